What follows belongs to an exercise in optimizing a design on an open flow for small area and a short achievable clock period; a production flow would make more cautious choices.
RTL that was checked went through simulation tests only; none was proved equivalent to the original.
Order is by start time. A run may have started before the one above it ended, and the first run may already hold edits.
Some runs may be left out. An edit can pass the tests and still lose a function that they never use.
Function not checked in runs 2 to 5, 7, 11 to 17, 25 to 30, 34 to 37, 44, 45, 50 and 51: the RTL went through the layout flow alone.

===== flow/config.mk =====
export PLATFORM = sky130hd
export DESIGN_NAME = mac
export DESIGN_NICKNAME = mac
export VERILOG_FILES = /design/flow/design.v
export SDC_FILE = /design/flow/constraint.sdc
export NUM_CORES = 4
export LEC_CHECK = 0
export CAP_MARGIN = 20
export CORE_MARGIN = 2
export CORE_UTILIZATION = 40
export SLEW_MARGIN = 20

===== flow/design.v =====
module fullreg #(  parameter N = 16 )(
    input [N-1:0] d,
    output reg [N-1:0] q,
    input clk,
    input en,
    input clr,  
    input rst   
    );
always @(posedge clk,posedge rst) begin
    if(rst)
        q=0;
    else    
    if(en==1)begin
        if(clr)
            q=0;
        else
            q=d;
    end
end
endmodule
`timescale 1ns / 1ps
module adder
   #(parameter integer N=16)
   (
    input  [N-1:0] x1,
    input  [N-1:0] x2,
    output  [N-1:0] y
    );
    assign y=$unsigned(x1)+$unsigned(x2);
endmodule
`timescale 1ns / 1ps
module mult
   #(parameter integer N=9)
   (
    input  [N-1:0] x1,
    input  [N-1:0] x2,
    output  [2*N-1:0] y
    );
    assign y=$signed(x1)*$signed(x2);
endmodule
`timescale 1ns / 1ps
module mac(
    input [15:0] x1,
    input [15:0] x2,
    input clk,
    input rst,
    input en,
    output [39:0] y
    );
     wire [39:0]adder_out,reg_out,adder_x2;
     wire [31:0] mult_out;
      mult #(.N(16)) mult0
    (
    .x1(x1),
    .x2(x2),    
    .y(mult_out)
    );
    assign adder_x2={{8{mult_out[31]}},mult_out};
     adder #(.N(40)) adder0
    (
    .x1(reg_out),
    .x2(adder_x2),
    .y(adder_out)    
    );
     fullreg #(.N(40)) reg0
    (
    .d(adder_out),
    .q(reg_out),
    .clk(clk),
    .en(en),
    .rst(rst),
    .clr(1'b0)
    );
    assign y=reg_out;
endmodule

===== flow/constraint.sdc =====
create_clock -name core_clock -period 12.0 [get_ports {clk}]
set_input_delay 2.4000 -clock core_clock [delete_from_list [all_inputs] [get_ports {clk}]]
set_output_delay 2.4000 -clock core_clock [all_outputs]
set_load 0.01 [all_outputs]

===== flow/run.sh =====
#!/bin/bash
# synth_recipe.tcl (not shown) runs the flow's synth.tcl, then flattens the netlist and writes it again
# the make line also repeats each setting of config.mk as NAME=value (left out here)
make -C /OpenROAD-flow-scripts/flow DESIGN_CONFIG=/design/flow/config.mk WORK_HOME=/design/flow/orfs CLKGATE_MAP_FILE= SYNTH_SCRIPT=/design/flow/synth_recipe.tcl finish

==> impl_metrics.tcl, run 1 <==
set metrics [dict create \
    tightest_slew_ns 1.04 \
    syn_area_mm2 0.0132 \
    drc 0 \
    path_class "input port to flip-flop" \
    die_y_um 185 \
    wl_per_cell_um 15.6 \
    die_width_um 185 \
    async_reset_ff_frac 1.00 \
    core_mm2 0.0325 \
    rsz0062_at_grt "false" \
    rr_endpoint "reg0.q[36]$_DFFE_PP0P_" \
    skew_ns 0.00820 \
    grt_usage 0.183 \
    holdPathStages 1 \
    antenna_found_initial 0 \
    grt_max_degree 48 \
    max_freq_mhz 89.6 \
    slowest_delay_ns 0.94 \
    area_growth_pct 10.3 \
    setup_viol 0 \
    fillers 3191 \
    start_util 0.406 \
    layout_common_cells "296 x inv_1, 263 x fa_1, 137 x nand2_1" \
    rows 66 \
    clkTransAtPathRegs_ns 0.06 \
    fin_crit_sh 0.930 \
    status "complete, no violations" \
    dr_total_vias 9499 \
    yosys_warnings 1 \
    cts.repair.resized 0 \
    drive_gt1_frac 0.0472 \
    cpMostUsedCell "fa_1" \
    reg2reg_slack_ns 8.37 \
    largest_reg_flops 40 \
    gp_congestion 0.875 \
    cts_setup_buffers 0 \
    synth_ff_type "dfrtp_1" \
    grt_pass1_vias 10000 \
    r2r.worst_path.cells 13 \
    min_to "reg0.q[39]$_DFFE_PP0P_" \
    clkLatencyLatePin_ns 0.29 \
    slew_violations 0 \
    wl_um 29600 \
    die_area_mm2 0.0344 \
    cp_max_fo 16 \
    cts.path.max_buffers 2 \
    numClockSinks 40 \
    dr.first_iter.drc_count 375 \
    cts_hold_buf 0 \
    final_common_cell "inv_1" \
    ant_nets 0 \
    layout.nets 1884 \
    netlist-cell-type-count 59 \
    hold_viol 0 \
    rr_startpoint "reg0.q[0]$_DFFE_PP0P_" \
    hold_start "reg0.q[39]$_DFFE_PP0P_" \
    gr-total-overflow 0 \
    cts_buffers 5 \
    drtPass1Iterations 5 \
    hold_path.class "flip-flop to flip-flop" \
    crit_family "adder cells" \
    synth-edff-count 0 \
    antenna_cells 0 \
    fin_crit_ns 11.16 \
    viasPerCell 4.99 \
    cts_tree "yes" \
    cts_root_buffer "clkbuf_16" \
    critPathLaunchType "input port" \
    worstPathArrival_ns 11.33 \
    postLayoutCoreUtil 0.448 \
    path_buf_inv 6 \
    ys_seq_area_frac 0.0760 \
    relSlewSlack 0.304 \
    netlist_instances 1410 \
    hpwl_um 25200 \
    port_buffers 74 \
    worst_path_max_delay_cell "clkdlybuf4s50_1" \
    htree_levels 2 \
    io_pins 75 \
    cp_data_required_time_ns 12.17 \
    avgSynthCellArea_um2 9.34 \
    grt_pass1_wl_um 49800 \
    fin_setup_tns_ns 0 \
    endpoint_kind "flip-flop" \
    maxCapViolCount 0 \
    synth_seq_cells 40 \
]
[per-stage QoR]
step                      cells  cell area [um2]  hold slack (ns)  setup WS [ns]
after floorplan            1410            13200            0.504           1.90
after global placement     1896            14400            0.469          0.724
after detailed placement   1896            14400            0.467          0.541
after CTS                  1903            14500            0.481          0.842
after global routing       1903            14500            0.486          0.305
final                      1903            14500            0.481          0.845
[worst max path at each step]
stage	depth (start not counted)	endpoint	slack, ns	start
final	35	reg0.q[36]$_DFFE_PP0P_	0.84	x1[7]
after floorplan	35	reg0.q[36]$_DFFE_PP0P_	1.90	x2[7]
after global placement	35	reg0.q[38]$_DFFE_PP0P_	0.72	x1[7]
after detailed placement	35	reg0.q[38]$_DFFE_PP0P_	0.54	x1[7]
after CTS	35	reg0.q[36]$_DFFE_PP0P_	0.84	x1[7]
after global routing	36	reg0.q[37]$_DFFE_PP0P_	0.31	x1[7]
[area by class of cell]
cell class | instances | area [um2] | share of cell area
clock buffers | 6 | 129 | 0.00887
clock inverters | 1 | 5.00 | 0.000344
inverters | 296 | 1110 | 0.0765
multi-input cells | 1031 | 10900 | 0.750
flip-flops and latches | 40 | 1000 | 0.0689
well taps | 442 | 553 | 0.0381
repair buffers | 87 | 833 | 0.0573
[cell usage after synthesis, types with 3 or more instances]
cell type,count,share of area
a211oi_1,5,0.0028
a21o_1,33,0.019
a21oi_1,58,0.022
a31oi_1,11,0.0052
and2_1,126,0.060
and3_1,8,0.0038
and4_1,3,0.0020
buf_1,3,0.00085
clkbuf_1,39,0.011
dfrtp_1,40,0.076
fa_1,263,0.40
ha_1,125,0.12
inv_1,296,0.084
mux2_2,35,0.030
nand2_1,137,0.039
nand2b_1,15,0.0071
nand3_1,11,0.0042
nand4_1,7,0.0033
nor2_1,31,0.0088
nor2b_1,8,0.0038
nor3_1,4,0.0015
o21a_1,8,0.0046
o21ai_0,21,0.0080
o21ai_1,3,0.0011
o21bai_1,10,0.0057
xnor2_1,54,0.036
xor2_1,17,0.011
[worst register-to-register path, cell delays in order, from the launching register on]
cell and delay, ns:
dfrtp_1 0.42, ha_1 0.25, fa_1 0.41, a21o_1 0.22
a21oi_2 0.18, o21bai_1 0.15, a211oi_2 0.35, o31ai_2 0.20
a31oi_4 0.27, o21ai_2 0.11, a2111o_1 0.41, a31oi_1 0.22
xnor2_1 0.08, mux2_2 0.26
[metal layers]
layer	up-vias	track usage	wire [um]
met4	0	0.0460	775
met1	4837	0.233	12500
li1	4471	-	-
met5	-	0	0
met2	149	0.332	15600
met3	42	0.0182	794
[kinds of logic after synthesis]
| group | count (synthesis) | synth area share |
|---|---|---|
| adders and majority gates | 388 | 0.518 |
| buffers and inverters | 339 | 0.0967 |
| DFF | 40 | 0.0760 |
| muxes | 36 | 0.0307 |
| AOI/OAI and AO/OA | 182 | 0.0949 |
| xor gates and xnor gates | 71 | 0.0472 |
| and+or+nand+nor | 354 | 0.136 |
Power of run 1 is not shown: default switching activity piles up to over one toggle a cycle in this logic, so the estimate is an artifact.
==> run 2: too many edits to list; what changed since run 1 <==
flow/design.v: 75 -> 849 lines; modules unchanged: 3
  mac: edited, 34 -> 809 lines, shown in part
  code outside the modules changed too, not shown
==> module mac, changes in run 2, first 142 of 829 lines <==
@@ -7,28 +7,803 @@
     output [39:0] y
     );
-     wire [39:0]adder_out,reg_out,adder_x2;
-     wire [31:0] mult_out;
-      mult #(.N(16)) mult0
-    (
-    .x1(x1),
-    .x2(x2),    
-    .y(mult_out)
-    );
-    assign adder_x2={{8{mult_out[31]}},mult_out};
-     adder #(.N(40)) adder0
-    (
-    .x1(reg_out),
-    .x2(adder_x2),
-    .y(adder_out)    
-    );
-     fullreg #(.N(40)) reg0
-    (
-    .d(adder_out),
-    .q(reg_out),
-    .clk(clk),
-    .en(en),
-    .rst(rst),
-    .clr(1'b0)
-    );
-    assign y=reg_out;
+reg [39:0] A;
+reg K10;
+reg K20;
+reg K30;
+wire s1;
+wire c2;
+wire s3;
+wire c4;
+wire s5;
+wire c6;
+wire s7;
+wire c8;
+wire s9;
+wire c10;
+wire s11;
+wire c12;
+wire s13;
+wire c14;
+wire s15;
+wire c16;
+wire s17;
+wire c18;
+wire s19;
+wire c20;
+wire s21;
+wire c22;
+wire s23;
+wire c24;
+wire s25;
+wire c26;
+wire s27;
+wire c28;
+wire s29;
+wire c30;
+wire s31;
+wire c32;
+wire s33;
+wire c34;
+wire s35;
+wire c36;
+wire s37;
+wire c38;
+wire s39;
+wire c40;
+wire s41;
+wire c42;
+wire s43;
+wire c44;
+wire s45;
+wire c46;
+wire s47;
+wire c48;
+wire s49;
+wire c50;
+wire s51;
+wire c52;
+wire s53;
+wire c54;
+wire s55;
+wire c56;
+wire s57;
+wire c58;
+wire s59;
+wire c60;
+wire s61;
+wire c62;
+wire s63;
+wire c64;
+wire s65;
+wire c66;
+wire s67;
+wire c68;
+wire s69;
+wire c70;
+wire s71;
+wire c72;
+wire s73;
+wire c74;
+wire s75;
+wire c76;
+wire s77;
+wire c78;
+wire s79;
+wire c80;
+wire s81;
+wire c82;
+wire s83;
+wire c84;
+wire s85;
+wire c86;
+wire s87;
+wire c88;
+wire s89;
+wire c90;
+wire s91;
+wire c92;
+wire s93;
+wire c94;
+wire s95;
+wire c96;
+wire s97;
+wire c98;
+wire s99;
+wire c100;
+wire s101;
+wire c102;
+wire s103;
+wire c104;
+wire s105;
+wire c106;
+wire s107;
+wire c108;
+wire s109;
+wire c110;
==> impl_metrics.tcl, run 2 <==
set metrics [dict create \
    wl_per_cell_um 18.2 \
    fin_setup_tns_ns 0 \
    r2r.worst_path.cells 14 \
    hpwl_um 25400 \
    path_class "input port to flip-flop" \
    maxCapViolCount 0 \
    fin_crit_ns 8.58 \
    status "complete, no violations" \
    dr.first_iter.drc_count 1269 \
    die_area_mm2 0.0296 \
    synth_top_area_frac 0.209 \
    numClockSinks 43 \
    die_y_um 172 \
    worstSetupEndpoint "K30$_DFF_PP0_" \
    yosys.area.top_type "fa_1" \
    core_mm2 0.0278 \
    avgSynthCellArea_um2 7.28 \
    tightest_slew_ns 0.984 \
    fin_crit_sh 0.715 \
    viasPerCell 5.56 \
    port_buffers 74 \
    synth.area.top_cells "fa_1 21%, o21ai_0 11%, dfrtp_1 9.5%" \
    rsz0062_at_grt "false" \
    cts_root_buffer "clkbuf_16" \
    synth_ff_type "dfrtp_1" \
    drc 0 \
    ys_seq_area_frac 0.0952 \
    wl_um 34300 \
    synth_fa_ha_area_frac 0.302 \
    synth_compound_area_frac 0.248 \
    ant_nets 0 \
    syn_area_mm2 0.0113 \
    largest_reg_flops 40 \
    synth_seq_cells 43 \
    grt_pass1_wl_um 54300 \
    gr-total-overflow 0 \
    cts_tree "yes" \
    drtPass1Iterations 6 \
    relSlewSlack 0.342 \
    hold_path.class "flip-flop to flip-flop" \
    io_pins 75 \
    clkLatencyLatePin_ns 0.31 \
    setup_viol 0 \
    critPathLaunchType "input port" \
    grt_max_degree 78 \
    cts_buffers 5 \
    cp_max_fo 24 \
    skew_ns 0.00738 \
    die_width_um 172 \
    endpoint_kind "flip-flop" \
    grt_pass1_vias 9622 \
    start_util 0.407 \
    worstPathArrival_ns 8.75 \
    cts_hold_buf 0 \
    antenna_cells 0 \
    reg2reg_slack_ns 7.41 \
    cts.path.max_buffers 2 \
    grt_usage 0.237 \
    synthSimpleGateAreaFrac 0.176 \
    drive_gt1_frac 0.0344 \
    hold_viol 0 \
    netlist-cell-type-count 60 \
    rr_endpoint "K30$_DFF_PP0_" \
    async_reset_ff_frac 1.00 \
    synth-xor-area-share 0.0659 \
    layout_common_cells "239 x o21ai_0, 181 x nand2_1, 175 x inv_1" \
    synth_top_family_by_area "adder cells" \
    synthMuxAreaShare 0 \
    synthTopCellsByCount "239 x o21ai_0, 181 x nand2_1, 176 x inv_1" \
    htree_levels 2 \
    antenna_found_initial 2 \
    synth.most_common_cell "o21ai_0" \
    rows 61 \
    slew_violations 0 \
    cp-startpoint "x2[5]" \
    cts.repair.resized 0 \
    layout.nets 1746 \
    dr_total_vias 10500 \
    gp_congestion 0.856 \
    cp_data_required_time_ns 12.17 \
    cts_setup_buffers 0 \
    synth-edff-count 0 \
    max_freq_mhz 117 \
    fillers 2891 \
    clkTransAtPathRegs_ns 0.08 \
    area_growth_pct 8.01 \
    netlist_instances 1552 \
    yosys_warnings 1 \
    rr_startpoint "A[18]$_DFF_PP0_" \
    final_common_cell "o21ai_0" \
]
-- run 2: cells by family (layout without fill, tap and decap cells) --
| family | after synthesis | after routing |
|---|---|---|
| adder cells (fa/ha/maj) | 203 | 203 |
| buffers and inverters | 318 | 279 |
| AND/OR/NAND/NOR | 451 | 451 |
| flip-flops | 43 | 43 |
| XOR/XNOR | 85 | 85 |
| AO/OA/AOI/OAI | 452 | 452 |
-- run 2: cell type report --
class                   instances  area, um2  area share
repair buffers                 95        896      0.0734
well taps                     378        473      0.0388
clock inverters                 2       12.5     0.00103
clock buffers                   6        129      0.0106
inverters                     176        662      0.0542
multi-input cells            1191       8950       0.734
flip-flops and latches         43       1080      0.0882
-- run 2: stage by stage --
stage               instances  area (um2)  setup slack [ns]   util  hold slack, ns
floorplan                1552       11300              4.74      -           0.590
global placement         1883       12100              3.25  0.434           0.611
detailed placement       1883       12100              3.16  0.434           0.619
CTS                      1891       12200              3.49  0.439           0.636
global route             1891       12200              2.99  0.439           0.663
finish                   1891       12200              3.42  0.439           0.628
-- run 2: critical path: stages --
cell and delay, ns:
clkdlybuf4s50_1 0.96, inv_1 0.24, nor2_1 0.71, a22oi_1 0.19, nand2_1 0.12, nand2_1 0.08, fa_1 0.59, inv_1 0.06
fa_1 0.35, inv_1 0.08, fa_1 0.43, fa_1 0.50, inv_1 0.04, ha_1 0.26, ha_1 0.22, fa_1 0.41
a21o_1 0.21, a211oi_1 0.23, nor2_1 0.09, o41ai_1 0.40, o21ai_0 0.16
-- run 2: layer usage --
metal | routed length (um) | vias up | share of wire | track usage
met5 | 13 | - | 0.00038 | 0
met4 | 346 | 2 | 0.010 | 0.0406
met3 | 3150 | 29 | 0.092 | 0.0412
met2 | 14700 | 416 | 0.43 | 0.352
met1 | 16100 | 5024 | 0.47 | 0.362
li1 | - | 5042 | - | -
-- run 2: worst min-delay path by stage --
stage	end	from	depth (start not counted)	slack [ns]
3_5_place_dp	A[0]$_DFF_PP0_	A[0]$_DFF_PP0_	2	0.62
5_1_grt	A[0]$_DFF_PP0_	A[0]$_DFF_PP0_	2	0.66
3_3_place_gp	A[0]$_DFF_PP0_	A[0]$_DFF_PP0_	2	0.61
6_report	A[0]$_DFF_PP0_	A[0]$_DFF_PP0_	2	0.63
2_1_floorplan	A[0]$_DFF_PP0_	A[0]$_DFF_PP0_	2	0.59
4_1_cts	A[0]$_DFF_PP0_	A[0]$_DFF_PP0_	2	0.64
Power of run 2 is not shown: the default activity estimate is doubtful for this run.
==> run 3: too many edits to list; what changed since run 2 <==
flow/design.v: 849 -> 920 lines; modules unchanged: 3
  mac: edited, 809 -> 880 lines, shown in part
==> module mac, changes in run 3, first 84 of 737 lines <==
@@ -7,8 +7,5 @@
     output [39:0] y
     );
-reg [39:0] A;
-reg K10;
-reg K20;
-reg K30;
+reg [39:0] S, C;
 wire s1;
 wire c2;
@@ -319,4 +316,48 @@
 wire s307;
 wire c308;
+wire s309;
+wire c310;
+wire s311;
+wire c312;
+wire s313;
+wire c314;
+wire s315;
+wire c316;
+wire s317;
+wire c318;
+wire s319;
+wire c320;
+wire s321;
+wire c322;
+wire s323;
+wire c324;
+wire s325;
+wire c326;
+wire s327;
+wire c328;
+wire s329;
+wire c330;
+wire s331;
+wire c332;
+wire s333;
+wire c334;
+wire s335;
+wire c336;
+wire s337;
+wire c338;
+wire s339;
+wire c340;
+wire s341;
+wire c342;
+wire s343;
+wire c344;
+wire s345;
+wire c346;
+wire s347;
+wire c348;
+wire s349;
+wire c350;
+wire s351;
+wire c352;
 wire one0 = en & (x2[0] ^ 1'b0);
 wire two0 = en & ((x2[1] & ~x2[0] & ~1'b0) | (~x2[1] & x2[0] & 1'b0));
@@ -479,66 +520,66 @@
 wire pp7_15 = ((one7 & x1[15]) | (two7 & x1[14])) ^ neg7;
 wire pp7_16 = ~(((one7 & x1[15]) | (two7 & x1[15])) ^ neg7);
-assign s1 = A[0] ^ neg0;
-assign c2 = A[0] & neg0;
-assign s3 = A[1] ^ c2;
-assign c4 = A[1] & c2;
-assign s5 = A[2] ^ neg1 ^ pp0_2;
-assign c6 = (A[2] & neg1) | (A[2] & pp0_2) | (neg1 & pp0_2);
-assign s7 = pp1_0 ^ c4;
-assign c8 = pp1_0 & c4;
-assign s9 = A[3] ^ pp0_3 ^ pp1_1;
-assign c10 = (A[3] & pp0_3) | (A[3] & pp1_1) | (pp0_3 & pp1_1);
-assign s11 = c8 ^ c6;
-assign c12 = c8 & c6;
-assign s13 = A[4] ^ neg2 ^ pp0_4;
-assign c14 = (A[4] & neg2) | (A[4] & pp0_4) | (neg2 & pp0_4);
-assign s15 = pp1_2 ^ pp2_0 ^ c10;
-assign c16 = (pp1_2 & pp2_0) | (pp1_2 & c10) | (pp2_0 & c10);
-assign s17 = s13 ^ c12;
-assign c18 = s13 & c12;
-assign s19 = A[5] ^ pp0_5 ^ pp1_3;
-assign c20 = (A[5] & pp0_5) | (A[5] & pp1_3) | (pp0_5 & pp1_3);
-assign s21 = pp2_1 ^ c14 ^ s19;
-assign c22 = (pp2_1 & c14) | (pp2_1 & s19) | (c14 & s19);
==> impl_metrics.tcl, run 3 <==
set metrics [dict create \
    yosys.area.top_type "fa_1" \
    grt_pass1_wl_um 60400 \
    inverters_excl_clock 213 \
    grt_use_met3 0.0481 \
    cts_hold_buf 0 \
    seq_cells 80 \
    yosys_warnings 1 \
    fillers 3155 \
    tightest_slew_ns 1.12 \
    syn_area_mm2 0.0126 \
    synth-edff-count 0 \
    cts.repair.resized 0 \
    cts_buffers 9 \
    synth.area.top_cells "fa_1 23%, dfrtp_1 16%, o21ai_0 9.9%" \
    cp_data_required_time_ns 12.23 \
    drive_gt1_frac 0.0363 \
    synth_top_family_by_area "adder cells" \
    path_class "input port to flip-flop" \
    maxCapViolCount 0 \
    critPathLaunchType "input port" \
    layout_common_cells "249 x o21ai_0, 210 x inv_1, 194 x nand2_1" \
    hpwl_um 28300 \
    drtPass1Iterations 6 \
    drc 0 \
    synth_fa_ha_area_frac 0.298 \
    endpoint_kind "flip-flop" \
    worstPathArrival_ns 7.32 \
    synthMuxAreaShare 0 \
    num_tap_cells 402 \
    multi_input_cells 1223 \
    synthTopCellsByCount "249 x o21ai_0, 211 x inv_1, 194 x nand2_1" \
    die_y_um 182 \
    cts_tree "yes" \
    sh_seq_area 0.144 \
    grt_max_degree 80 \
    grt_pass1_vias 10900 \
    synth_ff_type "dfrtp_1" \
    synth_compound_area_frac 0.249 \
    cp_max_fo 23 \
    synth.most_common_cell "o21ai_0" \
    synth_top_area_frac 0.227 \
    final_common_cell "o21ai_0" \
    setup_viol 0 \
    antenna_cells 2 \
    clkbuf_count 10 \
    multi_input_area_mm2 0.00933 \
    ys_seq_area_frac 0.158 \
    cts_setup_buffers 0 \
    wl_um 37200 \
    area_growth_pct 9.83 \
    status "complete, no violations" \
    fin_setup_tns_ns 0 \
    viasPerCell 5.51 \
    cts_root_buffer "clkbuf_16" \
    clkLatencyLatePin_ns 0.35 \
    seqCellArea_mm2 0.00200 \
    clkTransAtPathRegs_ns 0.07 \
    rsz0062_at_grt "false" \
    relSlewSlack 0.254 \
    clkCellAreaFrac 0.0249 \
    gr-usage-met1 0.347 \
    cts.path.max_buffers 2 \
    die_width_um 182 \
    nNonClkBuffers 94 \
    rows 65 \
    max_freq_mhz 141 \
    start_util 0.403 \
    dr.first_iter.drc_count 993 \
    ant_nets 0 \
    buf_share 0.0640 \
    die_area_mm2 0.0330 \
    dr_total_vias 11200 \
    htree_levels 3 \
    fin_crit_ns 7.09 \
    wl_per_cell_um 18.3 \
    layout.nets 1870 \
    gr-total-overflow 0 \
    port_buffers 74 \
    io_pins 75 \
    gp_congestion 0.931 \
    netlist-cell-type-count 57 \
    multi_input_area_share 0.672 \
    grt_usage 0.231 \
    netlist_instances 1648 \
    synth_seq_cells 80 \
    finalHoldWorstSlack_ns 0.571 \
    synth-xor-area-share 0.0458 \
    skew_ns 0.0117 \
    largest_class "multi-input gates" \
    synthSimpleGateAreaFrac 0.146 \
    hold_viol 0 \
    avgSynthCellArea_um2 7.67 \
    core_mm2 0.0313 \
    hold_path.class "flip-flop to flip-flop" \
    slew_violations 0 \
    async_reset_ff_frac 1.00 \
    grt-busiest-layer "met1" \
    numClockSinks 80 \
    antenna_found_initial 1 \
    fin_crit_sh 0.591 \
    use_met2 0.337 \
]
[run 3: cell count changes after synthesis, moves of 13 or more]
cell      before  now
fa_1         118  143
clkbuf_1      99  125
buf_2         27    4
a21oi_1       25   38
dfrtp_1       43   80
xnor2_1       63   40
nor2b_1       28   14
inv_1        176  211
nand2_1      181  194
[run 3: cell families after synthesis]
group                    after synthesis
adder cells (fa/ha/maj)              215
buffers and inverters                345
AO/OA/AOI/OAI                        507
flip-flops                            80
XOR/XNOR                              66
AND/OR/NAND/NOR                      435
[run 3: final timing paths]
| check | cells past startpoint | slack, ns | startpoint | end |
|---|---|---|---|---|
| max | 12 | 4.91 | x2[9] | C[18]$_DFF_PP0_ |
| min | 1 | 0.57 | S[3]$_DFF_PP0_ | S[3]$_DFF_PP0_ |
| max reg2reg | 13 | 8.25 | C[17]$_DFF_PP0_ | C[20]$_DFF_PP0_ |
| min reg2reg | 1 | 0.57 | S[3]$_DFF_PP0_ | S[3]$_DFF_PP0_ |
| max in group asynchronous | 3 | 8.58 | rst | C[29]$_DFF_PP0_ |
| min in group asynchronous | 2 | 2.31 | rst | S[1]$_DFF_PP0_ |
[run 3: through the flow]
| stage | utilization | area (um2) | instances | setup slack (ns) |
|---|---|---|---|---|
| 2_1_floorplan | - | 12600 | 1648 | 5.95 |
| 3_3_place_gp | 0.432 | 13500 | 2012 | 4.71 |
| 3_5_place_dp | 0.432 | 13500 | 2012 | 4.61 |
| 4_1_cts | 0.443 | 13900 | 2028 | 4.98 |
| 5_1_grt | 0.443 | 13900 | 2028 | 4.62 |
| 6_report | 0.443 | 13900 | 2030 | 4.91 |
[run 3: layer usage]
| metal | vias up | share of wire |
|---|---|---|
| met5 | - | 0 |
| met4 | 0 | 0.018 |
| met3 | 43 | 0.087 |
| met2 | 418 | 0.42 |
| met1 | 5385 | 0.47 |
| li1 | 5346 | - |
[run 3: critical path: stages]
cell and delay [ns]:
clkdlybuf4s50_1 0.92, inv_1 0.27, nor2_1 0.87, a22oi_1 0.21
nand2_1 0.12, nand2_1 0.07, fa_1 0.44, fa_1 0.52
fa_1 0.46, fa_1 0.54, inv_1 0.05, fa_1 0.43
Power of run 3 is not shown: the default activity estimate is doubtful for this run.
==> run 4: changes to the inputs <==
--- a/flow/config.mk
+++ b/flow/config.mk
@@ -6,4 +6,5 @@
 export NUM_CORES = 4
 export LEC_CHECK = 0
+export ABC_AREA = 1
 export CAP_MARGIN = 20
 export CORE_MARGIN = 2
==> impl_metrics.tcl, run 4 <==
set metrics [dict create \
    status "complete, no violations" \
    cts.repair.resized 0 \
    antenna_cells 0 \
    cts_hold_buf 0 \
    synth_fa_ha_area_frac 0.316 \
    synth.area.top_cells "fa_1 24%, dfrtp_1 17%, xor2_1 11%" \
    wl_um 32400 \
    drc 0 \
    cts_root_buffer "clkbuf_16" \
    htree_levels 3 \
    ys_seq_area_frac 0.169 \
    port_buffers 74 \
    die_area_mm2 0.0311 \
    cts_buffers 9 \
    crit_family "adder cells" \
    grt_usage 0.219 \
    yosys.area.top_type "fa_1" \
    synth_compound_area_frac 0.128 \
    grt_pass1_vias 9681 \
    synth-xor-area-share 0.117 \
    synthTopCellsByCount "342 x inv_1, 271 x nand2_1, 152 x xor2_1" \
    slowest_delay_ns 0.72 \
    drtPass1Iterations 5 \
    drive_gt1_frac 0.0704 \
    synth-edff-count 0 \
    cp_cell_sequence "clkdlybuf4s50_1, nand2_1, nor2_1, a31oi_2, o22ai_1, xor2_1, fa_1, fa_1, fa_1, fa_1, inv_1, fa_1" \
    viasPerCell 5.02 \
    layout.nets 1750 \
    dr.first_iter.drc_count 951 \
    cp_data_required_time_ns 12.22 \
    antenna_found_initial 0 \
    clkTransAtPathRegs_ns 0.07 \
    relSlewSlack 0.360 \
    tightest_slew_ns 0.960 \
    place_inst 1880 \
    cts_tree "yes" \
    hold_path.class "flip-flop to flip-flop" \
    final_common_cell "inv_1" \
    numClockSinks 80 \
    gp_congestion 0.884 \
    synth_top_family_by_area "adder cells" \
    skew_ns 0.0158 \
    cp_max_fo 16 \
    rows 63 \
    cts.path.max_buffers 2 \
    io_pins 75 \
    fin_cells 1896 \
    max_freq_mhz 138 \
    cts_setup_buffers 0 \
    slew_violations 0 \
    postLayoutCoreUtil 0.450 \
    clkLatencyLatePin_ns 0.34 \
    synth_top_area_frac 0.241 \
    avgSynthCellArea_um2 8.17 \
    netlist-cell-type-count 34 \
    rsz0062_at_grt "false" \
    endpoint_kind "flip-flop" \
    hold_viol 0 \
    critPathLaunchType "input port" \
    fillers 2943 \
    core_mm2 0.0294 \
    async_reset_ff_frac 1.00 \
    path_buf_inv 2 \
    die_y_um 176 \
    grt_max_degree 81 \
    dr_total_vias 9525 \
    layout_common_cells "341 x inv_1, 271 x nand2_1, 152 x xor2_1" \
    path_class "input port to flip-flop" \
    wl_per_cell_um 17.1 \
    cpMostUsedCell "fa_1" \
    netlist_instances 1453 \
    grt_pass1_wl_um 52800 \
    gr-total-overflow 0 \
    hpwl_um 26100 \
    yosys_warnings 1 \
    finalHoldWorstSlack_ns 0.578 \
    syn_area_mm2 0.0119 \
    synth_ff_type "dfrtp_1" \
    fin_crit_sh 0.604 \
    ant_nets 0 \
    fin_crit_ns 7.25 \
    synth.most_common_cell "inv_1" \
    start_util 0.404 \
    worstPathArrival_ns 7.47 \
    synthMuxAreaShare 0 \
    area_growth_pct 11.5 \
    fin_setup_tns_ns 0 \
    synthSimpleGateAreaFrac 0.143 \
    worst_path_max_delay_cell "clkdlybuf4s50_1" \
    setup_viol 0 \
    synth_seq_cells 80 \
    maxCapViolCount 0 \
    die_width_um 176 \
]
[run 4: cell types whose count changed after synthesis, moves of 16 or more]
| cell | delta |
|---|---|
| o21ai_0 | -231 |
| inv_1 | +131 |
| xor2_1 | +126 |
| clkbuf_1 | -117 |
| a22oi_1 | -105 |
| nand2_1 | +77 |
| nor2_1 | -74 |
| o22ai_1 | +70 |
| o22ai_2 | +50 |
| a21boi_0 | -45 |
| xnor2_1 | -34 |
| nand3_1 | +21 |
| and2_1 | -16 |
[run 4: logic make-up (layout without fill, tap and decap cells)]
| kind of cell | count (synthesis) | in the layout |
|---|---|---|
| AND/OR/NAND/NOR | 419 | 419 |
| buffers and inverters | 391 | 444 |
| adder cells (fa/ha/maj) | 214 | 214 |
| AO/OA/AOI/OAI | 191 | 191 |
| XOR/XNOR | 158 | 158 |
| flip-flops | 80 | 80 |
[run 4: metal layers]
metal	GRT usage	part of all wire	vias to the layer above
met1	0.323	0.47	4568
met4	0.0541	0.019	0
li1	-	-	4522
met2	0.333	0.44	384
met3	0.0383	0.078	51
met5	0	0	-
[run 4: stage by stage]
step / setup WS [ns] / cell area (um2)
floorplan: 6.07 / 11900
global placement: 4.48 / 12900
detailed placement: 4.45 / 12900
CTS: 4.79 / 13200
global route: 4.46 / 13200
finish: 4.75 / 13200
[run 4: cell type report]
type	instances	area, um2	area share
Inverter	350	1320	0.0994
Multi-Input combinational cell	982	8350	0.631
Tap cell	390	488	0.0369
Timing Repair Buffer	78	774	0.0585
Clock inverter	7	80.1	0.00605
Sequential cell	80	2000	0.151
Clock buffer	9	225	0.0170
[run 4: final timing paths]
kind / from / endpoint / slack (ns) / cells past startpoint
min: S[3]$_DFF_PP0_ / S[3]$_DFF_PP0_ / 0.58 / 1
min in group asynchronous: rst / C[1]$_DFF_PP0_ / 2.54 / 3
max in group asynchronous: rst / C[37]$_DFF_PP0_ / 8.91 / 3
max: en / C[18]$_DFF_PP0_ / 4.75 / 12
max reg2reg: C[17]$_DFF_PP0_ / C[20]$_DFF_PP0_ / 8.29 / 13
min reg2reg: S[3]$_DFF_PP0_ / S[3]$_DFF_PP0_ / 0.58 / 1
[run 4: worst register-to-register path: cells and delay by family (launching register included)]
kind / cells / cell delay, ns
adder cells (fa/ha/maj): 7 / 2.77
flip-flops: 1 / 0.40
buffers and inverters: 6 / 0.40
Power of run 4 is not shown: the default activity estimate is doubtful for this run.
==> run 5: changes to the inputs <==
--- a/flow/config.mk
+++ b/flow/config.mk
@@ -10,3 +10,4 @@
 export CORE_MARGIN = 2
 export CORE_UTILIZATION = 40
+export SETUP_SLACK_MARGIN = 5
 export SLEW_MARGIN = 20
==> impl_metrics.tcl, run 5 <==
set metrics [dict create \
    hold_viol 0 \
    synth_top_area_frac 0.241 \
    cts_setup_buffers 0 \
    grt_pass1_vias 9697 \
    hold_start "S[3]$_DFF_PP0_" \
    path_class "input port to flip-flop" \
    die_width_um 176 \
    io_pins 75 \
    layout_setup_ws_ns 5.36 \
    wl_um 32500 \
    fillers 2937 \
    synthTopCellsByCount "342 x inv_1, 271 x nand2_1, 152 x xor2_1" \
    syn_area_mm2 0.0119 \
    fin_crit_sh 0.553 \
    netlist-cell-type-count 34 \
    ant_nets 0 \
    endpoint_kind "flip-flop" \
    yosys_warnings 1 \
    avgSynthCellArea_um2 8.17 \
    hpwl_um 26100 \
    antenna_cells 0 \
    cts_buffers 9 \
    drc 0 \
    port_buffers 74 \
    drive_gt1_frac 0.0744 \
    slowest_delay_ns 0.62 \
    critPathLaunchType "input port" \
    cts.path.max_buffers 2 \
    pre_cts_slack_ns 4.45 \
    status "complete, no violations" \
    antenna_found_initial 0 \
    dr.first_iter.drc_count 785 \
    design_area_mm2 0.0133 \
    ys_seq_area_frac 0.169 \
    synth-edff-count 0 \
    cp_max_fo 17 \
    start_util 0.404 \
    yosys.area.top_type "fa_1" \
    gr-total-overflow 0 \
    gp_congestion 0.884 \
    rows 63 \
    cts_root_buffer "clkbuf_16" \
    layout_common_cells "341 x inv_1, 266 x nand2_1, 152 x xor2_1" \
    crit_family "adder cells" \
    cp_data_required_time_ns 12.22 \
    grt_max_degree 81 \
    async_reset_ff_frac 1.00 \
    die_y_um 176 \
    rr_startpoint "C[17]$_DFF_PP0_" \
    layout.nets 1750 \
    tightest_slew_ns 0.841 \
    hold_path.class "flip-flop to flip-flop" \
    dr_total_vias 9492 \
    grt_pass1_wl_um 52800 \
    fin_setup_tns_ns 0 \
    core_mm2 0.0294 \
    worst_path_max_delay_cell "dlymetal6s2s_1" \
    netlist_instances 1453 \
    cts_hold_buf 0 \
    synth_seq_cells 80 \
    synth.most_common_cell "inv_1" \
    grt_usage 0.219 \
    fin_crit_ns 6.64 \
    maxCapViolCount 0 \
    cts_tree "yes" \
    clkLatencyLatePin_ns 0.34 \
    setup_viol 0 \
    die_area_mm2 0.0311 \
    drtPass1Iterations 6 \
    relSlewSlack 0.439 \
    htree_levels 3 \
    path_buf_inv 3 \
    clkTransAtPathRegs_ns 0.07 \
    viasPerCell 5.01 \
    worstPathArrival_ns 6.86 \
    area_growth_pct 11.9 \
    numClockSinks 80 \
    cp-startpoint "en" \
    synth.area.top_cells "fa_1 24%, dfrtp_1 17%, xor2_1 11%" \
    placed_area_mm2 0.0129 \
    wl_per_cell_um 17.1 \
    synth_ff_type "dfrtp_1" \
    max_freq_mhz 151 \
    cpMostUsedCell "fa_1" \
    rsz0062_at_grt "false" \
    cp_cell_sequence "dlymetal6s2s_1, inv_2, a21oi_1, nand2_1, o22ai_1, xor2_1, fa_1, fa_1, fa_1, fa_1, inv_1, fa_1" \
    skew_ns 0.0167 \
    final_common_cell "inv_1" \
    slew_violations 0 \
]
[run 5: logic make-up (layout without fill, tap and decap cells)]
group / count (synthesis) / after routing / share of synthesized area
simple gates: 419 / 419 / 0.143
buf+inv: 391 / 444 / 0.128
fa+ha+maj: 214 / 214 / 0.316
compound gates: 191 / 191 / 0.128
xor+xnor: 158 / 158 / 0.117
flops: 80 / 80 / 0.169
[run 5: worst register-to-register path, cell delays in order, from the launching register on]
cell,delay (ns)
dfrtp_1,0.40
inv_1,0.07
ha_1,0.14
inv_1,0.05
fa_1,0.48
inv_1,0.07
fa_1,0.48
inv_1,0.05
fa_1,0.40
inv_1,0.08
fa_1,0.44
fa_1,0.42
inv_1,0.09
fa_1,0.42
[run 5: metal layers]
layer	track usage	share of wire	wire length (um)
met1	0.321	0.47	15400
met2	0.333	0.44	14200
met3	0.0413	0.072	2340
met4	0.0541	0.018	573
met5	0	0	0
[run 5: area by class of cell]
| cell class | count | area [um2] | area share |
|---|---|---|---|
| clock inverter | 7 | 80.1 | 0.00603 |
| inverter | 350 | 1320 | 0.0990 |
| clock buffer | 9 | 225 | 0.0170 |
| timing repair buffer | 78 | 777 | 0.0585 |
| multi-input combinational | 982 | 8390 | 0.632 |
| sequential | 80 | 2000 | 0.151 |
| tap | 390 | 488 | 0.0367 |
[run 5: worst paths after layout]
| check | end | slack, ns | cells after the start |
|---|---|---|---|
| worst max-delay path | C[18]$_DFF_PP0_ | 5.36 | 12 |
| worst min-delay path | S[3]$_DFF_PP0_ | 0.58 | 1 |
| worst max register to register | C[20]$_DFF_PP0_ | 8.29 | 13 |
| worst min register to register | S[3]$_DFF_PP0_ | 0.58 | 1 |
| max in group asynchronous | C[37]$_DFF_PP0_ | 8.89 | 3 |
| min in group asynchronous | C[1]$_DFF_PP0_ | 2.54 | 3 |
[run 5: stage by stage]
stage	util	hold slack [ns]	cells
after floorplan	-	0.538	1453
after global placement	0.440	0.558	1880
after detailed placement	0.440	0.566	1880
after CTS	0.451	0.581	1896
after global routing	0.452	0.609	1896
final	0.452	0.578	1896
[run 5: repair_timing]
item	4_1_cts	5_1_grt
resized for setup	9	3
hold endpoints to repair	0	0
endpoints found under the setup margin	8	10
Power of run 5 is not shown: the default activity estimate is doubtful for this run.
==> run 6: too many edits to list; what changed since run 5 <==
flow/design.v: 920 -> 922 lines; modules unchanged: 3
  fa_cell: new, 4 lines
  ha_cell: new, 4 lines
  mac: edited, 880 -> 874 lines, shown in part
==> module fa_cell as of run 6 <==
module fa_cell(input a, input b, input c, output s, output co);
  assign s = a ^ b ^ c;
  assign co = (a & b) | (a & c) | (b & c);
endmodule
==> module ha_cell as of run 6 <==
module ha_cell(input a, input b, output s, output co);
  assign s = a ^ b;
  assign co = a & b;
endmodule
==> module mac as of run 6, first 169 of 874 lines <==
module mac(
    input [15:0] x1,
    input [15:0] x2,
    input clk,
    input rst,
    input en,
    output [39:0] y
    );
reg [39:0] S;
reg [39:0] C;
wire s1;
wire c2;
wire s3;
wire c4;
wire s5;
wire c6;
wire s7;
wire c8;
wire s9;
wire c10;
wire s11;
wire c12;
wire s13;
wire c14;
wire s15;
wire c16;
wire s17;
wire c18;
wire s19;
wire c20;
wire s21;
wire c22;
wire s23;
wire c24;
wire s25;
wire c26;
wire s27;
wire c28;
wire s29;
wire c30;
wire s31;
wire c32;
wire s33;
wire c34;
wire s35;
wire c36;
wire s37;
wire c38;
wire s39;
wire c40;
wire s41;
wire c42;
wire s43;
wire c44;
wire s45;
wire c46;
wire s47;
wire c48;
wire s49;
wire c50;
wire s51;
wire c52;
wire s53;
wire c54;
wire s55;
wire c56;
wire s57;
wire c58;
wire s59;
wire c60;
wire s61;
wire c62;
wire s63;
wire c64;
wire s65;
wire c66;
wire s67;
wire c68;
wire s69;
wire c70;
wire s71;
wire c72;
wire s73;
wire c74;
wire s75;
wire c76;
wire s77;
wire c78;
wire s79;
wire c80;
wire s81;
wire c82;
wire s83;
wire c84;
wire s85;
wire c86;
wire s87;
wire c88;
wire s89;
wire c90;
wire s91;
wire c92;
wire s93;
wire c94;
wire s95;
wire c96;
wire s97;
wire c98;
wire s99;
wire c100;
wire s101;
wire c102;
wire s103;
wire c104;
wire s105;
wire c106;
wire s107;
wire c108;
wire s109;
wire c110;
wire s111;
wire c112;
wire s113;
wire c114;
wire s115;
wire c116;
wire s117;
wire c118;
wire s119;
wire c120;
wire s121;
wire c122;
wire s123;
wire c124;
wire s125;
wire c126;
wire s127;
wire c128;
wire s129;
wire c130;
wire s131;
wire c132;
wire s133;
wire c134;
wire s135;
wire c136;
wire s137;
wire c138;
wire s139;
wire c140;
wire s141;
wire c142;
wire s143;
wire c144;
wire s145;
wire c146;
wire s147;
wire c148;
wire s149;
wire c150;
wire s151;
wire c152;
wire s153;
wire c154;
wire s155;
wire c156;
wire s157;
wire c158;
wire s159;
--- a/flow/config.mk
+++ b/flow/config.mk
@@ -12,2 +12,3 @@
 export SETUP_SLACK_MARGIN = 5
 export SLEW_MARGIN = 20
+export SYNTH_HIERARCHICAL = 1
==> impl_metrics.tcl, run 6 <==
set metrics [dict create \
    skew_ns 0.00718 \
    netlist-cell-type-count 29 \
    multi_input_area_mm2 0.00704 \
    fillers 2316 \
    gp_congestion 0.856 \
    cts_root_buffer "clkbuf_16" \
    port_buffers 74 \
    grt_pass1_wl_um 35800 \
    dr_total_vias 6689 \
    hold_start "C[0]$_DFF_PP0_" \
    cpMostUsedCell "fa_1" \
    place_inst 1295 \
    async_reset_ff_frac 1.00 \
    wl_per_cell_um 16.6 \
    avgSynthCellArea_um2 10.4 \
    grt_usage 0.178 \
    synth.most_common_cell "fa_1" \
    pre_cts_slack_ns 5.08 \
    status "complete, no violations" \
    hpwl_um 17600 \
    die_y_um 160 \
    netlist_instances 937 \
    dr.first_iter.drc_count 446 \
    fin_crit_sh 0.550 \
    hold_viol 0 \
    synthTopCellsByCount "166 x fa_1, 148 x xor2_1, 133 x inv_1" \
    hold_path.class "flip-flop to flip-flop" \
    final_common_cell "fa_1" \
    rr_endpoint "C[20]$_DFF_PP0_" \
    cts_hold_buf 0 \
    grt_pass1_vias 6741 \
    critPathLaunchType "input port" \
    endpoint_kind "flip-flop" \
    rows 57 \
    setup_viol 0 \
    syn_area_mm2 0.00976 \
    clkLatencyLatePin_ns 0.35 \
    relSlewSlack 0.524 \
    start_util 0.405 \
    cts.path.max_buffers 2 \
    maxCapViolCount 0 \
    r2r.worst_path.cells 9 \
    max_freq_mhz 152 \
    cts_setup_buffers 0 \
    largest_reg_flops 40 \
    ys_seq_area_frac 0.192 \
    yosys.area.top_type "fa_1" \
    drtPass1Iterations 6 \
    synth.area.top_cells "fa_1 34%, dfrtp_1 19%, xor2_1 13%" \
    synth_ff_type "dfrtp_1" \
    core_mm2 0.0241 \
    grt_max_degree 76 \
    cp_max_fo 15 \
    antenna_cells 0 \
    fin_crit_ns 6.60 \
    worst_path_max_delay_cell "clkdlybuf4s50_1" \
    layout.nets 1241 \
    fin_cells 1311 \
    die_width_um 160 \
    die_area_mm2 0.0257 \
    rsz0062_at_grt "false" \
    yosys_warnings 7 \
    numClockSinks 75 \
    cp_data_required_time_ns 12.22 \
    area_growth_pct 12.2 \
    fin_setup_tns_ns 0 \
    synth_top_area_frac 0.341 \
    seqCellArea_mm2 0.00188 \
    cts.repair.resized 0 \
    clkTransAtPathRegs_ns 0.06 \
    synth_seq_cells 75 \
    holdPathStages 1 \
    ant_nets 0 \
    htree_levels 3 \
    antenna_found_initial 0 \
    cp_cell_sequence "clkdlybuf4s50_1, inv_2, nor2_1, nand2_1, o21ai_2, inv_1, o22ai_1, xor2_1, fa_1, fa_1, fa_1, fa_1, fa_1" \
    synth-edff-count 0 \
    layout_setup_ws_ns 5.40 \
    slew_violations 0 \
    rr_startpoint "C[17]$_DFF_PP0_" \
    tightest_slew_ns 0.713 \
    finalHoldWorstSlack_ns 0.569 \
    wl_um 21800 \
    worstPathArrival_ns 6.82 \
    path_class "input port to flip-flop" \
    cts_buffers 9 \
    cts_tree "yes" \
    layout_common_cells "166 x fa_1, 148 x xor2_1, 132 x inv_1" \
    io_pins 75 \
    drive_gt1_frac 0.0608 \
    viasPerCell 5.10 \
    drc 0 \
    reg2reg_slack_ns 8.51 \
    min_to "S[1]$_DFF_PP0_" \
    slowest_delay_ns 0.62 \
    gr-total-overflow 0 \
]
[run 6: changes by cell type after synthesis, moves of 29 or more]
| cell | before | now |
|---|---|---|
| a21oi_1 | 39 | 10 |
| inv_1 | 342 | 133 |
| nand2_1 | 271 | 94 |
| nor2_1 | 79 | 26 |
| o22ai_1 | 70 | 109 |
| o22ai_2 | 50 | 10 |
[run 6: metal layers]
metal,GRT usage,part of all wire,vias to the layer above
li1,-,-,3084
met1,0.259,0.47,3395
met2,0.277,0.47,183
met3,0.0257,0.047,27
met4,0.0500,0.017,0
met5,0,0,-
[run 6: worst max path at each step]
| stage | from | to | slack [ns] | cells after the start |
|---|---|---|---|---|
| 3_3_place_gp | en | S[16]$_DFF_PP0_ | 5.14 | 13 |
| 4_1_cts | en | S[16]$_DFF_PP0_ | 5.43 | 13 |
| 2_1_floorplan | en | S[16]$_DFF_PP0_ | 6.20 | 10 |
| 3_5_place_dp | en | S[16]$_DFF_PP0_ | 5.08 | 13 |
| 5_1_grt | en | S[16]$_DFF_PP0_ | 5.19 | 13 |
| 6_report | en | S[16]$_DFF_PP0_ | 5.40 | 13 |
[run 6: cell families after synthesis]
family          after synthesis  share of synthesized area
flops                        75                      0.192
xor+xnor                    154                      0.138
simple gates                141                     0.0654
buf+inv                     192                     0.0857
fa+ha+maj                   224                      0.415
compound gates              151                      0.103
[run 6: final cells by class]
| class | instances | area share |
|---|---|---|
| sequential | 75 | 0.171 |
| inverter | 151 | 0.0518 |
| timing repair buffer | 75 | 0.0687 |
| tap | 324 | 0.0370 |
| clock inverter | 5 | 0.00560 |
| clock buffer | 11 | 0.0222 |
| multi-input combinational | 670 | 0.643 |
[run 6: per-module statistics from Yosys (local to each module, per instance)]
module	cell area [um2]	cells
mac	6660	778
fa_cell	20.0	1
ha_cell	12.5	1
[run 6: through the flow]
stage,cell area [um2],utilization
2_1_floorplan,9760,-
3_3_place_gp,10600,0.441
3_5_place_dp,10600,0.441
4_1_cts,10900,0.454
5_1_grt,10900,0.454
6_report,10900,0.454
[run 6: worst max-delay path: cells and delay by family]
| kind | cells | cell delay (ns) |
|---|---|---|
| XOR/XNOR | 1 | 0.20 |
| adder cells (fa/ha/maj) | 5 | 2.36 |
| AND/OR/NAND/NOR | 2 | 0.17 |
| AO/OA/AOI/OAI | 2 | 0.22 |
| buffers and inverters | 3 | 1.46 |
Power of run 6 is not shown: the default activity estimate is doubtful for this run.
==> run 7: changes to the inputs <==
--- a/flow/design.v
+++ b/flow/design.v
@@ -56,5 +56,5 @@
     );
 reg [39:0] S;
-reg [39:0] C;
+reg [39:4] C;
 wire s1;
 wire c2;
@@ -569,10 +569,10 @@
 wire pp7_15 = ((one7 & x1[15]) | (two7 & x1[14])) ^ neg7;
 wire pp7_16 = ~(((one7 & x1[15]) | (two7 & x1[15])) ^ neg7);
-fa_cell fs1 (.a(S[0]), .b(C[0]), .c(neg0), .s(s1), .co(c2));
-fa_cell fs3 (.a(S[1]), .b(C[1]), .c(pp0_1), .s(s3), .co(c4));
-fa_cell fs5 (.a(S[2]), .b(C[2]), .c(neg1), .s(s5), .co(c6));
-fa_cell fs7 (.a(pp0_2), .b(pp1_0), .c(s5), .s(s7), .co(c8));
-fa_cell fs9 (.a(S[3]), .b(C[3]), .c(pp0_3), .s(s9), .co(c10));
-fa_cell fs11 (.a(pp1_1), .b(c6), .c(c8), .s(s11), .co(c12));
+fa_cell fs1 (.a(S[0]), .b(neg0), .c(pp0_0), .s(s1), .co(c2));
+fa_cell fs3 (.a(S[1]), .b(pp0_1), .c(c2), .s(s3), .co(c4));
+fa_cell fs5 (.a(S[2]), .b(neg1), .c(pp0_2), .s(s5), .co(c6));
+fa_cell fs7 (.a(pp1_0), .b(s5), .c(c4), .s(s7), .co(c8));
+fa_cell fs9 (.a(S[3]), .b(pp0_3), .c(pp1_1), .s(s9), .co(c10));
+fa_cell fs11 (.a(c6), .b(s9), .c(c8), .s(s11), .co(c12));
 fa_cell fs13 (.a(S[4]), .b(C[4]), .c(neg2), .s(s13), .co(c14));
 fa_cell fs15 (.a(pp0_4), .b(pp1_2), .c(pp2_0), .s(s15), .co(c16));
@@ -762,16 +762,17 @@
 assign c350 = S[39] | C[39];
 fa_cell fs351 (.a(c346), .b(s349), .c(c348), .s(s351), .co(c352));
-wire [39:0] Sn = {s351, c344, s343, c336, s335, c328, s327, c320, c316, c312, c306, c300, c292, c284, c274, c264, c252, c240, c226, c212, c196, c180, c162, s161, c128, c112, c98, c84, c72, c60, c50, c40, c32, s29, c18, c12, s9, c4, c2, pp0_0};
-wire [39:0] Cn = {1'b0, s347, 1'b0, s339, 1'b0, s331, 1'b0, s323, s319, s315, s311, s305, s299, s291, s283, s273, s263, s251, s239, s225, s211, s195, s179, 1'b0, s143, s127, s111, s97, s83, s71, s59, s49, s39, s31, s23, s17, s11, s7, s3, s1};
+wire [39:0] Sn = {s351, c344, s343, c336, s335, c328, s327, c320, c316, c312, c306, c300, c292, c284, c274, c264, c252, c240, c226, c212, c196, c180, c162, s161, c128, c112, c98, c84, c72, c60, c50, c40, c32, s29, c18, c12, s11, s7, s3, s1};
+wire [39:4] Cn = {1'b0, s347, 1'b0, s339, 1'b0, s331, 1'b0, s323, s319, s315, s311, s305, s299, s291, s283, s273, s263, s251, s239, s225, s211, s195, s179, 1'b0, s143, s127, s111, s97, s83, s71, s59, s49, s39, s31, s23, s17};
 always @(posedge clk or posedge rst)
   if (rst) begin
     S <= 40'd0;
-    C <= 40'd0;
+    C <= 36'd0;
   end else begin
     S <= Sn;
     C <= Cn;
   end
-wire [39:0] ya = S[39:0], yb = C[39:0];
-wire [39:0] p0 = ya ^ yb, g0 = ya & yb;
+assign y[3:0] = S[3:0];
+wire [35:0] ya = S[39:4], yb = C[39:4];
+wire [35:0] p0 = ya ^ yb, g0 = ya & yb;
 wire bg0_1 = g0[1] | (p0[1] & g0[0]);
 wire bp0_1 = p0[1] & p0[0];
@@ -810,8 +811,4 @@
 wire bg0_35 = g0[35] | (p0[35] & g0[34]);
 wire bp0_35 = p0[35] & p0[34];
-wire bg0_37 = g0[37] | (p0[37] & g0[36]);
-wire bp0_37 = p0[37] & p0[36];
-wire bg0_39 = g0[39] | (p0[39] & g0[38]);
-wire bp0_39 = p0[39] & p0[38];
 wire bg1_3 = bg0_3 | (bp0_3 & bg0_1);
 wire bp1_3 = bp0_3 & bp0_1;
@@ -832,6 +829,4 @@
 wire bg1_35 = bg0_35 | (bp0_35 & bg0_33);
 wire bp1_35 = bp0_35 & bp0_33;
-wire bg1_39 = bg0_39 | (bp0_39 & bg0_37);
-wire bp1_39 = bp0_39 & bp0_37;
 wire bg2_7 = bg1_7 | (bp1_7 & bg1_3);
 wire bp2_7 = bp1_7 & bp1_3;
@@ -842,6 +837,4 @@
 wire bg2_31 = bg1_31 | (bp1_31 & bg1_27);
 wire bp2_31 = bp1_31 & bp1_27;
-wire bg2_39 = bg1_39 | (bp1_39 & bg1_35);
-wire bp2_39 = bp1_39 & bp1_35;
 wire bg3_15 = bg2_15 | (bp2_15 & bg2_7);
 wire bp3_15 = bp2_15 & bp2_7;
@@ -852,6 +845,4 @@
 wire bg8_23 = bg2_23 | (bp2_23 & bg3_15);
 wire bp8_23 = bp2_23 & bp3_15;
-wire bg8_39 = bg2_39 | (bp2_39 & bg4_31);
-wire bp8_39 = bp2_39 & bp4_31;
 wire bg9_11 = bg1_11 | (bp1_11 & bg2_7);
 wire bp9_11 = bp1_11 & bp2_7;
@@ -878,6 +869,4 @@
 wire bg10_33 = bg0_33 | (bp0_33 & bg4_31);
 wire bp10_33 = bp0_33 & bp4_31;
-wire bg10_37 = bg0_37 | (bp0_37 & bg9_35);
-wire bp10_37 = bp0_37 & bp9_35;
 wire bg11_2 = g0[2] | (p0[2] & bg0_1);
 wire bp11_2 = p0[2] & bp0_1;
@@ -914,9 +903,5 @@
 wire bg11_34 = g0[34] | (p0[34] & bg10_33);
 wire bp11_34 = p0[34] & bp10_33;
-wire bg11_36 = g0[36] | (p0[36] & bg9_35);
-wire bp11_36 = p0[36] & bp9_35;
-wire bg11_38 = g0[38] | (p0[38] & bg10_37);
-wire bp11_38 = p0[38] & bp10_37;
-wire [39:0] cy = {bg11_38, bg10_37, bg11_36, bg9_35, bg11_34, bg10_33, bg11_32, bg4_31, bg11_30, bg10_29, bg11_28, bg9_27, bg11_26, bg10_25, bg11_24, bg8_23, bg11_22, bg10_21, bg11_20, bg9_19, bg11_18, bg10_17, bg11_16, bg3_15, bg11_14, bg10_13, bg11_12, bg9_11, bg11_10, bg10_9, bg11_8, bg2_7, bg11_6, bg10_5, bg11_4, bg1_3, bg11_2, bg0_1, g0[0], 1'b0};
-assign y[39:0] = p0 ^ cy;
+wire [35:0] cy = {bg11_34, bg10_33, bg11_32, bg4_31, bg11_30, bg10_29, bg11_28, bg9_27, bg11_26, bg10_25, bg11_24, bg8_23, bg11_22, bg10_21, bg11_20, bg9_19, bg11_18, bg10_17, bg11_16, bg3_15, bg11_14, bg10_13, bg11_12, bg9_11, bg11_10, bg10_9, bg11_8, bg2_7, bg11_6, bg10_5, bg11_4, bg1_3, bg11_2, bg0_1, g0[0], 1'b0};
+assign y[39:4] = p0 ^ cy;
 endmodule
==> impl_metrics.tcl, run 7 <==
set metrics [dict create \
    die_y_um 158 \
    antenna_cells 0 \
    maxCapViolCount 0 \
    io_pins 75 \
    max_freq_mhz 151 \
    netlist-cell-type-count 30 \
    cp_cell_sequence "clkdlybuf4s50_1, inv_2, nor2_1, nand2_1, o21ai_2, inv_1, o22ai_1, xor2_1, fa_1, fa_1, fa_1, fa_1, fa_1" \
    antenna_found_initial 0 \
    start_util 0.405 \
    gp_congestion 0.912 \
    synthTopCellsByCount "164 x fa_1, 147 x xor2_1, 120 x inv_1" \
    drive_gt1_frac 0.0661 \
    cts_hold_buf 0 \
    netlist_instances 892 \
    rr_endpoint "C[16]$_DFF_PP0_" \
    cts_setup_buffers 0 \
    yosys_warnings 7 \
    worstSetupEndpoint "C[14]$_DFF_PP0_" \
    avgSynthCellArea_um2 10.6 \
    path_class "input port to flip-flop" \
    fin_crit_ns 6.64 \
    slew_violations 0 \
    cp_max_fo 15 \
    tightest_slew_ns 0.934 \
    rsz0062_at_grt "false" \
    layout_common_cells "164 x fa_1, 147 x xor2_1, 119 x inv_1" \
    relSlewSlack 0.377 \
    grt_usage 0.189 \
    holdPathStages 1 \
    wl_per_cell_um 17.4 \
    crit_cells 13 \
    synth_fa_ha_area_frac 0.419 \
    synthMuxAreaShare 0 \
    async_reset_ff_frac 1.00 \
    skew_ns 0.00948 \
    htree_levels 3 \
    rows 56 \
    core_mm2 0.0233 \
    synth_seq_cells 71 \
    drc 0 \
    grt_pass1_wl_um 35900 \
    endpoint_kind "flip-flop" \
    die_width_um 158 \
    synth.most_common_cell "fa_1" \
    hold_viol 0 \
    synth.area.top_cells "fa_1 35%, dfrtp_1 19%, xor2_1 14%" \
    die_area_mm2 0.0249 \
    grt_max_degree 72 \
    slowest_delay_ns 0.64 \
    multi_input_area_mm2 0.00686 \
    numClockSinks 71 \
    ant_nets 0 \
    final_common_cell "fa_1" \
    setup_viol 0 \
    cts_tree "yes" \
    clkLatencyLatePin_ns 0.35 \
    status "complete, no violations" \
    dr.first_iter.drc_count 473 \
    cp_data_required_time_ns 12.21 \
    synth_top_area_frac 0.347 \
    synth_top_family_by_area "adder cells" \
    synth_ff_type "dfrtp_1" \
    crit_family "adder cells" \
    worstPathArrival_ns 6.86 \
    cts.repair.resized 0 \
    fillers 2181 \
    cts_root_buffer "clkbuf_16" \
    fin_crit_sh 0.554 \
    hpwl_um 16900 \
    drtPass1Iterations 5 \
    worst_path_max_delay_cell "clkdlybuf4s50_1" \
    gr-total-overflow 0 \
    viasPerCell 5.08 \
    critPathLaunchType "input port" \
    synth-edff-count 0 \
    reg2reg_slack_ns 8.48 \
    clkTransAtPathRegs_ns 0.06 \
    grt_pass1_vias 6482 \
    cp-startpoint "en" \
    layout.nets 1186 \
    synthSimpleGateAreaFrac 0.0581 \
    synth-xor-area-share 0.141 \
    largest_reg_flops 40 \
    fin_setup_tns_ns 0 \
    syn_area_mm2 0.00946 \
    hold_path.class "flip-flop to flip-flop" \
    wl_um 21900 \
    cts_buffers 9 \
    cts.path.max_buffers 2 \
    seqCellArea_mm2 0.00178 \
    cpMostUsedCell "fa_1" \
    port_buffers 74 \
    ys_seq_area_frac 0.188 \
    synth_compound_area_frac 0.108 \
    rr_startpoint "S[17]$_DFF_PP0_" \
    yosys.area.top_type "fa_1" \
    path_buf_inv 3 \
    r2r.worst_path.cells 9 \
    area_growth_pct 12.5 \
    dr_total_vias 6390 \
]
[run 7: cell types whose count changed in the layout (fill, tap and decap cells not counted), sizes merged, moves of 4 or more]
cell / previous run / this run
nor2: 26 / 22
nand4: 0 / 4
ha: 58 / 54
dfrtp: 75 / 71
nand2: 94 / 69
inv: 151 / 138
[run 7: cell type report]
type | count | area share
multi-input combinational | 638 | 0.645
sequential | 71 | 0.167
timing repair buffer | 75 | 0.0703
inverter | 138 | 0.0487
tap | 319 | 0.0375
clock buffer | 10 | 0.0225
clock inverter | 6 | 0.00870
[run 7: per-module statistics from Yosys, one instance, submodules excluded]
| module | flops+latches | area [um2] | cells inside | times used |
|---|---|---|---|---|
| fa_cell | 0 | 20.0 | 1 | 147 |
| ha_cell | 0 | 12.5 | 1 | 12 |
| mac | 71 | 6360 | 733 | 1 |
[run 7: how the worst min path moves through the flow]
stage,endpoint,slack (ns),start
3_5_place_dp,S[1]$_DFF_PP0_,0.58,S[1]$_DFF_PP0_
3_3_place_gp,S[1]$_DFF_PP0_,0.59,S[1]$_DFF_PP0_
6_report,S[0]$_DFF_PP0_,0.60,S[0]$_DFF_PP0_
2_1_floorplan,S[0]$_DFF_PP0_,0.55,S[0]$_DFF_PP0_
5_1_grt,S[0]$_DFF_PP0_,0.64,S[0]$_DFF_PP0_
4_1_cts,S[0]$_DFF_PP0_,0.61,S[0]$_DFF_PP0_
[run 7: cells by family after synthesis]
group	after synthesis
DFF	71
xor gates and xnor gates	152
and+or+nand+nor	115
AOI/OAI and AO/OA	153
buffers and inverters	183
adders and majority gates	218
[run 7: per-layer routing]
metal | share of wire | track usage
met1 | 0.47 | 0.286
met2 | 0.44 | 0.273
met3 | 0.072 | 0.0446
met4 | 0.015 | 0.0424
met5 | 0 | 0
[run 7: per-stage QoR]
step | utilization | cells | hold WS [ns] | cell area (um2) | worst slack [ns]
2_1_floorplan | - | 892 | 0.545 | 9460 | 6.20
6_report | 0.456 | 1257 | 0.597 | 10600 | 5.36
5_1_grt | 0.456 | 1257 | 0.638 | 10600 | 5.12
3_3_place_gp | 0.442 | 1241 | 0.589 | 10300 | 5.09
3_5_place_dp | 0.442 | 1241 | 0.585 | 10300 | 5.06
4_1_cts | 0.456 | 1257 | 0.612 | 10600 | 5.41
Power of run 7 is not shown: the default activity estimate is doubtful for this run.
==> run 8: changes to the inputs <==
==> flow/design.v: back to that of run 6 <==
==> flow/flow/run.sh (new file) <==
#!/bin/bash
MARGIN=${MARGIN:-7}
bash standard.sh SETUP_SLACK_MARGIN=$MARGIN finish > standard.log 2>&1
==> flow/standard.sh (new file) <==
#!/bin/bash
# synth_recipe.tcl (not shown) runs the flow's synth.tcl, then flattens the netlist and writes it again
# the make line also repeats each setting of config.mk as NAME=value (left out here)
make -C /OpenROAD-flow-scripts/flow DESIGN_CONFIG=/design/flow/config.mk WORK_HOME=/design/flow/orfs CLKGATE_MAP_FILE= SYNTH_SCRIPT=/design/flow/synth_recipe.tcl "${@:-finish}"
removed: flow/run.sh
==> impl_metrics.tcl, run 8 <==
set metrics [dict create \
    ant_nets 0 \
    ys_seq_area_frac 0.192 \
    grt_max_degree 76 \
    cts_setup_buffers 127 \
    synth_top_area_frac 0.341 \
    yosys_warnings 7 \
    seqCellArea_mm2 0.00188 \
    drive_gt1_frac 0.465 \
    numClockSinks 75 \
    rr_startpoint "C[17]$_DFF_PP0_" \
    port_buffers 74 \
    synth_seq_cells 75 \
    setup_viol 0 \
    die_y_um 160 \
    netlist_instances 937 \
    layout_common_cells "124 x xor2_1, 116 x buf_4, 97 x inv_1" \
    wl_um 29400 \
    avgSynthCellArea_um2 10.4 \
    synth.most_common_cell "fa_1" \
    synth.area.top_cells "fa_1 34%, dfrtp_1 19%, xor2_1 13%" \
    rsz0062_at_grt "true" \
    multi_input_cells 670 \
    fin_crit_sh 0.453 \
    antenna_found_initial 0 \
    cts_root_buffer "clkbuf_16" \
    synth_ff_type "dfrtp_1" \
    reg2reg_slack_ns 8.53 \
    endpoint_kind "flip-flop" \
    area_growth_pct 41.0 \
    clkTransAtPathRegs_ns 0.06 \
    final_common_cell "xor2_1" \
    slowest_delay_ns 0.54 \
    critPathLaunchType "input port" \
    skew_ns 0.0127 \
    cts.path.max_buffers 2 \
    cp_max_fo 7 \
    largest_reg_flops 40 \
    htree_levels 3 \
    synth-edff-count 0 \
    syn_area_mm2 0.00976 \
    tightest_slew_ns 0.734 \
    buf_share 0.150 \
    wl_per_cell_um 20.0 \
    fin_crit_ns 5.44 \
    yosys.area.top_type "fa_1" \
    maxCapViolCount 0 \
    clkCellAreaFrac 0.0205 \
    worst_path_max_delay_cell "fa_2" \
    cpMostUsedCell "fa_2" \
    sh_seq_area 0.137 \
    nNonClkBuffers 230 \
    seq_cells 75 \
    num_tap_cells 324 \
    multi_input_area_mm2 0.00840 \
    cts_tree "yes" \
    hpwl_um 18400 \
    cp-startpoint "x2[7]" \
    inverters_excl_clock 152 \
    gp_congestion 0.882 \
    core_mm2 0.0241 \
    clkLatencyLatePin_ns 0.36 \
    slew_violations 0 \
    r2r.worst_path.cells 9 \
    path_class "input port to flip-flop" \
    fillers 1967 \
    viasPerCell 5.30 \
    dr.first_iter.drc_count 683 \
    gr-total-overflow 0 \
    cp_cell_sequence "buf_4, nand2_1, inv_2, nor3_4, inv_4, o22ai_2, xor2_1, fa_2, fa_2, fa_1, fa_2, fa_2" \
    multi_input_area_share 0.611 \
    hold_path.class "flip-flop to flip-flop" \
    holdPathStages 1 \
    start_util 0.405 \
    drc 0 \
    fin_setup_tns_ns 0 \
    io_pins 75 \
    synthTopCellsByCount "166 x fa_1, 148 x xor2_1, 133 x inv_1" \
    rows 57 \
    grt_pass1_wl_um 44900 \
    status "complete, no violations" \
    cts.repair.resized 445 \
    netlist-cell-type-count 29 \
    drtPass1Iterations 7 \
    largest_class "multi-input gates" \
    grt_pass1_vias 8027 \
    relSlewSlack 0.511 \
    cts_hold_buf 0 \
    worstSetupEndpoint "S[16]$_DFF_PP0_" \
    layout.nets 1397 \
    max_freq_mhz 184 \
    async_reset_ff_frac 1.00 \
    grt_usage 0.227 \
    clkbuf_count 9 \
    die_area_mm2 0.0257 \
    hold_viol 0 \
    cp_data_required_time_ns 12.29 \
    worstPathArrival_ns 5.73 \
    rr_endpoint "C[20]$_DFF_PP0_" \
    antenna_cells 0 \
    cts_buffers 9 \
    dr_total_vias 7769 \
    die_width_um 160 \
]
-- run 8: changes by cell type after synthesis, moves of 2 or more --
cell     before  now
a21o_1        3    1
buf_4        18   14
dfrtp_1      71   75
fa_1        164  166
ha_1         54   58
inv_1       120  133
nand2_1      69   94
nand4_1       4    0
nor2_1       22   26
nor3_1        1    3
-- run 8: how the worst min path moves through the flow --
stage | end | startpoint | slack, ns
finish | C[36]$_DFF_PP0_ | S[35]$_DFF_PP0_ | 0.62
global route | C[36]$_DFF_PP0_ | S[35]$_DFF_PP0_ | 0.65
CTS | S[3]$_DFF_PP0_ | C[3]$_DFF_PP0_ | 0.57
detailed placement | S[3]$_DFF_PP0_ | C[3]$_DFF_PP0_ | 0.57
global placement | S[3]$_DFF_PP0_ | C[3]$_DFF_PP0_ | 0.55
floorplan | C[34]$_DFF_PP0_ | S[33]$_DFF_PP0_ | 0.54
-- run 8: cell families after synthesis --
logic type,after synthesis,share of synthesized area
buf+inv,192,0.0857
fa+ha+maj,224,0.415
simple gates,141,0.0654
compound gates,151,0.103
flops,75,0.192
xor+xnor,154,0.138
-- run 8: routing by layer --
layer	vias up	wire length, um	GRT usage
met5	-	0	0
met4	0	903	0.0610
met3	87	2880	0.0548
met2	401	13700	0.343
met1	3904	11900	0.330
li1	3377	-	-
-- run 8: per-module statistics from Yosys (local to each module, per instance) --
module / copies in the design / cell area [um2] / flip-flops and latches / cells inside
ha_cell: 12 / 12.5 / 0 / 1
fa_cell: 147 / 20.0 / 0 / 1
mac: 1 / 6660 / 75 / 778
-- run 8: through the flow --
| stage | hold WS, ns | cell area (um2) | utilization | std cells | worst slack, ns |
|---|---|---|---|---|---|
| after floorplan | 0.540 | 10000 | - | 937 | 6.41 |
| after global placement | 0.552 | 10900 | 0.451 | 1295 | 4.98 |
| after detailed placement | 0.570 | 10900 | 0.451 | 1295 | 4.86 |
| after CTS | 0.572 | 12900 | 0.533 | 1438 | 6.65 |
| after global routing | 0.653 | 13800 | 0.571 | 1465 | 6.48 |
| final | 0.618 | 13800 | 0.571 | 1465 | 6.56 |
-- run 8: worst max-delay path: cells and delay by family --
kind	cells	cell delay, ns
adders and majority gates	5	2.33
buffers and inverters	3	0.28
xor gates and xnor gates	1	0.27
and+or+nand+nor	2	0.23
AOI/OAI and AO/OA	1	0.19
Power of run 8 is not shown: the default activity estimate is doubtful for this run.
==> run 9: changes to the inputs <==
==> flow/flow/run.sh (replaced) <==
#!/bin/bash
MARGIN=${MARGIN:-8}
bash standard.sh SETUP_SLACK_MARGIN=$MARGIN finish > standard.log 2>&1
==> impl_metrics.tcl, run 9 <==
set metrics [dict create \
    syn_area_mm2 0.00976 \
    inverters_excl_clock 152 \
    relSlewSlack 0.512 \
    num_tap_cells 324 \
    synth.area.top_cells "fa_1 34%, dfrtp_1 19%, xor2_1 13%" \
    port_buffers 74 \
    cts_buffers 9 \
    drtPass1Iterations 5 \
    seqCellArea_mm2 0.00188 \
    core_mm2 0.0241 \
    cp_max_fo 6 \
    maxCapViolCount 0 \
    synthTopCellsByCount "166 x fa_1, 148 x xor2_1, 133 x inv_1" \
    grt-busiest-layer "met2" \
    skew_ns 0.00861 \
    netlist_instances 937 \
    synth_top_area_frac 0.341 \
    ys_seq_area_frac 0.192 \
    seq_cells 75 \
    endpoint_kind "flip-flop" \
    tightest_slew_ns 0.732 \
    avgSynthCellArea_um2 10.4 \
    max_freq_mhz 180 \
    die_y_um 160 \
    clkbuf_count 10 \
    rr_startpoint "C[17]$_DFF_PP0_" \
    dr_total_vias 7709 \
    synth_ff_type "dfrtp_1" \
    fin_crit_ns 5.55 \
    drive_gt1_frac 0.530 \
    nNonClkBuffers 233 \
    buf_share 0.149 \
    cts_tree "yes" \
    largest_class "multi-input gates" \
    viasPerCell 5.24 \
    cts_hold_buf 0 \
    dr.first_iter.drc_count 549 \
    sh_seq_area 0.131 \
    clkTransAtPathRegs_ns 0.06 \
    use_met2 0.343 \
    numClockSinks 75 \
    antenna_found_initial 0 \
    hold_viol 0 \
    rsz0062_at_grt "true" \
    yosys.area.top_type "fa_1" \
    cp-startpoint "x2[11]" \
    clkCellAreaFrac 0.0222 \
    async_reset_ff_frac 1.00 \
    rows 57 \
    holdPathStages 1 \
    r2r.worst_path.cells 9 \
    worstPathArrival_ns 5.83 \
    htree_levels 3 \
    start_util 0.405 \
    gp_congestion 0.862 \
    multi_input_cells 670 \
    multi_input_area_share 0.618 \
    layout.nets 1400 \
    antenna_cells 0 \
    setup_viol 0 \
    drc 0 \
    die_width_um 160 \
    cp_data_required_time_ns 12.29 \
    gr-total-overflow 0 \
    final_common_cell "xor2_1" \
    grt_max_degree 76 \
    cts_root_buffer "clkbuf_16" \
    grt_pass1_vias 8149 \
    largest_reg_flops 40 \
    io_pins 75 \
    critPathLaunchType "input port" \
    hold_start "S[1]$_DFF_PP0_" \
    fillers 1919 \
    synth-edff-count 0 \
    area_growth_pct 46.6 \
    grt_pass1_wl_um 44200 \
    die_area_mm2 0.0257 \
    cts.path.max_buffers 2 \
    fin_crit_sh 0.462 \
    clkLatencyLatePin_ns 0.36 \
    ant_nets 0 \
    gr-usage-met1 0.309 \
    hpwl_um 18000 \
    grt_usage 0.221 \
    fin_setup_tns_ns 0 \
    grt_use_met3 0.0447 \
    synth_seq_cells 75 \
    hold_path.class "flip-flop to flip-flop" \
    layout_common_cells "104 x xor2_1, 103 x fa_2, 98 x buf_4" \
    wl_per_cell_um 19.3 \
    netlist-cell-type-count 29 \
    slew_violations 0 \
    multi_input_area_mm2 0.00883 \
    yosys_warnings 7 \
    path_class "input port to flip-flop" \
    wl_um 28300 \
    status "complete, no violations" \
    synth.most_common_cell "fa_1" \
]
==> run 9: per-stage QoR <==
step	instances	util	hold slack, ns	instance area [um2]	setup slack [ns]
after floorplan	937	-	0.540	10500	6.41
after global placement	1296	0.466	0.562	11200	5.38
after detailed placement	1296	0.466	0.560	11200	5.32
after CTS	1432	0.554	0.586	13400	6.57
after global routing	1470	0.593	0.660	14300	6.36
final	1470	0.593	0.618	14300	6.45
==> run 9: kinds of logic (layout without fill, tap and decap cells) <==
family / Yosys count / in the layout / share of synthesized area
buffers and inverters: 192 / 401 / 0.0857
AOI/OAI and AO/OA: 151 / 151 / 0.103
DFF: 75 / 75 / 0.192
and+or+nand+nor: 141 / 141 / 0.0654
adders and majority gates: 224 / 224 / 0.415
xor gates and xnor gates: 154 / 154 / 0.138
==> run 9: final timing paths <==
check,end,slack (ns)
hold reg to reg,C[1]$_DFF_PP0_,0.62
setup reg to reg,C[20]$_DFF_PP0_,8.50
hold / removal,C[1]$_DFF_PP0_,0.62
min in group asynchronous,S[39]$_DFF_PP0_,2.58
max in group asynchronous,C[12]$_DFF_PP0_,8.85
setup / recovery,C[20]$_DFF_PP0_,6.45
==> run 9: repair_timing <==
item                       4_1_cts  5_1_grt
setup endpoints to repair       99       94
gates cloned                     1        0
pin swaps                      105       87
hold endpoints to repair         0        0
gates resized for setup        479      153
buffers inserted               119       38
==> run 9: layer usage <==
| metal | wire, um | vias to the layer above | share of wire |
|---|---|---|---|
| met3 | 2100 | 82 | 0.074 |
| met2 | 13400 | 355 | 0.47 |
| met4 | 897 | 0 | 0.032 |
| met1 | 11900 | 3909 | 0.42 |
| li1 | - | 3363 | - |
| met5 | 0 | - | 0 |
==> run 9: critical path, stage by stage <==
cell and delay (ns):
buf_4 0.14, nand2_2 0.06, inv_2 0.04, nor3_4 0.25, clkinv_4 0.18, buf_6 0.18
o22ai_4 0.18, xor2_2 0.21, fa_2 0.49, fa_2 0.39, fa_2 0.40, fa_2 0.37
fa_2 0.52
==> run 9: per-module statistics from Yosys (local to each module, per instance) <==
module   area (um2)  copies in the design  cells inside  flops+latches
ha_cell        12.5                    12             1              0
mac            6660                     1           778             75
fa_cell        20.0                   147             1              0
Power of run 9 is not shown: the default activity estimate is doubtful for this run.
==> run 10: changes to the inputs <==
==> flow/flow/run.sh (replaced) <==
#!/bin/bash
MARGIN=${MARGIN:-6}
bash standard.sh SETUP_SLACK_MARGIN=$MARGIN finish > standard.log 2>&1
==> impl_metrics.tcl, run 10 <==
set metrics [dict create \
    die_width_um 160 \
    grt-busiest-layer "met2" \
    setup_viol 0 \
    ys_seq_area_frac 0.192 \
    slowest_delay_ns 0.51 \
    synth_ff_type "dfrtp_1" \
    synthTopCellsByCount "166 x fa_1, 148 x xor2_1, 133 x inv_1" \
    dr.first_iter.drc_count 492 \
    netlist_instances 937 \
    status "complete, no violations" \
    multi_input_area_mm2 0.00728 \
    layout.nets 1276 \
    gr-total-overflow 0 \
    avgSynthCellArea_um2 10.4 \
    synth_seq_cells 75 \
    gr-usage-met1 0.263 \
    layout_common_cells "156 x fa_1, 144 x xor2_1, 122 x inv_1" \
    max_freq_mhz 169 \
    endpoint_kind "flip-flop" \
    clkLatencyLatePin_ns 0.35 \
    multi_input_area_share 0.632 \
    grt_pass1_vias 6925 \
    ant_nets 0 \
    seq_cells 75 \
    synth.most_common_cell "fa_1" \
    tightest_slew_ns 0.724 \
    num_tap_cells 324 \
    area_growth_pct 18.0 \
    antenna_cells 0 \
    largest_reg_flops 40 \
    cts_root_buffer "clkbuf_16" \
    async_reset_ff_frac 1.00 \
    worst_path_max_delay_cell "fa_1" \
    maxCapViolCount 0 \
    synth_top_area_frac 0.341 \
    grt_max_degree 76 \
    multi_input_cells 670 \
    fillers 2266 \
    clkCellAreaFrac 0.0264 \
    placed_area_mm2 0.0106 \
    grt_pass1_wl_um 36500 \
    cts.path.max_buffers 2 \
    path_buf_inv 2 \
    drive_gt1_frac 0.145 \
    start_util 0.405 \
    yosys_warnings 7 \
    hpwl_um 17600 \
    hold_path.class "flip-flop to flip-flop" \
    antenna_found_initial 0 \
    cts_buffers 9 \
    drtPass1Iterations 5 \
    inverters_excl_clock 153 \
    clkbuf_count 11 \
    cp_data_required_time_ns 12.22 \
    gp_congestion 0.856 \
    largest_class "multi-input gates" \
    port_buffers 74 \
    critPathLaunchType "input port" \
    rows 57 \
    grt_use_met3 0.0275 \
    die_area_mm2 0.0257 \
    rsz0062_at_grt "true" \
    fin_crit_ns 5.93 \
    wl_per_cell_um 16.8 \
    final_common_cell "fa_1" \
    die_y_um 160 \
    netlist-cell-type-count 29 \
    path_class "input port to flip-flop" \
    use_met2 0.284 \
    cp_cell_sequence "clkdlybuf4s50_1, nand2_1, o21ai_2, clkinvlp_4, o22ai_1, xor2_1, fa_1, fa_1, fa_1, fa_1, fa_1" \
    syn_area_mm2 0.00976 \
    relSlewSlack 0.517 \
    skew_ns 0.00694 \
    sh_seq_area 0.163 \
    htree_levels 3 \
    synth.area.top_cells "fa_1 34%, dfrtp_1 19%, xor2_1 13%" \
    io_pins 75 \
    slew_violations 0 \
    fin_setup_tns_ns 0 \
    seqCellArea_mm2 0.00188 \
    cts_tree "yes" \
    grt_usage 0.181 \
    nNonClkBuffers 108 \
    core_mm2 0.0241 \
    crit_family "adder cells" \
    numClockSinks 75 \
    wl_um 22600 \
    fin_crit_sh 0.494 \
    dr_total_vias 6834 \
    synth-edff-count 0 \
    yosys.area.top_type "fa_1" \
    hold_viol 0 \
    design_area_mm2 0.0115 \
    cp_max_fo 7 \
    clkTransAtPathRegs_ns 0.06 \
    cpMostUsedCell "fa_1" \
    worstPathArrival_ns 6.15 \
    cts_hold_buf 0 \
    drc 0 \
    buf_share 0.0893 \
    viasPerCell 5.08 \
]
-- run 10: cell count changes in the layout (fill, tap and decap cells not counted), moves of 16 or more --
cell,previous run,this run
xor2_1,104,144
o22ai_2,40,23
xor2_2,43,4
clkdlybuf4s50_1,1,59
buf_4,98,31
inv_1,93,122
nand2_1,59,87
ha_1,42,58
o22ai_1,52,95
fa_2,103,10
buf_2,30,2
o22ai_4,27,1
buf_6,72,1
fa_1,63,156
-- run 10: per-module statistics from Yosys (local to each module, per instance) --
| module | cells | flops+latches | times used |
|---|---|---|---|
| fa_cell | 1 | 0 | 147 |
| ha_cell | 1 | 0 | 12 |
| mac | 778 | 75 | 1 |
-- run 10: worst paths after layout --
path                                    to       startpoint  slack (ns)  depth (start not counted)
setup / recovery           C[18]$_DFF_PP0_           x2[15]        6.07                         11
hold / removal              S[1]$_DFF_PP0_   C[0]$_DFF_PP0_        0.57                          1
setup reg to reg           C[20]$_DFF_PP0_  C[17]$_DFF_PP0_        8.51                          9
hold reg to reg             S[1]$_DFF_PP0_   C[0]$_DFF_PP0_        0.57                          1
max in group asynchronous   C[2]$_DFF_PP0_              rst        8.96                          3
min in group asynchronous  S[39]$_DFF_PP0_              rst        2.54                          3
-- run 10: what timing repair did --
item / CTS / global route
setup endpoints to repair: 32 / 20
gates cloned: 2 / 0
setup buffers: 18 / 15
resized for setup: 33 / 58
pin swaps: 8 / 8
-- run 10: stage by stage --
step                hold slack, ns  setup WS, ns  instances  utilization
floorplan                    0.540          6.20        937            -
global placement             0.562          5.14       1295        0.441
detailed placement           0.564          5.08       1295        0.441
CTS                          0.577          5.99       1331        0.464
global route                 0.618          5.93       1346        0.478
finish                       0.570          6.07       1346        0.478
-- run 10: metal layers --
layer  wire, um  vias to the layer above
li1           -                     3147
met4        335                        0
met3       1430                       21
met1      10000                     3433
met2      10800                      233
met5          0                        -
-- run 10: kinds of logic (layout without fill, tap and decap cells) --
kind of cell / count (synthesis) / after routing / synth area share
AOI/OAI and AO/OA: 151 / 151 / 0.103
xor gates and xnor gates: 154 / 154 / 0.138
adders and majority gates: 224 / 224 / 0.415
buffers and inverters: 192 / 277 / 0.0857
DFF: 75 / 75 / 0.192
and+or+nand+nor: 141 / 141 / 0.0654
Power of run 10 is not shown: the default activity estimate is doubtful for this run.
--- run 11: outline of the changes from run 10 ---
flow/design.v: 922 -> 850 lines; modules unchanged: 5
  mac: edited, 874 -> 802 lines, shown in part
==> module mac as of run 11, first 169 of 802 lines <==
module mac(
    input [15:0] x1,
    input [15:0] x2,
    input clk,
    input rst,
    input en,
    output [39:0] y
    );
reg [39:0] S;
reg [39:0] C;
wire s1;
wire c2;
wire s3;
wire c4;
wire s5;
wire c6;
wire s7;
wire c8;
wire s9;
wire c10;
wire s11;
wire c12;
wire s13;
wire c14;
wire s15;
wire c16;
wire s17;
wire c18;
wire s19;
wire c20;
wire s21;
wire c22;
wire s23;
wire c24;
wire s25;
wire c26;
wire s27;
wire c28;
wire s29;
wire c30;
wire s31;
wire c32;
wire s33;
wire c34;
wire s35;
wire c36;
wire s37;
wire c38;
wire s39;
wire c40;
wire s41;
wire c42;
wire s43;
wire c44;
wire s45;
wire c46;
wire s47;
wire c48;
wire s49;
wire c50;
wire s51;
wire c52;
wire s53;
wire c54;
wire s55;
wire c56;
wire s57;
wire c58;
wire s59;
wire c60;
wire s61;
wire c62;
wire s63;
wire c64;
wire s65;
wire c66;
wire s67;
wire c68;
wire s69;
wire c70;
wire s71;
wire c72;
wire s73;
wire c74;
wire s75;
wire c76;
wire s77;
wire c78;
wire s79;
wire c80;
wire s81;
wire c82;
wire s83;
wire c84;
wire s85;
wire c86;
wire s87;
wire c88;
wire s89;
wire c90;
wire s91;
wire c92;
wire s93;
wire c94;
wire s95;
wire c96;
wire s97;
wire c98;
wire s99;
wire c100;
wire s101;
wire c102;
wire s103;
wire c104;
wire s105;
wire c106;
wire s107;
wire c108;
wire s109;
wire c110;
wire s111;
wire c112;
wire s113;
wire c114;
wire s115;
wire c116;
wire s117;
wire c118;
wire s119;
wire c120;
wire s121;
wire c122;
wire s123;
wire c124;
wire s125;
wire c126;
wire s127;
wire c128;
wire s129;
wire c130;
wire s131;
wire c132;
wire s133;
wire c134;
wire s135;
wire c136;
wire s137;
wire c138;
wire s139;
wire c140;
wire s141;
wire c142;
wire s143;
wire c144;
wire s145;
wire c146;
wire s147;
wire c148;
wire s149;
wire c150;
wire s151;
wire c152;
wire s153;
wire c154;
wire s155;
wire c156;
wire s157;
wire c158;
wire s159;
==> impl_metrics.tcl, run 11 <==
set metrics [dict create \
    path_class "flip-flop to primary output" \
    relSlewSlack 0.500 \
    wl_per_cell_um 17.7 \
    critPathLaunchType "flip-flop" \
    synth_fa_ha_area_frac 0.370 \
    cts_buffers 9 \
    die_width_um 157 \
    rsz0062_at_grt "false" \
    synth_top_family_by_area "adder cells" \
    synth_compound_area_frac 0.109 \
    start_util 0.403 \
    maxCapViolCount 0 \
    skew_ns 0.0113 \
    yosys_warnings 7 \
    cts_tree "yes" \
    cp_data_required_time_ns 9.60 \
    die_y_um 157 \
    wl_um 22600 \
    fin_crit_sh 0.481 \
    avgSynthCellArea_um2 10.2 \
    drive_gt1_frac 0.0832 \
    max_freq_mhz 173 \
    final_common_cell "xor2_1" \
    yosys.area.top_type "fa_1" \
    port_buffers 74 \
    dr_total_vias 6508 \
    setup_viol 0 \
    hpwl_um 17400 \
    htree_levels 3 \
    io_pins 75 \
    gp_congestion 0.910 \
    grt_pass1_vias 6678 \
    antenna_cells 0 \
    viasPerCell 5.08 \
    layout.nets 1187 \
    hold_path.class "flip-flop to flip-flop" \
    synth_top_area_frac 0.290 \
    numClockSinks 80 \
    gr-total-overflow 0 \
    antenna_found_initial 0 \
    syn_area_mm2 0.00938 \
    status "complete, no violations" \
    cts_hold_buf 0 \
    fillers 2213 \
    cp_max_fo 3 \
    slew_violations 0 \
    ant_nets 0 \
    synthSimpleGateAreaFrac 0.0674 \
    netlist_instances 919 \
    endpoint_kind "primary output" \
    grt_max_degree 45 \
    cts_root_buffer "clkbuf_16" \
    area_growth_pct 13.2 \
    dr.first_iter.drc_count 540 \
    hold_viol 0 \
    rows 56 \
    tightest_slew_ns 0.749 \
    synth-xor-area-share 0.145 \
    clkTransAtPathRegs_ns 0.07 \
    drc 0 \
    core_mm2 0.0233 \
    fin_setup_tns_ns 0 \
    cts.path.max_buffers 2 \
    die_area_mm2 0.0247 \
    layout_common_cells "142 x xor2_1, 133 x fa_1, 116 x inv_1" \
    netlist-cell-type-count 32 \
    synth.area.top_cells "fa_1 29%, dfrtp_1 21%, xor2_1 13%" \
    grt_pass1_wl_um 36500 \
    synth.most_common_cell "xor2_1" \
    worstPathArrival_ns 3.38 \
    synth_ff_type "dfrtp_1" \
    async_reset_ff_frac 1.00 \
    grt_usage 0.194 \
    synthTopCellsByCount "142 x xor2_1, 136 x fa_1, 119 x inv_1" \
    drtPass1Iterations 5 \
    clkLatencyLatePin_ns 0.35 \
    ys_seq_area_frac 0.213 \
    synth-edff-count 0 \
    fin_crit_ns 5.78 \
    synth_seq_cells 80 \
    synthMuxAreaShare 0 \
]
run 11: worst paths after layout:
check	to	slack [ns]	cells past startpoint	from
min in group asynchronous	C[39]$_DFF_PP0_	2.43	2	rst
hold / removal	C[39]$_DFF_PP0_	0.60	2	C[39]$_DFF_PP0_
setup reg to reg	C[16]$_DFF_PP0_	7.26	16	C[0]$_DFF_PP0_
setup / recovery	y[15]	6.22	11	C[7]$_DFF_PP0_
hold reg to reg	C[39]$_DFF_PP0_	0.60	2	C[39]$_DFF_PP0_
max in group asynchronous	C[8]$_DFF_PP0_	8.53	3	rst
run 11: per-layer routing:
layer  GRT usage  part of all wire  vias to the layer above
li1            -                 -                     3021
met1       0.281              0.46                     3243
met2       0.298              0.46                      214
met3      0.0430             0.069                       30
met4      0.0450             0.017                        0
met5           0                 0                        -
run 11: kinds of logic after synthesis:
logic type      count (synthesis)
flops                          80
compound gates                154
buf+inv                       193
xor+xnor                      155
simple gates                  141
fa+ha+maj                     196
run 11: timing repair:
item | in CTS | in global routing
buffers inserted | 3 | 2
setup endpoints to repair | 27 | 34
pin swaps | 4 | 3
resized for setup | 10 | 18
run 11: cell type report:
type	instances	area [um2]	share of cell area
clock buffers	10	239	0.0225
clock inverters	6	90.1	0.00849
inverters	139	526	0.0495
multi-input cells	646	6560	0.618
flip-flops and latches	80	2000	0.189
well taps	319	399	0.0376
repair buffers	80	803	0.0757
run 11: critical path: stages (launching register included):
cell and delay (ns):
dfrtp_1 0.36, ha_1 0.33, nand2_1 0.09, nor2_1 0.11
nand3_1 0.09, nand2_2 0.15, inv_1 0.10, o21bai_1 0.24
a31oi_1 0.15, fa_1 0.43, xnor2_2 0.35, clkdlybuf4s50_1 0.62
run 11: modules after synthesis, one instance, submodules excluded:
module   cells inside  flops+latches  times used  cell area, um2
mac               784             80           1            6820
fa_cell             1              0         116            20.0
ha_cell             1              0          19            12.5
run 11: stage by stage:
| stage | util | area [um2] | std cells | setup slack [ns] | hold slack, ns |
|---|---|---|---|---|---|
| after global routing | 0.456 | 10600 | 1280 | 6.02 | 0.631 |
| after detailed placement | 0.437 | 10200 | 1259 | 5.53 | 0.597 |
| after global placement | 0.437 | 10200 | 1259 | 5.61 | 0.594 |
| after CTS | 0.453 | 10500 | 1278 | 5.99 | 0.610 |
| after floorplan | - | 9380 | 919 | 6.67 | 0.561 |
| final | 0.456 | 10600 | 1280 | 6.22 | 0.603 |
Power of run 11 is not shown: the default activity estimate is doubtful for this run.
==> run 12: changes to the inputs <==
--- a/flow/design.v
+++ b/flow/design.v
@@ -353,12 +353,4 @@
 wire s295;
 wire c296;
-wire s297;
-wire c298;
-wire s299;
-wire c300;
-wire s301;
-wire c302;
-wire s303;
-wire c304;
 wire one0 = en & (x2[0] ^ 1'b0);
 wire two0 = en & ((x2[1] & ~x2[0] & ~1'b0) | (~x2[1] & x2[0] & 1'b0));
@@ -521,175 +513,172 @@
 wire pp7_15 = ((one7 & x1[15]) | (two7 & x1[14])) ^ neg7;
 wire pp7_16 = ~(((one7 & x1[15]) | (two7 & x1[15])) ^ neg7);
-ha_cell hs1 (.a(y[14]), .b(neg7), .s(s1), .co(c2));
-ha_cell hs3 (.a(y[15]), .b(pp0_15), .s(s3), .co(c4));
-assign s5 = ~(y[16] ^ pp0_16);
-assign c6 = y[16] | pp0_16;
-assign s7 = ~y[17];
-assign c8 = y[17];
-ha_cell hs9 (.a(y[8]), .b(neg4), .s(s9), .co(c10));
-ha_cell hs11 (.a(y[9]), .b(pp0_9), .s(s11), .co(c12));
-fa_cell fs13 (.a(y[10]), .b(neg5), .c(pp0_10), .s(s13), .co(c14));
-ha_cell hs15 (.a(pp1_8), .b(pp2_6), .s(s15), .co(c16));
-fa_cell fs17 (.a(y[11]), .b(pp0_11), .c(pp1_9), .s(s17), .co(c18));
-ha_cell hs19 (.a(pp2_7), .b(pp3_5), .s(s19), .co(c20));
-fa_cell fs21 (.a(y[12]), .b(neg6), .c(pp0_12), .s(s21), .co(c22));
-fa_cell fs23 (.a(pp1_10), .b(pp2_8), .c(pp3_6), .s(s23), .co(c24));
-ha_cell hs25 (.a(pp4_4), .b(pp5_2), .s(s25), .co(c26));
-fa_cell fs27 (.a(y[13]), .b(pp0_13), .c(pp1_11), .s(s27), .co(c28));
-fa_cell fs29 (.a(pp2_9), .b(pp3_7), .c(pp4_5), .s(s29), .co(c30));
-ha_cell hs31 (.a(pp5_3), .b(pp6_1), .s(s31), .co(c32));
-fa_cell fs33 (.a(s1), .b(pp0_14), .c(pp1_12), .s(s33), .co(c34));
-fa_cell fs35 (.a(pp2_10), .b(pp3_8), .c(pp4_6), .s(s35), .co(c36));
-fa_cell fs37 (.a(pp5_4), .b(pp6_2), .c(pp7_0), .s(s37), .co(c38));
-fa_cell fs39 (.a(c2), .b(pp1_13), .c(pp2_11), .s(s39), .co(c40));
-fa_cell fs41 (.a(pp3_9), .b(pp4_7), .c(pp5_5), .s(s41), .co(c42));
-fa_cell fs43 (.a(pp6_3), .b(pp7_1), .c(s3), .s(s43), .co(c44));
-fa_cell fs45 (.a(pp1_14), .b(pp2_12), .c(pp3_10), .s(s45), .co(c46));
-fa_cell fs47 (.a(pp4_8), .b(pp5_6), .c(pp6_4), .s(s47), .co(c48));
-fa_cell fs49 (.a(pp7_2), .b(c4), .c(s5), .s(s49), .co(c50));
-fa_cell fs51 (.a(s7), .b(pp1_15), .c(pp2_13), .s(s51), .co(c52));
-fa_cell fs53 (.a(pp3_11), .b(pp4_9), .c(pp5_7), .s(s53), .co(c54));
-fa_cell fs55 (.a(pp6_5), .b(pp7_3), .c(c6), .s(s55), .co(c56));
-fa_cell fs57 (.a(y[18]), .b(c8), .c(pp1_16), .s(s57), .co(c58));
-fa_cell fs59 (.a(pp2_14), .b(pp3_12), .c(pp4_10), .s(s59), .co(c60));
-fa_cell fs61 (.a(pp5_8), .b(pp6_6), .c(pp7_4), .s(s61), .co(c62));
-assign s63 = ~(y[19] ^ pp2_15);
-assign c64 = y[19] | pp2_15;
-fa_cell fs65 (.a(pp3_13), .b(pp4_11), .c(pp5_9), .s(s65), .co(c66));
-ha_cell hs67 (.a(pp6_7), .b(pp7_5), .s(s67), .co(c68));
-fa_cell fs69 (.a(y[20]), .b(pp2_16), .c(pp3_14), .s(s69), .co(c70));
-fa_cell fs71 (.a(pp4_12), .b(pp5_10), .c(pp6_8), .s(s71), .co(c72));
-assign s73 = ~(y[21] ^ pp3_15);
-assign c74 = y[21] | pp3_15;
-ha_cell hs75 (.a(pp4_13), .b(pp5_11), .s(s75), .co(c76));
-fa_cell fs77 (.a(y[22]), .b(pp3_16), .c(pp4_14), .s(s77), .co(c78));
-assign s79 = ~y[23];
-assign c80 = y[23];
-ha_cell hs81 (.a(y[4]), .b(neg2), .s(s81), .co(c82));
-ha_cell hs83 (.a(y[5]), .b(pp0_5), .s(s83), .co(c84));
-fa_cell fs85 (.a(y[6]), .b(neg3), .c(pp0_6), .s(s85), .co(c86));
-ha_cell hs87 (.a(pp1_4), .b(pp2_2), .s(s87), .co(c88));
-fa_cell fs89 (.a(y[7]), .b(pp0_7), .c(pp1_5), .s(s89), .co(c90));
-ha_cell hs91 (.a(pp2_3), .b(pp3_1), .s(s91), .co(c92));
-fa_cell fs93 (.a(s9), .b(pp0_8), .c(pp1_6), .s(s93), .co(c94));
-fa_cell fs95 (.a(pp2_4), .b(pp3_2), .c(pp4_0), .s(s95), .co(c96));
-fa_cell fs97 (.a(c10), .b(pp1_7), .c(pp2_5), .s(s97), .co(c98));
-fa_cell fs99 (.a(pp3_3), .b(pp4_1), .c(s11), .s(s99), .co(c100));
-fa_cell fs101 (.a(pp3_4), .b(pp4_2), .c(pp5_0), .s(s101), .co(c102));
-fa_cell fs103 (.a(c12), .b(s15), .c(s13), .s(s103), .co(c104));
-fa_cell fs105 (.a(pp4_3), .b(pp5_1), .c(c16), .s(s105), .co(c106));
-fa_cell fs107 (.a(s19), .b(c14), .c(s17), .s(s107), .co(c108));
-fa_cell fs109 (.a(pp6_0), .b(c20), .c(s25), .s(s109), .co(c110));
-fa_cell fs111 (.a(c18), .b(s21), .c(s23), .s(s111), .co(c112));
-fa_cell fs113 (.a(c26), .b(s31), .c(c22), .s(s113), .co(c114));
-fa_cell fs115 (.a(c24), .b(s27), .c(s29), .s(s115), .co(c116));
-fa_cell fs117 (.a(c32), .b(c28), .c(c30), .s(s117), .co(c118));
-fa_cell fs119 (.a(s33), .b(s35), .c(s37), .s(s119), .co(c120));
-fa_cell fs121 (.a(c34), .b(c36), .c(c38), .s(s121), .co(c122));
-fa_cell fs123 (.a(s39), .b(s41), .c(s43), .s(s123), .co(c124));
-fa_cell fs125 (.a(c40), .b(c42), .c(s45), .s(s125), .co(c126));
-fa_cell fs127 (.a(s47), .b(c44), .c(s49), .s(s127), .co(c128));
-fa_cell fs129 (.a(c46), .b(c48), .c(s51), .s(s129), .co(c130));
-fa_cell fs131 (.a(s53), .b(c50), .c(s55), .s(s131), .co(c132));
-fa_cell fs133 (.a(c52), .b(c54), .c(s57), .s(s133), .co(c134));
-fa_cell fs135 (.a(s59), .b(s61), .c(c56), .s(s135), .co(c136));
-fa_cell fs137 (.a(s67), .b(c58), .c(c60), .s(s137), .co(c138));
-fa_cell fs139 (.a(c62), .b(s63), .c(s65), .s(s139), .co(c140));
-fa_cell fs141 (.a(pp7_6), .b(c68), .c(c64), .s(s141), .co(c142));
-fa_cell fs143 (.a(c66), .b(s69), .c(s71), .s(s143), .co(c144));
-fa_cell fs145 (.a(pp6_9), .b(pp7_7), .c(s75), .s(s145), .co(c146));
-fa_cell fs147 (.a(c70), .b(c72), .c(s73), .s(s147), .co(c148));
-fa_cell fs149 (.a(pp5_12), .b(pp6_10), .c(pp7_8), .s(s149), .co(c150));
-fa_cell fs151 (.a(c76), .b(c74), .c(s77), .s(s151), .co(c152));
-fa_cell fs153 (.a(s79), .b(pp4_15), .c(pp5_13), .s(s153), .co(c154));
-fa_cell fs155 (.a(pp6_11), .b(pp7_9), .c(c78), .s(s155), .co(c156));
-fa_cell fs157 (.a(y[24]), .b(c80), .c(pp4_16), .s(s157), .co(c158));
-fa_cell fs159 (.a(pp5_14), .b(pp6_12), .c(pp7_10), .s(s159), .co(c160));
-assign s161 = ~(y[25] ^ pp5_15);
-assign c162 = y[25] | pp5_15;
-ha_cell hs163 (.a(pp6_13), .b(pp7_11), .s(s163), .co(c164));
-fa_cell fs165 (.a(y[26]), .b(pp5_16), .c(pp6_14), .s(s165), .co(c166));
-assign s167 = ~y[27];
-assign c168 = y[27];
-ha_cell hs169 (.a(y[2]), .b(neg1), .s(s169), .co(c170));
-ha_cell hs171 (.a(y[3]), .b(pp0_3), .s(s171), .co(c172));
-fa_cell fs173 (.a(s81), .b(pp0_4), .c(pp1_2), .s(s173), .co(c174));
-fa_cell fs175 (.a(c82), .b(pp1_3), .c(pp2_1), .s(s175), .co(c176));
-fa_cell fs177 (.a(pp3_0), .b(c84), .c(s87), .s(s177), .co(c178));
-fa_cell fs179 (.a(c88), .b(s91), .c(c86), .s(s179), .co(c180));
-fa_cell fs181 (.a(c92), .b(c90), .c(s93), .s(s181), .co(c182));
-fa_cell fs183 (.a(c94), .b(c96), .c(s97), .s(s183), .co(c184));
-fa_cell fs185 (.a(c98), .b(s101), .c(c100), .s(s185), .co(c186));
-fa_cell fs187 (.a(c102), .b(s105), .c(c104), .s(s187), .co(c188));
-fa_cell fs189 (.a(c106), .b(s109), .c(c108), .s(s189), .co(c190));
-fa_cell fs191 (.a(c110), .b(c112), .c(s113), .s(s191), .co(c192));
-fa_cell fs193 (.a(c114), .b(c116), .c(s117), .s(s193), .co(c194));
-fa_cell fs195 (.a(c118), .b(c120), .c(s121), .s(s195), .co(c196));
-fa_cell fs197 (.a(c122), .b(s125), .c(c124), .s(s197), .co(c198));
-fa_cell fs199 (.a(c126), .b(s129), .c(c128), .s(s199), .co(c200));
-fa_cell fs201 (.a(c130), .b(s133), .c(c132), .s(s201), .co(c202));
-fa_cell fs203 (.a(c134), .b(s137), .c(s139), .s(s203), .co(c204));
-fa_cell fs205 (.a(c138), .b(c140), .c(s141), .s(s205), .co(c206));
-fa_cell fs207 (.a(s145), .b(c142), .c(c144), .s(s207), .co(c208));
-fa_cell fs209 (.a(s149), .b(c146), .c(c148), .s(s209), .co(c210));
-fa_cell fs211 (.a(c150), .b(s153), .c(c152), .s(s211), .co(c212));
-fa_cell fs213 (.a(c154), .b(s157), .c(s159), .s(s213), .co(c214));
-fa_cell fs215 (.a(s163), .b(c158), .c(c160), .s(s215), .co(c216));
-fa_cell fs217 (.a(pp7_12), .b(c164), .c(c162), .s(s217), .co(c218));
-fa_cell fs219 (.a(s167), .b(pp6_15), .c(pp7_13), .s(s219), .co(c220));
-fa_cell fs221 (.a(y[28]), .b(c168), .c(pp6_16), .s(s221), .co(c222));
-assign s223 = ~y[29];
-assign c224 = y[29];
-ha_cell hs225 (.a(y[0]), .b(neg0), .s(s225), .co(c226));
-ha_cell hs227 (.a(y[1]), .b(pp0_1), .s(s227), .co(c228));
-fa_cell fs229 (.a(s169), .b(pp0_2), .c(pp1_0), .s(s229), .co(c230));
-fa_cell fs231 (.a(c170), .b(pp1_1), .c(s171), .s(s231), .co(c232));
-fa_cell fs233 (.a(pp2_0), .b(c172), .c(s173), .s(s233), .co(c234));
-fa_cell fs235 (.a(s83), .b(c174), .c(s175), .s(s235), .co(c236));
-fa_cell fs237 (.a(c176), .b(s85), .c(s177), .s(s237), .co(c238));
-fa_cell fs239 (.a(s89), .b(c178), .c(s179), .s(s239), .co(c240));
-fa_cell fs241 (.a(s95), .b(c180), .c(s181), .s(s241), .co(c242));
-fa_cell fs243 (.a(s99), .b(c182), .c(s183), .s(s243), .co(c244));
-fa_cell fs245 (.a(c184), .b(s103), .c(s185), .s(s245), .co(c246));
-fa_cell fs247 (.a(s107), .b(c186), .c(s187), .s(s247), .co(c248));
-fa_cell fs249 (.a(s111), .b(c188), .c(s189), .s(s249), .co(c250));
-fa_cell fs251 (.a(s115), .b(c190), .c(s191), .s(s251), .co(c252));
-fa_cell fs253 (.a(s119), .b(c192), .c(s193), .s(s253), .co(c254));
-fa_cell fs255 (.a(s123), .b(c194), .c(s195), .s(s255), .co(c256));
-fa_cell fs257 (.a(c196), .b(s127), .c(s197), .s(s257), .co(c258));
-fa_cell fs259 (.a(s131), .b(c198), .c(s199), .s(s259), .co(c260));
-fa_cell fs261 (.a(s135), .b(c200), .c(s201), .s(s261), .co(c262));
-fa_cell fs263 (.a(c136), .b(s203), .c(c202), .s(s263), .co(c264));
-fa_cell fs265 (.a(s143), .b(c204), .c(s205), .s(s265), .co(c266));
-fa_cell fs267 (.a(s147), .b(c206), .c(s207), .s(s267), .co(c268));
-fa_cell fs269 (.a(s151), .b(c208), .c(s209), .s(s269), .co(c270));
-fa_cell fs271 (.a(s155), .b(c210), .c(s211), .s(s271), .co(c272));
-fa_cell fs273 (.a(c156), .b(s213), .c(c212), .s(s273), .co(c274));
-fa_cell fs275 (.a(s161), .b(c214), .c(s215), .s(s275), .co(c276));
-fa_cell fs277 (.a(s165), .b(c216), .c(s217), .s(s277), .co(c278));
-fa_cell fs279 (.a(c166), .b(s219), .c(c218), .s(s279), .co(c280));
-fa_cell fs281 (.a(pp7_14), .b(c220), .c(s221), .s(s281), .co(c282));
-fa_cell fs283 (.a(s223), .b(pp7_15), .c(c222), .s(s283), .co(c284));
-fa_cell fs285 (.a(y[30]), .b(c224), .c(pp7_16), .s(s285), .co(c286));
-assign s287 = ~y[31];
-assign c288 = y[31];
-assign s289 = ~y[32];
-assign c290 = y[32];
-assign s291 = ~y[33];
-assign c292 = y[33];
-assign s293 = ~y[34];
-assign c294 = y[34];
-assign s295 = ~y[35];
-assign c296 = y[35];
-assign s297 = ~y[36];
-assign c298 = y[36];
-assign s299 = ~y[37];
-assign c300 = y[37];
-assign s301 = ~y[38];
-assign c302 = y[38];
-assign s303 = ~y[39];
-assign c304 = y[39];
-wire [39:0] Sn = {c302, c300, c298, c296, c294, c292, c290, c288, c286, c284, c282, c280, c278, c276, c274, c272, c270, c268, c266, c264, c262, c260, c258, c256, c254, c252, c250, c248, c246, c244, c242, c240, c238, c236, c234, c232, c230, c228, c226, pp0_0};
-wire [39:0] Cn = {s303, s301, s299, s297, s295, s293, s291, s289, s287, s285, s283, s281, s279, s277, s275, s273, s271, s269, s267, s265, s263, s261, s259, s257, s255, s253, s251, s249, s247, s245, s243, s241, s239, s237, s235, s233, s231, s229, s227, s225};
+wire s0n = ~pp0_16;
+wire [4:0] yi = y[18:14];
+wire [5:0] yinc = {1'b0, yi} + {5'b0, neg7};
+ha_cell hs1 (.a(y[8]), .b(neg4), .s(s1), .co(c2));
+ha_cell hs3 (.a(y[9]), .b(pp0_9), .s(s3), .co(c4));
+fa_cell fs5 (.a(y[10]), .b(neg5), .c(pp0_10), .s(s5), .co(c6));
+ha_cell hs7 (.a(pp1_8), .b(pp2_6), .s(s7), .co(c8));
+fa_cell fs9 (.a(y[11]), .b(pp0_11), .c(pp1_9), .s(s9), .co(c10));
+ha_cell hs11 (.a(pp2_7), .b(pp3_5), .s(s11), .co(c12));
+fa_cell fs13 (.a(y[12]), .b(neg6), .c(pp0_12), .s(s13), .co(c14));
+fa_cell fs15 (.a(pp1_10), .b(pp2_8), .c(pp3_6), .s(s15), .co(c16));
+ha_cell hs17 (.a(pp4_4), .b(pp5_2), .s(s17), .co(c18));
+fa_cell fs19 (.a(y[13]), .b(pp0_13), .c(pp1_11), .s(s19), .co(c20));
+fa_cell fs21 (.a(pp2_9), .b(pp3_7), .c(pp4_5), .s(s21), .co(c22));
+ha_cell hs23 (.a(pp5_3), .b(pp6_1), .s(s23), .co(c24));
+fa_cell fs25 (.a(yinc[0]), .b(pp0_14), .c(pp1_12), .s(s25), .co(c26));
+fa_cell fs27 (.a(pp2_10), .b(pp3_8), .c(pp4_6), .s(s27), .co(c28));
+fa_cell fs29 (.a(pp5_4), .b(pp6_2), .c(pp7_0), .s(s29), .co(c30));
+fa_cell fs31 (.a(yinc[1]), .b(pp0_15), .c(pp1_13), .s(s31), .co(c32));
+fa_cell fs33 (.a(pp2_11), .b(pp3_9), .c(pp4_7), .s(s33), .co(c34));
+fa_cell fs35 (.a(pp5_5), .b(pp6_3), .c(pp7_1), .s(s35), .co(c36));
+fa_cell fs37 (.a(yinc[2]), .b(pp1_14), .c(pp2_12), .s(s37), .co(c38));
+fa_cell fs39 (.a(pp3_10), .b(pp4_8), .c(pp5_6), .s(s39), .co(c40));
+fa_cell fs41 (.a(pp6_4), .b(pp7_2), .c(s0n), .s(s41), .co(c42));
+fa_cell fs43 (.a(yinc[3]), .b(pp1_15), .c(pp2_13), .s(s43), .co(c44));
+fa_cell fs45 (.a(pp3_11), .b(pp4_9), .c(pp5_7), .s(s45), .co(c46));
+fa_cell fs47 (.a(pp6_5), .b(pp7_3), .c(s0n), .s(s47), .co(c48));
+fa_cell fs49 (.a(yinc[4]), .b(pp1_16), .c(pp2_14), .s(s49), .co(c50));
+fa_cell fs51 (.a(pp3_12), .b(pp4_10), .c(pp5_8), .s(s51), .co(c52));
+fa_cell fs53 (.a(pp6_6), .b(pp7_4), .c(pp0_16), .s(s53), .co(c54));
+assign s55 = ~(y[19] ^ yinc[5]);
+assign c56 = y[19] | yinc[5];
+fa_cell fs57 (.a(pp2_15), .b(pp3_13), .c(pp4_11), .s(s57), .co(c58));
+fa_cell fs59 (.a(pp5_9), .b(pp6_7), .c(pp7_5), .s(s59), .co(c60));
+fa_cell fs61 (.a(y[20]), .b(pp2_16), .c(pp3_14), .s(s61), .co(c62));
+fa_cell fs63 (.a(pp4_12), .b(pp5_10), .c(pp6_8), .s(s63), .co(c64));
+assign s65 = ~(y[21] ^ pp3_15);
+assign c66 = y[21] | pp3_15;
+ha_cell hs67 (.a(pp4_13), .b(pp5_11), .s(s67), .co(c68));
+fa_cell fs69 (.a(y[22]), .b(pp3_16), .c(pp4_14), .s(s69), .co(c70));
+assign s71 = ~y[23];
+assign c72 = y[23];
+ha_cell hs73 (.a(y[4]), .b(neg2), .s(s73), .co(c74));
+ha_cell hs75 (.a(y[5]), .b(pp0_5), .s(s75), .co(c76));
+fa_cell fs77 (.a(y[6]), .b(neg3), .c(pp0_6), .s(s77), .co(c78));
+ha_cell hs79 (.a(pp1_4), .b(pp2_2), .s(s79), .co(c80));
+fa_cell fs81 (.a(y[7]), .b(pp0_7), .c(pp1_5), .s(s81), .co(c82));
+ha_cell hs83 (.a(pp2_3), .b(pp3_1), .s(s83), .co(c84));
+fa_cell fs85 (.a(s1), .b(pp0_8), .c(pp1_6), .s(s85), .co(c86));
+fa_cell fs87 (.a(pp2_4), .b(pp3_2), .c(pp4_0), .s(s87), .co(c88));
+fa_cell fs89 (.a(c2), .b(pp1_7), .c(pp2_5), .s(s89), .co(c90));
+fa_cell fs91 (.a(pp3_3), .b(pp4_1), .c(s3), .s(s91), .co(c92));
+fa_cell fs93 (.a(pp3_4), .b(pp4_2), .c(pp5_0), .s(s93), .co(c94));
+fa_cell fs95 (.a(c4), .b(s7), .c(s5), .s(s95), .co(c96));
+fa_cell fs97 (.a(pp4_3), .b(pp5_1), .c(c8), .s(s97), .co(c98));
+fa_cell fs99 (.a(s11), .b(c6), .c(s9), .s(s99), .co(c100));
+fa_cell fs101 (.a(pp6_0), .b(c12), .c(s17), .s(s101), .co(c102));
+fa_cell fs103 (.a(c10), .b(s13), .c(s15), .s(s103), .co(c104));
+fa_cell fs105 (.a(c18), .b(s23), .c(c14), .s(s105), .co(c106));
+fa_cell fs107 (.a(c16), .b(s19), .c(s21), .s(s107), .co(c108));
+fa_cell fs109 (.a(c24), .b(c20), .c(c22), .s(s109), .co(c110));
+fa_cell fs111 (.a(s25), .b(s27), .c(s29), .s(s111), .co(c112));
+fa_cell fs113 (.a(c26), .b(c28), .c(c30), .s(s113), .co(c114));
+fa_cell fs115 (.a(s31), .b(s33), .c(s35), .s(s115), .co(c116));
+fa_cell fs117 (.a(c32), .b(c34), .c(c36), .s(s117), .co(c118));
+fa_cell fs119 (.a(s37), .b(s39), .c(s41), .s(s119), .co(c120));
+fa_cell fs121 (.a(c38), .b(c40), .c(c42), .s(s121), .co(c122));
+fa_cell fs123 (.a(s43), .b(s45), .c(s47), .s(s123), .co(c124));
+fa_cell fs125 (.a(c44), .b(c46), .c(c48), .s(s125), .co(c126));
+fa_cell fs127 (.a(s49), .b(s51), .c(s53), .s(s127), .co(c128));
+fa_cell fs129 (.a(s55), .b(c50), .c(c52), .s(s129), .co(c130));
+fa_cell fs131 (.a(c54), .b(s57), .c(s59), .s(s131), .co(c132));
+fa_cell fs133 (.a(pp7_6), .b(c56), .c(c58), .s(s133), .co(c134));
+fa_cell fs135 (.a(c60), .b(s61), .c(s63), .s(s135), .co(c136));
+fa_cell fs137 (.a(pp6_9), .b(pp7_7), .c(s67), .s(s137), .co(c138));
+fa_cell fs139 (.a(c62), .b(c64), .c(s65), .s(s139), .co(c140));
+fa_cell fs141 (.a(pp5_12), .b(pp6_10), .c(pp7_8), .s(s141), .co(c142));
+fa_cell fs143 (.a(c68), .b(c66), .c(s69), .s(s143), .co(c144));
+fa_cell fs145 (.a(s71), .b(pp4_15), .c(pp5_13), .s(s145), .co(c146));
+fa_cell fs147 (.a(pp6_11), .b(pp7_9), .c(c70), .s(s147), .co(c148));
+fa_cell fs149 (.a(y[24]), .b(c72), .c(pp4_16), .s(s149), .co(c150));
+fa_cell fs151 (.a(pp5_14), .b(pp6_12), .c(pp7_10), .s(s151), .co(c152));
+assign s153 = ~(y[25] ^ pp5_15);
+assign c154 = y[25] | pp5_15;
+ha_cell hs155 (.a(pp6_13), .b(pp7_11), .s(s155), .co(c156));
+fa_cell fs157 (.a(y[26]), .b(pp5_16), .c(pp6_14), .s(s157), .co(c158));
+assign s159 = ~y[27];
+assign c160 = y[27];
+ha_cell hs161 (.a(y[2]), .b(neg1), .s(s161), .co(c162));
+ha_cell hs163 (.a(y[3]), .b(pp0_3), .s(s163), .co(c164));
+fa_cell fs165 (.a(s73), .b(pp0_4), .c(pp1_2), .s(s165), .co(c166));
+fa_cell fs167 (.a(c74), .b(pp1_3), .c(pp2_1), .s(s167), .co(c168));
+fa_cell fs169 (.a(pp3_0), .b(c76), .c(s79), .s(s169), .co(c170));
+fa_cell fs171 (.a(c80), .b(s83), .c(c78), .s(s171), .co(c172));
+fa_cell fs173 (.a(c84), .b(c82), .c(s85), .s(s173), .co(c174));
+fa_cell fs175 (.a(c86), .b(c88), .c(s89), .s(s175), .co(c176));
+fa_cell fs177 (.a(c90), .b(s93), .c(c92), .s(s177), .co(c178));
+fa_cell fs179 (.a(c94), .b(s97), .c(c96), .s(s179), .co(c180));
+fa_cell fs181 (.a(c98), .b(s101), .c(c100), .s(s181), .co(c182));
+fa_cell fs183 (.a(c102), .b(c104), .c(s105), .s(s183), .co(c184));
+fa_cell fs185 (.a(c106), .b(c108), .c(s109), .s(s185), .co(c186));
+fa_cell fs187 (.a(c110), .b(c112), .c(s113), .s(s187), .co(c188));
+fa_cell fs189 (.a(c114), .b(c116), .c(s117), .s(s189), .co(c190));
+fa_cell fs191 (.a(c118), .b(c120), .c(s121), .s(s191), .co(c192));
+fa_cell fs193 (.a(c122), .b(c124), .c(s125), .s(s193), .co(c194));
+fa_cell fs195 (.a(c126), .b(c128), .c(s129), .s(s195), .co(c196));
+fa_cell fs197 (.a(c130), .b(c132), .c(s133), .s(s197), .co(c198));
+fa_cell fs199 (.a(s137), .b(c134), .c(c136), .s(s199), .co(c200));
+fa_cell fs201 (.a(s141), .b(c138), .c(c140), .s(s201), .co(c202));
+fa_cell fs203 (.a(c142), .b(s145), .c(c144), .s(s203), .co(c204));
+fa_cell fs205 (.a(c146), .b(s149), .c(s151), .s(s205), .co(c206));
+fa_cell fs207 (.a(s155), .b(c150), .c(c152), .s(s207), .co(c208));
+fa_cell fs209 (.a(pp7_12), .b(c156), .c(c154), .s(s209), .co(c210));
+fa_cell fs211 (.a(s159), .b(pp6_15), .c(pp7_13), .s(s211), .co(c212));
+fa_cell fs213 (.a(y[28]), .b(c160), .c(pp6_16), .s(s213), .co(c214));
+assign s215 = ~y[29];
+assign c216 = y[29];
+ha_cell hs217 (.a(y[0]), .b(neg0), .s(s217), .co(c218));
+ha_cell hs219 (.a(y[1]), .b(pp0_1), .s(s219), .co(c220));
+fa_cell fs221 (.a(s161), .b(pp0_2), .c(pp1_0), .s(s221), .co(c222));
+fa_cell fs223 (.a(c162), .b(pp1_1), .c(s163), .s(s223), .co(c224));
+fa_cell fs225 (.a(pp2_0), .b(c164), .c(s165), .s(s225), .co(c226));
+fa_cell fs227 (.a(s75), .b(c166), .c(s167), .s(s227), .co(c228));
+fa_cell fs229 (.a(c168), .b(s77), .c(s169), .s(s229), .co(c230));
+fa_cell fs231 (.a(s81), .b(c170), .c(s171), .s(s231), .co(c232));
+fa_cell fs233 (.a(s87), .b(c172), .c(s173), .s(s233), .co(c234));
+fa_cell fs235 (.a(s91), .b(c174), .c(s175), .s(s235), .co(c236));
+fa_cell fs237 (.a(c176), .b(s95), .c(s177), .s(s237), .co(c238));
+fa_cell fs239 (.a(s99), .b(c178), .c(s179), .s(s239), .co(c240));
+fa_cell fs241 (.a(s103), .b(c180), .c(s181), .s(s241), .co(c242));
+fa_cell fs243 (.a(s107), .b(c182), .c(s183), .s(s243), .co(c244));
+fa_cell fs245 (.a(s111), .b(c184), .c(s185), .s(s245), .co(c246));
+fa_cell fs247 (.a(s115), .b(c186), .c(s187), .s(s247), .co(c248));
+fa_cell fs249 (.a(s119), .b(c188), .c(s189), .s(s249), .co(c250));
+fa_cell fs251 (.a(s123), .b(c190), .c(s191), .s(s251), .co(c252));
+fa_cell fs253 (.a(s127), .b(c192), .c(s193), .s(s253), .co(c254));
+fa_cell fs255 (.a(s131), .b(c194), .c(s195), .s(s255), .co(c256));
+fa_cell fs257 (.a(s135), .b(c196), .c(s197), .s(s257), .co(c258));
+fa_cell fs259 (.a(s139), .b(c198), .c(s199), .s(s259), .co(c260));
+fa_cell fs261 (.a(s143), .b(c200), .c(s201), .s(s261), .co(c262));
+fa_cell fs263 (.a(s147), .b(c202), .c(s203), .s(s263), .co(c264));
+fa_cell fs265 (.a(c148), .b(s205), .c(c204), .s(s265), .co(c266));
+fa_cell fs267 (.a(s153), .b(c206), .c(s207), .s(s267), .co(c268));
+fa_cell fs269 (.a(s157), .b(c208), .c(s209), .s(s269), .co(c270));
+fa_cell fs271 (.a(c158), .b(s211), .c(c210), .s(s271), .co(c272));
+fa_cell fs273 (.a(pp7_14), .b(c212), .c(s213), .s(s273), .co(c274));
+fa_cell fs275 (.a(s215), .b(pp7_15), .c(c214), .s(s275), .co(c276));
+fa_cell fs277 (.a(y[30]), .b(c216), .c(pp7_16), .s(s277), .co(c278));
+assign s279 = ~y[31];
+assign c280 = y[31];
+assign s281 = ~y[32];
+assign c282 = y[32];
+assign s283 = ~y[33];
+assign c284 = y[33];
+assign s285 = ~y[34];
+assign c286 = y[34];
+assign s287 = ~y[35];
+assign c288 = y[35];
+assign s289 = ~y[36];
+assign c290 = y[36];
+assign s291 = ~y[37];
+assign c292 = y[37];
+assign s293 = ~y[38];
+assign c294 = y[38];
+assign s295 = ~y[39];
+assign c296 = y[39];
+wire [39:0] Sn = {c294, c292, c290, c288, c286, c284, c282, c280, c278, c276, c274, c272, c270, c268, c266, c264, c262, c260, c258, c256, c254, c252, c250, c248, c246, c244, c242, c240, c238, c236, c234, c232, c230, c228, c226, c224, c222, c220, c218, pp0_0};
+wire [39:0] Cn = {s295, s293, s291, s289, s287, s285, s283, s281, s279, s277, s275, s273, s271, s269, s267, s265, s263, s261, s259, s257, s255, s253, s251, s249, s247, s245, s243, s241, s239, s237, s235, s233, s231, s229, s227, s225, s223, s221, s219, s217};
 always @(posedge clk or posedge rst)
   if (rst) begin
==> impl_metrics.tcl, run 12 <==
set metrics [dict create \
    pre_cts_slack_ns 5.51 \
    layout_common_cells "144 x xor2_1, 134 x fa_1, 105 x inv_1" \
    relSlewSlack 0.396 \
    final_common_cell "xor2_1" \
    wl_per_cell_um 18.0 \
    area_growth_pct 12.3 \
    antenna_found_initial 0 \
    status "complete, no violations" \
    placed_area_mm2 0.0105 \
    seqCellArea_mm2 0.00200 \
    cp_max_fo 10 \
    gr-usage-met1 0.262 \
    grt_pass1_wl_um 37500 \
    cpMostUsedCell "fa_1" \
    fin_crit_ns 5.96 \
    async_reset_ff_frac 1.00 \
    synth_ff_type "dfrtp_1" \
    design_area_mm2 0.0110 \
    cp_data_required_time_ns 12.23 \
    port_buffers 74 \
    place_inst 1263 \
    avgSynthCellArea_um2 10.6 \
    max_freq_mhz 168 \
    synth-edff-count 0 \
    die_y_um 160 \
    cts_hold_buf 0 \
    drive_gt1_frac 0.149 \
    postLayoutCoreUtil 0.454 \
    cts_buffers 9 \
    yosys.area.top_type "fa_1" \
    dr.first_iter.drc_count 437 \
    fin_cells 1281 \
    yosys_warnings 7 \
    grt_max_degree 81 \
    fillers 2323 \
    clkTransAtPathRegs_ns 0.07 \
    grt_usage 0.187 \
    start_util 0.405 \
    viasPerCell 5.08 \
    slew_violations 0 \
    rows 57 \
    hold_path.class "flip-flop to flip-flop" \
    layout_setup_ws_ns 6.04 \
    die_area_mm2 0.0256 \
    cts.path.max_buffers 2 \
    rsz0062_at_grt "true" \
    hpwl_um 17700 \
    finalHoldWorstSlack_ns 0.604 \
    drc 0 \
    numClockSinks 80 \
    hold_viol 0 \
    layout.nets 1182 \
    drtPass1Iterations 5 \
    synth_seq_cells 80 \
    gp_congestion 0.860 \
    critPathLaunchType "input port" \
    antenna_cells 0 \
    path_class "input port to flip-flop" \
    tightest_slew_ns 0.905 \
    setup_viol 0 \
    core_mm2 0.0241 \
    htree_levels 3 \
    wl_um 23100 \
    gr-total-overflow 0 \
    grt-busiest-layer "met2" \
    maxCapViolCount 0 \
    synth.most_common_cell "xor2_1" \
    ant_nets 0 \
    skew_ns 0.0120 \
    grt_use_met3 0.0364 \
    cts_root_buffer "clkbuf_16" \
    fin_setup_tns_ns 0 \
    io_pins 75 \
    slowest_delay_ns 0.67 \
    ys_seq_area_frac 0.205 \
    synthTopCellsByCount "145 x xor2_1, 137 x fa_1, 106 x inv_1" \
    synth.area.top_cells "fa_1 28%, dfrtp_1 21%, xor2_1 13%" \
    clkLatencyLatePin_ns 0.36 \
    netlist-cell-type-count 32 \
    syn_area_mm2 0.00975 \
    netlist_instances 917 \
    fin_crit_sh 0.496 \
    worst_path_max_delay_cell "clkdlybuf4s50_1" \
    endpoint_kind "flip-flop" \
    cp_cell_sequence "clkdlybuf4s50_1, clkinv_1, nor3_1, o21bai_1, fa_1, fa_1, fa_1, fa_1" \
    grt_pass1_vias 6811 \
    multi_input_area_mm2 0.00697 \
    cts_tree "yes" \
    use_met2 0.302 \
    die_width_um 160 \
    dr_total_vias 6507 \
    worstPathArrival_ns 6.19 \
    synth_top_area_frac 0.281 \
]
-- run 12: cell types whose count changed in the layout (fill, tap and decap cells not counted), moves of 3 or more --
cell	change
nand2_2	+3
o22ai_1	-59
nand2_1	-4
inv_1	-11
buf_4	-4
o22ai_2	+58
-- run 12: cell families (layout without fill, tap and decap cells) --
group / after synthesis / in the layout / share of synthesized area
xor gates and xnor gates: 157 / 157 / 0.141
and+or+nand+nor: 145 / 145 / 0.0674
adders and majority gates: 195 / 195 / 0.356
DFF: 80 / 80 / 0.205
AOI/OAI and AO/OA: 155 / 155 / 0.143
buffers and inverters: 185 / 225 / 0.0876
-- run 12: cell type report --
| class | count | share of cell area |
|---|---|---|
| inverter | 132 | 0.0458 |
| clock inverter | 6 | 0.00628 |
| multi-input combinational | 652 | 0.636 |
| timing repair buffer | 77 | 0.0712 |
| tap | 324 | 0.0370 |
| clock buffer | 10 | 0.0209 |
| sequential | 80 | 0.183 |
-- run 12: final timing paths --
check / startpoint / to / slack [ns] / cells after the start
worst max-delay path: x1[15] / C[16]$_DFF_PP0_ / 6.04 / 8
worst min-delay path: S[39]$_DFF_PP0_ / C[39]$_DFF_PP0_ / 0.60 / 2
worst max register to register: C[0]$_DFF_PP0_ / C[19]$_DFF_PP0_ / 6.78 / 17
worst min register to register: S[39]$_DFF_PP0_ / C[39]$_DFF_PP0_ / 0.60 / 2
max in group asynchronous: rst / S[0]$_DFF_PP0_ / 8.90 / 3
min in group asynchronous: rst / C[36]$_DFF_PP0_ / 2.55 / 3
-- run 12: timing repair --
action                                  4_1_cts  5_1_grt
buffers inserted                              2        0
pin swaps                                     3        2
endpoints found under the hold margin         0        0
endpoints found under the setup margin       28        8
resized for setup                            15       14
-- run 12: metal layers --
metal,wire [um],up-vias
met3,1290,39
met2,10900,202
met5,0,-
met1,10400,3251
li1,-,3015
met4,440,0
-- run 12: Yosys stat by module, one instance, submodules excluded --
module	times used	cell area, um2	cells inside	flip-flops and latches
ha_cell	16	12.5	1	0
fa_cell	117	20.0	1	0
mac	1	7210	784	80
-- run 12: worst max-delay path: cells and delay by family --
kind	cells	cell delay [ns]
adders and majority gates	4	1.90
buffers and inverters	2	1.13
AOI/OAI and AO/OA	1	0.29
and+or+nand+nor	1	0.46
Power of run 12 is not shown: the default activity estimate is doubtful for this run.
==> run 13: changes to the inputs <==
==> flow/flow/run.sh (replaced) <==
#!/bin/bash
MARGIN=${MARGIN:-6}
bash standard.sh SETUP_SLACK_MARGIN=$MARGIN "BUFFER_PORTS_ARGS=-buffer_cell sky130_fd_sc_hd__buf_2" finish > standard.log 2>&1
==> impl_metrics.tcl, run 13 <==
set metrics [dict create \
    endpoint_kind "primary output" \
    cts_buffers 9 \
    die_area_mm2 0.0256 \
    pre_cts_slack_ns 6.07 \
    status "complete, no violations" \
    synth_top_area_frac 0.281 \
    critPathLaunchType "flip-flop" \
    placed_area_mm2 0.0102 \
    yosys.area.top_type "fa_1" \
    slew_violations 0 \
    dr.first_iter.drc_count 369 \
    dr_total_vias 6465 \
    ant_nets 0 \
    avgSynthCellArea_um2 10.6 \
    postLayoutCoreUtil 0.437 \
    max_freq_mhz 174 \
    rsz0062_at_grt "false" \
    start_util 0.405 \
    setup_viol 0 \
    grt_pass1_wl_um 37600 \
    skew_ns 0.0125 \
    gp_congestion 0.878 \
    fin_setup_tns_ns 0 \
    cts_tree "yes" \
    cp_max_fo 5 \
    hold_path.class "flip-flop to flip-flop" \
    multi_input_area_mm2 0.00693 \
    synth_seq_cells 80 \
    seqCellArea_mm2 0.00200 \
    hold_viol 0 \
    wl_per_cell_um 17.9 \
    htree_levels 3 \
    viasPerCell 5.05 \
    path_class "flip-flop to primary output" \
    hpwl_um 17900 \
    die_width_um 160 \
    synth.area.top_cells "fa_1 28%, dfrtp_1 21%, xor2_1 13%" \
    synth.most_common_cell "xor2_1" \
    netlist-cell-type-count 32 \
    clkLatencyLatePin_ns 0.35 \
    drive_gt1_frac 0.218 \
    die_y_um 160 \
    area_growth_pct 8.05 \
    gr-total-overflow 0 \
    antenna_found_initial 0 \
    fin_crit_sh 0.479 \
    grt_max_degree 81 \
    grt_pass1_vias 6855 \
    numClockSinks 80 \
    final_common_cell "xor2_1" \
    drc 0 \
    place_inst 1263 \
    synth-edff-count 0 \
    syn_area_mm2 0.00975 \
    drtPass1Iterations 5 \
    fin_cells 1280 \
    synthTopCellsByCount "145 x xor2_1, 137 x fa_1, 106 x inv_1" \
    grt_usage 0.187 \
    wl_um 22900 \
    clkTransAtPathRegs_ns 0.06 \
    netlist_instances 917 \
    tightest_slew_ns 0.879 \
    yosys_warnings 7 \
    cts_root_buffer "clkbuf_16" \
    async_reset_ff_frac 1.00 \
    port_buffers 74 \
    finalHoldWorstSlack_ns 0.609 \
    maxCapViolCount 0 \
    antenna_cells 0 \
    cp_data_required_time_ns 9.60 \
    io_pins 75 \
    design_area_mm2 0.0105 \
    rows 57 \
    layout_common_cells "145 x xor2_1, 137 x fa_1, 105 x inv_1" \
    layout_setup_ws_ns 6.25 \
    relSlewSlack 0.413 \
    worstPathArrival_ns 3.35 \
    layout.nets 1181 \
    cts.path.max_buffers 2 \
    fillers 2385 \
    fin_crit_ns 5.75 \
    ys_seq_area_frac 0.205 \
    core_mm2 0.0241 \
    synth_ff_type "dfrtp_1" \
]
run 13: cell counts after synthesis:
No cell type changed its count.
run 13: worst max-delay path, stage by stage (launching register included):
cell and delay (ns):
dfrtp_1 0.37, ha_1 0.20, fa_1 0.40, nand3_1 0.13, nand3_2 0.12, nand2_2 0.12, nand2_1 0.11, nand2_1 0.10
nand2_2 0.12, nand2_1 0.09, nand2_1 0.13, a31o_2 0.24, fa_1 0.40, xnor2_2 0.21, inv_1 0.11, buf_2 0.15
run 13: cell type report:
type / instances / share of cell area
multi-input cells: 652 / 0.658
flip-flops and latches: 80 / 0.190
inverters: 132 / 0.0471
well taps: 324 / 0.0385
repair buffers: 76 / 0.0369
clock buffers: 11 / 0.0240
clock inverters: 5 / 0.00594
run 13: metal layers:
layer / GRT usage / vias up / routed length, um
li1: - / 3013 / -
met1: 0.266 / 3232 / 10600
met2: 0.302 / 200 / 10900
met3: 0.0369 / 20 / 1190
met4: 0.0348 / 0 / 238
met5: 0 / - / 0
run 13: cell families (layout without fill, tap and decap cells):
| group | count (synthesis) | in the layout | synth area share |
|---|---|---|---|
| buf+inv | 185 | 224 | 0.0876 |
| xor+xnor | 157 | 157 | 0.141 |
| fa+ha+maj | 195 | 195 | 0.356 |
| flops | 80 | 80 | 0.205 |
| compound gates | 155 | 155 | 0.143 |
| simple gates | 145 | 145 | 0.0674 |
run 13: worst paths after layout:
path | from | end | slack, ns | cells past startpoint
min in group asynchronous | rst | C[37]$_DFF_PP0_ | 2.21 | 3
worst max-delay path | C[0]$_DFF_PP0_ | y[27] | 6.25 | 15
max in group asynchronous | rst | C[0]$_DFF_PP0_ | 9.22 | 3
worst min-delay path | S[39]$_DFF_PP0_ | C[39]$_DFF_PP0_ | 0.61 | 2
worst max register to register | C[0]$_DFF_PP0_ | C[19]$_DFF_PP0_ | 6.69 | 17
worst min register to register | S[39]$_DFF_PP0_ | C[39]$_DFF_PP0_ | 0.61 | 2
run 13: repair_timing:
action                     in CTS  in global routing
buffers inserted                0                  1
hold buffers                    0                  0
hold endpoints to repair        0                  0
setup endpoints to repair       2                  4
resized for setup               2                  4
pin swaps                       1                  2
run 13: Yosys stat by module, one instance, submodules excluded:
module   flops+latches  cell area, um2
ha_cell              0            12.5
mac                 80            7210
fa_cell              0            20.0
Power of run 13 is not shown: the default activity estimate is doubtful for this run.
==> run 14: changes to the inputs <==
==> flow/design.v: back to that of run 11 <==
==> impl_metrics.tcl, run 14 <==
set metrics [dict create \
    postLayoutCoreUtil 0.437 \
    status "complete, no violations" \
    cp_data_required_time_ns 9.60 \
    clkTransAtPathRegs_ns 0.06 \
    dr_total_vias 6510 \
    grt_pass1_vias 6760 \
    use_met2 0.306 \
    numClockSinks 80 \
    drc 0 \
    wl_um 22900 \
    hpwl_um 17500 \
    synth.most_common_cell "xor2_1" \
    cts_root_buffer "clkbuf_16" \
    die_area_mm2 0.0247 \
    critPathLaunchType "flip-flop" \
    slew_violations 0 \
    syn_area_mm2 0.00938 \
    synthTopCellsByCount "142 x xor2_1, 136 x fa_1, 119 x inv_1" \
    ant_nets 0 \
    fillers 2286 \
    skew_ns 0.00834 \
    layout.nets 1183 \
    rr_endpoint "C[16]$_DFF_PP0_" \
    drtPass1Iterations 5 \
    fin_crit_ns 5.68 \
    grt_max_degree 47 \
    grt-busiest-layer "met2" \
    avgSynthCellArea_um2 10.2 \
    netlist-cell-type-count 32 \
    endpoint_kind "primary output" \
    yosys_warnings 7 \
    drive_gt1_frac 0.142 \
    die_y_um 157 \
    htree_levels 3 \
    gp_congestion 0.922 \
    final_common_cell "xor2_1" \
    holdPathStages 2 \
    cts_buffers 9 \
    yosys.area.top_type "fa_1" \
    async_reset_ff_frac 1.00 \
    synth_top_area_frac 0.290 \
    cts_tree "yes" \
    gr-total-overflow 0 \
    grt_use_met3 0.0463 \
    port_buffers 74 \
    antenna_found_initial 0 \
    grt_pass1_wl_um 37200 \
    relSlewSlack 0.467 \
    fin_setup_tns_ns 0 \
    r2r.worst_path.cells 15 \
    min_to "C[39]$_DFF_PP0_" \
    grt_usage 0.198 \
    multi_input_area_mm2 0.00650 \
    gr-usage-met1 0.279 \
    clkLatencyLatePin_ns 0.35 \
    area_growth_pct 8.47 \
    rr_startpoint "C[7]$_DFF_PP0_" \
    core_mm2 0.0233 \
    dr.first_iter.drc_count 459 \
    hold_start "S[39]$_DFF_PP0_" \
    synth_seq_cells 80 \
    cts.path.max_buffers 2 \
    rsz0062_at_grt "false" \
    io_pins 75 \
    tightest_slew_ns 0.800 \
    setup_viol 0 \
    max_freq_mhz 176 \
    path_class "flip-flop to primary output" \
    start_util 0.403 \
    synth-edff-count 0 \
    reg2reg_slack_ns 7.07 \
    worstPathArrival_ns 3.28 \
    cp_max_fo 5 \
    ys_seq_area_frac 0.213 \
    rows 56 \
    seqCellArea_mm2 0.00200 \
    synth.area.top_cells "fa_1 29%, dfrtp_1 21%, xor2_1 13%" \
    cts_hold_buf 0 \
    hold_viol 0 \
    synth_ff_type "dfrtp_1" \
    wl_per_cell_um 18.0 \
    hold_path.class "flip-flop to flip-flop" \
    maxCapViolCount 0 \
    die_width_um 157 \
    netlist_instances 919 \
    viasPerCell 5.11 \
    fin_crit_sh 0.473 \
    antenna_cells 0 \
    layout_common_cells "142 x xor2_1, 136 x fa_1, 118 x inv_1" \
]
==> run 14: cell count changes after synthesis, sizes merged, moves of 2 or more <==
cell and change:
inv +9, nand3 -3, xor2 -3, a21oi -2, buf +2, clkinv -2, ha +2
==> run 14: cells by family after synthesis <==
logic type / Yosys count / share of synthesized area
xor gates and xnor gates: 155 / 0.145
adders and majority gates: 196 / 0.370
buffers and inverters: 193 / 0.0953
AOI/OAI and AO/OA: 154 / 0.109
DFF: 80 / 0.213
and+or+nand+nor: 141 / 0.0674
==> run 14: routing by layer <==
layer  wire length [um]  vias to the layer above
li1                   -                     3010
met1              10200                     3223
met2              10500                      245
met3               1720                       32
met4                453                        0
met5                  0                        -
==> run 14: metrics by stage <==
stage | worst slack, ns | instance area, um2 | cells | hold slack, ns
floorplan | 6.67 | 9380 | 919 | 0.561
global placement | 6.13 | 9780 | 1259 | 0.594
detailed placement | 6.06 | 9780 | 1259 | 0.596
CTS | 6.10 | 10100 | 1274 | 0.608
global route | 6.02 | 10200 | 1275 | 0.652
finish | 6.32 | 10200 | 1275 | 0.595
==> run 14: worst max-delay path by stage <==
stage,from,end,cells past startpoint
floorplan,x2[9],C[17]$_DFF_PP0_,11
global placement,en,C[19]$_DFF_PP0_,12
detailed placement,en,C[16]$_DFF_PP0_,12
CTS,C[0]$_DFF_PP0_,y[23],16
global route,C[0]$_DFF_PP0_,y[31],18
finish,C[0]$_DFF_PP0_,y[29],16
==> run 14: cell type report <==
class	count	area share
multi-input combinational	646	0.639
clock inverter	5	0.0127
inverter	139	0.0514
tap	319	0.0392
timing repair buffer	76	0.0379
sequential	80	0.197
clock buffer	10	0.0225
==> run 14: repair_timing <==
item | 4_1_cts | 5_1_grt
resized for setup | 1 | 3
pin swaps | 0 | 2
buffers inserted | 0 | 1
setup endpoints to repair | 2 | 4
==> run 14: per-module statistics from Yosys, one instance, submodules excluded <==
module | cell area (um2) | flops+latches
ha_cell | 12.5 | 0
fa_cell | 20.0 | 0
mac | 6820 | 80
==> run 14: critical path: stages (launching register included) <==
cell     delay [ns]
dfrtp_1        0.36
ha_1           0.21
fa_1           0.38
nand2_1        0.07
nand2_1        0.08
nand3_1        0.09
nand2_1        0.15
nand2_1        0.15
nand2_4        0.12
nand2_1        0.08
nand2_1        0.10
nand2_1        0.08
nand2_1        0.09
fa_1           0.39
xnor2_1        0.31
inv_1          0.12
buf_2          0.16
Power of run 14 is not shown: the default activity estimate is doubtful for this run.
==> run 15: changes to the inputs <==
==> flow/flow/run.sh (replaced) <==
#!/bin/bash
MARGIN=${MARGIN:-6.5}
bash standard.sh SETUP_SLACK_MARGIN=$MARGIN "BUFFER_PORTS_ARGS=-buffer_cell sky130_fd_sc_hd__buf_2" finish > standard.log 2>&1
==> impl_metrics.tcl, run 15 <==
set metrics [dict create \
    status "complete, no violations" \
    postLayoutCoreUtil 0.447 \
    grt_pass1_wl_um 37300 \
    port_buffers 74 \
    dr_total_vias 6584 \
    maxCapViolCount 0 \
    fin_crit_sh 0.450 \
    ys_seq_area_frac 0.213 \
    clkTransAtPathRegs_ns 0.06 \
    synth.most_common_cell "xor2_1" \
    synth.area.top_cells "fa_1 29%, dfrtp_1 21%, xor2_1 13%" \
    synthTopCellsByCount "142 x xor2_1, 136 x fa_1, 119 x inv_1" \
    yosys_warnings 7 \
    dr.first_iter.drc_count 422 \
    reg2reg_slack_ns 7.36 \
    fin_setup_tns_ns 0 \
    cp-startpoint "en" \
    hold_start "S[39]$_DFF_PP0_" \
    htree_levels 3 \
    yosys.area.top_type "fa_1" \
    netlist_instances 919 \
    netlist-cell-type-count 32 \
    die_area_mm2 0.0247 \
    critPathLaunchType "input port" \
    hpwl_um 17500 \
    max_freq_mhz 185 \
    cts_hold_buf 0 \
    ant_nets 0 \
    cts_tree "yes" \
    wl_um 23200 \
    gp_congestion 0.922 \
    start_util 0.403 \
    gr-total-overflow 0 \
    hold_path.class "flip-flop to flip-flop" \
    worstPathArrival_ns 5.61 \
    hold_viol 0 \
    cts_root_buffer "clkbuf_16" \
    endpoint_kind "flip-flop" \
    setup_viol 0 \
    clkLatencyLatePin_ns 0.35 \
    rsz0062_at_grt "true" \
    core_mm2 0.0233 \
    numClockSinks 80 \
    drc 0 \
    cts_buffers 9 \
    area_growth_pct 10.9 \
    tightest_slew_ns 0.799 \
    layout.nets 1190 \
    path_class "input port to flip-flop" \
    rr_startpoint "C[0]$_DFF_PP0_" \
    rows 56 \
    grt_usage 0.199 \
    antenna_found_initial 0 \
    syn_area_mm2 0.00938 \
    drive_gt1_frac 0.186 \
    cts.path.max_buffers 2 \
    layout_setup_ws_ns 6.60 \
    async_reset_ff_frac 1.00 \
    grt_max_degree 47 \
    synth_top_area_frac 0.290 \
    wl_per_cell_um 18.1 \
    grt_pass1_vias 6771 \
    avgSynthCellArea_um2 10.2 \
    drtPass1Iterations 5 \
    pre_cts_slack_ns 6.06 \
    final_common_cell "xor2_1" \
    synth-edff-count 0 \
    layout_common_cells "142 x xor2_1, 131 x fa_1, 113 x inv_1" \
    cp_max_fo 15 \
    slew_violations 0 \
    synth_seq_cells 80 \
    synth_ff_type "dfrtp_1" \
    die_y_um 157 \
    viasPerCell 5.14 \
    fillers 2256 \
    skew_ns 0.00866 \
    io_pins 75 \
    fin_crit_ns 5.40 \
    cp_data_required_time_ns 12.22 \
    antenna_cells 0 \
    die_width_um 157 \
    finalHoldWorstSlack_ns 0.610 \
    relSlewSlack 0.467 \
]
==> run 15: path summary, 6_finish.rpt <==
path                                         to  cells after the start
worst max-delay path            C[19]$_DFF_PP0_                     12
max in group asynchronous       S[13]$_DFF_PP0_                      3
worst max register to register  C[16]$_DFF_PP0_                     16
min in group asynchronous       C[39]$_DFF_PP0_                      2
worst min register to register  C[39]$_DFF_PP0_                      2
worst min-delay path            C[39]$_DFF_PP0_                      2
==> run 15: layer usage <==
layer | vias up | part of all wire | track usage
met5 | - | 0 | 0
met2 | 241 | 0.46 | 0.307
met4 | 0 | 0.019 | 0.0571
met1 | 3293 | 0.45 | 0.280
li1 | 3020 | - | -
met3 | 30 | 0.073 | 0.0463
==> run 15: area by class of cell <==
type | count | area [um2] | share of cell area
tap | 319 | 399 | 0.0384
inverter | 139 | 536 | 0.0515
multi-input combinational | 646 | 6670 | 0.641
clock buffer | 10 | 229 | 0.0220
timing repair buffer | 83 | 440 | 0.0423
clock inverter | 5 | 129 | 0.0124
sequential | 80 | 2000 | 0.192
==> run 15: kinds of logic (layout without fill, tap and decap cells) <==
kind of cell	Yosys count	count (layout)	share of synthesized area
AOI/OAI and AO/OA	154	154	0.109
xor gates and xnor gates	155	155	0.145
adders and majority gates	196	196	0.370
buffers and inverters	193	237	0.0953
DFF	80	80	0.213
and+or+nand+nor	141	141	0.0674
==> run 15: critical path, cell delays in order <==
cell and delay [ns]:
clkbuf_4 0.18, inv_4 0.24, nor2_1 0.07, nand2_1 0.08, o21ai_2 0.08, inv_2 0.28, o22ai_1 0.15, xor2_1 0.21
fa_1 0.57, fa_1 0.42, fa_1 0.52, fa_1 0.41
==> run 15: timing repair <==
item,in CTS,in global routing
setup endpoints to repair,26,30
setup buffers,5,3
resized for setup,14,42
pin swaps,6,9
==> run 15: modules after synthesis (local to each module, per instance) <==
module   copies in the design  cell area [um2]
ha_cell                    19             12.5
fa_cell                   116             20.0
mac                         1             6820
==> run 15: metrics by stage <==
step,instance area [um2],cells
floorplan,9380,919
global placement,9780,1259
detailed placement,9780,1259
CTS,10200,1279
global route,10400,1282
finish,10400,1282
Power of run 15 is not shown: the default activity estimate is doubtful for this run.
==> run 16: changes to the inputs <==
==> flow/flow/run.sh (replaced) <==
#!/bin/bash
MARGIN=${MARGIN:-6}
bash standard.sh SETUP_SLACK_MARGIN=$MARGIN "BUFFER_PORTS_ARGS=-buffer_cell sky130_fd_sc_hd__buf_1" finish > standard.log 2>&1
==> impl_metrics.tcl, run 16 <==
set metrics [dict create \
    cts_buffers 9 \
    gr-total-overflow 0 \
    layout.nets 1187 \
    slowest_delay_ns 0.41 \
    area_growth_pct 7.08 \
    wl_per_cell_um 18.0 \
    synth-edff-count 0 \
    cpMostUsedCell "nand2_1" \
    core_mm2 0.0233 \
    fillers 2356 \
    syn_area_mm2 0.00938 \
    status "complete, no violations" \
    cts.path.max_buffers 2 \
    synth.most_common_cell "xor2_1" \
    endpoint_kind "primary output" \
    synth.area.top_cells "fa_1 29%, dfrtp_1 21%, xor2_1 13%" \
    synth_seq_cells 80 \
    setup_viol 0 \
    cts_tree "yes" \
    antenna_cells 0 \
    rsz0062_at_grt "false" \
    cp_cell_sequence "ha_1, fa_1, nand2_1, nand2_1, nand3_1, nand2_1, nand2_1, nand2_2, nand2_1, nand2_1, a31o_2, fa_1, xnor2_2, inv_1, buf_1" \
    skew_ns 0.0147 \
    netlist-cell-type-count 32 \
    placed_area_mm2 0.00969 \
    io_pins 75 \
    hpwl_um 17600 \
    start_util 0.403 \
    ys_seq_area_frac 0.213 \
    clkTransAtPathRegs_ns 0.07 \
    maxCapViolCount 0 \
    hold_path.class "flip-flop to flip-flop" \
    hold_viol 0 \
    slew_violations 0 \
    grt_usage 0.196 \
    yosys.area.top_type "fa_1" \
    dr_total_vias 6601 \
    tightest_slew_ns 0.741 \
    rows 56 \
    design_area_mm2 0.0100 \
    fin_crit_ns 5.73 \
    synth_top_area_frac 0.290 \
    netlist_instances 919 \
    drtPass1Iterations 5 \
    gp_congestion 0.908 \
    die_width_um 157 \
    ant_nets 0 \
    dr.first_iter.drc_count 507 \
    clkLatencyLatePin_ns 0.36 \
    path_buf_inv 2 \
    layout_common_cells "142 x xor2_1, 136 x fa_1, 118 x inv_1" \
    wl_um 23100 \
    crit_family "adder cells" \
    fin_crit_sh 0.477 \
    synthTopCellsByCount "142 x xor2_1, 136 x fa_1, 119 x inv_1" \
    numClockSinks 80 \
    final_common_cell "xor2_1" \
    async_reset_ff_frac 1.00 \
    avgSynthCellArea_um2 10.2 \
    worst_path_max_delay_cell "fa_1" \
    pre_cts_slack_ns 5.79 \
    cp_data_required_time_ns 9.60 \
    htree_levels 3 \
    viasPerCell 5.16 \
    port_buffers 74 \
    max_freq_mhz 175 \
    drc 0 \
    synth_ff_type "dfrtp_1" \
    critPathLaunchType "flip-flop" \
    grt_max_degree 45 \
    worstPathArrival_ns 3.33 \
    fin_setup_tns_ns 0 \
    cts_root_buffer "clkbuf_16" \
    path_class "flip-flop to primary output" \
    die_y_um 157 \
    antenna_found_initial 0 \
    drive_gt1_frac 0.0728 \
    die_area_mm2 0.0247 \
    relSlewSlack 0.505 \
    grt_pass1_vias 6837 \
    layout_setup_ws_ns 6.27 \
    finalHoldWorstSlack_ns 0.602 \
    cp_max_fo 5 \
    grt_pass1_wl_um 37000 \
    yosys_warnings 7 \
]
## run 16: cell counts after synthesis
Identical to the previous run, type by type.
## run 16: timing repair
action | 4_1_cts | 5_1_grt
hold endpoints to repair | 0 | 0
gates resized for setup | 2 | 3
hold buffers | 0 | 0
pin swaps | 0 | 2
endpoints found under the setup margin | 2 | 6
setup buffers | 0 | 5
## run 16: path summary, 6_finish.rpt
check                                 from  depth (start not counted)  slack [ns]               to
setup / recovery            C[0]$_DFF_PP0_                         15        6.27            y[27]
max in group asynchronous              rst                          3        8.87  C[15]$_DFF_PP0_
setup reg to reg            C[7]$_DFF_PP0_                         15        7.18  C[16]$_DFF_PP0_
hold / removal             S[39]$_DFF_PP0_                          2        0.60  C[39]$_DFF_PP0_
min in group asynchronous              rst                          2        2.09  S[39]$_DFF_PP0_
hold reg to reg            S[39]$_DFF_PP0_                          2        0.60  C[39]$_DFF_PP0_
## run 16: cells by family after synthesis
kind of cell               Yosys count  share of synthesized area
AOI/OAI and AO/OA                  154                      0.109
and+or+nand+nor                    141                     0.0674
DFF                                 80                      0.213
buffers and inverters              193                     0.0953
xor gates and xnor gates           155                      0.145
adders and majority gates          196                      0.370
## run 16: Yosys stat by module, one instance, submodules excluded
module | copies in the design | area [um2] | flops+latches | cells inside
fa_cell | 116 | 20.0 | 0 | 1
ha_cell | 19 | 12.5 | 0 | 1
mac | 1 | 6820 | 80 | 784
## run 16: through the flow
stage | utilization | instances
3_5_place_dp | 0.417 | 1259
5_1_grt | 0.432 | 1280
2_1_floorplan | - | 919
3_3_place_gp | 0.417 | 1259
4_1_cts | 0.429 | 1275
6_report | 0.432 | 1280
## run 16: routing by layer
metal | global-route usage | vias to the layer above | part of all wire
li1 | - | 3022 | -
met3 | 0.0432 | 34 | 0.079
met5 | 0 | - | 0
met2 | 0.306 | 272 | 0.46
met1 | 0.276 | 3273 | 0.44
met4 | 0.0515 | 0 | 0.021
## run 16: final cells by class
class / instances / area [um2] / share of cell area
multi-input combinational: 646 / 6510 / 0.648
sequential: 80 / 2000 / 0.199
inverter: 139 / 523 / 0.0521
tap: 319 / 399 / 0.0397
timing repair buffer: 80 / 324 / 0.0323
clock buffer: 9 / 225 / 0.0224
clock inverter: 7 / 61.3 / 0.00611
Power of run 16 is left out: the tool's default activity adds up to more than one toggle a clock period on the data nets, which glitch-free logic cannot reach.
==> run 17: changes to the inputs <==
==> flow/flow/run.sh (replaced) <==
#!/bin/bash
# The standard layout (standard.sh: ORFS synthesis to final layout) with a
# few extra ORFS settings; the clock, constraints and synthesis script are
# unchanged. Settings come from flow/params.sh:
#   MARGIN      setup slack that repair_timing aims for (ns)
#   PORTBUF     cell used to buffer every input and output port
#   EXTRA       further ORFS make variables
set -u
. flow/params.sh
bash standard.sh SETUP_SLACK_MARGIN=$MARGIN "BUFFER_PORTS_ARGS=-buffer_cell $PORTBUF" $EXTRA finish > standard.log 2>&1
==> flow/flow/params.sh (new file) <==
MARGIN=7
PORTBUF=sky130_fd_sc_hd__buf_2
EXTRA=""
==> impl_metrics.tcl, run 17 <==
set metrics [dict create \
    setup_viol 0 \
    io_pins 75 \
    tightest_slew_ns 0.671 \
    slew_violations 0 \
    dr_total_vias 7452 \
    gp_congestion 0.931 \
    viasPerCell 5.19 \
    die_y_um 157 \
    hold_viol 0 \
    area_growth_pct 42.8 \
    core_mm2 0.0233 \
    ant_nets 0 \
    relSlewSlack 0.552 \
    layout.nets 1342 \
    sh_seq_area 0.150 \
    holdPathStages 2 \
    drc 0 \
    synth_seq_cells 80 \
    synth_ff_type "dfrtp_1" \
    max_freq_mhz 187 \
    skew_ns 0.0176 \
    multi_input_area_share 0.593 \
    synth.area.top_cells "fa_1 29%, dfrtp_1 21%, xor2_1 13%" \
    inverters_excl_clock 146 \
    r2r.worst_path.cells 32 \
    synth.most_common_cell "xor2_1" \
    endpoint_kind "primary output" \
    layout_common_cells "116 x xor2_1, 100 x buf_4, 79 x dfrtp_1" \
    status "complete, no violations" \
    grt_pass1_wl_um 41400 \
    hold_start "S[31]$_DFF_PP0_" \
    antenna_found_initial 0 \
    synth_top_area_frac 0.290 \
    fillers 1900 \
    yosys.area.top_type "fa_1" \
    worstPathArrival_ns 2.94 \
    cp_max_fo 4 \
    maxCapViolCount 0 \
    wl_um 27600 \
    path_class "flip-flop to primary output" \
    clkCellAreaFrac 0.0246 \
    hpwl_um 17500 \
    cts_hold_buf 0 \
    rr_startpoint "S[0]$_DFF_PP0_" \
    synthTopCellsByCount "142 x xor2_1, 136 x fa_1, 119 x inv_1" \
    ys_seq_area_frac 0.213 \
    numClockSinks 80 \
    htree_levels 3 \
    clkbuf_count 9 \
    die_width_um 157 \
    avgSynthCellArea_um2 10.2 \
    grt_pass1_vias 7592 \
    grt_max_degree 74 \
    cts.path.max_buffers 2 \
    multi_input_cells 646 \
    async_reset_ff_frac 1.00 \
    hold_path.class "flip-flop to flip-flop" \
    synth-edff-count 0 \
    drive_gt1_frac 0.516 \
    fin_crit_ns 5.34 \
    cts_buffers 9 \
    seqCellArea_mm2 0.00200 \
    drtPass1Iterations 6 \
    yosys_warnings 7 \
    num_tap_cells 319 \
    gr-total-overflow 0 \
    start_util 0.403 \
    dr.first_iter.drc_count 601 \
    syn_area_mm2 0.00938 \
    min_to "C[31]$_DFF_PP0_" \
    fin_crit_sh 0.445 \
    antenna_cells 0 \
    seq_cells 80 \
    grt_usage 0.221 \
    cp_data_required_time_ns 9.60 \
    nNonClkBuffers 228 \
    clkTransAtPathRegs_ns 0.07 \
    reg2reg_slack_ns 6.74 \
    rows 56 \
    fin_setup_tns_ns 0 \
    die_area_mm2 0.0247 \
    buf_share 0.149 \
    largest_class "multi-input gates" \
    final_common_cell "xor2_1" \
    cts_tree "yes" \
    netlist-cell-type-count 32 \
    rsz0062_at_grt "true" \
    multi_input_area_mm2 0.00795 \
    netlist_instances 919 \
    rr_endpoint "C[28]$_DFF_PP0_" \
    clkLatencyLatePin_ns 0.36 \
    port_buffers 74 \
    wl_per_cell_um 19.3 \
    cts_root_buffer "clkbuf_16" \
    critPathLaunchType "flip-flop" \
]
run 17: cell counts after synthesis:
Identical to the previous run, type by type.
run 17: worst max-delay path by stage:
stage,cells after the start,slack [ns],to,from
floorplan,11,6.80,C[19]$_DFF_PP0_,en
global placement,11,6.00,C[17]$_DFF_PP0_,en
detailed placement,9,5.93,C[16]$_DFF_PP0_,en
CTS,18,6.64,y[31],C[0]$_DFF_PP0_
global route,17,6.55,y[29],S[0]$_DFF_PP0_
finish,17,6.66,y[29],S[0]$_DFF_PP0_
run 17: modules after synthesis, one instance, submodules excluded:
module | cells inside | cell area, um2 | flip-flops and latches | copies in the design
mac | 784 | 6820 | 80 | 1
fa_cell | 1 | 20.0 | 0 | 116
ha_cell | 1 | 12.5 | 0 | 19
run 17: cells by family (layout without fill, tap and decap cells):
family / after synthesis / after routing / synth area share
fa+ha+maj: 196 / 196 / 0.370
xor+xnor: 155 / 155 / 0.145
compound gates: 154 / 154 / 0.109
flops: 80 / 80 / 0.213
simple gates: 141 / 141 / 0.0674
buf+inv: 193 / 390 / 0.0953
run 17: per-layer routing:
layer,global-route usage,vias up,share of wire
met3,0.0441,81,0.077
met4,0.0710,0,0.034
met5,0,-,0
met2,0.343,312,0.47
li1,-,3323,-
met1,0.311,3736,0.41
run 17: timing repair:
action | 4_1_cts | 5_1_grt
setup buffers | 100 | 52
gates cloned | 7 | 0
pin swaps | 84 | 91
gates resized for setup | 205 | 175
setup endpoints to repair | 62 | 68
run 17: critical path: stages (launching register included):
cell and delay [ns]:
dfrtp_1 0.37, ha_2 0.19, fa_2 0.34, nand2_2 0.08
nand2_2 0.06, nand3_2 0.08, nand2_4 0.07, nand2_4 0.09
nand2_8 0.09, nand2_4 0.08, nand2_4 0.06, nand2_2 0.06
nand2_2 0.07, buf_6 0.12, fa_2 0.35, xnor2_2 0.23
inv_2 0.09, buf_6 0.13
run 17: per-stage QoR:
step,hold WS (ns),setup slack (ns),instance area [um2],instances,utilization
floorplan,0.561,6.80,9720,919,-
global placement,0.600,6.00,10100,1259,0.433
detailed placement,0.590,5.93,10100,1259,0.433
CTS,0.637,6.64,12200,1382,0.522
global route,0.675,6.55,13400,1435,0.576
finish,0.645,6.66,13400,1435,0.576
Power of run 17 is not shown: the default activity estimate is doubtful for this run.
==> run 18: changes to the inputs <==
--- a/flow/design.v
+++ b/flow/design.v
@@ -56,5 +56,5 @@
     );
 reg [39:0] S;
-reg [39:0] C;
+reg [31:0] C;
 wire s1;
 wire c2;
@@ -690,15 +690,16 @@
 assign s303 = ~y[39];
 assign c304 = y[39];
-wire [39:0] Sn = {c302, c300, c298, c296, c294, c292, c290, c288, c286, c284, c282, c280, c278, c276, c274, c272, c270, c268, c266, c264, c262, c260, c258, c256, c254, c252, c250, c248, c246, c244, c242, c240, c238, c236, c234, c232, c230, c228, c226, pp0_0};
-wire [39:0] Cn = {s303, s301, s299, s297, s295, s293, s291, s289, s287, s285, s283, s281, s279, s277, s275, s273, s271, s269, s267, s265, s263, s261, s259, s257, s255, s253, s251, s249, s247, s245, s243, s241, s239, s237, s235, s233, s231, s229, s227, s225};
+wire [7:0] hs = {c302, c300, c298, c296, c294, c292, c290, c288} + {s303, s301, s299, s297, s295, s293, s291, s289};
+wire [39:0] Sn = {hs[7], hs[6], hs[5], hs[4], hs[3], hs[2], hs[1], hs[0], c286, c284, c282, c280, c278, c276, c274, c272, c270, c268, c266, c264, c262, c260, c258, c256, c254, c252, c250, c248, c246, c244, c242, c240, c238, c236, c234, c232, c230, c228, c226, pp0_0};
+wire [31:0] Cn = {s287, s285, s283, s281, s279, s277, s275, s273, s271, s269, s267, s265, s263, s261, s259, s257, s255, s253, s251, s249, s247, s245, s243, s241, s239, s237, s235, s233, s231, s229, s227, s225};
 always @(posedge clk or posedge rst)
   if (rst) begin
     S <= 40'd0;
-    C <= 40'd0;
+    C <= 32'd0;
   end else begin
     S <= Sn;
     C <= Cn;
   end
-wire [39:0] ya = S[39:0], yb = C[39:0];
+wire [39:0] ya = S[39:0], yb = {8'd0, C};
 wire [39:0] p0 = ya ^ yb, g0 = ya & yb;
 wire bg0_1 = g0[1] | (p0[1] & g0[0]);
==> flow/flow/params.sh (replaced) <==
MARGIN=6.5
PORTBUF=sky130_fd_sc_hd__buf_2
EXTRA="ABC_LOAD_IN_FF=2"
==> impl_metrics.tcl, run 18 <==
set metrics [dict create \
    antenna_cells 0 \
    skew_ns 0.00893 \
    cts_tree "yes" \
    status "complete, no violations" \
    cts_buffers 9 \
    yosys.area.top_type "fa_1" \
    layout_common_cells "145 x xor2_1, 130 x fa_1, 108 x o22ai_1" \
    start_util 0.407 \
    worstPathArrival_ns 3.06 \
    numClockSinks 72 \
    synth_seq_cells 72 \
    netlist-cell-type-count 33 \
    dr.first_iter.drc_count 567 \
    die_width_um 156 \
    final_common_cell "xor2_1" \
    fin_setup_tns_ns 0 \
    core_mm2 0.0226 \
    synth_ff_type "dfrtp_1" \
    critPathLaunchType "flip-flop" \
    hpwl_um 17700 \
    hold_viol 0 \
    fin_crit_sh 0.455 \
    gp_congestion 0.890 \
    die_area_mm2 0.0243 \
    cp_max_fo 4 \
    wl_per_cell_um 18.6 \
    antenna_found_initial 0 \
    slowest_delay_ns 0.38 \
    tightest_slew_ns 0.939 \
    max_freq_mhz 183 \
    async_reset_ff_frac 1.00 \
    largest_reg_flops 40 \
    viasPerCell 5.34 \
    synth-edff-count 0 \
    clkLatencyLatePin_ns 0.35 \
    gr-total-overflow 0 \
    setup_viol 0 \
    fin_crit_ns 5.46 \
    synthTopCellsByCount "145 x xor2_1, 133 x fa_1, 110 x inv_1" \
    grt_usage 0.202 \
    cp_cell_sequence "ha_2, fa_2, nand2_1, nand2_2, nand3_2, nand2_2, nand2_2, nand2_4, nand2_4, nand2_4, nand2_1, nand2_2, nand2_1, nand2_1, fa_2, xnor2_4, inv_2, buf_2" \
    cts.path.max_buffers 2 \
    rsz0062_at_grt "true" \
    path_class "flip-flop to primary output" \
    syn_area_mm2 0.00921 \
    relSlewSlack 0.374 \
    cts_hold_buf 0 \
    fillers 2196 \
    placed_area_mm2 0.00959 \
    rows 55 \
    grt_pass1_wl_um 37900 \
    port_buffers 74 \
    clkTransAtPathRegs_ns 0.06 \
    drive_gt1_frac 0.178 \
    cts_root_buffer "clkbuf_16" \
    wl_um 23000 \
    synth.most_common_cell "xor2_1" \
    yosys_warnings 7 \
    drtPass1Iterations 6 \
    maxCapViolCount 0 \
    die_y_um 156 \
    area_growth_pct 9.45 \
    ant_nets 0 \
    avgSynthCellArea_um2 10.2 \
    drc 0 \
    ys_seq_area_frac 0.196 \
    design_area_mm2 0.0101 \
    grt_max_degree 73 \
    netlist_instances 906 \
    htree_levels 3 \
    worst_path_max_delay_cell "fa_2" \
    cp_data_required_time_ns 9.60 \
    hold_path.class "flip-flop to flip-flop" \
    layout.nets 1177 \
    synth_top_area_frac 0.289 \
    synth.area.top_cells "fa_1 29%, dfrtp_1 20%, xor2_1 14%" \
    slew_violations 0 \
    dr_total_vias 6582 \
    io_pins 75 \
    endpoint_kind "primary output" \
    grt_pass1_vias 7058 \
]
==> run 18: logic make-up (layout without fill, tap and decap cells) <==
logic type      after synthesis  after routing  share of synthesized area
fa+ha+maj                   198            198                      0.377
simple gates                126            126                     0.0642
buf+inv                     184            226                     0.0922
xor+xnor                    161            161                      0.153
compound gates              165            165                      0.118
flops                        72             72                      0.196
==> run 18: final timing paths <==
check / startpoint / cells past startpoint / slack, ns / to
worst max-delay path: C[0]$_DFF_PP0_ / 18 / 6.54 / y[31]
min in group asynchronous: rst / 3 / 2.34 / C[7]$_DFF_PP0_
worst min-delay path: S[0]$_DFF_PP0_ / 2 / 0.64 / C[0]$_DFF_PP0_
max in group asynchronous: rst / 3 / 9.06 / S[22]$_DFF_PP0_
worst max register to register: C[0]$_DFF_PP0_ / 17 / 7.39 / C[16]$_DFF_PP0_
worst min register to register: S[0]$_DFF_PP0_ / 2 / 0.64 / C[0]$_DFF_PP0_
==> run 18: worst max-delay path: cells and delay by family (launching register included) <==
kind                     cells  cell delay, ns
XOR/XNOR                     1            0.30
adder cells (fa/ha/maj)      3            0.93
buffers and inverters        2            0.20
flip-flops                   1            0.37
AND/OR/NAND/NOR             12            0.90
==> run 18: per-module statistics from Yosys, one instance, submodules excluded <==
module / area [um2] / flip-flops and latches / cells / times used
fa_cell: 20.0 / 0 / 1 / 116
mac: 6650 / 72 / 771 / 1
ha_cell: 12.5 / 0 / 1 / 19
==> run 18: routing by layer <==
layer,wire (um),global-route usage,share of wire
met4,436,0.0524,0.019
met2,11100,0.335,0.48
met3,1470,0.0336,0.064
met5,0,0,0
met1,10000,0.277,0.44
==> run 18: cell type report <==
cell class              instances  area (um2)  share of cell area
clock buffers                   9         225              0.0223
clock inverters                 6        85.1             0.00844
inverters                     130         500              0.0496
multi-input cells             650        6690               0.663
flip-flops and latches         72        1800               0.179
well taps                     285         357              0.0354
repair buffers                 81         425              0.0422
==> run 18: through the flow <==
step | instances | setup WS, ns | util | hold WS [ns]
CTS | 1232 | 6.42 | 0.442 | 0.641
global route | 1233 | 6.45 | 0.445 | 0.662
floorplan | 906 | 6.67 | - | 0.608
detailed placement | 1212 | 5.99 | 0.423 | 0.625
finish | 1233 | 6.54 | 0.445 | 0.639
global placement | 1212 | 6.03 | 0.423 | 0.619
==> run 18: what timing repair did <==
item,CTS,global route
setup endpoints to repair,27,27
hold endpoints to repair,0,0
pin swaps,6,4
gates resized for setup,18,26
setup buffers,5,1
Power of run 18 is not shown: the default activity estimate is doubtful for this run.
==> run 19: changes to the inputs <==
--- a/flow/config.mk
+++ b/flow/config.mk
@@ -9,5 +9,6 @@
 export CAP_MARGIN = 20
 export CORE_MARGIN = 2
-export CORE_UTILIZATION = 40
+export CORE_UTILIZATION = 60
+export CTS_BUF_LIST = sky130_fd_sc_hd__clkbuf_4 sky130_fd_sc_hd__clkbuf_8
 export SETUP_SLACK_MARGIN = 5
 export SLEW_MARGIN = 20
==> impl_metrics.tcl, run 19 <==
set metrics [dict create \
    status "complete, no violations" \
    cp_max_fo 17 \
    drive_gt1_frac 0.187 \
    port_buffers 74 \
    layout.nets 1184 \
    final_common_cell "xor2_1" \
    max_freq_mhz 185 \
    grt_pass1_vias 7009 \
    maxCapViolCount 0 \
    path_buf_inv 2 \
    wl_um 22300 \
    synth_seq_cells 72 \
    hpwl_um 17400 \
    slew_violations 0 \
    netlist-cell-type-count 33 \
    avgSynthCellArea_um2 10.2 \
    fin_crit_sh 0.451 \
    drtPass1Iterations 4 \
    yosys_warnings 7 \
    synth_top_area_frac 0.289 \
    grt_pass1_wl_um 36600 \
    ys_seq_area_frac 0.196 \
    die_area_mm2 0.0164 \
    cp_cell_sequence "clkbuf_4, nand2_1, inv_2, xor2_1, fa_1, fa_1, fa_1, fa_1" \
    core_mm2 0.0151 \
    yosys.area.top_type "fa_1" \
    area_growth_pct 7.09 \
    wl_per_cell_um 19.5 \
    viasPerCell 5.85 \
    synth_ff_type "dfrtp_1" \
    slowest_delay_ns 0.57 \
    grt_usage 0.292 \
    path_class "input port to flip-flop" \
    async_reset_ff_frac 1.00 \
    syn_area_mm2 0.00921 \
    grt_max_degree 73 \
    skew_ns 0.0148 \
    fin_setup_tns_ns 0 \
    cts.path.max_buffers 2 \
    hold_viol 0 \
    io_pins 75 \
    rsz0062_at_grt "true" \
    cts_tree "yes" \
    endpoint_kind "flip-flop" \
    fin_crit_ns 5.41 \
    worstPathArrival_ns 5.66 \
    drc 0 \
    worst_path_max_delay_cell "fa_1" \
    setup_viol 0 \
    die_width_um 128 \
    antenna_cells 0 \
    hold_path.class "flip-flop to flip-flop" \
    cpMostUsedCell "fa_1" \
    synthTopCellsByCount "145 x xor2_1, 133 x fa_1, 110 x inv_1" \
    cp_data_required_time_ns 12.24 \
    crit_family "adder cells" \
    start_util 0.611 \
    fillers 1287 \
    clkLatencyLatePin_ns 0.38 \
    cts_root_buffer "clkbuf_8" \
    layout_common_cells "145 x xor2_1, 129 x fa_1, 108 x o22ai_1" \
    dr.first_iter.drc_count 533 \
    dr_total_vias 6686 \
    die_y_um 128 \
    gr-total-overflow 0 \
    ant_nets 0 \
    gp_congestion 0.956 \
    synth.most_common_cell "xor2_1" \
    synth.area.top_cells "fa_1 29%, dfrtp_1 20%, xor2_1 14%" \
    antenna_found_initial 0 \
    rows 45 \
    critPathLaunchType "input port" \
    htree_levels 3 \
    cts_buffers 9 \
    numClockSinks 72 \
    largest_reg_flops 40 \
    synth-edff-count 0 \
    tightest_slew_ns 0.925 \
    netlist_instances 906 \
    relSlewSlack 0.383 \
    clkTransAtPathRegs_ns 0.08 \
]
## run 19: per-stage QoR
stage	hold WS, ns	std cells	util	setup WS [ns]	instance area, um2
finish	0.660	1143	0.654	6.59	9870
global placement	0.605	1115	0.627	6.09	9470
floorplan	0.608	906	-	6.67	9210
CTS	0.672	1132	0.642	6.46	9690
global route	0.702	1143	0.654	6.47	9870
detailed placement	0.649	1115	0.627	5.99	9470
## run 19: cell families after synthesis
logic type / Yosys count / synth area share
compound gates: 165 / 0.118
xor+xnor: 161 / 0.153
fa+ha+maj: 198 / 0.377
buf+inv: 184 / 0.0922
flops: 72 / 0.196
simple gates: 126 / 0.0642
## run 19: timing repair
item / 4_1_cts / 5_1_grt
pin swaps: 5 / 11
gates cloned: 0 / 0
setup endpoints to repair: 18 / 17
buffers inserted: 2 / 11
hold buffers: 0 / 0
resized for setup: 15 / 34
## run 19: path summary, 6_finish.rpt
kind | slack [ns] | start | depth (start not counted) | end
worst max-delay path | 6.59 | en | 8 | C[18]$_DFF_PP0_
worst min register to register | 0.66 | S[31]$_DFF_PP0_ | 2 | C[31]$_DFF_PP0_
min in group asynchronous | 2.31 | rst | 3 | C[16]$_DFF_PP0_
max in group asynchronous | 9.10 | rst | 3 | C[5]$_DFF_PP0_
worst min-delay path | 0.66 | S[31]$_DFF_PP0_ | 2 | C[31]$_DFF_PP0_
worst max register to register | 7.41 | S[0]$_DFF_PP0_ | 17 | C[15]$_DFF_PP0_
## run 19: cell type report
| type | count | area, um2 | share of cell area |
|---|---|---|---|
| Inverter | 130 | 503 | 0.0510 |
| Multi-Input combinational cell | 650 | 6690 | 0.678 |
| Sequential cell | 72 | 1800 | 0.183 |
| Clock buffer | 9 | 124 | 0.0126 |
| Timing Repair Buffer | 88 | 478 | 0.0484 |
| Tap cell | 188 | 235 | 0.0238 |
| Clock inverter | 6 | 37.5 | 0.00380 |
## run 19: Yosys stat by module, one instance, submodules excluded
module,flip-flops and latches,cell area [um2],cells inside
ha_cell,0,12.5,1
mac,72,6650,771
fa_cell,0,20.0,1
## run 19: layer usage
layer  vias to the layer above  wire, um  track usage
met5                         -         0            0
met1                      3363      9980        0.423
li1                       3043         -            -
met2                       251     10600        0.460
met4                         0       377       0.0802
met3                        29      1380       0.0522
Power of run 19 is left out: the tool's default activity adds up to more than one toggle a clock period on the data nets, which glitch-free logic cannot reach.
==> run 20: changes to the inputs <==
==> flow/flow/params.sh (replaced) <==
MARGIN=6.7
PORTBUF=sky130_fd_sc_hd__buf_2
EXTRA="ABC_LOAD_IN_FF=2"
==> impl_metrics.tcl, run 20 <==
set metrics [dict create \
    status "complete, no violations" \
    synth.area.top_cells "fa_1 29%, dfrtp_1 20%, xor2_1 14%" \
    ant_nets 0 \
    cp_data_required_time_ns 12.25 \
    die_width_um 128 \
    cp-startpoint "x2[5]" \
    slew_violations 0 \
    layout_common_cells "134 x xor2_1, 120 x fa_1, 100 x inv_1" \
    netlist-cell-type-count 33 \
    hpwl_um 17300 \
    layout.nets 1224 \
    clkTransAtPathRegs_ns 0.08 \
    drive_gt1_frac 0.283 \
    drtPass1Iterations 5 \
    synth.most_common_cell "xor2_1" \
    fin_crit_sh 0.443 \
    dr_total_vias 6923 \
    critPathLaunchType "input port" \
    largest_reg_flops 40 \
    io_pins 75 \
    relSlewSlack 0.373 \
    drc 0 \
    final_common_cell "xor2_1" \
    fin_crit_ns 5.32 \
    cpMostUsedCell "fa_2" \
    cts_hold_buf 0 \
    cp_cell_sequence "buf_2, nand2_1, inv_1, nor3_4, clkinv_4, buf_2, o22ai_1, xor2_1, fa_2, fa_2, fa_2, fa_1" \
    max_freq_mhz 188 \
    slowest_delay_ns 0.54 \
    gp_congestion 0.940 \
    path_class "input port to flip-flop" \
    ys_seq_area_frac 0.196 \
    synth_ff_type "dfrtp_1" \
    syn_area_mm2 0.00921 \
    wl_per_cell_um 19.6 \
    rows 45 \
    cts.path.max_buffers 2 \
    hold_viol 0 \
    gr-total-overflow 0 \
    grt_usage 0.292 \
    endpoint_kind "flip-flop" \
    rsz0062_at_grt "true" \
    htree_levels 3 \
    area_growth_pct 15.5 \
    clkLatencyLatePin_ns 0.38 \
    hold_path.class "flip-flop to flip-flop" \
    antenna_cells 0 \
    antenna_found_initial 0 \
    holdPathStages 2 \
    r2r.worst_path.cells 15 \
    yosys.area.top_type "fa_1" \
    tightest_slew_ns 0.940 \
    port_buffers 74 \
    dr.first_iter.drc_count 512 \
    setup_viol 0 \
    synth_seq_cells 72 \
    maxCapViolCount 0 \
    synth_top_area_frac 0.289 \
    synth-edff-count 0 \
    viasPerCell 5.85 \
    worstPathArrival_ns 5.57 \
    fin_setup_tns_ns 0 \
    cts_root_buffer "clkbuf_8" \
    start_util 0.611 \
    synthTopCellsByCount "145 x xor2_1, 133 x fa_1, 110 x inv_1" \
    die_area_mm2 0.0164 \
    grt_max_degree 73 \
    numClockSinks 72 \
    yosys_warnings 7 \
    netlist_instances 906 \
    cp_max_fo 6 \
    rr_endpoint "C[16]$_DFF_PP0_" \
    reg2reg_slack_ns 7.50 \
    async_reset_ff_frac 1.00 \
    hold_start "S[0]$_DFF_PP0_" \
    die_y_um 128 \
    min_to "C[0]$_DFF_PP0_" \
    grt_pass1_vias 7066 \
    core_mm2 0.0151 \
    skew_ns 0.0172 \
    cts_buffers 9 \
    grt_pass1_wl_um 36500 \
    worst_path_max_delay_cell "fa_2" \
    rr_startpoint "C[7]$_DFF_PP0_" \
    cts_tree "yes" \
    avgSynthCellArea_um2 10.2 \
    wl_um 23200 \
]
-- run 20: changes by cell type in the layout (fill, tap and decap cells not counted), sizes merged --
cell      previous run  this run
clkbuf              10        13
clkinvlp             0         3
buf                 87       126
clkinv               7         6
inv                129       124
bufinv               0         1
-- run 20: metrics by stage --
stage	instance area (um2)	hold slack, ns	util	cells	setup WS (ns)
6_report	10600	0.646	0.705	1183	6.68
4_1_cts	9900	0.638	0.656	1140	6.59
2_1_floorplan	9220	0.608	-	906	6.70
3_5_place_dp	9470	0.616	0.628	1115	5.97
3_3_place_gp	9470	0.602	0.628	1115	6.13
5_1_grt	10600	0.685	0.705	1183	6.55
-- run 20: what timing repair did --
item,4_1_cts,5_1_grt
resized for setup,44,88
setup buffers,10,41
gates cloned,0,2
endpoints found under the setup margin,50,32
pin swaps,16,37
-- run 20: per-layer routing --
metal,wire length (um),GRT usage,up-vias
met5,0,0,-
met1,9800,0.410,3482
met3,1830,0.0551,25
met2,11300,0.477,312
li1,-,-,3104
met4,302,0.0666,0
-- run 20: critical path: cells and delay by family --
kind,cells,cell delay (ns)
buf+inv,4,0.51
fa+ha+maj,4,1.80
xor+xnor,1,0.29
simple gates,2,0.34
compound gates,1,0.22
-- run 20: area by class of cell --
| type | instances | area, um2 |
|---|---|---|
| clock buffers | 13 | 173 |
| clock inverters | 2 | 37.5 |
| fillers | 1173 | 4450 |
| inverters | 130 | 527 |
| multi-input cells | 650 | 7050 |
| flip-flops and latches | 72 | 1800 |
| well taps | 188 | 235 |
| repair buffers | 126 | 800 |
| repair inverters | 2 | 12.5 |
-- run 20: how the worst max path moves through the flow --
stage                      endpoint  slack [ns]  depth (start not counted)
global route                  y[31]        6.55                         17
CTS                           y[23]        6.59                         16
global placement    C[19]$_DFF_PP0_        6.13                         12
detailed placement  C[16]$_DFF_PP0_        5.97                         12
finish              C[13]$_DFF_PP0_        6.68                         12
floorplan           C[18]$_DFF_PP0_        6.70                         11
-- run 20: logic make-up after synthesis --
logic type,count (synthesis),synth area share
AOI/OAI and AO/OA,165,0.118
buffers and inverters,184,0.0922
xor gates and xnor gates,161,0.153
and+or+nand+nor,126,0.0642
DFF,72,0.196
adders and majority gates,198,0.377
-- run 20: per-module statistics from Yosys (local to each module, per instance) --
module   cells inside  area (um2)
ha_cell             1        12.5
fa_cell             1        20.0
mac               771        6650
Power of run 20 is not shown: the default activity estimate is doubtful for this run.
==> run 21: changes to the inputs <==
==> flow/flow/params.sh (replaced) <==
MARGIN=6.5
PORTBUF=sky130_fd_sc_hd__buf_2
EXTRA="ABC_LOAD_IN_FF=2"
--- a/flow/config.mk
+++ b/flow/config.mk
@@ -9,5 +9,5 @@
 export CAP_MARGIN = 20
 export CORE_MARGIN = 2
-export CORE_UTILIZATION = 60
+export CORE_UTILIZATION = 75
 export CTS_BUF_LIST = sky130_fd_sc_hd__clkbuf_4 sky130_fd_sc_hd__clkbuf_8
 export SETUP_SLACK_MARGIN = 5
==> impl_metrics.tcl, run 21 <==
set metrics [dict create \
    cp_data_required_time_ns 9.60 \
    max_freq_mhz 183 \
    fin_crit_sh 0.454 \
    nNonClkBuffers 90 \
    clkLatencyLatePin_ns 0.39 \
    core_mm2 0.0120 \
    sh_seq_area 0.183 \
    synth-edff-count 0 \
    synth_seq_cells 72 \
    synth_compound_area_frac 0.118 \
    num_tap_cells 147 \
    clkbuf_count 10 \
    relSlewSlack 0.386 \
    rr_startpoint "C[7]$_DFF_PP0_" \
    hpwl_um 16800 \
    hold_start "S[0]$_DFF_PP0_" \
    gp_congestion 0.961 \
    start_util 0.767 \
    die_y_um 115 \
    synth.area.top_cells "fa_1 29%, dfrtp_1 20%, xor2_1 14%" \
    slew_violations 0 \
    synthTopCellsByCount "145 x xor2_1, 133 x fa_1, 110 x inv_1" \
    syn_area_mm2 0.00921 \
    setup_viol 0 \
    synth_fa_ha_area_frac 0.377 \
    layout.nets 1186 \
    maxCapViolCount 0 \
    seqCellArea_mm2 0.00180 \
    wl_um 22600 \
    drive_gt1_frac 0.187 \
    wl_per_cell_um 20.4 \
    numClockSinks 72 \
    grt_pass1_vias 7146 \
    clkTransAtPathRegs_ns 0.08 \
    drc 0 \
    die_area_mm2 0.0132 \
    viasPerCell 6.29 \
    ys_seq_area_frac 0.196 \
    synth.most_common_cell "xor2_1" \
    rows 40 \
    async_reset_ff_frac 1.00 \
    multi_input_area_mm2 0.00667 \
    grt_pass1_wl_um 36000 \
    gr-total-overflow 0 \
    hold_path.class "flip-flop to flip-flop" \
    cts_tree "yes" \
    critPathLaunchType "flip-flop" \
    cts_buffers 9 \
    cts.path.max_buffers 2 \
    synthSimpleGateAreaFrac 0.0642 \
    hold_viol 0 \
    io_pins 75 \
    cp-startpoint "C[0]$_DFF_PP0_" \
    cts_hold_buf 0 \
    clkCellAreaFrac 0.0223 \
    multi_input_cells 650 \
    cts_root_buffer "clkbuf_8" \
    dr_total_vias 6955 \
    yosys.area.top_type "fa_1" \
    avgSynthCellArea_um2 10.2 \
    layout_common_cells "145 x xor2_1, 129 x fa_1, 107 x o22ai_1" \
    cp_max_fo 4 \
    antenna_cells 0 \
    htree_levels 3 \
    rsz0062_at_grt "true" \
    fin_setup_tns_ns 0 \
    synth-xor-area-share 0.153 \
    area_growth_pct 7.10 \
    synthMuxAreaShare 0 \
    placed_area_mm2 0.00941 \
    synth_top_family_by_area "adder cells" \
    fillers 719 \
    inverters_excl_clock 130 \
    dr.first_iter.drc_count 781 \
    largest_reg_flops 40 \
    netlist-cell-type-count 33 \
    seq_cells 72 \
    grt_usage 0.358 \
    multi_input_area_share 0.676 \
    path_class "flip-flop to primary output" \
    ant_nets 0 \
    skew_ns 0.0160 \
    netlist_instances 906 \
    final_common_cell "xor2_1" \
    grt_max_degree 73 \
    reg2reg_slack_ns 7.30 \
    largest_class "multi-input gates" \
    endpoint_kind "primary output" \
    fin_crit_ns 5.45 \
    drtPass1Iterations 8 \
    status "complete, no violations" \
    worstPathArrival_ns 3.05 \
    synth_ff_type "dfrtp_1" \
    design_area_mm2 0.00987 \
    tightest_slew_ns 0.921 \
    buf_share 0.0500 \
    synth_top_area_frac 0.289 \
    antenna_found_initial 0 \
    port_buffers 74 \
    yosys_warnings 7 \
    die_width_um 115 \
]
==> run 21: cell counts after synthesis <==
Identical to the previous run, type by type.
==> run 21: critical path: stages, from the launching register on <==
cell,delay [ns]
dfrtp_1,0.37
ha_2,0.18
fa_2,0.34
nand2_2,0.06
nand2_1,0.06
nand3_1,0.10
nand2_2,0.12
nand2_2,0.11
nand2_4,0.09
inv_2,0.08
nor2_1,0.05
nor2_2,0.17
o21ai_2,0.09
fa_2,0.37
xnor2_2,0.24
inv_2,0.07
buf_2,0.14
==> run 21: cells by family (layout without fill, tap and decap cells) <==
group	after synthesis	count (layout)
adder cells (fa/ha/maj)	198	198
AO/OA/AOI/OAI	165	165
flip-flops	72	72
AND/OR/NAND/NOR	126	126
buffers and inverters	184	236
XOR/XNOR	161	161
==> run 21: metal layers <==
layer  up-vias  wire length, um  track usage
met5         -                0            0
met4         0              706        0.110
met3        86             2150       0.0944
met2       434            10700        0.571
met1      3399             9020        0.488
li1       3036                -            -
==> run 21: final timing paths <==
check / end / cells past startpoint
min in group asynchronous: C[15]$_DFF_PP0_ / 3
worst min register to register: C[0]$_DFF_PP0_ / 2
worst min-delay path: C[0]$_DFF_PP0_ / 2
max in group asynchronous: C[24]$_DFF_PP0_ / 3
worst max register to register: C[16]$_DFF_PP0_ / 16
worst max-delay path: y[23] / 16
==> run 21: per-stage QoR <==
step / utilization / worst slack, ns / hold slack (ns) / instances
floorplan: - / 6.67 / 0.608 / 906
CTS: 0.809 / 6.46 / 0.635 / 1095
global route: 0.822 / 6.40 / 0.666 / 1105
global placement: 0.784 / 6.13 / 0.599 / 1074
finish: 0.822 / 6.55 / 0.636 / 1105
detailed placement: 0.784 / 6.03 / 0.621 / 1074
==> run 21: modules after synthesis, one instance, submodules excluded <==
| module | times used | flops+latches | cell area, um2 |
|---|---|---|---|
| ha_cell | 19 | 0 | 12.5 |
| fa_cell | 116 | 0 | 20.0 |
| mac | 1 | 72 | 6650 |
==> run 21: timing repair <==
| item | in CTS | in global routing |
|---|---|---|
| setup endpoints to repair | 17 | 22 |
| buffers inserted | 5 | 10 |
| pin swaps | 5 | 11 |
| endpoints found under the hold margin | 0 | 0 |
| resized for setup | 12 | 30 |
| gates cloned | 0 | 0 |
Power of run 21 is not shown: default switching activity piles up to over one toggle a cycle in this logic, so the estimate is an artifact.
==> run 22: changes to the inputs <==
==> flow/flow/params.sh (replaced) <==
MARGIN=6.5
PORTBUF=sky130_fd_sc_hd__buf_2
EXTRA="ABC_LOAD_IN_FF=1"
--- a/flow/config.mk
+++ b/flow/config.mk
@@ -9,5 +9,5 @@
 export CAP_MARGIN = 20
 export CORE_MARGIN = 2
-export CORE_UTILIZATION = 75
+export CORE_UTILIZATION = 60
 export CTS_BUF_LIST = sky130_fd_sc_hd__clkbuf_4 sky130_fd_sc_hd__clkbuf_8
 export SETUP_SLACK_MARGIN = 5
==> impl_metrics.tcl, run 22 <==
set metrics [dict create \
    multi_input_area_mm2 0.00677 \
    tightest_slew_ns 0.931 \
    viasPerCell 5.77 \
    die_area_mm2 0.0165 \
    synthTopCellsByCount "145 x xor2_1, 133 x fa_1, 111 x inv_1" \
    port_buffers 74 \
    avgSynthCellArea_um2 10.2 \
    grt_pass1_wl_um 36100 \
    cpMostUsedCell "nand2_2" \
    seqCellArea_mm2 0.00180 \
    rsz0062_at_grt "true" \
    fin_crit_sh 0.447 \
    yosys.area.top_type "fa_1" \
    antenna_cells 0 \
    setup_viol 0 \
    dr.first_iter.drc_count 509 \
    syn_area_mm2 0.00928 \
    grt_usage 0.285 \
    fillers 1255 \
    layout_common_cells "144 x xor2_1, 129 x fa_1, 103 x inv_1" \
    die_width_um 128 \
    drtPass1Iterations 5 \
    largest_reg_flops 40 \
    critPathLaunchType "flip-flop" \
    maxCapViolCount 0 \
    slowest_delay_ns 0.38 \
    cp_cell_sequence "ha_2, fa_2, nand2_2, nand2_2, nand3_2, nand2_4, nand2_4, nand2_8, nand2_4, nand2_4, nand2_1, nand2_2, nand2_2, nand2_2, fa_2, xnor2_2, inv_1, buf_2" \
    path_class "flip-flop to primary output" \
    cts_setup_buffers 7 \
    die_y_um 128 \
    placed_area_mm2 0.00952 \
    ys_seq_area_frac 0.194 \
    endpoint_kind "primary output" \
    max_freq_mhz 186 \
    synth.most_common_cell "xor2_1" \
    worst_path_max_delay_cell "fa_2" \
    antenna_found_initial 0 \
    hold_viol 0 \
    cts_hold_buf 0 \
    wl_per_cell_um 18.9 \
    drive_gt1_frac 0.200 \
    htree_levels 3 \
    worstPathArrival_ns 2.97 \
    cts.path.max_buffers 2 \
    dr_total_vias 6606 \
    start_util 0.613 \
    cts_tree "yes" \
    ant_nets 0 \
    clkTransAtPathRegs_ns 0.08 \
    final_common_cell "xor2_1" \
    gr-total-overflow 0 \
    yosys_warnings 7 \
    synth-edff-count 0 \
    crit_family "simple AND/OR/NAND/NOR gates" \
    hold_path.class "flip-flop to flip-flop" \
    relSlewSlack 0.379 \
    cts_buffers 9 \
    netlist-cell-type-count 33 \
    cp_max_fo 4 \
    hpwl_um 16900 \
    cp_data_required_time_ns 9.60 \
    synth.area.top_cells "fa_1 29%, dfrtp_1 19%, xor2_1 14%" \
    grt_pass1_vias 7108 \
    clkLatencyLatePin_ns 0.38 \
    async_reset_ff_frac 1.00 \
    rows 45 \
    io_pins 75 \
    synth_top_area_frac 0.287 \
    gp_congestion 0.939 \
    core_mm2 0.0151 \
    fin_crit_ns 5.37 \
    numClockSinks 72 \
    synth_ff_type "dfrtp_1" \
    drc 0 \
    layout.nets 1185 \
    slew_violations 0 \
    netlist_instances 906 \
    status "complete, no violations" \
    synth_seq_cells 72 \
    cts.repair.resized 19 \
    grt_max_degree 73 \
    skew_ns 0.0164 \
    fin_setup_tns_ns 0 \
    path_buf_inv 2 \
    design_area_mm2 0.0101 \
    cts_root_buffer "clkbuf_8" \
    wl_um 21600 \
    area_growth_pct 8.61 \
]
-- run 22: cell types whose count changed after synthesis, sizes merged --
cell,before,now
clkbuf,13,6
buf,41,48
-- run 22: Yosys stat by module, one instance, submodules excluded --
module / cell area (um2) / copies in the design / flops+latches
mac: 6720 / 1 / 72
fa_cell: 20.0 / 116 / 0
ha_cell: 12.5 / 19 / 0
-- run 22: metal layers --
layer	part of all wire	vias up	global-route usage
met2	0.47	252	0.456
li1	-	3022	-
met1	0.45	3300	0.408
met3	0.066	32	0.0520
met5	0	-	0
met4	0.018	0	0.0730
-- run 22: worst paths after layout --
| path | from | endpoint | slack (ns) | depth (start not counted) |
|---|---|---|---|---|
| max | C[0]$_DFF_PP0_ | y[31] | 6.63 | 18 |
| min | S[0]$_DFF_PP0_ | C[0]$_DFF_PP0_ | 0.65 | 2 |
| max reg2reg | C[7]$_DFF_PP0_ | C[15]$_DFF_PP0_ | 7.41 | 15 |
| min reg2reg | S[0]$_DFF_PP0_ | C[0]$_DFF_PP0_ | 0.65 | 2 |
| max in group asynchronous | rst | S[29]$_DFF_PP0_ | 9.09 | 3 |
| min in group asynchronous | rst | S[36]$_DFF_PP0_ | 2.31 | 3 |
-- run 22: area by class of cell --
| type | count | area share |
|---|---|---|
| Multi-Input combinational cell | 650 | 0.672 |
| Clock buffer | 9 | 0.0123 |
| Tap cell | 188 | 0.0233 |
| Timing Repair Buffer | 89 | 0.0506 |
| Sequential cell | 72 | 0.179 |
| Clock inverter | 6 | 0.0132 |
| Inverter | 130 | 0.0504 |
-- run 22: worst reg2reg max path: cells and delay by family, from the launching register on --
family | cells | cell delay, ns
simple gates | 4 | 0.46
flops | 1 | 0.37
compound gates | 2 | 0.35
buf+inv | 2 | 0.16
fa+ha+maj | 7 | 3.11
-- run 22: stage by stage --
stage	hold WS [ns]	std cells	util	setup WS, ns
after floorplan	0.608	906	-	6.67
after global routing	0.675	1144	0.666	6.48
after global placement	0.603	1115	0.629	6.00
after detailed placement	0.626	1115	0.629	5.89
final	0.650	1144	0.666	6.63
after CTS	0.650	1137	0.655	6.52
-- run 22: kinds of logic after synthesis --
family,Yosys count,synth area share
fa+ha+maj,198,0.374
flops,72,0.194
compound gates,165,0.123
simple gates,126,0.0638
xor+xnor,161,0.152
buf+inv,184,0.0931
Power of run 22 is left out for the same reason.
==> run 23: changes to the inputs <==
==> flow/flow/params.sh (replaced) <==
MARGIN=6.5
PORTBUF=sky130_fd_sc_hd__buf_2
EXTRA="ABC_LOAD_IN_FF=2 RECOVER_POWER=30"
==> impl_metrics.tcl, run 23 <==
set metrics [dict create \
    syn_area_mm2 0.00921 \
    dr_wl_met2_um 10500 \
    layout.nets 1184 \
    die_area_mm2 0.0164 \
    dr_total_vias 6650 \
    synth_top_area_frac 0.289 \
    netlist-cell-type-count 33 \
    wl_met1_um 9800 \
    status "complete, but fails checks" \
    hold_viol 0 \
    fillers 1287 \
    numClockSinks 72 \
    drtPass1Iterations 5 \
    wl_um 22200 \
    drc 0 \
    gr-total-overflow 0 \
    die_width_um 128 \
    wl_per_cell_um 19.4 \
    fin_crit_sh 0.478 \
    setup_viol 0 \
    max_freq_mhz 174 \
    die_y_um 128 \
    rows 45 \
    path_class "input port to async pin" \
    relSlewSlack -1.61 \
    grt_usage 0.292 \
    ys_seq_area_frac 0.196 \
    drive_gt1_frac 0.184 \
    critPathLaunchType "input port" \
    start_util 0.611 \
    cp_data_required_time_ns 11.57 \
    ant_nets 0 \
    cts_root_buffer "clkbuf_8" \
    design_area_mm2 0.00986 \
    clkLatencyLatePin_ns 0.38 \
    synth.area.top_cells "fa_1 29%, dfrtp_1 20%, xor2_1 14%" \
    avgSynthCellArea_um2 10.2 \
    cts.path.max_buffers 2 \
    synth.most_common_cell "xor2_1" \
    core_mm2 0.0151 \
    yosys_warnings 7 \
    synth_ff_type "dfrtp_1" \
    routed-wl-met3_um 1520 \
    largest_reg_flops 40 \
    fin_setup_tns_ns 0 \
    clkTransAtPathRegs_ns 0.09 \
    fin_crit_ns 5.73 \
    hold_path.class "flip-flop to flip-flop" \
    placed_area_mm2 0.00947 \
    tightest_slew_ns 3.91 \
    grt_pass1_wl_um 36600 \
    viasPerCell 5.82 \
    seqCellArea_mm2 0.00180 \
    layout_common_cells "145 x xor2_1, 130 x fa_1, 108 x o22ai_1" \
    maxCapViolCount 1 \
    worstPathArrival_ns 5.31 \
    rsz0062_at_grt "true" \
    slew_violations 73 \
    holdPathStages 2 \
    multi_input_area_mm2 0.00669 \
    synth-edff-count 0 \
    async_reset_ff_frac 1.00 \
    port_buffers 74 \
    hpwl_um 17400 \
    cp_max_fo 72 \
    htree_levels 3 \
    endpoint_kind "async pin" \
    cts_hold_buf 0 \
    r2r.worst_path.cells 17 \
    final_common_cell "xor2_1" \
    cts_buffers 9 \
    cts_tree "yes" \
    io_pins 75 \
    skew_ns 0.0151 \
    antenna_found_initial 0 \
    antenna_cells 0 \
    highest_layer "met4" \
    area_growth_pct 7.02 \
    yosys.area.top_type "fa_1" \
    synthTopCellsByCount "145 x xor2_1, 133 x fa_1, 110 x inv_1" \
    grt_max_degree 73 \
    grt_pass1_vias 7009 \
    so.violations "capacitance limit, slew limit" \
    netlist_instances 906 \
    gp_congestion 0.956 \
    synth_seq_cells 72 \
    dr.first_iter.drc_count 534 \
]
[run 23: path summary, 6_finish.rpt]
check                                 from               to  slack [ns]
max in group core_clock                 en  C[18]$_DFF_PP0_        6.58
setup reg to reg            S[0]$_DFF_PP0_  C[15]$_DFF_PP0_        7.41
hold reg to reg            S[31]$_DFF_PP0_  C[31]$_DFF_PP0_        0.66
hold / removal             S[31]$_DFF_PP0_  C[31]$_DFF_PP0_        0.66
min in group asynchronous              rst  C[16]$_DFF_PP0_        3.55
setup / recovery                       rst   C[5]$_DFF_PP0_        6.27
[run 23: logic make-up (layout without fill, tap and decap cells)]
kind of cell    count (synthesis)  count (layout)  synth area share
compound gates                165             165             0.118
xor+xnor                      161             161             0.153
fa+ha+maj                     198             198             0.377
buf+inv                       184             233            0.0922
flops                          72              72             0.196
simple gates                  126             126            0.0642
[run 23: timing repair]
item                       in CTS  in global routing
pin swaps                       5                 11
setup buffers                   2                 11
resized for setup              15                 34
setup endpoints to repair      18                 17
[run 23: through the flow]
step                setup WS (ns)  std cells  hold slack (ns)  utilization
finish                       6.27       1143            0.659        0.653
detailed placement           5.99       1115            0.649        0.627
global placement             6.09       1115            0.605        0.627
CTS                          6.46       1132            0.672        0.642
floorplan                    6.67        906            0.608            -
global route                 5.33       1143            0.702        0.653
[run 23: cell type report]
| class | count | area share |
|---|---|---|
| clock buffer | 9 | 0.0126 |
| clock inverter | 6 | 0.00381 |
| tap | 188 | 0.0239 |
| inverter | 130 | 0.0510 |
| multi-input combinational | 650 | 0.678 |
| sequential | 72 | 0.183 |
| timing repair buffer | 88 | 0.0481 |
[run 23: modules after synthesis (local to each module, per instance)]
module,cells,area [um2],flops+latches,times used
mac,771,6650,72,1
fa_cell,1,20.0,0,116
ha_cell,1,12.5,0,19
[run 23: worst max-delay path: stages]
cell	delay [ns]
buf_2	0.09
inv_1	0.04
clkbuf_1	2.74
[run 23: metal layers]
layer | global-route usage | vias to the layer above
met2 | 0.460 | 261
met3 | 0.0522 | 29
met4 | 0.0802 | 0
met5 | 0 | -
met1 | 0.423 | 3327
li1 | - | 3033
Power of run 23 is left out for the same reason.
==> run 24: changes to the inputs <==
==> flow/flow/params.sh (replaced) <==
MARGIN=6.5
PORTBUF=sky130_fd_sc_hd__buf_2
EXTRA="ABC_LOAD_IN_FF=2"
--- a/flow/config.mk
+++ b/flow/config.mk
@@ -11,4 +11,5 @@
 export CORE_UTILIZATION = 60
 export CTS_BUF_LIST = sky130_fd_sc_hd__clkbuf_4 sky130_fd_sc_hd__clkbuf_8
+export PLACE_DENSITY = 0.8
 export SETUP_SLACK_MARGIN = 5
 export SLEW_MARGIN = 20
==> impl_metrics.tcl, run 24 <==
set metrics [dict create \
    cp_max_fo 4 \
    skew_ns 0.00957 \
    hpwl_um 16400 \
    drc 0 \
    clkLatencyLatePin_ns 0.38 \
    grt_usage 0.283 \
    wl_per_cell_um 18.9 \
    die_area_mm2 0.0164 \
    relSlewSlack 0.397 \
    htree_levels 3 \
    final_common_cell "xor2_1" \
    fin_setup_tns_ns 0 \
    wl_um 21500 \
    grt_pass1_wl_um 35500 \
    cts_root_buffer "clkbuf_8" \
    cp_data_required_time_ns 9.60 \
    synth.area.top_cells "fa_1 29%, dfrtp_1 20%, xor2_1 14%" \
    async_reset_ff_frac 1.00 \
    netlist_instances 906 \
    gr-total-overflow 0 \
    hold_path.class "flip-flop to flip-flop" \
    port_buffers 74 \
    clkTransAtPathRegs_ns 0.08 \
    io_pins 75 \
    fin_crit_sh 0.449 \
    cts_buffers 9 \
    yosys_warnings 7 \
    endpoint_kind "primary output" \
    start_util 0.611 \
    numClockSinks 72 \
    die_y_um 128 \
    synth-edff-count 0 \
    status "complete, no violations" \
    avgSynthCellArea_um2 10.2 \
    path_class "flip-flop to primary output" \
    viasPerCell 5.91 \
    rsz0062_at_grt "true" \
    gp_congestion 0.932 \
    worstPathArrival_ns 2.98 \
    synth_ff_type "dfrtp_1" \
    grt_max_degree 73 \
    maxCapViolCount 0 \
    netlist-cell-type-count 33 \
    syn_area_mm2 0.00921 \
    tightest_slew_ns 0.904 \
    grt_pass1_vias 6910 \
    antenna_cells 0 \
    largest_reg_flops 40 \
    critPathLaunchType "flip-flop" \
    fin_crit_ns 5.38 \
    synth_top_area_frac 0.289 \
    synth.most_common_cell "xor2_1" \
    cts_tree "yes" \
    antenna_found_initial 0 \
    rows 45 \
    ant_nets 0 \
    area_growth_pct 7.09 \
    max_freq_mhz 186 \
    drtPass1Iterations 5 \
    layout.nets 1181 \
    synth_seq_cells 72 \
    setup_viol 0 \
    core_mm2 0.0151 \
    cts.path.max_buffers 2 \
    slew_violations 0 \
    dr.first_iter.drc_count 502 \
    dr_total_vias 6746 \
    die_width_um 128 \
    hold_viol 0 \
    ys_seq_area_frac 0.196 \
    drive_gt1_frac 0.185 \
    synthTopCellsByCount "145 x xor2_1, 133 x fa_1, 110 x inv_1" \
    yosys.area.top_type "fa_1" \
    layout_common_cells "145 x xor2_1, 130 x fa_1, 107 x o22ai_1" \
    cts_hold_buf 0 \
]
## run 24: timing repair
action	in CTS	in global routing
buffers inserted	3	7
setup endpoints to repair	20	29
pin swaps	5	11
resized for setup	14	34
## run 24: final cells by class
type / instances / area [um2]
well taps: 188 / 235
inverters: 130 / 500
fillers: 1163 / 5220
clock inverters: 6 / 46.3
repair buffers: 85 / 455
clock buffers: 10 / 131
multi-input cells: 650 / 6700
flip-flops and latches: 72 / 1800
## run 24: layer usage
metal	share of wire	vias up	global-route usage	routed length (um)
li1	-	3029	-	-
met1	0.40	3342	0.370	8670
met2	0.49	314	0.458	10500
met3	0.074	61	0.0705	1600
met4	0.035	0	0.112	748
met5	0	-	0	0
## run 24: metrics by stage
stage          cells  setup WS [ns]   util  hold slack (ns)  area [um2]
2_1_floorplan    906           6.67      -            0.608        9210
3_3_place_gp    1115           6.11  0.627            0.614        9470
3_5_place_dp    1115           6.02  0.627            0.625        9470
4_1_cts         1134           6.48  0.644            0.646        9720
5_1_grt         1141           6.40  0.654            0.691        9870
6_report        1141           6.62  0.654            0.654        9870
## run 24: cells by family (layout without fill, tap and decap cells)
logic type                 after synthesis  after routing  share of synthesized area
buffers and inverters                  184            231                     0.0922
and+or+nand+nor                        126            126                     0.0642
AOI/OAI and AO/OA                      165            165                      0.118
adders and majority gates              198            198                      0.377
xor gates and xnor gates               161            161                      0.153
DFF                                     72             72                      0.196
## run 24: path summary, 6_finish.rpt
path / from / endpoint / slack, ns / depth (start not counted)
max in group asynchronous: rst / C[21]$_DFF_PP0_ / 9.13 / 3
min reg2reg: S[0]$_DFF_PP0_ / C[0]$_DFF_PP0_ / 0.65 / 2
min in group asynchronous: rst / S[3]$_DFF_PP0_ / 2.29 / 3
max reg2reg: C[0]$_DFF_PP0_ / C[15]$_DFF_PP0_ / 7.45 / 16
min: S[0]$_DFF_PP0_ / C[0]$_DFF_PP0_ / 0.65 / 2
max: C[15]$_DFF_PP0_ / y[21] / 6.62 / 14
## run 24: critical path, stage by stage, from the launching register on
cell	delay, ns
dfrtp_1	0.37
ha_1	0.33
nand2_1	0.09
nor2_1	0.21
inv_1	0.07
nor2_1	0.18
nand2_4	0.09
nand2_8	0.11
inv_4	0.05
nor2_1	0.11
nor2_2	0.07
buf_4	0.13
fa_1	0.38
xnor2_1	0.23
buf_2	0.17
Power of run 24 is left out for the same reason.
==> run 25: changes to the inputs <==
--- a/flow/design.v
+++ b/flow/design.v
@@ -702,5 +702,9 @@
   end
 wire [39:0] ya = S[39:0], yb = {8'd0, C};
-wire [39:0] p0 = ya ^ yb, g0 = ya & yb;
+wire [39:0] p0, g0;
+genvar gi;
+generate for (gi = 0; gi < 40; gi = gi + 1) begin : pg
+  ha_cell h (.a(ya[gi]), .b(yb[gi]), .s(p0[gi]), .co(g0[gi]));
+end endgenerate
 wire bg0_1 = g0[1] | (p0[1] & g0[0]);
 wire bp0_1 = p0[1] & p0[0];
==> flow/flow/params.sh (replaced) <==
MARGIN=6.5
PORTBUF=sky130_fd_sc_hd__buf_1
EXTRA="ABC_LOAD_IN_FF=2"
--- a/flow/config.mk
+++ b/flow/config.mk
@@ -11,5 +11,4 @@
 export CORE_UTILIZATION = 60
 export CTS_BUF_LIST = sky130_fd_sc_hd__clkbuf_4 sky130_fd_sc_hd__clkbuf_8
-export PLACE_DENSITY = 0.8
 export SETUP_SLACK_MARGIN = 5
 export SLEW_MARGIN = 20
==> impl_metrics.tcl, run 25 <==
set metrics [dict create \
    syn_area_mm2 0.00934 \
    ys_seq_area_frac 0.193 \
    synth.area.top_cells "fa_1 25%, dfrtp_1 19%, xor2_1 13%" \
    largest_reg_flops 40 \
    die_area_mm2 0.0166 \
    cts_tree "yes" \
    cts.path.max_buffers 2 \
    netlist_instances 960 \
    async_reset_ff_frac 1.00 \
    synth_top_area_frac 0.251 \
    cp_data_required_time_ns 12.26 \
    path_class "input port to flip-flop" \
    grt_max_degree 73 \
    grt_pass1_wl_um 35900 \
    maxCapViolCount 0 \
    dr.first_iter.drc_count 599 \
    synthTopCellsByCount "142 x xor2_1, 120 x nand2_1, 117 x fa_1" \
    synth-edff-count 0 \
    setup_viol 0 \
    synth.most_common_cell "xor2_1" \
    fin_setup_tns_ns 0 \
    critPathLaunchType "input port" \
    skew_ns 0.0159 \
    cts_hold_buf 0 \
    dr_total_vias 6944 \
    synthSimpleGateAreaFrac 0.0893 \
    start_util 0.614 \
    gr-total-overflow 0 \
    wl_um 21900 \
    layout_common_cells "140 x xor2_1, 117 x fa_1, 108 x o22ai_1" \
    fin_crit_ns 5.37 \
    antenna_found_initial 0 \
    design_area_mm2 0.00998 \
    relSlewSlack 0.383 \
    netlist-cell-type-count 34 \
    synth_compound_area_frac 0.113 \
    crit_cells 12 \
    port_buffers 74 \
    drc 0 \
    cts.repair.resized 10 \
    drive_gt1_frac 0.109 \
    path_buf_inv 3 \
    endpoint_kind "flip-flop" \
    die_y_um 129 \
    hold_viol 0 \
    clkLatencyLatePin_ns 0.40 \
    synth_top_family_by_area "adder cells" \
    hpwl_um 16800 \
    viasPerCell 5.77 \
    grt_pass1_vias 7144 \
    synth_seq_cells 72 \
    synth_ff_type "dfrtp_1" \
    cts_buffers 9 \
    cts_root_buffer "clkbuf_8" \
    rsz0062_at_grt "true" \
    yosys_warnings 7 \
    core_mm2 0.0152 \
    fin_crit_sh 0.447 \
    cp_cell_sequence "clkbuf_4, inv_4, nor2_1, nand2_1, o21ai_1, inv_2, o22ai_1, xor2_1, fa_1, fa_1, fa_1, fa_1" \
    slowest_delay_ns 0.54 \
    yosys.area.top_type "fa_1" \
    area_growth_pct 6.90 \
    clkTransAtPathRegs_ns 0.08 \
    crit_family "adder cells" \
    io_pins 75 \
    slew_violations 0 \
    avgSynthCellArea_um2 9.72 \
    worstPathArrival_ns 5.63 \
    hold_path.class "flip-flop to flip-flop" \
    ant_nets 0 \
    synth-xor-area-share 0.148 \
    htree_levels 3 \
    die_width_um 129 \
    worst_path_max_delay_cell "fa_1" \
    layout.nets 1250 \
    cp_max_fo 15 \
    wl_per_cell_um 18.2 \
    antenna_cells 0 \
    cpMostUsedCell "fa_1" \
    rows 45 \
    max_freq_mhz 186 \
    status "complete, no violations" \
    holdPathStages 2 \
    numClockSinks 72 \
    synth_fa_ha_area_frac 0.369 \
    tightest_slew_ns 0.926 \
    cts_setup_buffers 0 \
    gp_congestion 0.957 \
    final_common_cell "xor2_1" \
    grt_usage 0.281 \
    synthMuxAreaShare 0 \
    drtPass1Iterations 8 \
    r2r.worst_path.cells 18 \
    placed_area_mm2 0.00951 \
]
==> run 25: cell families after synthesis <==
kind of cell | Yosys count
AND/OR/NAND/NOR | 191
buffers and inverters | 173
adder cells (fa/ha/maj) | 205
AO/OA/AOI/OAI | 160
XOR/XNOR | 158
other | 1
flip-flops | 72
==> run 25: routing by layer <==
metal,wire (um),global-route usage,vias to the layer above,part of all wire
li1,-,-,3235,-
met4,476,0.101,0,0.022
met1,9450,0.400,3344,0.43
met5,0,0,-,0
met2,10400,0.442,327,0.48
met3,1550,0.0412,38,0.071
==> run 25: worst register-to-register path, cell delays in order (launching register included) <==
cell	delay, ns
dfrtp_1	0.37
ha_1	0.29
ha_1	0.19
inv_1	0.06
nand2_2	0.06
nand2_2	0.08
nand2_4	0.07
nand2_4	0.09
a21oi_1	0.07
or2_2	0.31
a31o_2	0.21
ha_1	0.17
nor2_1	0.11
xnor2_1	0.23
ha_1	0.33
fa_1	0.46
fa_1	0.39
fa_1	0.51
fa_1	0.41
==> run 25: per-module statistics from Yosys (local to each module, per instance) <==
module | copies in the design | cell area [um2] | flip-flops and latches
fa_cell | 116 | 20.0 | 0
ha_cell | 59 | 12.5 | 0
mac | 1 | 6270 | 72
==> run 25: layout make-up <==
cell class	count	area (um2)
clock inverter	6	115
fill	1297	5220
clock buffer	10	138
timing repair buffer	87	385
tap	188	235
inverter	118	448
sequential	72	1800
multi-input combinational	722	6860
==> run 25: path summary, 6_finish.rpt <==
kind | startpoint | end | slack (ns)
setup / recovery | en | C[17]$_DFF_PP0_ | 6.63
hold / removal | C[0]$_DFF_PP0_ | C[0]$_DFF_PP0_ | 0.62
setup reg to reg | S[1]$_DFF_PP0_ | C[16]$_DFF_PP0_ | 7.48
hold reg to reg | C[0]$_DFF_PP0_ | C[0]$_DFF_PP0_ | 0.62
max in group asynchronous | rst | S[2]$_DFF_PP0_ | 9.13
min in group asynchronous | rst | S[36]$_DFF_PP0_ | 2.27
==> run 25: stage by stage <==
step | hold slack, ns | std cells | utilization | setup slack, ns
finish | 0.617 | 1203 | 0.656 | 6.63
detailed placement | 0.619 | 1175 | 0.626 | 5.83
CTS | 0.626 | 1191 | 0.644 | 6.50
floorplan | 0.589 | 967 | - | 6.67
global route | 0.669 | 1203 | 0.656 | 6.39
global placement | 0.597 | 1175 | 0.626 | 5.96
Power of run 25 is left out for the same reason.
==> run 26: too many edits to list; what changed since run 25 <==
flow/design.v: 855 -> 844 lines; modules unchanged: 5
  mac: edited, 807 -> 796 lines, shown in part
==> module mac as of run 26, first 169 of 796 lines <==
module mac(
    input [15:0] x1,
    input [15:0] x2,
    input clk,
    input rst,
    input en,
    output [39:0] y
    );
reg [39:0] S;
reg [31:0] C;
wire s1;
wire c2;
wire s3;
wire c4;
wire s5;
wire c6;
wire s7;
wire c8;
wire s9;
wire c10;
wire s11;
wire c12;
wire s13;
wire c14;
wire s15;
wire c16;
wire s17;
wire c18;
wire s19;
wire c20;
wire s21;
wire c22;
wire s23;
wire c24;
wire s25;
wire c26;
wire s27;
wire c28;
wire s29;
wire c30;
wire s31;
wire c32;
wire s33;
wire c34;
wire s35;
wire c36;
wire s37;
wire c38;
wire s39;
wire c40;
wire s41;
wire c42;
wire s43;
wire c44;
wire s45;
wire c46;
wire s47;
wire c48;
wire s49;
wire c50;
wire s51;
wire c52;
wire s53;
wire c54;
wire s55;
wire c56;
wire s57;
wire c58;
wire s59;
wire c60;
wire s61;
wire c62;
wire s63;
wire c64;
wire s65;
wire c66;
wire s67;
wire c68;
wire s69;
wire c70;
wire s71;
wire c72;
wire s73;
wire c74;
wire s75;
wire c76;
wire s77;
wire c78;
wire s79;
wire c80;
wire s81;
wire c82;
wire s83;
wire c84;
wire s85;
wire c86;
wire s87;
wire c88;
wire s89;
wire c90;
wire s91;
wire c92;
wire s93;
wire c94;
wire s95;
wire c96;
wire s97;
wire c98;
wire s99;
wire c100;
wire s101;
wire c102;
wire s103;
wire c104;
wire s105;
wire c106;
wire s107;
wire c108;
wire s109;
wire c110;
wire s111;
wire c112;
wire s113;
wire c114;
wire s115;
wire c116;
wire s117;
wire c118;
wire s119;
wire c120;
wire s121;
wire c122;
wire s123;
wire c124;
wire s125;
wire c126;
wire s127;
wire c128;
wire s129;
wire c130;
wire s131;
wire c132;
wire s133;
wire c134;
wire s135;
wire c136;
wire s137;
wire c138;
wire s139;
wire c140;
wire s141;
wire c142;
wire s143;
wire c144;
wire s145;
wire c146;
wire s147;
wire c148;
wire s149;
wire c150;
wire s151;
wire c152;
wire s153;
wire c154;
wire s155;
wire c156;
wire s157;
wire c158;
wire s159;
==> impl_metrics.tcl, run 26 <==
set metrics [dict create \
    hpwl_um 17800 \
    rows 46 \
    viasPerCell 5.73 \
    synth.most_common_cell "xor2_1" \
    cts_buffers 9 \
    critPathLaunchType "input port" \
    dr_total_vias 6898 \
    synth-xor-area-share 0.148 \
    yosys.area.top_type "fa_1" \
    synth_top_family_by_area "adder cells" \
    rsz0062_at_grt "true" \
    gr-total-overflow 0 \
    layout_common_cells "145 x xor2_1, 118 x fa_1, 90 x nand2_1" \
    clkTransAtPathRegs_ns 0.09 \
    drive_gt1_frac 0.171 \
    grt_pass1_vias 7243 \
    cts_root_buffer "clkbuf_8" \
    synth.area.top_cells "fa_1 24%, dfrtp_1 19%, xor2_1 13%" \
    path_class "input port to flip-flop" \
    slew_violations 0 \
    start_util 0.611 \
    yosys_warnings 7 \
    endpoint_kind "flip-flop" \
    drc 0 \
    ant_nets 0 \
    status "complete, no violations" \
    cp_data_required_time_ns 12.25 \
    synth-edff-count 0 \
    core_mm2 0.0158 \
    synth_ff_type "dfrtp_1" \
    cpMostUsedCell "fa_1" \
    antenna_found_initial 0 \
    die_width_um 131 \
    postLayoutCoreUtil 0.653 \
    cp_cell_sequence "clkbuf_4, inv_4, nor2_1, nand2_1, o21ai_1, inv_2, o22ai_2, xor2_1, fa_1, fa_1, fa_1, fa_1" \
    clkLatencyLatePin_ns 0.37 \
    worst_path_max_delay_cell "fa_1" \
    syn_area_mm2 0.00967 \
    cts.path.max_buffers 2 \
    synth_fa_ha_area_frac 0.358 \
    cts_tree "yes" \
    die_y_um 131 \
    dr.first_iter.drc_count 523 \
    fin_crit_ns 5.40 \
    die_area_mm2 0.0171 \
    skew_ns 0.0143 \
    async_reset_ff_frac 1.00 \
    slowest_delay_ns 0.58 \
    io_pins 75 \
    grt_usage 0.286 \
    synthSimpleGateAreaFrac 0.0800 \
    synth_top_area_frac 0.244 \
    area_growth_pct 6.92 \
    fin_setup_tns_ns 0 \
    antenna_cells 0 \
    grt_pass1_wl_um 37200 \
    synthTopCellsByCount "146 x xor2_1, 118 x fa_1, 104 x nand2_1" \
    finalHoldWorstSlack_ns 0.637 \
    cp_max_fo 15 \
    relSlewSlack 0.391 \
    ys_seq_area_frac 0.186 \
    grt_max_degree 73 \
    synth_compound_area_frac 0.149 \
    worstPathArrival_ns 5.65 \
    setup_viol 0 \
    layout.nets 1224 \
    synth_seq_cells 72 \
    fin_crit_sh 0.450 \
    wl_um 23000 \
    synthMuxAreaShare 0 \
    largest_reg_flops 40 \
    netlist-cell-type-count 33 \
    port_buffers 74 \
    hold_path.class "flip-flop to flip-flop" \
    gp_congestion 0.919 \
    htree_levels 3 \
    max_freq_mhz 185 \
    avgSynthCellArea_um2 10.3 \
    wl_per_cell_um 19.1 \
    drtPass1Iterations 5 \
    final_common_cell "xor2_1" \
    numClockSinks 72 \
    hold_viol 0 \
    netlist_instances 939 \
    tightest_slew_ns 0.914 \
    maxCapViolCount 0 \
]
run 26: cell types whose count changed after synthesis, moves of 4 or more:
cell	delta
o22ai_1	-59
o22ai_2	+58
inv_1	-18
nand2_1	-16
buf_4	+5
inv_2	+4
xor2_1	+4
run 26: routing by layer:
metal,GRT usage,up-vias,wire (um)
li1,-,3163,-
met1,0.386,3455,9850
met3,0.0334,49,1070
met5,0,-,0
met4,0.120,0,728
met2,0.474,231,11400
run 26: path summary, 6_finish.rpt:
check                          startpoint         endpoint  slack [ns]  cells past startpoint
max in group asynchronous             rst  S[20]$_DFF_PP0_        9.12                      3
hold reg to reg            C[0]$_DFF_PP0_   C[0]$_DFF_PP0_        0.64                      2
setup reg to reg           C[1]$_DFF_PP0_  C[19]$_DFF_PP0_        7.03                     20
setup / recovery                       en  C[19]$_DFF_PP0_        6.60                     12
min in group asynchronous             rst  C[31]$_DFF_PP0_        2.26                      3
hold / removal             C[0]$_DFF_PP0_   C[0]$_DFF_PP0_        0.64                      2
run 26: modules after synthesis (local to each module, per instance):
module	flops+latches	cells inside	cell area, um2	copies in the design
ha_cell	0	1	12.5	56
fa_cell	0	1	20.0	117
mac	72	766	6630	1
run 26: layout make-up:
cell class	count	area (um2)
clock buffers	9	124
clock inverters	7	100
fillers	1307	5490
inverters	107	428
multi-input cells	713	7280
flip-flops and latches	72	1800
well taps	216	270
repair buffers	80	334
run 26: worst max-delay path, delay by kind of cell:
| family | cells | cell delay [ns] |
|---|---|---|
| AOI/OAI and AO/OA | 2 | 0.20 |
| and+or+nand+nor | 2 | 0.13 |
| adders and majority gates | 4 | 1.94 |
| buffers and inverters | 3 | 0.76 |
| xor gates and xnor gates | 1 | 0.20 |
run 26: stage by stage:
stage | worst slack, ns | cells | area [um2]
5_1_grt | 6.49 | 1204 | 10300
2_1_floorplan | 6.53 | 946 | 9700
4_1_cts | 6.49 | 1199 | 10100
6_report | 6.60 | 1204 | 10300
3_3_place_gp | 5.98 | 1183 | 9890
3_5_place_dp | 5.89 | 1183 | 9890
run 26: timing repair:
| action | 4_1_cts | 5_1_grt |
|---|---|---|
| pin swaps | 0 | 12 |
| setup endpoints to repair | 39 | 23 |
| hold buffers | 0 | 0 |
| buffers inserted | 0 | 5 |
| hold endpoints to repair | 0 | 0 |
| resized for setup | 11 | 50 |
Power of run 26 is not shown: the default activity estimate is doubtful for this run.
==> run 27: changes to the inputs <==
==> flow/design.v: back to that of run 25 <==
==> flow/flow/params.sh (replaced) <==
MARGIN=6.8
PORTBUF=sky130_fd_sc_hd__buf_1
EXTRA="ABC_LOAD_IN_FF=2"
==> impl_metrics.tcl, run 27 <==
set metrics [dict create \
    clkLatencyLatePin_ns 0.39 \
    hold_path.class "flip-flop to flip-flop" \
    rsz0062_at_grt "true" \
    fillers 1171 \
    grt_usage 0.284 \
    cts_root_buffer "clkbuf_8" \
    netlist_instances 960 \
    crit_family "simple AND/OR/NAND/NOR gates" \
    cts_tree "yes" \
    yosys_warnings 7 \
    layout_common_cells "134 x xor2_1, 107 x fa_1, 95 x o22ai_1" \
    endpoint_kind "primary output" \
    port_buffers 74 \
    synthTopCellsByCount "142 x xor2_1, 120 x nand2_1, 117 x fa_1" \
    synth_ff_type "dfrtp_1" \
    antenna_cells 0 \
    path_buf_inv 2 \
    numClockSinks 72 \
    max_freq_mhz 193 \
    path_class "flip-flop to primary output" \
    dr_total_vias 7210 \
    gr-total-overflow 0 \
    async_reset_ff_frac 1.00 \
    synth.most_common_cell "xor2_1" \
    skew_ns 0.0101 \
    area_growth_pct 15.5 \
    dr_wl_met2_um 10900 \
    fin_crit_sh 0.432 \
    drtPass1Iterations 5 \
    dr.first_iter.drc_count 587 \
    avgSynthCellArea_um2 9.72 \
    hpwl_um 17000 \
    ys_seq_area_frac 0.193 \
    wl_per_cell_um 18.4 \
    drc 0 \
    die_y_um 129 \
    grt_max_degree 73 \
    io_pins 75 \
    ant_nets 0 \
    fin_crit_ns 5.18 \
    syn_area_mm2 0.00934 \
    final_common_cell "xor2_1" \
    routed-wl-met3_um 1790 \
    core_mm2 0.0152 \
    layout.nets 1287 \
    die_area_mm2 0.0166 \
    grt_pass1_wl_um 36100 \
    synth_seq_cells 72 \
    cts.path.max_buffers 2 \
    slowest_delay_ns 0.37 \
    yosys.area.top_type "fa_1" \
    tightest_slew_ns 0.932 \
    viasPerCell 5.81 \
    worst_path_max_delay_cell "dfrtp_1" \
    relSlewSlack 0.379 \
    slew_violations 0 \
    cts_buffers 9 \
    rows 45 \
    fin_setup_tns_ns 0 \
    cpMostUsedCell "nand2_4" \
    synth.area.top_cells "fa_1 25%, dfrtp_1 19%, xor2_1 13%" \
    cp_max_fo 5 \
    cp_cell_sequence "ha_1, ha_2, inv_2, nand2_2, nand2_2, nand2_4, nand2_4, nand2_4, nand2_4, nand2_8, nand2_4, nand2_4, nand2_2, nand2_2, nand2_2, nand2_1, ha_2, nor2_4, xnor2_2, buf_2" \
    htree_levels 3 \
    synth-edff-count 0 \
    hold_viol 0 \
    cp_data_required_time_ns 9.60 \
    highest_layer "met4" \
    drive_gt1_frac 0.223 \
    largest_reg_flops 40 \
    grt_pass1_vias 7219 \
    start_util 0.614 \
    status "complete, no violations" \
    antenna_found_initial 0 \
    setup_viol 0 \
    maxCapViolCount 0 \
    die_width_um 129 \
    netlist-cell-type-count 34 \
    gp_congestion 0.932 \
    synth_top_area_frac 0.251 \
    clkTransAtPathRegs_ns 0.09 \
    wl_um 22800 \
    wl_met1_um 9540 \
    worstPathArrival_ns 2.78 \
    critPathLaunchType "flip-flop" \
]
run 27: per-stage QoR:
stage          hold WS (ns)  area [um2]   util  std cells  setup slack [ns]
3_5_place_dp          0.632        9600  0.632       1175              5.79
3_3_place_gp          0.597        9600  0.632       1175              5.87
2_1_floorplan         0.589        9470      -        967              6.79
5_1_grt               0.684       10800  0.709       1240              6.66
4_1_cts               0.653       10200  0.669       1209              6.74
6_report              0.645       10800  0.709       1240              6.82
run 27: final timing paths:
check                                     from  cells past startpoint               to  slack (ns)
worst max-delay path            S[1]$_DFF_PP0_                     20            y[31]        6.82
worst min register to register  S[0]$_DFF_PP0_                      2   C[0]$_DFF_PP0_        0.64
worst min-delay path            S[0]$_DFF_PP0_                      2   C[0]$_DFF_PP0_        0.64
worst max register to register  S[1]$_DFF_PP0_                     19  C[17]$_DFF_PP0_        7.51
max in group asynchronous                  rst                      3  C[25]$_DFF_PP0_        9.13
min in group asynchronous                  rst                      3  C[15]$_DFF_PP0_        2.27
run 27: layout make-up:
| type | count | area (um2) | share of cell area |
|---|---|---|---|
| Clock buffer | 9 | 124 | 0.0115 |
| Tap cell | 188 | 235 | 0.0218 |
| Inverter | 118 | 497 | 0.0461 |
| Timing Repair Buffer | 124 | 709 | 0.0658 |
| Clock inverter | 7 | 101 | 0.00940 |
| Multi-Input combinational cell | 722 | 7310 | 0.678 |
| Sequential cell | 72 | 1800 | 0.167 |
run 27: repair_timing:
action	in CTS	in global routing
setup buffers	18	31
resized for setup	62	105
hold buffers	0	0
endpoints found under the setup margin	56	40
pin swaps	27	44
run 27: kinds of logic (layout without fill, tap and decap cells):
logic type | count (synthesis) | in the layout | synth area share
other | 1 | 8 | 0.000402
and+or+nand+nor | 191 | 191 | 0.0893
buffers and inverters | 173 | 258 | 0.0873
adders and majority gates | 205 | 205 | 0.369
AOI/OAI and AO/OA | 160 | 160 | 0.113
DFF | 72 | 72 | 0.193
xor gates and xnor gates | 158 | 158 | 0.148
run 27: per-module statistics from Yosys, one instance, submodules excluded:
module / cells inside / copies in the design / cell area, um2
fa_cell: 1 / 116 / 20.0
mac: 785 / 1 / 6270
ha_cell: 1 / 59 / 12.5
run 27: metal layers:
layer | vias to the layer above | GRT usage
met5 | - | 0
met4 | 0 | 0.0780
met3 | 47 | 0.0653
met2 | 307 | 0.459
met1 | 3552 | 0.390
li1 | 3304 | -
Power of run 27 is left out: the tool's default activity adds up to more than one toggle a clock period on the data nets, which glitch-free logic cannot reach.
--- run 28: outline of the changes from run 27 ---
flow/design.v: 855 -> 844 lines; modules unchanged: 5
  mac: edited, 807 -> 796 lines, shown in part
==> module mac, changes in run 28, first 39 of 658 lines <==
@@ -305,344 +305,333 @@
 wire s295;
 wire c296;
-wire s297;
-wire c298;
-wire s299;
-wire c300;
-wire s301;
-wire c302;
-wire s303;
-wire c304;
 wire one0 = en & (x2[0] ^ 1'b0);
 wire two0 = en & ((x2[1] & ~x2[0] & ~1'b0) | (~x2[1] & x2[0] & 1'b0));
-wire neg0 = en & x2[1];
-wire pp0_0 = ((one0 & x1[0]) | (two0 & 1'b0)) ^ neg0;
-wire pp0_1 = ((one0 & x1[1]) | (two0 & x1[0])) ^ neg0;
-wire pp0_2 = ((one0 & x1[2]) | (two0 & x1[1])) ^ neg0;
-wire pp0_3 = ((one0 & x1[3]) | (two0 & x1[2])) ^ neg0;
-wire pp0_4 = ((one0 & x1[4]) | (two0 & x1[3])) ^ neg0;
-wire pp0_5 = ((one0 & x1[5]) | (two0 & x1[4])) ^ neg0;
-wire pp0_6 = ((one0 & x1[6]) | (two0 & x1[5])) ^ neg0;
-wire pp0_7 = ((one0 & x1[7]) | (two0 & x1[6])) ^ neg0;
-wire pp0_8 = ((one0 & x1[8]) | (two0 & x1[7])) ^ neg0;
-wire pp0_9 = ((one0 & x1[9]) | (two0 & x1[8])) ^ neg0;
-wire pp0_10 = ((one0 & x1[10]) | (two0 & x1[9])) ^ neg0;
-wire pp0_11 = ((one0 & x1[11]) | (two0 & x1[10])) ^ neg0;
-wire pp0_12 = ((one0 & x1[12]) | (two0 & x1[11])) ^ neg0;
-wire pp0_13 = ((one0 & x1[13]) | (two0 & x1[12])) ^ neg0;
-wire pp0_14 = ((one0 & x1[14]) | (two0 & x1[13])) ^ neg0;
-wire pp0_15 = ((one0 & x1[15]) | (two0 & x1[14])) ^ neg0;
-wire pp0_16 = ~(((one0 & x1[15]) | (two0 & x1[15])) ^ neg0);
+wire neg0 = en & x2[1] & ~(x2[0] & 1'b0);
+wire pp0_0 = (one0 & (x1[0] ^ neg0)) | (two0 & (1'b0 ^ neg0));
+wire pp0_1 = (one0 & (x1[1] ^ neg0)) | (two0 & (x1[0] ^ neg0));
+wire pp0_2 = (one0 & (x1[2] ^ neg0)) | (two0 & (x1[1] ^ neg0));
+wire pp0_3 = (one0 & (x1[3] ^ neg0)) | (two0 & (x1[2] ^ neg0));
+wire pp0_4 = (one0 & (x1[4] ^ neg0)) | (two0 & (x1[3] ^ neg0));
+wire pp0_5 = (one0 & (x1[5] ^ neg0)) | (two0 & (x1[4] ^ neg0));
+wire pp0_6 = (one0 & (x1[6] ^ neg0)) | (two0 & (x1[5] ^ neg0));
==> flow/flow/params.sh (replaced) <==
MARGIN=6.5
PORTBUF=sky130_fd_sc_hd__buf_1
EXTRA="ABC_LOAD_IN_FF=2"
==> impl_metrics.tcl, run 28 <==
set metrics [dict create \
    status "complete, no violations" \
    synth-edff-count 0 \
    htree_levels 3 \
    tightest_slew_ns 0.925 \
    largest_class "multi-input gates" \
    core_mm2 0.0150 \
    fin_crit_sh 0.447 \
    netlist-cell-type-count 28 \
    nNonClkBuffers 87 \
    worstPathArrival_ns 5.63 \
    ant_nets 0 \
    largest_reg_flops 40 \
    rsz0062_at_grt "true" \
    dr_total_vias 6867 \
    synth.area.top_cells "fa_1 26%, dfrtp_1 20%, ha_1 13%" \
    dr.first_iter.drc_count 475 \
    rows 45 \
    fillers 1266 \
    clkLatencyLatePin_ns 0.39 \
    avgSynthCellArea_um2 9.86 \
    reg2reg_slack_ns 7.16 \
    die_width_um 127 \
    endpoint_kind "flip-flop" \
    relSlewSlack 0.383 \
    sh_seq_area 0.184 \
    fin_crit_ns 5.37 \
    clkCellAreaFrac 0.0199 \
    multi_input_area_mm2 0.00692 \
    cp_max_fo 17 \
    slew_violations 0 \
    area_growth_pct 7.63 \
    fin_setup_tns_ns 0 \
    synth_seq_cells 72 \
    seqCellArea_mm2 0.00180 \
    multi_input_area_share 0.705 \
    wl_um 21600 \
    start_util 0.607 \
    syn_area_mm2 0.00912 \
    synthTopCellsByCount "121 x xnor2_1, 118 x fa_1, 110 x o22ai_1" \
    grt_pass1_vias 6842 \
    ys_seq_area_frac 0.198 \
    grt_max_degree 73 \
    final_common_cell "xnor2_1" \
    gr-total-overflow 0 \
    numClockSinks 72 \
    layout.nets 1215 \
    wl_per_cell_um 18.7 \
    grt_usage 0.284 \
    seq_cells 72 \
    cp_data_required_time_ns 12.26 \
    die_area_mm2 0.0162 \
    maxCapViolCount 0 \
    antenna_cells 0 \
    cts_tree "yes" \
    gp_congestion 0.912 \
    synth_top_area_frac 0.259 \
    cts_buffers 9 \
    grt_pass1_wl_um 35500 \
    port_buffers 74 \
    netlist_instances 925 \
    synth_ff_type "dfrtp_1" \
    hold_viol 0 \
    viasPerCell 5.92 \
    yosys.area.top_type "fa_1" \
    clkbuf_count 10 \
    drive_gt1_frac 0.0886 \
    num_tap_cells 188 \
    cts_root_buffer "clkbuf_8" \
    synth.most_common_cell "xnor2_1" \
    path_class "input port to flip-flop" \
    layout_common_cells "116 x xnor2_1, 115 x fa_1, 105 x o22ai_1" \
    cts.path.max_buffers 2 \
    setup_viol 0 \
    hpwl_um 17800 \
    hold_path.class "flip-flop to flip-flop" \
    clkTransAtPathRegs_ns 0.08 \
    async_reset_ff_frac 1.00 \
    drc 0 \
    critPathLaunchType "input port" \
    io_pins 75 \
    buf_share 0.0408 \
    multi_input_cells 728 \
    drtPass1Iterations 5 \
    inverters_excl_clock 69 \
    antenna_found_initial 0 \
    max_freq_mhz 186 \
    skew_ns 0.0109 \
    die_y_um 127 \
    yosys_warnings 7 \
]
run 28: cell count changes in the layout (fill, tap and decap cells not counted), moves of 17 or more:
cell     delta
inv_1      -22
xnor2_1   +106
o22ai_2    -17
buf_4      -35
a21oi_1    +17
xor2_1    -100
run 28: metal layers:
| layer | global-route usage | wire (um) | up-vias |
|---|---|---|---|
| li1 | - | - | 3166 |
| met1 | 0.422 | 10100 | 3458 |
| met2 | 0.447 | 9920 | 222 |
| met3 | 0.0452 | 1290 | 21 |
| met4 | 0.0640 | 317 | 0 |
| met5 | 0 | 0 | - |
run 28: cell families after synthesis:
group | Yosys count | synth area share
other | 1 | 0.000411
AOI/OAI and AO/OA | 173 | 0.113
adders and majority gates | 213 | 0.389
xor gates and xnor gates | 156 | 0.150
and+or+nand+nor | 178 | 0.0797
DFF | 72 | 0.198
buffers and inverters | 132 | 0.0705
run 28: worst max-delay path, cell delays in order:
cell and delay, ns:
buf_1 0.28, nand2_4 0.23, or2_2 0.48, o22ai_1 0.34, fa_1 0.51, fa_1 0.45
fa_1 0.53, fa_1 0.40
run 28: worst paths after layout:
path	from	end	cells after the start
max	x2[1]	C[14]$_DFF_PP0_	8
min	C[0]$_DFF_PP0_	C[0]$_DFF_PP0_	2
max reg2reg	S[1]$_DFF_PP0_	C[19]$_DFF_PP0_	20
min reg2reg	C[0]$_DFF_PP0_	C[0]$_DFF_PP0_	2
max in group asynchronous	rst	S[25]$_DFF_PP0_	3
min in group asynchronous	rst	S[16]$_DFF_PP0_	3
run 28: per-module statistics from Yosys, one instance, submodules excluded:
| module | cells | times used | cell area, um2 |
|---|---|---|---|
| mac | 752 | 1 | 6080 |
| fa_cell | 1 | 117 | 20.0 |
| ha_cell | 1 | 56 | 12.5 |
run 28: what timing repair did:
item / CTS / global route
endpoints found under the setup margin: 45 / 35
hold buffers: 0 / 0
buffers inserted: 1 / 4
pin swaps: 2 / 8
resized for setup: 20 / 36
run 28: metrics by stage:
stage,std cells,setup slack (ns),area (um2),hold WS (ns),utilization
after global placement,1139,5.51,9380,0.602,0.624
after detailed placement,1139,5.45,9380,0.623,0.624
final,1159,6.63,9810,0.650,0.653
after global routing,1159,6.46,9810,0.681,0.653
after floorplan,932,6.52,9180,0.589,-
after CTS,1155,6.48,9640,0.653,0.641
Power of run 28 is not shown: the default activity estimate is doubtful for this run.
==> run 29: changes to the inputs <==
==> flow/flow/params.sh (replaced) <==
MARGIN=6.8
PORTBUF=sky130_fd_sc_hd__buf_1
EXTRA="ABC_LOAD_IN_FF=2"
==> impl_metrics.tcl, run 29 <==
set metrics [dict create \
    status "complete, no violations" \
    grt_pass1_vias 7300 \
    tightest_slew_ns 0.991 \
    dr_total_vias 7335 \
    endpoint_kind "flip-flop" \
    wl_um 24900 \
    synth.most_common_cell "xnor2_1" \
    port_buffers 74 \
    antenna_found_initial 0 \
    cp-startpoint "x2[11]" \
    start_util 0.607 \
    setup_viol 0 \
    synth_ff_type "dfrtp_1" \
    finalHoldWorstSlack_ns 0.627 \
    ant_nets 0 \
    grt_max_degree 73 \
    worstPathArrival_ns 5.43 \
    netlist-cell-type-count 28 \
    cp_max_fo 11 \
    fin_crit_sh 0.432 \
    avgSynthCellArea_um2 9.86 \
    drtPass1Iterations 5 \
    critPathLaunchType "input port" \
    synthTopCellsByCount "121 x xnor2_1, 118 x fa_1, 110 x o22ai_1" \
    cp_cell_sequence "buf_1, ha_2, nor3_4, buf_12, xnor2_2, o22ai_1, ha_1, fa_1, fa_1, fa_1" \
    die_width_um 127 \
    cts.path.max_buffers 2 \
    cts_root_buffer "clkbuf_8" \
    yosys.area.top_type "fa_1" \
    final_common_cell "xnor2_1" \
    maxCapViolCount 0 \
    syn_area_mm2 0.00912 \
    dr.first_iter.drc_count 491 \
    clkLatencyLatePin_ns 0.39 \
    cp_data_required_time_ns 12.25 \
    skew_ns 0.0126 \
    netlist_instances 925 \
    viasPerCell 6.03 \
    synth_seq_cells 72 \
    die_y_um 127 \
    synth-edff-count 0 \
    ys_seq_area_frac 0.198 \
    gp_congestion 0.926 \
    hpwl_um 18200 \
    path_class "input port to flip-flop" \
    largest_reg_flops 40 \
    cts_hold_buf 0 \
    htree_levels 3 \
    rr_startpoint "C[1]$_DFF_PP0_" \
    grt_pass1_wl_um 38100 \
    rows 45 \
    relSlewSlack 0.339 \
    rsz0062_at_grt "true" \
    die_area_mm2 0.0162 \
    fin_setup_tns_ns 0 \
    layout.nets 1274 \
    core_mm2 0.0150 \
    hold_start "C[0]$_DFF_PP0_" \
    async_reset_ff_frac 1.00 \
    grt_usage 0.308 \
    fin_crit_ns 5.18 \
    cts_tree "yes" \
    slowest_delay_ns 0.57 \
    gr-total-overflow 0 \
    synth.area.top_cells "fa_1 26%, dfrtp_1 20%, ha_1 13%" \
    clkTransAtPathRegs_ns 0.08 \
    slew_violations 0 \
    hold_viol 0 \
    yosys_warnings 7 \
    area_growth_pct 21.3 \
    layout_common_cells "99 x xnor2_1, 86 x o22ai_1, 83 x fa_1" \
    wl_per_cell_um 20.4 \
    max_freq_mhz 193 \
    drive_gt1_frac 0.276 \
    worst_path_max_delay_cell "fa_1" \
    seqCellArea_mm2 0.00180 \
    multi_input_area_mm2 0.00761 \
    cts_buffers 9 \
    synth_top_area_frac 0.259 \
    drc 0 \
    cpMostUsedCell "fa_1" \
    antenna_cells 0 \
    numClockSinks 72 \
    io_pins 75 \
    hold_path.class "flip-flop to flip-flop" \
    fillers 1105 \
]
==> run 29: critical path: cells and delay by family <==
family                   cells  cell delay [ns]
AO/OA/AOI/OAI                1             0.37
XOR/XNOR                     1             0.10
adder cells (fa/ha/maj)      5             1.99
buffers and inverters        2             0.31
AND/OR/NAND/NOR              1             0.25
==> run 29: final cells by class <==
type                    instances  share of cell area
repair buffers                146              0.0874
flip-flops and latches         72               0.163
inverters                      69              0.0252
clock inverters                 1            0.000452
multi-input cells             728               0.688
clock buffers                  13              0.0145
well taps                     188              0.0213
==> run 29: per-layer routing <==
layer  up-vias  GRT usage  part of all wire
li1       3298          -                 -
met1      3655      0.443              0.43
met2       332      0.480              0.47
met3        50     0.0494             0.079
met4         0      0.104             0.025
met5         -          0                 0
==> run 29: metrics by stage <==
step,area (um2),cells,setup WS [ns],util
6_report,11100,1217,6.82,0.736
5_1_grt,11100,1217,6.68,0.736
4_1_cts,10300,1179,6.75,0.684
3_5_place_dp,9610,1138,5.13,0.639
3_3_place_gp,9610,1138,5.25,0.639
2_1_floorplan,9440,932,6.56,-
==> run 29: path summary, 6_finish.rpt <==
path | endpoint | slack (ns) | cells after the start
setup / recovery | C[14]$_DFF_PP0_ | 6.82 | 10
hold / removal | C[0]$_DFF_PP0_ | 0.63 | 2
setup reg to reg | C[19]$_DFF_PP0_ | 7.35 | 21
hold reg to reg | C[0]$_DFF_PP0_ | 0.63 | 2
max in group asynchronous | C[28]$_DFF_PP0_ | 9.12 | 3
min in group asynchronous | S[38]$_DFF_PP0_ | 2.29 | 3
==> run 29: timing repair <==
| action | in CTS | in global routing |
|---|---|---|
| pin swaps | 20 | 50 |
| resized for setup | 89 | 118 |
| endpoints found under the setup margin | 67 | 47 |
| gates cloned | 0 | 3 |
| buffers inserted | 27 | 35 |
==> run 29: modules after synthesis (local to each module, per instance) <==
module   times used  cells  flip-flops and latches
fa_cell         117      1                       0
mac               1    752                      72
ha_cell          56      1                       0
==> run 29: logic make-up (layout without fill, tap and decap cells) <==
| kind of cell | after synthesis | in the layout | share of synthesized area |
|---|---|---|---|
| AOI/OAI and AO/OA | 173 | 173 | 0.113 |
| xor gates and xnor gates | 156 | 156 | 0.150 |
| adders and majority gates | 213 | 213 | 0.389 |
| buffers and inverters | 132 | 229 | 0.0705 |
| DFF | 72 | 72 | 0.198 |
| other | 1 | 8 | 0.000411 |
| and+or+nand+nor | 178 | 178 | 0.0797 |
Power of run 29 is not shown: the default activity estimate is doubtful for this run.
==> run 30: changes to the inputs <==
==> flow/design.v: back to that of run 25 <==
==> flow/flow/params.sh (replaced) <==
MARGIN=7.0
PORTBUF=sky130_fd_sc_hd__buf_1
EXTRA="ABC_LOAD_IN_FF=2"
==> impl_metrics.tcl, run 30 <==
set metrics [dict create \
    io_pins 75 \
    endpoint_kind "primary output" \
    syn_area_mm2 0.00934 \
    core_mm2 0.0152 \
    async_reset_ff_frac 1.00 \
    max_freq_mhz 189 \
    netlist-cell-type-count 34 \
    drtPass1Iterations 5 \
    layout_setup_ws_ns 6.72 \
    slowest_delay_ns 0.38 \
    dr_wl_met2_um 14200 \
    layout_common_cells "122 x buf_4, 114 x xor2_1, 87 x nand2_1" \
    synth.most_common_cell "xor2_1" \
    yosys.area.top_type "fa_1" \
    cts_buffers 9 \
    synth_seq_cells 72 \
    synth_ff_type "dfrtp_1" \
    port_buffers 74 \
    place_inst 1175 \
    skew_ns 0.0130 \
    grt_pass1_wl_um 40300 \
    fin_setup_tns_ns 0 \
    layout.nets 1391 \
    fin_cells 1344 \
    cp_max_fo 2 \
    cp_data_required_time_ns 9.60 \
    die_width_um 129 \
    maxCapViolCount 0 \
    die_y_um 129 \
    synth_top_area_frac 0.251 \
    wl_per_cell_um 21.2 \
    hold_viol 0 \
    cpMostUsedCell "buf_4" \
    wl_met1_um 10800 \
    dr.first_iter.drc_count 643 \
    routed-wl-met3_um 2330 \
    worst_path_max_delay_cell "dfrtp_1" \
    fin_crit_ns 5.28 \
    avgSynthCellArea_um2 9.72 \
    htree_levels 3 \
    clkTransAtPathRegs_ns 0.08 \
    gr-total-overflow 0 \
    status "complete, no violations" \
    hold_path.class "flip-flop to flip-flop" \
    hpwl_um 17200 \
    die_area_mm2 0.0166 \
    largest_reg_flops 40 \
    relSlewSlack 0.359 \
    fin_crit_sh 0.440 \
    viasPerCell 6.00 \
    start_util 0.614 \
    final_common_cell "buf_4" \
    rows 45 \
    area_growth_pct 38.4 \
    antenna_cells 0 \
    synthTopCellsByCount "142 x xor2_1, 120 x nand2_1, 117 x fa_1" \
    antenna_found_initial 0 \
    cts_root_buffer "clkbuf_8" \
    synth-edff-count 0 \
    grt_pass1_vias 7983 \
    synth.area.top_cells "fa_1 25%, dfrtp_1 19%, xor2_1 13%" \
    cp_cell_sequence "ha_1, ha_2, inv_2, nand2_2, buf_4, buf_6, buf_4, buf_4, buf_4, buf_4, buf_4, buf_6, ha_4, nor2_4, xnor2_2, buf_2" \
    cts_tree "yes" \
    worstPathArrival_ns 2.88 \
    grt_usage 0.316 \
    wl_um 28500 \
    cts_hold_buf 0 \
    drc 0 \
    numClockSinks 72 \
    slew_violations 0 \
    critPathLaunchType "flip-flop" \
    drive_gt1_frac 0.449 \
    highest_layer "met4" \
    reg2reg_slack_ns 6.79 \
    dr_total_vias 8061 \
    grt_max_degree 73 \
    clkLatencyLatePin_ns 0.39 \
    pre_cts_slack_ns 5.52 \
    netlist_instances 960 \
    setup_viol 0 \
    ant_nets 0 \
    ys_seq_area_frac 0.193 \
    gp_congestion 0.914 \
    path_class "flip-flop to primary output" \
    rsz0062_at_grt "true" \
    cts.path.max_buffers 2 \
    yosys_warnings 7 \
    tightest_slew_ns 0.962 \
]
## run 30: cell type report
class                           instances  area (um2)
Clock inverter                          6         113
Clock buffer                           10         138
Timing Repair inverter                  2        15.0
Tap cell                              188         235
Timing Repair Buffer                  226        1820
Sequential cell                        72        1800
Multi-Input combinational cell        722        8240
Fill cell                             787        2280
Inverter                              118         559
## run 30: metal layers
layer  vias up  track usage
met5         -            0
met2       434        0.522
li1       3503            -
met1      4022        0.432
met4         0        0.102
met3       102       0.0511
## run 30: repair_timing
action                     4_1_cts  5_1_grt
setup endpoints to repair       71       60
pin swaps                       70       83
cloned                           3        0
hold endpoints to repair         0        0
gates resized for setup        176      234
buffers inserted                91       59
## run 30: cell families (layout without fill, tap and decap cells)
kind of cell             Yosys count  after routing  synth area share
AND/OR/NAND/NOR                  191            191            0.0893
other                              1              8          0.000402
XOR/XNOR                         158            158             0.148
AO/OA/AOI/OAI                    160            160             0.113
adder cells (fa/ha/maj)          205            205             0.369
buffers and inverters            173            362            0.0873
flip-flops                        72             72             0.193
## run 30: modules after synthesis (local to each module, per instance)
module / area, um2 / flip-flops and latches / cells inside / copies in the design
mac: 6270 / 72 / 785 / 1
fa_cell: 20.0 / 0 / 1 / 116
ha_cell: 12.5 / 0 / 1 / 59
## run 30: metrics by stage
step                hold slack (ns)  cell area [um2]  utilization
finish                        0.636            12900        0.850
global route                  0.699            12900        0.850
CTS                           0.626            11400        0.750
detailed placement            0.606             9760        0.642
global placement              0.596             9760        0.642
floorplan                     0.589             9660            -
## run 30: critical path: cells and delay by family (launching register included)
| family | cells | cell delay, ns |
|---|---|---|
| adder cells (fa/ha/maj) | 3 | 0.65 |
| XOR/XNOR | 1 | 0.14 |
| flip-flops | 1 | 0.38 |
| AND/OR/NAND/NOR | 2 | 0.18 |
| buffers and inverters | 10 | 1.13 |
## run 30: path summary, 6_finish.rpt
| check | start | to | cells after the start |
|---|---|---|---|
| worst max-delay path | S[1]$_DFF_PP0_ | y[3] | 16 |
| max in group asynchronous | rst | C[29]$_DFF_PP0_ | 3 |
| min in group asynchronous | rst | S[12]$_DFF_PP0_ | 3 |
| worst min register to register | C[0]$_DFF_PP0_ | C[0]$_DFF_PP0_ | 2 |
| worst max register to register | S[1]$_DFF_PP0_ | S[39]$_DFF_PP0_ | 44 |
| worst min-delay path | C[0]$_DFF_PP0_ | C[0]$_DFF_PP0_ | 2 |
Power of run 30 is not shown: the default activity estimate is doubtful for this run.
==> run 31: changes to the inputs <==
--- a/flow/design.v
+++ b/flow/design.v
@@ -702,9 +702,5 @@
   end
 wire [39:0] ya = S[39:0], yb = {8'd0, C};
-wire [39:0] p0, g0;
-genvar gi;
-generate for (gi = 0; gi < 40; gi = gi + 1) begin : pg
-  ha_cell h (.a(ya[gi]), .b(yb[gi]), .s(p0[gi]), .co(g0[gi]));
-end endgenerate
+wire [39:0] p0 = ya ^ yb, g0 = ya & yb;
 wire bg0_1 = g0[1] | (p0[1] & g0[0]);
 wire bp0_1 = p0[1] & p0[0];
==> flow/flow/params.sh (replaced) <==
MARGIN=6.5
PORTBUF=sky130_fd_sc_hd__buf_1
EXTRA="ABC_LOAD_IN_FF=2"
==> impl_metrics.tcl, run 31 <==
set metrics [dict create \
    die_area_mm2 0.0164 \
    rr_endpoint "C[15]$_DFF_PP0_" \
    hold_viol 0 \
    synthMuxAreaShare 0 \
    endpoint_kind "primary output" \
    layout_common_cells "145 x xor2_1, 129 x fa_1, 108 x o22ai_1" \
    synth_seq_cells 72 \
    async_reset_ff_frac 1.00 \
    cts_tree "yes" \
    layout.nets 1182 \
    synth.most_common_cell "xor2_1" \
    start_util 0.611 \
    antenna_found_initial 0 \
    status "complete, no violations" \
    drtPass1Iterations 5 \
    gp_congestion 0.956 \
    hpwl_um 16900 \
    largest_reg_flops 40 \
    rr_startpoint "C[0]$_DFF_PP0_" \
    htree_levels 3 \
    synth_fa_ha_area_frac 0.377 \
    synth.area.top_cells "fa_1 29%, dfrtp_1 20%, xor2_1 14%" \
    die_y_um 128 \
    drc 0 \
    relSlewSlack 0.368 \
    avgSynthCellArea_um2 10.2 \
    grt_pass1_wl_um 35700 \
    grt_max_degree 73 \
    core_mm2 0.0151 \
    netlist-cell-type-count 33 \
    cts_root_buffer "clkbuf_8" \
    ant_nets 0 \
    dr.first_iter.drc_count 493 \
    tightest_slew_ns 0.948 \
    syn_area_mm2 0.00921 \
    area_growth_pct 6.88 \
    cts_buffers 9 \
    skew_ns 0.0102 \
    wl_um 21600 \
    yosys_warnings 7 \
    grt_pass1_vias 6852 \
    synth_ff_type "dfrtp_1" \
    placed_area_mm2 0.00937 \
    maxCapViolCount 0 \
    dr_total_vias 6647 \
    worstSetupEndpoint "y[23]" \
    wl_per_cell_um 18.9 \
    r2r.worst_path.cells 17 \
    synth_top_area_frac 0.289 \
    numClockSinks 72 \
    viasPerCell 5.82 \
    setup_viol 0 \
    netlist_instances 906 \
    final_common_cell "xor2_1" \
    port_buffers 74 \
    cp_max_fo 4 \
    yosys.area.top_type "fa_1" \
    synthSimpleGateAreaFrac 0.0642 \
    cp_data_required_time_ns 9.60 \
    fin_crit_sh 0.450 \
    cts.path.max_buffers 2 \
    ys_seq_area_frac 0.196 \
    synthTopCellsByCount "145 x xor2_1, 133 x fa_1, 110 x inv_1" \
    rows 45 \
    clkTransAtPathRegs_ns 0.08 \
    slew_violations 0 \
    synth_top_family_by_area "adder cells" \
    worstPathArrival_ns 3.00 \
    design_area_mm2 0.00985 \
    gr-total-overflow 0 \
    fin_setup_tns_ns 0 \
    clkLatencyLatePin_ns 0.38 \
    hold_path.class "flip-flop to flip-flop" \
    antenna_cells 0 \
    reg2reg_slack_ns 7.28 \
    max_freq_mhz 185 \
    fin_crit_ns 5.40 \
    grt_usage 0.285 \
    path_class "flip-flop to primary output" \
    cp-startpoint "C[0]$_DFF_PP0_" \
    io_pins 75 \
    drive_gt1_frac 0.116 \
    synth-xor-area-share 0.153 \
    rsz0062_at_grt "true" \
    critPathLaunchType "flip-flop" \
    die_width_um 128 \
    synth-edff-count 0 \
    synth_compound_area_frac 0.118 \
]
## run 31: cell count changes after synthesis, sizes merged, moves of 2 or more
cell,previous run,this run
a21o,2,6
a31o,4,0
a31oi,2,4
fa,117,133
ha,88,65
inv,117,129
nand2,121,79
nand3,11,9
nand4,2,4
nor2,47,24
o21bai,1,3
xor2,142,145
## run 31: layout make-up
class	count	area, um2
well taps	188	235
inverters	130	498
fillers	1256	5240
repair buffers	86	382
multi-input cells	650	6710
flip-flops and latches	72	1800
clock inverters	5	80.1
clock buffers	11	145
## run 31: what timing repair did
action / in CTS / in global routing
pin swaps: 6 / 13
buffers inserted: 2 / 9
setup endpoints to repair: 34 / 20
resized for setup: 24 / 32
hold buffers: 0 / 0
## run 31: through the flow
step                hold slack, ns   util  setup WS (ns)  std cells
floorplan                    0.608      -           6.67        906
global route                 0.681  0.653           6.44       1142
global placement             0.599  0.621           5.94       1115
detailed placement           0.631  0.621           5.88       1115
CTS                          0.651  0.641           6.52       1133
finish                       0.643  0.653           6.60       1142
## run 31: per-layer routing
metal,track usage,share of wire,vias to the layer above
met3,0.0430,0.066,34
li1,-,-,3025
met4,0.0866,0.019,0
met2,0.449,0.47,284
met1,0.414,0.45,3304
met5,0,0,-
## run 31: worst max-delay path: stages, from the launching register on
cell,delay (ns)
dfrtp_1,0.37
ha_2,0.19
fa_2,0.39
nand2_2,0.07
nand2_2,0.06
nand3_2,0.10
nand2_4,0.09
nand2_4,0.10
nand2_8,0.08
inv_4,0.07
nor2_1,0.04
nor2_2,0.16
o21ai_2,0.10
fa_2,0.37
xnor2_2,0.23
inv_2,0.07
buf_6,0.12
## run 31: worst min path at each step
stage	cells past startpoint	start	endpoint	slack [ns]
after global placement	2	S[0]$_DFF_PP0_	C[0]$_DFF_PP0_	0.60
final	2	S[0]$_DFF_PP0_	C[0]$_DFF_PP0_	0.64
after CTS	2	S[0]$_DFF_PP0_	C[0]$_DFF_PP0_	0.65
after detailed placement	2	S[0]$_DFF_PP0_	C[0]$_DFF_PP0_	0.63
after floorplan	2	S[31]$_DFF_PP0_	C[31]$_DFF_PP0_	0.61
after global routing	2	S[0]$_DFF_PP0_	C[0]$_DFF_PP0_	0.68
## run 31: cell families after synthesis
group,after synthesis
AOI/OAI and AO/OA,165
xor gates and xnor gates,161
adders and majority gates,198
buffers and inverters,184
DFF,72
and+or+nand+nor,126
Power of run 31 is left out: the tool's default activity adds up to more than one toggle a clock period on the data nets, which glitch-free logic cannot reach.
==> run 32: changes to the inputs <==
==> flow/flow/params.sh (replaced) <==
MARGIN=6.5
PORTBUF=sky130_fd_sc_hd__buf_1
EXTRA="ABC_LOAD_IN_FF=2 SETUP_MOVE_SEQUENCE=unbuffer,sizeup,swap"
==> impl_metrics.tcl, run 32 <==
set metrics [dict create \
    viasPerCell 5.85 \
    layout.nets 1171 \
    final_common_cell "xor2_1" \
    drc 0 \
    wl_per_cell_um 19.1 \
    rr_endpoint "C[15]$_DFF_PP0_" \
    largest_reg_flops 40 \
    synth-edff-count 0 \
    path_class "flip-flop to primary output" \
    rr_startpoint "S[0]$_DFF_PP0_" \
    numClockSinks 72 \
    synth_seq_cells 72 \
    cts_root_buffer "clkbuf_8" \
    start_util 0.611 \
    ant_nets 0 \
    netlist_instances 906 \
    cp_max_fo 4 \
    die_area_mm2 0.0164 \
    hpwl_um 16900 \
    worstPathArrival_ns 3.01 \
    antenna_cells 0 \
    layout_setup_ws_ns 6.59 \
    cts.path.max_buffers 2 \
    ys_seq_area_frac 0.196 \
    drtPass1Iterations 5 \
    avgSynthCellArea_um2 10.2 \
    die_width_um 128 \
    max_freq_mhz 185 \
    relSlewSlack 0.371 \
    io_pins 75 \
    endpoint_kind "primary output" \
    synthTopCellsByCount "145 x xor2_1, 133 x fa_1, 110 x inv_1" \
    critPathLaunchType "flip-flop" \
    hold_path.class "flip-flop to flip-flop" \
    pre_cts_slack_ns 5.88 \
    setup_viol 0 \
    grt_pass1_wl_um 35700 \
    area_growth_pct 6.45 \
    port_buffers 74 \
    cts_hold_buf 0 \
    fin_crit_ns 5.41 \
    grt_max_degree 73 \
    fin_crit_sh 0.451 \
    cp-startpoint "S[0]$_DFF_PP0_" \
    tightest_slew_ns 0.943 \
    synth_top_area_frac 0.289 \
    syn_area_mm2 0.00921 \
    wl_um 21700 \
    hold_viol 0 \
    placed_area_mm2 0.00937 \
    clkLatencyLatePin_ns 0.38 \
    rows 45 \
    status "complete, no violations" \
    gr-total-overflow 0 \
    htree_levels 3 \
    design_area_mm2 0.00981 \
    cts_setup_buffers 0 \
    clkTransAtPathRegs_ns 0.08 \
    skew_ns 0.0106 \
    slew_violations 0 \
    grt_usage 0.286 \
    cp_data_required_time_ns 9.60 \
    die_y_um 128 \
    gp_congestion 0.956 \
    dr_total_vias 6615 \
    r2r.worst_path.cells 16 \
    maxCapViolCount 0 \
    yosys.area.top_type "fa_1" \
    fin_setup_tns_ns 0 \
    core_mm2 0.0151 \
    worstSetupEndpoint "y[31]" \
    synth_ff_type "dfrtp_1" \
    cts_buffers 9 \
    antenna_found_initial 0 \
    reg2reg_slack_ns 7.37 \
    synth.most_common_cell "xor2_1" \
    netlist-cell-type-count 33 \
    cts_tree "yes" \
    layout_common_cells "145 x xor2_1, 126 x fa_1, 106 x o22ai_1" \
    yosys_warnings 7 \
    dr.first_iter.drc_count 558 \
    rsz0062_at_grt "true" \
    grt_pass1_vias 6843 \
    async_reset_ff_frac 1.00 \
    drive_gt1_frac 0.109 \
    synth.area.top_cells "fa_1 29%, dfrtp_1 20%, xor2_1 14%" \
]
[run 32: metrics by stage]
stage                     cells  hold slack (ns)  utilization
after floorplan             906            0.608            -
after global placement     1115            0.599        0.621
after detailed placement   1115            0.631        0.621
after CTS                  1131            0.651        0.642
after global routing       1131            0.681        0.650
final                      1131            0.641        0.650
[run 32: kinds of logic (layout without fill, tap and decap cells)]
logic type | Yosys count | count (layout) | synth area share
adders and majority gates | 198 | 198 | 0.377
buffers and inverters | 184 | 221 | 0.0922
AOI/OAI and AO/OA | 165 | 165 | 0.118
xor gates and xnor gates | 161 | 161 | 0.153
and+or+nand+nor | 126 | 126 | 0.0642
DFF | 72 | 72 | 0.196
[run 32: area by class of cell]
class                      instances  area, um2
timing repair buffer              75        309
clock inverter                     5       80.1
multi-input combinational        650       6740
fill                            1250       5280
clock buffer                      11        145
tap                              188        235
inverter                         130        493
sequential                        72       1800
[run 32: per-module statistics from Yosys, one instance, submodules excluded]
module | cell area, um2 | copies in the design
mac | 6650 | 1
ha_cell | 12.5 | 19
fa_cell | 20.0 | 116
[run 32: worst min path at each step]
stage | startpoint | end | depth (start not counted)
final | C[0]$_DFF_PP0_ | C[0]$_DFF_PP0_ | 2
after global routing | C[0]$_DFF_PP0_ | C[0]$_DFF_PP0_ | 2
after CTS | S[0]$_DFF_PP0_ | C[0]$_DFF_PP0_ | 2
after detailed placement | S[0]$_DFF_PP0_ | C[0]$_DFF_PP0_ | 2
after global placement | S[0]$_DFF_PP0_ | C[0]$_DFF_PP0_ | 2
after floorplan | S[31]$_DFF_PP0_ | C[31]$_DFF_PP0_ | 2
[run 32: what timing repair did]
item,in CTS,in global routing
resized for setup,27,35
endpoints found under the setup margin,34,17
pin swaps,9,16
[run 32: layer usage]
layer,track usage,part of all wire
met2,0.450,0.47
met3,0.0476,0.064
met1,0.411,0.45
met5,0,0
met4,0.0866,0.018
[run 32: critical path, cell delays in order, from the launching register on]
cell     delay [ns]
dfrtp_1        0.37
ha_2           0.19
fa_2           0.39
nand2_2        0.08
nand2_2        0.06
nand3_2        0.10
nand2_4        0.09
nand2_4        0.09
nand2_8        0.08
nand2_4        0.08
nand2_4        0.07
nand2_4        0.07
nand2_4        0.05
nand2_2        0.06
nand2_2        0.05
fa_2           0.37
xnor2_2        0.20
inv_2          0.09
buf_6          0.13
Power of run 32 is left out for the same reason.
==> run 33: changes to the inputs <==
==> flow/flow/params.sh (replaced) <==
MARGIN=6.5
PORTBUF=sky130_fd_sc_hd__buf_1
EXTRA="ABC_LOAD_IN_FF=2 SKIP_GATE_CLONING=1"
==> impl_metrics.tcl, run 33 <==
set metrics [dict create \
    setup_viol 0 \
    cts_hold_buf 0 \
    place_inst 1115 \
    synth_seq_cells 72 \
    final_common_cell "xor2_1" \
    path_buf_inv 3 \
    synth_compound_area_frac 0.118 \
    fin_setup_tns_ns 0 \
    async_reset_ff_frac 1.00 \
    critPathLaunchType "flip-flop" \
    io_pins 75 \
    grt_max_degree 73 \
    crit_family "adder cells" \
    syn_area_mm2 0.00921 \
    area_growth_pct 6.88 \
    yosys_warnings 7 \
    grt_pass1_wl_um 35700 \
    seqCellArea_mm2 0.00180 \
    cts_tree "yes" \
    cp_data_required_time_ns 9.60 \
    hold_path.class "flip-flop to flip-flop" \
    dr.first_iter.drc_count 493 \
    synth-edff-count 0 \
    antenna_cells 0 \
    synth_top_family_by_area "adder cells" \
    port_buffers 74 \
    die_y_um 128 \
    dr_total_vias 6647 \
    synthTopCellsByCount "145 x xor2_1, 133 x fa_1, 110 x inv_1" \
    slowest_delay_ns 0.39 \
    slew_violations 0 \
    hold_viol 0 \
    worst_path_max_delay_cell "fa_2" \
    start_util 0.611 \
    synth-xor-area-share 0.153 \
    rows 45 \
    path_class "flip-flop to primary output" \
    fin_cells 1142 \
    grt_usage 0.285 \
    core_mm2 0.0151 \
    wl_per_cell_um 18.9 \
    min_to "C[0]$_DFF_PP0_" \
    avgSynthCellArea_um2 10.2 \
    grt_pass1_vias 6852 \
    ys_seq_area_frac 0.196 \
    hold_start "S[0]$_DFF_PP0_" \
    numClockSinks 72 \
    drive_gt1_frac 0.116 \
    endpoint_kind "primary output" \
    layout_common_cells "145 x xor2_1, 129 x fa_1, 108 x o22ai_1" \
    reg2reg_slack_ns 7.28 \
    placed_area_mm2 0.00937 \
    holdPathStages 2 \
    cts_buffers 9 \
    synth.most_common_cell "xor2_1" \
    tightest_slew_ns 0.948 \
    rsz0062_at_grt "true" \
    r2r.worst_path.cells 17 \
    ant_nets 0 \
    relSlewSlack 0.368 \
    synthMuxAreaShare 0 \
    design_area_mm2 0.00985 \
    status "complete, no violations" \
    gr-total-overflow 0 \
    clkTransAtPathRegs_ns 0.08 \
    rr_startpoint "C[0]$_DFF_PP0_" \
    maxCapViolCount 0 \
    cts_root_buffer "clkbuf_8" \
    drtPass1Iterations 5 \
    synth.area.top_cells "fa_1 29%, dfrtp_1 20%, xor2_1 14%" \
    drc 0 \
    cp_cell_sequence "ha_2, fa_2, nand2_2, nand2_2, nand3_2, nand2_4, nand2_4, nand2_8, inv_4, nor2_1, nor2_2, o21ai_2, fa_2, xnor2_2, inv_2, buf_6" \
    synth_ff_type "dfrtp_1" \
    fin_crit_ns 5.40 \
    cts.path.max_buffers 2 \
    skew_ns 0.0102 \
    cp_max_fo 4 \
    htree_levels 3 \
    multi_input_area_mm2 0.00671 \
    synth_top_area_frac 0.289 \
    gp_congestion 0.956 \
    largest_reg_flops 40 \
    fillers 1256 \
    hpwl_um 16900 \
    layout.nets 1182 \
    clkLatencyLatePin_ns 0.38 \
    max_freq_mhz 185 \
    worstPathArrival_ns 3.00 \
    netlist-cell-type-count 33 \
    die_width_um 128 \
    synth_fa_ha_area_frac 0.377 \
    die_area_mm2 0.0164 \
    antenna_found_initial 0 \
    synthSimpleGateAreaFrac 0.0642 \
    yosys.area.top_type "fa_1" \
    netlist_instances 906 \
    wl_um 21600 \
    fin_crit_sh 0.450 \
    viasPerCell 5.82 \
    rr_endpoint "C[15]$_DFF_PP0_" \
]
run 33: cell counts after synthesis:
Identical to the previous run, type by type.
run 33: worst max path at each step:
stage                     cells after the start               to  slack [ns]            from
final                                        16            y[23]        6.60  C[0]$_DFF_PP0_
after global routing                         16            y[23]        6.44  C[0]$_DFF_PP0_
after CTS                                    11  C[17]$_DFF_PP0_        6.52              en
after detailed placement                     11  C[17]$_DFF_PP0_        5.88              en
after global placement                       12  C[19]$_DFF_PP0_        5.94              en
after floorplan                              11  C[18]$_DFF_PP0_        6.67           x2[7]
run 33: layout make-up:
type,instances,share of cell area
multi-input combinational,650,0.681
sequential,72,0.183
inverter,130,0.0506
timing repair buffer,86,0.0387
tap,188,0.0239
clock buffer,11,0.0147
clock inverter,5,0.00813
run 33: cell families after synthesis:
| family | count (synthesis) |
|---|---|
| fa+ha+maj | 198 |
| flops | 72 |
| xor+xnor | 161 |
| simple gates | 126 |
| compound gates | 165 |
| buf+inv | 184 |
run 33: metrics by stage:
step / hold WS [ns] / utilization / setup WS [ns]
after CTS: 0.651 / 0.641 / 6.52
after global placement: 0.599 / 0.621 / 5.94
after floorplan: 0.608 / - / 6.67
final: 0.643 / 0.653 / 6.60
after global routing: 0.681 / 0.653 / 6.44
after detailed placement: 0.631 / 0.621 / 5.88
run 33: repair_timing:
item	CTS	global route
setup endpoints to repair	34	20
pin swaps	6	13
resized for setup	24	32
setup buffers	2	9
run 33: per-layer routing:
| metal | vias up | GRT usage | wire (um) |
|---|---|---|---|
| met2 | 284 | 0.449 | 10100 |
| li1 | 3025 | - | - |
| met3 | 34 | 0.0430 | 1440 |
| met1 | 3304 | 0.414 | 9710 |
| met5 | - | 0 | 0 |
| met4 | 0 | 0.0866 | 402 |
run 33: worst register-to-register path, stage by stage, from the launching register on:
cell      delay, ns
dfrtp_1        0.37
ha_2           0.19
fa_2           0.39
nand2_2        0.07
nand2_2        0.06
nand3_2        0.10
nand2_4        0.09
buf_4          0.15
inv_1          0.11
o21bai_2       0.09
a31oi_1        0.21
fa_1           0.45
inv_1          0.10
ha_1           0.26
fa_1           0.53
fa_1           0.47
fa_1           0.54
fa_1           0.40
run 33: modules after synthesis, one instance, submodules excluded:
module / flops+latches / area [um2] / times used
mac: 72 / 6650 / 1
fa_cell: 0 / 20.0 / 116
ha_cell: 0 / 12.5 / 19
Power of run 33 is left out for the same reason.
==> run 34: changes to the inputs <==
==> flow/design.v: back to that of run 28 <==
==> flow/flow/params.sh (replaced) <==
MARGIN=6.5
PORTBUF=sky130_fd_sc_hd__buf_1
EXTRA="ABC_LOAD_IN_FF=2"
--- a/flow/config.mk
+++ b/flow/config.mk
@@ -11,4 +11,5 @@
 export CORE_UTILIZATION = 60
 export CTS_BUF_LIST = sky130_fd_sc_hd__clkbuf_4 sky130_fd_sc_hd__clkbuf_8
+export GPL_TIMING_DRIVEN = 0
 export SETUP_SLACK_MARGIN = 5
 export SLEW_MARGIN = 20
==> impl_metrics.tcl, run 34 <==
set metrics [dict create \
    ys_seq_area_frac 0.198 \
    cp-startpoint "x2[3]" \
    synthTopCellsByCount "121 x xnor2_1, 118 x fa_1, 110 x o22ai_1" \
    die_y_um 127 \
    area_growth_pct 12.3 \
    avgSynthCellArea_um2 9.86 \
    grt_usage 0.285 \
    cp_max_fo 10 \
    finalHoldWorstSlack_ns 0.629 \
    synth_top_family_by_area "adder cells" \
    synth-xor-area-share 0.150 \
    cts_hold_buf 0 \
    fin_cells 1211 \
    drive_gt1_frac 0.136 \
    synthMuxAreaShare 0 \
    synth.most_common_cell "xnor2_1" \
    rows 45 \
    grt_max_degree 40 \
    numClockSinks 72 \
    place_inst 1179 \
    relSlewSlack 0.475 \
    hold_start "C[0]$_DFF_PP0_" \
    r2r.worst_path.cells 20 \
    synth_compound_area_frac 0.113 \
    drtPass1Iterations 5 \
    worstPathArrival_ns 5.63 \
    clkLatencyLatePin_ns 0.37 \
    die_width_um 127 \
    htree_levels 3 \
    rr_endpoint "C[19]$_DFF_PP0_" \
    rsz0062_at_grt "true" \
    tightest_slew_ns 0.788 \
    ant_nets 0 \
    fillers 1225 \
    layout.nets 1266 \
    synthSimpleGateAreaFrac 0.0797 \
    layout_common_cells "114 x xnor2_1, 114 x fa_1, 107 x o22ai_1" \
    synth-edff-count 0 \
    cpMostUsedCell "fa_1" \
    synth_fa_ha_area_frac 0.389 \
    cp_data_required_time_ns 12.24 \
    fin_crit_sh 0.449 \
    min_to "C[0]$_DFF_PP0_" \
    rr_startpoint "S[1]$_DFF_PP0_" \
    dr.first_iter.drc_count 608 \
    layout_setup_ws_ns 6.61 \
    synth.area.top_cells "fa_1 26%, dfrtp_1 20%, ha_1 13%" \
    io_pins 75 \
    max_freq_mhz 186 \
    status "complete, no violations" \
    largest_reg_flops 40 \
    placed_area_mm2 0.00966 \
    start_util 0.607 \
    cts_tree "yes" \
    postLayoutCoreUtil 0.681 \
    netlist-cell-type-count 28 \
    grt_pass1_wl_um 35600 \
    slowest_delay_ns 0.54 \
    synth_ff_type "dfrtp_1" \
    cts_buffers 9 \
    pre_cts_slack_ns 5.82 \
    port_buffers 58 \
    gr-total-overflow 0 \
    viasPerCell 5.80 \
    wl_um 22100 \
    synth_seq_cells 72 \
    design_area_mm2 0.0102 \
    antenna_cells 0 \
    netlist_instances 925 \
    die_area_mm2 0.0162 \
    critPathLaunchType "input port" \
    maxCapViolCount 0 \
    cts_root_buffer "clkbuf_8" \
    setup_viol 0 \
    syn_area_mm2 0.00912 \
    cp_cell_sequence "buf_1, inv_1, or3_1, a21oi_2, inv_1, clkbuf_2, o22ai_2, fa_1, fa_1, fa_1, fa_1" \
    antenna_found_initial 0 \
    cts.path.max_buffers 2 \
    yosys.area.top_type "fa_1" \
    skew_ns 0.0136 \
    yosys_warnings 7 \
    fin_setup_tns_ns 0 \
    fin_crit_ns 5.39 \
    wl_per_cell_um 18.2 \
    path_class "input port to flip-flop" \
    async_reset_ff_frac 1.00 \
    slew_violations 0 \
    drc 0 \
    core_mm2 0.0150 \
    worst_path_max_delay_cell "fa_1" \
    dr_total_vias 7023 \
    hold_viol 0 \
    hpwl_um 18200 \
    reg2reg_slack_ns 7.17 \
    endpoint_kind "flip-flop" \
    hold_path.class "flip-flop to flip-flop" \
    clkTransAtPathRegs_ns 0.08 \
    holdPathStages 2 \
    synth_top_area_frac 0.259 \
    gp_congestion 0.946 \
    grt_pass1_vias 7005 \
]
-- run 34: cell types whose count changed in the layout (fill, tap and decap cells not counted), moves of 25 or more --
| cell | previous run | this run |
|---|---|---|
| xor2_1 | 145 | 33 |
| xnor2_1 | 10 | 114 |
| inv_1 | 101 | 67 |
| ha_1 | 64 | 92 |
| buf_4 | 12 | 37 |
| nand2_1 | 68 | 93 |
-- run 34: worst max path at each step --
stage                           end  slack [ns]  cells past startpoint
floorplan           C[17]$_DFF_PP0_        6.52                     12
global placement    C[16]$_DFF_PP0_        5.88                     10
detailed placement  C[19]$_DFF_PP0_        5.82                     14
CTS                           y[31]        6.43                     21
global route        C[19]$_DFF_PP0_        6.43                     11
finish              C[13]$_DFF_PP0_        6.61                     11
-- run 34: routing by layer --
| layer | up-vias | routed length [um] | track usage |
|---|---|---|---|
| met3 | 17 | 1740 | 0.0620 |
| li1 | 3275 | - | - |
| met4 | 0 | 233 | 0.0562 |
| met2 | 259 | 9820 | 0.430 |
| met1 | 3472 | 10300 | 0.430 |
| met5 | - | 0 | 0 |
-- run 34: modules after synthesis, one instance, submodules excluded --
module / cell area, um2 / copies in the design
mac: 6080 / 1
ha_cell: 12.5 / 56
fa_cell: 20.0 / 117
-- run 34: logic make-up (layout without fill, tap and decap cells) --
family	after synthesis	count (layout)
AO/OA/AOI/OAI	173	173
XOR/XNOR	156	156
adder cells (fa/ha/maj)	213	213
buffers and inverters	132	223
flip-flops	72	72
other	1	8
AND/OR/NAND/NOR	178	178
-- run 34: final cells by class --
cell class	count	area, um2	share of cell area
inverters	69	262	0.0255
multi-input cells	728	6960	0.679
flip-flops and latches	72	1800	0.176
clock buffers	11	145	0.0142
well taps	188	235	0.0230
plain buffers	63	403	0.0393
repair buffers	75	380	0.0372
clock inverters	5	56.3	0.00550
-- run 34: critical path, delay by kind of cell --
family	cells	cell delay, ns
compound gates	2	0.41
fa+ha+maj	4	1.85
simple gates	1	0.34
buf+inv	4	0.62
-- run 34: what timing repair did --
item | 4_1_cts | 5_1_grt
pin swaps | 7 | 15
gates resized for setup | 22 | 50
setup endpoints to repair | 29 | 28
buffers inserted | 6 | 10
Power of run 34 is not shown: the default activity estimate is doubtful for this run.
==> run 35: changes to the inputs <==
==> flow/flow/params.sh (replaced) <==
MARGIN=6.4
PORTBUF=sky130_fd_sc_hd__buf_1
EXTRA="ABC_LOAD_IN_FF=2"
--- a/flow/config.mk
+++ b/flow/config.mk
@@ -11,5 +11,4 @@
 export CORE_UTILIZATION = 60
 export CTS_BUF_LIST = sky130_fd_sc_hd__clkbuf_4 sky130_fd_sc_hd__clkbuf_8
-export GPL_TIMING_DRIVEN = 0
 export SETUP_SLACK_MARGIN = 5
 export SLEW_MARGIN = 20
==> impl_metrics.tcl, run 35 <==
set metrics [dict create \
    fin_crit_ns 5.46 \
    max_freq_mhz 183 \
    viasPerCell 5.91 \
    fillers 1277 \
    cts_tree "yes" \
    hold_path.class "flip-flop to flip-flop" \
    synth_compound_area_frac 0.113 \
    hpwl_um 17800 \
    synth_top_family_by_area "adder cells" \
    cts_buffers 9 \
    fin_crit_sh 0.455 \
    dr.first_iter.drc_count 478 \
    grt_pass1_wl_um 36700 \
    ys_seq_area_frac 0.198 \
    cts_hold_buf 0 \
    synth_top_area_frac 0.259 \
    drc 0 \
    grt_pass1_vias 7061 \
    maxCapViolCount 0 \
    clkLatencyLatePin_ns 0.39 \
    rows 45 \
    htree_levels 3 \
    core_mm2 0.0150 \
    synth_seq_cells 72 \
    start_util 0.607 \
    layout_common_cells "120 x xnor2_1, 117 x fa_1, 109 x o22ai_1" \
    port_buffers 74 \
    cts_setup_buffers 0 \
    netlist_instances 925 \
    die_y_um 127 \
    avgSynthCellArea_um2 9.86 \
    hold_viol 0 \
    cts_root_buffer "clkbuf_8" \
    setup_viol 0 \
    synth.most_common_cell "xnor2_1" \
    die_width_um 127 \
    die_area_mm2 0.0162 \
    endpoint_kind "flip-flop" \
    gr-total-overflow 0 \
    numClockSinks 72 \
    synthTopCellsByCount "121 x xnor2_1, 118 x fa_1, 110 x o22ai_1" \
    synth_fa_ha_area_frac 0.389 \
    yosys.area.top_type "fa_1" \
    wl_um 22400 \
    cts.repair.resized 11 \
    synth-xor-area-share 0.150 \
    wl_per_cell_um 19.2 \
    synth.area.top_cells "fa_1 26%, dfrtp_1 20%, ha_1 13%" \
    cp_data_required_time_ns 12.24 \
    largest_reg_flops 40 \
    final_common_cell "xnor2_1" \
    cts.path.max_buffers 2 \
    synth-edff-count 0 \
    synthMuxAreaShare 0 \
    antenna_found_initial 0 \
    synthSimpleGateAreaFrac 0.0797 \
    dr_total_vias 6895 \
    gp_congestion 0.935 \
    io_pins 75 \
    area_growth_pct 7.09 \
    critPathLaunchType "input port" \
    antenna_cells 0 \
    fin_setup_tns_ns 0 \
    synth_ff_type "dfrtp_1" \
    worstPathArrival_ns 5.70 \
    ant_nets 0 \
    layout.nets 1222 \
    path_class "input port to flip-flop" \
    cp_max_fo 18 \
    grt_max_degree 73 \
    grt_usage 0.294 \
    yosys_warnings 7 \
    async_reset_ff_frac 1.00 \
    skew_ns 0.0206 \
    drtPass1Iterations 5 \
    slew_violations 0 \
    status "complete, no violations" \
    relSlewSlack 0.349 \
    netlist-cell-type-count 28 \
    drive_gt1_frac 0.0756 \
    clkTransAtPathRegs_ns 0.07 \
    syn_area_mm2 0.00912 \
    tightest_slew_ns 0.977 \
    rsz0062_at_grt "true" \
]
-- run 35: cells by family (layout without fill, tap and decap cells) --
logic type / after synthesis / after routing
DFF: 72 / 72
buffers and inverters: 132 / 179
xor gates and xnor gates: 156 / 156
other: 1 / 8
and+or+nand+nor: 178 / 178
AOI/OAI and AO/OA: 173 / 173
adders and majority gates: 213 / 213
-- run 35: final timing paths --
path                                      from              end  slack, ns  depth (start not counted)
worst max-delay path                        en  C[20]$_DFF_PP0_       6.54                         11
worst min-delay path            C[0]$_DFF_PP0_   C[0]$_DFF_PP0_       0.63                          2
worst max register to register  S[1]$_DFF_PP0_  C[20]$_DFF_PP0_       7.16                         20
worst min register to register  C[0]$_DFF_PP0_   C[0]$_DFF_PP0_       0.63                          2
max in group asynchronous                  rst   C[3]$_DFF_PP0_       9.08                          3
min in group asynchronous                  rst  C[13]$_DFF_PP0_       2.27                          3
-- run 35: worst max-delay path, cell delays in order --
cell,delay [ns]
clkbuf_4,0.24
inv_2,0.18
nor3_2,0.20
buf_6,0.27
xor2_1,0.22
nand3_1,0.15
o21ai_0,0.17
fa_1,0.47
fa_1,0.43
fa_1,0.54
fa_1,0.43
-- run 35: through the flow --
step	instances	setup slack [ns]	area, um2	hold WS (ns)	utilization
after floorplan	932	6.43	9160	0.589	-
after detailed placement	1139	5.36	9360	0.621	0.623
after CTS	1155	6.40	9630	0.635	0.641
after global routing	1167	6.32	9770	0.685	0.650
after global placement	1139	5.50	9360	0.599	0.623
final	1167	6.54	9770	0.633	0.650
-- run 35: modules after synthesis, one instance, submodules excluded --
| module | flip-flops and latches | area, um2 | cells | times used |
|---|---|---|---|---|
| mac | 72 | 6080 | 752 | 1 |
| fa_cell | 0 | 20.0 | 1 | 117 |
| ha_cell | 0 | 12.5 | 1 | 56 |
-- run 35: routing by layer --
metal	GRT usage	routed length (um)	up-vias
li1	-	-	3184
met1	0.437	10300	3426
met2	0.445	10100	261
met3	0.0515	1700	24
met4	0.0873	341	0
met5	0	0	-
-- run 35: layout make-up --
cell class / instances / area [um2] / area share
multi-input combinational: 728 / 6790 / 0.695
sequential: 72 / 1800 / 0.184
timing repair buffer: 94 / 445 / 0.0456
inverter: 69 / 259 / 0.0265
tap: 188 / 235 / 0.0241
clock buffer: 12 / 159 / 0.0163
clock inverter: 4 / 76.3 / 0.00782
Power of run 35 is not shown: the default activity estimate is doubtful for this run.
==> run 36: changes to the inputs <==
==> flow/flow/params.sh (replaced) <==
MARGIN=6.5
PORTBUF=sky130_fd_sc_hd__buf_1
EXTRA="ABC_LOAD_IN_FF=2"
--- a/flow/config.mk
+++ b/flow/config.mk
@@ -7,9 +7,9 @@
 export LEC_CHECK = 0
 export ABC_AREA = 1
-export CAP_MARGIN = 20
+export CAP_MARGIN = 5
 export CORE_MARGIN = 2
 export CORE_UTILIZATION = 60
 export CTS_BUF_LIST = sky130_fd_sc_hd__clkbuf_4 sky130_fd_sc_hd__clkbuf_8
 export SETUP_SLACK_MARGIN = 5
-export SLEW_MARGIN = 20
+export SLEW_MARGIN = 5
 export SYNTH_HIERARCHICAL = 1
==> impl_metrics.tcl, run 36 <==
set metrics [dict create \
    status "complete, no violations" \
    area_growth_pct 7.63 \
    viasPerCell 5.92 \
    clkLatencyLatePin_ns 0.39 \
    worst_path_max_delay_cell "fa_1" \
    antenna_found_initial 0 \
    htree_levels 3 \
    cp_cell_sequence "buf_1, nand2_4, or2_2, o22ai_1, fa_1, fa_1, fa_1, fa_1" \
    synth_top_family_by_area "adder cells" \
    dr_total_vias 6867 \
    rows 45 \
    rsz0062_at_grt "true" \
    drtPass1Iterations 5 \
    cts_buffers 9 \
    path_class "input port to flip-flop" \
    ys_seq_area_frac 0.198 \
    relSlewSlack 0.383 \
    synthSimpleGateAreaFrac 0.0797 \
    slew_violations 0 \
    layout_common_cells "116 x xnor2_1, 115 x fa_1, 105 x o22ai_1" \
    synth_top_area_frac 0.259 \
    seqCellArea_mm2 0.00180 \
    grt_pass1_vias 6842 \
    grt_usage 0.284 \
    drc 0 \
    critPathLaunchType "input port" \
    synth_seq_cells 72 \
    wl_um 21600 \
    synth-xor-area-share 0.150 \
    port_buffers 74 \
    synth_ff_type "dfrtp_1" \
    max_freq_mhz 186 \
    cp_data_required_time_ns 12.26 \
    final_common_cell "xnor2_1" \
    yosys_warnings 7 \
    hpwl_um 17800 \
    synthMuxAreaShare 0 \
    fin_crit_sh 0.447 \
    hold_viol 0 \
    cts_tree "yes" \
    cpMostUsedCell "fa_1" \
    fin_crit_ns 5.37 \
    cts.repair.resized 20 \
    grt_pass1_wl_um 35500 \
    antenna_cells 0 \
    largest_reg_flops 40 \
    cts_root_buffer "clkbuf_8" \
    crit_family "adder cells" \
    grt_max_degree 73 \
    async_reset_ff_frac 1.00 \
    cts_setup_buffers 1 \
    fin_setup_tns_ns 0 \
    die_area_mm2 0.0162 \
    netlist_instances 925 \
    numClockSinks 72 \
    avgSynthCellArea_um2 9.86 \
    yosys.area.top_type "fa_1" \
    gp_congestion 0.912 \
    skew_ns 0.0109 \
    gr-total-overflow 0 \
    start_util 0.607 \
    worstPathArrival_ns 5.63 \
    ant_nets 0 \
    multi_input_area_mm2 0.00692 \
    hold_path.class "flip-flop to flip-flop" \
    synth_compound_area_frac 0.113 \
    dr.first_iter.drc_count 475 \
    endpoint_kind "flip-flop" \
    design_area_mm2 0.00981 \
    synthTopCellsByCount "121 x xnor2_1, 118 x fa_1, 110 x o22ai_1" \
    layout.nets 1215 \
    synth_fa_ha_area_frac 0.389 \
    core_mm2 0.0150 \
    clkTransAtPathRegs_ns 0.08 \
    slowest_delay_ns 0.53 \
    netlist-cell-type-count 28 \
    placed_area_mm2 0.00938 \
    setup_viol 0 \
    synth.most_common_cell "xnor2_1" \
    maxCapViolCount 0 \
    wl_per_cell_um 18.7 \
    cp_max_fo 17 \
    cts.path.max_buffers 2 \
    fillers 1266 \
    synth.area.top_cells "fa_1 26%, dfrtp_1 20%, ha_1 13%" \
    synth-edff-count 0 \
    drive_gt1_frac 0.0886 \
    syn_area_mm2 0.00912 \
    cts_hold_buf 0 \
    postLayoutCoreUtil 0.653 \
    path_buf_inv 1 \
    die_width_um 127 \
    die_y_um 127 \
    tightest_slew_ns 0.925 \
    io_pins 75 \
]
[run 36: cell count changes in the layout (fill, tap and decap cells not counted), moves of 3 or more]
cell     delta
buf_4       -5
nand2_1     -3
nor2_1      -3
nor2_2      +3
o22ai_1     -4
o22ai_2     +4
xnor2_1     -4
xnor2_2     +4
[run 36: cells by family (layout without fill, tap and decap cells)]
kind of cell / Yosys count / in the layout
DFF: 72 / 72
xor gates and xnor gates: 156 / 156
buffers and inverters: 132 / 171
AOI/OAI and AO/OA: 173 / 173
adders and majority gates: 213 / 213
and+or+nand+nor: 178 / 178
other: 1 / 8
[run 36: area by class of cell]
type	instances	area share
clock buffer	10	0.0140
clock inverter	5	0.00586
inverter	69	0.0266
multi-input combinational	728	0.705
sequential	72	0.184
tap	188	0.0240
timing repair buffer	87	0.0408
[run 36: per-layer routing]
layer / vias up / part of all wire / global-route usage
met5: - / 0 / 0
met4: 0 / 0.015 / 0.0640
met3: 21 / 0.060 / 0.0452
met2: 222 / 0.46 / 0.447
met1: 3458 / 0.47 / 0.422
li1: 3166 / - / -
[run 36: per-module statistics from Yosys (local to each module, per instance)]
| module | copies in the design | flops+latches |
|---|---|---|
| mac | 1 | 72 |
| fa_cell | 117 | 0 |
| ha_cell | 56 | 0 |
[run 36: metrics by stage]
| stage | worst slack (ns) | std cells | hold WS (ns) |
|---|---|---|---|
| 6_report | 6.63 | 1159 | 0.650 |
| 2_1_floorplan | 6.52 | 932 | 0.589 |
| 5_1_grt | 6.46 | 1159 | 0.681 |
| 3_3_place_gp | 5.51 | 1139 | 0.602 |
| 3_5_place_dp | 5.45 | 1139 | 0.623 |
| 4_1_cts | 6.48 | 1155 | 0.653 |
[run 36: worst min-delay path: cells and delay by family (launching register included)]
kind	cells	cell delay, ns
adder cells (fa/ha/maj)	2	0.28
flip-flops	1	0.34
[run 36: path summary, 6_finish.rpt]
path                           startpoint         endpoint  slack, ns  depth (start not counted)
setup / recovery                    x2[1]  C[14]$_DFF_PP0_       6.63                          8
hold / removal             C[0]$_DFF_PP0_   C[0]$_DFF_PP0_       0.65                          2
setup reg to reg           S[1]$_DFF_PP0_  C[19]$_DFF_PP0_       7.16                         20
hold reg to reg            C[0]$_DFF_PP0_   C[0]$_DFF_PP0_       0.65                          2
max in group asynchronous             rst  S[25]$_DFF_PP0_       9.14                          3
min in group asynchronous             rst  S[16]$_DFF_PP0_       2.27                          3
Power of run 36 is not shown: the default activity estimate is doubtful for this run.
==> run 37: changes to the inputs <==
==> flow/flow/params.sh (replaced) <==
MARGIN=6.5
PORTBUF=sky130_fd_sc_hd__buf_1
EXTRA="ABC_LOAD_IN_FF=3"
--- a/flow/config.mk
+++ b/flow/config.mk
@@ -7,9 +7,9 @@
 export LEC_CHECK = 0
 export ABC_AREA = 1
-export CAP_MARGIN = 5
+export CAP_MARGIN = 20
 export CORE_MARGIN = 2
 export CORE_UTILIZATION = 60
 export CTS_BUF_LIST = sky130_fd_sc_hd__clkbuf_4 sky130_fd_sc_hd__clkbuf_8
 export SETUP_SLACK_MARGIN = 5
-export SLEW_MARGIN = 5
+export SLEW_MARGIN = 20
 export SYNTH_HIERARCHICAL = 1
==> impl_metrics.tcl, run 37 <==
set metrics [dict create \
    rsz0062_at_grt "true" \
    cts_buffers 9 \
    fin_crit_sh 0.454 \
    fin_setup_tns_ns 0 \
    cp_max_fo 17 \
    syn_area_mm2 0.00914 \
    min_to "C[0]$_DFF_PP0_" \
    setup_viol 0 \
    die_area_mm2 0.0162 \
    maxCapViolCount 0 \
    rows 45 \
    antenna_found_initial 0 \
    clkTransAtPathRegs_ns 0.08 \
    layout_common_cells "117 x xnor2_1, 115 x fa_1, 108 x o22ai_1" \
    cts.path.max_buffers 2 \
    cts_tree "yes" \
    slew_violations 0 \
    wl_um 22000 \
    numClockSinks 72 \
    hold_viol 0 \
    die_width_um 127 \
    endpoint_kind "flip-flop" \
    viasPerCell 5.89 \
    dr_total_vias 6841 \
    gp_congestion 0.925 \
    yosys.area.top_type "fa_1" \
    cts_root_buffer "clkbuf_8" \
    largest_reg_flops 40 \
    r2r.worst_path.cells 19 \
    die_y_um 127 \
    dr.first_iter.drc_count 392 \
    gr-total-overflow 0 \
    start_util 0.608 \
    max_freq_mhz 184 \
    drtPass1Iterations 5 \
    antenna_cells 0 \
    critPathLaunchType "input port" \
    netlist_instances 925 \
    core_mm2 0.0150 \
    wl_per_cell_um 19.0 \
    hpwl_um 17800 \
    tightest_slew_ns 0.916 \
    port_buffers 74 \
    grt_pass1_vias 6897 \
    async_reset_ff_frac 1.00 \
    skew_ns 0.0113 \
    path_class "input port to flip-flop" \
    grt_max_degree 73 \
    grt_usage 0.288 \
    synth.most_common_cell "xnor2_1" \
    fin_crit_ns 5.44 \
    reg2reg_slack_ns 7.11 \
    avgSynthCellArea_um2 9.88 \
    final_common_cell "xnor2_1" \
    htree_levels 3 \
    synth-edff-count 0 \
    status "complete, no violations" \
    synth_ff_type "dfrtp_1" \
    yosys_warnings 7 \
    worstPathArrival_ns 5.71 \
    synth_seq_cells 72 \
    holdPathStages 2 \
    layout.nets 1216 \
    area_growth_pct 7.37 \
    netlist-cell-type-count 29 \
    io_pins 75 \
    grt_pass1_wl_um 35900 \
    rr_startpoint "S[1]$_DFF_PP0_" \
    cp_data_required_time_ns 12.26 \
    synthTopCellsByCount "121 x xnor2_1, 118 x fa_1, 110 x o22ai_1" \
    cts_hold_buf 0 \
    drive_gt1_frac 0.0843 \
    synth.area.top_cells "fa_1 26%, dfrtp_1 20%, ha_1 13%" \
    synth_top_area_frac 0.259 \
    hold_start "C[0]$_DFF_PP0_" \
    fillers 1255 \
    hold_path.class "flip-flop to flip-flop" \
    ant_nets 0 \
    relSlewSlack 0.389 \
    rr_endpoint "C[17]$_DFF_PP0_" \
    drc 0 \
    clkLatencyLatePin_ns 0.39 \
    ys_seq_area_frac 0.197 \
]
-- run 37: worst max-delay path by stage --
stage,startpoint,slack (ns),cells past startpoint,to
2_1_floorplan,en,6.52,12,C[17]$_DFF_PP0_
6_report,x2[1],6.56,8,C[14]$_DFF_PP0_
3_5_place_dp,en,5.46,9,C[20]$_DFF_PP0_
5_1_grt,S[1]$_DFF_PP0_,6.46,20,y[39]
3_3_place_gp,en,5.60,12,C[19]$_DFF_PP0_
4_1_cts,x2[1],6.49,9,C[20]$_DFF_PP0_
-- run 37: what timing repair did --
item,CTS,global route
endpoints found under the setup margin,40,30
resized for setup,16,31
setup buffers,1,5
pin swaps,2,8
-- run 37: logic make-up (layout without fill, tap and decap cells) --
family                     count (synthesis)  count (layout)  share of synthesized area
AOI/OAI and AO/OA                        173             173                      0.112
xor gates and xnor gates                 156             156                      0.150
adders and majority gates                213             213                      0.389
buffers and inverters                    132             173                     0.0723
DFF                                       72              72                      0.197
other                                      1               8                   0.000410
and+or+nand+nor                          178             178                     0.0796
-- run 37: modules after synthesis, one instance, submodules excluded --
module   cells inside  flops+latches
ha_cell             1              0
mac               752             72
fa_cell             1              0
-- run 37: cell type report --
class,count,area [um2],share of cell area
multi-input combinational,728,6870,0.701
tap,188,235,0.0240
sequential,72,1800,0.184
inverter,69,262,0.0267
timing repair buffer,88,412,0.0420
clock buffer,10,138,0.0140
clock inverter,6,90.1,0.00918
-- run 37: layer usage --
| layer | global-route usage | wire, um | vias up |
|---|---|---|---|
| met4 | 0.0911 | 429 | 0 |
| met2 | 0.450 | 10300 | 235 |
| li1 | - | - | 3181 |
| met3 | 0.0440 | 1340 | 29 |
| met5 | 0 | 0 | - |
| met1 | 0.416 | 10000 | 3396 |
-- run 37: through the flow --
step	instance area, um2	instances	setup WS (ns)	hold slack, ns	util
after global routing	9810	1161	6.46	0.669	0.653
final	9810	1161	6.56	0.626	0.653
after detailed placement	9380	1139	5.46	0.612	0.624
after CTS	9680	1156	6.49	0.630	0.644
after floorplan	9200	932	6.52	0.589	-
after global placement	9380	1139	5.60	0.600	0.624
-- run 37: critical path, stage by stage --
cell and delay [ns]:
buf_1 0.28, nand2_4 0.23, or2_2 0.49, o22ai_1 0.39, fa_1 0.52, fa_1 0.45
fa_1 0.53, fa_1 0.41
Power of run 37 is not shown: the default activity estimate is doubtful for this run.
==> run 38: changes to the inputs <==
--- a/flow/design.v
+++ b/flow/design.v
@@ -692,8 +692,52 @@
 wire [39:0] ya = S[39:0], yb = {8'd0, C};
 wire [39:0] p0, g0;
-genvar gi;
-generate for (gi = 0; gi < 40; gi = gi + 1) begin : pg
-  ha_cell h (.a(ya[gi]), .b(yb[gi]), .s(p0[gi]), .co(g0[gi]));
-end endgenerate
+ha_cell pg0 (.a(ya[0]), .b(yb[0]), .s(p0[0]), .co(g0[0]));
+ha_cell pg1 (.a(ya[1]), .b(yb[1]), .s(p0[1]), .co(g0[1]));
+ha_cell pg2 (.a(ya[2]), .b(yb[2]), .s(p0[2]), .co(g0[2]));
+ha_cell pg3 (.a(ya[3]), .b(yb[3]), .s(p0[3]), .co(g0[3]));
+ha_cell pg4 (.a(ya[4]), .b(yb[4]), .s(p0[4]), .co(g0[4]));
+ha_cell pg5 (.a(ya[5]), .b(yb[5]), .s(p0[5]), .co(g0[5]));
+ha_cell pg6 (.a(ya[6]), .b(yb[6]), .s(p0[6]), .co(g0[6]));
+ha_cell pg7 (.a(ya[7]), .b(yb[7]), .s(p0[7]), .co(g0[7]));
+ha_cell pg8 (.a(ya[8]), .b(yb[8]), .s(p0[8]), .co(g0[8]));
+ha_cell pg9 (.a(ya[9]), .b(yb[9]), .s(p0[9]), .co(g0[9]));
+ha_cell pg10 (.a(ya[10]), .b(yb[10]), .s(p0[10]), .co(g0[10]));
+ha_cell pg11 (.a(ya[11]), .b(yb[11]), .s(p0[11]), .co(g0[11]));
+ha_cell pg12 (.a(ya[12]), .b(yb[12]), .s(p0[12]), .co(g0[12]));
+ha_cell pg13 (.a(ya[13]), .b(yb[13]), .s(p0[13]), .co(g0[13]));
+ha_cell pg14 (.a(ya[14]), .b(yb[14]), .s(p0[14]), .co(g0[14]));
+ha_cell pg15 (.a(ya[15]), .b(yb[15]), .s(p0[15]), .co(g0[15]));
+ha_cell pg16 (.a(ya[16]), .b(yb[16]), .s(p0[16]), .co(g0[16]));
+ha_cell pg17 (.a(ya[17]), .b(yb[17]), .s(p0[17]), .co(g0[17]));
+ha_cell pg18 (.a(ya[18]), .b(yb[18]), .s(p0[18]), .co(g0[18]));
+ha_cell pg19 (.a(ya[19]), .b(yb[19]), .s(p0[19]), .co(g0[19]));
+ha_cell pg20 (.a(ya[20]), .b(yb[20]), .s(p0[20]), .co(g0[20]));
+ha_cell pg21 (.a(ya[21]), .b(yb[21]), .s(p0[21]), .co(g0[21]));
+ha_cell pg22 (.a(ya[22]), .b(yb[22]), .s(p0[22]), .co(g0[22]));
+ha_cell pg23 (.a(ya[23]), .b(yb[23]), .s(p0[23]), .co(g0[23]));
+ha_cell pg24 (.a(ya[24]), .b(yb[24]), .s(p0[24]), .co(g0[24]));
+ha_cell pg25 (.a(ya[25]), .b(yb[25]), .s(p0[25]), .co(g0[25]));
+ha_cell pg26 (.a(ya[26]), .b(yb[26]), .s(p0[26]), .co(g0[26]));
+ha_cell pg27 (.a(ya[27]), .b(yb[27]), .s(p0[27]), .co(g0[27]));
+ha_cell pg28 (.a(ya[28]), .b(yb[28]), .s(p0[28]), .co(g0[28]));
+ha_cell pg29 (.a(ya[29]), .b(yb[29]), .s(p0[29]), .co(g0[29]));
+ha_cell pg30 (.a(ya[30]), .b(yb[30]), .s(p0[30]), .co(g0[30]));
+ha_cell pg31 (.a(ya[31]), .b(yb[31]), .s(p0[31]), .co(g0[31]));
+assign p0[32] = ya[32];
+assign g0[32] = 1'b0;
+assign p0[33] = ya[33];
+assign g0[33] = 1'b0;
+assign p0[34] = ya[34];
+assign g0[34] = 1'b0;
+assign p0[35] = ya[35];
+assign g0[35] = 1'b0;
+assign p0[36] = ya[36];
+assign g0[36] = 1'b0;
+assign p0[37] = ya[37];
+assign g0[37] = 1'b0;
+assign p0[38] = ya[38];
+assign g0[38] = 1'b0;
+assign p0[39] = ya[39];
+assign g0[39] = 1'b0;
 wire bg0_1 = g0[1] | (p0[1] & g0[0]);
 wire bp0_1 = p0[1] & p0[0];
==> flow/flow/params.sh (replaced) <==
MARGIN=6.5
PORTBUF=sky130_fd_sc_hd__buf_1
EXTRA="ABC_LOAD_IN_FF=2"
==> impl_metrics.tcl, run 38 <==
set metrics [dict create \
    antenna_found_initial 0 \
    maxCapViolCount 0 \
    cts_buffers 9 \
    die_area_mm2 0.0159 \
    cts.path.max_buffers 2 \
    layout_setup_ws_ns 6.62 \
    async_reset_ff_frac 1.00 \
    pre_cts_slack_ns 5.47 \
    netlist_instances 889 \
    gp_congestion 0.874 \
    clkTransAtPathRegs_ns 0.07 \
    worst_path_max_delay_cell "fa_2" \
    cp_cell_sequence "buf_4, inv_4, nor3_4, buf_12, ha_4, ha_2, nand3_1, xnor2_2, fa_2, fa_2, fa_1, fa_1" \
    status "complete, no violations" \
    io_pins 75 \
    fillers 1172 \
    skew_ns 0.0138 \
    final_common_cell "fa_1" \
    yosys_warnings 7 \
    drtPass1Iterations 4 \
    synth_top_area_frac 0.264 \
    relSlewSlack 0.370 \
    synth-edff-count 0 \
    grt_usage 0.290 \
    rsz0062_at_grt "true" \
    grt_pass1_vias 6952 \
    hold_path.class "flip-flop to flip-flop" \
    critPathLaunchType "input port" \
    placed_area_mm2 0.00918 \
    grt_pass1_wl_um 35600 \
    wl_um 22000 \
    die_width_um 126 \
    htree_levels 3 \
    dr_total_vias 6734 \
    netlist-cell-type-count 29 \
    synth.most_common_cell "xnor2_1" \
    layout.nets 1175 \
    rows 44 \
    synth.area.top_cells "fa_1 26%, dfrtp_1 20%, ha_1 12%" \
    setup_viol 0 \
    design_area_mm2 0.00972 \
    largest_reg_flops 40 \
    area_growth_pct 8.73 \
    start_util 0.615 \
    antenna_cells 0 \
    cts_hold_buf 0 \
    cp_data_required_time_ns 12.24 \
    path_class "input port to flip-flop" \
    tightest_slew_ns 0.945 \
    finalHoldWorstSlack_ns 0.634 \
    port_buffers 74 \
    fin_setup_tns_ns 0 \
    grt_max_degree 73 \
    synthTopCellsByCount "120 x xnor2_1, 118 x fa_1, 110 x o22ai_1" \
    synth_ff_type "dfrtp_1" \
    drive_gt1_frac 0.105 \
    viasPerCell 5.99 \
    ant_nets 0 \
    ys_seq_area_frac 0.201 \
    avgSynthCellArea_um2 10.1 \
    dr.first_iter.drc_count 472 \
    yosys.area.top_type "fa_1" \
    core_mm2 0.0145 \
    cts_root_buffer "clkbuf_8" \
    synth_seq_cells 72 \
    slew_violations 0 \
    wl_per_cell_um 19.6 \
    fin_cells 1124 \
    fin_crit_sh 0.448 \
    postLayoutCoreUtil 0.669 \
    layout_common_cells "115 x fa_1, 114 x xnor2_1, 104 x o22ai_1" \
    cts_tree "yes" \
    clkLatencyLatePin_ns 0.38 \
    hpwl_um 17700 \
    worstPathArrival_ns 5.62 \
    hold_viol 0 \
    drc 0 \
    cp_max_fo 15 \
    max_freq_mhz 186 \
    slowest_delay_ns 0.55 \
    gr-total-overflow 0 \
    fin_crit_ns 5.38 \
    place_inst 1092 \
    endpoint_kind "flip-flop" \
    reg2reg_slack_ns 7.09 \
    die_y_um 126 \
    numClockSinks 72 \
    syn_area_mm2 0.00894 \
]
==> run 38: area by class of cell <==
class / count / area, um2 / area share
clock inverter: 3 / 65.1 / 0.00669
timing repair buffer: 98 / 483 / 0.0497
clock buffer: 13 / 160 / 0.0165
multi-input combinational: 687 / 6730 / 0.692
inverter: 67 / 254 / 0.0261
sequential: 72 / 1800 / 0.185
tap: 184 / 230 / 0.0237
==> run 38: per-layer routing <==
| metal | global-route usage | wire length, um | vias to the layer above |
|---|---|---|---|
| li1 | - | - | 3078 |
| met3 | 0.0523 | 1460 | 23 |
| met1 | 0.431 | 10100 | 3408 |
| met5 | 0 | 0 | - |
| met2 | 0.451 | 10100 | 225 |
| met4 | 0.0588 | 305 | 0 |
==> run 38: cell families after synthesis <==
| group | synth area share |
|---|---|
| adders and majority gates | 0.386 |
| AOI/OAI and AO/OA | 0.117 |
| xor gates and xnor gates | 0.153 |
| and+or+nand+nor | 0.0718 |
| buffers and inverters | 0.0711 |
| DFF | 0.201 |
==> run 38: worst max-delay path, delay by kind of cell <==
family | cells | cell delay (ns)
fa+ha+maj | 6 | 2.08
buf+inv | 3 | 0.51
simple gates | 2 | 0.40
xor+xnor | 1 | 0.19
==> run 38: worst paths after layout <==
kind / cells past startpoint / start / end
worst max-delay path: 12 / en / C[19]$_DFF_PP0_
worst min-delay path: 2 / C[0]$_DFF_PP0_ / C[0]$_DFF_PP0_
worst max register to register: 21 / S[1]$_DFF_PP0_ / C[19]$_DFF_PP0_
worst min register to register: 2 / C[0]$_DFF_PP0_ / C[0]$_DFF_PP0_
max in group asynchronous: 3 / rst / S[4]$_DFF_PP0_
min in group asynchronous: 3 / rst / S[38]$_DFF_PP0_
==> run 38: repair_timing <==
item / 4_1_cts / 5_1_grt
pin swaps: 4 / 6
resized for setup: 21 / 32
buffers inserted: 3 / 13
setup endpoints to repair: 40 / 24
==> run 38: per-module statistics from Yosys, one instance, submodules excluded <==
| module | cells | area [um2] | flip-flops and latches |
|---|---|---|---|
| ha_cell | 1 | 12.5 | 0 |
| mac | 724 | 6000 | 72 |
| fa_cell | 1 | 20.0 | 0 |
Power of run 38 is not shown: the default activity estimate is doubtful for this run.
==> run 39: changes to the inputs <==
--- a/flow/design.v
+++ b/flow/design.v
@@ -515,5 +515,6 @@
 wire s0n = ~pp0_16;
 wire [4:0] yi = y[18:14];
-wire [5:0] yinc = {1'b0, yi} + {5'b0, neg7};
+wire [5:0] yp1 = {1'b0, yi} + 6'd1;
+wire [5:0] yinc = neg7 ? yp1 : {1'b0, yi};
 ha_cell hs1 (.a(y[8]), .b(neg4), .s(s1), .co(c2));
 ha_cell hs3 (.a(y[9]), .b(pp0_9), .s(s3), .co(c4));
==> impl_metrics.tcl, run 39 <==
set metrics [dict create \
    reg2reg_slack_ns 7.01 \
    avgSynthCellArea_um2 10.0 \
    cts_root_buffer "clkbuf_8" \
    dr_total_vias 6719 \
    port_buffers 74 \
    io_pins 75 \
    ys_seq_area_frac 0.201 \
    antenna_cells 0 \
    fin_cells 1125 \
    status "complete, no violations" \
    synth.most_common_cell "xnor2_1" \
    synth_top_area_frac 0.264 \
    antenna_found_initial 0 \
    syn_area_mm2 0.00895 \
    r2r.worst_path.cells 21 \
    worst_path_max_delay_cell "fa_1" \
    gp_congestion 0.909 \
    cpMostUsedCell "fa_1" \
    yosys.area.top_type "fa_1" \
    cts_tree "yes" \
    cp-startpoint "en" \
    wl_um 22500 \
    hold_start "C[0]$_DFF_PP0_" \
    netlist_instances 891 \
    netlist-cell-type-count 30 \
    wl_per_cell_um 20.0 \
    grt_max_degree 73 \
    synth_seq_cells 72 \
    fin_crit_sh 0.451 \
    setup_viol 0 \
    grt_usage 0.297 \
    die_area_mm2 0.0159 \
    synth_ff_type "dfrtp_1" \
    clkTransAtPathRegs_ns 0.08 \
    fin_setup_tns_ns 0 \
    critPathLaunchType "input port" \
    endpoint_kind "flip-flop" \
    hold_viol 0 \
    worstPathArrival_ns 5.66 \
    viasPerCell 5.97 \
    grt_pass1_vias 7013 \
    slew_violations 0 \
    place_inst 1093 \
    cts.path.max_buffers 2 \
    numClockSinks 72 \
    drtPass1Iterations 5 \
    clkLatencyLatePin_ns 0.39 \
    rr_endpoint "C[19]$_DFF_PP0_" \
    die_y_um 126 \
    async_reset_ff_frac 1.00 \
    gr-total-overflow 0 \
    drc 0 \
    synthTopCellsByCount "122 x xnor2_1, 118 x fa_1, 110 x o22ai_1" \
    path_class "input port to flip-flop" \
    relSlewSlack 0.372 \
    cp_data_required_time_ns 12.25 \
    die_width_um 126 \
    yosys_warnings 7 \
    synth.area.top_cells "fa_1 26%, dfrtp_1 20%, ha_1 12%" \
    layout_common_cells "118 x xnor2_1, 118 x fa_1, 105 x o22ai_1" \
    rows 44 \
    fin_crit_ns 5.41 \
    skew_ns 0.0134 \
    slowest_delay_ns 0.55 \
    min_to "C[0]$_DFF_PP0_" \
    cts_hold_buf 0 \
    layout.nets 1175 \
    cp_max_fo 15 \
    grt_pass1_wl_um 36600 \
    area_growth_pct 7.90 \
    synth-edff-count 0 \
    ant_nets 0 \
    holdPathStages 2 \
    core_mm2 0.0145 \
    tightest_slew_ns 0.941 \
    rr_startpoint "S[1]$_DFF_PP0_" \
    cts_buffers 9 \
    maxCapViolCount 0 \
    htree_levels 3 \
    rsz0062_at_grt "true" \
    hpwl_um 17500 \
    hold_path.class "flip-flop to flip-flop" \
    largest_reg_flops 40 \
    start_util 0.616 \
    dr.first_iter.drc_count 447 \
    max_freq_mhz 185 \
    cp_cell_sequence "buf_4, inv_4, nor3_1, inv_1, o22ai_1, fa_1, fa_1, fa_1, fa_1" \
    drive_gt1_frac 0.0946 \
]
[run 39: worst max path at each step]
stage | slack (ns) | to
after floorplan | 6.61 | C[20]$_DFF_PP0_
after global placement | 5.47 | C[17]$_DFF_PP0_
after detailed placement | 5.32 | C[18]$_DFF_PP0_
after CTS | 6.52 | y[31]
after global routing | 6.43 | y[31]
final | 6.59 | C[16]$_DFF_PP0_
[run 39: worst max-delay path, delay by kind of cell]
kind | cells | cell delay (ns)
AO/OA/AOI/OAI | 1 | 0.39
buffers and inverters | 3 | 0.64
adder cells (fa/ha/maj) | 4 | 1.88
AND/OR/NAND/NOR | 1 | 0.34
[run 39: per-layer routing]
metal	vias to the layer above	track usage	part of all wire
li1	3104	-	-
met1	3322	0.428	0.44
met2	269	0.465	0.46
met3	24	0.0582	0.085
met4	0	0.0808	0.014
met5	-	0	0
[run 39: logic make-up (layout without fill, tap and decap cells)]
| kind of cell | Yosys count | in the layout | share of synthesized area |
|---|---|---|---|
| AO/OA/AOI/OAI | 177 | 177 | 0.118 |
| XOR/XNOR | 157 | 157 | 0.154 |
| adder cells (fa/ha/maj) | 204 | 204 | 0.384 |
| buffers and inverters | 132 | 182 | 0.0714 |
| flip-flops | 72 | 72 | 0.201 |
| AND/OR/NAND/NOR | 149 | 149 | 0.0718 |
[run 39: repair_timing]
action	CTS	global route
pin swaps	1	6
setup buffers	3	12
gates resized for setup	22	32
cloned	0	1
endpoints found under the setup margin	44	29
[run 39: area by class of cell]
| type | instances | area (um2) |
|---|---|---|
| Timing Repair Buffer | 97 | 514 |
| Inverter | 69 | 262 |
| Multi-Input combinational cell | 687 | 6680 |
| Tap cell | 184 | 230 |
| Clock inverter | 5 | 33.8 |
| Fill cell | 1194 | 4880 |
| Sequential cell | 72 | 1800 |
| Clock buffer | 11 | 139 |
[run 39: per-stage QoR]
step                 util  area (um2)  worst slack [ns]  hold slack (ns)
floorplan               -        8950              6.61            0.589
finish              0.665        9660              6.59            0.654
detailed placement  0.630        9160              5.32            0.626
CTS                 0.649        9430              6.52            0.647
global route        0.665        9660              6.43            0.676
global placement    0.630        9160              5.47            0.605
[run 39: per-module statistics from Yosys (local to each module, per instance)]
module   flip-flops and latches  cells inside  cell area [um2]  times used
mac                          72           726             6010           1
fa_cell                       0             1             20.0         117
ha_cell                       0             1             12.5          48
Power of run 39 is not shown: the default activity estimate is doubtful for this run.
==> run 40: changes to the inputs <==
==> flow/flow/params.sh (replaced) <==
MARGIN=6.8
PORTBUF=sky130_fd_sc_hd__buf_1
EXTRA="ABC_LOAD_IN_FF=2"
==> impl_metrics.tcl, run 40 <==
set metrics [dict create \
    grt_usage 0.301 \
    core_mm2 0.0145 \
    rows 44 \
    final_common_cell "xnor2_1" \
    netlist_instances 891 \
    cp_max_fo 6 \
    numClockSinks 72 \
    status "complete, no violations" \
    dr_total_vias 6935 \
    synth-edff-count 0 \
    critPathLaunchType "input port" \
    path_buf_inv 2 \
    hold_viol 0 \
    hpwl_um 17700 \
    design_area_mm2 0.0107 \
    r2r.worst_path.cells 21 \
    synth_fa_ha_area_frac 0.384 \
    worstSetupEndpoint "C[18]$_DFF_PP0_" \
    wl_um 23600 \
    antenna_found_initial 0 \
    cts.path.max_buffers 2 \
    place_inst 1093 \
    rr_startpoint "S[1]$_DFF_PP0_" \
    dr.first_iter.drc_count 374 \
    cp_cell_sequence "buf_2, ha_2, nor3_4, buf_6, xor2_2, nand2_1, o21ai_4, fa_2, fa_2, fa_1, fa_1" \
    crit_family "adder cells" \
    placed_area_mm2 0.00936 \
    start_util 0.616 \
    reg2reg_slack_ns 7.25 \
    synthTopCellsByCount "122 x xnor2_1, 118 x fa_1, 110 x o22ai_1" \
    cts_hold_buf 0 \
    synthSimpleGateAreaFrac 0.0718 \
    fin_setup_tns_ns 0 \
    gp_congestion 0.904 \
    max_freq_mhz 191 \
    rr_endpoint "C[16]$_DFF_PP0_" \
    layout_common_cells "101 x xnor2_1, 93 x fa_1, 91 x o22ai_1" \
    synth_ff_type "dfrtp_1" \
    fin_cells 1166 \
    worstPathArrival_ns 5.49 \
    relSlewSlack 0.352 \
    synthMuxAreaShare 0 \
    clkTransAtPathRegs_ns 0.08 \
    synth_top_family_by_area "adder cells" \
    rsz0062_at_grt "true" \
    ant_nets 0 \
    synth_compound_area_frac 0.118 \
    port_buffers 74 \
    endpoint_kind "flip-flop" \
    die_y_um 126 \
    fin_crit_ns 5.25 \
    grt_pass1_vias 7220 \
    holdPathStages 2 \
    synth-xor-area-share 0.154 \
    gr-total-overflow 0 \
    largest_reg_flops 40 \
    viasPerCell 5.95 \
    slew_violations 0 \
    synth.most_common_cell "xnor2_1" \
    cts_tree "yes" \
    netlist-cell-type-count 30 \
    layout.nets 1216 \
    path_class "input port to flip-flop" \
    cts_root_buffer "clkbuf_8" \
    drc 0 \
    ys_seq_area_frac 0.201 \
    avgSynthCellArea_um2 10.0 \
    synth_top_area_frac 0.264 \
    die_area_mm2 0.0159 \
    fillers 1056 \
    fin_crit_sh 0.437 \
    hold_path.class "flip-flop to flip-flop" \
    io_pins 75 \
    synth.area.top_cells "fa_1 26%, dfrtp_1 20%, ha_1 12%" \
    tightest_slew_ns 0.972 \
    setup_viol 0 \
    antenna_cells 0 \
    cp-startpoint "x2[1]" \
    grt_max_degree 73 \
    worst_path_max_delay_cell "fa_1" \
    area_growth_pct 19.7 \
    yosys.area.top_type "fa_1" \
    cp_data_required_time_ns 12.25 \
    syn_area_mm2 0.00895 \
    synth_seq_cells 72 \
    htree_levels 3 \
    crit_cells 11 \
    grt_pass1_wl_um 37100 \
    slowest_delay_ns 0.50 \
    drtPass1Iterations 5 \
    async_reset_ff_frac 1.00 \
    cts_buffers 9 \
    clkLatencyLatePin_ns 0.37 \
    wl_per_cell_um 20.3 \
    drive_gt1_frac 0.257 \
    maxCapViolCount 0 \
    yosys_warnings 7 \
    skew_ns 0.0147 \
    die_width_um 126 \
    postLayoutCoreUtil 0.737 \
]
==> run 40: changes by cell type in the layout (fill, tap and decap cells not counted), sizes merged <==
cell and delta:
clkbuf +3, bufinv +2, clkinv -2, clkinvlp -1, buf +40, inv -1
==> run 40: how the worst min path moves through the flow <==
| stage | startpoint | end | slack, ns |
|---|---|---|---|
| 2_1_floorplan | C[0]$_DFF_PP0_ | C[0]$_DFF_PP0_ | 0.59 |
| 3_3_place_gp | C[0]$_DFF_PP0_ | C[0]$_DFF_PP0_ | 0.60 |
| 3_5_place_dp | C[0]$_DFF_PP0_ | C[0]$_DFF_PP0_ | 0.61 |
| 4_1_cts | C[0]$_DFF_PP0_ | C[0]$_DFF_PP0_ | 0.63 |
| 5_1_grt | C[0]$_DFF_PP0_ | C[0]$_DFF_PP0_ | 0.67 |
| 6_report | C[0]$_DFF_PP0_ | C[0]$_DFF_PP0_ | 0.62 |
==> run 40: repair_timing <==
action,in CTS,in global routing
setup endpoints to repair,71,41
buffers inserted,29,25
gates resized for setup,67,101
gates cloned,0,3
pin swaps,17,37
==> run 40: cell type report <==
cell class,count,area [um2],share of cell area
Clock buffer,13,160,0.0149
Clock inverter,3,65.1,0.00607
Inverter,69,268,0.0250
Multi-Input combinational cell,687,7300,0.681
Sequential cell,72,1800,0.168
Tap cell,184,230,0.0215
Timing Repair Buffer,138,891,0.0831
==> run 40: modules after synthesis (local to each module, per instance) <==
module | flops+latches | cells | cell area [um2]
mac | 72 | 726 | 6010
fa_cell | 0 | 1 | 20.0
ha_cell | 0 | 1 | 12.5
==> run 40: per-layer routing <==
metal / share of wire / wire, um / track usage / vias up
met5: 0 / 0 / 0 / -
met4: 0.015 / 366 / 0.0718 / 0
met3: 0.070 / 1650 / 0.0599 / 31
met2: 0.48 / 11200 / 0.488 / 245
met1: 0.44 / 10400 / 0.422 / 3481
li1: - / - / - / 3178
==> run 40: metrics by stage <==
step	setup slack (ns)	hold slack, ns
6_report	6.75	0.623
5_1_grt	6.69	0.674
4_1_cts	6.76	0.632
3_5_place_dp	5.38	0.612
3_3_place_gp	5.46	0.602
2_1_floorplan	6.76	0.589
==> run 40: cell families after synthesis <==
kind of cell               count (synthesis)
adders and majority gates                204
AOI/OAI and AO/OA                        177
xor gates and xnor gates                 157
and+or+nand+nor                          149
buffers and inverters                    132
DFF                                       72
Power of run 40 is not shown: the default activity estimate is doubtful for this run.
==> run 41: changes to the inputs <==
--- a/flow/design.v
+++ b/flow/design.v
@@ -515,6 +515,5 @@
 wire s0n = ~pp0_16;
 wire [4:0] yi = y[18:14];
-wire [5:0] yp1 = {1'b0, yi} + 6'd1;
-wire [5:0] yinc = neg7 ? yp1 : {1'b0, yi};
+wire [5:0] yinc = {1'b0, yi} + {5'b0, neg7};
 ha_cell hs1 (.a(y[8]), .b(neg4), .s(s1), .co(c2));
 ha_cell hs3 (.a(y[9]), .b(pp0_9), .s(s3), .co(c4));
==> impl_metrics.tcl, run 41 <==
set metrics [dict create \
    status "complete, no violations" \
    antenna_found_initial 0 \
    tightest_slew_ns 0.977 \
    routed-wl-met3_um 1970 \
    hold_viol 0 \
    wl_met1_um 10400 \
    cts_hold_buf 0 \
    pre_cts_slack_ns 5.16 \
    area_growth_pct 20.2 \
    synth-edff-count 0 \
    rows 44 \
    grt_pass1_vias 7179 \
    postLayoutCoreUtil 0.740 \
    fin_crit_ns 5.21 \
    synth.most_common_cell "xnor2_1" \
    port_buffers 74 \
    cts_buffers 9 \
    layout.nets 1214 \
    grt_pass1_wl_um 36700 \
    design_area_mm2 0.0107 \
    drive_gt1_frac 0.265 \
    start_util 0.615 \
    fillers 1039 \
    die_y_um 126 \
    finalHoldWorstSlack_ns 0.641 \
    max_freq_mhz 192 \
    drtPass1Iterations 5 \
    worstPathArrival_ns 5.48 \
    grt_usage 0.298 \
    cp_max_fo 9 \
    relSlewSlack 0.349 \
    hold_path.class "flip-flop to flip-flop" \
    cts_root_buffer "clkbuf_8" \
    path_class "input port to flip-flop" \
    syn_area_mm2 0.00894 \
    placed_area_mm2 0.00940 \
    die_area_mm2 0.0159 \
    cp_data_required_time_ns 12.27 \
    cts_tree "yes" \
    synth.area.top_cells "fa_1 26%, dfrtp_1 20%, ha_1 12%" \
    clkTransAtPathRegs_ns 0.08 \
    netlist-cell-type-count 29 \
    slew_violations 0 \
    clkLatencyLatePin_ns 0.40 \
    ant_nets 0 \
    maxCapViolCount 0 \
    dr_wl_met2_um 10700 \
    antenna_cells 0 \
    gp_congestion 0.868 \
    netlist_instances 889 \
    skew_ns 0.0175 \
    wl_per_cell_um 20.4 \
    yosys_warnings 7 \
    grt_max_degree 73 \
    rsz0062_at_grt "true" \
    synth_top_area_frac 0.264 \
    fin_setup_tns_ns 0 \
    setup_viol 0 \
    synthTopCellsByCount "120 x xnor2_1, 118 x fa_1, 110 x o22ai_1" \
    yosys.area.top_type "fa_1" \
    avgSynthCellArea_um2 10.1 \
    numClockSinks 72 \
    gr-total-overflow 0 \
    core_mm2 0.0145 \
    hpwl_um 17400 \
    synth_seq_cells 72 \
    layout_setup_ws_ns 6.79 \
    place_inst 1091 \
    viasPerCell 6.06 \
    fin_cells 1163 \
    async_reset_ff_frac 1.00 \
    io_pins 75 \
    synth_ff_type "dfrtp_1" \
    critPathLaunchType "input port" \
    wl_um 23700 \
    dr_total_vias 7045 \
    drc 0 \
    ys_seq_area_frac 0.201 \
    highest_layer "met4" \
    endpoint_kind "flip-flop" \
    cts.path.max_buffers 2 \
    die_width_um 126 \
    final_common_cell "xnor2_1" \
    largest_reg_flops 40 \
    htree_levels 3 \
    fin_crit_sh 0.434 \
    dr.first_iter.drc_count 508 \
    layout_common_cells "104 x xnor2_1, 88 x o22ai_1, 86 x fa_1" \
]
## run 41: cell count changes in the layout (fill, tap and decap cells not counted), moves of 4 or more
| cell | previous run | this run |
|---|---|---|
| fa_1 | 93 | 86 |
| buf_6 | 12 | 8 |
| nor2_1 | 12 | 18 |
| buf_1 | 62 | 54 |
| clkbuf_2 | 1 | 10 |
| xnor2_4 | 0 | 4 |
| xnor2_2 | 21 | 12 |
| buf_4 | 46 | 51 |
| fa_2 | 25 | 32 |
| ha_1 | 75 | 70 |
| ha_4 | 5 | 10 |
| nor2_2 | 10 | 5 |
## run 41: kinds of logic (layout without fill, tap and decap cells)
group                      count (synthesis)  after routing  share of synthesized area
adders and majority gates                205            205                      0.386
AOI/OAI and AO/OA                        175            175                      0.117
DFF                                       72             72                      0.201
and+or+nand+nor                          151            151                     0.0718
buffers and inverters                    130            220                     0.0711
xor gates and xnor gates                 156            156                      0.153
## run 41: critical path, cell delays in order
cell and delay, ns:
buf_1 0.71, xnor2_1 0.26, o22ai_1 0.30, fa_2 0.50
fa_2 0.37, fa_1 0.50, fa_2 0.42
## run 41: routing by layer
metal  global-route usage  vias up
met4                0.101        0
li1                     -     3165
met3               0.0484       49
met2                0.453      340
met5               0.0186        -
met1                0.437     3491
## run 41: final cells by class
cell class              count  area, um2  area share
clock buffers              11        145      0.0135
clock inverters             5       32.5     0.00303
inverters                  67        267      0.0248
multi-input cells         687       7370       0.686
flip-flops and latches     72       1800       0.168
well taps                 184        230      0.0214
repair buffers            137        903      0.0840
## run 41: repair_timing
item                       in CTS  in global routing
cloned                          0                  2
setup endpoints to repair      68                 43
pin swaps                      17                 44
gates resized for setup        83                 98
setup buffers                  27                 27
## run 41: worst paths after layout
| check | from | endpoint | slack [ns] | cells after the start |
|---|---|---|---|---|
| min in group asynchronous | rst | S[21]$_DFF_PP0_ | 2.27 | 3 |
| worst min register to register | C[0]$_DFF_PP0_ | C[0]$_DFF_PP0_ | 0.64 | 2 |
| worst max register to register | S[1]$_DFF_PP0_ | C[19]$_DFF_PP0_ | 7.28 | 21 |
| max in group asynchronous | rst | C[0]$_DFF_PP0_ | 9.13 | 3 |
| worst max-delay path | x1[11] | C[16]$_DFF_PP0_ | 6.79 | 7 |
| worst min-delay path | C[0]$_DFF_PP0_ | C[0]$_DFF_PP0_ | 0.64 | 2 |
Power of run 41 is not shown: the default activity estimate is doubtful for this run.
==> run 42: changes to the inputs <==
--- a/flow/design.v
+++ b/flow/design.v
@@ -515,5 +515,6 @@
 wire s0n = ~pp0_16;
 wire [4:0] yi = y[18:14];
-wire [5:0] yinc = {1'b0, yi} + {5'b0, neg7};
+wire [5:0] yp1 = {1'b0, yi} + 6'd1;
+wire [5:0] yinc = neg7 ? yp1 : {1'b0, yi};
 ha_cell hs1 (.a(y[8]), .b(neg4), .s(s1), .co(c2));
 ha_cell hs3 (.a(y[9]), .b(pp0_9), .s(s3), .co(c4));
==> flow/flow/params.sh (replaced) <==
MARGIN=6.6
PORTBUF=sky130_fd_sc_hd__buf_1
EXTRA="ABC_LOAD_IN_FF=2"
==> impl_metrics.tcl, run 42 <==
set metrics [dict create \
    max_freq_mhz 188 \
    layout_common_cells "118 x xnor2_1, 116 x fa_1, 99 x o22ai_1" \
    clkTransAtPathRegs_ns 0.08 \
    skew_ns 0.0142 \
    yosys.area.top_type "fa_1" \
    multi_input_area_mm2 0.00677 \
    grt_max_degree 73 \
    fillers 1165 \
    maxCapViolCount 0 \
    die_y_um 126 \
    area_growth_pct 11.3 \
    synth_ff_type "dfrtp_1" \
    cts.path.max_buffers 2 \
    gr-total-overflow 0 \
    drtPass1Iterations 5 \
    reg2reg_slack_ns 7.02 \
    yosys_warnings 7 \
    drive_gt1_frac 0.134 \
    drc 0 \
    hpwl_um 17500 \
    numClockSinks 72 \
    grt_usage 0.298 \
    path_class "input port to flip-flop" \
    fin_crit_sh 0.444 \
    start_util 0.616 \
    r2r.worst_path.cells 21 \
    rr_endpoint "C[19]$_DFF_PP0_" \
    status "complete, no violations" \
    avgSynthCellArea_um2 10.0 \
    netlist_instances 891 \
    worstSetupEndpoint "C[14]$_DFF_PP0_" \
    cts_root_buffer "clkbuf_8" \
    io_pins 75 \
    fin_setup_tns_ns 0 \
    wl_per_cell_um 20.2 \
    layout.nets 1201 \
    critPathLaunchType "input port" \
    seqCellArea_mm2 0.00180 \
    hold_viol 0 \
    synth_top_area_frac 0.264 \
    ys_seq_area_frac 0.201 \
    cp-startpoint "x2[1]" \
    final_common_cell "xnor2_1" \
    tightest_slew_ns 0.940 \
    fin_crit_ns 5.33 \
    slew_violations 0 \
    grt_pass1_wl_um 36700 \
    die_area_mm2 0.0159 \
    cp_max_fo 11 \
    postLayoutCoreUtil 0.685 \
    async_reset_ff_frac 1.00 \
    synthTopCellsByCount "122 x xnor2_1, 118 x fa_1, 110 x o22ai_1" \
    cp_data_required_time_ns 12.25 \
    antenna_cells 0 \
    synth-edff-count 0 \
    rsz0062_at_grt "true" \
    dr.first_iter.drc_count 542 \
    die_width_um 126 \
    relSlewSlack 0.373 \
    viasPerCell 5.98 \
    rr_startpoint "S[1]$_DFF_PP0_" \
    setup_viol 0 \
    antenna_found_initial 0 \
    dr_total_vias 6882 \
    hold_start "C[0]$_DFF_PP0_" \
    grt_pass1_vias 7048 \
    wl_um 23200 \
    port_buffers 74 \
    synth.most_common_cell "xnor2_1" \
    core_mm2 0.0145 \
    synth.area.top_cells "fa_1 26%, dfrtp_1 20%, ha_1 12%" \
    endpoint_kind "flip-flop" \
    cts_tree "yes" \
    largest_reg_flops 40 \
    syn_area_mm2 0.00895 \
    clkLatencyLatePin_ns 0.39 \
    hold_path.class "flip-flop to flip-flop" \
    netlist-cell-type-count 30 \
    htree_levels 3 \
    rows 44 \
    ant_nets 0 \
    worstPathArrival_ns 5.58 \
    gp_congestion 0.909 \
    synth_seq_cells 72 \
    cts_buffers 9 \
]
-- run 42: modules after synthesis, one instance, submodules excluded --
| module | cells inside | flip-flops and latches |
|---|---|---|
| mac | 726 | 72 |
| ha_cell | 1 | 0 |
| fa_cell | 1 | 0 |
-- run 42: layout make-up --
| cell class | instances | share of cell area |
|---|---|---|
| clock inverters | 5 | 0.00339 |
| inverters | 69 | 0.0263 |
| repair buffers | 123 | 0.0730 |
| well taps | 184 | 0.0231 |
| flip-flops and latches | 72 | 0.181 |
| multi-input cells | 687 | 0.679 |
| clock buffers | 11 | 0.0139 |
-- run 42: cells by family after synthesis --
kind of cell	after synthesis	synth area share
adders and majority gates	204	0.384
AOI/OAI and AO/OA	177	0.118
xor gates and xnor gates	157	0.154
and+or+nand+nor	149	0.0718
buffers and inverters	132	0.0714
DFF	72	0.201
-- run 42: per-layer routing --
metal	share of wire	GRT usage
met1	0.44	0.431
met2	0.47	0.470
met3	0.076	0.0540
met5	0	0
met4	0.018	0.0769
-- run 42: metrics by stage --
| step | instance area (um2) | setup slack (ns) | std cells | hold WS (ns) |
|---|---|---|---|---|
| global route | 9960 | 6.55 | 1151 | 0.676 |
| floorplan | 8950 | 6.61 | 891 | 0.589 |
| finish | 9960 | 6.67 | 1151 | 0.657 |
| global placement | 9160 | 5.47 | 1093 | 0.605 |
| detailed placement | 9160 | 5.32 | 1093 | 0.626 |
| CTS | 9490 | 6.59 | 1114 | 0.647 |
-- run 42: worst max-delay path, stage by stage --
cell and delay, ns:
clkbuf_2 0.16, ha_1 0.24, nor3_2 0.21, buf_6 0.19, buf_4 0.14, xnor2_1 0.18, o22ai_2 0.17, fa_1 0.49
fa_1 0.46, fa_1 0.53, fa_1 0.41
-- run 42: worst min path at each step --
stage,endpoint,cells past startpoint,slack (ns)
finish,C[0]$_DFF_PP0_,2,0.66
global route,C[0]$_DFF_PP0_,2,0.68
CTS,C[0]$_DFF_PP0_,2,0.65
detailed placement,C[0]$_DFF_PP0_,2,0.63
global placement,C[0]$_DFF_PP0_,2,0.61
floorplan,C[0]$_DFF_PP0_,2,0.59
-- run 42: timing repair --
item,in CTS,in global routing
pin swaps,5,5
buffers inserted,5,36
gates resized for setup,34,42
setup endpoints to repair,48,33
hold buffers,0,0
gates cloned,0,1
hold endpoints to repair,0,0
Power of run 42 is not shown: the default activity estimate is doubtful for this run.
==> run 43: changes to the inputs <==
==> flow/flow/params.sh (replaced) <==
MARGIN=6.5
PORTBUF=sky130_fd_sc_hd__buf_1
EXTRA="ABC_LOAD_IN_FF=2 REMOVE_ABC_BUFFERS=1"
==> impl_metrics.tcl, run 43 <==
set metrics [dict create \
    fin_crit_sh 0.453 \
    synth_top_area_frac 0.264 \
    place_inst 1093 \
    start_util 0.616 \
    cts_hold_buf 0 \
    relSlewSlack 0.362 \
    wl_um 22800 \
    viasPerCell 6.03 \
    synth.area.top_cells "fa_1 26%, dfrtp_1 20%, ha_1 12%" \
    dr.first_iter.drc_count 531 \
    rows 44 \
    die_y_um 126 \
    cp_data_required_time_ns 12.25 \
    clkLatencyLatePin_ns 0.38 \
    avgSynthCellArea_um2 10.0 \
    cts_root_buffer "clkbuf_8" \
    hold_viol 0 \
    ant_nets 0 \
    cts.path.max_buffers 2 \
    dr_total_vias 6787 \
    die_area_mm2 0.0159 \
    yosys.area.top_type "fa_1" \
    path_class "input port to flip-flop" \
    antenna_cells 0 \
    htree_levels 3 \
    async_reset_ff_frac 1.00 \
    netlist-cell-type-count 30 \
    max_freq_mhz 184 \
    finalHoldWorstSlack_ns 0.645 \
    layout_setup_ws_ns 6.56 \
    fin_crit_ns 5.44 \
    postLayoutCoreUtil 0.671 \
    layout_common_cells "118 x fa_1, 117 x xnor2_1, 106 x o22ai_1" \
    layout.nets 1175 \
    largest_reg_flops 40 \
    gp_congestion 0.954 \
    drc 0 \
    worstPathArrival_ns 5.69 \
    fin_cells 1125 \
    grt_max_degree 73 \
    pre_cts_slack_ns 5.33 \
    area_growth_pct 9.02 \
    hpwl_um 17700 \
    netlist_instances 891 \
    yosys_warnings 7 \
    design_area_mm2 0.00976 \
    antenna_found_initial 0 \
    status "complete, no violations" \
    numClockSinks 72 \
    synth-edff-count 0 \
    fillers 1204 \
    die_width_um 126 \
    cts_buffers 9 \
    cp_max_fo 16 \
    rsz0062_at_grt "true" \
    setup_viol 0 \
    grt_pass1_vias 7291 \
    grt_pass1_wl_um 37700 \
    placed_area_mm2 0.00916 \
    synth.most_common_cell "xnor2_1" \
    maxCapViolCount 0 \
    drive_gt1_frac 0.0956 \
    ys_seq_area_frac 0.201 \
    core_mm2 0.0145 \
    tightest_slew_ns 0.957 \
    grt_usage 0.305 \
    synth_seq_cells 72 \
    syn_area_mm2 0.00895 \
    drtPass1Iterations 5 \
    cts_tree "yes" \
    gr-total-overflow 0 \
    final_common_cell "fa_1" \
    io_pins 75 \
    endpoint_kind "flip-flop" \
    skew_ns 0.00990 \
    critPathLaunchType "input port" \
    fin_setup_tns_ns 0 \
    synth_ff_type "dfrtp_1" \
    hold_path.class "flip-flop to flip-flop" \
    clkTransAtPathRegs_ns 0.07 \
    slew_violations 0 \
    synthTopCellsByCount "122 x xnor2_1, 118 x fa_1, 110 x o22ai_1" \
    port_buffers 74 \
    wl_per_cell_um 20.2 \
]
-- run 43: cell type report --
class	instances	area (um2)	area share
clock inverters	2	35.0	0.00359
repair buffers	97	523	0.0536
inverters	69	262	0.0268
multi-input cells	687	6720	0.689
well taps	184	230	0.0236
flip-flops and latches	72	1800	0.185
clock buffers	14	186	0.0191
-- run 43: layer usage --
metal / GRT usage / share of wire / routed length [um] / vias to the layer above
met5: 0 / 0 / 0 / -
met4: 0.0905 / 0.017 / 397 / 0
met3: 0.0523 / 0.079 / 1800 / 30
met2: 0.466 / 0.46 / 10400 / 299
met1: 0.450 / 0.45 / 10100 / 3379
li1: - / - / - / 3079
-- run 43: worst max-delay path, cell delays in order --
cell	delay (ns)
buf_1	0.28
ha_1	0.31
nand2_2	0.27
inv_1	0.09
o21ai_0	0.41
fa_1	0.53
fa_1	0.46
fa_1	0.53
fa_1	0.41
-- run 43: final timing paths --
| kind | startpoint | cells past startpoint | to | slack (ns) |
|---|---|---|---|---|
| min | C[0]$_DFF_PP0_ | 2 | C[0]$_DFF_PP0_ | 0.65 |
| max reg2reg | S[1]$_DFF_PP0_ | 21 | C[19]$_DFF_PP0_ | 6.99 |
| max | x2[1] | 9 | C[19]$_DFF_PP0_ | 6.56 |
| min in group asynchronous | rst | 3 | S[37]$_DFF_PP0_ | 2.30 |
| max in group asynchronous | rst | 3 | S[0]$_DFF_PP0_ | 9.09 |
| min reg2reg | C[0]$_DFF_PP0_ | 2 | C[0]$_DFF_PP0_ | 0.65 |
-- run 43: repair_timing --
item                                    in CTS  in global routing
setup buffers                               10                  5
hold endpoints to repair                     0                  0
pin swaps                                    5                  7
resized for setup                           22                 34
gates cloned                                 0                  1
endpoints found under the setup margin      54                 26
-- run 43: cells by family after synthesis --
family	after synthesis	share of synthesized area
xor gates and xnor gates	157	0.154
DFF	72	0.201
and+or+nand+nor	149	0.0718
buffers and inverters	132	0.0714
adders and majority gates	204	0.384
AOI/OAI and AO/OA	177	0.118
-- run 43: modules after synthesis, one instance, submodules excluded --
module / cells / area (um2) / flops+latches / times used
mac: 726 / 6010 / 72 / 1
fa_cell: 1 / 20.0 / 0 / 117
ha_cell: 1 / 12.5 / 0 / 48
Power of run 43 is not shown: the default activity estimate is doubtful for this run.
==> run 44: changes to the inputs <==
--- a/flow/design.v
+++ b/flow/design.v
@@ -741,149 +741,205 @@
 assign p0[39] = ya[39];
 assign g0[39] = 1'b0;
-wire bg0_1 = g0[1] | (p0[1] & g0[0]);
-wire bp0_1 = p0[1] & p0[0];
-wire bg0_3 = g0[3] | (p0[3] & g0[2]);
-wire bp0_3 = p0[3] & p0[2];
-wire bg0_5 = g0[5] | (p0[5] & g0[4]);
-wire bp0_5 = p0[5] & p0[4];
-wire bg0_7 = g0[7] | (p0[7] & g0[6]);
-wire bp0_7 = p0[7] & p0[6];
-wire bg0_9 = g0[9] | (p0[9] & g0[8]);
-wire bp0_9 = p0[9] & p0[8];
-wire bg0_11 = g0[11] | (p0[11] & g0[10]);
-wire bp0_11 = p0[11] & p0[10];
-wire bg0_13 = g0[13] | (p0[13] & g0[12]);
-wire bp0_13 = p0[13] & p0[12];
-wire bg0_15 = g0[15] | (p0[15] & g0[14]);
-wire bp0_15 = p0[15] & p0[14];
-wire bg0_17 = g0[17] | (p0[17] & g0[16]);
-wire bp0_17 = p0[17] & p0[16];
-wire bg0_19 = g0[19] | (p0[19] & g0[18]);
-wire bp0_19 = p0[19] & p0[18];
-wire bg0_21 = g0[21] | (p0[21] & g0[20]);
-wire bp0_21 = p0[21] & p0[20];
-wire bg0_23 = g0[23] | (p0[23] & g0[22]);
-wire bp0_23 = p0[23] & p0[22];
-wire bg0_25 = g0[25] | (p0[25] & g0[24]);
-wire bp0_25 = p0[25] & p0[24];
-wire bg0_27 = g0[27] | (p0[27] & g0[26]);
-wire bp0_27 = p0[27] & p0[26];
-wire bg0_29 = g0[29] | (p0[29] & g0[28]);
-wire bp0_29 = p0[29] & p0[28];
-wire bg0_31 = g0[31] | (p0[31] & g0[30]);
-wire bp0_31 = p0[31] & p0[30];
-wire bg0_33 = g0[33] | (p0[33] & g0[32]);
-wire bp0_33 = p0[33] & p0[32];
-wire bg0_35 = g0[35] | (p0[35] & g0[34]);
-wire bp0_35 = p0[35] & p0[34];
-wire bg0_37 = g0[37] | (p0[37] & g0[36]);
-wire bp0_37 = p0[37] & p0[36];
-wire bg0_39 = g0[39] | (p0[39] & g0[38]);
-wire bp0_39 = p0[39] & p0[38];
-wire bg1_3 = bg0_3 | (bp0_3 & bg0_1);
-wire bp1_3 = bp0_3 & bp0_1;
-wire bg1_7 = bg0_7 | (bp0_7 & bg0_5);
-wire bp1_7 = bp0_7 & bp0_5;
-wire bg1_11 = bg0_11 | (bp0_11 & bg0_9);
-wire bp1_11 = bp0_11 & bp0_9;
-wire bg1_15 = bg0_15 | (bp0_15 & bg0_13);
-wire bp1_15 = bp0_15 & bp0_13;
-wire bg1_19 = bg0_19 | (bp0_19 & bg0_17);
-wire bp1_19 = bp0_19 & bp0_17;
-wire bg1_23 = bg0_23 | (bp0_23 & bg0_21);
-wire bp1_23 = bp0_23 & bp0_21;
-wire bg1_27 = bg0_27 | (bp0_27 & bg0_25);
-wire bp1_27 = bp0_27 & bp0_25;
-wire bg1_31 = bg0_31 | (bp0_31 & bg0_29);
-wire bp1_31 = bp0_31 & bp0_29;
-wire bg1_35 = bg0_35 | (bp0_35 & bg0_33);
-wire bp1_35 = bp0_35 & bp0_33;
-wire bg1_39 = bg0_39 | (bp0_39 & bg0_37);
-wire bp1_39 = bp0_39 & bp0_37;
-wire bg2_7 = bg1_7 | (bp1_7 & bg1_3);
-wire bp2_7 = bp1_7 & bp1_3;
-wire bg2_15 = bg1_15 | (bp1_15 & bg1_11);
-wire bp2_15 = bp1_15 & bp1_11;
-wire bg2_23 = bg1_23 | (bp1_23 & bg1_19);
-wire bp2_23 = bp1_23 & bp1_19;
-wire bg2_31 = bg1_31 | (bp1_31 & bg1_27);
-wire bp2_31 = bp1_31 & bp1_27;
-wire bg2_39 = bg1_39 | (bp1_39 & bg1_35);
-wire bp2_39 = bp1_39 & bp1_35;
-wire bg3_15 = bg2_15 | (bp2_15 & bg2_7);
-wire bp3_15 = bp2_15 & bp2_7;
-wire bg3_31 = bg2_31 | (bp2_31 & bg2_23);
-wire bp3_31 = bp2_31 & bp2_23;
-wire bg4_31 = bg3_31 | (bp3_31 & bg3_15);
-wire bp4_31 = bp3_31 & bp3_15;
-wire bg8_23 = bg2_23 | (bp2_23 & bg3_15);
-wire bp8_23 = bp2_23 & bp3_15;
-wire bg8_39 = bg2_39 | (bp2_39 & bg4_31);
-wire bp8_39 = bp2_39 & bp4_31;
-wire bg9_11 = bg1_11 | (bp1_11 & bg2_7);
-wire bp9_11 = bp1_11 & bp2_7;
-wire bg9_19 = bg1_19 | (bp1_19 & bg3_15);
-wire bp9_19 = bp1_19 & bp3_15;
-wire bg9_27 = bg1_27 | (bp1_27 & bg8_23);
-wire bp9_27 = bp1_27 & bp8_23;
-wire bg9_35 = bg1_35 | (bp1_35 & bg4_31);
-wire bp9_35 = bp1_35 & bp4_31;
-wire bg10_5 = bg0_5 | (bp0_5 & bg1_3);
-wire bp10_5 = bp0_5 & bp1_3;
-wire bg10_9 = bg0_9 | (bp0_9 & bg2_7);
-wire bp10_9 = bp0_9 & bp2_7;
-wire bg10_13 = bg0_13 | (bp0_13 & bg9_11);
-wire bp10_13 = bp0_13 & bp9_11;
-wire bg10_17 = bg0_17 | (bp0_17 & bg3_15);
-wire bp10_17 = bp0_17 & bp3_15;
-wire bg10_21 = bg0_21 | (bp0_21 & bg9_19);
-wire bp10_21 = bp0_21 & bp9_19;
-wire bg10_25 = bg0_25 | (bp0_25 & bg8_23);
-wire bp10_25 = bp0_25 & bp8_23;
-wire bg10_29 = bg0_29 | (bp0_29 & bg9_27);
-wire bp10_29 = bp0_29 & bp9_27;
-wire bg10_33 = bg0_33 | (bp0_33 & bg4_31);
-wire bp10_33 = bp0_33 & bp4_31;
-wire bg10_37 = bg0_37 | (bp0_37 & bg9_35);
-wire bp10_37 = bp0_37 & bp9_35;
-wire bg11_2 = g0[2] | (p0[2] & bg0_1);
-wire bp11_2 = p0[2] & bp0_1;
-wire bg11_4 = g0[4] | (p0[4] & bg1_3);
-wire bp11_4 = p0[4] & bp1_3;
-wire bg11_6 = g0[6] | (p0[6] & bg10_5);
-wire bp11_6 = p0[6] & bp10_5;
-wire bg11_8 = g0[8] | (p0[8] & bg2_7);
-wire bp11_8 = p0[8] & bp2_7;
-wire bg11_10 = g0[10] | (p0[10] & bg10_9);
-wire bp11_10 = p0[10] & bp10_9;
-wire bg11_12 = g0[12] | (p0[12] & bg9_11);
-wire bp11_12 = p0[12] & bp9_11;
-wire bg11_14 = g0[14] | (p0[14] & bg10_13);
-wire bp11_14 = p0[14] & bp10_13;
-wire bg11_16 = g0[16] | (p0[16] & bg3_15);
-wire bp11_16 = p0[16] & bp3_15;
-wire bg11_18 = g0[18] | (p0[18] & bg10_17);
-wire bp11_18 = p0[18] & bp10_17;
-wire bg11_20 = g0[20] | (p0[20] & bg9_19);
-wire bp11_20 = p0[20] & bp9_19;
-wire bg11_22 = g0[22] | (p0[22] & bg10_21);
-wire bp11_22 = p0[22] & bp10_21;
-wire bg11_24 = g0[24] | (p0[24] & bg8_23);
-wire bp11_24 = p0[24] & bp8_23;
-wire bg11_26 = g0[26] | (p0[26] & bg10_25);
-wire bp11_26 = p0[26] & bp10_25;
-wire bg11_28 = g0[28] | (p0[28] & bg9_27);
-wire bp11_28 = p0[28] & bp9_27;
-wire bg11_30 = g0[30] | (p0[30] & bg10_29);
-wire bp11_30 = p0[30] & bp10_29;
-wire bg11_32 = g0[32] | (p0[32] & bg4_31);
-wire bp11_32 = p0[32] & bp4_31;
-wire bg11_34 = g0[34] | (p0[34] & bg10_33);
-wire bp11_34 = p0[34] & bp10_33;
-wire bg11_36 = g0[36] | (p0[36] & bg9_35);
-wire bp11_36 = p0[36] & bp9_35;
-wire bg11_38 = g0[38] | (p0[38] & bg10_37);
-wire bp11_38 = p0[38] & bp10_37;
-wire [39:0] cy = {bg11_38, bg10_37, bg11_36, bg9_35, bg11_34, bg10_33, bg11_32, bg4_31, bg11_30, bg10_29, bg11_28, bg9_27, bg11_26, bg10_25, bg11_24, bg8_23, bg11_22, bg10_21, bg11_20, bg9_19, bg11_18, bg10_17, bg11_16, bg3_15, bg11_14, bg10_13, bg11_12, bg9_11, bg11_10, bg10_9, bg11_8, bg2_7, bg11_6, bg10_5, bg11_4, bg1_3, bg11_2, bg0_1, g0[0], 1'b0};
+wire sg0_1 = g0[1] | (p0[1] & g0[0]);
+wire sp0_1 = p0[1] & p0[0];
+wire sg0_3 = g0[3] | (p0[3] & g0[2]);
+wire sp0_3 = p0[3] & p0[2];
+wire sg0_5 = g0[5] | (p0[5] & g0[4]);
+wire sp0_5 = p0[5] & p0[4];
+wire sg0_7 = g0[7] | (p0[7] & g0[6]);
+wire sp0_7 = p0[7] & p0[6];
+wire sg0_9 = g0[9] | (p0[9] & g0[8]);
+wire sp0_9 = p0[9] & p0[8];
+wire sg0_11 = g0[11] | (p0[11] & g0[10]);
+wire sp0_11 = p0[11] & p0[10];
+wire sg0_13 = g0[13] | (p0[13] & g0[12]);
+wire sp0_13 = p0[13] & p0[12];
+wire sg0_15 = g0[15] | (p0[15] & g0[14]);
+wire sp0_15 = p0[15] & p0[14];
+wire sg0_17 = g0[17] | (p0[17] & g0[16]);
+wire sp0_17 = p0[17] & p0[16];
+wire sg0_19 = g0[19] | (p0[19] & g0[18]);
+wire sp0_19 = p0[19] & p0[18];
+wire sg0_21 = g0[21] | (p0[21] & g0[20]);
+wire sp0_21 = p0[21] & p0[20];
+wire sg0_23 = g0[23] | (p0[23] & g0[22]);
+wire sp0_23 = p0[23] & p0[22];
+wire sg0_25 = g0[25] | (p0[25] & g0[24]);
+wire sp0_25 = p0[25] & p0[24];
+wire sg0_27 = g0[27] | (p0[27] & g0[26]);
+wire sp0_27 = p0[27] & p0[26];
+wire sg0_29 = g0[29] | (p0[29] & g0[28]);
+wire sp0_29 = p0[29] & p0[28];
+wire sg0_31 = g0[31] | (p0[31] & g0[30]);
+wire sp0_31 = p0[31] & p0[30];
+wire sg0_33 = g0[33] | (p0[33] & g0[32]);
+wire sp0_33 = p0[33] & p0[32];
+wire sg0_35 = g0[35] | (p0[35] & g0[34]);
+wire sp0_35 = p0[35] & p0[34];
+wire sg0_37 = g0[37] | (p0[37] & g0[36]);
+wire sp0_37 = p0[37] & p0[36];
+wire sg0_39 = g0[39] | (p0[39] & g0[38]);
+wire sp0_39 = p0[39] & p0[38];
+wire sg1_2 = g0[2] | (p0[2] & sg0_1);
+wire sp1_2 = p0[2] & sp0_1;
+wire sg1_3 = sg0_3 | (sp0_3 & sg0_1);
+wire sp1_3 = sp0_3 & sp0_1;
+wire sg1_6 = g0[6] | (p0[6] & sg0_5);
+wire sp1_6 = p0[6] & sp0_5;
+wire sg1_7 = sg0_7 | (sp0_7 & sg0_5);
+wire sp1_7 = sp0_7 & sp0_5;
+wire sg1_10 = g0[10] | (p0[10] & sg0_9);
+wire sp1_10 = p0[10] & sp0_9;
+wire sg1_11 = sg0_11 | (sp0_11 & sg0_9);
+wire sp1_11 = sp0_11 & sp0_9;
+wire sg1_14 = g0[14] | (p0[14] & sg0_13);
+wire sp1_14 = p0[14] & sp0_13;
+wire sg1_15 = sg0_15 | (sp0_15 & sg0_13);
+wire sp1_15 = sp0_15 & sp0_13;
+wire sg1_18 = g0[18] | (p0[18] & sg0_17);
+wire sp1_18 = p0[18] & sp0_17;
+wire sg1_19 = sg0_19 | (sp0_19 & sg0_17);
+wire sp1_19 = sp0_19 & sp0_17;
+wire sg1_22 = g0[22] | (p0[22] & sg0_21);
+wire sp1_22 = p0[22] & sp0_21;
+wire sg1_23 = sg0_23 | (sp0_23 & sg0_21);
+wire sp1_23 = sp0_23 & sp0_21;
+wire sg1_26 = g0[26] | (p0[26] & sg0_25);
+wire sp1_26 = p0[26] & sp0_25;
+wire sg1_27 = sg0_27 | (sp0_27 & sg0_25);
+wire sp1_27 = sp0_27 & sp0_25;
+wire sg1_30 = g0[30] | (p0[30] & sg0_29);
+wire sp1_30 = p0[30] & sp0_29;
+wire sg1_31 = sg0_31 | (sp0_31 & sg0_29);
+wire sp1_31 = sp0_31 & sp0_29;
+wire sg1_34 = g0[34] | (p0[34] & sg0_33);
+wire sp1_34 = p0[34] & sp0_33;
+wire sg1_35 = sg0_35 | (sp0_35 & sg0_33);
+wire sp1_35 = sp0_35 & sp0_33;
+wire sg1_38 = g0[38] | (p0[38] & sg0_37);
+wire sp1_38 = p0[38] & sp0_37;
+wire sg1_39 = sg0_39 | (sp0_39 & sg0_37);
+wire sp1_39 = sp0_39 & sp0_37;
+wire sg2_4 = g0[4] | (p0[4] & sg1_3);
+wire sp2_4 = p0[4] & sp1_3;
+wire sg2_5 = sg0_5 | (sp0_5 & sg1_3);
+wire sp2_5 = sp0_5 & sp1_3;
+wire sg2_6 = sg1_6 | (sp1_6 & sg1_3);
+wire sp2_6 = sp1_6 & sp1_3;
+wire sg2_7 = sg1_7 | (sp1_7 & sg1_3);
+wire sp2_7 = sp1_7 & sp1_3;
+wire sg2_12 = g0[12] | (p0[12] & sg1_11);
+wire sp2_12 = p0[12] & sp1_11;
+wire sg2_13 = sg0_13 | (sp0_13 & sg1_11);
+wire sp2_13 = sp0_13 & sp1_11;
+wire sg2_14 = sg1_14 | (sp1_14 & sg1_11);
+wire sp2_14 = sp1_14 & sp1_11;
+wire sg2_15 = sg1_15 | (sp1_15 & sg1_11);
+wire sp2_15 = sp1_15 & sp1_11;
+wire sg2_20 = g0[20] | (p0[20] & sg1_19);
+wire sp2_20 = p0[20] & sp1_19;
+wire sg2_21 = sg0_21 | (sp0_21 & sg1_19);
+wire sp2_21 = sp0_21 & sp1_19;
+wire sg2_22 = sg1_22 | (sp1_22 & sg1_19);
+wire sp2_22 = sp1_22 & sp1_19;
+wire sg2_23 = sg1_23 | (sp1_23 & sg1_19);
+wire sp2_23 = sp1_23 & sp1_19;
+wire sg2_28 = g0[28] | (p0[28] & sg1_27);
+wire sp2_28 = p0[28] & sp1_27;
+wire sg2_29 = sg0_29 | (sp0_29 & sg1_27);
+wire sp2_29 = sp0_29 & sp1_27;
+wire sg2_30 = sg1_30 | (sp1_30 & sg1_27);
+wire sp2_30 = sp1_30 & sp1_27;
+wire sg2_31 = sg1_31 | (sp1_31 & sg1_27);
+wire sp2_31 = sp1_31 & sp1_27;
+wire sg2_36 = g0[36] | (p0[36] & sg1_35);
+wire sp2_36 = p0[36] & sp1_35;
+wire sg2_37 = sg0_37 | (sp0_37 & sg1_35);
+wire sp2_37 = sp0_37 & sp1_35;
+wire sg2_38 = sg1_38 | (sp1_38 & sg1_35);
+wire sp2_38 = sp1_38 & sp1_35;
+wire sg2_39 = sg1_39 | (sp1_39 & sg1_35);
+wire sp2_39 = sp1_39 & sp1_35;
+wire sg3_8 = g0[8] | (p0[8] & sg2_7);
+wire sp3_8 = p0[8] & sp2_7;
+wire sg3_9 = sg0_9 | (sp0_9 & sg2_7);
+wire sp3_9 = sp0_9 & sp2_7;
+wire sg3_10 = sg1_10 | (sp1_10 & sg2_7);
+wire sp3_10 = sp1_10 & sp2_7;
+wire sg3_11 = sg1_11 | (sp1_11 & sg2_7);
+wire sp3_11 = sp1_11 & sp2_7;
+wire sg3_12 = sg2_12 | (sp2_12 & sg2_7);
+wire sp3_12 = sp2_12 & sp2_7;
+wire sg3_13 = sg2_13 | (sp2_13 & sg2_7);
+wire sp3_13 = sp2_13 & sp2_7;
+wire sg3_14 = sg2_14 | (sp2_14 & sg2_7);
+wire sp3_14 = sp2_14 & sp2_7;
+wire sg3_15 = sg2_15 | (sp2_15 & sg2_7);
+wire sp3_15 = sp2_15 & sp2_7;
+wire sg3_24 = g0[24] | (p0[24] & sg2_23);
+wire sp3_24 = p0[24] & sp2_23;
+wire sg3_25 = sg0_25 | (sp0_25 & sg2_23);
+wire sp3_25 = sp0_25 & sp2_23;
+wire sg3_26 = sg1_26 | (sp1_26 & sg2_23);
+wire sp3_26 = sp1_26 & sp2_23;
+wire sg3_27 = sg1_27 | (sp1_27 & sg2_23);
+wire sp3_27 = sp1_27 & sp2_23;
+wire sg3_28 = sg2_28 | (sp2_28 & sg2_23);
+wire sp3_28 = sp2_28 & sp2_23;
+wire sg3_29 = sg2_29 | (sp2_29 & sg2_23);
+wire sp3_29 = sp2_29 & sp2_23;
+wire sg3_30 = sg2_30 | (sp2_30 & sg2_23);
+wire sp3_30 = sp2_30 & sp2_23;
+wire sg3_31 = sg2_31 | (sp2_31 & sg2_23);
+wire sp3_31 = sp2_31 & sp2_23;
+wire sg4_16 = g0[16] | (p0[16] & sg3_15);
+wire sp4_16 = p0[16] & sp3_15;
+wire sg4_17 = sg0_17 | (sp0_17 & sg3_15);
+wire sp4_17 = sp0_17 & sp3_15;
+wire sg4_18 = sg1_18 | (sp1_18 & sg3_15);
+wire sp4_18 = sp1_18 & sp3_15;
+wire sg4_19 = sg1_19 | (sp1_19 & sg3_15);
+wire sp4_19 = sp1_19 & sp3_15;
+wire sg4_20 = sg2_20 | (sp2_20 & sg3_15);
+wire sp4_20 = sp2_20 & sp3_15;
+wire sg4_21 = sg2_21 | (sp2_21 & sg3_15);
+wire sp4_21 = sp2_21 & sp3_15;
+wire sg4_22 = sg2_22 | (sp2_22 & sg3_15);
+wire sp4_22 = sp2_22 & sp3_15;
+wire sg4_23 = sg2_23 | (sp2_23 & sg3_15);
+wire sp4_23 = sp2_23 & sp3_15;
+wire sg4_24 = sg3_24 | (sp3_24 & sg3_15);
+wire sp4_24 = sp3_24 & sp3_15;
+wire sg4_25 = sg3_25 | (sp3_25 & sg3_15);
+wire sp4_25 = sp3_25 & sp3_15;
+wire sg4_26 = sg3_26 | (sp3_26 & sg3_15);
+wire sp4_26 = sp3_26 & sp3_15;
+wire sg4_27 = sg3_27 | (sp3_27 & sg3_15);
+wire sp4_27 = sp3_27 & sp3_15;
+wire sg4_28 = sg3_28 | (sp3_28 & sg3_15);
+wire sp4_28 = sp3_28 & sp3_15;
+wire sg4_29 = sg3_29 | (sp3_29 & sg3_15);
+wire sp4_29 = sp3_29 & sp3_15;
+wire sg4_30 = sg3_30 | (sp3_30 & sg3_15);
+wire sp4_30 = sp3_30 & sp3_15;
+wire sg4_31 = sg3_31 | (sp3_31 & sg3_15);
+wire sp4_31 = sp3_31 & sp3_15;
+wire sg5_32 = g0[32] | (p0[32] & sg4_31);
+wire sp5_32 = p0[32] & sp4_31;
+wire sg5_33 = sg0_33 | (sp0_33 & sg4_31);
+wire sp5_33 = sp0_33 & sp4_31;
+wire sg5_34 = sg1_34 | (sp1_34 & sg4_31);
+wire sp5_34 = sp1_34 & sp4_31;
+wire sg5_35 = sg1_35 | (sp1_35 & sg4_31);
+wire sp5_35 = sp1_35 & sp4_31;
+wire sg5_36 = sg2_36 | (sp2_36 & sg4_31);
+wire sp5_36 = sp2_36 & sp4_31;
+wire sg5_37 = sg2_37 | (sp2_37 & sg4_31);
+wire sp5_37 = sp2_37 & sp4_31;
+wire sg5_38 = sg2_38 | (sp2_38 & sg4_31);
+wire sp5_38 = sp2_38 & sp4_31;
+wire sg5_39 = sg2_39 | (sp2_39 & sg4_31);
+wire sp5_39 = sp2_39 & sp4_31;
+wire [39:0] cy = {sg5_38, sg5_37, sg5_36, sg5_35, sg5_34, sg5_33, sg5_32, sg4_31, sg4_30, sg4_29, sg4_28, sg4_27, sg4_26, sg4_25, sg4_24, sg4_23, sg4_22, sg4_21, sg4_20, sg4_19, sg4_18, sg4_17, sg4_16, sg3_15, sg3_14, sg3_13, sg3_12, sg3_11, sg3_10, sg3_9, sg3_8, sg2_7, sg2_6, sg2_5, sg2_4, sg1_3, sg1_2, sg0_1, g0[0], 1'b0};
 assign y[39:0] = p0 ^ cy;
 endmodule
==> flow/flow/params.sh (replaced) <==
MARGIN=6.5
PORTBUF=sky130_fd_sc_hd__buf_1
EXTRA="ABC_LOAD_IN_FF=2"
==> impl_metrics.tcl, run 44 <==
set metrics [dict create \
    path_class "input port to flip-flop" \
    netlist_instances 942 \
    largest_reg_flops 40 \
    yosys_warnings 7 \
    max_freq_mhz 184 \
    tightest_slew_ns 0.946 \
    antenna_cells 0 \
    holdPathStages 3 \
    cts_tree "yes" \
    dr_wl_met2_um 10200 \
    highest_layer "met4" \
    rr_startpoint "S[1]$_DFF_PP0_" \
    slew_violations 0 \
    rsz0062_at_grt "true" \
    placed_area_mm2 0.00942 \
    grt_pass1_vias 7137 \
    die_width_um 127 \
    reg2reg_slack_ns 7.20 \
    antenna_found_initial 0 \
    fin_crit_ns 5.43 \
    min_to "S[36]$_DFF_PP0_" \
    synthTopCellsByCount "119 x xnor2_1, 118 x fa_1, 111 x o22ai_1" \
    layout_common_cells "119 x xnor2_1, 118 x fa_1, 111 x o22ai_1" \
    final_common_cell "xnor2_1" \
    synth.area.top_cells "fa_1 26%, dfrtp_1 20%, xnor2_1 11%" \
    gp_congestion 0.938 \
    status "complete, no violations" \
    start_util 0.606 \
    synth.most_common_cell "xnor2_1" \
    setup_viol 0 \
    rr_endpoint "C[19]$_DFF_PP0_" \
    syn_area_mm2 0.00912 \
    clkTransAtPathRegs_ns 0.08 \
    layout.nets 1214 \
    drc 0 \
    drtPass1Iterations 6 \
    avgSynthCellArea_um2 9.68 \
    fin_crit_sh 0.452 \
    htree_levels 3 \
    worst_path_max_delay_cell "fa_1" \
    io_pins 75 \
    async_reset_ff_frac 1.00 \
    slowest_delay_ns 0.55 \
    synth-edff-count 0 \
    skew_ns 0.0153 \
    place_inst 1149 \
    viasPerCell 5.92 \
    die_y_um 127 \
    fin_cells 1184 \
    path_buf_inv 2 \
    r2r.worst_path.cells 21 \
    rows 45 \
    ant_nets 0 \
    synth_seq_cells 72 \
    netlist-cell-type-count 40 \
    layout_setup_ws_ns 6.57 \
    synth_top_area_frac 0.259 \
    die_area_mm2 0.0162 \
    hold_start "S[36]$_DFF_PP0_" \
    routed-wl-met3_um 1850 \
    gr-total-overflow 0 \
    clkLatencyLatePin_ns 0.39 \
    grt_usage 0.296 \
    critPathLaunchType "input port" \
    postLayoutCoreUtil 0.659 \
    hold_viol 0 \
    hpwl_um 17900 \
    port_buffers 74 \
    ys_seq_area_frac 0.198 \
    cts_root_buffer "clkbuf_8" \
    wl_per_cell_um 19.1 \
    pre_cts_slack_ns 5.20 \
    relSlewSlack 0.369 \
    cts.path.max_buffers 2 \
    area_growth_pct 8.74 \
    cp_cell_sequence "buf_1, ha_1, nor3_2, buf_6, xor2_1, nand2_1, o21ai_1, fa_1, fa_1, fa_1, fa_1" \
    drive_gt1_frac 0.116 \
    yosys.area.top_type "fa_1" \
    cp_max_fo 6 \
    wl_um 22700 \
    cp_data_required_time_ns 12.26 \
    cpMostUsedCell "fa_1" \
    finalHoldWorstSlack_ns 0.607 \
    synth_ff_type "dfrtp_1" \
    core_mm2 0.0150 \
    crit_family "adder cells" \
    maxCapViolCount 0 \
    cts_buffers 9 \
    endpoint_kind "flip-flop" \
    grt_max_degree 73 \
    design_area_mm2 0.00991 \
    fin_setup_tns_ns 0 \
    hold_path.class "flip-flop to flip-flop" \
    grt_pass1_wl_um 36800 \
    dr_total_vias 7008 \
    cts_hold_buf 0 \
    worstPathArrival_ns 5.69 \
    numClockSinks 72 \
    wl_met1_um 10100 \
    dr.first_iter.drc_count 561 \
]
## run 44: cell types whose count changed after synthesis, sizes merged, moves of 4 or more
cell	change
ha	-16
inv	+10
nand2	+47
nand4	-4
o21bai	+4
xor2	+13
## run 44: worst max-delay path by stage
stage	slack [ns]	to	from	cells after the start
2_1_floorplan	6.50	C[20]$_DFF_PP0_	x2[11]	10
3_3_place_gp	5.41	C[20]$_DFF_PP0_	en	9
3_5_place_dp	5.20	C[20]$_DFF_PP0_	en	9
4_1_cts	6.50	C[18]$_DFF_PP0_	x2[1]	9
5_1_grt	6.43	C[18]$_DFF_PP0_	x2[1]	11
6_report	6.57	C[18]$_DFF_PP0_	x2[1]	11
## run 44: kinds of logic after synthesis
logic type / count (synthesis) / synth area share
simple gates: 191 / 0.0969
flops: 72 / 0.198
compound gates: 181 / 0.122
buf+inv: 143 / 0.0668
xor+xnor: 167 / 0.161
fa+ha+maj: 188 / 0.355
## run 44: repair_timing
| action | in CTS | in global routing |
|---|---|---|
| setup endpoints to repair | 38 | 23 |
| gates resized for setup | 12 | 29 |
| gates cloned | 0 | 0 |
| pin swaps | 0 | 7 |
| setup buffers | 0 | 19 |
## run 44: layout make-up
cell class	count	area, um2
tap	188	235
multi-input combinational	727	6850
timing repair buffer	101	519
sequential	72	1800
inverter	80	303
clock buffer	13	166
fill	1262	5120
clock inverter	3	40.0
## run 44: per-module statistics from Yosys (local to each module, per instance)
module / area [um2] / cells / times used
mac: 6170 / 777 / 1
fa_cell: 20.0 / 1 / 117
ha_cell: 12.5 / 1 / 48
## run 44: worst reg2reg max path, cell delays in order, from the launching register on
cell,delay (ns)
dfrtp_1,0.36
ha_1,0.29
ha_1,0.19
inv_1,0.05
nand2_1,0.07
nand2_1,0.08
nand2_2,0.07
nand2_2,0.08
nand2_4,0.10
a21oi_2,0.22
o21bai_1,0.10
nand2_1,0.08
nand2_1,0.07
xnor2_1,0.34
inv_1,0.12
ha_1,0.22
nand4_1,0.11
xor2_1,0.25
fa_1,0.47
fa_1,0.47
fa_1,0.53
fa_1,0.40
## run 44: metal layers
| layer | track usage | vias up |
|---|---|---|
| li1 | - | 3213 |
| met1 | 0.432 | 3466 |
| met2 | 0.455 | 287 |
| met3 | 0.0494 | 42 |
| met4 | 0.0983 | 0 |
| met5 | 0 | - |
Power of run 44 is not shown: the default activity estimate is doubtful for this run.
==> run 45: changes to the inputs <==
==> flow/flow/params.sh (replaced) <==
MARGIN=6.8
PORTBUF=sky130_fd_sc_hd__buf_1
EXTRA="ABC_LOAD_IN_FF=2"
==> impl_metrics.tcl, run 45 <==
set metrics [dict create \
    hpwl_um 17900 \
    path_class "input port to flip-flop" \
    synthTopCellsByCount "119 x xnor2_1, 118 x fa_1, 111 x o22ai_1" \
    maxCapViolCount 0 \
    drc 0 \
    final_common_cell "xnor2_1" \
    start_util 0.606 \
    design_area_mm2 0.0109 \
    async_reset_ff_frac 1.00 \
    ys_seq_area_frac 0.198 \
    synth.most_common_cell "xnor2_1" \
    layout.nets 1246 \
    worstPathArrival_ns 5.46 \
    postLayoutCoreUtil 0.723 \
    seqCellArea_mm2 0.00180 \
    ant_nets 0 \
    die_area_mm2 0.0162 \
    clkLatencyLatePin_ns 0.37 \
    synth-edff-count 0 \
    hold_path.class "flip-flop to flip-flop" \
    dr_total_vias 7204 \
    die_width_um 127 \
    endpoint_kind "flip-flop" \
    setup_viol 0 \
    avgSynthCellArea_um2 9.68 \
    cts_tree "yes" \
    antenna_cells 0 \
    fin_setup_tns_ns 0 \
    cp_cell_sequence "buf_8, ha_4, nor3_4, buf_6, clkbuf_16, nand4_1, xor2_2, fa_2, fa_2, fa_1, fa_1" \
    hold_start "S[36]$_DFF_PP0_" \
    die_y_um 127 \
    synth.area.top_cells "fa_1 26%, dfrtp_1 20%, xnor2_1 11%" \
    grt_max_degree 73 \
    slew_violations 0 \
    grt_usage 0.307 \
    placed_area_mm2 0.00966 \
    rr_startpoint "S[1]$_DFF_PP0_" \
    fillers 1131 \
    yosys.area.top_type "fa_1" \
    grt_pass1_vias 7547 \
    cp-startpoint "x2[14]" \
    rsz0062_at_grt "true" \
    rows 45 \
    hold_viol 0 \
    fin_crit_ns 5.22 \
    io_pins 75 \
    worst_path_max_delay_cell "fa_1" \
    grt_pass1_wl_um 38600 \
    largest_reg_flops 40 \
    status "complete, no violations" \
    cts_hold_buf 0 \
    numClockSinks 72 \
    netlist_instances 942 \
    max_freq_mhz 191 \
    synth_top_area_frac 0.259 \
    rr_endpoint "C[19]$_DFF_PP0_" \
    min_to "S[36]$_DFF_PP0_" \
    dr.first_iter.drc_count 526 \
    drive_gt1_frac 0.247 \
    reg2reg_slack_ns 7.18 \
    layout_common_cells "105 x xnor2_1, 97 x o22ai_1, 90 x fa_1" \
    synth_seq_cells 72 \
    cp_max_fo 5 \
    skew_ns 0.00728 \
    netlist-cell-type-count 40 \
    area_growth_pct 19.1 \
    gp_congestion 0.916 \
    viasPerCell 5.93 \
    syn_area_mm2 0.00912 \
    cts_root_buffer "clkbuf_8" \
    gr-total-overflow 0 \
    htree_levels 3 \
    holdPathStages 3 \
    multi_input_area_mm2 0.00738 \
    tightest_slew_ns 0.944 \
    fin_crit_sh 0.435 \
    cts.path.max_buffers 2 \
    cts_buffers 9 \
    synth_ff_type "dfrtp_1" \
    wl_um 24000 \
    yosys_warnings 7 \
    relSlewSlack 0.371 \
    critPathLaunchType "input port" \
    r2r.worst_path.cells 22 \
    port_buffers 74 \
    wl_per_cell_um 19.7 \
    drtPass1Iterations 6 \
    antenna_found_initial 0 \
    cp_data_required_time_ns 12.24 \
    slowest_delay_ns 0.56 \
    clkTransAtPathRegs_ns 0.08 \
    core_mm2 0.0150 \
]
## run 45: cell counts after synthesis
Identical to the previous run, type by type.
## run 45: routing by layer
layer  track usage  wire length (um)  vias to the layer above
li1              -                 -                     3294
met1         0.434             10400                     3590
met2         0.498             11500                      278
met3        0.0440              1590                       42
met4        0.0899               506                        0
met5             0                 0                        -
## run 45: cell type report
class | instances | area share
clock buffer | 10 | 0.0127
clock inverter | 5 | 0.00749
inverter | 80 | 0.0286
multi-input combinational | 727 | 0.679
sequential | 72 | 0.166
tap | 188 | 0.0217
timing repair buffer | 133 | 0.0844
## run 45: per-module statistics from Yosys (local to each module, per instance)
module | cells | times used | flip-flops and latches
fa_cell | 1 | 117 | 0
ha_cell | 1 | 48 | 0
mac | 777 | 1 | 72
## run 45: kinds of logic after synthesis
group           after synthesis  synth area share
compound gates              181             0.122
xor+xnor                    167             0.161
fa+ha+maj                   188             0.355
buf+inv                     143            0.0668
flops                        72             0.198
simple gates                191            0.0969
## run 45: worst max-delay path by stage
stage / to / slack, ns / depth (start not counted)
after floorplan: C[17]$_DFF_PP0_ / 6.78 / 10
after global placement: C[19]$_DFF_PP0_ / 5.41 / 9
after detailed placement: C[19]$_DFF_PP0_ / 5.34 / 9
after CTS: y[27] / 6.74 / 17
after global routing: y[27] / 6.73 / 17
final: C[19]$_DFF_PP0_ / 6.78 / 11
## run 45: critical path: cells and delay by family
| kind | cells | cell delay (ns) |
|---|---|---|
| adder cells (fa/ha/maj) | 5 | 2.04 |
| buffers and inverters | 3 | 0.38 |
| XOR/XNOR | 1 | 0.27 |
| AND/OR/NAND/NOR | 2 | 0.35 |
## run 45: through the flow
| step | worst slack (ns) | hold slack (ns) | instances |
|---|---|---|---|
| finish | 6.78 | 0.588 | 1215 |
| global placement | 5.41 | 0.572 | 1147 |
| detailed placement | 5.34 | 0.577 | 1147 |
| global route | 6.73 | 0.629 | 1215 |
| CTS | 6.74 | 0.593 | 1185 |
| floorplan | 6.78 | 0.548 | 942 |
## run 45: timing repair
action	CTS	global route
cloned	1	1
pin swaps	17	38
resized for setup	50	83
endpoints found under the setup margin	52	40
setup buffers	22	29
Power of run 45 is not shown: the default activity estimate is doubtful for this run.
==> run 46: changes to the inputs <==
==> flow/design.v: back to that of run 39 <==
==> flow/flow/params.sh (replaced) <==
MARGIN=6.5
PORTBUF=sky130_fd_sc_hd__buf_1
EXTRA="ABC_LOAD_IN_FF=2"
--- a/flow/config.mk
+++ b/flow/config.mk
@@ -14,2 +14,3 @@
 export SLEW_MARGIN = 20
 export SYNTH_HIERARCHICAL = 1
+export TNS_END_PERCENT = 5
==> impl_metrics.tcl, run 46 <==
set metrics [dict create \
    status "complete, no violations" \
    grt_pass1_wl_um 36500 \
    slew_violations 0 \
    skew_ns 0.0117 \
    min_to "C[0]$_DFF_PP0_" \
    fin_crit_sh 0.454 \
    drive_gt1_frac 0.0790 \
    grt_pass1_vias 6998 \
    fin_crit_ns 5.45 \
    worstPathArrival_ns 5.70 \
    fin_setup_tns_ns 0 \
    maxCapViolCount 0 \
    viasPerCell 5.97 \
    r2r.worst_path.cells 21 \
    yosys_warnings 7 \
    wl_per_cell_um 19.8 \
    synth-edff-count 0 \
    rr_startpoint "S[1]$_DFF_PP0_" \
    synth.area.top_cells "fa_1 26%, dfrtp_1 20%, ha_1 12%" \
    relSlewSlack 0.375 \
    numClockSinks 72 \
    layout.nets 1171 \
    grt_usage 0.297 \
    synth.most_common_cell "xnor2_1" \
    synth_seq_cells 72 \
    wl_um 22200 \
    die_area_mm2 0.0159 \
    layout_common_cells "120 x xnor2_1, 118 x fa_1, 108 x o22ai_1" \
    core_mm2 0.0145 \
    dr_total_vias 6697 \
    placed_area_mm2 0.00916 \
    cts_buffers 9 \
    drtPass1Iterations 4 \
    tightest_slew_ns 0.938 \
    synthTopCellsByCount "122 x xnor2_1, 118 x fa_1, 110 x o22ai_1" \
    die_y_um 126 \
    design_area_mm2 0.00955 \
    hold_path.class "flip-flop to flip-flop" \
    avgSynthCellArea_um2 10.0 \
    ant_nets 0 \
    setup_viol 0 \
    max_freq_mhz 184 \
    async_reset_ff_frac 1.00 \
    cts_tree "yes" \
    endpoint_kind "flip-flop" \
    critPathLaunchType "input port" \
    rows 44 \
    rsz0062_at_grt "true" \
    port_buffers 74 \
    grt_max_degree 73 \
    dr.first_iter.drc_count 496 \
    ys_seq_area_frac 0.201 \
    hold_start "C[0]$_DFF_PP0_" \
    cts_hold_buf 0 \
    rr_endpoint "C[19]$_DFF_PP0_" \
    area_growth_pct 6.70 \
    largest_reg_flops 40 \
    netlist_instances 891 \
    clkTransAtPathRegs_ns 0.08 \
    start_util 0.616 \
    path_class "input port to flip-flop" \
    syn_area_mm2 0.00895 \
    io_pins 75 \
    antenna_cells 0 \
    htree_levels 3 \
    reg2reg_slack_ns 7.01 \
    hpwl_um 17500 \
    cp_data_required_time_ns 12.25 \
    netlist-cell-type-count 30 \
    die_width_um 126 \
    hold_viol 0 \
    antenna_found_initial 0 \
    synth_ff_type "dfrtp_1" \
    cts_root_buffer "clkbuf_8" \
    drc 0 \
    holdPathStages 2 \
    gr-total-overflow 0 \
    cts.path.max_buffers 2 \
    fillers 1211 \
    final_common_cell "xnor2_1" \
    synth_top_area_frac 0.264 \
    clkLatencyLatePin_ns 0.38 \
    cp_max_fo 15 \
    yosys.area.top_type "fa_1" \
    gp_congestion 0.909 \
]
==> run 46: how the worst max path moves through the flow <==
| stage | start | end | slack (ns) | cells after the start |
|---|---|---|---|---|
| final | x2[1] | C[15]$_DFF_PP0_ | 6.55 | 9 |
| after global routing | S[1]$_DFF_PP0_ | y[31] | 6.40 | 20 |
| after CTS | S[1]$_DFF_PP0_ | y[31] | 6.47 | 20 |
| after detailed placement | en | C[18]$_DFF_PP0_ | 5.32 | 9 |
| after global placement | en | C[17]$_DFF_PP0_ | 5.47 | 9 |
| after floorplan | x2[3] | C[20]$_DFF_PP0_ | 6.61 | 10 |
==> run 46: what timing repair did <==
item | in CTS | in global routing
hold endpoints to repair | 0 | 0
gates cloned | 0 | 0
setup buffers | 3 | 9
pin swaps | 1 | 4
setup endpoints to repair | 44 | 29
resized for setup | 21 | 18
==> run 46: modules after synthesis (local to each module, per instance) <==
module,flip-flops and latches,cells inside,copies in the design
mac,72,726,1
ha_cell,0,1,48
fa_cell,0,1,117
==> run 46: worst max-delay path: stages <==
cell,delay (ns)
buf_1,0.18
or3_1,0.40
a21oi_1,0.29
inv_2,0.20
o22ai_1,0.31
fa_1,0.50
fa_1,0.46
fa_1,0.54
fa_1,0.41
==> run 46: routing by layer <==
metal	up-vias	GRT usage	part of all wire
met1	3328	0.428	0.45
met2	256	0.464	0.46
met5	-	0	0
li1	3087	-	-
met4	0	0.0808	0.014
met3	26	0.0578	0.082
==> run 46: per-stage QoR <==
stage	utilization	instances	hold WS, ns	setup WS (ns)
2_1_floorplan	-	891	0.589	6.61
3_3_place_gp	0.630	1093	0.605	5.47
3_5_place_dp	0.630	1093	0.626	5.32
4_1_cts	0.648	1112	0.647	6.47
5_1_grt	0.657	1121	0.683	6.40
6_report	0.657	1121	0.652	6.55
==> run 46: layout make-up <==
type                       count  area, um2  area share
multi-input combinational    687       6620       0.693
sequential                    72       1800       0.189
timing repair buffer          93        462      0.0483
inverter                      69        262      0.0274
tap                          184        230      0.0241
clock buffer                  11        139      0.0145
clock inverter                 5       33.8     0.00354
==> run 46: cells by family after synthesis <==
family	share of synthesized area
adder cells (fa/ha/maj)	0.384
AO/OA/AOI/OAI	0.118
XOR/XNOR	0.154
AND/OR/NAND/NOR	0.0718
buffers and inverters	0.0714
flip-flops	0.201
Power of run 46 is not shown: the default activity estimate is doubtful for this run.
==> run 47: changes to the inputs <==
==> flow/flow/params.sh (replaced) <==
MARGIN=6.5
PORTBUF=sky130_fd_sc_hd__buf_1
EXTRA="ABC_LOAD_IN_FF=2 SKIP_LAST_GASP=1"
--- a/flow/config.mk
+++ b/flow/config.mk
@@ -14,3 +14,2 @@
 export SLEW_MARGIN = 20
 export SYNTH_HIERARCHICAL = 1
-export TNS_END_PERCENT = 5
==> impl_metrics.tcl, run 47 <==
set metrics [dict create \
    die_y_um 126 \
    drtPass1Iterations 5 \
    clkLatencyLatePin_ns 0.39 \
    relSlewSlack 0.372 \
    ant_nets 0 \
    fillers 1194 \
    hold_path.class "flip-flop to flip-flop" \
    worst_path_max_delay_cell "fa_1" \
    grt_max_degree 73 \
    grt_usage 0.297 \
    wl_um 22500 \
    yosys.area.top_type "fa_1" \
    synth_top_area_frac 0.264 \
    rows 44 \
    drive_gt1_frac 0.0946 \
    cp_cell_sequence "buf_4, inv_4, nor3_1, inv_1, o22ai_1, fa_1, fa_1, fa_1, fa_1" \
    die_area_mm2 0.0159 \
    layout.nets 1175 \
    rsz0062_at_grt "true" \
    core_mm2 0.0145 \
    grt_pass1_wl_um 36600 \
    yosys_warnings 7 \
    fin_crit_sh 0.451 \
    htree_levels 3 \
    largest_reg_flops 40 \
    seqCellArea_mm2 0.00180 \
    synth-edff-count 0 \
    maxCapViolCount 0 \
    gp_congestion 0.909 \
    layout_common_cells "118 x xnor2_1, 118 x fa_1, 105 x o22ai_1" \
    cts_tree "yes" \
    synth.area.top_cells "fa_1 26%, dfrtp_1 20%, ha_1 12%" \
    synthTopCellsByCount "122 x xnor2_1, 118 x fa_1, 110 x o22ai_1" \
    synth_ff_type "dfrtp_1" \
    cts.path.max_buffers 2 \
    synth.most_common_cell "xnor2_1" \
    syn_area_mm2 0.00895 \
    io_pins 75 \
    max_freq_mhz 185 \
    multi_input_area_mm2 0.00668 \
    grt_pass1_vias 7013 \
    dr.first_iter.drc_count 447 \
    start_util 0.616 \
    dr_total_vias 6719 \
    path_class "input port to flip-flop" \
    area_growth_pct 7.90 \
    avgSynthCellArea_um2 10.0 \
    cpMostUsedCell "fa_1" \
    worstPathArrival_ns 5.66 \
    numClockSinks 72 \
    netlist-cell-type-count 30 \
    crit_family "adder cells" \
    antenna_cells 0 \
    slowest_delay_ns 0.55 \
    status "complete, no violations" \
    cp_data_required_time_ns 12.25 \
    cts_root_buffer "clkbuf_8" \
    fin_crit_ns 5.41 \
    die_width_um 126 \
    gr-total-overflow 0 \
    antenna_found_initial 0 \
    slew_violations 0 \
    skew_ns 0.0134 \
    hold_viol 0 \
    port_buffers 74 \
    cp_max_fo 15 \
    wl_per_cell_um 20.0 \
    setup_viol 0 \
    synth_seq_cells 72 \
    clkTransAtPathRegs_ns 0.08 \
    cts_hold_buf 0 \
    netlist_instances 891 \
    pre_cts_slack_ns 5.32 \
    hpwl_um 17500 \
    critPathLaunchType "input port" \
    path_buf_inv 3 \
    fin_setup_tns_ns 0 \
    async_reset_ff_frac 1.00 \
    tightest_slew_ns 0.941 \
    layout_setup_ws_ns 6.59 \
    drc 0 \
    cts_buffers 9 \
    ys_seq_area_frac 0.201 \
    endpoint_kind "flip-flop" \
    viasPerCell 5.97 \
]
## run 47: kinds of logic after synthesis
family / after synthesis / synth area share
AO/OA/AOI/OAI: 177 / 0.118
XOR/XNOR: 157 / 0.154
adder cells (fa/ha/maj): 204 / 0.384
buffers and inverters: 132 / 0.0714
flip-flops: 72 / 0.201
AND/OR/NAND/NOR: 149 / 0.0718
## run 47: through the flow
| stage | hold WS [ns] | std cells | utilization | area [um2] |
|---|---|---|---|---|
| final | 0.654 | 1125 | 0.665 | 9660 |
| after global placement | 0.605 | 1093 | 0.630 | 9160 |
| after global routing | 0.676 | 1125 | 0.665 | 9660 |
| after CTS | 0.647 | 1112 | 0.649 | 9430 |
| after detailed placement | 0.626 | 1093 | 0.630 | 9160 |
| after floorplan | 0.589 | 891 | - | 8950 |
## run 47: tightest hold or removal path, delay by kind of cell, from the launching register on
| family | cells | cell delay, ns |
|---|---|---|
| flops | 1 | 0.33 |
| fa+ha+maj | 2 | 0.29 |
## run 47: cell type report
type                            count  share of cell area
Tap cell                          184              0.0238
Clock buffer                       11              0.0144
Clock inverter                      5             0.00350
Sequential cell                    72               0.187
Inverter                           69              0.0271
Timing Repair Buffer               97              0.0532
Multi-Input combinational cell    687               0.691
## run 47: layer usage
layer,vias up,GRT usage,share of wire
met3,24,0.0582,0.085
met5,-,0,0
met1,3322,0.428,0.44
li1,3104,-,-
met4,0,0.0808,0.014
met2,269,0.465,0.46
## run 47: timing repair
action / CTS / global route
buffers inserted: 3 / 12
gates cloned: 0 / 1
resized for setup: 22 / 32
setup endpoints to repair: 44 / 29
pin swaps: 1 / 6
## run 47: path summary, 6_finish.rpt
| path | start | endpoint | slack [ns] | cells past startpoint |
|---|---|---|---|---|
| setup / recovery | en | C[16]$_DFF_PP0_ | 6.59 | 9 |
| hold / removal | C[0]$_DFF_PP0_ | C[0]$_DFF_PP0_ | 0.65 | 2 |
| setup reg to reg | S[1]$_DFF_PP0_ | C[19]$_DFF_PP0_ | 7.01 | 21 |
| hold reg to reg | C[0]$_DFF_PP0_ | C[0]$_DFF_PP0_ | 0.65 | 2 |
| max in group asynchronous | rst | S[0]$_DFF_PP0_ | 9.10 | 3 |
| min in group asynchronous | rst | S[35]$_DFF_PP0_ | 2.27 | 3 |
## run 47: modules after synthesis (local to each module, per instance)
module	cells inside	flops+latches
fa_cell	1	0
ha_cell	1	0
mac	726	72
Power of run 47 is not shown: the default activity estimate is doubtful for this run.
==> run 48: changes to the inputs <==
==> flow/flow/params.sh (replaced) <==
MARGIN=6.6
PORTBUF=sky130_fd_sc_hd__buf_1
EXTRA="ABC_LOAD_IN_FF=2"
--- a/flow/config.mk
+++ b/flow/config.mk
@@ -14,2 +14,3 @@
 export SLEW_MARGIN = 20
 export SYNTH_HIERARCHICAL = 1
+export TNS_END_PERCENT = 5
==> impl_metrics.tcl, run 48 <==
set metrics [dict create \
    setup_viol 0 \
    port_buffers 74 \
    cpMostUsedCell "fa_1" \
    largest_reg_flops 40 \
    synth.most_common_cell "xnor2_1" \
    clkTransAtPathRegs_ns 0.08 \
    cp_cell_sequence "buf_1, ha_1, nor3_4, buf_12, xnor2_1, o21ai_0, fa_1, fa_1, fa_1, fa_1" \
    placed_area_mm2 0.00916 \
    antenna_found_initial 0 \
    ant_nets 0 \
    maxCapViolCount 0 \
    netlist-cell-type-count 30 \
    relSlewSlack 0.370 \
    async_reset_ff_frac 1.00 \
    finalHoldWorstSlack_ns 0.654 \
    antenna_cells 0 \
    synthTopCellsByCount "122 x xnor2_1, 118 x fa_1, 110 x o22ai_1" \
    start_util 0.616 \
    layout_common_cells "119 x xnor2_1, 117 x fa_1, 105 x o22ai_1" \
    rr_startpoint "S[1]$_DFF_PP0_" \
    dr.first_iter.drc_count 498 \
    synth.area.top_cells "fa_1 26%, dfrtp_1 20%, ha_1 12%" \
    synth_seq_cells 72 \
    cts_buffers 9 \
    fin_cells 1138 \
    min_to "C[0]$_DFF_PP0_" \
    avgSynthCellArea_um2 10.0 \
    design_area_mm2 0.00980 \
    yosys.area.top_type "fa_1" \
    crit_family "adder cells" \
    gr-total-overflow 0 \
    syn_area_mm2 0.00895 \
    wl_um 22900 \
    yosys_warnings 7 \
    final_common_cell "xnor2_1" \
    skew_ns 0.0107 \
    grt_pass1_wl_um 36600 \
    synth-edff-count 0 \
    numClockSinks 72 \
    slowest_delay_ns 0.54 \
    hold_start "C[0]$_DFF_PP0_" \
    die_area_mm2 0.0159 \
    cts.path.max_buffers 2 \
    path_class "input port to flip-flop" \
    hold_viol 0 \
    drive_gt1_frac 0.111 \
    cp_max_fo 11 \
    status "complete, no violations" \
    path_buf_inv 2 \
    grt_pass1_vias 7025 \
    grt_max_degree 73 \
    io_pins 75 \
    die_width_um 126 \
    cts_root_buffer "clkbuf_8" \
    fin_crit_ns 5.36 \
    rr_endpoint "C[19]$_DFF_PP0_" \
    rows 44 \
    synth_top_area_frac 0.264 \
    area_growth_pct 9.52 \
    rsz0062_at_grt "true" \
    drtPass1Iterations 5 \
    grt_usage 0.298 \
    netlist_instances 891 \
    layout.nets 1188 \
    viasPerCell 6.02 \
    htree_levels 3 \
    reg2reg_slack_ns 7.01 \
    core_mm2 0.0145 \
    die_y_um 126 \
    worstPathArrival_ns 5.62 \
    worst_path_max_delay_cell "fa_1" \
    critPathLaunchType "input port" \
    endpoint_kind "flip-flop" \
    wl_per_cell_um 20.1 \
    cts_tree "yes" \
    hpwl_um 17500 \
    max_freq_mhz 187 \
    cp_data_required_time_ns 12.25 \
    fin_setup_tns_ns 0 \
    ys_seq_area_frac 0.201 \
    synth_ff_type "dfrtp_1" \
    clkLatencyLatePin_ns 0.38 \
    gp_congestion 0.909 \
    slew_violations 0 \
    fin_crit_sh 0.447 \
    hold_path.class "flip-flop to flip-flop" \
    place_inst 1093 \
    holdPathStages 2 \
    drc 0 \
    dr_total_vias 6852 \
    tightest_slew_ns 0.946 \
    r2r.worst_path.cells 21 \
]
[run 48: tightest hold or removal path: cells and delay by family, from the launching register on]
kind	cells	cell delay (ns)
fa+ha+maj	2	0.29
flops	1	0.33
[run 48: how the worst max path moves through the flow]
stage                         startpoint         endpoint  slack [ns]  cells past startpoint
after floorplan                    x2[3]  C[20]$_DFF_PP0_        6.61                     10
after global placement                en  C[17]$_DFF_PP0_        5.47                      9
after detailed placement              en  C[18]$_DFF_PP0_        5.32                      9
after CTS                 S[1]$_DFF_PP0_            y[31]        6.54                     20
after global routing      S[1]$_DFF_PP0_            y[31]        6.53                     20
final                             x2[13]  C[15]$_DFF_PP0_        6.64                     10
[run 48: per-module statistics from Yosys, one instance, submodules excluded]
module | area, um2 | cells | flops+latches | copies in the design
fa_cell | 20.0 | 1 | 0 | 117
ha_cell | 12.5 | 1 | 0 | 48
mac | 6010 | 726 | 72 | 1
[run 48: area by class of cell]
class / instances / area [um2]
clock buffers: 11 / 139
clock inverters: 5 / 33.8
fillers: 1179 / 4730
inverters: 69 / 262
multi-input cells: 687 / 6730
flip-flops and latches: 72 / 1800
well taps: 184 / 230
repair buffers: 110 / 611
[run 48: kinds of logic (layout without fill, tap and decap cells)]
group,after synthesis,in the layout,share of synthesized area
AND/OR/NAND/NOR,149,149,0.0718
AO/OA/AOI/OAI,177,177,0.118
buffers and inverters,132,195,0.0714
flip-flops,72,72,0.201
XOR/XNOR,157,157,0.154
adder cells (fa/ha/maj),204,204,0.384
[run 48: through the flow]
| step | setup slack [ns] | utilization |
|---|---|---|
| floorplan | 6.61 | - |
| global placement | 5.47 | 0.630 |
| detailed placement | 5.32 | 0.630 |
| CTS | 6.54 | 0.650 |
| global route | 6.53 | 0.675 |
| finish | 6.64 | 0.675 |
[run 48: metal layers]
layer  up-vias  part of all wire  global-route usage
li1       3133                 -                   -
met1      3394              0.44               0.428
met2       290              0.46               0.469
met3        35             0.081              0.0582
met4         0             0.017              0.0769
met5         -                 0                   0
[run 48: repair_timing]
action,in CTS,in global routing
cloned,0,1
resized for setup,25,38
hold buffers,0,0
buffers inserted,4,24
setup endpoints to repair,48,34
pin swaps,3,7
Power of run 48 is not shown: the default activity estimate is doubtful for this run.
==> run 49: changes to the inputs <==
==> flow/flow/params.sh (replaced) <==
MARGIN=6.7
PORTBUF=sky130_fd_sc_hd__buf_1
EXTRA="ABC_LOAD_IN_FF=2"
==> impl_metrics.tcl, run 49 <==
set metrics [dict create \
    cts.path.max_buffers 2 \
    worstPathArrival_ns 5.56 \
    endpoint_kind "flip-flop" \
    wl_per_cell_um 19.9 \
    grt_usage 0.290 \
    yosys.area.top_type "fa_1" \
    clkLatencyLatePin_ns 0.38 \
    core_mm2 0.0145 \
    fin_setup_tns_ns 0 \
    slew_violations 0 \
    clkTransAtPathRegs_ns 0.08 \
    cts_tree "yes" \
    largest_reg_flops 40 \
    dr.first_iter.drc_count 700 \
    relSlewSlack 0.372 \
    hold_path.class "flip-flop to flip-flop" \
    netlist-cell-type-count 30 \
    area_growth_pct 13.0 \
    multi_input_area_mm2 0.00687 \
    synth.area.top_cells "fa_1 26%, dfrtp_1 20%, ha_1 12%" \
    worst_path_max_delay_cell "fa_1" \
    synthTopCellsByCount "122 x xnor2_1, 118 x fa_1, 110 x o22ai_1" \
    cp_data_required_time_ns 12.25 \
    drc 0 \
    wl_um 22900 \
    hold_viol 0 \
    path_class "input port to flip-flop" \
    port_buffers 74 \
    netlist_instances 891 \
    syn_area_mm2 0.00895 \
    gp_congestion 0.932 \
    rows 44 \
    status "complete, no violations" \
    yosys_warnings 7 \
    ys_seq_area_frac 0.201 \
    htree_levels 3 \
    layout.nets 1201 \
    hpwl_um 17100 \
    seqCellArea_mm2 0.00180 \
    fin_crit_ns 5.31 \
    avgSynthCellArea_um2 10.0 \
    fillers 1149 \
    async_reset_ff_frac 1.00 \
    rsz0062_at_grt "true" \
    start_util 0.616 \
    gr-total-overflow 0 \
    synth.most_common_cell "xnor2_1" \
    numClockSinks 72 \
    dr_total_vias 6927 \
    cts_hold_buf 0 \
    antenna_found_initial 0 \
    antenna_cells 0 \
    maxCapViolCount 0 \
    drive_gt1_frac 0.159 \
    critPathLaunchType "input port" \
    fin_crit_sh 0.442 \
    cp_max_fo 6 \
    tightest_slew_ns 0.942 \
    grt_pass1_wl_um 35700 \
    synth_top_area_frac 0.264 \
    cp_cell_sequence "buf_1, ha_1, nor3_4, buf_4, clkbuf_16, buf_4, nand2_1, o21ai_0, fa_1, fa_1, fa_1, fa_1" \
    drtPass1Iterations 6 \
    synth-edff-count 0 \
    max_freq_mhz 188 \
    io_pins 75 \
    synth_ff_type "dfrtp_1" \
    viasPerCell 6.02 \
    skew_ns 0.0129 \
    synth_seq_cells 72 \
    ant_nets 0 \
    cts_buffers 9 \
    grt_pass1_vias 7001 \
    die_area_mm2 0.0159 \
    grt_max_degree 73 \
    slowest_delay_ns 0.54 \
    layout_common_cells "115 x xnor2_1, 114 x fa_1, 104 x o22ai_1" \
    cts_root_buffer "clkbuf_8" \
    cpMostUsedCell "fa_1" \
    final_common_cell "xnor2_1" \
    setup_viol 0 \
    die_y_um 126 \
    die_width_um 126 \
]
run 49: per-stage QoR:
stage	hold WS (ns)	util	setup slack, ns	area, um2	instances
CTS	0.631	0.656	6.63	9540	1116
global route	0.689	0.696	6.62	10100	1151
detailed placement	0.611	0.630	5.39	9160	1094
finish	0.627	0.696	6.69	10100	1151
global placement	0.608	0.630	5.53	9160	1094
floorplan	0.589	-	6.68	8970	891
run 49: timing repair:
item                                    in CTS  in global routing
hold endpoints to repair                     0                  0
pin swaps                                    5                 23
cloned                                       0                  3
resized for setup                           36                 75
buffers inserted                             6                 32
endpoints found under the setup margin      54                 42
run 49: worst max-delay path, delay by kind of cell:
kind,cells,cell delay [ns]
buf+inv,4,0.53
compound gates,1,0.18
simple gates,2,0.32
fa+ha+maj,5,2.11
run 49: layout make-up:
type                    instances  share of cell area
well taps                     184              0.0228
clock inverters                 5             0.00544
flip-flops and latches         72               0.178
inverters                      69              0.0259
multi-input cells             687               0.679
repair buffers                123              0.0736
clock buffers                  11              0.0150
run 49: metal layers:
metal / wire length, um / track usage / vias up
li1: - / - / 3143
met2: 10100 / 0.432 / 310
met4: 492 / 0.0827 / 0
met3: 2030 / 0.0586 / 42
met1: 10300 / 0.434 / 3432
met5: 0 / 0.00929 / -
run 49: final timing paths:
check | to | slack [ns] | from | cells after the start
max | C[15]$_DFF_PP0_ | 6.69 | x2[13] | 12
min | C[0]$_DFF_PP0_ | 0.63 | C[0]$_DFF_PP0_ | 2
max reg2reg | C[19]$_DFF_PP0_ | 7.02 | C[1]$_DFF_PP0_ | 22
min reg2reg | C[0]$_DFF_PP0_ | 0.63 | C[0]$_DFF_PP0_ | 2
max in group asynchronous | S[0]$_DFF_PP0_ | 9.10 | rst | 3
min in group asynchronous | S[38]$_DFF_PP0_ | 2.27 | rst | 3
run 49: per-module statistics from Yosys (local to each module, per instance):
module,cell area [um2],copies in the design
fa_cell,20.0,117
ha_cell,12.5,48
mac,6010,1
run 49: logic make-up after synthesis:
logic type      after synthesis  synth area share
buf+inv                     132            0.0714
fa+ha+maj                   204             0.384
compound gates              177             0.118
xor+xnor                    157             0.154
simple gates                149            0.0718
flops                        72             0.201
Power of run 49 is not shown: the default activity estimate is doubtful for this run.
## Run 50: large edit since run 49, in outline
flow/design.v: 889 -> 898 lines; modules unchanged: 5
  mac: edited, 841 -> 850 lines, shown in part
==> module mac as of run 50, first 169 of 850 lines <==
module mac(
    input [15:0] x1,
    input [15:0] x2,
    input clk,
    input rst,
    input en,
    output [39:0] y
    );
reg [39:0] S;
reg [31:0] C;
wire s1;
wire c2;
wire s3;
wire c4;
wire s5;
wire c6;
wire s7;
wire c8;
wire s9;
wire c10;
wire s11;
wire c12;
wire s13;
wire c14;
wire s15;
wire c16;
wire s17;
wire c18;
wire s19;
wire c20;
wire s21;
wire c22;
wire s23;
wire c24;
wire s25;
wire c26;
wire s27;
wire c28;
wire s29;
wire c30;
wire s31;
wire c32;
wire s33;
wire c34;
wire s35;
wire c36;
wire s37;
wire c38;
wire s39;
wire c40;
wire s41;
wire c42;
wire s43;
wire c44;
wire s45;
wire c46;
wire s47;
wire c48;
wire s49;
wire c50;
wire s51;
wire c52;
wire s53;
wire c54;
wire s55;
wire c56;
wire s57;
wire c58;
wire s59;
wire c60;
wire s61;
wire c62;
wire s63;
wire c64;
wire s65;
wire c66;
wire s67;
wire c68;
wire s69;
wire c70;
wire s71;
wire c72;
wire s73;
wire c74;
wire s75;
wire c76;
wire s77;
wire c78;
wire s79;
wire c80;
wire s81;
wire c82;
wire s83;
wire c84;
wire s85;
wire c86;
wire s87;
wire c88;
wire s89;
wire c90;
wire s91;
wire c92;
wire s93;
wire c94;
wire s95;
wire c96;
wire s97;
wire c98;
wire s99;
wire c100;
wire s101;
wire c102;
wire s103;
wire c104;
wire s105;
wire c106;
wire s107;
wire c108;
wire s109;
wire c110;
wire s111;
wire c112;
wire s113;
wire c114;
wire s115;
wire c116;
wire s117;
wire c118;
wire s119;
wire c120;
wire s121;
wire c122;
wire s123;
wire c124;
wire s125;
wire c126;
wire s127;
wire c128;
wire s129;
wire c130;
wire s131;
wire c132;
wire s133;
wire c134;
wire s135;
wire c136;
wire s137;
wire c138;
wire s139;
wire c140;
wire s141;
wire c142;
wire s143;
wire c144;
wire s145;
wire c146;
wire s147;
wire c148;
wire s149;
wire c150;
wire s151;
wire c152;
wire s153;
wire c154;
wire s155;
wire c156;
wire s157;
wire c158;
wire s159;
==> flow/flow/params.sh (replaced) <==
MARGIN=6.5
PORTBUF=sky130_fd_sc_hd__buf_1
EXTRA="ABC_LOAD_IN_FF=2"
--- a/flow/config.mk
+++ b/flow/config.mk
@@ -14,3 +14,2 @@
 export SLEW_MARGIN = 20
 export SYNTH_HIERARCHICAL = 1
-export TNS_END_PERCENT = 5
==> impl_metrics.tcl, run 50 <==
set metrics [dict create \
    grt_max_degree 64 \
    status "complete, no violations" \
    setup_viol 0 \
    ys_seq_area_frac 0.183 \
    place_inst 1072 \
    viasPerCell 5.97 \
    cts.path.max_buffers 2 \
    cp-startpoint "x1[5]" \
    gr-total-overflow 0 \
    numClockSinks 63 \
    netlist_instances 867 \
    io_pins 75 \
    grt_pass1_vias 6754 \
    synth.most_common_cell "fa_1" \
    drive_gt1_frac 0.184 \
    slowest_delay_ns 0.58 \
    async_reset_ff_frac 1.00 \
    cp_data_required_time_ns 12.25 \
    dr.first_iter.drc_count 585 \
    die_area_mm2 0.0154 \
    largest_reg_flops 40 \
    fin_crit_ns 5.51 \
    r2r.worst_path.cells 22 \
    core_mm2 0.0140 \
    clkLatencyLatePin_ns 0.38 \
    yosys_warnings 7 \
    endpoint_kind "flip-flop" \
    syn_area_mm2 0.00863 \
    rows 43 \
    hpwl_um 16900 \
    hold_viol 0 \
    cts_buffers 9 \
    worstSetupEndpoint "S[21]$_DFF_PP0_" \
    synthTopCellsByCount "123 x fa_1, 109 x o22ai_1, 95 x xnor2_1" \
    cts_root_buffer "clkbuf_8" \
    yosys.area.top_type "fa_1" \
    rsz0062_at_grt "true" \
    skew_ns 0.0152 \
    worst_path_max_delay_cell "buf_1" \
    port_buffers 74 \
    wl_um 22600 \
    layout.nets 1181 \
    netlist-cell-type-count 32 \
    ant_nets 0 \
    maxCapViolCount 0 \
    crit_family "adder cells" \
    cp_max_fo 9 \
    crit_cells 8 \
    grt_pass1_wl_um 35000 \
    fin_cells 1132 \
    antenna_cells 0 \
    synth_top_area_frac 0.285 \
    fin_setup_tns_ns 0 \
    htree_levels 3 \
    reg2reg_slack_ns 6.96 \
    cts_tree "yes" \
    avgSynthCellArea_um2 9.95 \
    relSlewSlack 0.381 \
    cp_cell_sequence "buf_1, xor2_1, o22ai_2, fa_1, fa_2, fa_2, fa_2, fa_2" \
    rr_endpoint "S[21]$_DFF_PP0_" \
    area_growth_pct 15.6 \
    final_common_cell "fa_1" \
    synth_ff_type "dfrtp_1" \
    antenna_found_initial 0 \
    start_util 0.617 \
    clkTransAtPathRegs_ns 0.08 \
    path_buf_inv 1 \
    fin_crit_sh 0.459 \
    worstPathArrival_ns 5.77 \
    synth_seq_cells 63 \
    cts_hold_buf 0 \
    grt_usage 0.308 \
    drtPass1Iterations 5 \
    path_class "input port to flip-flop" \
    dr_total_vias 6758 \
    gp_congestion 0.893 \
    critPathLaunchType "input port" \
    rr_startpoint "C[3]$_DFF_PP0_" \
    fillers 1062 \
    die_width_um 124 \
    max_freq_mhz 181 \
    synth.area.top_cells "fa_1 29%, dfrtp_1 18%, ha_1 11%" \
    wl_per_cell_um 20.0 \
    layout_common_cells "99 x fa_1, 97 x o22ai_1, 80 x xnor2_1" \
    slew_violations 0 \
    cpMostUsedCell "fa_2" \
    finalHoldWorstSlack_ns 0.645 \
    hold_path.class "flip-flop to flip-flop" \
    drc 0 \
    die_y_um 124 \
    tightest_slew_ns 0.929 \
    synth-edff-count 0 \
    postLayoutCoreUtil 0.713 \
]
run 50: cell types whose count changed after synthesis, sizes merged, moves of 4 or more:
cell,before,now
a21oi,30,24
buf,46,39
dfrtp,72,63
fa,118,123
ha,86,75
inv,69,83
nand2,83,76
nand3,24,20
xnor2,122,95
xor2,35,61
run 50: worst min-delay path by stage:
stage	cells past startpoint	slack, ns	start	to
final	2	0.64	C[0]$_DFF_PP0_	C[0]$_DFF_PP0_
after global routing	2	0.69	C[0]$_DFF_PP0_	C[0]$_DFF_PP0_
after CTS	2	0.64	C[0]$_DFF_PP0_	C[0]$_DFF_PP0_
after detailed placement	2	0.63	C[0]$_DFF_PP0_	C[0]$_DFF_PP0_
after global placement	2	0.61	C[0]$_DFF_PP0_	C[0]$_DFF_PP0_
after floorplan	2	0.59	C[0]$_DFF_PP0_	C[0]$_DFF_PP0_
run 50: worst min-delay path, delay by kind of cell (launching register included):
family | cells | cell delay, ns
adder cells (fa/ha/maj) | 2 | 0.28
flip-flops | 1 | 0.33
run 50: cell type report:
| type | instances | area (um2) | area share |
|---|---|---|---|
| well taps | 180 | 225 | 0.0226 |
| clock buffers | 10 | 138 | 0.0138 |
| repair buffers | 127 | 815 | 0.0817 |
| multi-input cells | 664 | 6840 | 0.686 |
| inverters | 83 | 319 | 0.0320 |
| clock inverters | 5 | 58.8 | 0.00589 |
| flip-flops and latches | 63 | 1580 | 0.158 |
run 50: layer usage:
layer	global-route usage	part of all wire
met1	0.452	0.44
met2	0.487	0.46
met3	0.0527	0.082
met4	0.0625	0.018
met5	0	0
run 50: through the flow:
| stage | setup WS, ns | cell area (um2) |
|---|---|---|
| global placement | 5.34 | 9000 |
| finish | 6.49 | 9980 |
| CTS | 6.50 | 9480 |
| detailed placement | 5.18 | 9000 |
| global route | 6.44 | 9980 |
| floorplan | 6.30 | 8830 |
run 50: timing repair:
action                                  CTS  global route
resized for setup                        38            64
endpoints found under the setup margin   37            16
pin swaps                                 1            24
cloned                                    0             3
buffers inserted                         19            23
run 50: cell families (layout without fill, tap and decap cells):
logic type	after synthesis	after routing	share of synthesized area
AOI/OAI and AO/OA	166	166	0.114
xor gates and xnor gates	156	156	0.158
adders and majority gates	198	198	0.394
buffers and inverters	140	225	0.0794
DFF	63	63	0.183
and+or+nand+nor	144	144	0.0715
run 50: modules after synthesis (local to each module, per instance):
module   times used  cells
ha_cell          33      1
mac               1    711
fa_cell         123      1
Power of run 50 is not shown: the default activity estimate is doubtful for this run.
==> run 51: changes to the inputs <==
==> flow/flow/params.sh (replaced) <==
MARGIN=6.2
PORTBUF=sky130_fd_sc_hd__buf_1
EXTRA="ABC_LOAD_IN_FF=2"
==> impl_metrics.tcl, run 51 <==
set metrics [dict create \
    area_growth_pct 7.68 \
    status "complete, no violations" \
    hold_viol 0 \
    clkLatencyLatePin_ns 0.38 \
    netlist-cell-type-count 32 \
    ant_nets 0 \
    antenna_found_initial 0 \
    gr-total-overflow 0 \
    hold_start "C[0]$_DFF_PP0_" \
    synth-edff-count 0 \
    start_util 0.617 \
    highest_layer "met4" \
    rsz0062_at_grt "true" \
    htree_levels 3 \
    cts.path.max_buffers 2 \
    synthTopCellsByCount "123 x fa_1, 109 x o22ai_1, 95 x xnor2_1" \
    viasPerCell 5.89 \
    die_area_mm2 0.0154 \
    relSlewSlack 0.389 \
    slew_violations 0 \
    grt_max_degree 64 \
    fillers 1147 \
    ys_seq_area_frac 0.183 \
    critPathLaunchType "input port" \
    final_common_cell "fa_1" \
    synth.most_common_cell "fa_1" \
    layout_common_cells "118 x fa_1, 109 x o22ai_1, 95 x xnor2_1" \
    cts_root_buffer "clkbuf_8" \
    cts_tree "yes" \
    synth_top_area_frac 0.285 \
    fin_setup_tns_ns 0 \
    clkTransAtPathRegs_ns 0.08 \
    synth.area.top_cells "fa_1 29%, dfrtp_1 18%, ha_1 11%" \
    yosys_warnings 7 \
    cts_buffers 9 \
    synth_ff_type "dfrtp_1" \
    seqCellArea_mm2 0.00158 \
    wl_um 21600 \
    io_pins 75 \
    async_reset_ff_frac 1.00 \
    drive_gt1_frac 0.0819 \
    dr_total_vias 6530 \
    fin_crit_ns 5.72 \
    synth_seq_cells 63 \
    grt_usage 0.305 \
    rows 43 \
    core_mm2 0.0140 \
    netlist_instances 867 \
    path_class "input port to flip-flop" \
    dr_wl_met2_um 9670 \
    die_y_um 124 \
    grt_pass1_vias 6664 \
    setup_viol 0 \
    fin_cells 1108 \
    fin_crit_sh 0.476 \
    hold_path.class "flip-flop to flip-flop" \
    drtPass1Iterations 5 \
    grt_pass1_wl_um 34800 \
    gp_congestion 0.893 \
    worstPathArrival_ns 5.97 \
    largest_reg_flops 40 \
    layout.nets 1156 \
    avgSynthCellArea_um2 9.95 \
    multi_input_area_mm2 0.00644 \
    wl_met1_um 9780 \
    routed-wl-met3_um 1730 \
    place_inst 1072 \
    rr_startpoint "S[0]$_DFF_PP0_" \
    max_freq_mhz 175 \
    yosys.area.top_type "fa_1" \
    skew_ns 0.0115 \
    syn_area_mm2 0.00863 \
    cp_max_fo 16 \
    antenna_cells 0 \
    numClockSinks 63 \
    maxCapViolCount 0 \
    tightest_slew_ns 0.916 \
    cp-startpoint "en" \
    drc 0 \
    cp_data_required_time_ns 12.25 \
    hpwl_um 16900 \
    wl_per_cell_um 19.5 \
    cts_hold_buf 0 \
    endpoint_kind "flip-flop" \
    die_width_um 124 \
    dr.first_iter.drc_count 474 \
    port_buffers 74 \
]
[run 51: cell counts after synthesis]
No cell type changed its count.
[run 51: through the flow]
step                hold WS (ns)  utilization  instance area, um2  setup slack (ns)
detailed placement         0.617        0.632                8840              5.08
CTS                        0.634        0.649                9080              6.18
global placement           0.600        0.632                8840              5.14
global route               0.676        0.664                9290              6.16
floorplan                  0.589            -                8640              6.20
finish                     0.635        0.664                9290              6.28
[run 51: final timing paths]
kind                                        end  slack [ns]  cells past startpoint
max in group asynchronous        S[0]$_DFF_PP0_        9.19                      3
worst max-delay path            S[13]$_DFF_PP0_        6.28                     12
min in group asynchronous       S[39]$_DFF_PP0_        2.25                      3
worst max register to register  S[21]$_DFF_PP0_        6.89                     23
worst min-delay path             C[0]$_DFF_PP0_        0.64                      2
worst min register to register   C[0]$_DFF_PP0_        0.64                      2
[run 51: area by class of cell]
cell class / instances / share of cell area
inverters: 83 / 0.0335
multi-input cells: 664 / 0.693
flip-flops and latches: 63 / 0.170
repair buffers: 102 / 0.0551
clock buffers: 11 / 0.0156
well taps: 180 / 0.0242
clock inverters: 5 / 0.00875
[run 51: cell families after synthesis]
logic type / share of synthesized area
XOR/XNOR: 0.158
flip-flops: 0.183
buffers and inverters: 0.0794
adder cells (fa/ha/maj): 0.394
AND/OR/NAND/NOR: 0.0715
AO/OA/AOI/OAI: 0.114
[run 51: layer usage]
metal,global-route usage,vias to the layer above
li1,-,3000
met1,0.442,3194
met2,0.467,288
met3,0.0636,48
met4,0.0857,0
met5,0,-
[run 51: worst max-delay path, cell delays in order]
cell     delay (ns)
buf_4          0.21
inv_2          0.17
nor3_2         0.21
buf_6          0.22
xnor2_1        0.19
o22ai_1        0.16
fa_2           0.42
fa_1           0.43
fa_1           0.51
fa_1           0.42
ha_1           0.21
fa_1           0.42
[run 51: modules after synthesis, one instance, submodules excluded]
module / area [um2] / cells / copies in the design
fa_cell: 20.0 / 1 / 123
ha_cell: 12.5 / 1 / 33
mac: 5760 / 711 / 1
[run 51: repair_timing]
item,in CTS,in global routing
pin swaps,0,2
buffers inserted,0,20
endpoints found under the setup margin,27,11
resized for setup,8,18
Power of run 51 is not shown: the default activity estimate is doubtful for this run.
==> run 52: changes to the inputs <==
==> flow/design.v: back to that of run 39 <==
==> flow/flow/params.sh (replaced) <==
MARGIN=6.5
PORTBUF=sky130_fd_sc_hd__buf_1
EXTRA=""
==> impl_metrics.tcl, run 52 <==
set metrics [dict create \
    grt_pass1_wl_um 35700 \
    io_pins 75 \
    largest_reg_flops 40 \
    area_growth_pct 7.96 \
    fin_setup_tns_ns 0 \
    skew_ns 0.00941 \
    cp_cell_sequence "buf_1, ha_1, nand2_2, inv_1, o21ai_1, fa_1, fa_1, fa_1, fa_1" \
    path_buf_inv 2 \
    tightest_slew_ns 0.962 \
    start_util 0.615 \
    finalHoldWorstSlack_ns 0.646 \
    antenna_found_initial 0 \
    ys_seq_area_frac 0.201 \
    synth-edff-count 0 \
    synthMuxAreaShare 0 \
    port_buffers 74 \
    dr_total_vias 6738 \
    crit_family "adder cells" \
    cp_max_fo 16 \
    yosys_warnings 7 \
    cts_buffers 9 \
    endpoint_kind "flip-flop" \
    r2r.worst_path.cells 21 \
    cp_data_required_time_ns 12.24 \
    async_reset_ff_frac 1.00 \
    ant_nets 0 \
    drive_gt1_frac 0.0970 \
    dr.first_iter.drc_count 451 \
    place_inst 1094 \
    clkLatencyLatePin_ns 0.37 \
    synth_fa_ha_area_frac 0.383 \
    cts.path.max_buffers 2 \
    hold_path.class "flip-flop to flip-flop" \
    synth_seq_cells 72 \
    cts_hold_buf 0 \
    status "complete, no violations" \
    antenna_cells 0 \
    clkTransAtPathRegs_ns 0.08 \
    grt_pass1_vias 6930 \
    maxCapViolCount 0 \
    die_area_mm2 0.0160 \
    layout_common_cells "120 x xnor2_1, 118 x fa_1, 107 x o22ai_1" \
    rr_startpoint "S[1]$_DFF_PP0_" \
    rows 44 \
    synthSimpleGateAreaFrac 0.0716 \
    gr-total-overflow 0 \
    synth.most_common_cell "xnor2_1" \
    core_mm2 0.0146 \
    syn_area_mm2 0.00898 \
    drc 0 \
    wl_um 21800 \
    critPathLaunchType "input port" \
    reg2reg_slack_ns 6.96 \
    min_to "C[0]$_DFF_PP0_" \
    setup_viol 0 \
    rsz0062_at_grt "true" \
    fin_cells 1132 \
    final_common_cell "xnor2_1" \
    synth.area.top_cells "fa_1 26%, dfrtp_1 20%, ha_1 12%" \
    relSlewSlack 0.359 \
    path_class "input port to flip-flop" \
    synth_top_area_frac 0.263 \
    die_y_um 126 \
    synth-xor-area-share 0.153 \
    max_freq_mhz 184 \
    rr_endpoint "C[19]$_DFF_PP0_" \
    gp_congestion 0.906 \
    yosys.area.top_type "fa_1" \
    cts_root_buffer "clkbuf_8" \
    netlist_instances 891 \
    holdPathStages 2 \
    netlist-cell-type-count 31 \
    fin_crit_sh 0.452 \
    synth_compound_area_frac 0.117 \
    synth_ff_type "dfrtp_1" \
    worstPathArrival_ns 5.67 \
    slew_violations 0 \
    grt_usage 0.288 \
    hold_start "C[0]$_DFF_PP0_" \
    synthTopCellsByCount "122 x xnor2_1, 118 x fa_1, 110 x o22ai_1" \
    synth_top_family_by_area "adder cells" \
    numClockSinks 72 \
    hold_viol 0 \
    worst_path_max_delay_cell "fa_1" \
    drtPass1Iterations 8 \
    hpwl_um 17100 \
    slowest_delay_ns 0.55 \
    grt_max_degree 73 \
    fin_crit_ns 5.43 \
    die_width_um 126 \
    htree_levels 3 \
    cpMostUsedCell "fa_1" \
    cts_tree "yes" \
    avgSynthCellArea_um2 10.1 \
    layout.nets 1185 \
    viasPerCell 5.95 \
    wl_per_cell_um 19.3 \
]
-- run 52: cell count changes after synthesis, sizes merged, moves of 7 or more --
cell and delta:
xor2 -26, nand2 +7, xnor2 +27, inv -14
ha +11, dfrtp +9
-- run 52: tightest hold or removal path, cell delays in order (launching register included) --
cell     delay, ns
dfrtp_1       0.34
ha_1          0.14
ha_1          0.14
-- run 52: modules after synthesis, one instance, submodules excluded --
| module | flip-flops and latches | cells |
|---|---|---|
| fa_cell | 0 | 1 |
| ha_cell | 0 | 1 |
| mac | 72 | 726 |
-- run 52: per-stage QoR --
stage	util	setup slack [ns]	area, um2
6_report	0.664	6.57	9690
5_1_grt	0.664	6.46	9690
4_1_cts	0.643	6.44	9370
3_5_place_dp	0.628	5.38	9160
3_3_place_gp	0.628	5.52	9160
2_1_floorplan	-	6.67	8980
-- run 52: metal layers --
layer,global-route usage,share of wire,vias to the layer above
met3,0.0628,0.081,39
met4,0.0847,0.019,0
met2,0.435,0.45,271
met1,0.422,0.45,3322
met5,0,0,-
li1,-,-,3106
-- run 52: layout make-up --
class | count | area, um2
well taps | 184 | 230
inverters | 69 | 262
flip-flops and latches | 72 | 1800
clock buffers | 12 | 159
multi-input cells | 687 | 6650
fillers | 1220 | 4900
clock inverters | 1 | 5.00
repair buffers | 107 | 584
-- run 52: how the worst max path moves through the flow --
stage                     slack [ns]   start  cells past startpoint              end
after floorplan                 6.67  x2[11]                     10  C[20]$_DFF_PP0_
after detailed placement        5.38      en                      9  C[19]$_DFF_PP0_
after global placement          5.52      en                      9  C[20]$_DFF_PP0_
after CTS                       6.44      en                      8  C[15]$_DFF_PP0_
final                           6.57   x2[1]                      9  C[19]$_DFF_PP0_
after global routing            6.46   x2[1]                      9  C[19]$_DFF_PP0_
-- run 52: cell families after synthesis --
logic type                 count (synthesis)
AOI/OAI and AO/OA                        177
xor gates and xnor gates                 157
adders and majority gates                204
buffers and inverters                    132
DFF                                       72
and+or+nand+nor                          149
-- run 52: what timing repair did --
action,4_1_cts,5_1_grt
resized for setup,18,34
pin swaps,0,3
setup endpoints to repair,39,33
setup buffers,0,25
Power of run 52 is not shown: the default activity estimate is doubtful for this run.
==> run 53: changes to the inputs <==
==> flow/flow/params.sh (replaced) <==
MARGIN=6.5
PORTBUF=sky130_fd_sc_hd__buf_1
EXTRA="MATCH_CELL_FOOTPRINT=0"
==> impl_metrics.tcl, run 53 <==
set metrics [dict create \
    status "complete, no violations" \
    slew_violations 0 \
    worstPathArrival_ns 5.67 \
    cts_buffers 9 \
    rows 44 \
    layout.nets 1177 \
    drtPass1Iterations 5 \
    tightest_slew_ns 0.964 \
    grt_max_degree 73 \
    ant_nets 0 \
    yosys.area.top_type "fa_1" \
    hpwl_um 17100 \
    dr_wl_met2_um 9580 \
    routed-wl-met3_um 1740 \
    gr-total-overflow 0 \
    rsz0062_at_grt "true" \
    cp_max_fo 16 \
    cts.path.max_buffers 2 \
    avgSynthCellArea_um2 10.1 \
    synthTopCellsByCount "122 x xnor2_1, 118 x fa_1, 110 x o22ai_1" \
    viasPerCell 5.92 \
    async_reset_ff_frac 1.00 \
    synth.most_common_cell "xnor2_1" \
    layout_common_cells "120 x xnor2_1, 118 x fa_1, 107 x o22ai_1" \
    die_width_um 126 \
    skew_ns 0.00959 \
    cts_root_buffer "clkbuf_8" \
    wl_per_cell_um 19.2 \
    endpoint_kind "flip-flop" \
    largest_reg_flops 40 \
    max_freq_mhz 184 \
    synth_top_area_frac 0.263 \
    grt_use_met3 0.0624 \
    yosys_warnings 7 \
    final_common_cell "xnor2_1" \
    netlist-cell-type-count 31 \
    wl_um 21600 \
    synth_ff_type "dfrtp_1" \
    setup_viol 0 \
    highest_layer "met4" \
    numClockSinks 72 \
    fin_crit_ns 5.43 \
    maxCapViolCount 0 \
    antenna_found_initial 0 \
    hold_path.class "flip-flop to flip-flop" \
    hold_viol 0 \
    clkTransAtPathRegs_ns 0.08 \
    fin_setup_tns_ns 0 \
    netlist_instances 891 \
    area_growth_pct 7.26 \
    critPathLaunchType "input port" \
    ys_seq_area_frac 0.201 \
    wl_met1_um 9800 \
    core_mm2 0.0146 \
    grt_pass1_vias 6951 \
    io_pins 75 \
    drive_gt1_frac 0.0883 \
    port_buffers 74 \
    synth-edff-count 0 \
    synth_seq_cells 72 \
    cts_tree "yes" \
    syn_area_mm2 0.00898 \
    fin_crit_sh 0.452 \
    dr_total_vias 6651 \
    htree_levels 3 \
    gr-usage-met1 0.422 \
    relSlewSlack 0.357 \
    start_util 0.615 \
    use_met2 0.435 \
    grt-busiest-layer "met2" \
    antenna_cells 0 \
    gp_congestion 0.906 \
    grt_usage 0.288 \
    dr.first_iter.drc_count 483 \
    path_class "input port to flip-flop" \
    die_y_um 126 \
    cp_data_required_time_ns 12.24 \
    die_area_mm2 0.0160 \
    grt_pass1_wl_um 35700 \
    clkLatencyLatePin_ns 0.37 \
    drc 0 \
    synth.area.top_cells "fa_1 26%, dfrtp_1 20%, ha_1 12%" \
]
## run 53: cell types whose count changed in the layout (fill, tap and decap cells not counted)
| cell | delta |
|---|---|
| nand2_2 | -1 |
| nand2_1 | +1 |
| buf_4 | -8 |
## run 53: critical path, stage by stage
cell	delay [ns]
buf_1	0.28
ha_1	0.31
nand2_2	0.27
inv_1	0.10
o21ai_1	0.36
fa_1	0.51
fa_1	0.47
fa_1	0.55
fa_1	0.42
## run 53: what timing repair did
action / in CTS / in global routing
hold buffers: 0 / 0
gates cloned: 0 / 0
buffers inserted: 0 / 17
setup endpoints to repair: 39 / 31
gates resized for setup: 22 / 31
pin swaps: 0 / 3
## run 53: final timing paths
| path | startpoint | to | slack, ns | cells past startpoint |
|---|---|---|---|---|
| max in group asynchronous | rst | S[27]$_DFF_PP0_ | 9.07 | 3 |
| max | x2[1] | C[19]$_DFF_PP0_ | 6.57 | 9 |
| min reg2reg | C[0]$_DFF_PP0_ | C[0]$_DFF_PP0_ | 0.65 | 2 |
| max reg2reg | S[1]$_DFF_PP0_ | C[19]$_DFF_PP0_ | 6.97 | 21 |
| min | C[0]$_DFF_PP0_ | C[0]$_DFF_PP0_ | 0.65 | 2 |
| min in group asynchronous | rst | S[37]$_DFF_PP0_ | 2.29 | 3 |
## run 53: cell families (layout without fill, tap and decap cells)
kind of cell,after synthesis,count (layout),synth area share
AO/OA/AOI/OAI,177,177,0.117
XOR/XNOR,157,157,0.153
adder cells (fa/ha/maj),204,204,0.383
AND/OR/NAND/NOR,149,149,0.0716
flip-flops,72,72,0.201
buffers and inverters,132,181,0.0741
## run 53: layout make-up
cell class	count	area, um2
clock inverter	1	5.00
inverter	69	262
tap	184	230
timing repair buffer	99	524
clock buffer	12	159
fill	1224	4960
sequential	72	1800
multi-input combinational	687	6650
## run 53: per-stage QoR
stage | cell area [um2] | hold WS, ns | worst slack (ns) | instances | utilization
2_1_floorplan | 8980 | 0.589 | 6.67 | 891 | -
3_3_place_gp | 9160 | 0.603 | 5.52 | 1094 | 0.628
3_5_place_dp | 9160 | 0.638 | 5.38 | 1094 | 0.628
4_1_cts | 9380 | 0.657 | 6.43 | 1107 | 0.643
5_1_grt | 9630 | 0.683 | 6.47 | 1124 | 0.660
6_report | 9630 | 0.646 | 6.57 | 1124 | 0.660
Power of run 53 is not shown: the default activity estimate is doubtful for this run.
==> run 54: changes to the inputs <==
==> flow/flow/params.sh (replaced) <==
MARGIN=6.8
PORTBUF=sky130_fd_sc_hd__buf_1
EXTRA="MATCH_CELL_FOOTPRINT=0"
==> impl_metrics.tcl, run 54 <==
set metrics [dict create \
    avgSynthCellArea_um2 10.1 \
    async_reset_ff_frac 1.00 \
    die_y_um 126 \
    path_class "input port to flip-flop" \
    pre_cts_slack_ns 5.61 \
    maxCapViolCount 0 \
    crit_family "adder cells" \
    setup_viol 0 \
    start_util 0.615 \
    synthTopCellsByCount "122 x xnor2_1, 118 x fa_1, 110 x o22ai_1" \
    port_buffers 74 \
    clkLatencyLatePin_ns 0.39 \
    netlist_instances 891 \
    cts_root_buffer "clkbuf_8" \
    numClockSinks 72 \
    layout_setup_ws_ns 6.82 \
    synth_compound_area_frac 0.117 \
    rr_startpoint "S[1]$_DFF_PP0_" \
    rows 44 \
    grt_max_degree 73 \
    highest_layer "met4" \
    io_pins 75 \
    skew_ns 0.0150 \
    antenna_found_initial 0 \
    hpwl_um 17700 \
    routed-wl-met3_um 2190 \
    ys_seq_area_frac 0.201 \
    gp_congestion 0.902 \
    fillers 988 \
    clkTransAtPathRegs_ns 0.08 \
    worstSetupEndpoint "C[17]$_DFF_PP0_" \
    worstPathArrival_ns 5.43 \
    htree_levels 3 \
    synth_top_family_by_area "adder cells" \
    cts_hold_buf 0 \
    synthMuxAreaShare 0 \
    yosys.area.top_type "fa_1" \
    viasPerCell 6.10 \
    layout.nets 1231 \
    hold_viol 0 \
    rr_endpoint "C[19]$_DFF_PP0_" \
    synth-xor-area-share 0.153 \
    cp_data_required_time_ns 12.25 \
    cts_buffers 9 \
    dr_wl_met2_um 11600 \
    synth_fa_ha_area_frac 0.383 \
    grt_usage 0.314 \
    antenna_cells 0 \
    synth_ff_type "dfrtp_1" \
    relSlewSlack 0.380 \
    max_freq_mhz 193 \
    synth_top_area_frac 0.263 \
    fin_crit_sh 0.431 \
    tightest_slew_ns 0.931 \
    fin_setup_tns_ns 0 \
    rsz0062_at_grt "true" \
    r2r.worst_path.cells 23 \
    cp_max_fo 15 \
    critPathLaunchType "input port" \
    grt_pass1_wl_um 38500 \
    fin_crit_ns 5.18 \
    cts_tree "yes" \
    final_common_cell "xnor2_1" \
    die_area_mm2 0.0160 \
    status "complete, no violations" \
    placed_area_mm2 0.00944 \
    endpoint_kind "flip-flop" \
    worst_path_max_delay_cell "fa_1" \
    cts.path.max_buffers 2 \
    gr-total-overflow 0 \
    cp-startpoint "x2[7]" \
    synth.area.top_cells "fa_1 26%, dfrtp_1 20%, ha_1 12%" \
    dr.first_iter.drc_count 613 \
    drc 0 \
    ant_nets 0 \
    wl_met1_um 10500 \
    largest_reg_flops 40 \
    grt_pass1_vias 7201 \
    wl_per_cell_um 21.0 \
    wl_um 24800 \
    design_area_mm2 0.0112 \
    synthSimpleGateAreaFrac 0.0716 \
    drtPass1Iterations 5 \
    layout_common_cells "94 x xnor2_1, 89 x fa_1, 82 x o22ai_1" \
    slew_violations 0 \
    die_width_um 126 \
    slowest_delay_ns 0.55 \
    synth-edff-count 0 \
    synth_seq_cells 72 \
    path_buf_inv 2 \
    hold_path.class "flip-flop to flip-flop" \
    reg2reg_slack_ns 7.12 \
    syn_area_mm2 0.00898 \
    drive_gt1_frac 0.300 \
    synth.most_common_cell "xnor2_1" \
    holdPathStages 2 \
    dr_total_vias 7210 \
    crit_cells 10 \
    core_mm2 0.0146 \
    area_growth_pct 24.3 \
    netlist-cell-type-count 31 \
    cp_cell_sequence "buf_1, inv_1, nand2_1, a21oi_1, nand2_2, o22ai_1, fa_2, fa_2, fa_1, fa_1" \
    yosys_warnings 7 \
]
[run 54: routing by layer]
| layer | GRT usage | up-vias |
|---|---|---|
| met5 | 0 | - |
| met4 | 0.0918 | 0 |
| met3 | 0.0574 | 54 |
| met2 | 0.484 | 344 |
| met1 | 0.461 | 3604 |
| li1 | - | 3208 |
[run 54: final cells by class]
| class | count | area, um2 | share of cell area |
|---|---|---|---|
| timing repair buffer | 153 | 1110 | 0.0993 |
| clock inverter | 5 | 78.8 | 0.00706 |
| multi-input combinational | 687 | 7510 | 0.673 |
| clock buffer | 11 | 151 | 0.0136 |
| tap | 184 | 230 | 0.0206 |
| sequential | 72 | 1800 | 0.161 |
| inverter | 69 | 280 | 0.0251 |
[run 54: cell families after synthesis]
family	count (synthesis)
compound gates	177
flops	72
fa+ha+maj	204
xor+xnor	157
simple gates	149
buf+inv	132
[run 54: per-module statistics from Yosys, one instance, submodules excluded]
| module | copies in the design | area [um2] |
|---|---|---|
| fa_cell | 117 | 20.0 |
| mac | 1 | 6030 |
| ha_cell | 48 | 12.5 |
[run 54: through the flow]
| step | cells | util | hold slack (ns) |
|---|---|---|---|
| after CTS | 1140 | 0.699 | 0.662 |
| final | 1181 | 0.765 | 0.649 |
| after global routing | 1181 | 0.765 | 0.683 |
| after floorplan | 891 | - | 0.589 |
| after detailed placement | 1094 | 0.647 | 0.643 |
| after global placement | 1094 | 0.647 | 0.606 |
[run 54: worst min path at each step]
stage                     endpoint            from  slack [ns]
finish              C[0]$_DFF_PP0_  C[0]$_DFF_PP0_        0.65
global route        C[0]$_DFF_PP0_  C[0]$_DFF_PP0_        0.68
CTS                 S[1]$_DFF_PP0_  C[0]$_DFF_PP0_        0.66
detailed placement  S[1]$_DFF_PP0_  C[0]$_DFF_PP0_        0.64
global placement    C[0]$_DFF_PP0_  C[0]$_DFF_PP0_        0.61
floorplan           C[0]$_DFF_PP0_  C[0]$_DFF_PP0_        0.59
[run 54: what timing repair did]
| action | CTS | global route |
|---|---|---|
| cloned | 2 | 2 |
| endpoints found under the setup margin | 62 | 48 |
| buffers inserted | 28 | 39 |
| gates resized for setup | 80 | 168 |
| pin swaps | 18 | 64 |
[run 54: tightest hold or removal path, delay by kind of cell (launching register included)]
kind | cells | cell delay, ns
flops | 1 | 0.34
fa+ha+maj | 2 | 0.28
Power of run 54 is not shown: the default activity estimate is doubtful for this run.

==> port drivers added, routing unchanged <==
In the flow no input, the clock included, has a driving cell. The finished layouts below were timed again as built, in two steps. Step 1 sets driving cells, clkbuf_16 on the clock port and buf_2 on the other inputs (assumed; they add their load-dependent delay and slew). Step 2 adds t to the input delays and takes it off the output delays; t is the mean of the earliest and latest rising clock arrival at the registers after step 1. Input paths then give back, and output paths get back, about the clock's delay inside the block. a / b / c = ideal ports / drivers / drivers and shift; a / b = the first two.
run	shift t [ns]	setup slack, ns	hold slack, ns
run 1	0.323	0.845 / 0.861 / 0.538	0.481 / 0.481 / 0.481
run 2	0.346	3.417 / 3.437 / 3.091	0.628 / 0.628 / 0.628
run 3	0.393	4.914 / 4.908 / 4.515	0.571 / 0.571 / 0.571
run 4	0.379	4.747 / 4.763 / 4.384	0.578 / 0.578 / 0.578
run 5	0.378	5.362 / 5.377 / 4.999	0.578 / 0.578 / 0.578
run 6	0.393	5.404 / 5.422 / 5.029	0.569 / 0.569 / 0.569
run 7	0.389	5.356 / 5.378 / 4.990	0.597 / 0.597 / 0.597
run 8	0.400	6.562 / 6.450 / 6.050	0.618 / 0.618 / 0.618
run 9	0.397	6.455 / 6.470 / 6.073	0.618 / 0.618 / 0.618
run 10	0.393	6.071 / 6.084 / 5.691	0.570 / 0.570 / 0.570
run 11	0.394	6.225 / 6.179 / 5.873	0.603 / 0.603 / 0.603
run 12	0.399	6.042 / 6.059 / 5.660	0.604 / 0.604 / 0.604
run 13	0.389	6.248 / 6.201 / 6.058	0.609 / 0.609 / 0.609
run 14	0.389	6.319 / 6.275 / 6.020	0.595 / 0.595 / 0.595
run 15	0.388	6.602 / 6.620 / 6.236	0.610 / 0.610 / 0.610
run 16	0.398	6.273 / 6.225 / 5.936	0.602 / 0.602 / 0.602
run 17	0.394	6.662 / 6.618 / 6.286	0.645 / 0.645 / 0.645
run 18	0.392	6.537 / 6.489 / 6.232	0.639 / 0.639 / 0.639
run 19	0.408	6.586 / 6.570 / 6.192	0.660 / 0.660 / 0.660
run 20	0.410	6.684 / 6.662 / 6.293	0.646 / 0.646 / 0.646
run 21	0.425	6.550 / 6.511 / 6.177	0.636 / 0.636 / 0.636
run 22	0.408	6.631 / 6.591 / 6.270	0.650 / 0.650 / 0.650
run 23	0.407	6.267 / 6.283 / 5.876	0.659 / 0.659 / 0.659
run 24	0.420	6.617 / 6.577 / 6.250	0.654 / 0.654 / 0.654
run 25	0.426	6.635 / 6.610 / 6.223	0.617 / 0.617 / 0.617
run 26	0.403	6.603 / 6.606 / 6.203	0.637 / 0.637 / 0.637
run 27	0.423	6.821 / 6.781 / 6.402	0.645 / 0.645 / 0.645
run 28	0.419	6.632 / 6.603 / 6.226	0.650 / 0.650 / 0.650
run 29	0.419	6.819 / 6.810 / 6.420	0.627 / 0.627 / 0.627
run 30	0.420	6.722 / 6.680 / 6.260	0.636 / 0.636 / 0.636
run 31	0.411	6.597 / 6.556 / 6.259	0.643 / 0.643 / 0.643
run 32	0.412	6.590 / 6.550 / 6.234	0.641 / 0.641 / 0.641
run 33	0.411	6.597 / 6.556 / 6.259	0.643 / 0.643 / 0.643
run 34	0.405	6.611 / 6.595 / 6.224	0.629 / 0.629 / 0.629
run 35	0.417	6.543 / 6.555 / 6.138	0.633 / 0.633 / 0.633
run 36	0.419	6.632 / 6.603 / 6.226	0.650 / 0.650 / 0.650
run 37	0.421	6.556 / 6.560 / 6.139	0.626 / 0.626 / 0.626
run 38	0.411	6.621 / 6.603 / 6.226	0.634 / 0.634 / 0.634
run 39	0.418	6.592 / 6.574 / 6.182	0.654 / 0.654 / 0.654
run 40	0.404	6.754 / 6.775 / 6.370	0.623 / 0.623 / 0.623
run 41	0.427	6.788 / 6.771 / 6.359	0.641 / 0.641 / 0.641
run 42	0.418	6.673 / 6.673 / 6.272	0.657 / 0.657 / 0.657
run 43	0.416	6.563 / 6.565 / 6.149	0.645 / 0.645 / 0.645
run 44	0.426	6.575 / 6.585 / 6.170	0.607 / 0.607 / 0.607
run 45	0.410	6.775 / 6.776 / 6.366	0.588 / 0.588 / 0.588
run 46	0.417	6.553 / 6.569 / 6.156	0.652 / 0.652 / 0.652
run 47	0.418	6.592 / 6.574 / 6.182	0.654 / 0.654 / 0.654
run 48	0.418	6.638 / 6.649 / 6.239	0.654 / 0.654 / 0.654
run 49	0.411	6.692 / 6.708 / 6.297	0.627 / 0.627 / 0.627
run 50	0.408	6.488 / 6.501 / 6.093	0.645 / 0.645 / 0.645
run 51	0.411	6.282 / 6.298 / 5.887	0.635 / 0.635 / 0.635
run 52	0.406	6.574 / 6.589 / 6.183	0.646 / 0.646 / 0.646
run 53	0.405	6.571 / 6.586 / 6.181	0.646 / 0.646 / 0.646
run 54	0.419	6.822 / 6.797 / 6.397	0.649 / 0.649 / 0.649
For run 8, which loses most, drivers alone change the setup slack by -0.112 ns; drivers and shift together by -0.512 ns. The worst setup slack also covers recovery checks on asynchronous resets.
